This design comes from an exercise in tuning for small area on the open sky130 flow, not from production work.
Where RTL was checked, it was by simulation tests only, not by an equivalence proof against the original.
The runs stand in the order in which they began. Some may have run side by side, so a run need not build on the results above it, and the first need not be the original design.
Some runs may be left out. An edit can pass the tests and still lose a function that they never use.
Only the layout flow was run in runs 2 to 4, 13 and 14; the RTL was not checked for function there.

<file path="flow/config.mk">
export PLATFORM = sky130hd
export DESIGN_NAME = dct2d_core
export DESIGN_NICKNAME = dct2d_core
export VERILOG_FILES = /design/flow/design.v
export SDC_FILE = /design/flow/constraint.sdc
export NUM_CORES = 4
export LEC_CHECK = 0
export CAP_MARGIN = 20
export CORE_MARGIN = 2
export CORE_UTILIZATION = 25
export GPL_ROUTABILITY_DRIVEN = 1
export PLACE_DENSITY = 0.35
export SLEW_MARGIN = 20
</file>
<file path="flow/run.sh">
#!/bin/bash
# synth_recipe.tcl (not shown) runs the flow's synth.tcl, then flattens the netlist and writes it again
# the make line also repeats each setting of config.mk as NAME=value (left out here)
make -C /OpenROAD-flow-scripts/flow DESIGN_CONFIG=/design/flow/config.mk WORK_HOME=/design/flow/orfs CLKGATE_MAP_FILE= SYNTH_SCRIPT=/design/flow/synth_recipe.tcl finish
</file>
<file path="flow/constraint.sdc">
create_clock -name core_clock -period 14.0 [get_ports {clk}]
set_input_delay 2.8000 -clock core_clock [delete_from_list [all_inputs] [get_ports {clk}]]
set_output_delay 2.8000 -clock core_clock [all_outputs]
set_load 0.01 [all_outputs]
</file>
<file path="flow/design.v">
module DCT_1D11to12(DCT_out, DCT_in);
    parameter BW = 11;
    output [12*8-1:0] DCT_out;
    input [8*BW-1:0] DCT_in;
    localparam signed c4 = 8'h2d;
    localparam signed c1 = 8'h3f; 
    localparam signed c2 = 8'h3f;  
    localparam signed c3 = 8'h35;
    localparam signed c5 = 8'h24;
    localparam signed c6 = 8'h18;
    localparam signed c7 = 8'hc;   
    wire signed [11-1:0] data_in [0:7];
    wire signed [13-1:0] even_p_07;
    wire signed [13-1:0] even_p_16;
    wire signed [13-1:0] even_p_25;
    wire signed [13-1:0] even_p_34;
    wire signed [13-1:0] even_m_07;
    wire signed [13-1:0] even_m_16;
    wire signed [13-1:0] even_m_25;
    wire signed [13-1:0] even_m_34;
    wire signed [BW+16-1:0] acc [0:7];
    wire signed [12-1:0] acc_rounded [0:7];
    wire signed [20-1:0] c4p07, c4p16, c4p25, c4p34;
    wire signed [16-1:0] c4p07_pre, c4p16_pre, c4p25_pre, c4p34_pre;
    wire signed [20-1:0] c2p07;
    wire signed [15-1:0] c6p16_pre, c6p25_pre;
    wire signed [17-1:0] c6p16, c6p25;
    wire signed [20-1:0] c2p34;
    wire signed [20-1:0] c1m07, c1m16, c1m25;
    wire signed[16-1:0] c3m07_101, c3m16_101, c3m34_101;
    wire signed[15-1:0] c3m07_11, c3m16_11, c3m34_11;
    wire signed[20-1:0] c3m07, c3m16, c3m34;
    wire signed [17-1:0] c5m07_pre, c5m25_pre, c5m34_pre;
    wire signed [18-1:0] c5m07, c5m25, c5m34;
    wire signed [15-1:0] c7m16_pre, c7m25_pre, c7m34_pre;
    wire signed [16-1:0] c7m16, c7m25, c7m34;    
    assign data_in[7] = DCT_in[BW*1-1:BW*0];
    assign data_in[6] = DCT_in[BW*2-1:BW*1];
    assign data_in[5] = DCT_in[BW*3-1:BW*2];
    assign data_in[4] = DCT_in[BW*4-1:BW*3];
    assign data_in[3] = DCT_in[BW*5-1:BW*4];
    assign data_in[2] = DCT_in[BW*6-1:BW*5];
    assign data_in[1] = DCT_in[BW*7-1:BW*6];
    assign data_in[0] = DCT_in[BW*8-1:BW*7]; 
    assign even_p_07 = $signed({data_in[0][10], data_in[0]}) + $signed({data_in[7][10], data_in[7]});
    assign even_p_16 = $signed({data_in[1][10], data_in[1]}) + $signed({data_in[6][10], data_in[6]});
    assign even_p_25 = $signed({data_in[2][10], data_in[2]}) + $signed({data_in[5][10], data_in[5]});
    assign even_p_34 = $signed({data_in[3][10], data_in[3]}) + $signed({data_in[4][10], data_in[4]});
    assign even_m_07 = $signed({data_in[0][10], data_in[0]}) - $signed({data_in[7][10], data_in[7]});
    assign even_m_16 = $signed({data_in[1][10], data_in[1]}) - $signed({data_in[6][10], data_in[6]});
    assign even_m_25 = $signed({data_in[2][10], data_in[2]}) - $signed({data_in[5][10], data_in[5]});
    assign even_m_34 = $signed({data_in[3][10], data_in[3]}) - $signed({data_in[4][10], data_in[4]});
    assign c4p07_pre = $signed(even_p_07[11:0]) + $signed({even_p_07[11:0], 2'b00});
    assign c4p16_pre = $signed(even_p_16[11:0]) + $signed({even_p_16[11:0], 2'b00});
    assign c4p25_pre = $signed(even_p_25[11:0]) + $signed({even_p_25[11:0], 2'b00});
    assign c4p34_pre = $signed(even_p_34[11:0]) + $signed({even_p_34[11:0], 2'b00});
    assign c4p07 = $signed(c4p07_pre[14:0]) + $signed({c4p07_pre[14:0], 3'd0});
    assign c4p16 = $signed(c4p16_pre[14:0]) + $signed({c4p16_pre[14:0], 3'd0});
    assign c4p25 = $signed(c4p25_pre[14:0]) + $signed({c4p25_pre[14:0], 3'd0});
    assign c4p34 = $signed(c4p34_pre[14:0]) + $signed({c4p34_pre[14:0], 3'd0});
    assign c2p07 = $signed({even_p_07[11:0], 6'd0}) - $signed(even_p_07[11:0]);
    assign c6p16_pre = $signed(even_p_16[11:0]) + $signed({even_p_16[11:0], 1'b0});
    assign c6p16 = {c6p16_pre[13:0], 3'd0};
    assign c6p25_pre = $signed(even_p_25[11:0]) + $signed({even_p_25[11:0], 1'b0});
    assign c6p25 = {c6p25_pre[13:0], 3'd0};
    assign c2p34 = $signed({even_p_34[11:0], 6'd0}) - $signed(even_p_34[11:0]);
    assign c1m07 = $signed({even_m_07[11:0], 6'd0}) - $signed(even_m_07[11:0]);
    assign c1m16 = $signed({even_m_16[11:0], 6'd0}) - $signed(even_m_16[11:0]);
    assign c1m25 = $signed({even_m_25[11:0], 6'd0}) - $signed(even_m_25[11:0]);
    assign c3m07_101 = $signed({even_m_07[11:0], 2'd0}) + $signed(even_m_07[11:0]);
    assign c3m07_11 = $signed({even_m_07[11:0], 1'b0}) + $signed(even_m_07[11:0]);
    assign c3m07 = $signed({c3m07_11[13:0], 4'd0}) + $signed(c3m07_101[14:0]);
    assign c3m16_101 = $signed({even_m_16[11:0], 2'd0}) + $signed(even_m_16[11:0]);
    assign c3m16_11 = $signed({even_m_16[11:0], 1'b0}) + $signed(even_m_16[11:0]);
    assign c3m16 = $signed({c3m16_11[13:0], 4'd0}) + $signed(c3m16_101[14:0]);
    assign c3m34_101 = $signed({even_m_34, 2'd0}) + $signed(even_m_34[11:0]);
    assign c3m34_11 = $signed({even_m_34, 1'b0}) + $signed(even_m_34[11:0]);
    assign c3m34 = $signed({c3m34_11[13:0], 4'd0}) + $signed(c3m34_101[14:0]);    
    assign c5m07_pre = $signed({even_m_07, 3'd0}) + $signed(even_m_07[11:0]);
    assign c5m07 = {c5m07_pre[15:0], 2'd0};
    assign c5m25_pre = $signed({even_m_25, 3'd0}) + $signed(even_m_25[11:0]);
    assign c5m25 = {c5m25_pre[15:0], 2'd0};
    assign c5m34_pre = $signed({even_m_34, 3'd0}) + $signed(even_m_34[11:0]);
    assign c5m34 = {c5m34_pre[15:0], 2'd0};        
    assign c7m16_pre = $signed({even_m_16[11:0], 1'b0}) + $signed(even_m_16[11:0]);
    assign c7m16 = {c7m16_pre[13:0], 2'd0};
    assign c7m25_pre = $signed({even_m_25[11:0], 1'b0}) + $signed(even_m_25[11:0]);
    assign c7m25 = {c7m25_pre[13:0], 2'd0};
    assign c7m34_pre = $signed({even_m_34[11:0], 1'b0}) + $signed(even_m_34[11:0]);
    assign c7m34 = {c7m34_pre[13:0], 2'd0};          
    assign acc[0] = c4p07 + c4p16 + c4p25 + c4p34;
    assign acc[2] = c2p07 + c6p16 - c6p25 - c2p34;
    assign acc[4] = c4p07 - c4p16 - c4p25 + c4p34;
    assign acc[1] = $signed(c1m07[18:0]) + $signed(c3m16[18:0]) + c5m25 + c7m34;
    assign acc[3] = $signed(c3m07[18:0]) - c7m16 - $signed(c1m25[18:0]) - c5m34;
    assign acc[5] = c5m07 - $signed(c1m16[18:0]) + c7m25 + $signed(c3m34[18:0]);
    assign acc_rounded[0] = acc[0] [9+12:9];  
    assign acc_rounded[2] = acc[2] [7+12:7];
    assign acc_rounded[4] = acc[4] [7+12:7];
    assign acc_rounded[1] = acc[1] [7+12:7];
    assign acc_rounded[3] = acc[3] [7+12:7];
    assign acc_rounded[5] = acc[5] [7+12:7];
    assign DCT_out = {acc_rounded[0], acc_rounded[1], acc_rounded[2], acc_rounded[3], acc_rounded[4], acc_rounded[5], 24'd0};    
endmodule
module DCT_1D_8to11(DCT_out, DCT_in);
    parameter BW = 11;
    output [8*BW-1:0] DCT_out;
    input [64-1:0] DCT_in;
    localparam signed c4 = 8'h2d;
    localparam signed c1 = 8'h3f;
    localparam signed c2 = 8'h3f;  
    localparam signed c3 = 8'h35;
    localparam signed c5 = 8'h24;
    localparam signed c6 = 8'h18;
    localparam signed c7 = 8'hc;    
    wire [8-1:0] data_in [0:7];
    wire signed [11-1:0] even_p_07;
    wire signed [11-1:0] even_p_16;
    wire signed [11-1:0] even_p_25;
    wire signed [11-1:0] even_p_34;
    wire signed [11-1:0] even_m_07;
    wire signed [11-1:0] even_m_16;
    wire signed [11-1:0] even_m_25;
    wire signed [11-1:0] even_m_34;
    wire signed [21-1:0] acc [0:7];
    wire signed [BW-1:0] acc_rounded [0:7];
    wire signed [18-1:0] c4p07, c4p16, c4p25, c4p34;
    wire signed [14-1:0] c4p07_pre, c4p16_pre, c4p25_pre, c4p34_pre;
    wire signed [18-1:0] c2p07;
    wire signed [13-1:0] c6p16_pre, c6p25_pre;
    wire signed [15-1:0] c6p16, c6p25;
    wire signed [18-1:0] c2p34;
    wire signed [18-1:0] c1m07, c1m16, c1m25;
    wire signed[14-1:0] c3m07_101, c3m16_101, c3m34_101;
    wire signed[13-1:0] c3m07_11, c3m16_11, c3m34_11;
    wire signed[18-1:0] c3m07, c3m16, c3m34;
    wire signed [15-1:0] c5m07_pre, c5m25_pre, c5m34_pre;
    wire signed [16-1:0] c5m07, c5m25, c5m34;
    wire signed [13-1:0] c7m16_pre, c7m25_pre, c7m34_pre;
    wire signed [14-1:0] c7m16, c7m25, c7m34;
    assign data_in[7] = DCT_in[7:0];
    assign data_in[6] = DCT_in[15:8];
    assign data_in[5] = DCT_in[23:16];
    assign data_in[4] = DCT_in[31:24];
    assign data_in[3] = DCT_in[39:32];
    assign data_in[2] = DCT_in[47:40];
    assign data_in[1] = DCT_in[55:48];
    assign data_in[0] = DCT_in[63:56];
    assign c4p07_pre = even_p_07[9:0] + {even_p_07[9:0], 2'b00};
    assign c4p07 = c4p07_pre[12:0] + {c4p07_pre[12:0], 3'd0};    
    assign c4p16_pre = even_p_16[9:0] + {even_p_16[9:0], 2'b00};
    assign c4p16 = c4p16_pre[12:0] + {c4p16_pre[12:0], 3'd0};
    assign c4p25_pre = even_p_25[9:0] + {even_p_25[9:0], 2'b00};
    assign c4p25 = c4p25_pre[12:0] + {c4p25_pre[12:0], 3'd0};
    assign c4p34_pre = even_p_34[9:0] + {even_p_34[9:0], 2'b00};
    assign c4p34 = c4p34_pre[12:0] + {c4p34_pre[12:0], 3'd0};
    assign c2p07 = {even_p_07[9:0], 6'd0} - even_p_07[9:0];
    assign c6p16_pre = even_p_16[9:0] + {even_p_16[9:0], 1'b0};
    assign c6p16 = {c6p16_pre[12:0], 3'd0};
    assign c6p25_pre = even_p_25[9:0] + {even_p_25[9:0], 1'b0};
    assign c6p25 = {c6p25_pre[12:0], 3'd0};
    assign c2p34 = {even_p_34[9:0], 6'd0} - even_p_34[9:0];
    assign c1m07 = $signed({even_m_07[9:0], 6'd0}) - $signed(even_m_07[9:0]);
    assign c1m16 = $signed({even_m_16[9:0], 6'd0}) - $signed(even_m_16[9:0]);
    assign c1m25 = $signed({even_m_25[9:0], 6'd0}) - $signed(even_m_25[9:0]);
    assign c3m07_101 = $signed({even_m_07[9:0], 2'd0}) + $signed(even_m_07[9:0]);
    assign c3m07_11 = $signed({even_m_07[9:0], 1'b0}) + $signed(even_m_07[9:0]);
    assign c3m07 = $signed({c3m07_11[11:0], 4'd0}) + $signed(c3m07_101[12:0]);
    assign c3m16_101 = $signed({even_m_16[9:0], 2'd0}) + $signed(even_m_16[9:0]);
    assign c3m16_11 = $signed({even_m_16[9:0], 1'b0}) + $signed(even_m_16[9:0]);
    assign c3m16 = $signed({c3m16_11[11:0], 4'd0}) + $signed(c3m16_101[12:0]);
    assign c3m34_101 = $signed({even_m_34, 2'd0}) + $signed(even_m_34[9:0]);
    assign c3m34_11 = $signed({even_m_34, 1'b0}) + $signed(even_m_34[9:0]);
    assign c3m34 = $signed({c3m34_11[11:0], 4'd0}) + $signed(c3m34_101[12:0]);    
    assign c5m07_pre = $signed({even_m_07, 3'd0}) + $signed(even_m_07[9:0]);
    assign c5m07 = {c5m07_pre[13:0], 2'd0};
    assign c5m25_pre = $signed({even_m_25, 3'd0}) + $signed(even_m_25[9:0]);
    assign c5m25 = {c5m25_pre[13:0], 2'd0};
    assign c5m34_pre = $signed({even_m_34, 3'd0}) + $signed(even_m_34[9:0]);
    assign c5m34 = {c5m34_pre[13:0], 2'd0};        
    assign c7m16_pre = $signed({even_m_16[9:0], 1'b0}) + $signed(even_m_16[9:0]);
    assign c7m16 = {c7m16_pre[11:0], 2'd0};
    assign c7m25_pre = $signed({even_m_25[9:0], 1'b0}) + $signed(even_m_25[9:0]);
    assign c7m25 = {c7m25_pre[11:0], 2'd0};
    assign c7m34_pre = $signed({even_m_34[9:0], 1'b0}) + $signed(even_m_34[9:0]);
    assign c7m34 = {c7m34_pre[11:0], 2'd0};           
    assign even_p_07 = {1'b0, data_in[0]} + {1'b0, data_in[7]};
    assign even_p_16 = {1'b0, data_in[1]} + {1'b0, data_in[6]};
    assign even_p_25 = {1'b0, data_in[2]} + {1'b0, data_in[5]};
    assign even_p_34 = {1'b0, data_in[3]} + {1'b0, data_in[4]};
    assign even_m_07 = {1'b0, data_in[0]} - {1'b0, data_in[7]};
    assign even_m_16 = {1'b0, data_in[1]} - {1'b0, data_in[6]};
    assign even_m_25 = {1'b0, data_in[2]} - {1'b0, data_in[5]};
    assign even_m_34 = {1'b0, data_in[3]} - {1'b0, data_in[4]};    
    assign acc[0] = c4p07[16:0] + c4p16[16:0] + c4p25[16:0] + c4p34[16:0];
    assign acc[2] = c2p07[16:0] + c6p16[14:0] - c6p25[14:0] - c2p34[16:0];
    assign acc[4] = c4p07[16:0] - c4p16[16:0] - c4p25[16:0] + c4p34[16:0];    
    assign acc[1] = $signed(c1m07[16:0]) + $signed(c3m16[16:0]) + c5m25 + c7m34;
    assign acc[3] = $signed(c3m07[16:0]) - c7m16 - $signed(c1m25[16:0]) - c5m34;
    assign acc[5] = c5m07 - $signed(c1m16[16:0]) + c7m25 + $signed(c3m34[16:0]);
    assign acc_rounded[0] = acc[0] [7+BW-1:7];
    assign acc_rounded[2] = acc[2] [5+BW-1:5];
    assign acc_rounded[4] = acc[4] [5+BW-1:5];
    assign acc_rounded[3] = acc[3] [5+BW-1:5];
    assign acc_rounded[5] = acc[5] [5+BW-1:5];
    assign acc_rounded[1] = acc[1][16] ? (acc[1][15] ? acc[1][5+BW-1:5] : 11'b100_0000_0000) : (acc[1][15] ? 11'b011_1111_1111 : acc[1] [5+BW-1:5]);
    assign DCT_out = {acc_rounded[0], acc_rounded[1], acc_rounded[2], acc_rounded[3], acc_rounded[4], acc_rounded[5], 22'd0};
endmodule
module TPmem_11b
#( parameter BW = 11 )
(  input [8*BW-1:0]  i_data,
   input 	   i_clk,
   input	   i_Reset,
   output reg [8*BW-1:0] o_data,
   output reg	   o_en
);
reg [4-1:0]  counter ;
reg [8*BW-1:0] array [6-1:0];   
reg [6*BW-1:0] array_6_;        
reg [6*BW-1:0] array_7_;
wire [8*BW-1:0] col [8-1:0];
wire [8*BW-1:0] row [8-1:0];
wire [3-1:0] index = counter[3-1:0] ;
reg [8*BW-1:0] w_data;
always@(posedge i_clk) begin
    if(~i_Reset) begin
    counter <= 4'b0;
    o_data <= {BW{8'b0}};
    o_en <= 1'b0; 
    end
    else    begin
	o_data <= w_data ;
	o_en <= 1'b1 ;
    counter <= counter + 4'b1;
    end
end
integer i;
always@(posedge i_clk) begin
    if(~i_Reset) begin
	array_7_ <= {66'd0};
	array_6_ <= {66'd0};
	array[5] <= {11{8'b0}};
	array[4] <= {11{8'b0}};
	array[3] <= {11{8'b0}};
	array[2] <= {11{8'b0}};
	array[1] <= {11{8'b0}};
	array[0] <= {11{8'b0}};
    end
    else    begin
        if(counter[3] == 0) begin
            case (index)
                3'd0: array[index] <= i_data ;
                3'd1: array[index] <= i_data ;
                3'd2: array[index] <= i_data ;
                3'd3: array[index] <= i_data ;
                3'd4: array[index] <= i_data ;
                3'd5: array[index] <= i_data ;
                3'd6: array_6_ <= i_data[88-1:22] ;
                3'd7: array_7_ <= i_data[88-1:22] ;
            endcase
        end
        else if (counter[3] == 1) begin
            for (i = 0; i < 6; i = i + 1) begin
                array[i][(8-index)*BW - 1 -: BW] <= i_data[(8 - i)*BW - 1 -: BW];
            end               
            case (index)
                3'd0: begin array_6_[(6-index)*BW -1 -: BW] <= i_data[2*BW-1:1*BW] ; 
                            array_7_[(6-index)*BW -1 -: BW] <= i_data[1*BW-1:0*BW] ;
                end
                3'd1: begin array_6_[(6-index)*BW -1 -: BW] <= i_data[2*BW-1:1*BW] ; 
                            array_7_[(6-index)*BW -1 -: BW] <= i_data[1*BW-1:0*BW] ;
                end
                3'd2: begin array_6_[(6-index)*BW -1 -: BW] <= i_data[2*BW-1:1*BW] ; 
                            array_7_[(6-index)*BW -1 -: BW] <= i_data[1*BW-1:0*BW] ;
                end
                3'd3: begin array_6_[(6-index)*BW -1 -: BW] <= i_data[2*BW-1:1*BW] ; 
                            array_7_[(6-index)*BW -1 -: BW] <= i_data[1*BW-1:0*BW] ;
                end
                3'd4: begin array_6_[(6-index)*BW -1 -: BW] <= i_data[2*BW-1:1*BW] ; 
                            array_7_[(6-index)*BW -1 -: BW] <= i_data[1*BW-1:0*BW] ;
                end
                3'd5: begin array_6_[(6-index)*BW -1 -: BW] <= i_data[2*BW-1:1*BW] ; 
                            array_7_[(6-index)*BW -1 -: BW] <= i_data[1*BW-1:0*BW] ;
                end
            endcase
            end
        end
    end
assign col[0] = {{array[0][8*BW-1:7*BW]},{array[1][8*BW-1:7*BW]},{array[2][8*BW-1:7*BW]},{array[3][8*BW-1:7*BW]},{array[4][8*BW-1:7*BW]},{array[5][8*BW-1:7*BW]},{array_6_[6*BW-1:5*BW]},{array_7_[6*BW-1:5*BW]}} ; 
assign col[1] = {{array[0][7*BW-1:6*BW]},{array[1][7*BW-1:6*BW]},{array[2][7*BW-1:6*BW]},{array[3][7*BW-1:6*BW]},{array[4][7*BW-1:6*BW]},{array[5][7*BW-1:6*BW]},{array_6_[5*BW-1:4*BW]},{array_7_[5*BW-1:4*BW]}} ; 
assign col[2] = {{array[0][6*BW-1:5*BW]},{array[1][6*BW-1:5*BW]},{array[2][6*BW-1:5*BW]},{array[3][6*BW-1:5*BW]},{array[4][6*BW-1:5*BW]},{array[5][6*BW-1:5*BW]},{array_6_[4*BW-1:3*BW]},{array_7_[4*BW-1:3*BW]}} ; 
assign col[3] = {{array[0][5*BW-1:4*BW]},{array[1][5*BW-1:4*BW]},{array[2][5*BW-1:4*BW]},{array[3][5*BW-1:4*BW]},{array[4][5*BW-1:4*BW]},{array[5][5*BW-1:4*BW]},{array_6_[3*BW-1:2*BW]},{array_7_[3*BW-1:2*BW]}} ; 
assign col[4] = {{array[0][4*BW-1:3*BW]},{array[1][4*BW-1:3*BW]},{array[2][4*BW-1:3*BW]},{array[3][4*BW-1:3*BW]},{array[4][4*BW-1:3*BW]},{array[5][4*BW-1:3*BW]},{array_6_[2*BW-1:1*BW]},{array_7_[2*BW-1:1*BW]}} ; 
assign col[5] = {{array[0][3*BW-1:2*BW]},{array[1][3*BW-1:2*BW]},{array[2][3*BW-1:2*BW]},{array[3][3*BW-1:2*BW]},{array[4][3*BW-1:2*BW]},{array[5][3*BW-1:2*BW]},{array_6_[1*BW-1:0*BW]},{array_7_[1*BW-1:0*BW]}} ; 
assign col[6] = {{array[0][2*BW-1:1*BW]},{array[1][2*BW-1:1*BW]},{array[2][2*BW-1:1*BW]},{array[3][2*BW-1:1*BW]},{array[4][2*BW-1:1*BW]},{array[5][2*BW-1:1*BW]}, 22'd0} ; 
assign col[7] = {{array[0][1*BW-1:0*BW]},{array[1][1*BW-1:0*BW]},{array[2][1*BW-1:0*BW]},{array[3][1*BW-1:0*BW]},{array[4][1*BW-1:0*BW]},{array[5][1*BW-1:0*BW]}, 22'd0} ; 
assign row[0] = array[0]; 
assign row[1] = array[1]; 
assign row[2] = array[2]; 
assign row[3] = array[3]; 
assign row[4] = array[4]; 
assign row[5] = array[5]; 
assign row[6] = {array_6_, 22'd0}; 
assign row[7] = {array_7_, 22'd0}; 
always@(*) begin
    if(counter[3]==1'b1) begin
    w_data = col[index] ;
    end
    else    begin
    w_data = row[index];
    end
end
endmodule
module TPmem_12b
#( parameter BW = 12 )
(  input [8*BW-1:0]  i_data,
   input 	   i_clk,
   input	   i_Reset,
   output reg [8*BW-1:0] o_data,
   output reg	   o_en
);
reg [4-1:0]  counter ;
reg [6*BW-1:0] array [6-1:0];
wire [8*BW-1:0] col [8-1:0];
wire [8*BW-1:0] row [8-1:0];
wire [3-1:0] index = counter[3-1:0] ;
reg [8*BW-1:0] w_data;
always@(posedge i_clk) begin
    if(~i_Reset) begin
    counter <= 4'b0;
    o_data <= {BW{8'b0}};
    o_en <= 1'b0; 
    end
    else    begin
	o_data <= w_data ;
	o_en <= 1'b1 ;
    counter <= counter + 4'b1;
    end
end
integer i;
always@(posedge i_clk) begin
    if(~i_Reset) begin
	array[5] <= {BW{6'b0}};
	array[4] <= {BW{6'b0}};
	array[3] <= {BW{6'b0}};
	array[2] <= {BW{6'b0}};
	array[1] <= {BW{6'b0}};
	array[0] <= {BW{6'b0}};
    end
    else    begin
        if(counter[3] == 0) begin
            array[index] <= i_data[8*BW-1:2*BW] ;
        end
        else if (counter[3] == 1) begin
            for (i = 0; i < 6; i = i + 1) begin
                array[i][(6-index)*BW - 1 -: BW] <= i_data[(8 - i)*BW - 1 -: BW];
            end             
        end
    end
end
assign col[0] = {{array[0][6*BW-1:5*BW]},{array[1][6*BW-1:5*BW]},{array[2][6*BW-1:5*BW]},{array[3][6*BW-1:5*BW]},{array[4][6*BW-1:5*BW]},{array[5][6*BW-1:5*BW]}, 24'd0} ; 
assign col[1] = {{array[0][5*BW-1:4*BW]},{array[1][5*BW-1:4*BW]},{array[2][5*BW-1:4*BW]},{array[3][5*BW-1:4*BW]},{array[4][5*BW-1:4*BW]},{array[5][5*BW-1:4*BW]}, 24'd0} ; 
assign col[2] = {{array[0][4*BW-1:3*BW]},{array[1][4*BW-1:3*BW]},{array[2][4*BW-1:3*BW]},{array[3][4*BW-1:3*BW]},{array[4][4*BW-1:3*BW]},{array[5][4*BW-1:3*BW]}, 24'd0} ; 
assign col[3] = {{array[0][3*BW-1:2*BW]},{array[1][3*BW-1:2*BW]},{array[2][3*BW-1:2*BW]},{array[3][3*BW-1:2*BW]},{array[4][3*BW-1:2*BW]},{array[5][3*BW-1:2*BW]}, 24'd0} ; 
assign col[4] = {{array[0][2*BW-1:1*BW]},{array[1][2*BW-1:1*BW]},{array[2][2*BW-1:1*BW]},{array[3][2*BW-1:1*BW]},{array[4][2*BW-1:1*BW]},{array[5][2*BW-1:1*BW]}, 24'd0} ; 
assign col[5] = {{array[0][1*BW-1:0*BW]},{array[1][1*BW-1:0*BW]},{array[2][1*BW-1:0*BW]},{array[3][1*BW-1:0*BW]},{array[4][1*BW-1:0*BW]},{array[5][1*BW-1:0*BW]}, 24'd0} ; 
assign col[6] = 96'd0; 
assign col[7] = 96'd0; 
assign row[0] = {array[0], 24'd0}; 
assign row[1] = {array[1], 24'd0}; 
assign row[2] = {array[2], 24'd0}; 
assign row[3] = {array[3], 24'd0}; 
assign row[4] = {array[4], 24'd0}; 
assign row[5] = {array[5], 24'd0}; 
assign row[6] = 96'd0;
assign row[7] = 96'd0;
always@(*) begin
    if(counter[3]==1'b1) begin
    w_data = col[index] ;
    end
    else    begin
    w_data = row[index];
    end
end
endmodule
module TPmem_new
#( parameter BW = 8 )
(  input [8*BW-1:0]  i_data,
   input 	   i_clk,
   input	   i_Reset,
   output reg [8*BW-1:0] o_data,
   output reg	   o_en
);
reg [4-1:0]  counter ;
reg [8*BW-1:0] array [8-1:0];
wire [8*BW-1:0] col [8-1:0];
wire [8*BW-1:0] row [8-1:0];
wire [3-1:0] index = counter[3-1:0] ;
reg [8*BW-1:0] w_data;
always@(posedge i_clk) begin
    if(~i_Reset) begin
    counter <= 4'b0;
    o_data <= {BW{8'b0}};
    o_en <= 1'b0; 
    end
    else    begin
	o_data <= w_data ;
	o_en <= 1'b1 ;
    counter <= counter + 4'b1;
    end
end
integer i;
always@(posedge i_clk) begin
    if(~i_Reset) begin
	array[7] <= {BW{8'b0}};
	array[6] <= {BW{8'b0}};
	array[5] <= {BW{8'b0}};
	array[4] <= {BW{8'b0}};
	array[3] <= {BW{8'b0}};
	array[2] <= {BW{8'b0}};
	array[1] <= {BW{8'b0}};
	array[0] <= {BW{8'b0}};
    end
    else    begin
        if(counter[3] == 0) begin
            array[index] <= i_data ;
        end
        else if (counter[3] == 1) begin
            for (i = 0; i < 8; i = i + 1) begin
                array[i][(8-index)*BW - 1 -: BW] <= i_data[(8 - i)*BW - 1 -: BW];
            end             
        end
    end
end
assign col[0] = {{array[0][8*BW-1:7*BW]},{array[1][8*BW-1:7*BW]},{array[2][8*BW-1:7*BW]},{array[3][8*BW-1:7*BW]},{array[4][8*BW-1:7*BW]},{array[5][8*BW-1:7*BW]},{array[6][8*BW-1:7*BW]},{array[7][8*BW-1:7*BW]}} ; 
assign col[1] = {{array[0][7*BW-1:6*BW]},{array[1][7*BW-1:6*BW]},{array[2][7*BW-1:6*BW]},{array[3][7*BW-1:6*BW]},{array[4][7*BW-1:6*BW]},{array[5][7*BW-1:6*BW]},{array[6][7*BW-1:6*BW]},{array[7][7*BW-1:6*BW]}} ; 
assign col[2] = {{array[0][6*BW-1:5*BW]},{array[1][6*BW-1:5*BW]},{array[2][6*BW-1:5*BW]},{array[3][6*BW-1:5*BW]},{array[4][6*BW-1:5*BW]},{array[5][6*BW-1:5*BW]},{array[6][6*BW-1:5*BW]},{array[7][6*BW-1:5*BW]}} ; 
assign col[3] = {{array[0][5*BW-1:4*BW]},{array[1][5*BW-1:4*BW]},{array[2][5*BW-1:4*BW]},{array[3][5*BW-1:4*BW]},{array[4][5*BW-1:4*BW]},{array[5][5*BW-1:4*BW]},{array[6][5*BW-1:4*BW]},{array[7][5*BW-1:4*BW]}} ; 
assign col[4] = {{array[0][4*BW-1:3*BW]},{array[1][4*BW-1:3*BW]},{array[2][4*BW-1:3*BW]},{array[3][4*BW-1:3*BW]},{array[4][4*BW-1:3*BW]},{array[5][4*BW-1:3*BW]},{array[6][4*BW-1:3*BW]},{array[7][4*BW-1:3*BW]}} ; 
assign col[5] = {{array[0][3*BW-1:2*BW]},{array[1][3*BW-1:2*BW]},{array[2][3*BW-1:2*BW]},{array[3][3*BW-1:2*BW]},{array[4][3*BW-1:2*BW]},{array[5][3*BW-1:2*BW]},{array[6][3*BW-1:2*BW]},{array[7][3*BW-1:2*BW]}} ; 
assign col[6] = {{array[0][2*BW-1:1*BW]},{array[1][2*BW-1:1*BW]},{array[2][2*BW-1:1*BW]},{array[3][2*BW-1:1*BW]},{array[4][2*BW-1:1*BW]},{array[5][2*BW-1:1*BW]},{array[6][2*BW-1:1*BW]},{array[7][2*BW-1:1*BW]}} ; 
assign col[7] = {{array[0][1*BW-1:0*BW]},{array[1][1*BW-1:0*BW]},{array[2][1*BW-1:0*BW]},{array[3][1*BW-1:0*BW]},{array[4][1*BW-1:0*BW]},{array[5][1*BW-1:0*BW]},{array[6][1*BW-1:0*BW]},{array[7][1*BW-1:0*BW]}} ; 
assign row[0] = array[0]; 
assign row[1] = array[1]; 
assign row[2] = array[2]; 
assign row[3] = array[3]; 
assign row[4] = array[4]; 
assign row[5] = array[5]; 
assign row[6] = array[6]; 
assign row[7] = array[7]; 
always@(*) begin
    if(counter[3]==1'b1) begin
    w_data = col[index] ;
    end
    else    begin
    w_data = row[index];
    end
end
endmodule
module dct2d_core(clk, reset, din, dout);
parameter BW = 11;
input clk, reset;
input  [64-1:0]   din;
output [12*8-1:0] dout;
wire [8*BW-1:0] i_data;
wire [8*BW-1:0] o_data;
wire [12*8-1:0] dct_2d_out;
reg [4-1:0] seq;
always @(posedge clk) begin
    if (!reset) begin
        seq <= 4'd0;
    end
    else if (seq != 4'd10) begin
        seq <= seq + 4'd1;
    end
end
DCT_1D_8to11 #(.BW(BW)) dct_in (i_data, din);
TPmem_11b #(.BW(11) ) tp_new0 (.i_data(i_data), .i_clk(clk), .i_Reset(reset & ~(seq == 4'd0)), .o_data(o_data), .o_en());
DCT_1D11to12 #(.BW(BW)) dct_out (dct_2d_out, o_data);
TPmem_12b #(.BW(12) ) tp_new1 (.i_data(dct_2d_out), .i_clk(clk), .i_Reset(reset & ~(seq == 4'd9)), .o_data(dout), .o_en());
endmodule
</file>
==> results of run 1 <==
-- metal layers --
layer | part of all wire, % | wire length, um
met3 | 9.7 | 79570
met1 | 39 | 320700
met5 | 0.044 | 361
met2 | 43 | 353900
met4 | 7.7 | 62850
-- metrics by stage --
stage	hold WS (ns)	instance area (um2)	utilization, %	cells
6_report	0.4843	134500	29.08	19803
5_1_grt	0.5143	134300	29.02	19704
4_1_cts	0.4835	134200	29.00	19692
3_5_place_dp	0.4748	128500	27.78	19378
3_3_place_gp	0.4637	128400	27.75	19375
2_1_floorplan	0.4417	116000	-	13251
-- worst max-delay path by stage --
stage | cells after the start | start | slack (ns) | end
floorplan | 36 | din[24] | 3.64 | tp_new0.array[0][46]
global placement | 27 | din[8] | 0.93 | tp_new0.array[2][82]
detailed placement | 31 | din[16] | 0.92 | tp_new0.array[1][28]
CTS | 31 | din[16] | 1.84 | tp_new0.array[1][28]
global route | 35 | din[9] | 1.23 | tp_new0.array[0][51]
finish | 31 | din[16] | 1.67 | tp_new0.array[1][28]
-- worst max-delay path: cells and delay by family --
| kind | cells | cell delay (ns) |
|---|---|---|
| compound gates | 14 | 4.43 |
| fa+ha+maj | 8 | 2.83 |
| buf+inv | 6 | 1.52 |
| simple gates | 2 | 1.04 |
| xor+xnor | 1 | 0.24 |
-- state kept, by name, indices dropped and copies added, names as in the netlist --
| register | count |
|---|---|
| seq | 4 |
| tp_new0.array | 528 |
| tp_new0.array_6_ | 66 |
| tp_new0.array_7_ | 66 |
| tp_new0.counter | 4 |
| tp_new0.o_data | 88 |
| tp_new1.array | 432 |
| tp_new1.counter | 4 |
| tp_new1.o_data | 72 |
-- cells in the mapped netlist (91+ instances only) --
master       n
edfxtp_1   828
buf_1      103
xnor2_1    423
nand3_1    241
o21bai_1   206
a221oi_1   248
inv_1     1329
o221ai_1   212
mux2i_1    118
nor2_1     976
mux2_2     201
a21oi_1    930
nand2_1   1564
o21ai_0    474
dfxtp_1    436
clkbuf_1   674
a222oi_1   120
a22oi_1    443
a21o_1     131
ha_1       815
xor2_1     171
nand4_1     91
fa_1       636
nor3_1     133
o22ai_1    469
-- cells by family after synthesis --
family	share of synthesized area (%)
muxes	3.166
and+or+nand+nor	12.40
buffers and inverters	7.074
adders and majority gates	19.83
xor gates and xnor gates	4.508
DFF	28.98
other	0.006479
AOI/OAI and AO/OA	24.04
-- layout make-up --
type	count	area (um2)	share of cell area, %
clock buffers	230	4806	3.573
inverters	1335	5012	3.726
clock inverters	84	808.3	0.6009
repair buffers	777	6292	4.678
multi-input cells	9834	75990	56.49
flip-flops and latches	1264	33610	24.99
well taps	6174	7725	5.743
diodes	105	262.8	0.1953
==> impl_metrics.tcl, run 1 <==
set metrics [dict create \
    gp_congestion 1.048 \
    min_to "tp_new1.o_data[85]" \
    final-max-slew-violation-count 0 \
    drt_iter0_drc 16471 \
    holdCritStartpoint "tp_new1.array[0][61]" \
    wl_um 817400 \
    r2r-start "tp_new0.o_data[34]" \
    whs_path_depth 2 \
    setup_viol 0 \
    mostFrequentLayoutCell "nand2_1" \
    grt_pass1_vias 114531 \
    numPortBuffers 137 \
    cp_max_fo 12 \
    cp.arrival_ns 12.94 \
    clock_latency_ns 0.99 \
    ys.warnings.count 5 \
    cts_resized 0 \
    layout.nets 14900 \
    setup_tns_ns 0 \
    critPathSlowestCell "o21ai_1" \
    hold_viol_final 0 \
    end_kind "flop" \
    n_fill_cell 49146 \
    hold_buffers 0 \
    grt_use_total_pct 33.65 \
    hold_class "flop to flop" \
    critPathMaxStageDelay_ns 0.74 \
    ys_ff_latch 1264 \
    ys_async_sr_fraction_pct 0 \
    die_width_um 684.9 \
    worst_pin_slew_ns 1.364 \
    io_pins 162 \
    hpwl_um 634900 \
    gr-total-overflow 0 \
    clk_path_buf_depth 4 \
    clock_sinks 1264 \
    routed-via-count 117948 \
    outcome "complete, no violations" \
    period_minus_slack_ns 12.33 \
    grt_pass1_wl_um 1073000 \
    grt_max_degree 119 \
    area_delta_synth_final_pct 16.05 \
    setup_ws_ns 1.673 \
    synth_top_area_share_pct 21.45 \
    min_period_over_period_pct 88.05 \
    met1_usage_pct 41.20 \
    start_util_pct 25.05 \
    slew_headroom_pct 8.995 \
    busiest_layer "met2" \
    fin_skew_ns 0.1178 \
    viasPerCell 5.956 \
    drc_errors 0 \
    r2r_end "tp_new1.array[3][43]" \
    rsz0062_at_grt "no" \
    die_y_um 684.9 \
    layout_common_cells "nand2_1 (1,559), inv_1 (1,327), nor2_1 (925), a21oi_1 (911), edfxtp_1 (828)" \
    worst_setup_path_start_kind "input pin" \
    tritoncts "done" \
    fmax_ghz 0.08112 \
    synth_area_leaders "edfxtp_1 (21%), fa_1 (11%), ha_1 (8.8%)" \
    htreeDepth 4 \
    yosysSeqAreaShare_pct 28.98 \
    core_area_mm2 0.4626 \
    wl_per_cell_um 41.28 \
    rr_worst_depth 33 \
    cts.clk_slew.worst_paths_ns 0.05 \
    yosysTopAreaCell "edfxtp_1" \
    dp_slack_ns 0.9161 \
    antenna_found_initial 114 \
    crit_type "input pin to flop" \
    drive_gt1_share_pct 10.97 \
    root_buffer "clkbuf_16" \
    numCtsBuffers 171 \
    syn-cell-area_mm2 0.1159 \
    postSynthCellCount 13227 \
    synth_cell_types 110 \
    cts_setup_buffers 0 \
    die-area_mm2 0.4691 \
    cp.required_ns 14.61 \
    syn_area_per_cell_um2 8.763 \
    cap_violations 0 \
    row_count 250 \
    ant_nets 0 \
    met3_usage_pct 9.661 \
    synth-edff-count 828 \
    grt_use_met2_pct 51.51 \
    rrSetupSlack_ns 3.34 \
    drt_first_pass_iters 9 \
    synth-main-ff-cell "edfxtp_1" \
]
Power of run 1 is not shown: default switching activity piles up to over one toggle a cycle in this logic, so the estimate is an artifact.
--- run 2: outline of the changes from run 1 ---
flow/design.v: 481 -> 2706 lines; modules unchanged: 0
  dct_row: new, 1129 lines, not shown
  dct_col: new, 1475 lines, shown in part
  dct_fa: new, 4 lines
  dct_ha: new, 4 lines
  xpose_in: new, 32 lines
  xpose_out: new, 34 lines
  dct2d_core: edited, 22 -> 28 lines
  removed: DCT_1D11to12, DCT_1D_8to11, TPmem_11b, TPmem_12b, TPmem_new
==> module dct_col as of run 2, first 46 of 1475 lines <==
module dct_col(input [87:0] din, output [70:0] dout);
    wire [10:0] x0 = din[87:77];
    wire [10:0] x1 = din[76:66];
    wire [10:0] x2 = din[65:55];
    wire [10:0] x3 = din[54:44];
    wire [10:0] x4 = din[43:33];
    wire [10:0] x5 = din[32:22];
    wire [10:0] x6 = din[21:11];
    wire [10:0] x7 = din[10:0];
    wire n1, n2;
    dct_ha hn1 (.a(x0[0]), .b(x7[0]), .s(n1), .co(n2));
    wire n3, n4;
    dct_fa fn3 (.a(x0[1]), .b(x7[1]), .c(n2), .s(n3), .co(n4));
    wire n5, n6;
    dct_fa fn5 (.a(x0[2]), .b(x7[2]), .c(n4), .s(n5), .co(n6));
    wire n7, n8;
    dct_fa fn7 (.a(x0[3]), .b(x7[3]), .c(n6), .s(n7), .co(n8));
    wire n9, n10;
    dct_fa fn9 (.a(x0[4]), .b(x7[4]), .c(n8), .s(n9), .co(n10));
    wire n11, n12;
    dct_fa fn11 (.a(x0[5]), .b(x7[5]), .c(n10), .s(n11), .co(n12));
    wire n13, n14;
    dct_fa fn13 (.a(x0[6]), .b(x7[6]), .c(n12), .s(n13), .co(n14));
    wire n15, n16;
    dct_fa fn15 (.a(x0[7]), .b(x7[7]), .c(n14), .s(n15), .co(n16));
    wire n17, n18;
    dct_fa fn17 (.a(x0[8]), .b(x7[8]), .c(n16), .s(n17), .co(n18));
    wire n19, n20;
    dct_fa fn19 (.a(x0[9]), .b(x7[9]), .c(n18), .s(n19), .co(n20));
    wire n21, n22;
    dct_fa fn21 (.a(x0[10]), .b(x7[10]), .c(~n20), .s(n21), .co(n22));
    wire n23, n24;
    wire n25 = x7[0] ^ x0[0];
    wire n26 = x7[0] | x0[0];
    wire n27, n28;
    dct_fa fn27 (.a(x0[1]), .b(~x7[1]), .c(x0[0]), .s(n27), .co(n28));
    wire n29 = n26 ^ n27;
    wire n30 = ~n26 & n27;
    wire n31, n32;
    dct_fa fn31 (.a(x0[2]), .b(~x7[2]), .c(n28), .s(n31), .co(n32));
    wire n33, n34;
    dct_ha hn33 (.a(n30), .b(n31), .s(n33), .co(n34));
    wire n35, n36;
    dct_fa fn35 (.a(x0[3]), .b(~x7[3]), .c(n32), .s(n35), .co(n36));
    wire n37, n38;
    dct_ha hn37 (.a(n34), .b(n35), .s(n37), .co(n38));
==> module dct_fa as of run 2 <==
module dct_fa(input a, input b, input c, output s, output co);
    assign s = a ^ b ^ c;
    assign co = (a & b) | (a & c) | (b & c);
endmodule
==> module dct_ha as of run 2 <==
module dct_ha(input a, input b, output s, output co);
    assign s = a ^ b;
    assign co = a & b;
endmodule
==> module xpose_in as of run 2 <==
module xpose_in(input clk, input [2:0] ph, input [64:0] rowc, output [87:0] colin);
    reg [8*10-1:0]  l0;
    reg [9*11-1:0]  l1;
    reg [10*11-1:0] l2;
    reg [11*11-1:0] l3;
    reg [12*11-1:0] l4;
    reg [13*11-1:0] l5;
    always @(posedge clk) begin
        l0 <= {l0[7*10-1:0],  rowc[64:55]};
        l1 <= {l1[8*11-1:0],  rowc[54:44]};
        l2 <= {l2[9*11-1:0],  rowc[43:33]};
        l3 <= {l3[10*11-1:0], rowc[32:22]};
        l4 <= {l4[11*11-1:0], rowc[21:11]};
        l5 <= {l5[12*11-1:0], rowc[10:0]};
    end
    wire s0 = (ph == 3'd5);
    wire s1 = (ph == 3'd6);
    wire s2 = (ph == 3'd7);
    wire s3 = (ph == 3'd0);
    wire s4 = (ph == 3'd1);
    wire s5 = (ph == 3'd2);
    genvar j;
    generate for (j = 0; j < 8; j = j + 1) begin : g_col
        assign colin[(8-j)*11-1 -: 11] =
              ({11{s0}} & {1'b0, l0[(7-j)*10 +: 10]})
            | ({11{s1}} & l1[(8-j)*11 +: 11])
            | ({11{s2}} & l2[(9-j)*11 +: 11])
            | ({11{s3}} & l3[(10-j)*11 +: 11])
            | ({11{s4}} & l4[(11-j)*11 +: 11])
            | ({11{s5}} & l5[(12-j)*11 +: 11]);
    end endgenerate
endmodule
==> module xpose_out as of run 2 <==
module xpose_out(input clk, input [2:0] ph, input valid, input [70:0] colc, output [95:0] dout);
    reg [6*11-1:0]  y0;
    reg [7*12-1:0]  y1;
    reg [8*12-1:0]  y2;
    reg [9*12-1:0]  y3;
    reg [10*12-1:0] y4;
    reg [11*12-1:0] y5;
    always @(posedge clk) begin
        y0 <= {y0[5*11-1:0],  colc[70:60]};
        y1 <= {y1[6*12-1:0],  colc[59:48]};
        y2 <= {y2[7*12-1:0],  colc[47:36]};
        y3 <= {y3[8*12-1:0],  colc[35:24]};
        y4 <= {y4[9*12-1:0],  colc[23:12]};
        y5 <= {y5[10*12-1:0], colc[11:0]};
    end
    wire o0 = valid & (ph == 3'd3);
    wire o1 = valid & (ph == 3'd4);
    wire o2 = valid & (ph == 3'd5);
    wire o3 = valid & (ph == 3'd6);
    wire o4 = valid & (ph == 3'd7);
    wire o5 = valid & (ph == 3'd0);
    genvar k;
    generate for (k = 0; k < 6; k = k + 1) begin : g_out
        wire [10:0] a0 = y0[(5-k)*11 +: 11];
        assign dout[(8-k)*12-1 -: 12] =
              ({12{o0}} & {a0[10], a0})
            | ({12{o1}} & y1[(6-k)*12 +: 12])
            | ({12{o2}} & y2[(7-k)*12 +: 12])
            | ({12{o3}} & y3[(8-k)*12 +: 12])
            | ({12{o4}} & y4[(9-k)*12 +: 12])
            | ({12{o5}} & y5[(10-k)*12 +: 12]);
    end endgenerate
    assign dout[23:0] = 24'd0;
endmodule
==> module dct2d_core as of run 2 <==
module dct2d_core(clk, reset, din, dout);
input clk, reset;
input  [64-1:0]   din;
output [12*8-1:0] dout;
reg [2:0] ph;
reg [1:0] blk;
always @(posedge clk) begin
    if (!reset) begin
        ph <= 3'd0;
        blk <= 2'd0;
    end else begin
        ph <= ph + 3'd1;
        if (ph == 3'd7 && blk != 2'd3) blk <= blk + 2'd1;
    end
end
wire valid = blk[1] & (blk[0] | (ph >= 3'd3));
reg [63:0] d1, d2, d3, d4;
always @(posedge clk) begin
    d1 <= din; d2 <= d1; d3 <= d2; d4 <= d3;
end
wire [64:0] rowc;
dct_row u_row (.din(d4), .dout(rowc));
wire [87:0] colin;
wire [70:0] colc;
xpose_in  u_xin  (.clk(clk), .ph(ph), .rowc(rowc), .colin(colin));
dct_col   u_col  (.din(colin), .dout(colc));
xpose_out u_xout (.clk(clk), .ph(ph), .valid(valid), .colc(colc), .dout(dout));
endmodule
--- a/flow/config.mk
+++ b/flow/config.mk
@@ -11,3 +11,4 @@
 export GPL_ROUTABILITY_DRIVEN = 1
 export PLACE_DENSITY = 0.35
 export SLEW_MARGIN = 20
+export SYNTH_HIERARCHICAL = 1
==> impl_metrics.tcl, run 2 <==
set metrics [dict create \
    cp.required_ns 14.67 \
    die-area_mm2 0.2596 \
    yosysTopAreaCell "dfxtp_1" \
    rsz0062_at_grt "no" \
    cts_setup_buffers 0 \
    cts.clk_slew.worst_paths_ns 0.06 \
    critPathMaxStageDelay_ns 0.65 \
    ys_ff_latch 1552 \
    drt_iter0_drc 1357 \
    layout.nets 5705 \
    start_util_pct 25.14 \
    grt_pass1_vias 36155 \
    critPathSlowestCell "dfxtp_4" \
    cp.arrival_ns 13.37 \
    postSynthCellCount 4297 \
    die_y_um 509.5 \
    ant_nets 0 \
    holdCritStartpoint "u_xout.y5[22]" \
    synth_common_cells "dfxtp_1 (1,552), fa_1 (996), inv_1 (383)" \
    syn-cell-area_mm2 0.06389 \
    period_minus_slack_ns 12.71 \
    viasPerCell 3.897 \
    synth_cell_types 55 \
    end_kind "flop" \
    numPortBuffers 137 \
    htreeDepth 4 \
    worst_pin_slew_ns 1.039 \
    drive_gt1_share_pct 9.706 \
    hpwl_um 136100 \
    wl_um 173500 \
    crit_family "adder cells" \
    path_buf_inv 5 \
    hold_viol_final 0 \
    drt_first_pass_iters 5 \
    synth-edff-count 0 \
    crit_start "ph[2]" \
    synth-main-ff-cell "dfxtp_1" \
    n_fill_cell 25561 \
    clock_latency_ns 0.85 \
    crit_type "flop to flop" \
    die_width_um 509.5 \
    final-max-slew-violation-count 0 \
    ys.warnings.count 9 \
    antenna_found_initial 3 \
    setup_viol 0 \
    clk_path_buf_depth 3 \
    setup_tns_ns 0 \
    ys_async_sr_fraction_pct 0 \
    root_buffer "clkbuf_16" \
    grt_max_degree 56 \
    drc_errors 0 \
    clock_sinks 1552 \
    wl_per_cell_um 21.82 \
    yosysSeqAreaShare_pct 48.63 \
    mostFrequentLayoutCell "dfxtp_1" \
    tritoncts "done" \
    cap_violations 0 \
    slew_headroom_pct 30.30 \
    r2r-start "ph[2]" \
    cts_resized 0 \
    gp_congestion 0.7834 \
    io_pins 162 \
    yosysMostFrequentCell "dfxtp_1" \
    fin_skew_ns 0.06151 \
    hold_buffers 0 \
    numCtsBuffers 165 \
    largest_reg_flops 143 \
    reg.largest.list "u_xin.l5 x143, u_xin.l4 x132, u_xout.y5 x132" \
    gr-total-overflow 0 \
    fmax_ghz 0.07871 \
    area_delta_synth_final_pct 16.15 \
    top_register "u_xin.l5" \
    row_count 185 \
    routed-via-count 30995 \
    core_area_mm2 0.2542 \
    outcome "complete, no violations" \
    grt_pass1_wl_um 253100 \
    synth_area_leaders "dfxtp_1 (49%), fa_1 (31%), ha_1 (3.7%)" \
    layout_common_cells "dfxtp_1 (1,549), fa_1 (996), inv_1 (383), ha_1 (188), clkbuf_16 (165)" \
    grt_use_total_pct 13.56 \
    worst_setup_path_start_kind "flop" \
    synth_top_area_share_pct 48.63 \
    min_period_over_period_pct 90.75 \
    syn_area_per_cell_um2 14.87 \
    cp_max_fo 28 \
    hold_class "flop to flop" \
    critPathMostFrequentCell "fa_1" \
]
==> run 2: changes by cell type after synthesis, moves of 411 or more <==
cell,delta
dfxtp_1,+1116
nor2_1,-974
inv_1,-946
edfxtp_1,-828
ha_1,-627
o21ai_0,-462
a21oi_1,-923
xnor2_1,-411
nand2_1,-1439
clkbuf_1,-640
o22ai_1,-469
==> run 2: path summary, 6_finish.rpt <==
check                  end  slack, ns  cells past startpoint
max          u_xout.y3[11]       1.29                     33
min          u_xout.y5[34]       0.29                      0
max reg2reg  u_xout.y3[11]       1.29                     33
min reg2reg  u_xout.y5[34]       0.29                      0
==> run 2: cell families after synthesis <==
logic type	count (synthesis)	share of synthesized area (%)
flip-flops	1552	48.63
adder cells (fa/ha/maj)	1194	35.05
buffers and inverters	624	4.771
AO/OA/AOI/OAI	371	4.459
multiplexers	267	4.420
AND/OR/NAND/NOR	255	2.133
XOR/XNOR	33	0.5307
other	1	0.005870
==> run 2: per-stage QoR <==
stage          hold WS (ns)  util [%]  cells  instance area [um2]  setup WS [ns]
2_1_floorplan        0.3096         -   4320                63970          2.015
3_3_place_gp         0.3099     26.96   7654                68530          1.295
3_5_place_dp         0.3121     26.97   7654                68540          1.211
4_1_cts              0.2807     29.19   7951                74200          1.176
5_1_grt              0.2943     29.20   7953                74200         0.7660
6_report             0.2916     29.20   7953                74200          1.295
==> run 2: cell type report <==
cell class              instances  area, um2  area share, %
diodes                          2      5.005       0.006745
clock buffers                 230       4603          6.203
clock inverters                67       1061          1.430
multi-input cells            2144      29880          40.27
inverters                     384       1441          1.942
flip-flops and latches       1552      31080          41.89
well taps                    3366       4212          5.676
repair buffers                208       1917          2.583
==> run 2: Yosys stat by module, one instance, submodules excluded <==
module	copies in the design	cells inside	flops+latches
dct_ha	135	1	0
xpose_in	1	1227	685
dct_fa	996	1	0
xpose_out	1	1069	606
dct_row	1	265	0
dct_col	1	329	0
dct2d_core	1	276	261
==> run 2: per-layer routing <==
metal / up-vias / track usage (%) / part of all wire (%)
met1: 16208 / 16.20 / 41
met4: 0 / 3.013 / 1.7
li1: 14127 / - / -
met3: 183 / 2.017 / 2.9
met2: 477 / 25.37 / 54
met5: - / 0 / 0
Power of run 2 is left out for the same reason.
--- run 3: outline of the changes from run 2 ---
flow/design.v: 2706 -> 2380 lines; modules unchanged: 2
  dct_row: edited, 1129 -> 990 lines, not shown
  dct_col: edited, 1475 -> 1288 lines, shown in part
  xpose_in: edited, 32 -> 32 lines
  xpose_out: edited, 34 -> 34 lines
  dct2d_core: edited, 28 -> 28 lines
==> module dct_col, changes in run 3, first 38 of 2484 lines <==
@@ -29,1447 +29,1260 @@
     dct_fa fn19 (.a(x0[9]), .b(x7[9]), .c(n18), .s(n19), .co(n20));
     wire n21, n22;
     dct_fa fn21 (.a(x0[10]), .b(x7[10]), .c(~n20), .s(n21), .co(n22));
-    wire n23, n24;
-    wire n25 = x7[0] ^ x0[0];
-    wire n26 = x7[0] | x0[0];
+    wire n23 = x0[0] | ~x7[0];
+    wire n24 = x0[0] ^ x7[0];
+    wire n25, n26;
+    dct_fa fn25 (.a(x0[1]), .b(~x7[1]), .c(n23), .s(n25), .co(n26));
     wire n27, n28;
-    dct_fa fn27 (.a(x0[1]), .b(~x7[1]), .c(x0[0]), .s(n27), .co(n28));
-    wire n29 = n26 ^ n27;
-    wire n30 = ~n26 & n27;
+    dct_fa fn27 (.a(x0[2]), .b(~x7[2]), .c(n26), .s(n27), .co(n28));
+    wire n29, n30;
+    dct_fa fn29 (.a(x0[3]), .b(~x7[3]), .c(n28), .s(n29), .co(n30));
     wire n31, n32;
-    dct_fa fn31 (.a(x0[2]), .b(~x7[2]), .c(n28), .s(n31), .co(n32));
+    dct_fa fn31 (.a(x0[4]), .b(~x7[4]), .c(n30), .s(n31), .co(n32));
     wire n33, n34;
-    dct_ha hn33 (.a(n30), .b(n31), .s(n33), .co(n34));
+    dct_fa fn33 (.a(x0[5]), .b(~x7[5]), .c(n32), .s(n33), .co(n34));
     wire n35, n36;
-    dct_fa fn35 (.a(x0[3]), .b(~x7[3]), .c(n32), .s(n35), .co(n36));
+    dct_fa fn35 (.a(x0[6]), .b(~x7[6]), .c(n34), .s(n35), .co(n36));
     wire n37, n38;
-    dct_ha hn37 (.a(n34), .b(n35), .s(n37), .co(n38));
+    dct_fa fn37 (.a(x0[7]), .b(~x7[7]), .c(n36), .s(n37), .co(n38));
     wire n39, n40;
-    dct_fa fn39 (.a(x0[4]), .b(~x7[4]), .c(n36), .s(n39), .co(n40));
+    dct_fa fn39 (.a(x0[8]), .b(~x7[8]), .c(n38), .s(n39), .co(n40));
     wire n41, n42;
-    dct_ha hn41 (.a(n38), .b(n39), .s(n41), .co(n42));
+    dct_fa fn41 (.a(x0[9]), .b(~x7[9]), .c(n40), .s(n41), .co(n42));
     wire n43, n44;
-    dct_fa fn43 (.a(x0[5]), .b(~x7[5]), .c(n40), .s(n43), .co(n44));
==> module xpose_in as of run 3 <==
module xpose_in(input clk, input [7:0] oh, input [64:0] rowc, output [87:0] colin);
    reg [8*10-1:0]  l0;
    reg [9*11-1:0]  l1;
    reg [10*11-1:0] l2;
    reg [11*11-1:0] l3;
    reg [12*11-1:0] l4;
    reg [13*11-1:0] l5;
    always @(posedge clk) begin
        l0 <= {l0[7*10-1:0],  rowc[64:55]};
        l1 <= {l1[8*11-1:0],  rowc[54:44]};
        l2 <= {l2[9*11-1:0],  rowc[43:33]};
        l3 <= {l3[10*11-1:0], rowc[32:22]};
        l4 <= {l4[11*11-1:0], rowc[21:11]};
        l5 <= {l5[12*11-1:0], rowc[10:0]};
    end
    wire s0 = oh[5];
    wire s1 = oh[6];
    wire s2 = oh[7];
    wire s3 = oh[0];
    wire s4 = oh[1];
    wire s5 = oh[2];
    genvar j;
    generate for (j = 0; j < 8; j = j + 1) begin : g_col
        assign colin[(8-j)*11-1 -: 11] =
              ({11{s0}} & {1'b0, l0[(7-j)*10 +: 10]})
            | ({11{s1}} & l1[(8-j)*11 +: 11])
            | ({11{s2}} & l2[(9-j)*11 +: 11])
            | ({11{s3}} & l3[(10-j)*11 +: 11])
            | ({11{s4}} & l4[(11-j)*11 +: 11])
            | ({11{s5}} & l5[(12-j)*11 +: 11]);
    end endgenerate
endmodule
==> module xpose_out as of run 3 <==
module xpose_out(input clk, input [7:0] oh, input valid, input [70:0] colc, output [95:0] dout);
    reg [6*11-1:0]  y0;
    reg [7*12-1:0]  y1;
    reg [8*12-1:0]  y2;
    reg [9*12-1:0]  y3;
    reg [10*12-1:0] y4;
    reg [11*12-1:0] y5;
    always @(posedge clk) begin
        y0 <= {y0[5*11-1:0],  colc[70:60]};
        y1 <= {y1[6*12-1:0],  colc[59:48]};
        y2 <= {y2[7*12-1:0],  colc[47:36]};
        y3 <= {y3[8*12-1:0],  colc[35:24]};
        y4 <= {y4[9*12-1:0],  colc[23:12]};
        y5 <= {y5[10*12-1:0], colc[11:0]};
    end
    wire o0 = valid & oh[3];
    wire o1 = valid & oh[4];
    wire o2 = valid & oh[5];
    wire o3 = valid & oh[6];
    wire o4 = valid & oh[7];
    wire o5 = valid & oh[0];
    genvar k;
    generate for (k = 0; k < 6; k = k + 1) begin : g_out
        wire [10:0] a0 = y0[(5-k)*11 +: 11];
        assign dout[(8-k)*12-1 -: 12] =
              ({12{o0}} & {a0[10], a0})
            | ({12{o1}} & y1[(6-k)*12 +: 12])
            | ({12{o2}} & y2[(7-k)*12 +: 12])
            | ({12{o3}} & y3[(8-k)*12 +: 12])
            | ({12{o4}} & y4[(9-k)*12 +: 12])
            | ({12{o5}} & y5[(10-k)*12 +: 12]);
    end endgenerate
    assign dout[23:0] = 24'd0;
endmodule
==> module dct2d_core as of run 3 <==
module dct2d_core(clk, reset, din, dout);
input clk, reset;
input  [64-1:0]   din;
output [12*8-1:0] dout;
reg [7:0] oh;
reg [1:0] blk;
always @(posedge clk) begin
    if (!reset) begin
        oh <= 8'd1;
        blk <= 2'd0;
    end else begin
        oh <= {oh[6:0], oh[7]};
        if (oh[7] && blk != 2'd3) blk <= blk + 2'd1;
    end
end
wire valid = blk[1] & (blk[0] | ~(oh[0] | oh[1] | oh[2]));
reg [63:0] d1, d2, d3, d4;
always @(posedge clk) begin
    d1 <= din; d2 <= d1; d3 <= d2; d4 <= d3;
end
wire [64:0] rowc;
dct_row u_row (.din(d4), .dout(rowc));
wire [87:0] colin;
wire [70:0] colc;
xpose_in  u_xin  (.clk(clk), .oh(oh), .rowc(rowc), .colin(colin));
dct_col   u_col  (.din(colin), .dout(colc));
xpose_out u_xout (.clk(clk), .oh(oh), .valid(valid), .colc(colc), .dout(dout));
endmodule
--- a/flow/config.mk
+++ b/flow/config.mk
@@ -7,8 +7,9 @@
 export LEC_CHECK = 0
 export CAP_MARGIN = 20
 export CORE_MARGIN = 2
-export CORE_UTILIZATION = 25
+export CORE_UTILIZATION = 50
+export CTS_BUF_LIST = sky130_fd_sc_hd__clkbuf_2
 export GPL_ROUTABILITY_DRIVEN = 1
-export PLACE_DENSITY = 0.35
+export PLACE_DENSITY = 0.6
 export SLEW_MARGIN = 20
 export SYNTH_HIERARCHICAL = 1
==> impl_metrics.tcl, run 3 <==
set metrics [dict create \
    core_area_mm2 0.1181 \
    yosysMostFrequentCell "dfxtp_1" \
    setup_tns_ns 0 \
    fmax_ghz 0.07329 \
    setup_viol 0 \
    syn-cell-area_mm2 0.05956 \
    period_minus_slack_ns 13.65 \
    final-max-slew-violation-count 0 \
    ys.warnings.count 9 \
    wl_per_cell_um 20.72 \
    mostFrequentLayoutCell "dfxtp_1" \
    fin_util_pct 55.52 \
    min_period_over_period_pct 97.46 \
    dp_slack_ns -0.2418 \
    drive_gt1_share_pct 16.65 \
    grt_max_degree 78 \
    worst_pin_slew_ns 1.062 \
    ys_async_sr_fraction_pct 0 \
    synth_common_cells "dfxtp_1 (1,557), fa_1 (994), a22oi_1 (433)" \
    drt_iter0_drc 1545 \
    ant_nets 0 \
    layout_common_cells "dfxtp_1 (1,549), fa_1 (979), clkbuf_2 (529), a22oi_1 (428), inv_1 (308)" \
    viasPerCell 4.927 \
    crit_type "flop to flop" \
    cts.clk_slew.worst_paths_ns 0.10 \
    io_pins 162 \
    clock_sinks 1557 \
    cp_max_fo 8 \
    die_width_um 349.1 \
    hold_viol_final 0 \
    hold_class "flop to flop" \
    fin_skew_ns 0.2268 \
    slew_headroom_pct 29.17 \
    syn_area_per_cell_um2 15.59 \
    clk_path_buf_depth 4 \
    n_fill_cell 9774 \
    drt_first_pass_iters 5 \
    yosysSeqAreaShare_pct 52.34 \
    cp.arrival_ns 15.09 \
    area_delta_synth_final_pct 10.07 \
    critPathMaxStageDelay_ns 0.53 \
    synth-edff-count 0 \
    grt_pass1_wl_um 195200 \
    hold_buffers 0 \
    holdWs_ns 0.2145 \
    drc_errors 0 \
    hpwl_um 95760 \
    die-area_mm2 0.1219 \
    reg.largest.list "u_xin.l5 x143, u_xin.l4 x132, u_xout.y5 x132" \
    numCtsBuffers 376 \
    top_register "u_xin.l5" \
    routed-via-count 29806 \
    gp_congestion 0.8663 \
    row_count 126 \
    wl_um 125300 \
    end_kind "flop" \
    cp.required_ns 15.45 \
    synth_top_area_share_pct 52.34 \
    critPathSlowestCell "fa_1" \
    regArea_mm2 0.03119 \
    setup_ws_ns 0.3549 \
    root_buffer "clkbuf_2" \
    outcome "complete, no violations" \
    multi_input_area_mm2 0.02572 \
    synth-main-ff-cell "dfxtp_1" \
    grt_pass1_vias 34197 \
    crit_family "adder cells" \
    synth_cell_types 35 \
    htreeDepth 5 \
    clock_latency_ns 1.65 \
    cap_violations 0 \
    die_y_um 349.1 \
    postSynthCellCount 3820 \
    numPortBuffers 137 \
    yosysTopAreaCell "dfxtp_1" \
    ys_ff_latch 1557 \
    tritoncts "done" \
    critPathMostFrequentCell "fa_1" \
    worst_setup_path_start_kind "flop" \
    antenna_found_initial 5 \
    start_util_pct 50.44 \
    grt_use_total_pct 21.59 \
    path_buf_inv 9 \
    layout.nets 5359 \
    largest_reg_flops 143 \
    gr-total-overflow 0 \
    synth_area_leaders "dfxtp_1 (52%), fa_1 (33%), a22oi_1 (5.5%)" \
]
-- run 3: cell types whose count changed after synthesis, sizes merged, moves of 38 or more --
cell    before  now
o211ai      51    0
mux2       121    0
or2         38    0
nand2      125   12
a221oi      42    0
inv        383  309
mux2i      146    1
o221ai      62    0
a22oi      145  464
ha         188   39
nand3        5   80
-- run 3: Yosys stat by module, one instance, submodules excluded, excerpt --
module,copies in the design,cell area [um2],cells
dct2d_core,1,5455,285
dct_col,1,1316,250
dct_fa,994,20.02,1
dct_ha,19,12.51,1
dct_row,1,1162,209
xpose_in,1,16650,1088
-- run 3: routing by layer --
layer  routed length, um  GRT usage, %  vias up
li1                    -             -    13460
met1               50500         25.67    15486
met2               65840         38.07      633
met3                4494         4.215      225
met4                4483         9.368        2
met5                  16             0        -
-- run 3: timing repair --
action                     in CTS  in global routing
setup endpoints to repair       1                  3
gates resized for setup        12                  9
setup buffers                  11                  1
pin swaps                       5                  7
-- run 3: final cells by class --
type	count	share of cell area, %
flip-flops and latches	1557	47.58
multi-input cells	1756	39.23
clock buffers	529	4.038
repair buffers	260	3.519
well taps	1536	2.932
inverters	309	1.769
clock inverters	93	0.8894
diodes	9	0.03435
-- run 3: path summary, 6_finish.rpt --
check / end / cells past startpoint / startpoint / slack, ns
min reg2reg: u_xout.y2[24] / 0 / u_xout.y2[12] / 0.21
min: u_xout.y2[24] / 0 / u_xout.y2[12] / 0.21
max: u_xout.y3[11] / 41 / oh[7] / 0.35
max reg2reg: u_xout.y3[11] / 41 / oh[7] / 0.35
-- run 3: metrics by stage --
step	cell area (um2)	std cells
final	65560	6049
after CTS	65500	6039
after global placement	62140	5406
after floorplan	59650	3843
after global routing	65560	6049
after detailed placement	62140	5406
-- run 3: cells by family (layout without fill, tap and decap cells) --
group | Yosys count | after routing | synth area share [%]
buffers and inverters | 530 | 1191 | 4.746
DFF | 1557 | 1557 | 52.34
AOI/OAI and AO/OA | 546 | 546 | 7.021
xor gates and xnor gates | 13 | 13 | 0.3151
adders and majority gates | 1043 | 1043 | 34.42
other | 1 | 33 | 0.006296
and+or+nand+nor | 129 | 129 | 1.141
muxes | 1 | 1 | 0.01681
Power of run 3 is left out for the same reason.
==> run 4: changes to the inputs <==
--- a/flow/config.mk
+++ b/flow/config.mk
@@ -7,9 +7,9 @@
 export LEC_CHECK = 0
 export CAP_MARGIN = 20
 export CORE_MARGIN = 2
-export CORE_UTILIZATION = 50
-export CTS_BUF_LIST = sky130_fd_sc_hd__clkbuf_2
+export CORE_UTILIZATION = 25
+export CTS_BUF_LIST = sky130_fd_sc_hd__clkbuf_4
 export GPL_ROUTABILITY_DRIVEN = 1
-export PLACE_DENSITY = 0.6
+export PLACE_DENSITY = 0.35
 export SLEW_MARGIN = 20
 export SYNTH_HIERARCHICAL = 1
==> impl_metrics.tcl, run 4 <==
set metrics [dict create \
    synth_area_leaders "dfxtp_1 (52%), fa_1 (33%), a22oi_1 (5.5%)" \
    r2r-start "oh[0]" \
    crit_type "flop to flop" \
    gr-total-overflow 0 \
    postSynthCellCount 3820 \
    synthSimpleGateAreaFrac_pct 1.141 \
    row_count 179 \
    antenna_found_initial 16 \
    core_area_mm2 0.2374 \
    end_kind "flop" \
    grt_max_degree 66 \
    min_period_over_period_pct 96.73 \
    die_width_um 492.1 \
    drt_iter0_drc 1187 \
    synth-compound-area-share_pct 7.021 \
    fin_util_pct 29.27 \
    drive_gt1_share_pct 18.71 \
    ys_async_sr_fraction_pct 0 \
    numCtsBuffers 413 \
    yosysSeqAreaShare_pct 52.34 \
    grt_use_total_pct 12.66 \
    cp.required_ns 15.14 \
    largest_reg_flops 143 \
    crit_end "u_xout.y5[11]" \
    htreeDepth 5 \
    fin_skew_ns 0.1333 \
    drc_errors 0 \
    worst_setup_path_start_kind "flop" \
    synth-edff-count 0 \
    synth-main-ff-cell "dfxtp_1" \
    crit_start "oh[0]" \
    synth_cell_types 35 \
    layout.nets 5413 \
    ant_nets 0 \
    critPathSlowestCell "fa_2" \
    r2r_end "u_xout.y5[11]" \
    setup_tns_ns 0 \
    root_buffer "clkbuf_4" \
    ys_ff_latch 1557 \
    synth_fa_ha_area_share_pct 34.42 \
    hpwl_um 113900 \
    start_util_pct 25.09 \
    critPathMaxStageDelay_ns 0.60 \
    die_y_um 492.1 \
    mostFrequentLayoutCell "dfxtp_1" \
    cp_max_fo 11 \
    yosys.area_share.xor_xnor_pct 0.3151 \
    worst_pin_slew_ns 1.003 \
    synth_top_family_by_area "adder cells" \
    cts.clk_slew.worst_paths_ns 0.07 \
    final-max-slew-violation-count 0 \
    io_pins 162 \
    ys.warnings.count 9 \
    synth_top_area_share_pct 52.34 \
    wl_per_cell_um 19.33 \
    gp_congestion 0.7615 \
    hold_class "flop to flop" \
    fmax_ghz 0.07385 \
    yosysTopAreaCell "dfxtp_1" \
    grt_pass1_vias 35045 \
    n_fill_cell 24215 \
    layout_common_cells "dfxtp_1 (1,549), fa_1 (972), clkbuf_4 (610), a22oi_1 (429), inv_1 (307)" \
    setup_viol 0 \
    hold_viol_final 0 \
    period_minus_slack_ns 13.54 \
    grt_pass1_wl_um 225800 \
    cp.arrival_ns 14.69 \
    clock_latency_ns 1.33 \
    yosysMostFrequentCell "dfxtp_1" \
    synthMuxAreaShare_pct 0.01681 \
    clk_path_buf_depth 4 \
    rsz0062_at_grt "no" \
    tritoncts "done" \
    critPathMostFrequentCell "fa_1" \
    syn_area_per_cell_um2 15.59 \
    syn-cell-area_mm2 0.05956 \
    outcome "complete, no violations" \
    dp_slack_ns -0.3212 \
    rrSetupSlack_ns 0.46 \
    synth_common_cells "dfxtp_1 (1,557), fa_1 (994), a22oi_1 (433)" \
    clock_sinks 1557 \
    cap_violations 0 \
    drt_first_pass_iters 5 \
    reg.largest.list "u_xin.l5 x143, u_xin.l4 x132, u_xout.y5 x132" \
    area_delta_synth_final_pct 16.67 \
    setup_ws_ns 0.4584 \
    rr_worst_depth 35 \
    wl_um 149700 \
    die-area_mm2 0.2422 \
    numPortBuffers 137 \
    viasPerCell 3.832 \
    routed-via-count 29669 \
    slew_headroom_pct 33.17 \
    top_register "u_xin.l5" \
]
==> run 4: cell count changes in the layout (fill, tap and decap cells not counted), sizes merged <==
cell / change
buf: +17
diode: +1
clkinv: -31
clkinvlp: +1
inv: -3
clkbuf: +81
bufinv: -4
==> run 4: cells by family (layout without fill, tap and decap cells) <==
| kind of cell | Yosys count | after routing |
|---|---|---|
| flops | 1557 | 1557 |
| compound gates | 546 | 546 |
| xor+xnor | 13 | 13 |
| other cells | 1 | 34 |
| simple gates | 129 | 129 |
| buf+inv | 530 | 1252 |
| mux | 1 | 1 |
| fa+ha+maj | 1043 | 1043 |
==> run 4: what timing repair did <==
action,CTS,global route
setup endpoints to repair,2,3
buffers inserted,8,1
pin swaps,7,13
gates resized for setup,15,21
hold buffers,0,0
==> run 4: through the flow <==
stage	std cells	hold slack, ns	instance area (um2)
floorplan	3843	0.3096	59650
global placement	7057	0.3099	64340
detailed placement	7057	0.3121	64340
CTS	7731	0.2421	69380
global route	7739	0.2558	69480
finish	7742	0.2471	69490
==> run 4: how the worst min path moves through the flow <==
stage	start	endpoint	cells after the start
after floorplan	d1[0]	d2[0]	0
after global placement	u_xout.y2[0]	u_xout.y2[12]	0
after detailed placement	d1[38]	d2[38]	0
after CTS	d3[57]	d4[57]	0
after global routing	u_xin.l2[14]	u_xin.l2[25]	0
final	d3[57]	d4[57]	0
==> run 4: layout make-up <==
| type | instances | area (um2) | share of cell area [%] |
|---|---|---|---|
| Multi-Input combinational cell | 1756 | 25760 | 37.07 |
| Sequential cell | 1557 | 31200 | 44.90 |
| Antenna cell | 10 | 25.02 | 0.03601 |
| Timing Repair Buffer | 277 | 2455 | 3.533 |
| Clock inverter | 56 | 346.6 | 0.4988 |
| Tap cell | 3167 | 3963 | 5.703 |
| Inverter | 309 | 1160 | 1.669 |
| Clock buffer | 610 | 4579 | 6.590 |
==> run 4: Yosys stat by module, one instance, submodules excluded <==
module | cell area, um2 | flops+latches | times used | cells inside
xpose_in | 16650 | 685 | 1 | 1088
xpose_out | 14830 | 606 | 1 | 975
dct2d_core | 5455 | 266 | 1 | 285
dct_col | 1316 | 0 | 1 | 250
dct_row | 1162 | 0 | 1 | 209
dct_fa | 20.02 | 0 | 994 | 1
dct_ha | 12.51 | 0 | 19 | 1
==> run 4: layer usage <==
layer | GRT usage (%) | share of wire (%) | routed length, um
met5 | 0 | 0.0087 | 13
met1 | 14.87 | 41 | 61770
met4 | 3.983 | 2.2 | 3221
met2 | 22.84 | 53 | 78750
met3 | 2.733 | 3.9 | 5905
==> run 4: worst max-delay path: cells and delay by family, from the launching register on <==
family	cells	cell delay (ns)
flops	1	0.41
compound gates	1	0.17
fa+ha+maj	27	11.62
simple gates	1	0.13
buf+inv	5	0.67
xor+xnor	1	0.40
Power of run 4 is left out for the same reason.
==> run 5: too many edits to list; what changed since run 4 <==
flow/design.v: 2380 -> 2380 lines; modules unchanged: 5
  dct_row: edited, 990 -> 990 lines, not shown
  dct_col: edited, 1288 -> 1288 lines, shown in part
==> module dct_col, changes in run 5, first 36 of 1203 lines <==
@@ -338,76 +338,76 @@
     wire n329, n330;
     dct_fa fn329 (.a(n227), .b(n229), .c(n233), .s(n329), .co(n330));
     wire n331, n332;
-    dct_fa fn331 (.a(n327), .b(n329), .c(n328), .s(n331), .co(n332));
+    dct_fa fn331 (.a(n327), .b(n328), .c(n329), .s(n331), .co(n332));
     wire n333, n334;
     dct_fa fn333 (.a(n225), .b(n229), .c(n231), .s(n333), .co(n334));
     wire n335, n336;
-    dct_fa fn335 (.a(n235), .b(n330), .c(n333), .s(n335), .co(n336));
-    wire n337 = n335 & n332;
+    dct_fa fn335 (.a(n333), .b(n235), .c(n330), .s(n335), .co(n336));
+    wire n337 = n332 & n335;
     wire n338, n339;
     dct_fa fn338 (.a(n227), .b(n231), .c(n233), .s(n338), .co(n339));
     wire n340, n341;
-    dct_fa fn340 (.a(n237), .b(n334), .c(n338), .s(n340), .co(n341));
+    dct_fa fn340 (.a(n334), .b(n338), .c(n237), .s(n340), .co(n341));
     wire n342, n343;
-    dct_fa fn342 (.a(n336), .b(n340), .c(n337), .s(n342), .co(n343));
+    dct_fa fn342 (.a(n336), .b(n337), .c(n340), .s(n342), .co(n343));
     wire n344, n345;
     dct_fa fn344 (.a(n229), .b(n233), .c(n235), .s(n344), .co(n345));
     wire n346, n347;
-    dct_fa fn346 (.a(n239), .b(n339), .c(n344), .s(n346), .co(n347));
+    dct_fa fn346 (.a(n339), .b(n344), .c(n239), .s(n346), .co(n347));
     wire n348, n349;
-    dct_fa fn348 (.a(n341), .b(n346), .c(n343), .s(n348), .co(n349));
+    dct_fa fn348 (.a(n341), .b(n343), .c(n346), .s(n348), .co(n349));
     wire n350, n351;
     dct_fa fn350 (.a(n231), .b(n235), .c(n237), .s(n350), .co(n351));
     wire n352, n353;
-    dct_fa fn352 (.a(n241), .b(n345), .c(n350), .s(n352), .co(n353));
+    dct_fa fn352 (.a(n345), .b(n350), .c(n241), .s(n352), .co(n353));
     wire n354, n355;
-    dct_fa fn354 (.a(n347), .b(n352), .c(n349), .s(n354), .co(n355));
--- a/flow/config.mk
+++ b/flow/config.mk
@@ -7,9 +7,11 @@
 export LEC_CHECK = 0
 export CAP_MARGIN = 20
 export CORE_MARGIN = 2
-export CORE_UTILIZATION = 25
-export CTS_BUF_LIST = sky130_fd_sc_hd__clkbuf_4
+export CORE_UTILIZATION = 50
+export CTS_BUF_LIST = sky130_fd_sc_hd__clkbuf_8
+export CTS_CLUSTER_DIAMETER = 80
+export CTS_CLUSTER_SIZE = 20
 export GPL_ROUTABILITY_DRIVEN = 1
-export PLACE_DENSITY = 0.35
+export PLACE_DENSITY = 0.6
 export SLEW_MARGIN = 20
 export SYNTH_HIERARCHICAL = 1
==> impl_metrics.tcl, run 5 <==
set metrics [dict create \
    wl_um 116700 \
    clock_sinks 1557 \
    ys.warnings.count 9 \
    min_period_over_period_pct 86.76 \
    row_count 126 \
    grt_pass1_wl_um 184100 \
    grt_use_total_pct 20.21 \
    drt_iter0_drc 1638 \
    cap_violations 0 \
    top_register "u_xin.l5" \
    core_area_mm2 0.1182 \
    grt_pass1_vias 31334 \
    wl_per_cell_um 21.35 \
    yosysSeqAreaShare_pct 52.24 \
    synth-edff-count 0 \
    outcome "complete, no violations" \
    die-area_mm2 0.1221 \
    cts.clk_slew.worst_paths_ns 0.11 \
    die_y_um 349.4 \
    area_delta_synth_final_pct 5.788 \
    critPathMaxStageDelay_ns 0.81 \
    crit_start "oh[6]" \
    hold_viol_final 0 \
    fin_util_pct 53.38 \
    grt_use_met2_pct 34.97 \
    antenna_found_initial 5 \
    clk_path_buf_depth 3 \
    cts_resized 0 \
    reg.largest.list "u_xin.l5 x143, u_xin.l4 x132, u_xout.y5 x132" \
    period_minus_slack_ns 12.15 \
    drt_first_pass_iters 5 \
    ys_async_sr_fraction_pct 0 \
    htreeDepth 3 \
    whs_path_depth 0 \
    routed-via-count 27509 \
    numCtsBuffers 91 \
    rsz0062_at_grt "no" \
    layout.nets 5001 \
    layout_common_cells "dfxtp_1 (1,549), fa_1 (994), a22oi_1 (433), inv_1 (332), clkdlybuf4s50_1 (137)" \
    viasPerCell 5.036 \
    crit_type "flop to flop" \
    ys_ff_latch 1557 \
    synth_cell_types 36 \
    syn_area_per_cell_um2 15.53 \
    root_buffer "clkbuf_8" \
    start_util_pct 50.46 \
    hpwl_um 90360 \
    fin_skew_ns 0.04870 \
    largest_reg_flops 143 \
    setup_viol 0 \
    hold_buffers 0 \
    worst_pin_slew_ns 1.036 \
    gr-total-overflow 0 \
    holdCritStartpoint "u_xin.l5[2]" \
    r2r-start "oh[6]" \
    tritoncts "done" \
    cp.arrival_ns 12.81 \
    io_pins 162 \
    slew_headroom_pct 30.73 \
    busiest_layer "met2" \
    clock_latency_ns 0.80 \
    postSynthCellCount 3842 \
    critPathSlowestCell "dfxtp_4" \
    yosysTopAreaCell "dfxtp_1" \
    rr_worst_depth 27 \
    synth_top_area_share_pct 52.24 \
    numPortBuffers 137 \
    cts_setup_buffers 0 \
    critPathMostFrequentCell "fa_1" \
    mostFrequentLayoutCell "dfxtp_1" \
    synth_common_cells "dfxtp_1 (1,557), fa_1 (994), a22oi_1 (433)" \
    drive_gt1_share_pct 4.869 \
    cp.required_ns 14.66 \
    setup_tns_ns 0 \
    ant_nets 0 \
    met3_usage_pct 2.748 \
    cp_max_fo 49 \
    synth-main-ff-cell "dfxtp_1" \
    grt_max_degree 76 \
    drc_errors 0 \
    yosysMostFrequentCell "dfxtp_1" \
    syn-cell-area_mm2 0.05966 \
    fmax_ghz 0.08233 \
    end_kind "flop" \
    hold_class "flop to flop" \
    die_width_um 349.4 \
    final-max-slew-violation-count 0 \
    synth_area_leaders "dfxtp_1 (52%), fa_1 (33%), a22oi_1 (5.4%)" \
    met1_usage_pct 26.50 \
    gp_congestion 0.8560 \
    worst_setup_path_start_kind "flop" \
]
==> run 5: cell families (layout without fill, tap and decap cells) <==
family          count (synthesis)  count (layout)  synth area share (%)
flops                        1557            1557                 52.24
fa+ha+maj                    1043            1043                 34.36
buf+inv                       552             610                 4.914
compound gates                546             546                 7.008
simple gates                  129             129                 1.139
xor+xnor                       13              13                0.3146
other cells                     1              28              0.006285
mux                             1               1               0.01678
==> run 5: worst paths after layout <==
path                            slack (ns)             to
worst max-delay path                  1.85  u_xout.y4[11]
worst min-delay path                  0.29   u_xin.l5[13]
worst max register to register        1.85  u_xout.y4[11]
worst min register to register        0.29   u_xin.l5[13]
==> run 5: layout make-up <==
type	count	area, um2
Inverter	325	1220
Tap cell	1536	1922
Multi-Input combinational cell	1756	25650
Antenna cell	4	10.01
Sequential cell	1557	31190
Clock buffer	94	1294
Clock inverter	20	201.4
Fill cell	9772	55120
Timing Repair Buffer	171	1627
==> run 5: layer usage <==
| metal | vias up | wire [um] |
|---|---|---|
| li1 | 12396 | - |
| met1 | 14501 | 49720 |
| met2 | 459 | 59440 |
| met3 | 153 | 3809 |
| met4 | 0 | 3687 |
| met5 | - | 0 |
==> run 5: modules after synthesis (local to each module, per instance) <==
module	cells	copies in the design	flops+latches
dct_ha	1	22	0
dct_row	217	1	0
dct_fa	1	994	0
dct_col	261	1	0
dct2d_core	285	1	266
xpose_in	1088	1	685
xpose_out	975	1	606
==> run 5: worst max-delay path, delay by kind of cell, from the launching register on <==
family,cells,cell delay (ns)
xor gates and xnor gates,1,0.41
buffers and inverters,2,0.63
and+or+nand+nor,1,0.20
AOI/OAI and AO/OA,1,0.17
DFF,1,0.81
adders and majority gates,22,9.73
==> run 5: per-stage QoR <==
stage	setup slack (ns)	hold slack, ns	area, um2	std cells
after global placement	1.904	0.3098	61610	5345
after global routing	1.284	0.2826	63110	5462
final	1.854	0.2936	63120	5463
after floorplan	2.930	0.3096	59750	3865
after detailed placement	1.780	0.3121	61610	5345
after CTS	1.741	0.2730	63110	5459
Power of run 5 is left out for the same reason.
==> run 6: changes to the inputs <==
--- a/flow/config.mk
+++ b/flow/config.mk
@@ -8,9 +8,9 @@
 export CAP_MARGIN = 20
 export CORE_MARGIN = 2
 export CORE_UTILIZATION = 50
-export CTS_BUF_LIST = sky130_fd_sc_hd__clkbuf_8
+export CTS_BUF_LIST = sky130_fd_sc_hd__clkbuf_16
 export CTS_CLUSTER_DIAMETER = 80
-export CTS_CLUSTER_SIZE = 20
+export CTS_CLUSTER_SIZE = 30
 export GPL_ROUTABILITY_DRIVEN = 1
 export PLACE_DENSITY = 0.6
 export SLEW_MARGIN = 20
==> impl_metrics.tcl, run 6 <==
set metrics [dict create \
    area_delta_synth_final_pct 6.713 \
    hold_buffers 0 \
    place_area_mm2 0.06161 \
    ys_async_sr_fraction_pct 0 \
    ant_nets 0 \
    antenna_found_initial 4 \
    core_area_mm2 0.1182 \
    ys.warnings.count 9 \
    clk_path_buf_depth 3 \
    cap_violations 0 \
    wl_per_cell_um 21.38 \
    final-max-slew-violation-count 0 \
    routed-via-count 27426 \
    yosysMostFrequentCell "dfxtp_1" \
    grt_use_total_pct 20.18 \
    yosysSeqAreaShare_pct 52.24 \
    hold_class "flop to flop" \
    hold_viol_final 0 \
    top_register "u_xin.l5" \
    whs_path_depth 0 \
    critPathMaxStageDelay_ns 0.82 \
    clock_sinks 1557 \
    cts.clk_slew.worst_paths_ns 0.11 \
    setup_tns_ns 0 \
    mostFrequentLayoutCell "dfxtp_1" \
    syn_area_per_cell_um2 15.53 \
    yosysTopAreaCell "dfxtp_1" \
    reg.largest.list "u_xin.l5 x143, u_xin.l4 x132, u_xout.y5 x132" \
    drt_iter0_drc 1626 \
    n_fill_cell 9709 \
    min_period_over_period_pct 86.43 \
    cp.required_ns 14.57 \
    syn-cell-area_mm2 0.05966 \
    drt_first_pass_iters 8 \
    fin_area_mm2 0.06367 \
    gr-total-overflow 0 \
    layout_common_cells "dfxtp_1 (1,549), fa_1 (994), a22oi_1 (433), inv_1 (327), clkdlybuf4s50_1 (137)" \
    synth-edff-count 0 \
    numPortBuffers 137 \
    largest_reg_flops 143 \
    layout.nets 4977 \
    synth_area_leaders "dfxtp_1 (52%), fa_1 (33%), a22oi_1 (5.4%)" \
    root_buffer "clkbuf_16" \
    cp_max_fo 49 \
    worst_setup_path_start_kind "flop" \
    setup_ws_ns 1.900 \
    multi_input_area_mm2 0.02565 \
    row_count 126 \
    critPathSlowestCell "dfxtp_4" \
    grt_pass1_wl_um 183700 \
    numCtsBuffers 67 \
    synth_common_cells "dfxtp_1 (1,557), fa_1 (994), a22oi_1 (433)" \
    critPathMostFrequentCell "fa_1" \
    crit_type "flop to flop" \
    synth_top_area_share_pct 52.24 \
    outcome "complete, no violations" \
    io_pins 162 \
    fin_skew_ns 0.04199 \
    antenna_cells 0 \
    period_minus_slack_ns 12.10 \
    grt_pass1_vias 31054 \
    fmax_ghz 0.08264 \
    rsz0062_at_grt "no" \
    htreeDepth 3 \
    worst_pin_slew_ns 1.038 \
    start_util_pct 50.46 \
    wl_um 116300 \
    drc_errors 0 \
    synth-main-ff-cell "dfxtp_1" \
    fin_util_pct 53.85 \
    die_width_um 349.4 \
    viasPerCell 5.043 \
    tritoncts "done" \
    end_kind "flop" \
    die_y_um 349.4 \
    grt_max_degree 76 \
    drive_gt1_share_pct 4.485 \
    hpwl_um 90360 \
    die-area_mm2 0.1221 \
    gp_congestion 0.8560 \
    postSynthCellCount 3842 \
    cts_resized 0 \
    rr_worst_depth 27 \
    cp.arrival_ns 12.67 \
    cts_setup_buffers 0 \
    ys_ff_latch 1557 \
    regArea_mm2 0.03119 \
    setup_viol 0 \
    synth_cell_types 36 \
    clock_latency_ns 0.68 \
    dp_slack_ns 1.780 \
    slew_headroom_pct 30.79 \
]
==> run 6: area by class of cell <==
type                       count  area share [%]
sequential                  1557           49.00
multi-input combinational   1756           40.28
tap                         1536           3.019
clock buffer                  70           2.751
timing repair buffer         171           2.555
inverter                     325           1.916
clock inverter                23          0.4795
==> run 6: layer usage <==
| layer | up-vias | share of wire, % | global-route usage, % |
|---|---|---|---|
| met5 | - | 0 | 0 |
| met3 | 127 | 2.8 | 2.323 |
| met1 | 14511 | 43 | 26.83 |
| met4 | 0 | 2.7 | 5.313 |
| met2 | 418 | 52 | 35.24 |
| li1 | 12370 | - | - |
==> run 6: path summary, 6_finish.rpt <==
| check | start | endpoint | slack, ns |
|---|---|---|---|
| worst min register to register | u_xout.y5[35] | u_xout.y5[47] | 0.31 |
| worst min-delay path | u_xout.y5[35] | u_xout.y5[47] | 0.31 |
| worst max-delay path | oh[6] | u_xout.y4[11] | 1.90 |
| worst max register to register | oh[6] | u_xout.y4[11] | 1.90 |
==> run 6: Yosys stat by module, one instance, submodules excluded <==
module / cells / copies in the design / flip-flops and latches / area (um2)
dct2d_core: 285 / 1 / 266 / 5455
dct_col: 261 / 1 / 0 / 1364
dct_fa: 1 / 994 / 0 / 20.02
dct_ha: 1 / 22 / 0 / 12.51
dct_row: 217 / 1 / 0 / 1182
xpose_in: 1088 / 1 / 685 / 16650
xpose_out: 975 / 1 / 606 / 14830
==> run 6: through the flow <==
step,hold slack (ns),cells
floorplan,0.3096,3865
global placement,0.3098,5345
detailed placement,0.3121,5345
CTS,0.3164,5438
global route,0.3229,5438
finish,0.3080,5438
==> run 6: critical path: cells and delay by family (launching register included) <==
| kind | cells | cell delay (ns) |
|---|---|---|
| XOR/XNOR | 1 | 0.40 |
| adder cells (fa/ha/maj) | 22 | 9.72 |
| AO/OA/AOI/OAI | 1 | 0.17 |
| buffers and inverters | 2 | 0.62 |
| AND/OR/NAND/NOR | 1 | 0.20 |
| flip-flops | 1 | 0.82 |
==> run 6: kinds of logic (layout without fill, tap and decap cells) <==
| family | Yosys count | after routing | synth area share [%] |
|---|---|---|---|
| compound gates | 546 | 546 | 7.008 |
| mux | 1 | 1 | 0.01678 |
| flops | 1557 | 1557 | 52.24 |
| simple gates | 129 | 129 | 1.139 |
| other cells | 1 | 24 | 0.006285 |
| xor+xnor | 13 | 13 | 0.3146 |
| buf+inv | 552 | 589 | 4.914 |
| fa+ha+maj | 1043 | 1043 | 34.36 |
Power of run 6 is left out for the same reason.
==> run 7: changes to the inputs <==
--- a/flow/config.mk
+++ b/flow/config.mk
@@ -8,9 +8,9 @@
 export CAP_MARGIN = 20
 export CORE_MARGIN = 2
 export CORE_UTILIZATION = 50
-export CTS_BUF_LIST = sky130_fd_sc_hd__clkbuf_16
-export CTS_CLUSTER_DIAMETER = 80
-export CTS_CLUSTER_SIZE = 30
+export CTS_BUF_LIST = sky130_fd_sc_hd__clkbuf_8
+export CTS_CLUSTER_DIAMETER = 60
+export CTS_CLUSTER_SIZE = 16
 export GPL_ROUTABILITY_DRIVEN = 1
 export PLACE_DENSITY = 0.6
 export SLEW_MARGIN = 20
==> impl_metrics.tcl, run 7 <==
set metrics [dict create \
    tritoncts "done" \
    synth_area_leaders "dfxtp_1 (52%), fa_1 (33%), a22oi_1 (5.4%)" \
    r2r_end "u_xout.y4[11]" \
    yosysTopAreaCell "dfxtp_1" \
    worst_pin_slew_ns 1.045 \
    worst_setup_path_start_kind "flop" \
    rsz0062_at_grt "no" \
    rr_worst_depth 27 \
    slew_headroom_pct 30.32 \
    grt_pass1_wl_um 184500 \
    mostFrequentLayoutCell "dfxtp_1" \
    gr-total-overflow 0 \
    die-area_mm2 0.1221 \
    cp_max_fo 49 \
    rrSetupSlack_ns 1.84 \
    fmax_ghz 0.08222 \
    numPortBuffers 137 \
    yosysMostFrequentCell "dfxtp_1" \
    postSynthCellCount 3842 \
    min_period_over_period_pct 86.88 \
    synth_cell_types 36 \
    yosysSeqAreaShare_pct 52.24 \
    syn-cell-area_mm2 0.05966 \
    grt_max_degree 76 \
    hold_buffers 0 \
    end_kind "flop" \
    numCtsBuffers 118 \
    antenna_found_initial 6 \
    gp_congestion 0.8560 \
    die_y_um 349.4 \
    htreeDepth 3 \
    grt_pass1_vias 31584 \
    cts_resized 0 \
    start_util_pct 50.46 \
    hold_viol_final 0 \
    r2r-start "oh[6]" \
    row_count 126 \
    drc_errors 0 \
    area_delta_synth_final_pct 6.608 \
    drive_gt1_share_pct 5.881 \
    reg.largest.list "u_xin.l5 x143, u_xin.l4 x132, u_xout.y5 x132" \
    final-max-slew-violation-count 0 \
    ant_nets 0 \
    clock_latency_ns 0.81 \
    synth_common_cells "dfxtp_1 (1,557), fa_1 (994), a22oi_1 (433)" \
    synth-main-ff-cell "dfxtp_1" \
    drt_first_pass_iters 5 \
    ys.warnings.count 9 \
    crit_end "u_xout.y4[11]" \
    period_minus_slack_ns 12.16 \
    cts_setup_buffers 0 \
    die_width_um 349.4 \
    synth-edff-count 0 \
    drt_iter0_drc 1522 \
    outcome "complete, no violations" \
    root_buffer "clkbuf_8" \
    setup_tns_ns 0 \
    io_pins 162 \
    ys_ff_latch 1557 \
    cp.required_ns 14.69 \
    cts.clk_slew.worst_paths_ns 0.09 \
    layout_common_cells "dfxtp_1 (1,549), fa_1 (994), a22oi_1 (433), inv_1 (329), clkdlybuf4s50_1 (137)" \
    ys_async_sr_fraction_pct 0 \
    hpwl_um 90360 \
    cp.arrival_ns 12.85 \
    top_register "u_xin.l5" \
    cap_violations 0 \
    setup_viol 0 \
    wl_um 116700 \
    grt_use_total_pct 20.24 \
    clk_path_buf_depth 3 \
    layout.nets 5028 \
    viasPerCell 5.045 \
    routed-via-count 27753 \
    syn_area_per_cell_um2 15.53 \
    wl_per_cell_um 21.21 \
    synth_top_area_share_pct 52.24 \
    crit_type "flop to flop" \
    clock_sinks 1557 \
    largest_reg_flops 143 \
    hold_class "flop to flop" \
    whs_path_depth 0 \
    core_area_mm2 0.1182 \
    crit_start "oh[6]" \
    fin_skew_ns 0.05931 \
]
[run 7: cell counts after synthesis]
No cell type changed its count.
[run 7: cell type report]
cell class / count / area (um2)
clock buffers: 120 / 1652
well taps: 1536 / 1922
diodes: 3 / 7.507
fillers: 9718 / 54630
repair buffers: 171 / 1627
clock inverters: 33 / 335.3
flip-flops and latches: 1557 / 31190
inverters: 325 / 1220
multi-input cells: 1756 / 25650
[run 7: logic make-up (layout without fill, tap and decap cells)]
kind of cell | after synthesis | after routing | share of synthesized area [%]
AOI/OAI and AO/OA | 546 | 546 | 7.008
xor gates and xnor gates | 13 | 13 | 0.3146
muxes | 1 | 1 | 0.01678
buffers and inverters | 552 | 649 | 4.914
and+or+nand+nor | 129 | 129 | 1.139
DFF | 1557 | 1557 | 52.24
other | 1 | 27 | 0.006285
adders and majority gates | 1043 | 1043 | 34.36
[run 7: worst min path at each step]
| stage | end | startpoint | slack, ns |
|---|---|---|---|
| detailed placement | d2[11] | d1[11] | 0.31 |
| floorplan | d2[0] | d1[0] | 0.31 |
| finish | u_xout.y5[36] | u_xout.y5[24] | 0.31 |
| CTS | u_xout.y3[97] | u_xout.y3[85] | 0.30 |
| global placement | d2[14] | d1[14] | 0.31 |
| global route | u_xout.y3[97] | u_xout.y3[85] | 0.31 |
[run 7: through the flow]
stage | util (%) | hold WS (ns) | instance area (um2) | cells | setup WS, ns
final | 53.79 | 0.3118 | 63610 | 5501 | 1.837
after global routing | 53.79 | 0.3082 | 63610 | 5501 | 1.305
after CTS | 53.79 | 0.2981 | 63600 | 5498 | 1.749
after detailed placement | 52.11 | 0.3121 | 61610 | 5345 | 1.780
after global placement | 52.11 | 0.3098 | 61610 | 5345 | 1.904
after floorplan | - | 0.3096 | 59750 | 3865 | 2.930
[run 7: per-layer routing]
metal / track usage, % / vias up / wire length [um]
li1: - / 12473 / -
met1: 26.41 / 14618 / 49570
met2: 35.24 / 514 / 59910
met3: 2.945 / 148 / 3991
met4: 5.797 / 0 / 3193
met5: 0 / - / 0
[run 7: modules after synthesis (local to each module, per instance), excerpt]
module      flip-flops and latches  cells inside  times used  area (um2)
dct_row                          0           217           1        1182
dct_ha                           0             1          22       12.51
dct2d_core                     266           285           1        5455
dct_col                          0           261           1        1364
dct_fa                           0             1         994       20.02
xpose_in                       685          1088           1       16650
[run 7: worst max-delay path, cell delays in order (launching register included)]
cell and delay [ns]:
dfxtp_4 0.80, buf_4 0.57, a22oi_1 0.17, nand3_1 0.20, ha_1 0.19, fa_1 0.49
fa_1 0.47, fa_1 0.56, inv_1 0.07, fa_1 0.41, fa_1 0.40, fa_1 0.39
fa_1 0.41, fa_1 0.68, fa_1 0.48, fa_1 0.40, fa_1 0.43, fa_1 0.43
fa_1 0.42, fa_1 0.42, fa_1 0.43, fa_1 0.41, fa_1 0.54, fa_1 0.47
fa_1 0.40, fa_1 0.39, fa_1 0.53, xor3_1 0.41
Power of run 7 is left out for the same reason.
==> run 8: changes to the inputs <==
==> flow/flow/run.sh (new file) <==
#!/bin/bash
set -euo pipefail
export BUFFER_PORTS_ARGS="-buffer_cell sky130_fd_sc_hd__buf_1"
bash standard.sh > standard_flow.log 2>&1
==> flow/standard.sh (new file) <==
#!/bin/bash
# synth_recipe.tcl (not shown) runs the flow's synth.tcl, then flattens the netlist and writes it again
# the make line also repeats each setting of config.mk as NAME=value (left out here)
make -C /OpenROAD-flow-scripts/flow DESIGN_CONFIG=/design/flow/config.mk WORK_HOME=/design/flow/orfs CLKGATE_MAP_FILE= SYNTH_SCRIPT=/design/flow/synth_recipe.tcl "${@:-finish}"
removed: flow/run.sh
==> impl_metrics.tcl, run 8 <==
set metrics [dict create \
    n_fill_cell 9932 \
    tritoncts "done" \
    hold_viol_final 0 \
    synth_cell_types 36 \
    drive_gt1_share_pct 5.692 \
    layout_common_cells "dfxtp_1 (1,549), fa_1 (994), a22oi_1 (433), inv_1 (328), buf_1 (137)" \
    cp_max_fo 58 \
    fin_skew_ns 0.08228 \
    period_minus_slack_ns 11.78 \
    crit_type "flop to flop" \
    core_area_mm2 0.1182 \
    mostFrequentLayoutCell "dfxtp_1" \
    wl_per_cell_um 20.92 \
    synth_top_family_by_area "adder cells" \
    cts_setup_buffers 0 \
    slew_headroom_pct 25.95 \
    htreeDepth 3 \
    ant_nets 0 \
    fmax_ghz 0.08488 \
    yosysMostFrequentCell "dfxtp_1" \
    dp_slack_ns 2.185 \
    synth-compound-area-share_pct 7.008 \
    cap_violations 0 \
    largest_reg_flops 143 \
    worst_setup_path_start_kind "flop" \
    rsz0062_at_grt "no" \
    synthSimpleGateAreaFrac_pct 1.139 \
    synth_fa_ha_area_share_pct 34.36 \
    ys_ff_latch 1557 \
    multi_input_area_mm2 0.02565 \
    numCtsBuffers 117 \
    die-area_mm2 0.1221 \
    cts_resized 0 \
    row_count 126 \
    io_pins 162 \
    cts.clk_slew.worst_paths_ns 0.10 \
    ys_async_sr_fraction_pct 0 \
    numPortBuffers 137 \
    syn-cell-area_mm2 0.05966 \
    start_util_pct 50.46 \
    routed-via-count 27771 \
    synth-main-ff-cell "dfxtp_1" \
    synth_top_area_share_pct 52.24 \
    setup_viol 0 \
    clock_latency_ns 0.83 \
    clock_sinks 1557 \
    critPathSlowestCell "dfxtp_4" \
    cp.arrival_ns 12.50 \
    antenna_found_initial 2 \
    critPathMaxStageDelay_ns 0.85 \
    yosysTopAreaCell "dfxtp_1" \
    synth_area_leaders "dfxtp_1 (52%), fa_1 (33%), a22oi_1 (5.4%)" \
    synthMuxAreaShare_pct 0.01678 \
    die_width_um 349.4 \
    setup_ws_ns 2.219 \
    setup_tns_ns 0 \
    postSynthCellCount 3842 \
    yosys.area_share.xor_xnor_pct 0.3146 \
    fin_util_pct 53.06 \
    final-max-slew-violation-count 0 \
    drt_iter0_drc 1670 \
    gr-total-overflow 0 \
    end_kind "flop" \
    drc_errors 0 \
    ys.warnings.count 9 \
    wl_um 114900 \
    reg.largest.list "u_xin.l5 x143, u_xin.l4 x132, u_xout.y5 x132" \
    min_period_over_period_pct 84.15 \
    clk_path_buf_depth 3 \
    critPathMostFrequentCell "fa_1" \
    die_y_um 349.4 \
    top_register "u_xin.l5" \
    gp_congestion 0.8402 \
    hold_class "flop to flop" \
    root_buffer "clkbuf_8" \
    synth-edff-count 0 \
    viasPerCell 5.057 \
    grt_max_degree 80 \
    grt_pass1_wl_um 181800 \
    hold_buffers 0 \
    synth_common_cells "dfxtp_1 (1,557), fa_1 (994), a22oi_1 (433)" \
    grt_pass1_vias 31677 \
    drt_first_pass_iters 6 \
    worst_pin_slew_ns 1.111 \
    hpwl_um 88880 \
    syn_area_per_cell_um2 15.53 \
    yosysSeqAreaShare_pct 52.24 \
    cp.required_ns 14.71 \
    outcome "complete, no violations" \
    layout.nets 5024 \
    area_delta_synth_final_pct 5.159 \
    regArea_mm2 0.03119 \
    grt_use_total_pct 19.80 \
]
-- run 8: area by class of cell --
class | instances | area share, %
clock buffers | 118 | 2.588
multi-input cells | 1756 | 40.88
diodes | 3 | 0.01197
well taps | 1536 | 3.063
inverters | 325 | 1.944
repair buffers | 168 | 1.191
flip-flops and latches | 1557 | 49.72
clock inverters | 29 | 0.6023
-- run 8: cells by family after synthesis --
logic type      count (synthesis)
buf+inv                       552
other cells                     1
compound gates                546
simple gates                  129
flops                        1557
mux                             1
xor+xnor                       13
fa+ha+maj                    1043
-- run 8: modules after synthesis (local to each module, per instance) --
| module | area, um2 | flip-flops and latches |
|---|---|---|
| dct_ha | 12.51 | 0 |
| dct_fa | 20.02 | 0 |
| xpose_out | 14830 | 606 |
| xpose_in | 16650 | 685 |
| dct2d_core | 5455 | 266 |
| dct_col | 1364 | 0 |
| dct_row | 1182 | 0 |
-- run 8: critical path: cells and delay by family (launching register included) --
kind	cells	cell delay (ns)
XOR/XNOR	1	0.41
AO/OA/AOI/OAI	1	0.21
AND/OR/NAND/NOR	1	0.27
adder cells (fa/ha/maj)	22	9.86
flip-flops	1	0.85
-- run 8: through the flow --
| step | hold slack [ns] | instance area, um2 | std cells |
|---|---|---|---|
| finish | 0.2926 | 62740 | 5492 |
| global route | 0.2831 | 62740 | 5490 |
| CTS | 0.2768 | 62730 | 5489 |
| detailed placement | 0.3121 | 60730 | 5342 |
| global placement | 0.3096 | 60730 | 5342 |
| floorplan | 0.3096 | 59750 | 3865 |
-- run 8: metal layers --
metal	track usage, %	vias to the layer above	share of wire [%]
li1	-	12457	-
met1	25.60	14649	43
met3	2.546	162	3.2
met4	6.061	0	3.3
met2	34.81	503	51
met5	0	-	0
-- run 8: path summary, 6_finish.rpt --
check / from / to / slack (ns) / cells after the start
hold reg to reg: u_xout.y2[24] / u_xout.y2[36] / 0.29 / 0
setup / recovery: oh[7] / u_xout.y4[11] / 2.22 / 25
hold / removal: u_xout.y2[24] / u_xout.y2[36] / 0.29 / 0
setup reg to reg: oh[7] / u_xout.y4[11] / 2.22 / 25
Power of run 8 is left out for the same reason.
==> run 9: changes to the inputs <==
--- a/flow/design.v
+++ b/flow/design.v
@@ -2305,15 +2305,20 @@
     wire s3 = oh[0];
     wire s4 = oh[1];
     wire s5 = oh[2];
-    genvar j;
+    genvar j, b;
     generate for (j = 0; j < 8; j = j + 1) begin : g_col
-        assign colin[(8-j)*11-1 -: 11] =
-              ({11{s0}} & {1'b0, l0[(7-j)*10 +: 10]})
-            | ({11{s1}} & l1[(8-j)*11 +: 11])
-            | ({11{s2}} & l2[(9-j)*11 +: 11])
-            | ({11{s3}} & l3[(10-j)*11 +: 11])
-            | ({11{s4}} & l4[(11-j)*11 +: 11])
-            | ({11{s5}} & l5[(12-j)*11 +: 11]);
+        wire [10:0] v0 = {1'b0, l0[(7-j)*10 +: 10]};
+        wire [10:0] v1 = l1[(8-j)*11 +: 11];
+        wire [10:0] v2 = l2[(9-j)*11 +: 11];
+        wire [10:0] v3 = l3[(10-j)*11 +: 11];
+        wire [10:0] v4 = l4[(11-j)*11 +: 11];
+        wire [10:0] v5 = l5[(12-j)*11 +: 11];
+        for (b = 0; b < 11; b = b + 1) begin : g_bit
+            wire na, nb;
+            dct_aoi222 ma (.a0(s0), .b0(v0[b]), .a1(s1), .b1(v1[b]), .a2(s2), .b2(v2[b]), .y(na));
+            dct_aoi222 mb (.a0(s3), .b0(v3[b]), .a1(s4), .b1(v4[b]), .a2(s5), .b2(v5[b]), .y(nb));
+            assign colin[(7-j)*11 + b] = ~(na & nb);
+        end
     end endgenerate
 endmodule
 module xpose_out(input clk, input [7:0] oh, input valid, input [70:0] colc, output [95:0] dout);
@@ -2337,19 +2342,27 @@
     wire o3 = valid & oh[6];
     wire o4 = valid & oh[7];
     wire o5 = valid & oh[0];
-    genvar k;
+    genvar k, b;
     generate for (k = 0; k < 6; k = k + 1) begin : g_out
         wire [10:0] a0 = y0[(5-k)*11 +: 11];
-        assign dout[(8-k)*12-1 -: 12] =
-              ({12{o0}} & {a0[10], a0})
-            | ({12{o1}} & y1[(6-k)*12 +: 12])
-            | ({12{o2}} & y2[(7-k)*12 +: 12])
-            | ({12{o3}} & y3[(8-k)*12 +: 12])
-            | ({12{o4}} & y4[(9-k)*12 +: 12])
-            | ({12{o5}} & y5[(10-k)*12 +: 12]);
+        wire [11:0] v0 = {a0[10], a0};
+        wire [11:0] v1 = y1[(6-k)*12 +: 12];
+        wire [11:0] v2 = y2[(7-k)*12 +: 12];
+        wire [11:0] v3 = y3[(8-k)*12 +: 12];
+        wire [11:0] v4 = y4[(9-k)*12 +: 12];
+        wire [11:0] v5 = y5[(10-k)*12 +: 12];
+        for (b = 0; b < 12; b = b + 1) begin : g_bit
+            wire na, nb;
+            dct_aoi222 ma (.a0(o0), .b0(v0[b]), .a1(o1), .b1(v1[b]), .a2(o2), .b2(v2[b]), .y(na));
+            dct_aoi222 mb (.a0(o3), .b0(v3[b]), .a1(o4), .b1(v4[b]), .a2(o5), .b2(v5[b]), .y(nb));
+            assign dout[(7-k)*12 + b] = ~(na & nb);
+        end
     end endgenerate
     assign dout[23:0] = 24'd0;
 endmodule
+module dct_aoi222(input a0, input b0, input a1, input b1, input a2, input b2, output y);
+    assign y = ~((a0 & b0) | (a1 & b1) | (a2 & b2));
+endmodule
 module dct2d_core(clk, reset, din, dout);
 input clk, reset;
 input  [64-1:0]   din;
==> impl_metrics.tcl, run 9 <==
set metrics [dict create \
    outcome "complete, no violations" \
    worst_setup_path_start_kind "flop" \
    yosysSeqAreaShare_pct 53.70 \
    grt_pass1_vias 30375 \
    postSynthCellCount 3582 \
    syn-cell-area_mm2 0.05805 \
    hold_viol_final 0 \
    gr-total-overflow 0 \
    viasPerCell 5.079 \
    holdWs_ns 0.2896 \
    place_area_mm2 0.05987 \
    cp_max_fo 91 \
    synth_cell_types 29 \
    hpwl_um 84540 \
    drive_gt1_share_pct 4.967 \
    wl_um 109500 \
    gp_congestion 0.8628 \
    core_area_mm2 0.1157 \
    largest_reg_flops 143 \
    mostFrequentLayoutCell "dfxtp_1" \
    synthMuxAreaShare_pct 0.01724 \
    dr_wl_met3_um 5392 \
    synth_common_cells "dfxtp_1 (1,557), fa_1 (994), inv_1 (324)" \
    reg.largest.list "u_xin.l5 x143, u_xin.l4 x132, u_xout.y5 x132" \
    die_width_um 344.7 \
    synth-edff-count 0 \
    htreeDepth 3 \
    grt_use_total_pct 19.33 \
    ys.warnings.count 9 \
    wl_per_cell_um 20.55 \
    cap_violations 0 \
    die-area_mm2 0.1188 \
    clock_sinks 1557 \
    min_period_over_period_pct 85.82 \
    final-max-slew-violation-count 0 \
    synth_area_leaders "dfxtp_1 (54%), fa_1 (34%), a222oi_1 (5.5%)" \
    drt_first_pass_iters 7 \
    clk_path_buf_depth 3 \
    numPortBuffers 137 \
    synth-compound-area-share_pct 5.539 \
    cp.arrival_ns 12.69 \
    cts.clk_slew.worst_paths_ns 0.10 \
    hold_class "flop to flop" \
    ant_nets 0 \
    tritoncts "done" \
    io_pins 162 \
    fin_skew_ns 0.07029 \
    fmax_ghz 0.08323 \
    synth_top_area_share_pct 53.70 \
    setup_tns_ns 0 \
    antenna_found_initial 14 \
    synth-main-ff-cell "dfxtp_1" \
    routed-via-count 27073 \
    wl_met2_um 55910 \
    drc_errors 0 \
    layout.nets 4873 \
    slew_headroom_pct 24.14 \
    hold_buffers 0 \
    yosys.area_share.xor_xnor_pct 0.3233 \
    grt_max_degree 92 \
    fin_area_mm2 0.06206 \
    start_util_pct 50.16 \
    numCtsBuffers 118 \
    syn_area_per_cell_um2 16.21 \
    die_y_um 344.7 \
    ys_async_sr_fraction_pct 0 \
    yosysMostFrequentCell "dfxtp_1" \
    synthSimpleGateAreaFrac_pct 1.528 \
    synth_top_family_by_area "adder cells" \
    drt_iter0_drc 2669 \
    synth_fa_ha_area_share_pct 35.31 \
    rsz0062_at_grt "no" \
    worst_pin_slew_ns 1.138 \
    cts_setup_buffers 0 \
    row_count 125 \
    clock_latency_ns 0.83 \
    top_layer "met5" \
    layout_common_cells "dfxtp_1 (1,551), fa_1 (994), inv_1 (327), a222oi_1 (320), nand2_1 (164)" \
    crit_type "flop to flop" \
    period_minus_slack_ns 12.02 \
    ys_ff_latch 1557 \
    yosysTopAreaCell "dfxtp_1" \
    wl_met1_um 45190 \
    area_delta_synth_final_pct 6.910 \
    grt_pass1_wl_um 172300 \
    end_kind "flop" \
    setup_viol 0 \
    cts_resized 0 \
    top_register "u_xin.l5" \
    cp.required_ns 14.67 \
    n_fill_cell 9580 \
    root_buffer "clkbuf_8" \
]
run 9: changes by cell type after synthesis, sizes merged, moves of 6 or more:
cell | previous run | this run
a22oi | 464 | 0
a222oi | 8 | 320
nand2 | 12 | 164
buf | 220 | 113
nand3 | 80 | 0
a31oi | 72 | 0
clkbuf | 7 | 0
and2 | 14 | 20
run 9: area by class of cell:
class                   count  area (um2)  area share, %
flip-flops and latches   1557       31190          50.26
multi-input cells        1618       24930          40.18
well taps                1524        1907          3.073
clock buffers             121        1665          2.683
inverters                 324        1216          1.960
repair buffers            155       729.5          1.175
clock inverters            30       414.1         0.6673
diodes                      1       2.502       0.004032
run 9: per-module statistics from Yosys, one instance, submodules excluded:
module	copies in the design	area [um2]
dct2d_core	1	5455
dct_aoi222	320	10.01
dct_col	1	1364
dct_fa	994	20.02
dct_ha	22	12.51
dct_row	1	1182
xpose_in	1	14050
xpose_out	1	12620
run 9: cells by family after synthesis:
kind of cell	count (synthesis)
compound gates	322
xor+xnor	13
fa+ha+maj	1043
buf+inv	437
flops	1557
mux	1
other cells	2
simple gates	207
run 9: worst max-delay path, stage by stage (launching register included):
cell	delay [ns]
dfxtp_4	1.02
a222oi_1	0.30
nand2_1	0.19
ha_1	0.18
fa_1	0.48
fa_1	0.47
fa_1	0.40
fa_1	0.39
fa_1	0.40
fa_1	0.55
inv_1	0.07
fa_1	0.42
fa_1	0.71
fa_1	0.50
fa_1	0.40
fa_1	0.44
fa_1	0.44
fa_1	0.45
fa_1	0.45
fa_1	0.44
fa_1	0.42
fa_1	0.53
fa_1	0.45
fa_1	0.39
fa_1	0.40
fa_1	0.53
xor3_1	0.42
run 9: metrics by stage:
| stage | setup WS [ns] | util (%) | instances |
|---|---|---|---|
| after detailed placement | 1.901 | 51.73 | 5174 |
| after global placement | 2.087 | 51.73 | 5174 |
| after floorplan | 1.801 | - | 3612 |
| final | 1.985 | 53.62 | 5330 |
| after CTS | 1.850 | 53.53 | 5325 |
| after global routing | 1.471 | 53.62 | 5330 |
run 9: layer usage:
metal,up-vias,track usage (%)
li1,12086,-
met1,14173,24.94
met2,650,33.65
met3,156,3.221
met4,8,5.682
met5,-,0
run 9: worst paths after layout:
kind                   endpoint  cells past startpoint  slack, ns           from
setup / recovery  u_xout.y4[11]                     26       1.98          oh[0]
hold reg to reg   u_xout.y2[22]                      0       0.29  u_xout.y2[10]
setup reg to reg  u_xout.y4[11]                     26       1.98          oh[0]
hold / removal    u_xout.y2[22]                      0       0.29  u_xout.y2[10]
Power of run 9 is left out for the same reason.
==> run 10: changes to the inputs <==
--- a/flow/config.mk
+++ b/flow/config.mk
@@ -8,9 +8,9 @@
 export CAP_MARGIN = 20
 export CORE_MARGIN = 2
 export CORE_UTILIZATION = 50
-export CTS_BUF_LIST = sky130_fd_sc_hd__clkbuf_8
-export CTS_CLUSTER_DIAMETER = 60
-export CTS_CLUSTER_SIZE = 16
+export CTS_BUF_LIST = sky130_fd_sc_hd__clkbuf_4 sky130_fd_sc_hd__clkbuf_8
+export CTS_CLUSTER_DIAMETER = 50
+export CTS_CLUSTER_SIZE = 14
 export GPL_ROUTABILITY_DRIVEN = 1
 export PLACE_DENSITY = 0.6
 export SLEW_MARGIN = 20
==> impl_metrics.tcl, run 10 <==
set metrics [dict create \
    yosysSeqAreaShare_pct 53.70 \
    period_minus_slack_ns 11.98 \
    r2r_end "u_xout.y4[11]" \
    min_to "u_xout.y2[22]" \
    drt_first_pass_iters 8 \
    ys.warnings.count 9 \
    setup_viol 0 \
    drt_iter0_drc 2672 \
    viasPerCell 5.061 \
    htreeDepth 4 \
    ys_async_sr_fraction_pct 0 \
    gp_congestion 0.8628 \
    top_layer "met5" \
    syn-cell-area_mm2 0.05805 \
    gr-total-overflow 0 \
    ant_nets 0 \
    outcome "complete, no violations" \
    reg.largest.list "u_xin.l5 x143, u_xin.l4 x132, u_xout.y5 x132" \
    synth-main-ff-cell "dfxtp_1" \
    fmax_ghz 0.08346 \
    yosys.area_share.xor_xnor_pct 0.3233 \
    antenna_found_initial 9 \
    final-max-slew-violation-count 0 \
    holdCritStartpoint "u_xout.y2[10]" \
    yosysTopAreaCell "dfxtp_1" \
    root_buffer "clkbuf_8" \
    rrSetupSlack_ns 2.02 \
    synth_fa_ha_area_share_pct 35.31 \
    crit_type "flop to flop" \
    worst_setup_path_start_kind "flop" \
    largest_reg_flops 143 \
    cp.arrival_ns 12.68 \
    cts_setup_buffers 0 \
    row_count 125 \
    clock_sinks 1557 \
    numCtsBuffers 142 \
    synthMuxAreaShare_pct 0.01724 \
    wl_met1_um 46010 \
    routed-via-count 27191 \
    die-area_mm2 0.1188 \
    hold_buffers 0 \
    grt_pass1_wl_um 174000 \
    rr_worst_depth 26 \
    synthSimpleGateAreaFrac_pct 1.528 \
    tritoncts "done" \
    synth_top_area_share_pct 53.70 \
    synth_cell_types 29 \
    grt_pass1_vias 30711 \
    layout.nets 4897 \
    wl_per_cell_um 20.47 \
    hold_class "flop to flop" \
    rsz0062_at_grt "no" \
    layout_common_cells "dfxtp_1 (1,551), fa_1 (994), inv_1 (324), a222oi_1 (320), nand2_1 (164)" \
    hpwl_um 84540 \
    synth_top_family_by_area "adder cells" \
    cap_violations 0 \
    ys_ff_latch 1557 \
    synth_area_leaders "dfxtp_1 (54%), fa_1 (34%), a222oi_1 (5.5%)" \
    synth_common_cells "dfxtp_1 (1,557), fa_1 (994), inv_1 (324)" \
    synth-edff-count 0 \
    fin_skew_ns 0.05461 \
    setup_tns_ns 0 \
    whs_path_depth 0 \
    cp_max_fo 58 \
    die_y_um 344.7 \
    cp.required_ns 14.70 \
    top_register "u_xin.l5" \
    area_delta_synth_final_pct 7.792 \
    cts.clk_slew.worst_paths_ns 0.09 \
    postSynthCellCount 3582 \
    hold_viol_final 0 \
    numPortBuffers 137 \
    grt_max_degree 92 \
    fin_cells 5373 \
    yosysMostFrequentCell "dfxtp_1" \
    drive_gt1_share_pct 6.083 \
    n_fill_cell 9530 \
    core_area_mm2 0.1157 \
    io_pins 162 \
    grt_use_total_pct 19.53 \
    dr_wl_met3_um 4512 \
    synth-compound-area-share_pct 5.539 \
    cts_resized 0 \
    die_width_um 344.7 \
    crit_start "oh[7]" \
    clk_path_buf_depth 3 \
    place_inst 5174 \
    clock_latency_ns 0.84 \
    mostFrequentLayoutCell "dfxtp_1" \
    wl_met2_um 57110 \
    r2r-start "oh[7]" \
    drc_errors 0 \
    end_kind "flop" \
    worst_pin_slew_ns 1.137 \
    start_util_pct 50.16 \
    wl_um 110000 \
    syn_area_per_cell_um2 16.21 \
    slew_headroom_pct 24.20 \
    min_period_over_period_pct 85.59 \
]
run 10: worst max-delay path by stage:
stage / cells after the start / slack, ns / endpoint
2_1_floorplan: 27 / 1.80 / u_xout.y4[11]
3_3_place_gp: 26 / 2.09 / u_xout.y4[11]
3_5_place_dp: 26 / 1.90 / u_xout.y4[11]
4_1_cts: 26 / 1.93 / u_xout.y4[11]
5_1_grt: 26 / 1.56 / u_xout.y4[11]
6_report: 26 / 2.02 / u_xout.y4[11]
run 10: stage by stage:
stage / setup slack, ns / hold slack [ns] / cell area [um2] / util (%)
2_1_floorplan: 1.801 / 0.3096 / 58160 / -
3_3_place_gp: 2.087 / 0.3096 / 59870 / 51.73
3_5_place_dp: 1.901 / 0.3121 / 59870 / 51.73
4_1_cts: 1.929 / 0.2926 / 62460 / 53.97
5_1_grt: 1.558 / 0.2905 / 62570 / 54.06
6_report: 2.018 / 0.2910 / 62570 / 54.06
run 10: modules after synthesis, one instance, submodules excluded:
module,copies in the design,cell area (um2),cells,flip-flops and latches
xpose_in,1,14050,774,685
xpose_out,1,12620,709,606
dct2d_core,1,5455,285,266
dct_col,1,1364,261,0
dct_row,1,1182,217,0
dct_fa,994,20.02,1,0
dct_ha,22,12.51,1,0
dct_aoi222,320,10.01,1,0
run 10: logic make-up after synthesis:
kind of cell,after synthesis
flip-flops,1557
adder cells (fa/ha/maj),1043
buffers and inverters,437
AO/OA/AOI/OAI,322
AND/OR/NAND/NOR,207
XOR/XNOR,13
other,2
multiplexers,1
run 10: area by class of cell:
type / instances / area [um2] / share of cell area [%]
Inverter: 324 / 1216 / 1.944
Timing Repair Buffer: 155 / 729.5 / 1.166
Tap cell: 1524 / 1907 / 3.047
Clock buffer: 158 / 2131 / 3.405
Clock inverter: 35 / 457.9 / 0.7319
Sequential cell: 1557 / 31190 / 49.85
Multi-Input combinational cell: 1618 / 24930 / 39.85
Antenna cell: 2 / 5.005 / 0.007998
run 10: critical path: stages, from the launching register on:
cell	delay, ns
dfxtp_4	0.65
buf_4	0.63
a222oi_1	0.19
nand2_1	0.18
fa_1	0.51
fa_1	0.47
fa_1	0.40
fa_1	0.39
fa_1	0.40
fa_1	0.55
inv_1	0.07
fa_1	0.42
fa_1	0.71
fa_1	0.50
fa_1	0.40
fa_1	0.44
fa_1	0.44
fa_1	0.45
fa_1	0.45
fa_1	0.43
fa_1	0.42
fa_1	0.53
fa_1	0.45
fa_1	0.39
fa_1	0.40
fa_1	0.54
xor3_1	0.42
run 10: routing by layer:
| layer | track usage (%) | vias up |
|---|---|---|
| met5 | 0 | - |
| met3 | 3.161 | 139 |
| li1 | - | 12170 |
| met1 | 25.07 | 14261 |
| met2 | 34.39 | 619 |
| met4 | 5.321 | 2 |
Power of run 10 is left out for the same reason.
==> run 11: changes to the inputs <==
--- a/flow/config.mk
+++ b/flow/config.mk
@@ -8,9 +8,9 @@
 export CAP_MARGIN = 20
 export CORE_MARGIN = 2
 export CORE_UTILIZATION = 50
-export CTS_BUF_LIST = sky130_fd_sc_hd__clkbuf_4 sky130_fd_sc_hd__clkbuf_8
-export CTS_CLUSTER_DIAMETER = 50
-export CTS_CLUSTER_SIZE = 14
+export CTS_BUF_LIST = sky130_fd_sc_hd__clkbuf_4
+export CTS_CLUSTER_DIAMETER = 40
+export CTS_CLUSTER_SIZE = 10
 export GPL_ROUTABILITY_DRIVEN = 1
 export PLACE_DENSITY = 0.6
 export SLEW_MARGIN = 20
==> impl_metrics.tcl, run 11 <==
set metrics [dict create \
    outcome "complete, no violations" \
    r2r_end "u_xout.y4[11]" \
    fmax_ghz 0.08361 \
    largest_reg_flops 143 \
    setup_ws_ns 2.040 \
    synth_area_leaders "dfxtp_1 (54%), fa_1 (34%), a222oi_1 (5.5%)" \
    synth_cell_types 29 \
    area_delta_synth_final_pct 6.807 \
    die_width_um 344.7 \
    tritoncts "done" \
    cts.clk_slew.worst_paths_ns 0.10 \
    synth_top_family_by_area "adder cells" \
    cp.required_ns 15.01 \
    hold_class "flop to flop" \
    hold_viol_final 0 \
    synth_common_cells "dfxtp_1 (1,557), fa_1 (994), inv_1 (324)" \
    r2r-start "oh[0]" \
    postSynthCellCount 3582 \
    io_pins 162 \
    slew_headroom_pct 24.05 \
    ys_ff_latch 1557 \
    top_register "u_xin.l5" \
    drc_errors 0 \
    drt_first_pass_iters 10 \
    yosysMostFrequentCell "dfxtp_1" \
    synth-main-ff-cell "dfxtp_1" \
    die_y_um 344.7 \
    cp.arrival_ns 12.97 \
    start_util_pct 50.16 \
    dp_slack_ns 1.901 \
    cp_max_fo 91 \
    yosysSeqAreaShare_pct 53.70 \
    cap_violations 0 \
    grt_max_degree 92 \
    final-max-slew-violation-count 0 \
    setup_viol 0 \
    crit_start "oh[0]" \
    synth-edff-count 0 \
    synthSimpleGateAreaFrac_pct 1.528 \
    period_minus_slack_ns 11.96 \
    synth_fa_ha_area_share_pct 35.31 \
    wl_per_cell_um 20.31 \
    layout.nets 4946 \
    row_count 125 \
    die-area_mm2 0.1188 \
    cts_setup_buffers 0 \
    synth_top_area_share_pct 53.70 \
    cts_resized 0 \
    antenna_found_initial 10 \
    drt_iter0_drc 2713 \
    crit_type "flop to flop" \
    fin_skew_ns 0.08302 \
    crit_end "u_xout.y4[11]" \
    numCtsBuffers 191 \
    whs_path_depth 0 \
    layout_common_cells "dfxtp_1 (1,551), fa_1 (994), inv_1 (324), a222oi_1 (320), clkbuf_4 (201)" \
    core_area_mm2 0.1157 \
    synth-compound-area-share_pct 5.539 \
    n_fill_cell 9634 \
    ant_nets 0 \
    gp_congestion 0.8628 \
    routed-via-count 27554 \
    worst_setup_path_start_kind "flop" \
    drive_gt1_share_pct 7.256 \
    root_buffer "clkbuf_4" \
    rsz0062_at_grt "no" \
    wl_um 110200 \
    viasPerCell 5.076 \
    synthMuxAreaShare_pct 0.01724 \
    multi_input_area_mm2 0.02493 \
    grt_pass1_vias 31030 \
    gr-total-overflow 0 \
    mostFrequentLayoutCell "dfxtp_1" \
    syn_area_per_cell_um2 16.21 \
    hold_buffers 0 \
    end_kind "flop" \
    clock_sinks 1557 \
    grt_use_total_pct 19.59 \
    yosysTopAreaCell "dfxtp_1" \
    worst_pin_slew_ns 1.139 \
    yosys.area_share.xor_xnor_pct 0.3233 \
    ys.warnings.count 9 \
    clk_path_buf_depth 3 \
    numPortBuffers 137 \
    clock_latency_ns 1.11 \
    reg.largest.list "u_xin.l5 x143, u_xin.l4 x132, u_xout.y5 x132" \
    htreeDepth 4 \
    fin_util_pct 53.57 \
    rrSetupSlack_ns 2.04 \
    regArea_mm2 0.03119 \
    setup_tns_ns 0 \
    hpwl_um 84540 \
    syn-cell-area_mm2 0.05805 \
    ys_async_sr_fraction_pct 0 \
    grt_pass1_wl_um 174700 \
    rr_worst_depth 26 \
    min_period_over_period_pct 85.43 \
]
## run 11: cell counts after synthesis
Identical to the previous run, type by type.
## run 11: cell type report
type                       instances  area share, %
antenna                            4        0.01614
clock buffer                     201          2.434
clock inverter                    45         0.8113
inverter                         324          1.962
multi-input combinational       1618          40.22
sequential                      1557          50.31
tap                             1524          3.075
timing repair buffer             155          1.177
## run 11: worst min path at each step
stage,startpoint,to,slack (ns)
CTS,u_xout.y3[35],u_xout.y3[47],0.29
global placement,u_xout.y2[1],u_xout.y2[13],0.31
floorplan,d1[0],d2[0],0.31
global route,u_xout.y3[35],u_xout.y3[47],0.28
finish,u_xout.y3[35],u_xout.y3[47],0.30
detailed placement,d1[20],d2[20],0.31
## run 11: logic make-up after synthesis
group,count (synthesis)
flops,1557
fa+ha+maj,1043
buf+inv,437
compound gates,322
simple gates,207
xor+xnor,13
other cells,2
mux,1
## run 11: routing by layer
| metal | vias to the layer above | share of wire, % | global-route usage [%] | routed length (um) |
|---|---|---|---|---|
| met5 | - | 0.016 | 0 | 18 |
| met4 | 4 | 2.0 | 5.763 | 2207 |
| met3 | 138 | 4.5 | 3.298 | 4943 |
| met2 | 668 | 52 | 34.43 | 57440 |
| met1 | 14393 | 41 | 24.96 | 45610 |
| li1 | 12351 | - | - | - |
## run 11: modules after synthesis, one instance, submodules excluded
module | area [um2] | cells | flip-flops and latches
dct_ha | 12.51 | 1 | 0
dct2d_core | 5455 | 285 | 266
dct_aoi222 | 10.01 | 1 | 0
xpose_out | 12620 | 709 | 606
dct_col | 1364 | 261 | 0
dct_fa | 20.02 | 1 | 0
dct_row | 1182 | 217 | 0
xpose_in | 14050 | 774 | 685
## run 11: stage by stage
step                      hold slack (ns)  area, um2  cells
after floorplan                    0.3096      58160   3612
after global placement             0.3096      59870   5174
after detailed placement           0.3121      59870   5174
after CTS                          0.2866      61880   5420
after global routing               0.2788      62000   5427
final                              0.2967      62000   5428
## run 11: worst max-delay path, cell delays in order, from the launching register on
cell	delay, ns
dfxtp_4	1.02
a222oi_1	0.30
nand2_1	0.19
ha_1	0.18
fa_1	0.49
fa_1	0.48
fa_1	0.40
fa_1	0.39
fa_1	0.40
fa_1	0.55
inv_1	0.07
fa_1	0.42
fa_1	0.71
fa_1	0.50
fa_1	0.40
fa_1	0.44
fa_1	0.44
fa_1	0.45
fa_1	0.45
fa_1	0.44
fa_1	0.42
fa_1	0.53
fa_1	0.45
fa_1	0.39
fa_1	0.40
fa_1	0.53
xor3_1	0.43
Power of run 11 is left out for the same reason.
## Run 12: large edit since run 11, in outline
flow/design.v: 2393 -> 2265 lines; modules unchanged: 5
  dct_row: edited, 990 -> 940 lines, not shown
  dct_col: edited, 1288 -> 1206 lines, shown in part
  xpose_in: edited, 37 -> 41 lines
==> module dct_col, changes in run 12, first 38 of 1620 lines <==
@@ -331,958 +331,876 @@
     dct_fa fn321 (.a(~n65), .b(n109), .c(n320), .s(n321), .co(n322));
     wire n323, n324;
     dct_fa fn323 (.a(~n66), .b(n110), .c(n322), .s(n323), .co(n324));
-    wire n325 = n225 & n229;
-    wire n326, n327;
-    dct_fa fn326 (.a(n225), .b(n227), .c(n231), .s(n326), .co(n327));
-    wire n328 = n325 & n326;
+    wire n325, n326;
+    dct_ha hn325 (.a(n225), .b(n231), .s(n325), .co(n326));
+    wire n327, n328;
+    dct_fa fn327 (.a(n227), .b(n233), .c(n326), .s(n327), .co(n328));
     wire n329, n330;
-    dct_fa fn329 (.a(n227), .b(n229), .c(n233), .s(n329), .co(n330));
+    dct_fa fn329 (.a(n229), .b(n235), .c(n328), .s(n329), .co(n330));
     wire n331, n332;
-    dct_fa fn331 (.a(n327), .b(n328), .c(n329), .s(n331), .co(n332));
+    dct_fa fn331 (.a(n231), .b(n237), .c(n330), .s(n331), .co(n332));
     wire n333, n334;
-    dct_fa fn333 (.a(n225), .b(n229), .c(n231), .s(n333), .co(n334));
+    dct_fa fn333 (.a(n233), .b(n239), .c(n332), .s(n333), .co(n334));
     wire n335, n336;
-    dct_fa fn335 (.a(n333), .b(n235), .c(n330), .s(n335), .co(n336));
-    wire n337 = n332 & n335;
-    wire n338, n339;
-    dct_fa fn338 (.a(n227), .b(n231), .c(n233), .s(n338), .co(n339));
-    wire n340, n341;
-    dct_fa fn340 (.a(n334), .b(n338), .c(n237), .s(n340), .co(n341));
-    wire n342, n343;
-    dct_fa fn342 (.a(n336), .b(n337), .c(n340), .s(n342), .co(n343));
-    wire n344, n345;
-    dct_fa fn344 (.a(n229), .b(n233), .c(n235), .s(n344), .co(n345));
-    wire n346, n347;
-    dct_fa fn346 (.a(n339), .b(n344), .c(n239), .s(n346), .co(n347));
-    wire n348, n349;
-    dct_fa fn348 (.a(n341), .b(n343), .c(n346), .s(n348), .co(n349));
-    wire n350, n351;
-    dct_fa fn350 (.a(n231), .b(n235), .c(n237), .s(n350), .co(n351));
==> module xpose_in, changes in run 12 <==
@@ -27,11 +27,15 @@
         wire [10:0] v3 = l3[(10-j)*11 +: 11];
         wire [10:0] v4 = l4[(11-j)*11 +: 11];
         wire [10:0] v5 = l5[(12-j)*11 +: 11];
-        for (b = 0; b < 11; b = b + 1) begin : g_bit
+        for (b = 0; b < 10; b = b + 1) begin : g_bit
             wire na, nb;
             dct_aoi222 ma (.a0(s0), .b0(v0[b]), .a1(s1), .b1(v1[b]), .a2(s2), .b2(v2[b]), .y(na));
             dct_aoi222 mb (.a0(s3), .b0(v3[b]), .a1(s4), .b1(v4[b]), .a2(s5), .b2(v5[b]), .y(nb));
             assign colin[(7-j)*11 + b] = ~(na & nb);
         end
+        wire ta, tb;
+        dct_aoi222 ta_m (.a0(s1), .b0(v1[10]), .a1(s2), .b1(v2[10]), .a2(s3), .b2(v3[10]), .y(ta));
+        assign tb = ~((s4 & v4[10]) | (s5 & v5[10]));
+        assign colin[(7-j)*11 + 10] = ~(ta & tb);
     end endgenerate
 endmodule
==> impl_metrics.tcl, run 12 <==
set metrics [dict create \
    cts_setup_buffers 0 \
    clk_path_buf_depth 3 \
    ant_nets 0 \
    numCtsBuffers 185 \
    n_fill_cell 9365 \
    synth-main-ff-cell "dfxtp_1" \
    grt_pass1_vias 30555 \
    drt_first_pass_iters 9 \
    rrSetupSlack_ns 1.93 \
    synth_top_area_share_pct 55.00 \
    ys_async_sr_fraction_pct 0 \
    cts.clk_slew.worst_paths_ns 0.10 \
    top_register "u_xin.l5" \
    area_delta_synth_final_pct 6.273 \
    die_y_um 340.7 \
    tritoncts "done" \
    syn-cell-area_mm2 0.05667 \
    wl_per_cell_um 20.39 \
    min_period_over_period_pct 86.19 \
    grt_use_total_pct 19.66 \
    io_pins 162 \
    yosysSeqAreaShare_pct 55.00 \
    synth-edff-count 0 \
    clock_latency_ns 1.13 \
    htreeDepth 4 \
    critPathMaxStageDelay_ns 0.67 \
    gr-total-overflow 0 \
    grt_max_degree 74 \
    gp_congestion 0.8711 \
    crit_type "flop to flop" \
    cp.required_ns 15.01 \
    place_area_mm2 0.05839 \
    antenna_found_initial 5 \
    synth_common_cells "dfxtp_1 (1,557), fa_1 (914), inv_1 (345)" \
    row_count 123 \
    hold_viol_final 0 \
    wl_um 109100 \
    place_inst 5104 \
    routed-via-count 27056 \
    ys_ff_latch 1557 \
    fin_skew_ns 0.1059 \
    viasPerCell 5.057 \
    rsz0062_at_grt "no" \
    reg.largest.list "u_xin.l5 x143, u_xin.l4 x132, u_xout.y5 x132" \
    postSynthCellCount 3547 \
    fmax_ghz 0.08287 \
    ys.warnings.count 9 \
    cp_max_fo 66 \
    yosysMostFrequentCell "dfxtp_1" \
    largest_reg_flops 143 \
    start_util_pct 50.37 \
    final-max-slew-violation-count 0 \
    synth_area_leaders "dfxtp_1 (55%), fa_1 (32%), a222oi_1 (5.5%)" \
    setup_viol 0 \
    die_width_um 340.7 \
    period_minus_slack_ns 12.07 \
    dp_slack_ns 1.936 \
    fin_area_mm2 0.06022 \
    cap_violations 0 \
    synth_cell_types 29 \
    cp.arrival_ns 13.08 \
    clock_sinks 1557 \
    drc_errors 0 \
    grt_pass1_wl_um 171700 \
    syn_area_per_cell_um2 15.98 \
    numPortBuffers 137 \
    cts_resized 0 \
    fin_cells 5350 \
    critPathMostFrequentCell "fa_1" \
    layout_common_cells "dfxtp_1 (1,551), fa_1 (914), inv_1 (345), a222oi_1 (312), clkbuf_4 (198)" \
    core_area_mm2 0.1125 \
    root_buffer "clkbuf_4" \
    drive_gt1_share_pct 6.972 \
    slew_headroom_pct 30.77 \
    worst_pin_slew_ns 1.038 \
    die-area_mm2 0.1160 \
    critPathSlowestCell "buf_4" \
    end_kind "flop" \
    hpwl_um 84040 \
    layout.nets 4821 \
    worst_setup_path_start_kind "flop" \
    setup_tns_ns 0 \
    drt_iter0_drc 2650 \
    setup_ws_ns 1.933 \
    mostFrequentLayoutCell "dfxtp_1" \
    hold_buffers 0 \
    outcome "complete, no violations" \
    hold_class "flop to flop" \
    yosysTopAreaCell "dfxtp_1" \
]
==> run 12: cell count changes after synthesis, sizes merged, moves of 3 or more <==
cell | previous run | this run
a222oi | 320 | 312
a22oi | 0 | 8
and3 | 3 | 0
fa | 994 | 914
ha | 39 | 50
inv | 324 | 345
nand2 | 164 | 167
nor2 | 4 | 7
xnor2 | 7 | 20
xor3 | 4 | 0
==> run 12: path summary, 6_finish.rpt <==
path | start | end | cells past startpoint
setup / recovery | oh[5] | u_xout.y0[10] | 30
hold / removal | u_xin.l1[4] | u_xin.l1[15] | 0
setup reg to reg | oh[5] | u_xout.y0[10] | 30
hold reg to reg | u_xin.l1[4] | u_xin.l1[15] | 0
==> run 12: per-module statistics from Yosys, one instance, submodules excluded <==
module | area [um2] | cells | copies in the design
dct_aoi222 | 10.01 | 1 | 312
dct_col | 1384 | 278 | 1
xpose_in | 14130 | 783 | 1
dct_row | 1257 | 234 | 1
dct_ha | 12.51 | 1 | 32
dct2d_core | 5455 | 285 | 1
dct_fa | 20.02 | 1 | 914
xpose_out | 12620 | 709 | 1
==> run 12: kinds of logic after synthesis <==
group / share of synthesized area, %
AOI/OAI and AO/OA: 5.683
xor gates and xnor gates: 0.3246
adders and majority gates: 33.59
buffers and inverters: 3.829
DFF: 55.00
muxes: 0.01766
other: 0.006617
and+or+nand+nor: 1.543
==> run 12: final cells by class <==
type | instances | area, um2 | share of cell area (%)
diodes | 6 | 15.01 | 0.02493
flip-flops and latches | 1557 | 31190 | 51.79
inverters | 345 | 1295 | 2.150
repair buffers | 149 | 604.3 | 1.003
clock buffers | 198 | 1486 | 2.468
well taps | 1500 | 1877 | 3.116
multi-input cells | 1553 | 23430 | 38.90
clock inverters | 42 | 330.3 | 0.5485
==> run 12: metal layers <==
metal  track usage (%)  vias to the layer above  part of all wire [%]  routed length, um
met3             3.693                      177                   4.6               4994
met1             24.91                    14002                    42              45860
met2             34.12                      693                    51              55470
li1                  -                    12182                     -                  -
met4             6.342                        2                   2.5               2737
met5                 0                        -                 0.012                 13
==> run 12: metrics by stage <==
stage / hold slack, ns / util (%)
final: 0.3039 / 53.53
after global routing: 0.2742 / 53.53
after CTS: 0.2872 / 53.52
after detailed placement: 0.3121 / 51.90
after global placement: 0.3098 / 51.90
after floorplan: 0.3096 / -
==> run 12: worst max-delay path: cells and delay by family, from the launching register on <==
family | cells | cell delay (ns)
fa+ha+maj | 21 | 9.53
buf+inv | 5 | 0.97
flops | 1 | 0.56
xor+xnor | 2 | 0.35
compound gates | 1 | 0.30
simple gates | 1 | 0.21
Power of run 12 is left out for the same reason.
--- run 13: outline of the changes from run 12 ---
flow/design.v: 2265 -> 2226 lines; modules unchanged: 6
  dct_row: edited, 940 -> 925 lines, not shown
  dct_col: edited, 1206 -> 1182 lines, shown in part
==> module dct_col, changes in run 13, first 35 of 1093 lines <==
@@ -569,638 +569,614 @@
     assign s2[17] = ~n521;
     assign s2[18] = n523;
     wire n524, n525;
-    dct_ha hn524 (.a(n24), .b(n29), .s(n524), .co(n525));
+    dct_ha hn524 (.a(n68), .b(n69), .s(n524), .co(n525));
     wire n526, n527;
-    dct_fa fn526 (.a(n25), .b(n31), .c(n525), .s(n526), .co(n527));
+    dct_fa fn526 (.a(n69), .b(n71), .c(n525), .s(n526), .co(n527));
     wire n528, n529;
-    dct_fa fn528 (.a(n27), .b(n33), .c(n527), .s(n528), .co(n529));
+    dct_fa fn528 (.a(n71), .b(n73), .c(n527), .s(n528), .co(n529));
     wire n530, n531;
-    dct_fa fn530 (.a(n29), .b(n35), .c(n529), .s(n530), .co(n531));
+    dct_fa fn530 (.a(n73), .b(n75), .c(n529), .s(n530), .co(n531));
     wire n532, n533;
-    dct_fa fn532 (.a(n31), .b(n37), .c(n531), .s(n532), .co(n533));
+    dct_fa fn532 (.a(n75), .b(n77), .c(n531), .s(n532), .co(n533));
     wire n534, n535;
-    dct_fa fn534 (.a(n33), .b(n39), .c(n533), .s(n534), .co(n535));
+    dct_fa fn534 (.a(n77), .b(n79), .c(n533), .s(n534), .co(n535));
     wire n536, n537;
-    dct_fa fn536 (.a(n35), .b(n41), .c(n535), .s(n536), .co(n537));
+    dct_fa fn536 (.a(n79), .b(n81), .c(n535), .s(n536), .co(n537));
     wire n538, n539;
-    dct_fa fn538 (.a(n37), .b(n43), .c(n537), .s(n538), .co(n539));
+    dct_fa fn538 (.a(n81), .b(n83), .c(n537), .s(n538), .co(n539));
     wire n540, n541;
-    dct_fa fn540 (.a(n39), .b(n44), .c(n539), .s(n540), .co(n541));
+    dct_fa fn540 (.a(n83), .b(n85), .c(n539), .s(n540), .co(n541));
     wire n542, n543;
-    dct_fa fn542 (.a(n41), .b(n541), .c(n540), .s(n542), .co(n543));
+    dct_fa fn542 (.a(n85), .b(n87), .c(n541), .s(n542), .co(n543));
     wire n544, n545;
-    dct_fa fn544 (.a(n43), .b(n543), .c(n542), .s(n544), .co(n545));
==> impl_metrics.tcl, run 13 <==
set metrics [dict create \
    outcome "complete, no violations" \
    drc_errors 0 \
    grt_max_degree 74 \
    layout_common_cells "dfxtp_1 (1,551), fa_1 (894), inv_1 (385), a222oi_1 (312), clkbuf_4 (210)" \
    gr-total-overflow 0 \
    clock_latency_ns 1.13 \
    htreeDepth 4 \
    n_fill_cell 9406 \
    wl_met1_um 44700 \
    clock_sinks 1557 \
    yosysTopAreaCell "dfxtp_1" \
    worst_pin_slew_ns 0.9920 \
    grt_pass1_vias 30458 \
    synth_cell_types 30 \
    multi_input_area_mm2 0.02305 \
    setup_viol 0 \
    viasPerCell 5.016 \
    antenna_found_initial 9 \
    wl_um 108500 \
    fin_skew_ns 0.1045 \
    synth_area_leaders "dfxtp_1 (55%), fa_1 (32%), a222oi_1 (5.5%)" \
    die_width_um 340.0 \
    hold_class "flop to flop" \
    setup_ws_ns 1.654 \
    syn_area_per_cell_um2 15.81 \
    grt_use_total_pct 19.62 \
    cts_setup_buffers 0 \
    critPathSlowestCell "buf_4" \
    cp_max_fo 63 \
    rsz0062_at_grt "no" \
    cap_violations 0 \
    tritoncts "done" \
    die-area_mm2 0.1156 \
    ys_ff_latch 1557 \
    setup_tns_ns 0 \
    top_register "u_xin.l5" \
    die_y_um 340.0 \
    drt_iter0_drc 2232 \
    hold_viol_final 0 \
    yosysSeqAreaShare_pct 55.23 \
    slew_headroom_pct 33.87 \
    clk_path_buf_depth 3 \
    layout.nets 4830 \
    syn-cell-area_mm2 0.05644 \
    min_period_over_period_pct 88.19 \
    io_pins 162 \
    crit_type "flop to flop" \
    critPathMostFrequentCell "fa_1" \
    ant_nets 0 \
    routed-via-count 27039 \
    wl_met2_um 55180 \
    cp.required_ns 15.01 \
    postSynthCellCount 3569 \
    area_delta_synth_final_pct 6.950 \
    reg.largest.list "u_xin.l5 x143, u_xin.l4 x132, u_xout.y5 x132" \
    cts.clk_slew.worst_paths_ns 0.11 \
    synth-edff-count 0 \
    fin_cells 5391 \
    cts_resized 0 \
    final-max-slew-violation-count 0 \
    end_kind "flop" \
    fin_util_pct 53.80 \
    row_count 123 \
    numPortBuffers 137 \
    gp_congestion 0.8922 \
    worst_setup_path_start_kind "flop" \
    drt_first_pass_iters 6 \
    synth-main-ff-cell "dfxtp_1" \
    drive_gt1_share_pct 7.419 \
    synth_top_area_share_pct 55.23 \
    critPathMaxStageDelay_ns 0.66 \
    start_util_pct 50.31 \
    regArea_mm2 0.03119 \
    synth_common_cells "dfxtp_1 (1,557), fa_1 (894), inv_1 (385)" \
    cp.arrival_ns 13.36 \
    period_minus_slack_ns 12.35 \
    dr_wl_met3_um 5467 \
    numCtsBuffers 191 \
    ys.warnings.count 9 \
    root_buffer "clkbuf_4" \
    largest_reg_flops 143 \
    yosysMostFrequentCell "dfxtp_1" \
    top_layer "met5" \
    fmax_ghz 0.08100 \
    place_inst 5127 \
    hold_buffers 0 \
    dp_slack_ns 1.551 \
    hpwl_um 84140 \
    grt_pass1_wl_um 170600 \
    wl_per_cell_um 20.12 \
    mostFrequentLayoutCell "dfxtp_1" \
    ys_async_sr_fraction_pct 0 \
    core_area_mm2 0.1122 \
]
==> run 13: worst max-delay path, delay by kind of cell (launching register included) <==
kind	cells	cell delay, ns
AOI/OAI and AO/OA	1	0.24
DFF	1	0.61
and+or+nand+nor	1	0.19
adders and majority gates	22	9.93
buffers and inverters	5	0.97
xor gates and xnor gates	2	0.34
==> run 13: per-module statistics from Yosys (local to each module, per instance) <==
module / flops+latches / cells
dct2d_core: 266 / 285
dct_col: 0 / 301
dct_ha: 0 / 1
dct_row: 0 / 254
xpose_out: 606 / 709
dct_fa: 0 / 1
dct_aoi222: 0 / 1
xpose_in: 685 / 783
==> run 13: layout make-up <==
| type | instances | area share [%] |
|---|---|---|
| sequential | 1557 | 51.67 |
| multi-input combinational | 1536 | 38.19 |
| tap | 1500 | 3.109 |
| clock buffer | 210 | 2.612 |
| inverter | 385 | 2.394 |
| timing repair buffer | 149 | 1.001 |
| clock inverter | 45 | 0.9867 |
| antenna | 9 | 0.03731 |
==> run 13: logic make-up (layout without fill, tap and decap cells) <==
| family | after synthesis | in the layout | share of synthesized area [%] |
|---|---|---|---|
| adders and majority gates | 954 | 954 | 33.02 |
| other | 1 | 33 | 0.006644 |
| DFF | 1557 | 1557 | 55.23 |
| AOI/OAI and AO/OA | 324 | 324 | 5.697 |
| xor gates and xnor gates | 24 | 24 | 0.3724 |
| and+or+nand+nor | 209 | 209 | 1.563 |
| muxes | 1 | 1 | 0.01774 |
| buffers and inverters | 499 | 789 | 4.097 |
==> run 13: worst paths after layout <==
| path | startpoint | to | slack, ns | cells past startpoint |
|---|---|---|---|---|
| min | u_xout.y3[2] | u_xout.y3[14] | 0.29 | 0 |
| min reg2reg | u_xout.y3[2] | u_xout.y3[14] | 0.29 | 0 |
| max | oh[5] | u_xout.y0[10] | 1.65 | 31 |
| max reg2reg | oh[5] | u_xout.y0[10] | 1.65 | 31 |
==> run 13: stage by stage <==
| step | area, um2 | hold WS (ns) |
|---|---|---|
| 6_report | 60360 | 0.2944 |
| 5_1_grt | 60350 | 0.2745 |
| 4_1_cts | 60340 | 0.2661 |
| 3_5_place_dp | 58170 | 0.3121 |
| 3_3_place_gp | 58170 | 0.3096 |
| 2_1_floorplan | 56530 | 0.3096 |
==> run 13: per-layer routing <==
metal | vias up | track usage, %
met1 | 13927 | 24.31
met4 | 4 | 7.255
met5 | - | 0
met3 | 190 | 4.083
li1 | 12233 | -
met2 | 685 | 33.93
Power of run 13 is left out for the same reason.
==> run 14: changes to the inputs <==
--- a/flow/design.v
+++ b/flow/design.v
@@ -2114,60 +2114,393 @@
     assign co = a & b;
 endmodule
 module xpose_in(input clk, input [7:0] oh, input [64:0] rowc, output [87:0] colin);
-    reg [8*10-1:0]  l0;
-    reg [9*11-1:0]  l1;
-    reg [10*11-1:0] l2;
-    reg [11*11-1:0] l3;
-    reg [12*11-1:0] l4;
-    reg [13*11-1:0] l5;
+    reg [129:0] l0;
+    reg [87:0] l1;
+    reg [98:0] l2;
+    reg [109:0] l3;
+    reg [120:0] l4;
+    reg [131:0] l5;
     always @(posedge clk) begin
-        l0 <= {l0[7*10-1:0],  rowc[64:55]};
-        l1 <= {l1[8*11-1:0],  rowc[54:44]};
-        l2 <= {l2[9*11-1:0],  rowc[43:33]};
-        l3 <= {l3[10*11-1:0], rowc[32:22]};
-        l4 <= {l4[11*11-1:0], rowc[21:11]};
-        l5 <= {l5[12*11-1:0], rowc[10:0]};
+        l0 <= {l0[119:0], rowc[64:55]};
+        l1 <= {l1[76:0], rowc[54:44]};
+        l2 <= {l2[87:0], rowc[43:33]};
+        l3 <= {l3[98:0], rowc[32:22]};
+        l4 <= {l4[109:0], rowc[21:11]};
+        l5 <= {l5[120:0], rowc[10:0]};
     end
-    wire s0 = oh[5];
-    wire s1 = oh[6];
-    wire s2 = oh[7];
-    wire s3 = oh[0];
-    wire s4 = oh[1];
-    wire s5 = oh[2];
-    genvar j, b;
-    generate for (j = 0; j < 8; j = j + 1) begin : g_col
-        wire [10:0] v0 = {1'b0, l0[(7-j)*10 +: 10]};
-        wire [10:0] v1 = l1[(8-j)*11 +: 11];
-        wire [10:0] v2 = l2[(9-j)*11 +: 11];
-        wire [10:0] v3 = l3[(10-j)*11 +: 11];
-        wire [10:0] v4 = l4[(11-j)*11 +: 11];
-        wire [10:0] v5 = l5[(12-j)*11 +: 11];
-        for (b = 0; b < 10; b = b + 1) begin : g_bit
-            wire na, nb;
-            dct_aoi222 ma (.a0(s0), .b0(v0[b]), .a1(s1), .b1(v1[b]), .a2(s2), .b2(v2[b]), .y(na));
-            dct_aoi222 mb (.a0(s3), .b0(v3[b]), .a1(s4), .b1(v4[b]), .a2(s5), .b2(v5[b]), .y(nb));
-            assign colin[(7-j)*11 + b] = ~(na & nb);
-        end
-        wire ta, tb;
-        dct_aoi222 ta_m (.a0(s1), .b0(v1[10]), .a1(s2), .b1(v2[10]), .a2(s3), .b2(v3[10]), .y(ta));
-        assign tb = ~((s4 & v4[10]) | (s5 & v5[10]));
-        assign colin[(7-j)*11 + 10] = ~(ta & tb);
-    end endgenerate
+    wire s0 = oh[5];    
+    wire s1 = oh[6];    
+    wire s2 = oh[7];    
+    wire s3 = oh[0];    
+    wire s4 = oh[1];    
+    wire s5 = oh[2];    
+    wire c0_0a, c0_0b;
+    dct_aoi222 c0_0ma (.a0(s5), .b0(l0[120]), .a1(s0), .b1(l1[77]), .a2(s1), .b2(l2[88]), .y(c0_0a));
+    dct_aoi222 c0_0mb (.a0(s2), .b0(l3[99]), .a1(s3), .b1(l4[110]), .a2(s4), .b2(l5[121]), .y(c0_0b));
+    assign colin[77] = ~(c0_0a & c0_0b);
+    wire c0_1a, c0_1b;
+    dct_aoi222 c0_1ma (.a0(s5), .b0(l0[121]), .a1(s0), .b1(l1[78]), .a2(s1), .b2(l2[89]), .y(c0_1a));
+    dct_aoi222 c0_1mb (.a0(s2), .b0(l3[100]), .a1(s3), .b1(l4[111]), .a2(s4), .b2(l5[122]), .y(c0_1b));
+    assign colin[78] = ~(c0_1a & c0_1b);
+    wire c0_2a, c0_2b;
+    dct_aoi222 c0_2ma (.a0(s5), .b0(l0[122]), .a1(s0), .b1(l1[79]), .a2(s1), .b2(l2[90]), .y(c0_2a));
+    dct_aoi222 c0_2mb (.a0(s2), .b0(l3[101]), .a1(s3), .b1(l4[112]), .a2(s4), .b2(l5[123]), .y(c0_2b));
+    assign colin[79] = ~(c0_2a & c0_2b);
+    wire c0_3a, c0_3b;
+    dct_aoi222 c0_3ma (.a0(s5), .b0(l0[123]), .a1(s0), .b1(l1[80]), .a2(s1), .b2(l2[91]), .y(c0_3a));
+    dct_aoi222 c0_3mb (.a0(s2), .b0(l3[102]), .a1(s3), .b1(l4[113]), .a2(s4), .b2(l5[124]), .y(c0_3b));
+    assign colin[80] = ~(c0_3a & c0_3b);
+    wire c0_4a, c0_4b;
+    dct_aoi222 c0_4ma (.a0(s5), .b0(l0[124]), .a1(s0), .b1(l1[81]), .a2(s1), .b2(l2[92]), .y(c0_4a));
+    dct_aoi222 c0_4mb (.a0(s2), .b0(l3[103]), .a1(s3), .b1(l4[114]), .a2(s4), .b2(l5[125]), .y(c0_4b));
+    assign colin[81] = ~(c0_4a & c0_4b);
+    wire c0_5a, c0_5b;
+    dct_aoi222 c0_5ma (.a0(s5), .b0(l0[125]), .a1(s0), .b1(l1[82]), .a2(s1), .b2(l2[93]), .y(c0_5a));
+    dct_aoi222 c0_5mb (.a0(s2), .b0(l3[104]), .a1(s3), .b1(l4[115]), .a2(s4), .b2(l5[126]), .y(c0_5b));
+    assign colin[82] = ~(c0_5a & c0_5b);
+    wire c0_6a, c0_6b;
+    dct_aoi222 c0_6ma (.a0(s5), .b0(l0[126]), .a1(s0), .b1(l1[83]), .a2(s1), .b2(l2[94]), .y(c0_6a));
+    dct_aoi222 c0_6mb (.a0(s2), .b0(l3[105]), .a1(s3), .b1(l4[116]), .a2(s4), .b2(l5[127]), .y(c0_6b));
+    assign colin[83] = ~(c0_6a & c0_6b);
+    wire c0_7a, c0_7b;
+    dct_aoi222 c0_7ma (.a0(s5), .b0(l0[127]), .a1(s0), .b1(l1[84]), .a2(s1), .b2(l2[95]), .y(c0_7a));
+    dct_aoi222 c0_7mb (.a0(s2), .b0(l3[106]), .a1(s3), .b1(l4[117]), .a2(s4), .b2(l5[128]), .y(c0_7b));
+    assign colin[84] = ~(c0_7a & c0_7b);
+    wire c0_8a, c0_8b;
+    dct_aoi222 c0_8ma (.a0(s5), .b0(l0[128]), .a1(s0), .b1(l1[85]), .a2(s1), .b2(l2[96]), .y(c0_8a));
+    dct_aoi222 c0_8mb (.a0(s2), .b0(l3[107]), .a1(s3), .b1(l4[118]), .a2(s4), .b2(l5[129]), .y(c0_8b));
+    assign colin[85] = ~(c0_8a & c0_8b);
+    wire c0_9a, c0_9b;
+    dct_aoi222 c0_9ma (.a0(s5), .b0(l0[129]), .a1(s0), .b1(l1[86]), .a2(s1), .b2(l2[97]), .y(c0_9a));
+    dct_aoi222 c0_9mb (.a0(s2), .b0(l3[108]), .a1(s3), .b1(l4[119]), .a2(s4), .b2(l5[130]), .y(c0_9b));
+    assign colin[86] = ~(c0_9a & c0_9b);
+    wire c0_10a, c0_10b;
+    dct_aoi222 c0_10ma (.a0(s0), .b0(l1[87]), .a1(s1), .b1(l2[98]), .a2(s2), .b2(l3[109]), .y(c0_10a));
+    assign c0_10b = ~((s3 & l4[120]) | (s4 & l5[131]));
+    assign colin[87] = ~(c0_10a & c0_10b);
+    wire c1_0a, c1_0b;
+    dct_aoi222 c1_0ma (.a0(s5), .b0(l0[110]), .a1(s0), .b1(l1[66]), .a2(s1), .b2(l2[77]), .y(c1_0a));
+    dct_aoi222 c1_0mb (.a0(s2), .b0(l3[88]), .a1(s3), .b1(l4[99]), .a2(s4), .b2(l5[110]), .y(c1_0b));
+    assign colin[66] = ~(c1_0a & c1_0b);
+    wire c1_1a, c1_1b;
+    dct_aoi222 c1_1ma (.a0(s5), .b0(l0[111]), .a1(s0), .b1(l1[67]), .a2(s1), .b2(l2[78]), .y(c1_1a));
+    dct_aoi222 c1_1mb (.a0(s2), .b0(l3[89]), .a1(s3), .b1(l4[100]), .a2(s4), .b2(l5[111]), .y(c1_1b));
+    assign colin[67] = ~(c1_1a & c1_1b);
+    wire c1_2a, c1_2b;
+    dct_aoi222 c1_2ma (.a0(s5), .b0(l0[112]), .a1(s0), .b1(l1[68]), .a2(s1), .b2(l2[79]), .y(c1_2a));
+    dct_aoi222 c1_2mb (.a0(s2), .b0(l3[90]), .a1(s3), .b1(l4[101]), .a2(s4), .b2(l5[112]), .y(c1_2b));
+    assign colin[68] = ~(c1_2a & c1_2b);
+    wire c1_3a, c1_3b;
+    dct_aoi222 c1_3ma (.a0(s5), .b0(l0[113]), .a1(s0), .b1(l1[69]), .a2(s1), .b2(l2[80]), .y(c1_3a));
+    dct_aoi222 c1_3mb (.a0(s2), .b0(l3[91]), .a1(s3), .b1(l4[102]), .a2(s4), .b2(l5[113]), .y(c1_3b));
+    assign colin[69] = ~(c1_3a & c1_3b);
+    wire c1_4a, c1_4b;
+    dct_aoi222 c1_4ma (.a0(s5), .b0(l0[114]), .a1(s0), .b1(l1[70]), .a2(s1), .b2(l2[81]), .y(c1_4a));
+    dct_aoi222 c1_4mb (.a0(s2), .b0(l3[92]), .a1(s3), .b1(l4[103]), .a2(s4), .b2(l5[114]), .y(c1_4b));
+    assign colin[70] = ~(c1_4a & c1_4b);
+    wire c1_5a, c1_5b;
+    dct_aoi222 c1_5ma (.a0(s5), .b0(l0[115]), .a1(s0), .b1(l1[71]), .a2(s1), .b2(l2[82]), .y(c1_5a));
+    dct_aoi222 c1_5mb (.a0(s2), .b0(l3[93]), .a1(s3), .b1(l4[104]), .a2(s4), .b2(l5[115]), .y(c1_5b));
+    assign colin[71] = ~(c1_5a & c1_5b);
+    wire c1_6a, c1_6b;
+    dct_aoi222 c1_6ma (.a0(s5), .b0(l0[116]), .a1(s0), .b1(l1[72]), .a2(s1), .b2(l2[83]), .y(c1_6a));
+    dct_aoi222 c1_6mb (.a0(s2), .b0(l3[94]), .a1(s3), .b1(l4[105]), .a2(s4), .b2(l5[116]), .y(c1_6b));
+    assign colin[72] = ~(c1_6a & c1_6b);
+    wire c1_7a, c1_7b;
+    dct_aoi222 c1_7ma (.a0(s5), .b0(l0[117]), .a1(s0), .b1(l1[73]), .a2(s1), .b2(l2[84]), .y(c1_7a));
+    dct_aoi222 c1_7mb (.a0(s2), .b0(l3[95]), .a1(s3), .b1(l4[106]), .a2(s4), .b2(l5[117]), .y(c1_7b));
+    assign colin[73] = ~(c1_7a & c1_7b);
+    wire c1_8a, c1_8b;
+    dct_aoi222 c1_8ma (.a0(s5), .b0(l0[118]), .a1(s0), .b1(l1[74]), .a2(s1), .b2(l2[85]), .y(c1_8a));
+    dct_aoi222 c1_8mb (.a0(s2), .b0(l3[96]), .a1(s3), .b1(l4[107]), .a2(s4), .b2(l5[118]), .y(c1_8b));
+    assign colin[74] = ~(c1_8a & c1_8b);
+    wire c1_9a, c1_9b;
+    dct_aoi222 c1_9ma (.a0(s5), .b0(l0[119]), .a1(s0), .b1(l1[75]), .a2(s1), .b2(l2[86]), .y(c1_9a));
+    dct_aoi222 c1_9mb (.a0(s2), .b0(l3[97]), .a1(s3), .b1(l4[108]), .a2(s4), .b2(l5[119]), .y(c1_9b));
+    assign colin[75] = ~(c1_9a & c1_9b);
+    wire c1_10a, c1_10b;
+    dct_aoi222 c1_10ma (.a0(s0), .b0(l1[76]), .a1(s1), .b1(l2[87]), .a2(s2), .b2(l3[98]), .y(c1_10a));
+    assign c1_10b = ~((s3 & l4[109]) | (s4 & l5[120]));
+    assign colin[76] = ~(c1_10a & c1_10b);
+    wire c2_0a, c2_0b;
+    dct_aoi222 c2_0ma (.a0(s5), .b0(l0[100]), .a1(s0), .b1(l1[55]), .a2(s1), .b2(l2[66]), .y(c2_0a));
+    dct_aoi222 c2_0mb (.a0(s2), .b0(l3[77]), .a1(s3), .b1(l4[88]), .a2(s4), .b2(l5[99]), .y(c2_0b));
+    assign colin[55] = ~(c2_0a & c2_0b);
+    wire c2_1a, c2_1b;
+    dct_aoi222 c2_1ma (.a0(s5), .b0(l0[101]), .a1(s0), .b1(l1[56]), .a2(s1), .b2(l2[67]), .y(c2_1a));
+    dct_aoi222 c2_1mb (.a0(s2), .b0(l3[78]), .a1(s3), .b1(l4[89]), .a2(s4), .b2(l5[100]), .y(c2_1b));
+    assign colin[56] = ~(c2_1a & c2_1b);
+    wire c2_2a, c2_2b;
+    dct_aoi222 c2_2ma (.a0(s5), .b0(l0[102]), .a1(s0), .b1(l1[57]), .a2(s1), .b2(l2[68]), .y(c2_2a));
+    dct_aoi222 c2_2mb (.a0(s2), .b0(l3[79]), .a1(s3), .b1(l4[90]), .a2(s4), .b2(l5[101]), .y(c2_2b));
+    assign colin[57] = ~(c2_2a & c2_2b);
+    wire c2_3a, c2_3b;
+    dct_aoi222 c2_3ma (.a0(s5), .b0(l0[103]), .a1(s0), .b1(l1[58]), .a2(s1), .b2(l2[69]), .y(c2_3a));
+    dct_aoi222 c2_3mb (.a0(s2), .b0(l3[80]), .a1(s3), .b1(l4[91]), .a2(s4), .b2(l5[102]), .y(c2_3b));
+    assign colin[58] = ~(c2_3a & c2_3b);
+    wire c2_4a, c2_4b;
+    dct_aoi222 c2_4ma (.a0(s5), .b0(l0[104]), .a1(s0), .b1(l1[59]), .a2(s1), .b2(l2[70]), .y(c2_4a));
+    dct_aoi222 c2_4mb (.a0(s2), .b0(l3[81]), .a1(s3), .b1(l4[92]), .a2(s4), .b2(l5[103]), .y(c2_4b));
+    assign colin[59] = ~(c2_4a & c2_4b);
+    wire c2_5a, c2_5b;
+    dct_aoi222 c2_5ma (.a0(s5), .b0(l0[105]), .a1(s0), .b1(l1[60]), .a2(s1), .b2(l2[71]), .y(c2_5a));
+    dct_aoi222 c2_5mb (.a0(s2), .b0(l3[82]), .a1(s3), .b1(l4[93]), .a2(s4), .b2(l5[104]), .y(c2_5b));
+    assign colin[60] = ~(c2_5a & c2_5b);
+    wire c2_6a, c2_6b;
+    dct_aoi222 c2_6ma (.a0(s5), .b0(l0[106]), .a1(s0), .b1(l1[61]), .a2(s1), .b2(l2[72]), .y(c2_6a));
+    dct_aoi222 c2_6mb (.a0(s2), .b0(l3[83]), .a1(s3), .b1(l4[94]), .a2(s4), .b2(l5[105]), .y(c2_6b));
+    assign colin[61] = ~(c2_6a & c2_6b);
+    wire c2_7a, c2_7b;
+    dct_aoi222 c2_7ma (.a0(s5), .b0(l0[107]), .a1(s0), .b1(l1[62]), .a2(s1), .b2(l2[73]), .y(c2_7a));
+    dct_aoi222 c2_7mb (.a0(s2), .b0(l3[84]), .a1(s3), .b1(l4[95]), .a2(s4), .b2(l5[106]), .y(c2_7b));
+    assign colin[62] = ~(c2_7a & c2_7b);
+    wire c2_8a, c2_8b;
+    dct_aoi222 c2_8ma (.a0(s5), .b0(l0[108]), .a1(s0), .b1(l1[63]), .a2(s1), .b2(l2[74]), .y(c2_8a));
+    dct_aoi222 c2_8mb (.a0(s2), .b0(l3[85]), .a1(s3), .b1(l4[96]), .a2(s4), .b2(l5[107]), .y(c2_8b));
+    assign colin[63] = ~(c2_8a & c2_8b);
+    wire c2_9a, c2_9b;
+    dct_aoi222 c2_9ma (.a0(s5), .b0(l0[109]), .a1(s0), .b1(l1[64]), .a2(s1), .b2(l2[75]), .y(c2_9a));
+    dct_aoi222 c2_9mb (.a0(s2), .b0(l3[86]), .a1(s3), .b1(l4[97]), .a2(s4), .b2(l5[108]), .y(c2_9b));
+    assign colin[64] = ~(c2_9a & c2_9b);
+    wire c2_10a, c2_10b;
+    dct_aoi222 c2_10ma (.a0(s0), .b0(l1[65]), .a1(s1), .b1(l2[76]), .a2(s2), .b2(l3[87]), .y(c2_10a));
+    assign c2_10b = ~((s3 & l4[98]) | (s4 & l5[109]));
+    assign colin[65] = ~(c2_10a & c2_10b);
+    wire c3_0a, c3_0b;
+    dct_aoi222 c3_0ma (.a0(s5), .b0(l0[90]), .a1(s0), .b1(l1[44]), .a2(s1), .b2(l2[55]), .y(c3_0a));
+    dct_aoi222 c3_0mb (.a0(s2), .b0(l3[66]), .a1(s3), .b1(l4[77]), .a2(s4), .b2(l5[88]), .y(c3_0b));
+    assign colin[44] = ~(c3_0a & c3_0b);
+    wire c3_1a, c3_1b;
+    dct_aoi222 c3_1ma (.a0(s5), .b0(l0[91]), .a1(s0), .b1(l1[45]), .a2(s1), .b2(l2[56]), .y(c3_1a));
+    dct_aoi222 c3_1mb (.a0(s2), .b0(l3[67]), .a1(s3), .b1(l4[78]), .a2(s4), .b2(l5[89]), .y(c3_1b));
+    assign colin[45] = ~(c3_1a & c3_1b);
+    wire c3_2a, c3_2b;
+    dct_aoi222 c3_2ma (.a0(s5), .b0(l0[92]), .a1(s0), .b1(l1[46]), .a2(s1), .b2(l2[57]), .y(c3_2a));
+    dct_aoi222 c3_2mb (.a0(s2), .b0(l3[68]), .a1(s3), .b1(l4[79]), .a2(s4), .b2(l5[90]), .y(c3_2b));
+    assign colin[46] = ~(c3_2a & c3_2b);
+    wire c3_3a, c3_3b;
+    dct_aoi222 c3_3ma (.a0(s5), .b0(l0[93]), .a1(s0), .b1(l1[47]), .a2(s1), .b2(l2[58]), .y(c3_3a));
+    dct_aoi222 c3_3mb (.a0(s2), .b0(l3[69]), .a1(s3), .b1(l4[80]), .a2(s4), .b2(l5[91]), .y(c3_3b));
+    assign colin[47] = ~(c3_3a & c3_3b);
+    wire c3_4a, c3_4b;
+    dct_aoi222 c3_4ma (.a0(s5), .b0(l0[94]), .a1(s0), .b1(l1[48]), .a2(s1), .b2(l2[59]), .y(c3_4a));
+    dct_aoi222 c3_4mb (.a0(s2), .b0(l3[70]), .a1(s3), .b1(l4[81]), .a2(s4), .b2(l5[92]), .y(c3_4b));
+    assign colin[48] = ~(c3_4a & c3_4b);
+    wire c3_5a, c3_5b;
+    dct_aoi222 c3_5ma (.a0(s5), .b0(l0[95]), .a1(s0), .b1(l1[49]), .a2(s1), .b2(l2[60]), .y(c3_5a));
+    dct_aoi222 c3_5mb (.a0(s2), .b0(l3[71]), .a1(s3), .b1(l4[82]), .a2(s4), .b2(l5[93]), .y(c3_5b));
+    assign colin[49] = ~(c3_5a & c3_5b);
+    wire c3_6a, c3_6b;
+    dct_aoi222 c3_6ma (.a0(s5), .b0(l0[96]), .a1(s0), .b1(l1[50]), .a2(s1), .b2(l2[61]), .y(c3_6a));
+    dct_aoi222 c3_6mb (.a0(s2), .b0(l3[72]), .a1(s3), .b1(l4[83]), .a2(s4), .b2(l5[94]), .y(c3_6b));
+    assign colin[50] = ~(c3_6a & c3_6b);
+    wire c3_7a, c3_7b;
+    dct_aoi222 c3_7ma (.a0(s5), .b0(l0[97]), .a1(s0), .b1(l1[51]), .a2(s1), .b2(l2[62]), .y(c3_7a));
+    dct_aoi222 c3_7mb (.a0(s2), .b0(l3[73]), .a1(s3), .b1(l4[84]), .a2(s4), .b2(l5[95]), .y(c3_7b));
+    assign colin[51] = ~(c3_7a & c3_7b);
+    wire c3_8a, c3_8b;
+    dct_aoi222 c3_8ma (.a0(s5), .b0(l0[98]), .a1(s0), .b1(l1[52]), .a2(s1), .b2(l2[63]), .y(c3_8a));
+    dct_aoi222 c3_8mb (.a0(s2), .b0(l3[74]), .a1(s3), .b1(l4[85]), .a2(s4), .b2(l5[96]), .y(c3_8b));
+    assign colin[52] = ~(c3_8a & c3_8b);
+    wire c3_9a, c3_9b;
+    dct_aoi222 c3_9ma (.a0(s5), .b0(l0[99]), .a1(s0), .b1(l1[53]), .a2(s1), .b2(l2[64]), .y(c3_9a));
+    dct_aoi222 c3_9mb (.a0(s2), .b0(l3[75]), .a1(s3), .b1(l4[86]), .a2(s4), .b2(l5[97]), .y(c3_9b));
+    assign colin[53] = ~(c3_9a & c3_9b);
+    wire c3_10a, c3_10b;
+    dct_aoi222 c3_10ma (.a0(s0), .b0(l1[54]), .a1(s1), .b1(l2[65]), .a2(s2), .b2(l3[76]), .y(c3_10a));
+    assign c3_10b = ~((s3 & l4[87]) | (s4 & l5[98]));
+    assign colin[54] = ~(c3_10a & c3_10b);
+    wire c4_0a, c4_0b;
+    dct_aoi222 c4_0ma (.a0(s5), .b0(l0[80]), .a1(s0), .b1(l1[33]), .a2(s1), .b2(l2[44]), .y(c4_0a));
+    dct_aoi222 c4_0mb (.a0(s2), .b0(l3[55]), .a1(s3), .b1(l4[66]), .a2(s4), .b2(l5[77]), .y(c4_0b));
+    assign colin[33] = ~(c4_0a & c4_0b);
+    wire c4_1a, c4_1b;
+    dct_aoi222 c4_1ma (.a0(s5), .b0(l0[81]), .a1(s0), .b1(l1[34]), .a2(s1), .b2(l2[45]), .y(c4_1a));
+    dct_aoi222 c4_1mb (.a0(s2), .b0(l3[56]), .a1(s3), .b1(l4[67]), .a2(s4), .b2(l5[78]), .y(c4_1b));
+    assign colin[34] = ~(c4_1a & c4_1b);
+    wire c4_2a, c4_2b;
+    dct_aoi222 c4_2ma (.a0(s5), .b0(l0[82]), .a1(s0), .b1(l1[35]), .a2(s1), .b2(l2[46]), .y(c4_2a));
+    dct_aoi222 c4_2mb (.a0(s2), .b0(l3[57]), .a1(s3), .b1(l4[68]), .a2(s4), .b2(l5[79]), .y(c4_2b));
+    assign colin[35] = ~(c4_2a & c4_2b);
+    wire c4_3a, c4_3b;
+    dct_aoi222 c4_3ma (.a0(s5), .b0(l0[83]), .a1(s0), .b1(l1[36]), .a2(s1), .b2(l2[47]), .y(c4_3a));
+    dct_aoi222 c4_3mb (.a0(s2), .b0(l3[58]), .a1(s3), .b1(l4[69]), .a2(s4), .b2(l5[80]), .y(c4_3b));
+    assign colin[36] = ~(c4_3a & c4_3b);
+    wire c4_4a, c4_4b;
+    dct_aoi222 c4_4ma (.a0(s5), .b0(l0[84]), .a1(s0), .b1(l1[37]), .a2(s1), .b2(l2[48]), .y(c4_4a));
+    dct_aoi222 c4_4mb (.a0(s2), .b0(l3[59]), .a1(s3), .b1(l4[70]), .a2(s4), .b2(l5[81]), .y(c4_4b));
+    assign colin[37] = ~(c4_4a & c4_4b);
+    wire c4_5a, c4_5b;
+    dct_aoi222 c4_5ma (.a0(s5), .b0(l0[85]), .a1(s0), .b1(l1[38]), .a2(s1), .b2(l2[49]), .y(c4_5a));
+    dct_aoi222 c4_5mb (.a0(s2), .b0(l3[60]), .a1(s3), .b1(l4[71]), .a2(s4), .b2(l5[82]), .y(c4_5b));
+    assign colin[38] = ~(c4_5a & c4_5b);
+    wire c4_6a, c4_6b;
+    dct_aoi222 c4_6ma (.a0(s5), .b0(l0[86]), .a1(s0), .b1(l1[39]), .a2(s1), .b2(l2[50]), .y(c4_6a));
+    dct_aoi222 c4_6mb (.a0(s2), .b0(l3[61]), .a1(s3), .b1(l4[72]), .a2(s4), .b2(l5[83]), .y(c4_6b));
+    assign colin[39] = ~(c4_6a & c4_6b);
+    wire c4_7a, c4_7b;
+    dct_aoi222 c4_7ma (.a0(s5), .b0(l0[87]), .a1(s0), .b1(l1[40]), .a2(s1), .b2(l2[51]), .y(c4_7a));
+    dct_aoi222 c4_7mb (.a0(s2), .b0(l3[62]), .a1(s3), .b1(l4[73]), .a2(s4), .b2(l5[84]), .y(c4_7b));
+    assign colin[40] = ~(c4_7a & c4_7b);
+    wire c4_8a, c4_8b;
+    dct_aoi222 c4_8ma (.a0(s5), .b0(l0[88]), .a1(s0), .b1(l1[41]), .a2(s1), .b2(l2[52]), .y(c4_8a));
+    dct_aoi222 c4_8mb (.a0(s2), .b0(l3[63]), .a1(s3), .b1(l4[74]), .a2(s4), .b2(l5[85]), .y(c4_8b));
+    assign colin[41] = ~(c4_8a & c4_8b);
+    wire c4_9a, c4_9b;
+    dct_aoi222 c4_9ma (.a0(s5), .b0(l0[89]), .a1(s0), .b1(l1[42]), .a2(s1), .b2(l2[53]), .y(c4_9a));
+    dct_aoi222 c4_9mb (.a0(s2), .b0(l3[64]), .a1(s3), .b1(l4[75]), .a2(s4), .b2(l5[86]), .y(c4_9b));
+    assign colin[42] = ~(c4_9a & c4_9b);
+    wire c4_10a, c4_10b;
+    dct_aoi222 c4_10ma (.a0(s0), .b0(l1[43]), .a1(s1), .b1(l2[54]), .a2(s2), .b2(l3[65]), .y(c4_10a));
+    assign c4_10b = ~((s3 & l4[76]) | (s4 & l5[87]));
+    assign colin[43] = ~(c4_10a & c4_10b);
+    wire c5_0a, c5_0b;
+    dct_aoi222 c5_0ma (.a0(s5), .b0(l0[70]), .a1(s0), .b1(l1[22]), .a2(s1), .b2(l2[33]), .y(c5_0a));
+    dct_aoi222 c5_0mb (.a0(s2), .b0(l3[44]), .a1(s3), .b1(l4[55]), .a2(s4), .b2(l5[66]), .y(c5_0b));
+    assign colin[22] = ~(c5_0a & c5_0b);
+    wire c5_1a, c5_1b;
+    dct_aoi222 c5_1ma (.a0(s5), .b0(l0[71]), .a1(s0), .b1(l1[23]), .a2(s1), .b2(l2[34]), .y(c5_1a));
+    dct_aoi222 c5_1mb (.a0(s2), .b0(l3[45]), .a1(s3), .b1(l4[56]), .a2(s4), .b2(l5[67]), .y(c5_1b));
+    assign colin[23] = ~(c5_1a & c5_1b);
+    wire c5_2a, c5_2b;
+    dct_aoi222 c5_2ma (.a0(s5), .b0(l0[72]), .a1(s0), .b1(l1[24]), .a2(s1), .b2(l2[35]), .y(c5_2a));
+    dct_aoi222 c5_2mb (.a0(s2), .b0(l3[46]), .a1(s3), .b1(l4[57]), .a2(s4), .b2(l5[68]), .y(c5_2b));
+    assign colin[24] = ~(c5_2a & c5_2b);
+    wire c5_3a, c5_3b;
+    dct_aoi222 c5_3ma (.a0(s5), .b0(l0[73]), .a1(s0), .b1(l1[25]), .a2(s1), .b2(l2[36]), .y(c5_3a));
+    dct_aoi222 c5_3mb (.a0(s2), .b0(l3[47]), .a1(s3), .b1(l4[58]), .a2(s4), .b2(l5[69]), .y(c5_3b));
+    assign colin[25] = ~(c5_3a & c5_3b);
+    wire c5_4a, c5_4b;
+    dct_aoi222 c5_4ma (.a0(s5), .b0(l0[74]), .a1(s0), .b1(l1[26]), .a2(s1), .b2(l2[37]), .y(c5_4a));
+    dct_aoi222 c5_4mb (.a0(s2), .b0(l3[48]), .a1(s3), .b1(l4[59]), .a2(s4), .b2(l5[70]), .y(c5_4b));
+    assign colin[26] = ~(c5_4a & c5_4b);
+    wire c5_5a, c5_5b;
+    dct_aoi222 c5_5ma (.a0(s5), .b0(l0[75]), .a1(s0), .b1(l1[27]), .a2(s1), .b2(l2[38]), .y(c5_5a));
+    dct_aoi222 c5_5mb (.a0(s2), .b0(l3[49]), .a1(s3), .b1(l4[60]), .a2(s4), .b2(l5[71]), .y(c5_5b));
+    assign colin[27] = ~(c5_5a & c5_5b);
+    wire c5_6a, c5_6b;
+    dct_aoi222 c5_6ma (.a0(s5), .b0(l0[76]), .a1(s0), .b1(l1[28]), .a2(s1), .b2(l2[39]), .y(c5_6a));
+    dct_aoi222 c5_6mb (.a0(s2), .b0(l3[50]), .a1(s3), .b1(l4[61]), .a2(s4), .b2(l5[72]), .y(c5_6b));
+    assign colin[28] = ~(c5_6a & c5_6b);
+    wire c5_7a, c5_7b;
+    dct_aoi222 c5_7ma (.a0(s5), .b0(l0[77]), .a1(s0), .b1(l1[29]), .a2(s1), .b2(l2[40]), .y(c5_7a));
+    dct_aoi222 c5_7mb (.a0(s2), .b0(l3[51]), .a1(s3), .b1(l4[62]), .a2(s4), .b2(l5[73]), .y(c5_7b));
+    assign colin[29] = ~(c5_7a & c5_7b);
+    wire c5_8a, c5_8b;
+    dct_aoi222 c5_8ma (.a0(s5), .b0(l0[78]), .a1(s0), .b1(l1[30]), .a2(s1), .b2(l2[41]), .y(c5_8a));
+    dct_aoi222 c5_8mb (.a0(s2), .b0(l3[52]), .a1(s3), .b1(l4[63]), .a2(s4), .b2(l5[74]), .y(c5_8b));
+    assign colin[30] = ~(c5_8a & c5_8b);
+    wire c5_9a, c5_9b;
+    dct_aoi222 c5_9ma (.a0(s5), .b0(l0[79]), .a1(s0), .b1(l1[31]), .a2(s1), .b2(l2[42]), .y(c5_9a));
+    dct_aoi222 c5_9mb (.a0(s2), .b0(l3[53]), .a1(s3), .b1(l4[64]), .a2(s4), .b2(l5[75]), .y(c5_9b));
+    assign colin[31] = ~(c5_9a & c5_9b);
+    wire c5_10a, c5_10b;
+    dct_aoi222 c5_10ma (.a0(s0), .b0(l1[32]), .a1(s1), .b1(l2[43]), .a2(s2), .b2(l3[54]), .y(c5_10a));
+    assign c5_10b = ~((s3 & l4[65]) | (s4 & l5[76]));
+    assign colin[32] = ~(c5_10a & c5_10b);
+    wire c6_0a, c6_0b;
+    dct_aoi222 c6_0ma (.a0(s5), .b0(l0[60]), .a1(s0), .b1(l1[11]), .a2(s1), .b2(l2[22]), .y(c6_0a));
+    dct_aoi222 c6_0mb (.a0(s2), .b0(l3[33]), .a1(s3), .b1(l4[44]), .a2(s4), .b2(l5[55]), .y(c6_0b));
+    assign colin[11] = ~(c6_0a & c6_0b);
+    wire c6_1a, c6_1b;
+    dct_aoi222 c6_1ma (.a0(s5), .b0(l0[61]), .a1(s0), .b1(l1[12]), .a2(s1), .b2(l2[23]), .y(c6_1a));
+    dct_aoi222 c6_1mb (.a0(s2), .b0(l3[34]), .a1(s3), .b1(l4[45]), .a2(s4), .b2(l5[56]), .y(c6_1b));
+    assign colin[12] = ~(c6_1a & c6_1b);
+    wire c6_2a, c6_2b;
+    dct_aoi222 c6_2ma (.a0(s5), .b0(l0[62]), .a1(s0), .b1(l1[13]), .a2(s1), .b2(l2[24]), .y(c6_2a));
+    dct_aoi222 c6_2mb (.a0(s2), .b0(l3[35]), .a1(s3), .b1(l4[46]), .a2(s4), .b2(l5[57]), .y(c6_2b));
+    assign colin[13] = ~(c6_2a & c6_2b);
+    wire c6_3a, c6_3b;
+    dct_aoi222 c6_3ma (.a0(s5), .b0(l0[63]), .a1(s0), .b1(l1[14]), .a2(s1), .b2(l2[25]), .y(c6_3a));
+    dct_aoi222 c6_3mb (.a0(s2), .b0(l3[36]), .a1(s3), .b1(l4[47]), .a2(s4), .b2(l5[58]), .y(c6_3b));
+    assign colin[14] = ~(c6_3a & c6_3b);
+    wire c6_4a, c6_4b;
+    dct_aoi222 c6_4ma (.a0(s5), .b0(l0[64]), .a1(s0), .b1(l1[15]), .a2(s1), .b2(l2[26]), .y(c6_4a));
+    dct_aoi222 c6_4mb (.a0(s2), .b0(l3[37]), .a1(s3), .b1(l4[48]), .a2(s4), .b2(l5[59]), .y(c6_4b));
+    assign colin[15] = ~(c6_4a & c6_4b);
+    wire c6_5a, c6_5b;
+    dct_aoi222 c6_5ma (.a0(s5), .b0(l0[65]), .a1(s0), .b1(l1[16]), .a2(s1), .b2(l2[27]), .y(c6_5a));
+    dct_aoi222 c6_5mb (.a0(s2), .b0(l3[38]), .a1(s3), .b1(l4[49]), .a2(s4), .b2(l5[60]), .y(c6_5b));
+    assign colin[16] = ~(c6_5a & c6_5b);
+    wire c6_6a, c6_6b;
+    dct_aoi222 c6_6ma (.a0(s5), .b0(l0[66]), .a1(s0), .b1(l1[17]), .a2(s1), .b2(l2[28]), .y(c6_6a));
+    dct_aoi222 c6_6mb (.a0(s2), .b0(l3[39]), .a1(s3), .b1(l4[50]), .a2(s4), .b2(l5[61]), .y(c6_6b));
+    assign colin[17] = ~(c6_6a & c6_6b);
+    wire c6_7a, c6_7b;
+    dct_aoi222 c6_7ma (.a0(s5), .b0(l0[67]), .a1(s0), .b1(l1[18]), .a2(s1), .b2(l2[29]), .y(c6_7a));
+    dct_aoi222 c6_7mb (.a0(s2), .b0(l3[40]), .a1(s3), .b1(l4[51]), .a2(s4), .b2(l5[62]), .y(c6_7b));
+    assign colin[18] = ~(c6_7a & c6_7b);
+    wire c6_8a, c6_8b;
+    dct_aoi222 c6_8ma (.a0(s5), .b0(l0[68]), .a1(s0), .b1(l1[19]), .a2(s1), .b2(l2[30]), .y(c6_8a));
+    dct_aoi222 c6_8mb (.a0(s2), .b0(l3[41]), .a1(s3), .b1(l4[52]), .a2(s4), .b2(l5[63]), .y(c6_8b));
+    assign colin[19] = ~(c6_8a & c6_8b);
+    wire c6_9a, c6_9b;
+    dct_aoi222 c6_9ma (.a0(s5), .b0(l0[69]), .a1(s0), .b1(l1[20]), .a2(s1), .b2(l2[31]), .y(c6_9a));
+    dct_aoi222 c6_9mb (.a0(s2), .b0(l3[42]), .a1(s3), .b1(l4[53]), .a2(s4), .b2(l5[64]), .y(c6_9b));
+    assign colin[20] = ~(c6_9a & c6_9b);
+    wire c6_10a, c6_10b;
+    dct_aoi222 c6_10ma (.a0(s0), .b0(l1[21]), .a1(s1), .b1(l2[32]), .a2(s2), .b2(l3[43]), .y(c6_10a));
+    assign c6_10b = ~((s3 & l4[54]) | (s4 & l5[65]));
+    assign colin[21] = ~(c6_10a & c6_10b);
+    wire c7_0a, c7_0b;
+    dct_aoi222 c7_0ma (.a0(s5), .b0(l0[50]), .a1(s0), .b1(l1[0]), .a2(s1), .b2(l2[11]), .y(c7_0a));
+    dct_aoi222 c7_0mb (.a0(s2), .b0(l3[22]), .a1(s3), .b1(l4[33]), .a2(s4), .b2(l5[44]), .y(c7_0b));
+    assign colin[0] = ~(c7_0a & c7_0b);
+    wire c7_1a, c7_1b;
+    dct_aoi222 c7_1ma (.a0(s5), .b0(l0[51]), .a1(s0), .b1(l1[1]), .a2(s1), .b2(l2[12]), .y(c7_1a));
+    dct_aoi222 c7_1mb (.a0(s2), .b0(l3[23]), .a1(s3), .b1(l4[34]), .a2(s4), .b2(l5[45]), .y(c7_1b));
+    assign colin[1] = ~(c7_1a & c7_1b);
+    wire c7_2a, c7_2b;
+    dct_aoi222 c7_2ma (.a0(s5), .b0(l0[52]), .a1(s0), .b1(l1[2]), .a2(s1), .b2(l2[13]), .y(c7_2a));
+    dct_aoi222 c7_2mb (.a0(s2), .b0(l3[24]), .a1(s3), .b1(l4[35]), .a2(s4), .b2(l5[46]), .y(c7_2b));
+    assign colin[2] = ~(c7_2a & c7_2b);
+    wire c7_3a, c7_3b;
+    dct_aoi222 c7_3ma (.a0(s5), .b0(l0[53]), .a1(s0), .b1(l1[3]), .a2(s1), .b2(l2[14]), .y(c7_3a));
+    dct_aoi222 c7_3mb (.a0(s2), .b0(l3[25]), .a1(s3), .b1(l4[36]), .a2(s4), .b2(l5[47]), .y(c7_3b));
+    assign colin[3] = ~(c7_3a & c7_3b);
+    wire c7_4a, c7_4b;
+    dct_aoi222 c7_4ma (.a0(s5), .b0(l0[54]), .a1(s0), .b1(l1[4]), .a2(s1), .b2(l2[15]), .y(c7_4a));
+    dct_aoi222 c7_4mb (.a0(s2), .b0(l3[26]), .a1(s3), .b1(l4[37]), .a2(s4), .b2(l5[48]), .y(c7_4b));
+    assign colin[4] = ~(c7_4a & c7_4b);
+    wire c7_5a, c7_5b;
+    dct_aoi222 c7_5ma (.a0(s5), .b0(l0[55]), .a1(s0), .b1(l1[5]), .a2(s1), .b2(l2[16]), .y(c7_5a));
+    dct_aoi222 c7_5mb (.a0(s2), .b0(l3[27]), .a1(s3), .b1(l4[38]), .a2(s4), .b2(l5[49]), .y(c7_5b));
+    assign colin[5] = ~(c7_5a & c7_5b);
+    wire c7_6a, c7_6b;
+    dct_aoi222 c7_6ma (.a0(s5), .b0(l0[56]), .a1(s0), .b1(l1[6]), .a2(s1), .b2(l2[17]), .y(c7_6a));
+    dct_aoi222 c7_6mb (.a0(s2), .b0(l3[28]), .a1(s3), .b1(l4[39]), .a2(s4), .b2(l5[50]), .y(c7_6b));
+    assign colin[6] = ~(c7_6a & c7_6b);
+    wire c7_7a, c7_7b;
+    dct_aoi222 c7_7ma (.a0(s5), .b0(l0[57]), .a1(s0), .b1(l1[7]), .a2(s1), .b2(l2[18]), .y(c7_7a));
+    dct_aoi222 c7_7mb (.a0(s2), .b0(l3[29]), .a1(s3), .b1(l4[40]), .a2(s4), .b2(l5[51]), .y(c7_7b));
+    assign colin[7] = ~(c7_7a & c7_7b);
+    wire c7_8a, c7_8b;
+    dct_aoi222 c7_8ma (.a0(s5), .b0(l0[58]), .a1(s0), .b1(l1[8]), .a2(s1), .b2(l2[19]), .y(c7_8a));
+    dct_aoi222 c7_8mb (.a0(s2), .b0(l3[30]), .a1(s3), .b1(l4[41]), .a2(s4), .b2(l5[52]), .y(c7_8b));
+    assign colin[8] = ~(c7_8a & c7_8b);
+    wire c7_9a, c7_9b;
+    dct_aoi222 c7_9ma (.a0(s5), .b0(l0[59]), .a1(s0), .b1(l1[9]), .a2(s1), .b2(l2[20]), .y(c7_9a));
+    dct_aoi222 c7_9mb (.a0(s2), .b0(l3[31]), .a1(s3), .b1(l4[42]), .a2(s4), .b2(l5[53]), .y(c7_9b));
+    assign colin[9] = ~(c7_9a & c7_9b);
+    wire c7_10a, c7_10b;
+    dct_aoi222 c7_10ma (.a0(s0), .b0(l1[10]), .a1(s1), .b1(l2[21]), .a2(s2), .b2(l3[32]), .y(c7_10a));
+    assign c7_10b = ~((s3 & l4[43]) | (s4 & l5[54]));
+    assign colin[10] = ~(c7_10a & c7_10b);
 endmodule
 module xpose_out(input clk, input [7:0] oh, input valid, input [70:0] colc, output [95:0] dout);
-    reg [6*11-1:0]  y0;
-    reg [7*12-1:0]  y1;
-    reg [8*12-1:0]  y2;
-    reg [9*12-1:0]  y3;
-    reg [10*12-1:0] y4;
-    reg [11*12-1:0] y5;
+    reg [65:0] y0;
+    reg [83:0] y1;
+    reg [95:0] y2;
+    reg [107:0] y3;
+    reg [119:0] y4;
+    reg [131:0] y5;
     always @(posedge clk) begin
-        y0 <= {y0[5*11-1:0],  colc[70:60]};
-        y1 <= {y1[6*12-1:0],  colc[59:48]};
-        y2 <= {y2[7*12-1:0],  colc[47:36]};
-        y3 <= {y3[8*12-1:0],  colc[35:24]};
-        y4 <= {y4[9*12-1:0],  colc[23:12]};
-        y5 <= {y5[10*12-1:0], colc[11:0]};
+        y0 <= {y0[54:0], colc[70:60]};
+        y1 <= {y1[71:0], colc[59:48]};
+        y2 <= {y2[83:0], colc[47:36]};
+        y3 <= {y3[95:0], colc[35:24]};
+        y4 <= {y4[107:0], colc[23:12]};
+        y5 <= {y5[119:0], colc[11:0]};
     end
     wire o0 = valid & oh[3];
     wire o1 = valid & oh[4];
@@ -2175,22 +2508,294 @@
     wire o3 = valid & oh[6];
     wire o4 = valid & oh[7];
     wire o5 = valid & oh[0];
-    genvar k, b;
-    generate for (k = 0; k < 6; k = k + 1) begin : g_out
-        wire [10:0] a0 = y0[(5-k)*11 +: 11];
-        wire [11:0] v0 = {a0[10], a0};
-        wire [11:0] v1 = y1[(6-k)*12 +: 12];
-        wire [11:0] v2 = y2[(7-k)*12 +: 12];
-        wire [11:0] v3 = y3[(8-k)*12 +: 12];
-        wire [11:0] v4 = y4[(9-k)*12 +: 12];
-        wire [11:0] v5 = y5[(10-k)*12 +: 12];
-        for (b = 0; b < 12; b = b + 1) begin : g_bit
-            wire na, nb;
-            dct_aoi222 ma (.a0(o0), .b0(v0[b]), .a1(o1), .b1(v1[b]), .a2(o2), .b2(v2[b]), .y(na));
-            dct_aoi222 mb (.a0(o3), .b0(v3[b]), .a1(o4), .b1(v4[b]), .a2(o5), .b2(v5[b]), .y(nb));
-            assign dout[(7-k)*12 + b] = ~(na & nb);
-        end
-    end endgenerate
+    wire d0_0a, d0_0b;
+    dct_aoi222 d0_0ma (.a0(o0), .b0(y0[0]), .a1(o1), .b1(y1[12]), .a2(o2), .b2(y2[24]), .y(d0_0a));
+    dct_aoi222 d0_0mb (.a0(o3), .b0(y3[36]), .a1(o4), .b1(y4[48]), .a2(o5), .b2(y5[60]), .y(d0_0b));
+    assign dout[84] = ~(d0_0a & d0_0b);
+    wire d0_1a, d0_1b;
+    dct_aoi222 d0_1ma (.a0(o0), .b0(y0[1]), .a1(o1), .b1(y1[13]), .a2(o2), .b2(y2[25]), .y(d0_1a));
+    dct_aoi222 d0_1mb (.a0(o3), .b0(y3[37]), .a1(o4), .b1(y4[49]), .a2(o5), .b2(y5[61]), .y(d0_1b));
+    assign dout[85] = ~(d0_1a & d0_1b);
+    wire d0_2a, d0_2b;
+    dct_aoi222 d0_2ma (.a0(o0), .b0(y0[2]), .a1(o1), .b1(y1[14]), .a2(o2), .b2(y2[26]), .y(d0_2a));
+    dct_aoi222 d0_2mb (.a0(o3), .b0(y3[38]), .a1(o4), .b1(y4[50]), .a2(o5), .b2(y5[62]), .y(d0_2b));
+    assign dout[86] = ~(d0_2a & d0_2b);
+    wire d0_3a, d0_3b;
+    dct_aoi222 d0_3ma (.a0(o0), .b0(y0[3]), .a1(o1), .b1(y1[15]), .a2(o2), .b2(y2[27]), .y(d0_3a));
+    dct_aoi222 d0_3mb (.a0(o3), .b0(y3[39]), .a1(o4), .b1(y4[51]), .a2(o5), .b2(y5[63]), .y(d0_3b));
+    assign dout[87] = ~(d0_3a & d0_3b);
+    wire d0_4a, d0_4b;
+    dct_aoi222 d0_4ma (.a0(o0), .b0(y0[4]), .a1(o1), .b1(y1[16]), .a2(o2), .b2(y2[28]), .y(d0_4a));
+    dct_aoi222 d0_4mb (.a0(o3), .b0(y3[40]), .a1(o4), .b1(y4[52]), .a2(o5), .b2(y5[64]), .y(d0_4b));
+    assign dout[88] = ~(d0_4a & d0_4b);
+    wire d0_5a, d0_5b;
+    dct_aoi222 d0_5ma (.a0(o0), .b0(y0[5]), .a1(o1), .b1(y1[17]), .a2(o2), .b2(y2[29]), .y(d0_5a));
+    dct_aoi222 d0_5mb (.a0(o3), .b0(y3[41]), .a1(o4), .b1(y4[53]), .a2(o5), .b2(y5[65]), .y(d0_5b));
+    assign dout[89] = ~(d0_5a & d0_5b);
+    wire d0_6a, d0_6b;
+    dct_aoi222 d0_6ma (.a0(o0), .b0(y0[6]), .a1(o1), .b1(y1[18]), .a2(o2), .b2(y2[30]), .y(d0_6a));
+    dct_aoi222 d0_6mb (.a0(o3), .b0(y3[42]), .a1(o4), .b1(y4[54]), .a2(o5), .b2(y5[66]), .y(d0_6b));
+    assign dout[90] = ~(d0_6a & d0_6b);
+    wire d0_7a, d0_7b;
+    dct_aoi222 d0_7ma (.a0(o0), .b0(y0[7]), .a1(o1), .b1(y1[19]), .a2(o2), .b2(y2[31]), .y(d0_7a));
+    dct_aoi222 d0_7mb (.a0(o3), .b0(y3[43]), .a1(o4), .b1(y4[55]), .a2(o5), .b2(y5[67]), .y(d0_7b));
+    assign dout[91] = ~(d0_7a & d0_7b);
+    wire d0_8a, d0_8b;
+    dct_aoi222 d0_8ma (.a0(o0), .b0(y0[8]), .a1(o1), .b1(y1[20]), .a2(o2), .b2(y2[32]), .y(d0_8a));
+    dct_aoi222 d0_8mb (.a0(o3), .b0(y3[44]), .a1(o4), .b1(y4[56]), .a2(o5), .b2(y5[68]), .y(d0_8b));
+    assign dout[92] = ~(d0_8a & d0_8b);
+    wire d0_9a, d0_9b;
+    dct_aoi222 d0_9ma (.a0(o0), .b0(y0[9]), .a1(o1), .b1(y1[21]), .a2(o2), .b2(y2[33]), .y(d0_9a));
+    dct_aoi222 d0_9mb (.a0(o3), .b0(y3[45]), .a1(o4), .b1(y4[57]), .a2(o5), .b2(y5[69]), .y(d0_9b));
+    assign dout[93] = ~(d0_9a & d0_9b);
+    wire d0_10a, d0_10b;
+    dct_aoi222 d0_10ma (.a0(o0), .b0(y0[10]), .a1(o1), .b1(y1[22]), .a2(o2), .b2(y2[34]), .y(d0_10a));
+    dct_aoi222 d0_10mb (.a0(o3), .b0(y3[46]), .a1(o4), .b1(y4[58]), .a2(o5), .b2(y5[70]), .y(d0_10b));
+    assign dout[94] = ~(d0_10a & d0_10b);
+    wire d0_11a, d0_11b;
+    dct_aoi222 d0_11ma (.a0(o0), .b0(y0[10]), .a1(o1), .b1(y1[23]), .a2(o2), .b2(y2[35]), .y(d0_11a));
+    dct_aoi222 d0_11mb (.a0(o3), .b0(y3[47]), .a1(o4), .b1(y4[59]), .a2(o5), .b2(y5[71]), .y(d0_11b));
+    assign dout[95] = ~(d0_11a & d0_11b);
+    wire d1_0a, d1_0b;
+    dct_aoi222 d1_0ma (.a0(o0), .b0(y0[55]), .a1(o1), .b1(y1[72]), .a2(o2), .b2(y2[84]), .y(d1_0a));
+    dct_aoi222 d1_0mb (.a0(o3), .b0(y3[96]), .a1(o4), .b1(y4[108]), .a2(o5), .b2(y5[120]), .y(d1_0b));
+    assign dout[72] = ~(d1_0a & d1_0b);
+    wire d1_1a, d1_1b;
+    dct_aoi222 d1_1ma (.a0(o0), .b0(y0[56]), .a1(o1), .b1(y1[73]), .a2(o2), .b2(y2[85]), .y(d1_1a));
+    dct_aoi222 d1_1mb (.a0(o3), .b0(y3[97]), .a1(o4), .b1(y4[109]), .a2(o5), .b2(y5[121]), .y(d1_1b));
+    assign dout[73] = ~(d1_1a & d1_1b);
+    wire d1_2a, d1_2b;
+    dct_aoi222 d1_2ma (.a0(o0), .b0(y0[57]), .a1(o1), .b1(y1[74]), .a2(o2), .b2(y2[86]), .y(d1_2a));
+    dct_aoi222 d1_2mb (.a0(o3), .b0(y3[98]), .a1(o4), .b1(y4[110]), .a2(o5), .b2(y5[122]), .y(d1_2b));
+    assign dout[74] = ~(d1_2a & d1_2b);
+    wire d1_3a, d1_3b;
+    dct_aoi222 d1_3ma (.a0(o0), .b0(y0[58]), .a1(o1), .b1(y1[75]), .a2(o2), .b2(y2[87]), .y(d1_3a));
+    dct_aoi222 d1_3mb (.a0(o3), .b0(y3[99]), .a1(o4), .b1(y4[111]), .a2(o5), .b2(y5[123]), .y(d1_3b));
+    assign dout[75] = ~(d1_3a & d1_3b);
+    wire d1_4a, d1_4b;
+    dct_aoi222 d1_4ma (.a0(o0), .b0(y0[59]), .a1(o1), .b1(y1[76]), .a2(o2), .b2(y2[88]), .y(d1_4a));
+    dct_aoi222 d1_4mb (.a0(o3), .b0(y3[100]), .a1(o4), .b1(y4[112]), .a2(o5), .b2(y5[124]), .y(d1_4b));
+    assign dout[76] = ~(d1_4a & d1_4b);
+    wire d1_5a, d1_5b;
+    dct_aoi222 d1_5ma (.a0(o0), .b0(y0[60]), .a1(o1), .b1(y1[77]), .a2(o2), .b2(y2[89]), .y(d1_5a));
+    dct_aoi222 d1_5mb (.a0(o3), .b0(y3[101]), .a1(o4), .b1(y4[113]), .a2(o5), .b2(y5[125]), .y(d1_5b));
+    assign dout[77] = ~(d1_5a & d1_5b);
+    wire d1_6a, d1_6b;
+    dct_aoi222 d1_6ma (.a0(o0), .b0(y0[61]), .a1(o1), .b1(y1[78]), .a2(o2), .b2(y2[90]), .y(d1_6a));
+    dct_aoi222 d1_6mb (.a0(o3), .b0(y3[102]), .a1(o4), .b1(y4[114]), .a2(o5), .b2(y5[126]), .y(d1_6b));
+    assign dout[78] = ~(d1_6a & d1_6b);
+    wire d1_7a, d1_7b;
+    dct_aoi222 d1_7ma (.a0(o0), .b0(y0[62]), .a1(o1), .b1(y1[79]), .a2(o2), .b2(y2[91]), .y(d1_7a));
+    dct_aoi222 d1_7mb (.a0(o3), .b0(y3[103]), .a1(o4), .b1(y4[115]), .a2(o5), .b2(y5[127]), .y(d1_7b));
+    assign dout[79] = ~(d1_7a & d1_7b);
+    wire d1_8a, d1_8b;
+    dct_aoi222 d1_8ma (.a0(o0), .b0(y0[63]), .a1(o1), .b1(y1[80]), .a2(o2), .b2(y2[92]), .y(d1_8a));
+    dct_aoi222 d1_8mb (.a0(o3), .b0(y3[104]), .a1(o4), .b1(y4[116]), .a2(o5), .b2(y5[128]), .y(d1_8b));
+    assign dout[80] = ~(d1_8a & d1_8b);
+    wire d1_9a, d1_9b;
+    dct_aoi222 d1_9ma (.a0(o0), .b0(y0[64]), .a1(o1), .b1(y1[81]), .a2(o2), .b2(y2[93]), .y(d1_9a));
+    dct_aoi222 d1_9mb (.a0(o3), .b0(y3[105]), .a1(o4), .b1(y4[117]), .a2(o5), .b2(y5[129]), .y(d1_9b));
+    assign dout[81] = ~(d1_9a & d1_9b);
+    wire d1_10a, d1_10b;
+    dct_aoi222 d1_10ma (.a0(o0), .b0(y0[65]), .a1(o1), .b1(y1[82]), .a2(o2), .b2(y2[94]), .y(d1_10a));
+    dct_aoi222 d1_10mb (.a0(o3), .b0(y3[106]), .a1(o4), .b1(y4[118]), .a2(o5), .b2(y5[130]), .y(d1_10b));
+    assign dout[82] = ~(d1_10a & d1_10b);
+    wire d1_11a, d1_11b;
+    dct_aoi222 d1_11ma (.a0(o0), .b0(y0[65]), .a1(o1), .b1(y1[83]), .a2(o2), .b2(y2[95]), .y(d1_11a));
+    dct_aoi222 d1_11mb (.a0(o3), .b0(y3[107]), .a1(o4), .b1(y4[119]), .a2(o5), .b2(y5[131]), .y(d1_11b));
+    assign dout[83] = ~(d1_11a & d1_11b);
+    wire d2_0a, d2_0b;
+    dct_aoi222 d2_0ma (.a0(o0), .b0(y0[44]), .a1(o1), .b1(y1[60]), .a2(o2), .b2(y2[72]), .y(d2_0a));
+    dct_aoi222 d2_0mb (.a0(o3), .b0(y3[84]), .a1(o4), .b1(y4[96]), .a2(o5), .b2(y5[108]), .y(d2_0b));
+    assign dout[60] = ~(d2_0a & d2_0b);
+    wire d2_1a, d2_1b;
+    dct_aoi222 d2_1ma (.a0(o0), .b0(y0[45]), .a1(o1), .b1(y1[61]), .a2(o2), .b2(y2[73]), .y(d2_1a));
+    dct_aoi222 d2_1mb (.a0(o3), .b0(y3[85]), .a1(o4), .b1(y4[97]), .a2(o5), .b2(y5[109]), .y(d2_1b));
+    assign dout[61] = ~(d2_1a & d2_1b);
+    wire d2_2a, d2_2b;
+    dct_aoi222 d2_2ma (.a0(o0), .b0(y0[46]), .a1(o1), .b1(y1[62]), .a2(o2), .b2(y2[74]), .y(d2_2a));
+    dct_aoi222 d2_2mb (.a0(o3), .b0(y3[86]), .a1(o4), .b1(y4[98]), .a2(o5), .b2(y5[110]), .y(d2_2b));
+    assign dout[62] = ~(d2_2a & d2_2b);
+    wire d2_3a, d2_3b;
+    dct_aoi222 d2_3ma (.a0(o0), .b0(y0[47]), .a1(o1), .b1(y1[63]), .a2(o2), .b2(y2[75]), .y(d2_3a));
+    dct_aoi222 d2_3mb (.a0(o3), .b0(y3[87]), .a1(o4), .b1(y4[99]), .a2(o5), .b2(y5[111]), .y(d2_3b));
+    assign dout[63] = ~(d2_3a & d2_3b);
+    wire d2_4a, d2_4b;
+    dct_aoi222 d2_4ma (.a0(o0), .b0(y0[48]), .a1(o1), .b1(y1[64]), .a2(o2), .b2(y2[76]), .y(d2_4a));
+    dct_aoi222 d2_4mb (.a0(o3), .b0(y3[88]), .a1(o4), .b1(y4[100]), .a2(o5), .b2(y5[112]), .y(d2_4b));
+    assign dout[64] = ~(d2_4a & d2_4b);
+    wire d2_5a, d2_5b;
+    dct_aoi222 d2_5ma (.a0(o0), .b0(y0[49]), .a1(o1), .b1(y1[65]), .a2(o2), .b2(y2[77]), .y(d2_5a));
+    dct_aoi222 d2_5mb (.a0(o3), .b0(y3[89]), .a1(o4), .b1(y4[101]), .a2(o5), .b2(y5[113]), .y(d2_5b));
+    assign dout[65] = ~(d2_5a & d2_5b);
+    wire d2_6a, d2_6b;
+    dct_aoi222 d2_6ma (.a0(o0), .b0(y0[50]), .a1(o1), .b1(y1[66]), .a2(o2), .b2(y2[78]), .y(d2_6a));
+    dct_aoi222 d2_6mb (.a0(o3), .b0(y3[90]), .a1(o4), .b1(y4[102]), .a2(o5), .b2(y5[114]), .y(d2_6b));
+    assign dout[66] = ~(d2_6a & d2_6b);
+    wire d2_7a, d2_7b;
+    dct_aoi222 d2_7ma (.a0(o0), .b0(y0[51]), .a1(o1), .b1(y1[67]), .a2(o2), .b2(y2[79]), .y(d2_7a));
+    dct_aoi222 d2_7mb (.a0(o3), .b0(y3[91]), .a1(o4), .b1(y4[103]), .a2(o5), .b2(y5[115]), .y(d2_7b));
+    assign dout[67] = ~(d2_7a & d2_7b);
+    wire d2_8a, d2_8b;
+    dct_aoi222 d2_8ma (.a0(o0), .b0(y0[52]), .a1(o1), .b1(y1[68]), .a2(o2), .b2(y2[80]), .y(d2_8a));
+    dct_aoi222 d2_8mb (.a0(o3), .b0(y3[92]), .a1(o4), .b1(y4[104]), .a2(o5), .b2(y5[116]), .y(d2_8b));
+    assign dout[68] = ~(d2_8a & d2_8b);
+    wire d2_9a, d2_9b;
+    dct_aoi222 d2_9ma (.a0(o0), .b0(y0[53]), .a1(o1), .b1(y1[69]), .a2(o2), .b2(y2[81]), .y(d2_9a));
+    dct_aoi222 d2_9mb (.a0(o3), .b0(y3[93]), .a1(o4), .b1(y4[105]), .a2(o5), .b2(y5[117]), .y(d2_9b));
+    assign dout[69] = ~(d2_9a & d2_9b);
+    wire d2_10a, d2_10b;
+    dct_aoi222 d2_10ma (.a0(o0), .b0(y0[54]), .a1(o1), .b1(y1[70]), .a2(o2), .b2(y2[82]), .y(d2_10a));
+    dct_aoi222 d2_10mb (.a0(o3), .b0(y3[94]), .a1(o4), .b1(y4[106]), .a2(o5), .b2(y5[118]), .y(d2_10b));
+    assign dout[70] = ~(d2_10a & d2_10b);
+    wire d2_11a, d2_11b;
+    dct_aoi222 d2_11ma (.a0(o0), .b0(y0[54]), .a1(o1), .b1(y1[71]), .a2(o2), .b2(y2[83]), .y(d2_11a));
+    dct_aoi222 d2_11mb (.a0(o3), .b0(y3[95]), .a1(o4), .b1(y4[107]), .a2(o5), .b2(y5[119]), .y(d2_11b));
+    assign dout[71] = ~(d2_11a & d2_11b);
+    wire d3_0a, d3_0b;
+    dct_aoi222 d3_0ma (.a0(o0), .b0(y0[33]), .a1(o1), .b1(y1[48]), .a2(o2), .b2(y2[60]), .y(d3_0a));
+    dct_aoi222 d3_0mb (.a0(o3), .b0(y3[72]), .a1(o4), .b1(y4[84]), .a2(o5), .b2(y5[96]), .y(d3_0b));
+    assign dout[48] = ~(d3_0a & d3_0b);
+    wire d3_1a, d3_1b;
+    dct_aoi222 d3_1ma (.a0(o0), .b0(y0[34]), .a1(o1), .b1(y1[49]), .a2(o2), .b2(y2[61]), .y(d3_1a));
+    dct_aoi222 d3_1mb (.a0(o3), .b0(y3[73]), .a1(o4), .b1(y4[85]), .a2(o5), .b2(y5[97]), .y(d3_1b));
+    assign dout[49] = ~(d3_1a & d3_1b);
+    wire d3_2a, d3_2b;
+    dct_aoi222 d3_2ma (.a0(o0), .b0(y0[35]), .a1(o1), .b1(y1[50]), .a2(o2), .b2(y2[62]), .y(d3_2a));
+    dct_aoi222 d3_2mb (.a0(o3), .b0(y3[74]), .a1(o4), .b1(y4[86]), .a2(o5), .b2(y5[98]), .y(d3_2b));
+    assign dout[50] = ~(d3_2a & d3_2b);
+    wire d3_3a, d3_3b;
+    dct_aoi222 d3_3ma (.a0(o0), .b0(y0[36]), .a1(o1), .b1(y1[51]), .a2(o2), .b2(y2[63]), .y(d3_3a));
+    dct_aoi222 d3_3mb (.a0(o3), .b0(y3[75]), .a1(o4), .b1(y4[87]), .a2(o5), .b2(y5[99]), .y(d3_3b));
+    assign dout[51] = ~(d3_3a & d3_3b);
+    wire d3_4a, d3_4b;
+    dct_aoi222 d3_4ma (.a0(o0), .b0(y0[37]), .a1(o1), .b1(y1[52]), .a2(o2), .b2(y2[64]), .y(d3_4a));
+    dct_aoi222 d3_4mb (.a0(o3), .b0(y3[76]), .a1(o4), .b1(y4[88]), .a2(o5), .b2(y5[100]), .y(d3_4b));
+    assign dout[52] = ~(d3_4a & d3_4b);
+    wire d3_5a, d3_5b;
+    dct_aoi222 d3_5ma (.a0(o0), .b0(y0[38]), .a1(o1), .b1(y1[53]), .a2(o2), .b2(y2[65]), .y(d3_5a));
+    dct_aoi222 d3_5mb (.a0(o3), .b0(y3[77]), .a1(o4), .b1(y4[89]), .a2(o5), .b2(y5[101]), .y(d3_5b));
+    assign dout[53] = ~(d3_5a & d3_5b);
+    wire d3_6a, d3_6b;
+    dct_aoi222 d3_6ma (.a0(o0), .b0(y0[39]), .a1(o1), .b1(y1[54]), .a2(o2), .b2(y2[66]), .y(d3_6a));
+    dct_aoi222 d3_6mb (.a0(o3), .b0(y3[78]), .a1(o4), .b1(y4[90]), .a2(o5), .b2(y5[102]), .y(d3_6b));
+    assign dout[54] = ~(d3_6a & d3_6b);
+    wire d3_7a, d3_7b;
+    dct_aoi222 d3_7ma (.a0(o0), .b0(y0[40]), .a1(o1), .b1(y1[55]), .a2(o2), .b2(y2[67]), .y(d3_7a));
+    dct_aoi222 d3_7mb (.a0(o3), .b0(y3[79]), .a1(o4), .b1(y4[91]), .a2(o5), .b2(y5[103]), .y(d3_7b));
+    assign dout[55] = ~(d3_7a & d3_7b);
+    wire d3_8a, d3_8b;
+    dct_aoi222 d3_8ma (.a0(o0), .b0(y0[41]), .a1(o1), .b1(y1[56]), .a2(o2), .b2(y2[68]), .y(d3_8a));
+    dct_aoi222 d3_8mb (.a0(o3), .b0(y3[80]), .a1(o4), .b1(y4[92]), .a2(o5), .b2(y5[104]), .y(d3_8b));
+    assign dout[56] = ~(d3_8a & d3_8b);
+    wire d3_9a, d3_9b;
+    dct_aoi222 d3_9ma (.a0(o0), .b0(y0[42]), .a1(o1), .b1(y1[57]), .a2(o2), .b2(y2[69]), .y(d3_9a));
+    dct_aoi222 d3_9mb (.a0(o3), .b0(y3[81]), .a1(o4), .b1(y4[93]), .a2(o5), .b2(y5[105]), .y(d3_9b));
+    assign dout[57] = ~(d3_9a & d3_9b);
+    wire d3_10a, d3_10b;
+    dct_aoi222 d3_10ma (.a0(o0), .b0(y0[43]), .a1(o1), .b1(y1[58]), .a2(o2), .b2(y2[70]), .y(d3_10a));
+    dct_aoi222 d3_10mb (.a0(o3), .b0(y3[82]), .a1(o4), .b1(y4[94]), .a2(o5), .b2(y5[106]), .y(d3_10b));
+    assign dout[58] = ~(d3_10a & d3_10b);
+    wire d3_11a, d3_11b;
+    dct_aoi222 d3_11ma (.a0(o0), .b0(y0[43]), .a1(o1), .b1(y1[59]), .a2(o2), .b2(y2[71]), .y(d3_11a));
+    dct_aoi222 d3_11mb (.a0(o3), .b0(y3[83]), .a1(o4), .b1(y4[95]), .a2(o5), .b2(y5[107]), .y(d3_11b));
+    assign dout[59] = ~(d3_11a & d3_11b);
+    wire d4_0a, d4_0b;
+    dct_aoi222 d4_0ma (.a0(o0), .b0(y0[22]), .a1(o1), .b1(y1[36]), .a2(o2), .b2(y2[48]), .y(d4_0a));
+    dct_aoi222 d4_0mb (.a0(o3), .b0(y3[60]), .a1(o4), .b1(y4[72]), .a2(o5), .b2(y5[84]), .y(d4_0b));
+    assign dout[36] = ~(d4_0a & d4_0b);
+    wire d4_1a, d4_1b;
+    dct_aoi222 d4_1ma (.a0(o0), .b0(y0[23]), .a1(o1), .b1(y1[37]), .a2(o2), .b2(y2[49]), .y(d4_1a));
+    dct_aoi222 d4_1mb (.a0(o3), .b0(y3[61]), .a1(o4), .b1(y4[73]), .a2(o5), .b2(y5[85]), .y(d4_1b));
+    assign dout[37] = ~(d4_1a & d4_1b);
+    wire d4_2a, d4_2b;
+    dct_aoi222 d4_2ma (.a0(o0), .b0(y0[24]), .a1(o1), .b1(y1[38]), .a2(o2), .b2(y2[50]), .y(d4_2a));
+    dct_aoi222 d4_2mb (.a0(o3), .b0(y3[62]), .a1(o4), .b1(y4[74]), .a2(o5), .b2(y5[86]), .y(d4_2b));
+    assign dout[38] = ~(d4_2a & d4_2b);
+    wire d4_3a, d4_3b;
+    dct_aoi222 d4_3ma (.a0(o0), .b0(y0[25]), .a1(o1), .b1(y1[39]), .a2(o2), .b2(y2[51]), .y(d4_3a));
+    dct_aoi222 d4_3mb (.a0(o3), .b0(y3[63]), .a1(o4), .b1(y4[75]), .a2(o5), .b2(y5[87]), .y(d4_3b));
+    assign dout[39] = ~(d4_3a & d4_3b);
+    wire d4_4a, d4_4b;
+    dct_aoi222 d4_4ma (.a0(o0), .b0(y0[26]), .a1(o1), .b1(y1[40]), .a2(o2), .b2(y2[52]), .y(d4_4a));
+    dct_aoi222 d4_4mb (.a0(o3), .b0(y3[64]), .a1(o4), .b1(y4[76]), .a2(o5), .b2(y5[88]), .y(d4_4b));
+    assign dout[40] = ~(d4_4a & d4_4b);
+    wire d4_5a, d4_5b;
+    dct_aoi222 d4_5ma (.a0(o0), .b0(y0[27]), .a1(o1), .b1(y1[41]), .a2(o2), .b2(y2[53]), .y(d4_5a));
+    dct_aoi222 d4_5mb (.a0(o3), .b0(y3[65]), .a1(o4), .b1(y4[77]), .a2(o5), .b2(y5[89]), .y(d4_5b));
+    assign dout[41] = ~(d4_5a & d4_5b);
+    wire d4_6a, d4_6b;
+    dct_aoi222 d4_6ma (.a0(o0), .b0(y0[28]), .a1(o1), .b1(y1[42]), .a2(o2), .b2(y2[54]), .y(d4_6a));
+    dct_aoi222 d4_6mb (.a0(o3), .b0(y3[66]), .a1(o4), .b1(y4[78]), .a2(o5), .b2(y5[90]), .y(d4_6b));
+    assign dout[42] = ~(d4_6a & d4_6b);
+    wire d4_7a, d4_7b;
+    dct_aoi222 d4_7ma (.a0(o0), .b0(y0[29]), .a1(o1), .b1(y1[43]), .a2(o2), .b2(y2[55]), .y(d4_7a));
+    dct_aoi222 d4_7mb (.a0(o3), .b0(y3[67]), .a1(o4), .b1(y4[79]), .a2(o5), .b2(y5[91]), .y(d4_7b));
+    assign dout[43] = ~(d4_7a & d4_7b);
+    wire d4_8a, d4_8b;
+    dct_aoi222 d4_8ma (.a0(o0), .b0(y0[30]), .a1(o1), .b1(y1[44]), .a2(o2), .b2(y2[56]), .y(d4_8a));
+    dct_aoi222 d4_8mb (.a0(o3), .b0(y3[68]), .a1(o4), .b1(y4[80]), .a2(o5), .b2(y5[92]), .y(d4_8b));
+    assign dout[44] = ~(d4_8a & d4_8b);
+    wire d4_9a, d4_9b;
+    dct_aoi222 d4_9ma (.a0(o0), .b0(y0[31]), .a1(o1), .b1(y1[45]), .a2(o2), .b2(y2[57]), .y(d4_9a));
+    dct_aoi222 d4_9mb (.a0(o3), .b0(y3[69]), .a1(o4), .b1(y4[81]), .a2(o5), .b2(y5[93]), .y(d4_9b));
+    assign dout[45] = ~(d4_9a & d4_9b);
+    wire d4_10a, d4_10b;
+    dct_aoi222 d4_10ma (.a0(o0), .b0(y0[32]), .a1(o1), .b1(y1[46]), .a2(o2), .b2(y2[58]), .y(d4_10a));
+    dct_aoi222 d4_10mb (.a0(o3), .b0(y3[70]), .a1(o4), .b1(y4[82]), .a2(o5), .b2(y5[94]), .y(d4_10b));
+    assign dout[46] = ~(d4_10a & d4_10b);
+    wire d4_11a, d4_11b;
+    dct_aoi222 d4_11ma (.a0(o0), .b0(y0[32]), .a1(o1), .b1(y1[47]), .a2(o2), .b2(y2[59]), .y(d4_11a));
+    dct_aoi222 d4_11mb (.a0(o3), .b0(y3[71]), .a1(o4), .b1(y4[83]), .a2(o5), .b2(y5[95]), .y(d4_11b));
+    assign dout[47] = ~(d4_11a & d4_11b);
+    wire d5_0a, d5_0b;
+    dct_aoi222 d5_0ma (.a0(o0), .b0(y0[11]), .a1(o1), .b1(y1[24]), .a2(o2), .b2(y2[36]), .y(d5_0a));
+    dct_aoi222 d5_0mb (.a0(o3), .b0(y3[48]), .a1(o4), .b1(y4[60]), .a2(o5), .b2(y5[72]), .y(d5_0b));
+    assign dout[24] = ~(d5_0a & d5_0b);
+    wire d5_1a, d5_1b;
+    dct_aoi222 d5_1ma (.a0(o0), .b0(y0[12]), .a1(o1), .b1(y1[25]), .a2(o2), .b2(y2[37]), .y(d5_1a));
+    dct_aoi222 d5_1mb (.a0(o3), .b0(y3[49]), .a1(o4), .b1(y4[61]), .a2(o5), .b2(y5[73]), .y(d5_1b));
+    assign dout[25] = ~(d5_1a & d5_1b);
+    wire d5_2a, d5_2b;
+    dct_aoi222 d5_2ma (.a0(o0), .b0(y0[13]), .a1(o1), .b1(y1[26]), .a2(o2), .b2(y2[38]), .y(d5_2a));
+    dct_aoi222 d5_2mb (.a0(o3), .b0(y3[50]), .a1(o4), .b1(y4[62]), .a2(o5), .b2(y5[74]), .y(d5_2b));
+    assign dout[26] = ~(d5_2a & d5_2b);
+    wire d5_3a, d5_3b;
+    dct_aoi222 d5_3ma (.a0(o0), .b0(y0[14]), .a1(o1), .b1(y1[27]), .a2(o2), .b2(y2[39]), .y(d5_3a));
+    dct_aoi222 d5_3mb (.a0(o3), .b0(y3[51]), .a1(o4), .b1(y4[63]), .a2(o5), .b2(y5[75]), .y(d5_3b));
+    assign dout[27] = ~(d5_3a & d5_3b);
+    wire d5_4a, d5_4b;
+    dct_aoi222 d5_4ma (.a0(o0), .b0(y0[15]), .a1(o1), .b1(y1[28]), .a2(o2), .b2(y2[40]), .y(d5_4a));
+    dct_aoi222 d5_4mb (.a0(o3), .b0(y3[52]), .a1(o4), .b1(y4[64]), .a2(o5), .b2(y5[76]), .y(d5_4b));
+    assign dout[28] = ~(d5_4a & d5_4b);
+    wire d5_5a, d5_5b;
+    dct_aoi222 d5_5ma (.a0(o0), .b0(y0[16]), .a1(o1), .b1(y1[29]), .a2(o2), .b2(y2[41]), .y(d5_5a));
+    dct_aoi222 d5_5mb (.a0(o3), .b0(y3[53]), .a1(o4), .b1(y4[65]), .a2(o5), .b2(y5[77]), .y(d5_5b));
+    assign dout[29] = ~(d5_5a & d5_5b);
+    wire d5_6a, d5_6b;
+    dct_aoi222 d5_6ma (.a0(o0), .b0(y0[17]), .a1(o1), .b1(y1[30]), .a2(o2), .b2(y2[42]), .y(d5_6a));
+    dct_aoi222 d5_6mb (.a0(o3), .b0(y3[54]), .a1(o4), .b1(y4[66]), .a2(o5), .b2(y5[78]), .y(d5_6b));
+    assign dout[30] = ~(d5_6a & d5_6b);
+    wire d5_7a, d5_7b;
+    dct_aoi222 d5_7ma (.a0(o0), .b0(y0[18]), .a1(o1), .b1(y1[31]), .a2(o2), .b2(y2[43]), .y(d5_7a));
+    dct_aoi222 d5_7mb (.a0(o3), .b0(y3[55]), .a1(o4), .b1(y4[67]), .a2(o5), .b2(y5[79]), .y(d5_7b));
+    assign dout[31] = ~(d5_7a & d5_7b);
+    wire d5_8a, d5_8b;
+    dct_aoi222 d5_8ma (.a0(o0), .b0(y0[19]), .a1(o1), .b1(y1[32]), .a2(o2), .b2(y2[44]), .y(d5_8a));
+    dct_aoi222 d5_8mb (.a0(o3), .b0(y3[56]), .a1(o4), .b1(y4[68]), .a2(o5), .b2(y5[80]), .y(d5_8b));
+    assign dout[32] = ~(d5_8a & d5_8b);
+    wire d5_9a, d5_9b;
+    dct_aoi222 d5_9ma (.a0(o0), .b0(y0[20]), .a1(o1), .b1(y1[33]), .a2(o2), .b2(y2[45]), .y(d5_9a));
+    dct_aoi222 d5_9mb (.a0(o3), .b0(y3[57]), .a1(o4), .b1(y4[69]), .a2(o5), .b2(y5[81]), .y(d5_9b));
+    assign dout[33] = ~(d5_9a & d5_9b);
+    wire d5_10a, d5_10b;
+    dct_aoi222 d5_10ma (.a0(o0), .b0(y0[21]), .a1(o1), .b1(y1[34]), .a2(o2), .b2(y2[46]), .y(d5_10a));
+    dct_aoi222 d5_10mb (.a0(o3), .b0(y3[58]), .a1(o4), .b1(y4[70]), .a2(o5), .b2(y5[82]), .y(d5_10b));
+    assign dout[34] = ~(d5_10a & d5_10b);
+    wire d5_11a, d5_11b;
+    dct_aoi222 d5_11ma (.a0(o0), .b0(y0[21]), .a1(o1), .b1(y1[35]), .a2(o2), .b2(y2[47]), .y(d5_11a));
+    dct_aoi222 d5_11mb (.a0(o3), .b0(y3[59]), .a1(o4), .b1(y4[71]), .a2(o5), .b2(y5[83]), .y(d5_11b));
+    assign dout[35] = ~(d5_11a & d5_11b);
     assign dout[23:0] = 24'd0;
 endmodule
 module dct_aoi222(input a0, input b0, input a1, input b1, input a2, input b2, output y);
==> impl_metrics.tcl, run 14 <==
set metrics [dict create \
    multi_input_area_mm2 0.02305 \
    synthSimpleGateAreaFrac_pct 1.566 \
    viasPerCell 5.036 \
    layout_common_cells "dfxtp_1 (1,546), fa_1 (894), inv_1 (385), a222oi_1 (312), clkbuf_4 (201)" \
    drc_errors 0 \
    wl_um 109800 \
    synth_common_cells "dfxtp_1 (1,552), fa_1 (894), inv_1 (385)" \
    holdWs_ns 0.2721 \
    yosysMostFrequentCell "dfxtp_1" \
    period_minus_slack_ns 12.33 \
    syn-cell-area_mm2 0.05634 \
    die_y_um 339.7 \
    synth-compound-area-share_pct 5.708 \
    rrSetupSlack_ns 1.67 \
    synth-main-ff-cell "dfxtp_1" \
    gp_congestion 0.8694 \
    die_width_um 339.7 \
    mostFrequentLayoutCell "dfxtp_1" \
    worst_pin_slew_ns 0.9875 \
    drive_gt1_share_pct 7.141 \
    ys_async_sr_fraction_pct 0 \
    fin_skew_ns 0.09346 \
    wl_per_cell_um 20.43 \
    hpwl_um 85030 \
    grt_max_degree 74 \
    worst_setup_path_start_kind "flop" \
    htreeDepth 4 \
    critPathMostFrequentCell "fa_1" \
    area_delta_synth_final_pct 6.529 \
    ys_ff_latch 1552 \
    met1_usage_pct 25.02 \
    r2r_end "u_xout.y0[10]" \
    yosysSeqAreaShare_pct 55.15 \
    hold_viol_final 0 \
    start_util_pct 50.22 \
    tritoncts "done" \
    grt_use_total_pct 19.80 \
    n_fill_cell 9409 \
    gr-total-overflow 0 \
    outcome "complete, no violations" \
    synth_top_area_share_pct 55.15 \
    cp.required_ns 15.01 \
    drt_iter0_drc 2429 \
    postSynthCellCount 3564 \
    row_count 123 \
    crit_end "u_xout.y0[10]" \
    cp_max_fo 63 \
    routed-via-count 27058 \
    final-max-slew-violation-count 0 \
    numPortBuffers 137 \
    grt_use_met2_pct 34.49 \
    grt_pass1_wl_um 172500 \
    synth_cell_types 30 \
    syn_area_per_cell_um2 15.81 \
    root_buffer "clkbuf_4" \
    synth_top_family_by_area "adder cells" \
    clk_path_buf_depth 3 \
    hold_class "flop to flop" \
    hold_buffers 0 \
    synth_area_leaders "dfxtp_1 (55%), fa_1 (32%), a222oi_1 (5.5%)" \
    cts.clk_slew.worst_paths_ns 0.10 \
    fin_util_pct 53.50 \
    synthMuxAreaShare_pct 0.01777 \
    critPathMaxStageDelay_ns 0.66 \
    end_kind "flop" \
    io_pins 162 \
    regArea_mm2 0.03109 \
    drt_first_pass_iters 7 \
    setup_tns_ns 0 \
    clock_sinks 1552 \
    min_period_over_period_pct 88.06 \
    ant_nets 0 \
    antenna_found_initial 5 \
    r2r-start "oh[2]" \
    clock_latency_ns 1.11 \
    die-area_mm2 0.1154 \
    reg.largest.list "u_xin.l5 x132, u_xout.y5 x132, u_xin.l0 x130" \
    rsz0062_at_grt "no" \
    crit_type "flop to flop" \
    rr_worst_depth 31 \
    busiest_layer "met2" \
    fmax_ghz 0.08111 \
    critPathSlowestCell "buf_4" \
    yosys.area_share.xor_xnor_pct 0.3731 \
    crit_start "oh[2]" \
    core_area_mm2 0.1122 \
    numCtsBuffers 187 \
    grt_pass1_vias 30409 \
    yosysTopAreaCell "dfxtp_1" \
    cts_resized 0 \
    met3_usage_pct 3.590 \
    cts_setup_buffers 0 \
    synth-edff-count 0 \
    setup_viol 0 \
    slew_headroom_pct 34.17 \
    synth_fa_ha_area_share_pct 33.08 \
    ys.warnings.count 9 \
    layout.nets 4822 \
    cp.arrival_ns 13.34 \
    cap_violations 0 \
]
[run 14: cells by family after synthesis]
kind of cell / count (synthesis)
AO/OA/AOI/OAI: 324
XOR/XNOR: 24
adder cells (fa/ha/maj): 954
buffers and inverters: 499
flip-flops: 1552
multiplexers: 1
other: 1
AND/OR/NAND/NOR: 209
[run 14: how the worst min path moves through the flow]
stage / cells after the start / start / slack, ns / endpoint
finish: 0 / u_xin.l4[19] / 0.27 / u_xin.l4[30]
global route: 0 / u_xin.l0[9] / 0.28 / u_xin.l0[19]
CTS: 0 / u_xin.l4[19] / 0.26 / u_xin.l4[30]
detailed placement: 0 / d1[17] / 0.31 / d2[17]
global placement: 0 / u_xout.y5[17] / 0.31 / u_xout.y5[29]
floorplan: 0 / d1[0] / 0.31 / d2[0]
[run 14: Yosys stat by module (local to each module, per instance)]
module | area [um2] | cells | copies in the design | flops+latches
dct_aoi222 | 10.01 | 1 | 312 | 0
dct_col | 1476 | 301 | 1 | 0
xpose_out | 12620 | 709 | 1 | 606
dct_fa | 20.02 | 1 | 894 | 0
dct_row | 1349 | 254 | 1 | 0
dct_ha | 12.51 | 1 | 31 | 0
dct2d_core | 5455 | 285 | 1 | 266
xpose_in | 14030 | 778 | 1 | 680
[run 14: metal layers]
| metal | wire [um] | share of wire [%] | up-vias |
|---|---|---|---|
| li1 | - | - | 12210 |
| met1 | 46140 | 42 | 14004 |
| met2 | 55900 | 51 | 672 |
| met3 | 4866 | 4.4 | 172 |
| met4 | 2840 | 2.6 | 0 |
| met5 | 0 | 0 | - |
[run 14: cell type report]
| class | count | share of cell area, % |
|---|---|---|
| repair buffers | 150 | 1.019 |
| diodes | 8 | 0.03336 |
| clock buffers | 201 | 2.514 |
| inverters | 385 | 2.408 |
| clock inverters | 41 | 0.6900 |
| flip-flops and latches | 1552 | 51.80 |
| multi-input cells | 1536 | 38.41 |
| well taps | 1500 | 3.127 |
[run 14: through the flow]
| stage | std cells | worst slack (ns) | area, um2 |
|---|---|---|---|
| after floorplan | 3587 | 1.428 | 56430 |
| after global placement | 5123 | 1.700 | 58070 |
| final | 5373 | 1.671 | 60020 |
| after global routing | 5372 | 1.053 | 60020 |
| after detailed placement | 5123 | 1.618 | 58070 |
| after CTS | 5365 | 1.603 | 60000 |
[run 14: critical path: cells and delay by family, from the launching register on]
| family | cells | cell delay [ns] |
|---|---|---|
| AOI/OAI and AO/OA | 1 | 0.24 |
| xor gates and xnor gates | 2 | 0.35 |
| adders and majority gates | 22 | 9.87 |
| buffers and inverters | 5 | 0.98 |
| DFF | 1 | 0.62 |
| and+or+nand+nor | 1 | 0.19 |
Power of run 14 is left out for the same reason.
--- run 15: outline of the changes from run 14 ---
flow/design.v: 2831 -> 2801 lines; modules unchanged: 6
  dct_row: edited, 925 -> 914 lines, not shown
  dct_col: edited, 1182 -> 1163 lines, shown in part
==> module dct_col, changes in run 15, first 34 of 1458 lines <==
@@ -360,823 +360,804 @@
     wire n351, n352;
     dct_fa fn351 (.a(n250), .b(n350), .c(n349), .s(n351), .co(n352));
     wire n353 = n225 & n229;
-    wire n354, n355;
-    dct_fa fn354 (.a(n227), .b(n353), .c(n325), .s(n354), .co(n355));
-    wire n356, n357;
-    dct_fa fn356 (.a(n229), .b(n327), .c(n355), .s(n356), .co(n357));
-    wire n358, n359;
-    dct_fa fn358 (.a(n325), .b(n329), .c(n357), .s(n358), .co(n359));
+    wire n354 = (n227 & n353) | (n227 & n325) | (n353 & n325);
+    wire n355 = (n229 & n327) | (n229 & n354) | (n327 & n354);
+    wire n356 = (n325 & n329) | (n325 & n355) | (n329 & n355);
+    wire n357 = (n327 & n331) | (n327 & n356) | (n331 & n356);
+    wire n358 = (n329 & n333) | (n329 & n357) | (n333 & n357);
+    wire n359 = (n331 & n335) | (n331 & n358) | (n335 & n358);
     wire n360, n361;
-    dct_fa fn360 (.a(n327), .b(n331), .c(n359), .s(n360), .co(n361));
+    dct_fa fn360 (.a(n333), .b(n337), .c(n359), .s(n360), .co(n361));
     wire n362, n363;
-    dct_fa fn362 (.a(n329), .b(n333), .c(n361), .s(n362), .co(n363));
+    dct_fa fn362 (.a(n335), .b(n339), .c(n361), .s(n362), .co(n363));
     wire n364, n365;
-    dct_fa fn364 (.a(n331), .b(n335), .c(n363), .s(n364), .co(n365));
+    dct_fa fn364 (.a(n337), .b(n341), .c(n363), .s(n364), .co(n365));
     wire n366, n367;
-    dct_fa fn366 (.a(n333), .b(n337), .c(n365), .s(n366), .co(n367));
+    dct_fa fn366 (.a(n339), .b(n343), .c(n365), .s(n366), .co(n367));
     wire n368, n369;
-    dct_fa fn368 (.a(n335), .b(n339), .c(n367), .s(n368), .co(n369));
+    dct_fa fn368 (.a(n341), .b(n345), .c(n367), .s(n368), .co(n369));
     wire n370, n371;
-    dct_fa fn370 (.a(n337), .b(n341), .c(n369), .s(n370), .co(n371));
+    dct_fa fn370 (.a(n343), .b(n347), .c(n369), .s(n370), .co(n371));
==> impl_metrics.tcl, run 15 <==
set metrics [dict create \
    hold_viol_final 0 \
    cp.arrival_ns 13.42 \
    syn_area_per_cell_um2 15.65 \
    critPathMostFrequentCell "fa_1" \
    synth_area_leaders "dfxtp_1 (55%), fa_1 (31%), a222oi_1 (5.6%)" \
    busiest_layer "met2" \
    io_pins 162 \
    layout_common_cells "dfxtp_1 (1,546), fa_1 (864), inv_1 (392), a222oi_1 (312), clkbuf_4 (193)" \
    worst_pin_slew_ns 0.9735 \
    syn-cell-area_mm2 0.05605 \
    synth-compound-area-share_pct 6.173 \
    hpwl_um 86310 \
    synth_top_family_by_area "adder cells" \
    start_util_pct 50.51 \
    grt_max_degree 91 \
    yosys.area_share.xor_xnor_pct 0.3282 \
    area_delta_synth_final_pct 6.608 \
    hold_buffers 0 \
    clk_path_buf_depth 3 \
    grt_use_total_pct 20.14 \
    numCtsBuffers 186 \
    ys_ff_latch 1552 \
    slew_headroom_pct 35.10 \
    routed-via-count 27452 \
    clock_latency_ns 1.08 \
    ys_async_sr_fraction_pct 0 \
    drt_iter0_drc 2719 \
    fin_skew_ns 0.09779 \
    postSynthCellCount 3582 \
    met3_usage_pct 4.262 \
    synth-edff-count 0 \
    cp_max_fo 65 \
    setup_viol 0 \
    row_count 122 \
    cts_setup_buffers 0 \
    place_area_mm2 0.05778 \
    met1_usage_pct 24.99 \
    synth_common_cells "dfxtp_1 (1,552), fa_1 (864), inv_1 (392)" \
    period_minus_slack_ns 12.46 \
    end_kind "flop" \
    synth_cell_types 48 \
    wl_per_cell_um 20.67 \
    hold_class "flop to flop" \
    drt_first_pass_iters 7 \
    cap_violations 0 \
    gr-total-overflow 0 \
    core_area_mm2 0.1110 \
    reg.largest.list "u_xin.l5 x132, u_xout.y5 x132, u_xin.l0 x130" \
    critPathMaxStageDelay_ns 0.66 \
    synth_fa_ha_area_share_pct 32.35 \
    crit_type "flop to flop" \
    antenna_found_initial 10 \
    layout.nets 4810 \
    outcome "complete, no violations" \
    clock_sinks 1552 \
    synth_top_area_share_pct 55.43 \
    numPortBuffers 137 \
    gp_congestion 0.8809 \
    cts.clk_slew.worst_paths_ns 0.10 \
    yosysSeqAreaShare_pct 55.43 \
    die_y_um 338.8 \
    die-area_mm2 0.1148 \
    grt_pass1_vias 30842 \
    synthSimpleGateAreaFrac_pct 1.547 \
    tritoncts "done" \
    rsz0062_at_grt "no" \
    fin_area_mm2 0.05975 \
    fmax_ghz 0.08023 \
    cts_resized 0 \
    min_period_over_period_pct 89.03 \
    ys.warnings.count 9 \
    drive_gt1_share_pct 6.735 \
    setup_tns_ns 0 \
    yosysMostFrequentCell "dfxtp_1" \
    worst_setup_path_start_kind "flop" \
    critPathSlowestCell "buf_4" \
    ant_nets 0 \
    mostFrequentLayoutCell "dfxtp_1" \
    grt_pass1_wl_um 174300 \
    drc_errors 0 \
    cp.required_ns 14.96 \
    synth-main-ff-cell "dfxtp_1" \
    htreeDepth 4 \
    wl_um 111000 \
    die_width_um 338.8 \
    final-max-slew-violation-count 0 \
    synthMuxAreaShare_pct 0.01786 \
    grt_use_met2_pct 34.55 \
    yosysTopAreaCell "dfxtp_1" \
    root_buffer "clkbuf_4" \
    viasPerCell 5.112 \
]
==> run 15: area by class of cell <==
| cell class | count | area, um2 |
|---|---|---|
| Fill cell | 9219 | 51220 |
| Tap cell | 1488 | 1862 |
| Antenna cell | 7 | 17.52 |
| Timing Repair Buffer | 150 | 631.9 |
| Clock inverter | 41 | 481.7 |
| Inverter | 392 | 1471 |
| Clock buffer | 193 | 1449 |
| Sequential cell | 1552 | 31090 |
| Multi-Input combinational cell | 1547 | 22750 |
==> run 15: Yosys stat by module (local to each module, per instance), a selection <==
module / flops+latches / times used
dct2d_core: 266 / 1
dct_fa: 0 / 864
dct_ha: 0 / 31
dct_row: 0 / 1
xpose_in: 680 / 1
xpose_out: 606 / 1
==> run 15: worst max-delay path, delay by kind of cell (launching register included) <==
kind	cells	cell delay, ns
adders and majority gates	22	10.05
DFF	1	0.56
AOI/OAI and AO/OA	1	0.26
xor gates and xnor gates	2	0.35
buffers and inverters	5	0.96
and+or+nand+nor	1	0.20
==> run 15: worst paths after layout <==
path                     start             to  slack [ns]  cells past startpoint
setup / recovery         oh[2]  u_xout.y0[10]        1.54                     31
hold / removal    u_xin.l0[13]   u_xin.l0[23]        0.26                      0
setup reg to reg         oh[2]  u_xout.y0[10]        1.54                     31
hold reg to reg   u_xin.l0[13]   u_xin.l0[23]        0.26                      0
==> run 15: stage by stage <==
step	utilization [%]	worst slack, ns	cells	hold WS, ns
2_1_floorplan	-	1.428	3605	0.3096
3_3_place_gp	52.06	1.640	5128	0.3098
3_5_place_dp	52.06	1.524	5128	0.3121
4_1_cts	53.80	1.453	5362	0.2317
5_1_grt	53.84	0.9727	5368	0.2633
6_report	53.84	1.536	5370	0.2633
==> run 15: cells by family (layout without fill, tap and decap cells) <==
family	count (synthesis)	in the layout
compound gates	359	359
xor+xnor	21	21
mux	1	1
flops	1552	1552
buf+inv	506	776
fa+ha+maj	934	934
simple gates	208	208
other cells	1	31
==> run 15: per-layer routing <==
layer | vias to the layer above | share of wire, %
met4 | 6 | 2.9
met5 | - | 0.037
li1 | 12362 | -
met1 | 14072 | 41
met2 | 803 | 51
met3 | 209 | 5.4
Power of run 15 is left out for the same reason.
==> run 16: changes to the inputs <==
--- a/flow/design.v
+++ b/flow/design.v
@@ -375,9 +375,9 @@
     wire n343, n344;
     dct_fa fn343 (.a(n206), .b(n227), .c(n229), .s(n343), .co(n344));
     wire n345, n346;
-    dct_fa fn345 (.a(n343), .b(~n217), .c(n340), .s(n345), .co(n346));
-    wire n347, n348;
-    dct_ha hn347 (.a(n342), .b(n345), .s(n347), .co(n348));
+    dct_fa fn345 (.a(n343), .b(n340), .c(n342), .s(n345), .co(n346));
+    wire n347 = n217 ^ n345;
+    wire n348 = ~n217 & n345;
     wire n349, n350;
     dct_fa fn349 (.a(n207), .b(n229), .c(n231), .s(n349), .co(n350));
     wire n351, n352;
@@ -393,27 +393,27 @@
     wire n361, n362;
     dct_fa fn361 (.a(n211), .b(n233), .c(n235), .s(n361), .co(n362));
     wire n363, n364;
-    dct_fa fn363 (.a(n356), .b(n361), .c(~n222), .s(n363), .co(n364));
+    dct_fa fn363 (.a(n356), .b(n361), .c(n358), .s(n363), .co(n364));
     wire n365, n366;
-    dct_fa fn365 (.a(n358), .b(n363), .c(n360), .s(n365), .co(n366));
+    dct_fa fn365 (.a(~n222), .b(n360), .c(n363), .s(n365), .co(n366));
     wire n367, n368;
     dct_fa fn367 (.a(n213), .b(n235), .c(n237), .s(n367), .co(n368));
     wire n369, n370;
     dct_fa fn369 (.a(n362), .b(n367), .c(n364), .s(n369), .co(n370));
     wire n371, n372;
-    dct_fa fn371 (.a(n369), .b(n366), .c(n365), .s(n371), .co(n372));
+    dct_fa fn371 (.a(n366), .b(n365), .c(n369), .s(n371), .co(n372));
     wire n373, n374;
     dct_fa fn373 (.a(n215), .b(n237), .c(n239), .s(n373), .co(n374));
     wire n375, n376;
     dct_fa fn375 (.a(n368), .b(n373), .c(n370), .s(n375), .co(n376));
     wire n377, n378;
-    dct_fa fn377 (.a(n375), .b(n372), .c(n371), .s(n377), .co(n378));
+    dct_fa fn377 (.a(n372), .b(n371), .c(n375), .s(n377), .co(n378));
     wire n379, n380;
     dct_fa fn379 (.a(n217), .b(n239), .c(n240), .s(n379), .co(n380));
     wire n381, n382;
     dct_fa fn381 (.a(n374), .b(n379), .c(n376), .s(n381), .co(n382));
     wire n383, n384;
-    dct_fa fn383 (.a(n381), .b(n378), .c(n377), .s(n383), .co(n384));
+    dct_fa fn383 (.a(n378), .b(n377), .c(n381), .s(n383), .co(n384));
     wire n385, n386;
     dct_fa fn385 (.a(n219), .b(n240), .c(n380), .s(n385), .co(n386));
     wire n387, n388;
@@ -423,7 +423,7 @@
     wire n391 = n222 ^ n390 ^ n389;
     wire [15:0] s2;
     assign s2[5] = n341;
-    assign s2[6] = n347;
+    assign s2[6] = ~n347;
     assign s2[7] = n353;
     assign s2[8] = n359;
     assign s2[9] = ~n365;
@@ -538,14 +538,14 @@
     wire n494, n495;
     dct_fa fn494 (.a(n57), .b(n488), .c(n492), .s(n494), .co(n495));
     wire n496, n497;
-    dct_fa fn496 (.a(~n450), .b(n490), .c(n494), .s(n496), .co(n497));
-    wire n498 = n491 & n496;
+    dct_fa fn496 (.a(n490), .b(n494), .c(n491), .s(n496), .co(n497));
+    wire n498 = ~n450 & n496;
     wire n499, n500;
     dct_fa fn499 (.a(n392), .b(n464), .c(n414), .s(n499), .co(n500));
     wire n501, n502;
     dct_fa fn501 (.a(n493), .b(n59), .c(n495), .s(n501), .co(n502));
     wire n503, n504;
-    dct_fa fn503 (.a(n499), .b(n497), .c(n501), .s(n503), .co(n504));
+    dct_fa fn503 (.a(n499), .b(n501), .c(n497), .s(n503), .co(n504));
     wire n505, n506;
     dct_fa fn505 (.a(~n452), .b(n498), .c(n503), .s(n505), .co(n506));
     wire n507, n508;
@@ -553,9 +553,9 @@
     wire n509, n510;
     dct_fa fn509 (.a(n416), .b(n500), .c(n61), .s(n509), .co(n510));
     wire n511, n512;
-    dct_fa fn511 (.a(n502), .b(n507), .c(n504), .s(n511), .co(n512));
+    dct_fa fn511 (.a(n502), .b(n507), .c(n509), .s(n511), .co(n512));
     wire n513, n514;
-    dct_fa fn513 (.a(n509), .b(n506), .c(n511), .s(n513), .co(n514));
+    dct_fa fn513 (.a(n504), .b(n511), .c(n506), .s(n513), .co(n514));
     wire n515 = n454 ^ n513;
     wire n516 = ~n454 & n513;
     wire n517, n518;
@@ -565,7 +565,7 @@
     wire n521, n522;
     dct_fa fn521 (.a(n510), .b(n517), .c(n512), .s(n521), .co(n522));
     wire n523, n524;
-    dct_fa fn523 (.a(n519), .b(n514), .c(n521), .s(n523), .co(n524));
+    dct_fa fn523 (.a(n519), .b(n521), .c(n514), .s(n523), .co(n524));
     wire n525, n526;
     dct_fa fn525 (.a(~n456), .b(n516), .c(n523), .s(n525), .co(n526));
     wire n527, n528;
@@ -577,7 +577,7 @@
     wire n533, n534;
     dct_fa fn533 (.a(n458), .b(n522), .c(n531), .s(n533), .co(n534));
     wire n535, n536;
-    dct_fa fn535 (.a(n524), .b(n533), .c(n526), .s(n535), .co(n536));
+    dct_fa fn535 (.a(n533), .b(n524), .c(n526), .s(n535), .co(n536));
     wire n537, n538;
     dct_fa fn537 (.a(n23), .b(n400), .c(n472), .s(n537), .co(n538));
     wire n539, n540;
@@ -591,41 +591,41 @@
     wire n547, n548;
     dct_fa fn547 (.a(n25), .b(n402), .c(n538), .s(n547), .co(n548));
     wire n549, n550;
-    dct_fa fn549 (.a(n474), .b(n424), .c(~n540), .s(n549), .co(n550));
+    dct_fa fn549 (.a(n540), .b(n542), .c(n547), .s(n549), .co(n550));
     wire n551, n552;
-    dct_fa fn551 (.a(n542), .b(n547), .c(~n549), .s(n551), .co(n552));
+    dct_fa fn551 (.a(n474), .b(n424), .c(n462), .s(n551), .co(n552));
     wire n553, n554;
-    dct_fa fn553 (.a(~n462), .b(n544), .c(n551), .s(n553), .co(n554));
+    dct_fa fn553 (.a(n544), .b(n549), .c(n546), .s(n553), .co(n554));
     wire n555, n556;
-    dct_fa fn555 (.a(n553), .b(n546), .c(n545), .s(n555), .co(n556));
+    dct_fa fn555 (.a(~n551), .b(n545), .c(n553), .s(n555), .co(n556));
     wire n557, n558;
     dct_fa fn557 (.a(n27), .b(n404), .c(n426), .s(n557), .co(n558));
     wire n559, n560;
-    dct_fa fn559 (.a(n476), .b(~n548), .c(n550), .s(n559), .co(n560));
+    dct_fa fn559 (.a(n548), .b(n550), .c(n557), .s(n559), .co(n560));
     wire n561, n562;
-    dct_fa fn561 (.a(~n463), .b(n552), .c(n557), .s(n561), .co(n562));
+    dct_fa fn561 (.a(n476), .b(n463), .c(n552), .s(n561), .co(n562));
     wire n563, n564;
-    dct_fa fn563 (.a(~n559), .b(n554), .c(n561), .s(n563), .co(n564));
+    dct_fa fn563 (.a(n559), .b(n554), .c(n556), .s(n563), .co(n564));
     wire n565, n566;
-    dct_fa fn565 (.a(n563), .b(n556), .c(n555), .s(n565), .co(n566));
+    dct_fa fn565 (.a(~n561), .b(n555), .c(n563), .s(n565), .co(n566));
     wire n567, n568;
-    dct_fa fn567 (.a(n29), .b(~n406), .c(n427), .s(n567), .co(n568));
+    dct_fa fn567 (.a(n29), .b(n427), .c(n558), .s(n567), .co(n568));
     wire n569, n570;
-    dct_fa fn569 (.a(n478), .b(~n558), .c(n560), .s(n569), .co(n570));
+    dct_fa fn569 (.a(n406), .b(n478), .c(n562), .s(n569), .co(n570));
     wire n571, n572;
-    dct_fa fn571 (.a(n567), .b(n562), .c(~n569), .s(n571), .co(n572));
+    dct_fa fn571 (.a(n560), .b(n567), .c(~n569), .s(n571), .co(n572));
     wire n573, n574;
-    dct_fa fn573 (.a(n564), .b(n571), .c(n566), .s(n573), .co(n574));
+    dct_fa fn573 (.a(n571), .b(n564), .c(n566), .s(n573), .co(n574));
     wire n575, n576;
-    dct_fa fn575 (.a(n31), .b(n408), .c(n568), .s(n575), .co(n576));
+    dct_fa fn575 (.a(n31), .b(n408), .c(n480), .s(n575), .co(n576));
     wire n577, n578;
-    dct_fa fn577 (.a(n480), .b(~n570), .c(n575), .s(n577), .co(n578));
+    dct_fa fn577 (.a(n568), .b(n575), .c(n572), .s(n577), .co(n578));
     wire n579, n580;
-    dct_fa fn579 (.a(n572), .b(n577), .c(n574), .s(n579), .co(n580));
+    dct_fa fn579 (.a(~n570), .b(n577), .c(n574), .s(n579), .co(n580));
     wire n581, n582;
     dct_fa fn581 (.a(n32), .b(n409), .c(n481), .s(n581), .co(n582));
     wire n583, n584;
-    dct_fa fn583 (.a(n576), .b(n578), .c(n581), .s(n583), .co(n584));
+    dct_fa fn583 (.a(n576), .b(n581), .c(n578), .s(n583), .co(n584));
     wire n585, n586;
     dct_fa fn585 (.a(n583), .b(n580), .c(n579), .s(n585), .co(n586));
     wire n587, n588;
@@ -646,133 +646,133 @@
     wire n589 = n18 & n82;
     wire n590 = (n19 & n83) | (n19 & n589) | (n83 & n589);
     wire n591, n592;
-    dct_fa fn591 (.a(~n18), .b(n50), .c(n114), .s(n591), .co(n592));
+    dct_fa fn591 (.a(n18), .b(n21), .c(n85), .s(n591), .co(n592));
     wire n593, n594;
-    dct_fa fn593 (.a(n21), .b(n85), .c(n590), .s(n593), .co(n594));
-    wire n595 = ~n591 & n593;
+    dct_fa fn593 (.a(n50), .b(n114), .c(~n590), .s(n593), .co(n594));
+    wire n595 = n591 & ~n593;
     wire n596, n597;
-    dct_fa fn596 (.a(~n19), .b(n115), .c(n592), .s(n596), .co(n597));
+    dct_fa fn596 (.a(n19), .b(n23), .c(n87), .s(n596), .co(n597));
     wire n598, n599;
-    dct_fa fn598 (.a(n23), .b(n87), .c(n594), .s(n598), .co(n599));
+    dct_fa fn598 (.a(n115), .b(n392), .c(n594), .s(n598), .co(n599));
     wire n600, n601;
-    dct_fa fn600 (.a(n392), .b(n596), .c(~n595), .s(n600), .co(n601));
-    wire n602 = n598 | ~n600;
+    dct_fa fn600 (.a(n592), .b(n595), .c(n596), .s(n600), .co(n601));
+    wire n602 = ~n598 | n600;
     wire n603, n604;
-    dct_fa fn603 (.a(n18), .b(n21), .c(~n117), .s(n603), .co(n604));
+    dct_fa fn603 (.a(n18), .b(n21), .c(n25), .s(n603), .co(n604));
     wire n605, n606;
-    dct_fa fn605 (.a(n597), .b(n394), .c(~n603), .s(n605), .co(n606));
+    dct_fa fn605 (.a(n117), .b(n394), .c(n599), .s(n605), .co(n606));
     wire n607, n608;
-    dct_fa fn607 (.a(n25), .b(n89), .c(n599), .s(n607), .co(n608));
+    dct_fa fn607 (.a(n89), .b(n597), .c(n601), .s(n607), .co(n608));
     wire n609, n610;
-    dct_fa fn609 (.a(n605), .b(n601), .c(~n607), .s(n609), .co(n610));
-    wire n611 = n602 & ~n609;
+    dct_fa fn609 (.a(n603), .b(n602), .c(n607), .s(n609), .co(n610));
+    wire n611 = ~n605 & n609;
     wire n612, n613;
-    dct_fa fn612 (.a(n114), .b(~n19), .c(n119), .s(n612), .co(n613));
+    dct_fa fn612 (.a(n114), .b(n119), .c(n396), .s(n612), .co(n613));
     wire n614, n615;
-    dct_fa fn614 (.a(n396), .b(n606), .c(n612), .s(n614), .co(n615));
+    dct_fa fn614 (.a(n19), .b(n428), .c(n27), .s(n614), .co(n615));
     wire n616, n617;
-    dct_fa fn616 (.a(n604), .b(n428), .c(n27), .s(n616), .co(n617));
+    dct_fa fn616 (.a(n91), .b(n604), .c(n608), .s(n616), .co(n617));
     wire n618, n619;
-    dct_fa fn618 (.a(n91), .b(n608), .c(~n614), .s(n618), .co(n619));
+    dct_fa fn618 (.a(n614), .b(n610), .c(n616), .s(n618), .co(n619));
     wire n620, n621;
-    dct_fa fn620 (.a(~n610), .b(n616), .c(n618), .s(n620), .co(n621));
-    wire n622 = n611 | n620;
-    wire n623 = n611 ^ n620;
+    dct_fa fn620 (.a(n606), .b(n612), .c(~n611), .s(n620), .co(n621));
+    wire n622 = n618 | ~n620;
+    wire n623 = n618 ^ n620;
     wire n624, n625;
-    dct_fa fn624 (.a(n115), .b(n121), .c(n613), .s(n624), .co(n625));
+    dct_fa fn624 (.a(n115), .b(n121), .c(n398), .s(n624), .co(n625));
     wire n626, n627;
-    dct_fa fn626 (.a(n398), .b(n615), .c(n624), .s(n626), .co(n627));
+    dct_fa fn626 (.a(n447), .b(n430), .c(n29), .s(n626), .co(n627));
     wire n628, n629;
-    dct_fa fn628 (.a(n447), .b(n430), .c(n29), .s(n628), .co(n629));
+    dct_fa fn628 (.a(n93), .b(n615), .c(n617), .s(n628), .co(n629));
     wire n630, n631;
-    dct_fa fn630 (.a(n93), .b(n617), .c(n619), .s(n630), .co(n631));
+    dct_fa fn630 (.a(n626), .b(n619), .c(n628), .s(n630), .co(n631));
     wire n632, n633;
-    dct_fa fn632 (.a(n621), .b(n628), .c(n630), .s(n632), .co(n633));
+    dct_fa fn632 (.a(n613), .b(n624), .c(n621), .s(n632), .co(n633));
     wire n634, n635;
-    dct_fa fn634 (.a(~n626), .b(n622), .c(n632), .s(n634), .co(n635));
+    dct_fa fn634 (.a(n630), .b(n622), .c(~n632), .s(n634), .co(n635));
     wire n636, n637;
-    dct_fa fn636 (.a(n117), .b(n123), .c(n625), .s(n636), .co(n637));
+    dct_fa fn636 (.a(n117), .b(n123), .c(n400), .s(n636), .co(n637));
     wire n638, n639;
-    dct_fa fn638 (.a(n400), .b(n627), .c(n636), .s(n638), .co(n639));
+    dct_fa fn638 (.a(n448), .b(n432), .c(n31), .s(n638), .co(n639));
     wire n640, n641;
-    dct_fa fn640 (.a(n448), .b(n432), .c(n31), .s(n640), .co(n641));
+    dct_fa fn640 (.a(n95), .b(n627), .c(n629), .s(n640), .co(n641));
     wire n642, n643;
-    dct_fa fn642 (.a(n95), .b(n629), .c(n631), .s(n642), .co(n643));
+    dct_fa fn642 (.a(n638), .b(n631), .c(n640), .s(n642), .co(n643));
     wire n644, n645;
-    dct_fa fn644 (.a(n633), .b(n640), .c(n642), .s(n644), .co(n645));
+    dct_fa fn644 (.a(n625), .b(n636), .c(n633), .s(n644), .co(n645));
     wire n646, n647;
-    dct_fa fn646 (.a(~n638), .b(n635), .c(n644), .s(n646), .co(n647));
+    dct_fa fn646 (.a(n642), .b(n635), .c(~n644), .s(n646), .co(n647));
     wire n648, n649;
-    dct_fa fn648 (.a(n119), .b(n125), .c(n637), .s(n648), .co(n649));
+    dct_fa fn648 (.a(n119), .b(n125), .c(n402), .s(n648), .co(n649));
     wire n650, n651;
     dct_fa fn650 (.a(n450), .b(n434), .c(n32), .s(n650), .co(n651));
     wire n652, n653;
-    dct_fa fn652 (.a(n402), .b(n639), .c(n648), .s(n652), .co(n653));
+    dct_fa fn652 (.a(n96), .b(n639), .c(n650), .s(n652), .co(n653));
     wire n654, n655;
-    dct_fa fn654 (.a(n96), .b(n641), .c(n643), .s(n654), .co(n655));
+    dct_fa fn654 (.a(n641), .b(n652), .c(n643), .s(n654), .co(n655));
     wire n656, n657;
-    dct_fa fn656 (.a(n650), .b(n645), .c(n654), .s(n656), .co(n657));
+    dct_fa fn656 (.a(n637), .b(n648), .c(n645), .s(n656), .co(n657));
     wire n658, n659;
-    dct_fa fn658 (.a(~n652), .b(n647), .c(n656), .s(n658), .co(n659));
+    dct_fa fn658 (.a(n654), .b(n647), .c(~n656), .s(n658), .co(n659));
     wire n660, n661;
-    dct_fa fn660 (.a(n121), .b(n127), .c(n649), .s(n660), .co(n661));
+    dct_fa fn660 (.a(n121), .b(n127), .c(n404), .s(n660), .co(n661));
     wire n662, n663;
     dct_fa fn662 (.a(n452), .b(n436), .c(n651), .s(n662), .co(n663));
     wire n664, n665;
-    dct_fa fn664 (.a(n404), .b(n653), .c(n660), .s(n664), .co(n665));
+    dct_fa fn664 (.a(n653), .b(n662), .c(n655), .s(n664), .co(n665));
     wire n666, n667;
-    dct_fa fn666 (.a(n655), .b(n662), .c(~n664), .s(n666), .co(n667));
+    dct_fa fn666 (.a(n649), .b(n660), .c(n657), .s(n666), .co(n667));
     wire n668, n669;
-    dct_fa fn668 (.a(n657), .b(n666), .c(n659), .s(n668), .co(n669));
+    dct_fa fn668 (.a(n664), .b(n659), .c(~n666), .s(n668), .co(n669));
     wire n670, n671;
-    dct_fa fn670 (.a(n123), .b(~n454), .c(n128), .s(n670), .co(n671));
+    dct_fa fn670 (.a(n123), .b(n128), .c(n438), .s(n670), .co(n671));
     wire n672, n673;
-    dct_fa fn672 (.a(n661), .b(n670), .c(n438), .s(n672), .co(n673));
+    dct_fa fn672 (.a(n454), .b(n406), .c(n663), .s(n672), .co(n673));
     wire n674, n675;
-    dct_fa fn674 (.a(n406), .b(n663), .c(~n665), .s(n674), .co(n675));
+    dct_fa fn674 (.a(n661), .b(n670), .c(~n672), .s(n674), .co(n675));
     wire n676, n677;
-    dct_fa fn676 (.a(n667), .b(~n672), .c(n674), .s(n676), .co(n677));
+    dct_fa fn676 (.a(n665), .b(n669), .c(n668), .s(n676), .co(n677));
     wire n678, n679;
-    dct_fa fn678 (.a(n676), .b(n669), .c(n668), .s(n678), .co(n679));
+    dct_fa fn678 (.a(n674), .b(n667), .c(~n676), .s(n678), .co(n679));
     wire n680, n681;
-    dct_fa fn680 (.a(n125), .b(~n456), .c(n671), .s(n680), .co(n681));
+    dct_fa fn680 (.a(n125), .b(n440), .c(n408), .s(n680), .co(n681));
     wire n682, n683;
-    dct_fa fn682 (.a(n680), .b(n440), .c(n408), .s(n682), .co(n683));
+    dct_fa fn682 (.a(n671), .b(n675), .c(n680), .s(n682), .co(n683));
     wire n684, n685;
-    dct_fa fn684 (.a(~n673), .b(n675), .c(n677), .s(n684), .co(n685));
+    dct_fa fn684 (.a(n456), .b(n673), .c(~n682), .s(n684), .co(n685));
     wire n686, n687;
-    dct_fa fn686 (.a(~n682), .b(n684), .c(n679), .s(n686), .co(n687));
+    dct_fa fn686 (.a(n684), .b(n677), .c(~n679), .s(n686), .co(n687));
     wire n688, n689;
-    dct_fa fn688 (.a(n127), .b(n458), .c(n681), .s(n688), .co(n689));
+    dct_fa fn688 (.a(n127), .b(n458), .c(n409), .s(n688), .co(n689));
     wire n690, n691;
-    dct_fa fn690 (.a(n409), .b(n688), .c(n442), .s(n690), .co(n691));
+    dct_fa fn690 (.a(n442), .b(n681), .c(n688), .s(n690), .co(n691));
     wire n692, n693;
-    dct_fa fn692 (.a(n683), .b(~n685), .c(n690), .s(n692), .co(n693));
+    dct_fa fn692 (.a(n683), .b(n690), .c(~n685), .s(n692), .co(n693));
     wire n694, n695;
     dct_fa fn694 (.a(~n692), .b(n687), .c(n686), .s(n694), .co(n695));
     wire n696, n697;
     dct_fa fn696 (.a(n128), .b(n460), .c(n689), .s(n696), .co(n697));
     wire n698, n699;
-    dct_fa fn698 (.a(n696), .b(~n444), .c(n691), .s(n698), .co(n699));
+    dct_fa fn698 (.a(n691), .b(n696), .c(n693), .s(n698), .co(n699));
     wire n700, n701;
-    dct_fa fn700 (.a(n693), .b(n698), .c(~n695), .s(n700), .co(n701));
+    dct_fa fn700 (.a(n444), .b(~n698), .c(n695), .s(n700), .co(n701));
     wire n702, n703;
-    dct_fa fn702 (.a(n462), .b(~n697), .c(n445), .s(n702), .co(n703));
+    dct_fa fn702 (.a(n462), .b(n445), .c(~n697), .s(n702), .co(n703));
     wire n704, n705;
-    dct_fa fn704 (.a(n699), .b(~n702), .c(n701), .s(n704), .co(n705));
+    dct_fa fn704 (.a(n702), .b(~n699), .c(n701), .s(n704), .co(n705));
     wire n706 = n463 ^ n703 ^ n705;
     wire [15:0] s3;
-    assign s3[5] = ~n623;
+    assign s3[5] = n623;
     assign s3[6] = n634;
     assign s3[7] = n646;
     assign s3[8] = n658;
     assign s3[9] = ~n668;
-    assign s3[10] = n678;
+    assign s3[10] = ~n678;
     assign s3[11] = ~n686;
     assign s3[12] = n694;
-    assign s3[13] = ~n700;
-    assign s3[14] = ~n704;
-    assign s3[15] = ~n706;
+    assign s3[13] = n700;
+    assign s3[14] = n704;
+    assign s3[15] = n706;
     wire n707 = n50 & n114;
     wire n708 = (n51 & n115) | (n51 & n707) | (n115 & n707);
     wire n709, n710;
@@ -835,79 +835,79 @@
     wire n766, n767;
     dct_fa fn766 (.a(n753), .b(n434), .c(n128), .s(n766), .co(n767));
     wire n768, n769;
-    dct_fa fn768 (.a(~n53), .b(n755), .c(n764), .s(n768), .co(n769));
+    dct_fa fn768 (.a(n755), .b(n764), .c(n757), .s(n768), .co(n769));
     wire n770, n771;
-    dct_fa fn770 (.a(n757), .b(n766), .c(n768), .s(n770), .co(n771));
+    dct_fa fn770 (.a(n766), .b(n759), .c(n768), .s(n770), .co(n771));
     wire n772, n773;
-    dct_fa fn772 (.a(~n474), .b(n759), .c(n770), .s(n772), .co(n773));
+    dct_fa fn772 (.a(n761), .b(n770), .c(n763), .s(n772), .co(n773));
     wire n774, n775;
-    dct_fa fn774 (.a(n761), .b(n772), .c(n763), .s(n774), .co(n775));
+    dct_fa fn774 (.a(n53), .b(n474), .c(~n772), .s(n774), .co(n775));
     wire n776, n777;
     dct_fa fn776 (.a(n418), .b(n95), .c(n127), .s(n776), .co(n777));
     wire n778, n779;
     dct_fa fn778 (.a(n765), .b(n436), .c(n767), .s(n778), .co(n779));
     wire n780, n781;
-    dct_fa fn780 (.a(~n55), .b(n769), .c(n776), .s(n780), .co(n781));
+    dct_fa fn780 (.a(n776), .b(n769), .c(n778), .s(n780), .co(n781));
     wire n782, n783;
-    dct_fa fn782 (.a(n771), .b(n778), .c(n780), .s(n782), .co(n783));
+    dct_fa fn782 (.a(n771), .b(n780), .c(n773), .s(n782), .co(n783));
     wire n784, n785;
-    dct_fa fn784 (.a(~n476), .b(n773), .c(n782), .s(n784), .co(n785));
+    dct_fa fn784 (.a(n55), .b(n476), .c(n775), .s(n784), .co(n785));
     wire n786, n787;
-    dct_fa fn786 (.a(n784), .b(n775), .c(n774), .s(n786), .co(n787));
+    dct_fa fn786 (.a(n774), .b(~n782), .c(n784), .s(n786), .co(n787));
     wire n788, n789;
     dct_fa fn788 (.a(n96), .b(n420), .c(n128), .s(n788), .co(n789));
     wire n790, n791;
-    dct_fa fn790 (.a(~n57), .b(n777), .c(n788), .s(n790), .co(n791));
+    dct_fa fn790 (.a(n777), .b(n788), .c(n779), .s(n790), .co(n791));
     wire n792, n793;
-    dct_fa fn792 (.a(n779), .b(n781), .c(n790), .s(n792), .co(n793));
+    dct_fa fn792 (.a(n57), .b(n438), .c(n478), .s(n792), .co(n793));
     wire n794, n795;
-    dct_fa fn794 (.a(~n438), .b(n783), .c(n792), .s(n794), .co(n795));
+    dct_fa fn794 (.a(n781), .b(n790), .c(n783), .s(n794), .co(n795));
     wire n796, n797;
-    dct_fa fn796 (.a(~n478), .b(n785), .c(n794), .s(n796), .co(n797));
+    dct_fa fn796 (.a(n792), .b(n785), .c(n787), .s(n796), .co(n797));
     wire n798, n799;
-    dct_fa fn798 (.a(n796), .b(n787), .c(n786), .s(n798), .co(n799));
+    dct_fa fn798 (.a(~n794), .b(n786), .c(n796), .s(n798), .co(n799));
     wire n800, n801;
-    dct_fa fn800 (.a(~n59), .b(n422), .c(n789), .s(n800), .co(n801));
+    dct_fa fn800 (.a(n422), .b(n789), .c(n791), .s(n800), .co(n801));
     wire n802, n803;
-    dct_fa fn802 (.a(n791), .b(n800), .c(n793), .s(n802), .co(n803));
+    dct_fa fn802 (.a(n59), .b(n440), .c(n793), .s(n802), .co(n803));
     wire n804, n805;
-    dct_fa fn804 (.a(~n440), .b(n795), .c(n802), .s(n804), .co(n805));
+    dct_fa fn804 (.a(n800), .b(n480), .c(n795), .s(n804), .co(n805));
     wire n806, n807;
-    dct_fa fn806 (.a(n480), .b(n797), .c(n804), .s(n806), .co(n807));
+    dct_fa fn806 (.a(n802), .b(n797), .c(n799), .s(n806), .co(n807));
     wire n808, n809;
-    dct_fa fn808 (.a(n806), .b(n799), .c(n798), .s(n808), .co(n809));
+    dct_fa fn808 (.a(~n804), .b(n798), .c(n806), .s(n808), .co(n809));
     wire n810, n811;
-    dct_fa fn810 (.a(n61), .b(n424), .c(~n801), .s(n810), .co(n811));
+    dct_fa fn810 (.a(n61), .b(n424), .c(n442), .s(n810), .co(n811));
     wire n812, n813;
-    dct_fa fn812 (.a(n810), .b(n442), .c(~n803), .s(n812), .co(n813));
+    dct_fa fn812 (.a(n801), .b(n481), .c(~n810), .s(n812), .co(n813));
     wire n814, n815;
-    dct_fa fn814 (.a(n481), .b(n805), .c(~n812), .s(n814), .co(n815));
+    dct_fa fn814 (.a(~n803), .b(n812), .c(n805), .s(n814), .co(n815));
     wire n816, n817;
-    dct_fa fn816 (.a(n807), .b(n814), .c(n809), .s(n816), .co(n817));
+    dct_fa fn816 (.a(~n814), .b(n807), .c(n809), .s(n816), .co(n817));
     wire n818, n819;
-    dct_fa fn818 (.a(n63), .b(~n426), .c(n811), .s(n818), .co(n819));
+    dct_fa fn818 (.a(n426), .b(n444), .c(n813), .s(n818), .co(n819));
     wire n820, n821;
-    dct_fa fn820 (.a(n818), .b(~n444), .c(n813), .s(n820), .co(n821));
+    dct_fa fn820 (.a(n63), .b(n811), .c(~n818), .s(n820), .co(n821));
     wire n822, n823;
-    dct_fa fn822 (.a(n815), .b(~n820), .c(n817), .s(n822), .co(n823));
+    dct_fa fn822 (.a(n820), .b(~n815), .c(n817), .s(n822), .co(n823));
     wire n824, n825;
-    dct_fa fn824 (.a(n64), .b(~n427), .c(n819), .s(n824), .co(n825));
+    dct_fa fn824 (.a(n427), .b(n445), .c(n819), .s(n824), .co(n825));
     wire n826, n827;
-    dct_fa fn826 (.a(~n445), .b(n824), .c(n821), .s(n826), .co(n827));
+    dct_fa fn826 (.a(n64), .b(n821), .c(~n824), .s(n826), .co(n827));
     wire n828, n829;
-    dct_fa fn828 (.a(~n826), .b(n823), .c(n822), .s(n828), .co(n829));
+    dct_fa fn828 (.a(n826), .b(n823), .c(n822), .s(n828), .co(n829));
     wire n830 = n825 ^ n827 ^ n829;
     wire [15:0] s5;
     assign s5[5] = n738;
     assign s5[6] = n751;
     assign s5[7] = n762;
-    assign s5[8] = ~n774;
-    assign s5[9] = ~n786;
-    assign s5[10] = ~n798;
-    assign s5[11] = n808;
-    assign s5[12] = n816;
-    assign s5[13] = ~n822;
-    assign s5[14] = n828;
+    assign s5[8] = n774;
+    assign s5[9] = n786;
+    assign s5[10] = n798;
+    assign s5[11] = ~n808;
+    assign s5[12] = ~n816;
+    assign s5[13] = n822;
+    assign s5[14] = ~n828;
     assign s5[15] = n830;
     wire [10:0] r1 = s1[16] ? (s1[15] ? s1[15:5] : 11'h400) : (s1[15] ? 11'h3ff : s1[15:5]);
     assign dout = {s0[16:7], r1, s2[15:5], s3[15:5], s4[15:5], s5[15:5]};
@@ -1394,8 +1394,8 @@
     wire n446, n447;
     dct_fa fn446 (.a(n278), .b(n305), .c(n307), .s(n446), .co(n447));
     wire n448, n449;
-    dct_fa fn448 (.a(n446), .b(~n289), .c(n444), .s(n448), .co(n449));
-    wire n450 = n445 & n448;
+    dct_fa fn448 (.a(n446), .b(n444), .c(n445), .s(n448), .co(n449));
+    wire n450 = ~n289 & n448;
     wire n451, n452;
     dct_fa fn451 (.a(n279), .b(n307), .c(n309), .s(n451), .co(n452));
     wire n453, n454;
@@ -1429,27 +1429,27 @@
     wire n481, n482;
     dct_fa fn481 (.a(n289), .b(n317), .c(n319), .s(n481), .co(n482));
     wire n483, n484;
-    dct_fa fn483 (.a(n476), .b(n481), .c(~n300), .s(n483), .co(n484));
+    dct_fa fn483 (.a(n476), .b(n481), .c(n478), .s(n483), .co(n484));
     wire n485, n486;
-    dct_fa fn485 (.a(n478), .b(n483), .c(n480), .s(n485), .co(n486));
+    dct_fa fn485 (.a(~n300), .b(n480), .c(n483), .s(n485), .co(n486));
     wire n487, n488;
     dct_fa fn487 (.a(n291), .b(n319), .c(n321), .s(n487), .co(n488));
     wire n489, n490;
     dct_fa fn489 (.a(n482), .b(n487), .c(n484), .s(n489), .co(n490));
     wire n491, n492;
-    dct_fa fn491 (.a(n489), .b(n486), .c(n485), .s(n491), .co(n492));
+    dct_fa fn491 (.a(n486), .b(n485), .c(n489), .s(n491), .co(n492));
     wire n493, n494;
     dct_fa fn493 (.a(n293), .b(n321), .c(n323), .s(n493), .co(n494));
     wire n495, n496;
     dct_fa fn495 (.a(n488), .b(n493), .c(n490), .s(n495), .co(n496));
     wire n497, n498;
-    dct_fa fn497 (.a(n495), .b(n492), .c(n491), .s(n497), .co(n498));
+    dct_fa fn497 (.a(n492), .b(n491), .c(n495), .s(n497), .co(n498));
     wire n499, n500;
     dct_fa fn499 (.a(n295), .b(n323), .c(n324), .s(n499), .co(n500));
     wire n501, n502;
     dct_fa fn501 (.a(n494), .b(n499), .c(n496), .s(n501), .co(n502));
     wire n503, n504;
-    dct_fa fn503 (.a(n501), .b(n498), .c(n497), .s(n503), .co(n504));
+    dct_fa fn503 (.a(n498), .b(n497), .c(n501), .s(n503), .co(n504));
     wire n505, n506;
     dct_fa fn505 (.a(n297), .b(n324), .c(n500), .s(n505), .co(n506));
     wire n507, n508;
@@ -1605,23 +1605,23 @@
     wire n644, n645;
     dct_fa fn644 (.a(n75), .b(n638), .c(n642), .s(n644), .co(n645));
     wire n646, n647;
-    dct_fa fn646 (.a(~n588), .b(n640), .c(n644), .s(n646), .co(n647));
-    wire n648 = n641 & n646;
+    dct_fa fn646 (.a(n640), .b(n644), .c(n641), .s(n646), .co(n647));
+    wire n648 = ~n588 & n646;
     wire n649, n650;
     dct_fa fn649 (.a(n512), .b(n608), .c(n540), .s(n649), .co(n650));
     wire n651, n652;
     dct_fa fn651 (.a(n643), .b(n77), .c(n645), .s(n651), .co(n652));
     wire n653, n654;
-    dct_fa fn653 (.a(n649), .b(n647), .c(n651), .s(n653), .co(n654));
+    dct_fa fn653 (.a(n649), .b(n651), .c(n647), .s(n653), .co(n654));
     wire n655 = (~n590 & n648) | (~n590 & n653) | (n648 & n653);
     wire n656, n657;
     dct_fa fn656 (.a(n24), .b(n514), .c(n610), .s(n656), .co(n657));
     wire n658, n659;
     dct_fa fn658 (.a(n542), .b(n650), .c(n79), .s(n658), .co(n659));
     wire n660, n661;
-    dct_fa fn660 (.a(n652), .b(n656), .c(n654), .s(n660), .co(n661));
+    dct_fa fn660 (.a(n652), .b(n656), .c(n658), .s(n660), .co(n661));
     wire n662, n663;
-    dct_fa fn662 (.a(n658), .b(n655), .c(n660), .s(n662), .co(n663));
+    dct_fa fn662 (.a(n654), .b(n660), .c(n655), .s(n662), .co(n663));
     wire n664 = ~n592 & n662;
     wire n665, n666;
     dct_fa fn665 (.a(n25), .b(n516), .c(n612), .s(n665), .co(n666));
@@ -1630,7 +1630,7 @@
     wire n669, n670;
     dct_fa fn669 (.a(n659), .b(n665), .c(n661), .s(n669), .co(n670));
     wire n671, n672;
-    dct_fa fn671 (.a(n667), .b(n663), .c(n669), .s(n671), .co(n672));
+    dct_fa fn671 (.a(n667), .b(n669), .c(n663), .s(n671), .co(n672));
     wire n673, n674;
     dct_fa fn673 (.a(~n594), .b(n664), .c(n671), .s(n673), .co(n674));
     wire n675, n676;
@@ -1640,7 +1640,7 @@
     wire n679, n680;
     dct_fa fn679 (.a(n668), .b(n675), .c(n670), .s(n679), .co(n680));
     wire n681, n682;
-    dct_fa fn681 (.a(n677), .b(n672), .c(n679), .s(n681), .co(n682));
+    dct_fa fn681 (.a(n677), .b(n679), .c(n672), .s(n681), .co(n682));
     wire n683, n684;
     dct_fa fn683 (.a(~n596), .b(n674), .c(n681), .s(n683), .co(n684));
     wire n685, n686;
@@ -1650,7 +1650,7 @@
     wire n689, n690;
     dct_fa fn689 (.a(n678), .b(n685), .c(n680), .s(n689), .co(n690));
     wire n691, n692;
-    dct_fa fn691 (.a(n687), .b(n682), .c(n689), .s(n691), .co(n692));
+    dct_fa fn691 (.a(n687), .b(n689), .c(n682), .s(n691), .co(n692));
     wire n693, n694;
     dct_fa fn693 (.a(~n598), .b(n684), .c(n691), .s(n693), .co(n694));
     wire n695, n696;
@@ -1660,7 +1660,7 @@
     wire n699, n700;
     dct_fa fn699 (.a(n688), .b(n695), .c(n690), .s(n699), .co(n700));
     wire n701, n702;
-    dct_fa fn701 (.a(n697), .b(n692), .c(n699), .s(n701), .co(n702));
+    dct_fa fn701 (.a(n697), .b(n699), .c(n692), .s(n701), .co(n702));
     wire n703, n704;
     dct_fa fn703 (.a(~n600), .b(n694), .c(n701), .s(n703), .co(n704));
     wire n705, n706;
@@ -1672,7 +1672,7 @@
     wire n711, n712;
     dct_fa fn711 (.a(n602), .b(n700), .c(n709), .s(n711), .co(n712));
     wire n713, n714;
-    dct_fa fn713 (.a(n702), .b(n711), .c(n704), .s(n713), .co(n714));
+    dct_fa fn713 (.a(n711), .b(n702), .c(n704), .s(n713), .co(n714));
     wire n715, n716;
     dct_fa fn715 (.a(n35), .b(n526), .c(n622), .s(n715), .co(n716));
     wire n717, n718;
@@ -1686,41 +1686,41 @@
     wire n725, n726;
     dct_fa fn725 (.a(n37), .b(n528), .c(n716), .s(n725), .co(n726));
     wire n727, n728;
-    dct_fa fn727 (.a(n624), .b(n556), .c(~n718), .s(n727), .co(n728));
+    dct_fa fn727 (.a(n718), .b(n720), .c(n725), .s(n727), .co(n728));
     wire n729, n730;
-    dct_fa fn729 (.a(n720), .b(n725), .c(~n727), .s(n729), .co(n730));
+    dct_fa fn729 (.a(n624), .b(n556), .c(n606), .s(n729), .co(n730));
     wire n731, n732;
-    dct_fa fn731 (.a(~n606), .b(n722), .c(n729), .s(n731), .co(n732));
+    dct_fa fn731 (.a(n722), .b(n727), .c(n724), .s(n731), .co(n732));
     wire n733, n734;
-    dct_fa fn733 (.a(n731), .b(n724), .c(n723), .s(n733), .co(n734));
+    dct_fa fn733 (.a(~n729), .b(n723), .c(n731), .s(n733), .co(n734));
     wire n735, n736;
     dct_fa fn735 (.a(n39), .b(n530), .c(n558), .s(n735), .co(n736));
     wire n737, n738;
-    dct_fa fn737 (.a(n626), .b(~n726), .c(n728), .s(n737), .co(n738));
+    dct_fa fn737 (.a(n726), .b(n728), .c(n735), .s(n737), .co(n738));
     wire n739, n740;
-    dct_fa fn739 (.a(~n607), .b(n730), .c(n735), .s(n739), .co(n740));
+    dct_fa fn739 (.a(n626), .b(n607), .c(n730), .s(n739), .co(n740));
     wire n741, n742;
-    dct_fa fn741 (.a(~n737), .b(n732), .c(n739), .s(n741), .co(n742));
+    dct_fa fn741 (.a(n737), .b(n732), .c(n734), .s(n741), .co(n742));
     wire n743, n744;
-    dct_fa fn743 (.a(n741), .b(n734), .c(n733), .s(n743), .co(n744));
+    dct_fa fn743 (.a(~n739), .b(n733), .c(n741), .s(n743), .co(n744));
     wire n745, n746;
-    dct_fa fn745 (.a(n41), .b(~n532), .c(n559), .s(n745), .co(n746));
+    dct_fa fn745 (.a(n41), .b(n559), .c(n736), .s(n745), .co(n746));
     wire n747, n748;
-    dct_fa fn747 (.a(n628), .b(~n736), .c(n738), .s(n747), .co(n748));
+    dct_fa fn747 (.a(n532), .b(n628), .c(n740), .s(n747), .co(n748));
     wire n749, n750;
-    dct_fa fn749 (.a(n745), .b(n740), .c(~n747), .s(n749), .co(n750));
+    dct_fa fn749 (.a(n738), .b(n745), .c(~n747), .s(n749), .co(n750));
     wire n751, n752;
-    dct_fa fn751 (.a(n742), .b(n749), .c(n744), .s(n751), .co(n752));
+    dct_fa fn751 (.a(n749), .b(n742), .c(n744), .s(n751), .co(n752));
     wire n753, n754;
-    dct_fa fn753 (.a(n43), .b(n534), .c(n746), .s(n753), .co(n754));
+    dct_fa fn753 (.a(n43), .b(n534), .c(n630), .s(n753), .co(n754));
     wire n755, n756;
-    dct_fa fn755 (.a(n630), .b(~n748), .c(n753), .s(n755), .co(n756));
+    dct_fa fn755 (.a(n746), .b(n753), .c(n750), .s(n755), .co(n756));
     wire n757, n758;
-    dct_fa fn757 (.a(n750), .b(n755), .c(n752), .s(n757), .co(n758));
+    dct_fa fn757 (.a(~n748), .b(n755), .c(n752), .s(n757), .co(n758));
     wire n759, n760;
     dct_fa fn759 (.a(n44), .b(n535), .c(n631), .s(n759), .co(n760));
     wire n761, n762;
-    dct_fa fn761 (.a(n754), .b(n756), .c(n759), .s(n761), .co(n762));
+    dct_fa fn761 (.a(n754), .b(n759), .c(n756), .s(n761), .co(n762));
     wire n763, n764;
     dct_fa fn763 (.a(n761), .b(n758), .c(n757), .s(n763), .co(n764));
     wire n765 = n760 ^ n762 ^ n764;
@@ -1740,154 +1740,154 @@
     wire n766 = n24 & n112;
     wire n767 = (n25 & n113) | (n25 & n766) | (n113 & n766);
     wire n768, n769;
-    dct_fa fn768 (.a(~n24), .b(n68), .c(n156), .s(n768), .co(n769));
+    dct_fa fn768 (.a(n24), .b(n27), .c(n115), .s(n768), .co(n769));
     wire n770, n771;
-    dct_fa fn770 (.a(n27), .b(n115), .c(n767), .s(n770), .co(n771));
-    wire n772 = ~n768 & n770;
+    dct_fa fn770 (.a(n68), .b(n156), .c(~n767), .s(n770), .co(n771));
+    wire n772 = n768 & ~n770;
     wire n773, n774;
-    dct_fa fn773 (.a(~n25), .b(n157), .c(n769), .s(n773), .co(n774));
+    dct_fa fn773 (.a(n25), .b(n29), .c(n117), .s(n773), .co(n774));
     wire n775, n776;
-    dct_fa fn775 (.a(n29), .b(n117), .c(n771), .s(n775), .co(n776));
+    dct_fa fn775 (.a(n157), .b(n512), .c(n771), .s(n775), .co(n776));
     wire n777, n778;
-    dct_fa fn777 (.a(n512), .b(n773), .c(~n772), .s(n777), .co(n778));
-    wire n779 = n775 | ~n777;
+    dct_fa fn777 (.a(n769), .b(n772), .c(n773), .s(n777), .co(n778));
+    wire n779 = ~n775 | n777;
     wire n780, n781;
-    dct_fa fn780 (.a(n24), .b(n27), .c(~n159), .s(n780), .co(n781));
+    dct_fa fn780 (.a(n24), .b(n27), .c(n31), .s(n780), .co(n781));
     wire n782, n783;
-    dct_fa fn782 (.a(n774), .b(n514), .c(~n780), .s(n782), .co(n783));
+    dct_fa fn782 (.a(n159), .b(n514), .c(n776), .s(n782), .co(n783));
     wire n784, n785;
-    dct_fa fn784 (.a(n31), .b(n119), .c(n776), .s(n784), .co(n785));
+    dct_fa fn784 (.a(n119), .b(n774), .c(n778), .s(n784), .co(n785));
     wire n786, n787;
-    dct_fa fn786 (.a(n782), .b(n778), .c(~n784), .s(n786), .co(n787));
-    wire n788 = n779 & ~n786;
+    dct_fa fn786 (.a(n780), .b(n779), .c(n784), .s(n786), .co(n787));
+    wire n788 = ~n782 & n786;
     wire n789, n790;
-    dct_fa fn789 (.a(n156), .b(~n25), .c(n161), .s(n789), .co(n790));
+    dct_fa fn789 (.a(n156), .b(n161), .c(n516), .s(n789), .co(n790));
     wire n791, n792;
-    dct_fa fn791 (.a(n516), .b(n783), .c(n789), .s(n791), .co(n792));
+    dct_fa fn791 (.a(n25), .b(n560), .c(n33), .s(n791), .co(n792));
     wire n793, n794;
-    dct_fa fn793 (.a(n781), .b(n560), .c(n33), .s(n793), .co(n794));
+    dct_fa fn793 (.a(n121), .b(n781), .c(n785), .s(n793), .co(n794));
     wire n795, n796;
-    dct_fa fn795 (.a(n121), .b(n785), .c(~n791), .s(n795), .co(n796));
+    dct_fa fn795 (.a(n791), .b(n787), .c(n793), .s(n795), .co(n796));
     wire n797, n798;
-    dct_fa fn797 (.a(~n787), .b(n793), .c(n795), .s(n797), .co(n798));
-    wire n799 = n788 | n797;
+    dct_fa fn797 (.a(n783), .b(n789), .c(~n788), .s(n797), .co(n798));
+    wire n799 = n795 | ~n797;
     wire n800, n801;
-    dct_fa fn800 (.a(n157), .b(n163), .c(n790), .s(n800), .co(n801));
+    dct_fa fn800 (.a(n157), .b(n163), .c(n518), .s(n800), .co(n801));
     wire n802, n803;
-    dct_fa fn802 (.a(n518), .b(n792), .c(n800), .s(n802), .co(n803));
+    dct_fa fn802 (.a(n585), .b(n562), .c(n35), .s(n802), .co(n803));
     wire n804, n805;
-    dct_fa fn804 (.a(n585), .b(n562), .c(n35), .s(n804), .co(n805));
+    dct_fa fn804 (.a(n123), .b(n792), .c(n794), .s(n804), .co(n805));
     wire n806, n807;
-    dct_fa fn806 (.a(n123), .b(n794), .c(n796), .s(n806), .co(n807));
+    dct_fa fn806 (.a(n802), .b(n796), .c(n804), .s(n806), .co(n807));
     wire n808, n809;
-    dct_fa fn808 (.a(n798), .b(n804), .c(n806), .s(n808), .co(n809));
-    wire n810 = (~n802 & n799) | (~n802 & n808) | (n799 & n808);
+    dct_fa fn808 (.a(n790), .b(n800), .c(n798), .s(n808), .co(n809));
+    wire n810 = (n806 & n799) | (n806 & ~n808) | (n799 & ~n808);
     wire n811, n812;
-    dct_fa fn811 (.a(n159), .b(n165), .c(n801), .s(n811), .co(n812));
+    dct_fa fn811 (.a(n159), .b(n165), .c(n520), .s(n811), .co(n812));
     wire n813, n814;
-    dct_fa fn813 (.a(n520), .b(n803), .c(n811), .s(n813), .co(n814));
+    dct_fa fn813 (.a(n586), .b(n564), .c(n37), .s(n813), .co(n814));
     wire n815, n816;
-    dct_fa fn815 (.a(n586), .b(n564), .c(n37), .s(n815), .co(n816));
+    dct_fa fn815 (.a(n125), .b(n803), .c(n805), .s(n815), .co(n816));
     wire n817, n818;
-    dct_fa fn817 (.a(n125), .b(n805), .c(n807), .s(n817), .co(n818));
+    dct_fa fn817 (.a(n813), .b(n807), .c(n815), .s(n817), .co(n818));
     wire n819, n820;
-    dct_fa fn819 (.a(n809), .b(n815), .c(n817), .s(n819), .co(n820));
+    dct_fa fn819 (.a(n801), .b(n811), .c(n809), .s(n819), .co(n820));
     wire n821, n822;
-    dct_fa fn821 (.a(~n813), .b(n810), .c(n819), .s(n821), .co(n822));
+    dct_fa fn821 (.a(n817), .b(n810), .c(~n819), .s(n821), .co(n822));
     wire n823, n824;
-    dct_fa fn823 (.a(n161), .b(n167), .c(n812), .s(n823), .co(n824));
+    dct_fa fn823 (.a(n161), .b(n167), .c(n522), .s(n823), .co(n824));
     wire n825, n826;
-    dct_fa fn825 (.a(n522), .b(n814), .c(n823), .s(n825), .co(n826));
+    dct_fa fn825 (.a(n588), .b(n566), .c(n39), .s(n825), .co(n826));
     wire n827, n828;
-    dct_fa fn827 (.a(n588), .b(n566), .c(n39), .s(n827), .co(n828));
+    dct_fa fn827 (.a(n127), .b(n814), .c(n816), .s(n827), .co(n828));
     wire n829, n830;
-    dct_fa fn829 (.a(n127), .b(n816), .c(n818), .s(n829), .co(n830));
+    dct_fa fn829 (.a(n825), .b(n818), .c(n827), .s(n829), .co(n830));
     wire n831, n832;
-    dct_fa fn831 (.a(n820), .b(n827), .c(n829), .s(n831), .co(n832));
+    dct_fa fn831 (.a(n812), .b(n823), .c(n820), .s(n831), .co(n832));
     wire n833, n834;
-    dct_fa fn833 (.a(~n825), .b(n822), .c(n831), .s(n833), .co(n834));
+    dct_fa fn833 (.a(n829), .b(n822), .c(~n831), .s(n833), .co(n834));
     wire n835, n836;
-    dct_fa fn835 (.a(n163), .b(n169), .c(n824), .s(n835), .co(n836));
+    dct_fa fn835 (.a(n163), .b(n169), .c(n524), .s(n835), .co(n836));
     wire n837, n838;
-    dct_fa fn837 (.a(n524), .b(n826), .c(n835), .s(n837), .co(n838));
+    dct_fa fn837 (.a(n590), .b(n568), .c(n41), .s(n837), .co(n838));
     wire n839, n840;
-    dct_fa fn839 (.a(n590), .b(n568), .c(n41), .s(n839), .co(n840));
+    dct_fa fn839 (.a(n129), .b(n826), .c(n828), .s(n839), .co(n840));
     wire n841, n842;
-    dct_fa fn841 (.a(n129), .b(n828), .c(n830), .s(n841), .co(n842));
+    dct_fa fn841 (.a(n837), .b(n830), .c(n839), .s(n841), .co(n842));
     wire n843, n844;
-    dct_fa fn843 (.a(n832), .b(n839), .c(n841), .s(n843), .co(n844));
+    dct_fa fn843 (.a(n824), .b(n835), .c(n832), .s(n843), .co(n844));
     wire n845, n846;
-    dct_fa fn845 (.a(~n837), .b(n834), .c(n843), .s(n845), .co(n846));
+    dct_fa fn845 (.a(n841), .b(n834), .c(~n843), .s(n845), .co(n846));
     wire n847, n848;
-    dct_fa fn847 (.a(n165), .b(n171), .c(n836), .s(n847), .co(n848));
+    dct_fa fn847 (.a(n165), .b(n171), .c(n526), .s(n847), .co(n848));
     wire n849, n850;
-    dct_fa fn849 (.a(n526), .b(n838), .c(n847), .s(n849), .co(n850));
+    dct_fa fn849 (.a(n592), .b(n570), .c(n43), .s(n849), .co(n850));
     wire n851, n852;
-    dct_fa fn851 (.a(n592), .b(n570), .c(n43), .s(n851), .co(n852));
+    dct_fa fn851 (.a(n131), .b(n838), .c(n840), .s(n851), .co(n852));
     wire n853, n854;
-    dct_fa fn853 (.a(n131), .b(n840), .c(n842), .s(n853), .co(n854));
+    dct_fa fn853 (.a(n849), .b(n842), .c(n851), .s(n853), .co(n854));
     wire n855, n856;
-    dct_fa fn855 (.a(n844), .b(n851), .c(n853), .s(n855), .co(n856));
+    dct_fa fn855 (.a(n836), .b(n847), .c(n844), .s(n855), .co(n856));
     wire n857, n858;
-    dct_fa fn857 (.a(~n849), .b(n846), .c(n855), .s(n857), .co(n858));
+    dct_fa fn857 (.a(n853), .b(n846), .c(~n855), .s(n857), .co(n858));
     wire n859, n860;
-    dct_fa fn859 (.a(n167), .b(n173), .c(n848), .s(n859), .co(n860));
+    dct_fa fn859 (.a(n167), .b(n173), .c(n528), .s(n859), .co(n860));
     wire n861, n862;
     dct_fa fn861 (.a(n594), .b(n572), .c(n44), .s(n861), .co(n862));
     wire n863, n864;
-    dct_fa fn863 (.a(n528), .b(n850), .c(n859), .s(n863), .co(n864));
+    dct_fa fn863 (.a(n132), .b(n850), .c(n861), .s(n863), .co(n864));
     wire n865, n866;
-    dct_fa fn865 (.a(n132), .b(n852), .c(n854), .s(n865), .co(n866));
+    dct_fa fn865 (.a(n852), .b(n863), .c(n854), .s(n865), .co(n866));
     wire n867, n868;
-    dct_fa fn867 (.a(n861), .b(n856), .c(n865), .s(n867), .co(n868));
+    dct_fa fn867 (.a(n848), .b(n859), .c(n856), .s(n867), .co(n868));
     wire n869, n870;
-    dct_fa fn869 (.a(~n863), .b(n858), .c(n867), .s(n869), .co(n870));
+    dct_fa fn869 (.a(n865), .b(n858), .c(~n867), .s(n869), .co(n870));
     wire n871, n872;
-    dct_fa fn871 (.a(n169), .b(n175), .c(n860), .s(n871), .co(n872));
+    dct_fa fn871 (.a(n169), .b(n175), .c(n530), .s(n871), .co(n872));
     wire n873, n874;
     dct_fa fn873 (.a(n596), .b(n574), .c(n862), .s(n873), .co(n874));
     wire n875, n876;
-    dct_fa fn875 (.a(n530), .b(n864), .c(n871), .s(n875), .co(n876));
+    dct_fa fn875 (.a(n864), .b(n873), .c(n866), .s(n875), .co(n876));
     wire n877, n878;
-    dct_fa fn877 (.a(n866), .b(n873), .c(~n875), .s(n877), .co(n878));
+    dct_fa fn877 (.a(n860), .b(n871), .c(n868), .s(n877), .co(n878));
     wire n879, n880;
-    dct_fa fn879 (.a(n868), .b(n877), .c(n870), .s(n879), .co(n880));
+    dct_fa fn879 (.a(n875), .b(n870), .c(~n877), .s(n879), .co(n880));
     wire n881, n882;
-    dct_fa fn881 (.a(n171), .b(~n598), .c(n176), .s(n881), .co(n882));
+    dct_fa fn881 (.a(n171), .b(n176), .c(n576), .s(n881), .co(n882));
     wire n883, n884;
-    dct_fa fn883 (.a(n872), .b(n881), .c(n576), .s(n883), .co(n884));
+    dct_fa fn883 (.a(n598), .b(n532), .c(n874), .s(n883), .co(n884));
     wire n885, n886;
-    dct_fa fn885 (.a(n532), .b(n874), .c(~n876), .s(n885), .co(n886));
+    dct_fa fn885 (.a(n872), .b(n881), .c(~n883), .s(n885), .co(n886));
     wire n887, n888;
-    dct_fa fn887 (.a(n878), .b(~n883), .c(n885), .s(n887), .co(n888));
+    dct_fa fn887 (.a(n876), .b(n880), .c(n879), .s(n887), .co(n888));
     wire n889, n890;
-    dct_fa fn889 (.a(n887), .b(n880), .c(n879), .s(n889), .co(n890));
+    dct_fa fn889 (.a(n885), .b(n878), .c(~n887), .s(n889), .co(n890));
     wire n891, n892;
-    dct_fa fn891 (.a(n173), .b(~n600), .c(n882), .s(n891), .co(n892));
+    dct_fa fn891 (.a(n173), .b(n578), .c(n534), .s(n891), .co(n892));
     wire n893, n894;
-    dct_fa fn893 (.a(n891), .b(n578), .c(n534), .s(n893), .co(n894));
+    dct_fa fn893 (.a(n882), .b(n886), .c(n891), .s(n893), .co(n894));
     wire n895, n896;
-    dct_fa fn895 (.a(~n884), .b(n886), .c(n888), .s(n895), .co(n896));
+    dct_fa fn895 (.a(n600), .b(n884), .c(~n893), .s(n895), .co(n896));
     wire n897, n898;
-    dct_fa fn897 (.a(~n893), .b(n895), .c(n890), .s(n897), .co(n898));
+    dct_fa fn897 (.a(n895), .b(n888), .c(~n890), .s(n897), .co(n898));
     wire n899, n900;
-    dct_fa fn899 (.a(n175), .b(n602), .c(n892), .s(n899), .co(n900));
+    dct_fa fn899 (.a(n175), .b(n602), .c(n535), .s(n899), .co(n900));
     wire n901, n902;
-    dct_fa fn901 (.a(n535), .b(n899), .c(n580), .s(n901), .co(n902));
+    dct_fa fn901 (.a(n580), .b(n892), .c(n899), .s(n901), .co(n902));
     wire n903, n904;
-    dct_fa fn903 (.a(n894), .b(~n896), .c(n901), .s(n903), .co(n904));
+    dct_fa fn903 (.a(n894), .b(n901), .c(~n896), .s(n903), .co(n904));
     wire n905, n906;
     dct_fa fn905 (.a(~n903), .b(n898), .c(n897), .s(n905), .co(n906));
     wire n907, n908;
     dct_fa fn907 (.a(n176), .b(n604), .c(n900), .s(n907), .co(n908));
     wire n909, n910;
-    dct_fa fn909 (.a(n907), .b(~n582), .c(n902), .s(n909), .co(n910));
+    dct_fa fn909 (.a(n902), .b(n907), .c(n904), .s(n909), .co(n910));
     wire n911, n912;
-    dct_fa fn911 (.a(n904), .b(n909), .c(~n906), .s(n911), .co(n912));
+    dct_fa fn911 (.a(n582), .b(~n909), .c(n906), .s(n911), .co(n912));
     wire n913, n914;
-    dct_fa fn913 (.a(n606), .b(~n908), .c(n583), .s(n913), .co(n914));
+    dct_fa fn913 (.a(n606), .b(n583), .c(~n908), .s(n913), .co(n914));
     wire n915, n916;
-    dct_fa fn915 (.a(n910), .b(~n913), .c(n912), .s(n915), .co(n916));
+    dct_fa fn915 (.a(n913), .b(~n910), .c(n912), .s(n915), .co(n916));
     wire n917 = n607 ^ n914 ^ n916;
     wire [18:0] s3;
     assign s3[7] = n821;
@@ -1896,12 +1896,12 @@
     assign s3[10] = n857;
     assign s3[11] = n869;
     assign s3[12] = ~n879;
-    assign s3[13] = n889;
+    assign s3[13] = ~n889;
     assign s3[14] = ~n897;
     assign s3[15] = n905;
-    assign s3[16] = ~n911;
-    assign s3[17] = ~n915;
-    assign s3[18] = ~n917;
+    assign s3[16] = n911;
+    assign s3[17] = n915;
+    assign s3[18] = n917;
     wire n918 = n68 & n156;
     wire n919 = (n69 & n157) | (n69 & n918) | (n157 & n918);
     wire n920, n921;
@@ -1998,80 +1998,80 @@
     wire n1011, n1012;
     dct_fa fn1011 (.a(n998), .b(n572), .c(n176), .s(n1011), .co(n1012));
     wire n1013, n1014;
-    dct_fa fn1013 (.a(~n77), .b(n1000), .c(n1009), .s(n1013), .co(n1014));
+    dct_fa fn1013 (.a(n1000), .b(n1009), .c(n1002), .s(n1013), .co(n1014));
     wire n1015, n1016;
-    dct_fa fn1015 (.a(n1002), .b(n1011), .c(n1013), .s(n1015), .co(n1016));
+    dct_fa fn1015 (.a(n1011), .b(n1004), .c(n1013), .s(n1015), .co(n1016));
     wire n1017, n1018;
-    dct_fa fn1017 (.a(~n624), .b(n1004), .c(n1015), .s(n1017), .co(n1018));
+    dct_fa fn1017 (.a(n1006), .b(n1015), .c(n1008), .s(n1017), .co(n1018));
     wire n1019, n1020;
-    dct_fa fn1019 (.a(n1006), .b(n1017), .c(n1008), .s(n1019), .co(n1020));
+    dct_fa fn1019 (.a(n77), .b(n624), .c(~n1017), .s(n1019), .co(n1020));
     wire n1021, n1022;
     dct_fa fn1021 (.a(n550), .b(n131), .c(n175), .s(n1021), .co(n1022));
     wire n1023, n1024;
     dct_fa fn1023 (.a(n1010), .b(n574), .c(n1012), .s(n1023), .co(n1024));
     wire n1025, n1026;
-    dct_fa fn1025 (.a(~n79), .b(n1014), .c(n1021), .s(n1025), .co(n1026));
+    dct_fa fn1025 (.a(n1021), .b(n1014), .c(n1023), .s(n1025), .co(n1026));
     wire n1027, n1028;
-    dct_fa fn1027 (.a(n1016), .b(n1023), .c(n1025), .s(n1027), .co(n1028));
+    dct_fa fn1027 (.a(n1016), .b(n1025), .c(n1018), .s(n1027), .co(n1028));
     wire n1029, n1030;
-    dct_fa fn1029 (.a(~n626), .b(n1018), .c(n1027), .s(n1029), .co(n1030));
+    dct_fa fn1029 (.a(n79), .b(n626), .c(n1020), .s(n1029), .co(n1030));
     wire n1031, n1032;
-    dct_fa fn1031 (.a(n1029), .b(n1020), .c(n1019), .s(n1031), .co(n1032));
+    dct_fa fn1031 (.a(n1019), .b(~n1027), .c(n1029), .s(n1031), .co(n1032));
     wire n1033, n1034;
     dct_fa fn1033 (.a(n132), .b(n552), .c(n176), .s(n1033), .co(n1034));
     wire n1035, n1036;
-    dct_fa fn1035 (.a(~n81), .b(n1022), .c(n1033), .s(n1035), .co(n1036));
+    dct_fa fn1035 (.a(n1022), .b(n1033), .c(n1024), .s(n1035), .co(n1036));
     wire n1037, n1038;
-    dct_fa fn1037 (.a(n1024), .b(n1026), .c(n1035), .s(n1037), .co(n1038));
+    dct_fa fn1037 (.a(n81), .b(n576), .c(n628), .s(n1037), .co(n1038));
     wire n1039, n1040;
-    dct_fa fn1039 (.a(~n576), .b(n1028), .c(n1037), .s(n1039), .co(n1040));
+    dct_fa fn1039 (.a(n1026), .b(n1035), .c(n1028), .s(n1039), .co(n1040));
     wire n1041, n1042;
-    dct_fa fn1041 (.a(~n628), .b(n1030), .c(n1039), .s(n1041), .co(n1042));
+    dct_fa fn1041 (.a(n1037), .b(n1030), .c(n1032), .s(n1041), .co(n1042));
     wire n1043, n1044;
-    dct_fa fn1043 (.a(n1041), .b(n1032), .c(n1031), .s(n1043), .co(n1044));
+    dct_fa fn1043 (.a(~n1039), .b(n1031), .c(n1041), .s(n1043), .co(n1044));
     wire n1045, n1046;
-    dct_fa fn1045 (.a(~n83), .b(n554), .c(n1034), .s(n1045), .co(n1046));
+    dct_fa fn1045 (.a(n554), .b(n1034), .c(n1036), .s(n1045), .co(n1046));
     wire n1047, n1048;
-    dct_fa fn1047 (.a(n1036), .b(n1045), .c(n1038), .s(n1047), .co(n1048));
+    dct_fa fn1047 (.a(n83), .b(n578), .c(n1038), .s(n1047), .co(n1048));
     wire n1049, n1050;
-    dct_fa fn1049 (.a(~n578), .b(n1040), .c(n1047), .s(n1049), .co(n1050));
+    dct_fa fn1049 (.a(n1045), .b(n630), .c(n1040), .s(n1049), .co(n1050));
     wire n1051, n1052;
-    dct_fa fn1051 (.a(n630), .b(n1042), .c(n1049), .s(n1051), .co(n1052));
+    dct_fa fn1051 (.a(n1047), .b(n1042), .c(n1044), .s(n1051), .co(n1052));
     wire n1053, n1054;
-    dct_fa fn1053 (.a(n1051), .b(n1044), .c(n1043), .s(n1053), .co(n1054));
+    dct_fa fn1053 (.a(~n1049), .b(n1043), .c(n1051), .s(n1053), .co(n1054));
     wire n1055, n1056;
-    dct_fa fn1055 (.a(n85), .b(n556), .c(~n1046), .s(n1055), .co(n1056));
+    dct_fa fn1055 (.a(n85), .b(n556), .c(n580), .s(n1055), .co(n1056));
     wire n1057, n1058;
-    dct_fa fn1057 (.a(n1055), .b(n580), .c(~n1048), .s(n1057), .co(n1058));
+    dct_fa fn1057 (.a(n1046), .b(n631), .c(~n1055), .s(n1057), .co(n1058));
     wire n1059, n1060;
-    dct_fa fn1059 (.a(n631), .b(n1050), .c(~n1057), .s(n1059), .co(n1060));
+    dct_fa fn1059 (.a(~n1048), .b(n1057), .c(n1050), .s(n1059), .co(n1060));
     wire n1061, n1062;
-    dct_fa fn1061 (.a(n1052), .b(n1059), .c(n1054), .s(n1061), .co(n1062));
+    dct_fa fn1061 (.a(~n1059), .b(n1052), .c(n1054), .s(n1061), .co(n1062));
     wire n1063, n1064;
-    dct_fa fn1063 (.a(n87), .b(~n558), .c(n1056), .s(n1063), .co(n1064));
+    dct_fa fn1063 (.a(n558), .b(n582), .c(n1058), .s(n1063), .co(n1064));
     wire n1065, n1066;
-    dct_fa fn1065 (.a(n1063), .b(~n582), .c(n1058), .s(n1065), .co(n1066));
+    dct_fa fn1065 (.a(n87), .b(n1056), .c(~n1063), .s(n1065), .co(n1066));
     wire n1067, n1068;
-    dct_fa fn1067 (.a(n1060), .b(~n1065), .c(n1062), .s(n1067), .co(n1068));
+    dct_fa fn1067 (.a(n1065), .b(~n1060), .c(n1062), .s(n1067), .co(n1068));
     wire n1069, n1070;
-    dct_fa fn1069 (.a(n88), .b(~n559), .c(n1064), .s(n1069), .co(n1070));
+    dct_fa fn1069 (.a(n559), .b(n583), .c(n1064), .s(n1069), .co(n1070));
     wire n1071, n1072;
-    dct_fa fn1071 (.a(~n583), .b(n1069), .c(n1066), .s(n1071), .co(n1072));
+    dct_fa fn1071 (.a(n88), .b(n1066), .c(~n1069), .s(n1071), .co(n1072));
     wire n1073, n1074;
-    dct_fa fn1073 (.a(~n1071), .b(n1068), .c(n1067), .s(n1073), .co(n1074));
+    dct_fa fn1073 (.a(n1071), .b(n1068), .c(n1067), .s(n1073), .co(n1074));
     wire n1075 = n1070 ^ n1072 ^ n1074;
     wire [18:0] s5;
     assign s5[7] = n971;
     assign s5[8] = n983;
     assign s5[9] = n995;
     assign s5[10] = n1007;
-    assign s5[11] = ~n1019;
-    assign s5[12] = ~n1031;
-    assign s5[13] = ~n1043;
-    assign s5[14] = n1053;
-    assign s5[15] = n1061;
-    assign s5[16] = ~n1067;
-    assign s5[17] = n1073;
+    assign s5[11] = n1019;
+    assign s5[12] = n1031;
+    assign s5[13] = n1043;
+    assign s5[14] = ~n1053;
+    assign s5[15] = ~n1061;
+    assign s5[16] = n1067;
+    assign s5[17] = ~n1073;
     assign s5[18] = n1075;
     assign dout = {s0[19:9], s1[18:7], s2[18:7], s3[18:7], s4[18:7], s5[18:7]};
 endmodule
==> impl_metrics.tcl, run 16 <==
set metrics [dict create \
    outcome "complete, no violations" \
    htreeDepth 4 \
    rsz0062_at_grt "no" \
    fin_skew_ns 0.07946 \
    crit_type "flop to flop" \
    core_area_mm2 0.1108 \
    worst_pin_slew_ns 0.9521 \
    layout_common_cells "dfxtp_1 (1,546), fa_1 (864), inv_1 (343), a222oi_1 (312), clkbuf_4 (193)" \
    clock_sinks 1552 \
    wl_um 109800 \
    routed-via-count 27107 \
    gp_congestion 0.9001 \
    critPathMaxStageDelay_ns 0.83 \
    area_delta_synth_final_pct 6.431 \
    cp.arrival_ns 14.08 \
    synth-edff-count 0 \
    ys_async_sr_fraction_pct 0 \
    clk_path_buf_depth 3 \
    numPortBuffers 137 \
    io_pins 162 \
    drt_first_pass_iters 9 \
    end_kind "flop" \
    critPathSlowestCell "fa_1" \
    yosysMostFrequentCell "dfxtp_1" \
    hold_class "flop to flop" \
    cts_resized 0 \
    cp.required_ns 15.04 \
    syn-cell-area_mm2 0.05593 \
    worst_setup_path_start_kind "flop" \
    critPathMostFrequentCell "fa_1" \
    syn_area_per_cell_um2 15.78 \
    clock_latency_ns 1.12 \
    gr-total-overflow 0 \
    root_buffer "clkbuf_4" \
    drc_errors 0 \
    tritoncts "done" \
    antenna_found_initial 3 \
    cts_setup_buffers 0 \
    cap_violations 0 \
    mostFrequentLayoutCell "dfxtp_1" \
    ant_nets 0 \
    drt_iter0_drc 2605 \
    n_fill_cell 9269 \
    synth_area_leaders "dfxtp_1 (56%), fa_1 (31%), a222oi_1 (5.6%)" \
    die_y_um 338.5 \
    hold_buffers 0 \
    die_width_um 338.5 \
    postSynthCellCount 3545 \
    ys_ff_latch 1552 \
    synth-main-ff-cell "dfxtp_1" \
    reg.largest.list "u_xin.l5 x132, u_xout.y5 x132, u_xin.l0 x130" \
    final-max-slew-violation-count 0 \
    cp_max_fo 34 \
    viasPerCell 5.082 \
    grt_pass1_vias 30065 \
    synth_common_cells "dfxtp_1 (1,552), fa_1 (864), inv_1 (343)" \
    start_util_pct 50.47 \
    setup_viol 0 \
    fmax_ghz 0.07668 \
    grt_use_total_pct 20.06 \
    row_count 122 \
    grt_max_degree 73 \
    layout.nets 4774 \
    min_period_over_period_pct 93.15 \
    drive_gt1_share_pct 7.033 \
    ys.warnings.count 9 \
    setup_tns_ns 0 \
    die-area_mm2 0.1146 \
    hold_viol_final 0 \
    yosysSeqAreaShare_pct 55.55 \
    numCtsBuffers 184 \
    synth_top_area_share_pct 55.55 \
    yosysTopAreaCell "dfxtp_1" \
    cts.clk_slew.worst_paths_ns 0.11 \
    wl_per_cell_um 20.58 \
    hpwl_um 86550 \
    period_minus_slack_ns 13.04 \
    synth_cell_types 45 \
    slew_headroom_pct 36.53 \
    grt_pass1_wl_um 173900 \
]
run 16: cell families after synthesis:
logic type,synth area share [%]
mux,0.01790
fa+ha+maj,32.34
flops,55.55
simple gates,1.606
compound gates,6.245
xor+xnor,0.3288
buf+inv,3.910
other cells,0.006704
run 16: critical path, delay by kind of cell, from the launching register on:
kind / cells / cell delay, ns
AO/OA/AOI/OAI: 1 / 0.23
AND/OR/NAND/NOR: 1 / 0.16
adder cells (fa/ha/maj): 26 / 11.40
flip-flops: 1 / 0.80
buffers and inverters: 2 / 0.10
XOR/XNOR: 2 / 0.31
run 16: cell type report:
class / instances / area (um2) / area share (%)
flip-flops and latches: 1552 / 31090 / 52.22
multi-input cells: 1553 / 22770 / 38.26
well taps: 1488 / 1862 / 3.127
clock buffers: 193 / 1449 / 2.434
inverters: 343 / 1287 / 2.163
repair buffers: 159 / 679.4 / 1.141
clock inverters: 39 / 372.9 / 0.6263
diodes: 7 / 17.52 / 0.02942
run 16: worst paths after layout:
| path | endpoint | slack (ns) | start | depth (start not counted) |
|---|---|---|---|---|
| max | u_xout.y5[11] | 0.96 | oh[2] | 32 |
| min | u_xin.l4[35] | 0.30 | u_xin.l4[24] | 0 |
| max reg2reg | u_xout.y5[11] | 0.96 | oh[2] | 32 |
| min reg2reg | u_xin.l4[35] | 0.30 | u_xin.l4[24] | 0 |
run 16: Yosys stat by module (local to each module, per instance):
module / flops+latches / area, um2 / cells inside / times used
dct_fa: 0 / 20.02 / 1 / 864
dct_ha: 0 / 12.51 / 1 / 30
dct_row: 0 / 1413 / 257 / 1
xpose_in: 680 / 14030 / 778 / 1
dct2d_core: 266 / 5455 / 285 / 1
xpose_out: 606 / 12620 / 709 / 1
dct_col: 0 / 1622 / 310 / 1
dct_aoi222: 0 / 10.01 / 1 / 312
run 16: routing by layer:
layer	routed length [um]	GRT usage, %	up-vias
met1	47530	26.33	14026
met3	4666	3.426	128
met2	55550	34.49	673
met5	0	0	-
li1	-	-	12280
met4	2035	5.426	0
run 16: metrics by stage:
step | std cells | utilization, % | cell area [um2] | hold WS (ns) | worst slack, ns
3_5_place_dp | 5095 | 52.06 | 57690 | 0.3121 | 0.8504
3_3_place_gp | 5095 | 52.06 | 57690 | 0.3098 | 0.9326
5_1_grt | 5332 | 53.71 | 59530 | 0.2964 | 0.4149
4_1_cts | 5327 | 53.70 | 59510 | 0.2851 | 0.8565
2_1_floorplan | 3568 | - | 56020 | 0.3096 | 0.3484
6_report | 5334 | 53.72 | 59530 | 0.2960 | 0.9596
Power of run 16 is left out for the same reason.
==> run 17: changes to the inputs <==
--- a/flow/config.mk
+++ b/flow/config.mk
@@ -9,8 +9,8 @@
 export CORE_MARGIN = 2
 export CORE_UTILIZATION = 50
 export CTS_BUF_LIST = sky130_fd_sc_hd__clkbuf_4
-export CTS_CLUSTER_DIAMETER = 40
-export CTS_CLUSTER_SIZE = 10
+export CTS_CLUSTER_DIAMETER = 30
+export CTS_CLUSTER_SIZE = 12
 export GPL_ROUTABILITY_DRIVEN = 1
 export PLACE_DENSITY = 0.6
 export SLEW_MARGIN = 20
==> impl_metrics.tcl, run 17 <==
set metrics [dict create \
    synth_area_leaders "dfxtp_1 (56%), fa_1 (31%), a222oi_1 (5.6%)" \
    rsz0062_at_grt "no" \
    synth_top_area_share_pct 55.55 \
    root_buffer "clkbuf_4" \
    hold_viol_final 0 \
    yosysMostFrequentCell "dfxtp_1" \
    ys_async_sr_fraction_pct 0 \
    path_buf_inv 2 \
    synth_cell_types 45 \
    core_area_mm2 0.1108 \
    cp.required_ns 15.07 \
    outcome "complete, no violations" \
    die-area_mm2 0.1146 \
    syn_area_per_cell_um2 15.78 \
    wl_per_cell_um 20.06 \
    antenna_found_initial 8 \
    tritoncts "done" \
    worst_pin_slew_ns 0.9613 \
    yosysTopAreaCell "dfxtp_1" \
    clk_path_buf_depth 3 \
    fmax_ghz 0.07661 \
    yosysSeqAreaShare_pct 55.55 \
    layout_common_cells "dfxtp_1 (1,546), fa_1 (864), inv_1 (343), a222oi_1 (312), clkbuf_4 (238)" \
    die_y_um 338.5 \
    slew_headroom_pct 35.91 \
    worst_setup_path_start_kind "flop" \
    grt_pass1_vias 30345 \
    cp_max_fo 34 \
    hold_class "flop to flop" \
    critPathSlowestCell "dfxtp_2" \
    hpwl_um 86550 \
    ys.warnings.count 9 \
    viasPerCell 5.000 \
    drt_first_pass_iters 6 \
    htreeDepth 4 \
    ys_ff_latch 1552 \
    drc_errors 0 \
    min_period_over_period_pct 93.23 \
    critPathMaxStageDelay_ns 0.81 \
    ant_nets 0 \
    mostFrequentLayoutCell "dfxtp_1" \
    area_delta_synth_final_pct 9.950 \
    drive_gt1_share_pct 10.92 \
    synth_common_cells "dfxtp_1 (1,552), fa_1 (864), inv_1 (343)" \
    crit_type "flop to flop" \
    n_fill_cell 9112 \
    drt_iter0_drc 2722 \
    final-max-slew-violation-count 0 \
    fin_skew_ns 0.1126 \
    row_count 122 \
    routed-via-count 27609 \
    end_kind "flop" \
    io_pins 162 \
    clock_latency_ns 1.18 \
    cts.clk_slew.worst_paths_ns 0.11 \
    hold_buffers 0 \
    numPortBuffers 137 \
    gr-total-overflow 0 \
    cts_setup_buffers 0 \
    postSynthCellCount 3545 \
    reg.largest.list "u_xin.l5 x132, u_xout.y5 x132, u_xin.l0 x130" \
    syn-cell-area_mm2 0.05593 \
    layout.nets 4814 \
    die_width_um 338.5 \
    wl_um 110800 \
    setup_tns_ns 0 \
    cts_resized 0 \
    grt_use_total_pct 20.19 \
    critPathMostFrequentCell "fa_1" \
    cp.arrival_ns 14.12 \
    grt_pass1_wl_um 174300 \
    clock_sinks 1552 \
    period_minus_slack_ns 13.05 \
    gp_congestion 0.9001 \
    crit_family "adder cells" \
    numCtsBuffers 224 \
    start_util_pct 50.47 \
    grt_max_degree 73 \
    cap_violations 0 \
    synth-edff-count 0 \
    synth-main-ff-cell "dfxtp_1" \
    setup_viol 0 \
]
run 17: path summary, 6_finish.rpt:
path	from	to	slack (ns)	depth (start not counted)
max	oh[2]	u_xout.y5[11]	0.95	32
min	u_xout.y1[53]	u_xout.y1[65]	0.27	0
max reg2reg	oh[2]	u_xout.y5[11]	0.95	32
min reg2reg	u_xout.y1[53]	u_xout.y1[65]	0.27	0
run 17: through the flow:
| step | area [um2] | setup WS [ns] | instances | hold WS (ns) | util, % |
|---|---|---|---|---|---|
| after global placement | 57690 | 0.9326 | 5095 | 0.3098 | 52.06 |
| after detailed placement | 57690 | 0.8504 | 5095 | 0.3121 | 52.06 |
| after global routing | 61500 | 0.4428 | 5521 | 0.2515 | 55.49 |
| final | 61500 | 0.9477 | 5522 | 0.2730 | 55.50 |
| after floorplan | 56020 | 0.3484 | 3568 | 0.3096 | - |
| after CTS | 61490 | 0.8779 | 5517 | 0.2587 | 55.48 |
run 17: cell type report:
type	count	area (um2)	area share, %
flip-flops and latches	1552	31090	50.55
multi-input cells	1553	22770	37.03
clock inverters	184	2008	3.265
well taps	1488	1862	3.027
clock buffers	238	1787	2.905
inverters	343	1287	2.093
repair buffers	159	679.4	1.105
diodes	5	12.51	0.02034
run 17: routing by layer:
layer	vias up	track usage (%)	share of wire, %
li1	12562	-	-
met1	14155	25.63	42
met2	727	34.17	50
met3	157	4.464	5.1
met4	8	7.130	2.7
met5	-	0	0.048
run 17: cell families (layout without fill, tap and decap cells):
group | Yosys count | in the layout | synth area share, %
compound gates | 363 | 363 | 6.245
xor+xnor | 21 | 21 | 0.3288
fa+ha+maj | 930 | 930 | 32.34
buf+inv | 463 | 924 | 3.910
flops | 1552 | 1552 | 55.55
mux | 1 | 1 | 0.01790
other cells | 1 | 29 | 0.006704
simple gates | 214 | 214 | 1.606
run 17: modules after synthesis (local to each module, per instance):
module      cell area, um2  flip-flops and latches  cells  times used
xpose_in             14030                     680    778           1
dct_fa               20.02                       0      1         864
dct_aoi222           10.01                       0      1         312
dct2d_core            5455                     266    285           1
dct_row               1413                       0    257           1
dct_col               1622                       0    310           1
dct_ha               12.51                       0      1          30
xpose_out            12620                     606    709           1
Power of run 17 is left out for the same reason.
==> run 18: changes to the inputs <==
--- a/flow/config.mk
+++ b/flow/config.mk
@@ -8,9 +8,9 @@
 export CAP_MARGIN = 20
 export CORE_MARGIN = 2
 export CORE_UTILIZATION = 50
-export CTS_BUF_LIST = sky130_fd_sc_hd__clkbuf_4
-export CTS_CLUSTER_DIAMETER = 30
-export CTS_CLUSTER_SIZE = 12
+export CTS_BUF_LIST = sky130_fd_sc_hd__clkbuf_16
+export CTS_CLUSTER_DIAMETER = 60
+export CTS_CLUSTER_SIZE = 28
 export GPL_ROUTABILITY_DRIVEN = 1
 export PLACE_DENSITY = 0.6
 export SLEW_MARGIN = 20
==> impl_metrics.tcl, run 18 <==
set metrics [dict create \
    fin_cells 5239 \
    drive_gt1_share_pct 4.880 \
    fmax_ghz 0.07644 \
    clk_path_buf_depth 3 \
    mostFrequentLayoutCell "dfxtp_1" \
    hold_viol_final 0 \
    fin_skew_ns 0.03449 \
    start_util_pct 50.47 \
    layout_common_cells "dfxtp_1 (1,546), fa_1 (864), inv_1 (345), a222oi_1 (312), nand2_1 (171)" \
    synth_top_area_share_pct 55.55 \
    die_width_um 338.5 \
    ys_ff_latch 1552 \
    synthSimpleGateAreaFrac_pct 1.606 \
    critPathMaxStageDelay_ns 0.82 \
    reg.largest.list "u_xin.l5 x132, u_xout.y5 x132, u_xin.l0 x130" \
    hold_class "flop to flop" \
    synth-compound-area-share_pct 6.245 \
    layout.nets 4673 \
    hold_buffers 0 \
    cp.arrival_ns 13.70 \
    outcome "complete, no violations" \
    die-area_mm2 0.1146 \
    cap_violations 0 \
    place_area_mm2 0.05769 \
    drc_errors 0 \
    die_y_um 338.5 \
    place_inst 5095 \
    clock_sinks 1552 \
    dp_slack_ns 0.8504 \
    setup_tns_ns 0 \
    end_kind "flop" \
    ys.warnings.count 9 \
    routed-via-count 26544 \
    numPortBuffers 137 \
    synth_common_cells "dfxtp_1 (1,552), fa_1 (864), inv_1 (343)" \
    wl_per_cell_um 20.89 \
    yosysSeqAreaShare_pct 55.55 \
    hpwl_um 86550 \
    wl_um 109500 \
    rrSetupSlack_ns 0.92 \
    htreeDepth 3 \
    gp_congestion 0.9001 \
    drt_first_pass_iters 7 \
    critPathSlowestCell "fa_1" \
    critPathMostFrequentCell "fa_1" \
    cts_resized 0 \
    cp.required_ns 14.62 \
    synth_area_leaders "dfxtp_1 (56%), fa_1 (31%), a222oi_1 (5.6%)" \
    tritoncts "done" \
    worst_setup_path_start_kind "flop" \
    clock_latency_ns 0.69 \
    cts.clk_slew.worst_paths_ns 0.09 \
    ant_nets 0 \
    postSynthCellCount 3545 \
    setup_ws_ns 0.9185 \
    worst_pin_slew_ns 0.9386 \
    min_period_over_period_pct 93.44 \
    final-max-slew-violation-count 0 \
    numCtsBuffers 83 \
    drt_iter0_drc 2778 \
    synthMuxAreaShare_pct 0.01790 \
    grt_pass1_wl_um 171400 \
    ys_async_sr_fraction_pct 0 \
    synth-edff-count 0 \
    synth-main-ff-cell "dfxtp_1" \
    synth_cell_types 45 \
    fin_area_mm2 0.06065 \
    antenna_found_initial 6 \
    yosysTopAreaCell "dfxtp_1" \
    rsz0062_at_grt "no" \
    n_fill_cell 9079 \
    syn_area_per_cell_um2 15.78 \
    syn-cell-area_mm2 0.05593 \
    cts_setup_buffers 0 \
    synth_fa_ha_area_share_pct 32.34 \
    cp_max_fo 34 \
    slew_headroom_pct 37.43 \
    synth_top_family_by_area "adder cells" \
    yosysMostFrequentCell "dfxtp_1" \
    viasPerCell 5.067 \
    area_delta_synth_final_pct 8.431 \
    crit_type "flop to flop" \
    period_minus_slack_ns 13.08 \
    grt_pass1_vias 29045 \
    grt_max_degree 73 \
    row_count 122 \
    root_buffer "clkbuf_16" \
    yosys.area_share.xor_xnor_pct 0.3288 \
    setup_viol 0 \
    gr-total-overflow 0 \
    grt_use_total_pct 19.79 \
    core_area_mm2 0.1108 \
    io_pins 162 \
]
## run 18: Yosys stat by module, one instance, submodules excluded
module      area, um2  times used  cells
dct_col          1622           1    310
dct_aoi222      10.01         312      1
dct2d_core       5455           1    285
xpose_in        14030           1    778
dct_row          1413           1    257
dct_fa          20.02         864      1
xpose_out       12620           1    709
dct_ha          12.51          30      1
## run 18: final cells by class
cell class	instances	area, um2	share of cell area (%)
Clock buffer	84	2102	3.466
Inverter	343	1287	2.123
Clock inverter	59	853.3	1.407
Timing Repair Buffer	159	679.4	1.120
Tap cell	1488	1862	3.070
Sequential cell	1552	31090	51.26
Antenna cell	1	2.502	0.004126
Multi-Input combinational cell	1553	22770	37.55
## run 18: logic make-up after synthesis
group	Yosys count
AOI/OAI and AO/OA	363
muxes	1
adders and majority gates	930
and+or+nand+nor	214
buffers and inverters	463
other	1
xor gates and xnor gates	21
DFF	1552
## run 18: critical path: cells and delay by family, from the launching register on
kind | cells | cell delay [ns]
xor gates and xnor gates | 2 | 0.31
adders and majority gates | 26 | 11.41
buffers and inverters | 2 | 0.10
AOI/OAI and AO/OA | 1 | 0.23
and+or+nand+nor | 1 | 0.16
DFF | 1 | 0.81
## run 18: routing by layer
layer | wire (um) | global-route usage (%) | vias to the layer above
met5 | 54 | 0 | -
met4 | 3102 | 5.852 | 8
met3 | 5014 | 3.011 | 150
met2 | 54340 | 33.98 | 618
met1 | 46960 | 26.07 | 13726
li1 | - | - | 12042
## run 18: path summary, 6_finish.rpt
check                start            end  cells past startpoint
min reg2reg  u_xout.y3[22]  u_xout.y3[34]                      0
min          u_xout.y3[22]  u_xout.y3[34]                      0
max                  oh[2]  u_xout.y5[11]                     32
max reg2reg          oh[2]  u_xout.y5[11]                     32
## run 18: per-stage QoR
step	util, %	hold WS [ns]
3_3_place_gp	52.06	0.3098
6_report	54.73	0.3063
4_1_cts	54.73	0.3106
3_5_place_dp	52.06	0.3121
2_1_floorplan	-	0.3096
5_1_grt	54.73	0.3093
Power of run 18 is left out for the same reason.
==> run 19: changes to the inputs <==
--- a/flow/config.mk
+++ b/flow/config.mk
@@ -9,8 +9,8 @@
 export CORE_MARGIN = 2
 export CORE_UTILIZATION = 50
 export CTS_BUF_LIST = sky130_fd_sc_hd__clkbuf_16
-export CTS_CLUSTER_DIAMETER = 60
-export CTS_CLUSTER_SIZE = 28
+export CTS_CLUSTER_DIAMETER = 70
+export CTS_CLUSTER_SIZE = 35
 export GPL_ROUTABILITY_DRIVEN = 1
 export PLACE_DENSITY = 0.6
 export SLEW_MARGIN = 20
==> impl_metrics.tcl, run 19 <==
set metrics [dict create \
    critPathMaxStageDelay_ns 0.82 \
    layout_common_cells "dfxtp_1 (1,546), fa_1 (864), inv_1 (345), a222oi_1 (312), nand2_1 (171)" \
    synth_common_cells "dfxtp_1 (1,552), fa_1 (864), inv_1 (343)" \
    area_delta_synth_final_pct 7.438 \
    clk_path_buf_depth 3 \
    viasPerCell 5.070 \
    synth-edff-count 0 \
    setup_viol 0 \
    ys.warnings.count 9 \
    cp.required_ns 14.63 \
    wl_per_cell_um 20.94 \
    synth-main-ff-cell "dfxtp_1" \
    syn_area_per_cell_um2 15.78 \
    drt_iter0_drc 2728 \
    holdWs_ns 0.2898 \
    io_pins 162 \
    reg.largest.list "u_xin.l5 x132, u_xout.y5 x132, u_xin.l0 x130" \
    cp_max_fo 34 \
    htreeDepth 3 \
    tritoncts "done" \
    hold_class "flop to flop" \
    postSynthCellCount 3545 \
    synth_cell_types 45 \
    n_fill_cell 9141 \
    cp.arrival_ns 13.70 \
    synth_top_area_share_pct 55.55 \
    crit_type "flop to flop" \
    ys_ff_latch 1552 \
    r2r_end "u_xout.y5[11]" \
    critPathMostFrequentCell "fa_1" \
    wl_um 109100 \
    layout.nets 4657 \
    grt_max_degree 73 \
    clock_latency_ns 0.69 \
    cap_violations 0 \
    min_to "u_xin.l3[18]" \
    critPathSlowestCell "dfxtp_2" \
    ant_nets 0 \
    clock_sinks 1552 \
    drive_gt1_share_pct 4.088 \
    yosysSeqAreaShare_pct 55.55 \
    regArea_mm2 0.03109 \
    numCtsBuffers 67 \
    setup_tns_ns 0 \
    rr_worst_depth 32 \
    cts.clk_slew.worst_paths_ns 0.12 \
    die_y_um 338.5 \
    outcome "complete, no violations" \
    period_minus_slack_ns 13.07 \
    worst_pin_slew_ns 0.9525 \
    fin_skew_ns 0.04741 \
    gp_congestion 0.9001 \
    grt_pass1_vias 28806 \
    hold_viol_final 0 \
    yosysMostFrequentCell "dfxtp_1" \
    numPortBuffers 137 \
    cts_setup_buffers 0 \
    syn-cell-area_mm2 0.05593 \
    final-max-slew-violation-count 0 \
    routed-via-count 26405 \
    r2r-start "oh[2]" \
    mostFrequentLayoutCell "dfxtp_1" \
    fin_util_pct 54.23 \
    synth_area_leaders "dfxtp_1 (56%), fa_1 (31%), a222oi_1 (5.6%)" \
    start_util_pct 50.47 \
    die_width_um 338.5 \
    whs_path_depth 0 \
    core_area_mm2 0.1108 \
    rsz0062_at_grt "no" \
    root_buffer "clkbuf_16" \
    rrSetupSlack_ns 0.93 \
    cts_resized 0 \
    antenna_found_initial 6 \
    drt_first_pass_iters 8 \
    end_kind "flop" \
    row_count 122 \
    slew_headroom_pct 36.50 \
    grt_pass1_wl_um 170100 \
    hold_buffers 0 \
    die-area_mm2 0.1146 \
    ys_async_sr_fraction_pct 0 \
    gr-total-overflow 0 \
    worst_setup_path_start_kind "flop" \
    min_period_over_period_pct 93.37 \
    grt_use_total_pct 19.68 \
    fmax_ghz 0.07650 \
    holdCritStartpoint "u_xin.l3[7]" \
    yosysTopAreaCell "dfxtp_1" \
    drc_errors 0 \
    hpwl_um 86550 \
    multi_input_area_mm2 0.02277 \
]
-- run 19: changes by cell type in the layout (fill, tap and decap cells not counted), sizes merged --
cell,before,now
clkinvlp,2,1
bufinv,3,1
inv,370,368
diode,1,2
clkbuf,84,68
clkinv,27,16
-- run 19: kinds of logic after synthesis --
logic type	Yosys count	share of synthesized area, %
simple gates	214	1.606
flops	1552	55.55
fa+ha+maj	930	32.34
other cells	1	0.006704
mux	1	0.01790
xor+xnor	21	0.3288
buf+inv	463	3.910
compound gates	363	6.245
-- run 19: worst max path at each step --
stage / start / end / slack, ns / cells past startpoint
2_1_floorplan: oh[7] / u_xout.y5[11] / 0.35 / 33
3_3_place_gp: oh[2] / u_xout.y5[11] / 0.93 / 32
3_5_place_dp: oh[2] / u_xout.y5[11] / 0.85 / 32
4_1_cts: oh[2] / u_xout.y5[11] / 0.85 / 32
5_1_grt: oh[2] / u_xout.y5[11] / 0.42 / 32
6_report: oh[2] / u_xout.y5[11] / 0.93 / 32
-- run 19: stage by stage --
step / std cells / area [um2] / setup slack [ns]
detailed placement: 5095 / 57690 / 0.8504
CTS: 5206 / 60090 / 0.8510
global route: 5206 / 60090 / 0.4183
floorplan: 3568 / 56020 / 0.3484
finish: 5208 / 60100 / 0.9279
global placement: 5095 / 57690 / 0.9326
-- run 19: per-module statistics from Yosys (local to each module, per instance) --
module / cells / area (um2)
xpose_out: 709 / 12620
dct_ha: 1 / 12.51
dct_col: 310 / 1622
dct_row: 257 / 1413
xpose_in: 778 / 14030
dct_aoi222: 1 / 10.01
dct_fa: 1 / 20.02
dct2d_core: 285 / 5455
-- run 19: cell type report --
cell class | count | share of cell area, %
antenna | 2 | 0.008328
clock buffer | 68 | 2.832
clock inverter | 43 | 1.158
inverter | 343 | 2.142
multi-input combinational | 1553 | 37.90
sequential | 1552 | 51.73
tap | 1488 | 3.098
timing repair buffer | 159 | 1.131
-- run 19: worst max-delay path, delay by kind of cell (launching register included) --
kind                       cells  cell delay (ns)
xor gates and xnor gates       2             0.31
DFF                            1             0.82
and+or+nand+nor                1             0.16
AOI/OAI and AO/OA              1             0.23
adders and majority gates     26            11.38
buffers and inverters          2             0.10
-- run 19: metal layers --
metal  wire, um  global-route usage, %
met1      46610                  25.83
met2      54070                  33.50
met3       5067                  3.460
met4       3251                  5.935
met5         55                      0
Power of run 19 is left out for the same reason.
==> run 20: changes to the inputs <==
==> flow/flow/run.sh (replaced) <==
#!/bin/bash
set -euo pipefail
export BUFFER_PORTS_ARGS="-buffer_cell sky130_fd_sc_hd__buf_1"
export CTS_ARGS="-sink_clustering_enable -repair_clock_nets -dont_use_dummy_load -buf_list sky130_fd_sc_hd__clkbuf_4 -sink_clustering_size 10 -sink_clustering_max_diameter 40"
bash standard.sh > standard_flow.log 2>&1
--- a/flow/config.mk
+++ b/flow/config.mk
@@ -8,9 +8,9 @@
 export CAP_MARGIN = 20
 export CORE_MARGIN = 2
 export CORE_UTILIZATION = 50
-export CTS_BUF_LIST = sky130_fd_sc_hd__clkbuf_16
-export CTS_CLUSTER_DIAMETER = 70
-export CTS_CLUSTER_SIZE = 35
+export CTS_BUF_LIST = sky130_fd_sc_hd__clkbuf_4
+export CTS_CLUSTER_DIAMETER = 40
+export CTS_CLUSTER_SIZE = 10
 export GPL_ROUTABILITY_DRIVEN = 1
 export PLACE_DENSITY = 0.6
 export SLEW_MARGIN = 20
==> impl_metrics.tcl, run 20 <==
set metrics [dict create \
    outcome "complete, no violations" \
    synth-main-ff-cell "dfxtp_1" \
    cts_setup_buffers 0 \
    numCtsBuffers 184 \
    synth_top_area_share_pct 55.55 \
    critPathMostFrequentCell "fa_1" \
    postSynthCellCount 3545 \
    hold_class "flop to flop" \
    ant_nets 0 \
    syn_area_per_cell_um2 15.78 \
    viasPerCell 5.105 \
    clock_sinks 1552 \
    end_kind "flop" \
    row_count 122 \
    routed-via-count 26979 \
    fin_skew_ns 0.1709 \
    critPathMaxStageDelay_ns 0.82 \
    syn-cell-area_mm2 0.05593 \
    drive_gt1_share_pct 6.014 \
    htreeDepth 4 \
    wl_per_cell_um 20.82 \
    period_minus_slack_ns 13.06 \
    min_period_over_period_pct 93.27 \
    clk_path_buf_depth 3 \
    ys_async_sr_fraction_pct 0 \
    ys_ff_latch 1552 \
    grt_max_degree 73 \
    cts_resized 0 \
    antenna_found_initial 8 \
    drt_iter0_drc 2547 \
    cts.clk_slew.worst_paths_ns 0.10 \
    synth_cell_types 45 \
    area_delta_synth_final_pct 5.639 \
    worst_setup_path_start_kind "flop" \
    hold_viol_final 0 \
    drc_errors 0 \
    slew_headroom_pct 35.38 \
    die_width_um 338.5 \
    critPathSlowestCell "fa_1" \
    fmax_ghz 0.07658 \
    cp.required_ns 14.98 \
    synth-edff-count 0 \
    gr-total-overflow 0 \
    synth_area_leaders "dfxtp_1 (56%), fa_1 (31%), a222oi_1 (5.6%)" \
    yosysMostFrequentCell "dfxtp_1" \
    tritoncts "done" \
    die_y_um 338.5 \
    layout.nets 4774 \
    synth_common_cells "dfxtp_1 (1,552), fa_1 (864), inv_1 (343)" \
    hpwl_um 86550 \
    worst_pin_slew_ns 0.9693 \
    reg.largest.list "u_xin.l5 x132, u_xout.y5 x132, u_xin.l0 x130" \
    grt_pass1_vias 29849 \
    n_fill_cell 9300 \
    hold_buffers 0 \
    crit_type "flop to flop" \
    yosysSeqAreaShare_pct 55.55 \
    yosysTopAreaCell "dfxtp_1" \
    die-area_mm2 0.1146 \
    ys.warnings.count 9 \
    grt_pass1_wl_um 172600 \
    gp_congestion 0.9001 \
    mostFrequentLayoutCell "dfxtp_1" \
    numPortBuffers 137 \
    start_util_pct 50.47 \
    wl_um 110000 \
    clock_latency_ns 1.11 \
    rsz0062_at_grt "no" \
    layout_common_cells "dfxtp_1 (1,546), fa_1 (864), inv_1 (343), a222oi_1 (312), clkbuf_4 (184)" \
    drt_first_pass_iters 8 \
    core_area_mm2 0.1108 \
    cap_violations 0 \
    final-max-slew-violation-count 0 \
    io_pins 162 \
    cp_max_fo 34 \
    setup_viol 0 \
    setup_tns_ns 0 \
    cp.arrival_ns 14.04 \
    grt_use_total_pct 20.01 \
    root_buffer "clkbuf_4" \
]
run 20: cell count changes in the layout (fill, tap and decap cells not counted), moves of 2 or more:
cell,delta
clkbuf_4,+184
clkbuf_16,-68
clkinv_16,-7
clkinv_8,-7
inv_12,-7
inv_6,-6
inv_8,-6
diode_2,+4
inv_16,-4
inv_1,-2
run 20: cell families (layout without fill, tap and decap cells):
kind of cell             count (synthesis)  after routing  synth area share (%)
flip-flops                            1552           1552                 55.55
adder cells (fa/ha/maj)                930            930                 32.34
buffers and inverters                  463            686                 3.910
AO/OA/AOI/OAI                          363            363                 6.245
AND/OR/NAND/NOR                        214            214                 1.606
XOR/XNOR                                21             21                0.3288
other                                    1             30              0.006704
multiplexers                             1              1               0.01790
run 20: path summary, 6_finish.rpt:
path / slack (ns) / endpoint / depth (start not counted) / start
min: 0.25 / u_xout.y2[30] / 0 / u_xout.y2[18]
min reg2reg: 0.25 / u_xout.y2[30] / 0 / u_xout.y2[18]
max: 0.94 / u_xout.y5[11] / 32 / oh[2]
max reg2reg: 0.94 / u_xout.y5[11] / 32 / oh[2]
run 20: final cells by class:
type / instances / area, um2 / area share (%)
clock buffer: 184 / 1381 / 2.338
timing repair buffer: 159 / 679.4 / 1.150
tap: 1488 / 1862 / 3.151
inverter: 343 / 1287 / 2.179
antenna: 6 / 15.01 / 0.02541
sequential: 1552 / 31090 / 52.62
multi-input combinational: 1553 / 22770 / 38.54
run 20: through the flow:
| step | worst slack, ns | utilization [%] | instances | hold WS, ns | cell area (um2) |
|---|---|---|---|---|---|
| 2_1_floorplan | 0.3484 | - | 3568 | 0.3096 | 56020 |
| 3_3_place_gp | 0.9326 | 52.06 | 5095 | 0.3098 | 57690 |
| 3_5_place_dp | 0.8504 | 52.06 | 5095 | 0.3121 | 57690 |
| 4_1_cts | 0.8585 | 53.31 | 5279 | 0.2373 | 59070 |
| 5_1_grt | 0.4180 | 53.32 | 5284 | 0.2536 | 59090 |
| 6_report | 0.9415 | 53.32 | 5285 | 0.2514 | 59090 |
run 20: critical path, delay by kind of cell (launching register included):
kind | cells | cell delay [ns]
adders and majority gates | 26 | 11.39
DFF | 1 | 0.81
xor gates and xnor gates | 2 | 0.31
AOI/OAI and AO/OA | 1 | 0.24
and+or+nand+nor | 1 | 0.16
buffers and inverters | 2 | 0.10
run 20: modules after synthesis, one instance, submodules excluded:
module,flops+latches,cell area (um2),times used
dct_aoi222,0,10.01,312
xpose_out,606,12620,1
dct_ha,0,12.51,30
dct_row,0,1413,1
dct_fa,0,20.02,864
dct2d_core,266,5455,1
dct_col,0,1622,1
xpose_in,680,14030,1
run 20: per-layer routing:
layer	wire, um	up-vias	global-route usage (%)
met5	53	-	0
met4	3302	8	6.750
met3	5889	178	4.413
li1	-	12226	-
met2	54280	704	33.75
met1	46510	13863	25.65
Power of run 20 is left out for the same reason.
==> run 21: changes to the inputs <==
==> flow/flow/run.sh (replaced) <==
#!/bin/bash
set -euo pipefail
export BUFFER_PORTS_ARGS="-buffer_cell sky130_fd_sc_hd__buf_1"
export CTS_ARGS="-sink_clustering_enable -repair_clock_nets -dont_use_dummy_load -buf_list sky130_fd_sc_hd__clkbuf_4 -sink_clustering_size 12 -sink_clustering_max_diameter 40"
bash standard.sh > standard_flow.log 2>&1
==> impl_metrics.tcl, run 21 <==
set metrics [dict create \
    numPortBuffers 137 \
    clk_path_buf_depth 3 \
    drt_first_pass_iters 8 \
    grt_use_total_pct 19.97 \
    hpwl_um 86550 \
    ys.warnings.count 9 \
    io_pins 162 \
    dp_slack_ns 0.8504 \
    crit_type "flop to flop" \
    cts.clk_slew.worst_paths_ns 0.11 \
    core_area_mm2 0.1108 \
    critPathSlowestCell "fa_1" \
    htreeDepth 4 \
    rsz0062_at_grt "no" \
    wl_um 109900 \
    critPathMaxStageDelay_ns 0.82 \
    wl_per_cell_um 20.87 \
    ys_ff_latch 1552 \
    layout_common_cells "dfxtp_1 (1,546), fa_1 (864), inv_1 (343), a222oi_1 (312), nand2_1 (171)" \
    syn_area_per_cell_um2 15.78 \
    hold_class "flop to flop" \
    holdCritStartpoint "u_xout.y0[6]" \
    synth_cell_types 45 \
    fin_skew_ns 0.1840 \
    layout.nets 4751 \
    grt_pass1_vias 29649 \
    drive_gt1_share_pct 5.441 \
    r2r_end "u_xout.y5[11]" \
    critPathMostFrequentCell "fa_1" \
    crit_start "oh[2]" \
    mostFrequentLayoutCell "dfxtp_1" \
    outcome "complete, no violations" \
    worst_setup_path_start_kind "flop" \
    drc_errors 0 \
    met3_usage_pct 4.346 \
    path_buf_inv 2 \
    grt_pass1_wl_um 172000 \
    cts_resized 0 \
    die-area_mm2 0.1146 \
    min_to "u_xout.y0[17]" \
    end_kind "flop" \
    met1_usage_pct 25.67 \
    cp.arrival_ns 14.01 \
    synth_common_cells "dfxtp_1 (1,552), fa_1 (864), inv_1 (343)" \
    cp.required_ns 15.00 \
    synth_top_area_share_pct 55.55 \
    synth-edff-count 0 \
    rr_worst_depth 32 \
    cap_violations 0 \
    tritoncts "done" \
    routed-via-count 26838 \
    grt_max_degree 73 \
    gr-total-overflow 0 \
    fmax_ghz 0.07689 \
    gp_congestion 0.9001 \
    numCtsBuffers 161 \
    synth-main-ff-cell "dfxtp_1" \
    root_buffer "clkbuf_4" \
    period_minus_slack_ns 13.01 \
    crit_family "adder cells" \
    busiest_layer "met2" \
    min_period_over_period_pct 92.90 \
    start_util_pct 50.47 \
    whs_path_depth 0 \
    r2r-start "oh[2]" \
    cts_setup_buffers 0 \
    clock_latency_ns 1.10 \
    slew_headroom_pct 37.14 \
    die_y_um 338.5 \
    hold_viol_final 0 \
    drt_iter0_drc 2526 \
    antenna_found_initial 9 \
    clock_sinks 1552 \
    worst_pin_slew_ns 0.9429 \
    die_width_um 338.5 \
    yosysSeqAreaShare_pct 55.55 \
    viasPerCell 5.098 \
    hold_buffers 0 \
    cp_max_fo 34 \
    ys_async_sr_fraction_pct 0 \
    area_delta_synth_final_pct 5.339 \
    yosysTopAreaCell "dfxtp_1" \
    grt_use_met2_pct 33.62 \
    yosysMostFrequentCell "dfxtp_1" \
    synth_area_leaders "dfxtp_1 (56%), fa_1 (31%), a222oi_1 (5.6%)" \
    setup_viol 0 \
    syn-cell-area_mm2 0.05593 \
    rrSetupSlack_ns 0.99 \
    setup_tns_ns 0 \
    final-max-slew-violation-count 0 \
    reg.largest.list "u_xin.l5 x132, u_xout.y5 x132, u_xin.l0 x130" \
    ant_nets 0 \
    setup_ws_ns 0.9946 \
    postSynthCellCount 3545 \
    row_count 122 \
]
==> run 21: area by class of cell <==
class / count / area, um2
flip-flops and latches: 1552 / 31090
inverters: 343 / 1287
well taps: 1488 / 1862
diodes: 8 / 20.02
multi-input cells: 1553 / 22770
fillers: 9328 / 51900
clock buffers: 161 / 1209
repair buffers: 159 / 679.4
==> run 21: worst max-delay path by stage <==
stage | to | slack [ns] | depth (start not counted)
5_1_grt | u_xout.y5[11] | 0.50 | 32
3_5_place_dp | u_xout.y5[11] | 0.85 | 32
4_1_cts | u_xout.y5[11] | 0.90 | 32
3_3_place_gp | u_xout.y5[11] | 0.93 | 32
6_report | u_xout.y5[11] | 0.99 | 32
2_1_floorplan | u_xout.y5[11] | 0.35 | 33
==> run 21: logic make-up after synthesis <==
logic type	share of synthesized area, %
compound gates	6.245
xor+xnor	0.3288
fa+ha+maj	32.34
buf+inv	3.910
flops	55.55
mux	0.01790
other cells	0.006704
simple gates	1.606
==> run 21: modules after synthesis, one instance, submodules excluded <==
| module | flip-flops and latches | cells inside | area (um2) | times used |
|---|---|---|---|---|
| xpose_out | 606 | 709 | 12620 | 1 |
| dct_ha | 0 | 1 | 12.51 | 30 |
| dct_col | 0 | 310 | 1622 | 1 |
| dct_row | 0 | 257 | 1413 | 1 |
| xpose_in | 680 | 778 | 14030 | 1 |
| dct_aoi222 | 0 | 1 | 10.01 | 312 |
| dct2d_core | 266 | 285 | 5455 | 1 |
| dct_fa | 0 | 1 | 20.02 | 864 |
==> run 21: through the flow <==
step,instances,utilization (%),area (um2),hold slack [ns]
6_report,5264,53.17,58920,0.2365
3_3_place_gp,5095,52.06,57690,0.3098
3_5_place_dp,5095,52.06,57690,0.3121
4_1_cts,5256,53.15,58900,0.2200
2_1_floorplan,3568,-,56020,0.3096
5_1_grt,5263,53.17,58920,0.2247
==> run 21: worst register-to-register path, delay by kind of cell, from the launching register on <==
kind	cells	cell delay (ns)
AO/OA/AOI/OAI	1	0.24
XOR/XNOR	2	0.31
adder cells (fa/ha/maj)	26	11.41
flip-flops	1	0.81
AND/OR/NAND/NOR	1	0.16
buffers and inverters	2	0.10
==> run 21: per-layer routing <==
metal | share of wire, % | vias up | wire length [um]
met5 | 0.048 | - | 53
met4 | 3.2 | 8 | 3469
met3 | 5.3 | 189 | 5811
met2 | 49 | 712 | 53970
met1 | 42 | 13766 | 46580
li1 | - | 12163 | -
Power of run 21 is left out for the same reason.
==> run 22: changes to the inputs <==
--- a/flow/config.mk
+++ b/flow/config.mk
@@ -7,11 +7,11 @@
 export LEC_CHECK = 0
 export CAP_MARGIN = 20
 export CORE_MARGIN = 2
-export CORE_UTILIZATION = 50
+export CORE_UTILIZATION = 44
 export CTS_BUF_LIST = sky130_fd_sc_hd__clkbuf_4
 export CTS_CLUSTER_DIAMETER = 40
 export CTS_CLUSTER_SIZE = 10
 export GPL_ROUTABILITY_DRIVEN = 1
-export PLACE_DENSITY = 0.6
+export PLACE_DENSITY = 0.55
 export SLEW_MARGIN = 20
 export SYNTH_HIERARCHICAL = 1
==> impl_metrics.tcl, run 22 <==
set metrics [dict create \
    ys_async_sr_fraction_pct 0 \
    grt_pass1_vias 30036 \
    fin_skew_ns 0.1478 \
    end_kind "flop" \
    viasPerCell 4.964 \
    syn_area_per_cell_um2 15.78 \
    cap_violations 0 \
    top_layer "met5" \
    clock_latency_ns 1.13 \
    wl_met1_um 46110 \
    syn-cell-area_mm2 0.05593 \
    grt_use_total_pct 17.88 \
    numCtsBuffers 166 \
    critPathMaxStageDelay_ns 0.81 \
    io_pins 162 \
    root_buffer "clkbuf_4" \
    place_area_mm2 0.05786 \
    drt_first_pass_iters 7 \
    gp_congestion 0.9145 \
    wl_um 112100 \
    numPortBuffers 137 \
    min_period_over_period_pct 92.90 \
    ys_ff_latch 1552 \
    reg.largest.list "u_xin.l5 x132, u_xout.y5 x132, u_xin.l0 x130" \
    cts.clk_slew.worst_paths_ns 0.11 \
    layout_common_cells "dfxtp_1 (1,546), fa_1 (864), inv_1 (343), a222oi_1 (312), nand2_1 (171)" \
    antenna_found_initial 10 \
    core_area_mm2 0.1259 \
    hold_viol_final 0 \
    critPathMostFrequentCell "fa_1" \
    slew_headroom_pct 28.89 \
    synth_cell_types 45 \
    wl_met2_um 56320 \
    regArea_mm2 0.03109 \
    yosysTopAreaCell "dfxtp_1" \
    cp.arrival_ns 14.03 \
    layout.nets 4751 \
    drt_iter0_drc 2603 \
    grt_pass1_wl_um 174700 \
    gr-total-overflow 0 \
    start_util_pct 44.43 \
    worst_setup_path_start_kind "flop" \
    n_fill_cell 11205 \
    die-area_mm2 0.1300 \
    hpwl_um 87150 \
    outcome "complete, no violations" \
    crit_type "flop to flop" \
    die_y_um 360.5 \
    clk_path_buf_depth 3 \
    multi_input_area_mm2 0.02278 \
    cp_max_fo 33 \
    period_minus_slack_ns 13.01 \
    hold_buffers 0 \
    mostFrequentLayoutCell "dfxtp_1" \
    drive_gt1_share_pct 5.441 \
    setup_tns_ns 0 \
    final-max-slew-violation-count 0 \
    die_width_um 360.5 \
    synth_area_leaders "dfxtp_1 (56%), fa_1 (31%), a222oi_1 (5.6%)" \
    htreeDepth 4 \
    dr_wl_met3_um 6537 \
    area_delta_synth_final_pct 5.722 \
    synth-main-ff-cell "dfxtp_1" \
    yosysSeqAreaShare_pct 55.55 \
    fmax_ghz 0.07689 \
    clock_sinks 1552 \
    critPathSlowestCell "dfxtp_2" \
    ys.warnings.count 9 \
    yosysMostFrequentCell "dfxtp_1" \
    routed-via-count 26951 \
    rsz0062_at_grt "no" \
    synth-edff-count 0 \
    hold_class "flop to flop" \
    cts_setup_buffers 0 \
    cts_resized 0 \
    setup_viol 0 \
    ant_nets 0 \
    drc_errors 0 \
    cp.required_ns 15.03 \
    worst_pin_slew_ns 1.067 \
    synth_common_cells "dfxtp_1 (1,552), fa_1 (864), inv_1 (343)" \
    grt_max_degree 73 \
    fin_area_mm2 0.05914 \
    tritoncts "done" \
    synth_top_area_share_pct 55.55 \
    wl_per_cell_um 20.65 \
    postSynthCellCount 3545 \
    row_count 130 \
]
## run 22: cell counts after synthesis
No cell type changed its count.
## run 22: area by class of cell
type	count	area share, %
antenna	11	0.04655
clock buffer	166	2.107
inverter	343	2.177
multi-input combinational	1553	38.52
sequential	1552	52.57
tap	1650	3.491
timing repair buffer	154	1.085
## run 22: metrics by stage
| stage | hold WS [ns] | utilization (%) | setup slack, ns | std cells |
|---|---|---|---|---|
| after floorplan | 0.3096 | - | 0.3484 | 3568 |
| after global placement | 0.3097 | 45.96 | 0.8992 | 5252 |
| after detailed placement | 0.3121 | 45.96 | 0.8493 | 5252 |
| after CTS | 0.2229 | 46.95 | 0.9227 | 5418 |
| after global routing | 0.2290 | 46.96 | 0.4666 | 5425 |
| final | 0.2461 | 46.97 | 0.9942 | 5429 |
## run 22: worst paths after layout
| path | start | end | slack (ns) | cells after the start |
|---|---|---|---|---|
| worst max-delay path | oh[2] | u_xout.y5[11] | 0.99 | 32 |
| worst min-delay path | u_xin.l1[70] | u_xin.l1[81] | 0.25 | 0 |
| worst max register to register | oh[2] | u_xout.y5[11] | 0.99 | 32 |
| worst min register to register | u_xin.l1[70] | u_xin.l1[81] | 0.25 | 0 |
## run 22: Yosys stat by module (local to each module, per instance)
module	flip-flops and latches	copies in the design	cell area [um2]	cells inside
xpose_in	680	1	14030	778
xpose_out	606	1	12620	709
dct_row	0	1	1413	257
dct_fa	0	864	20.02	1
dct2d_core	266	1	5455	285
dct_col	0	1	1622	310
dct_aoi222	0	312	10.01	1
dct_ha	0	30	12.51	1
## run 22: cells by family after synthesis
| logic type | count (synthesis) | synth area share, % |
|---|---|---|
| flops | 1552 | 55.55 |
| buf+inv | 463 | 3.910 |
| fa+ha+maj | 930 | 32.34 |
| other cells | 1 | 0.006704 |
| xor+xnor | 21 | 0.3288 |
| compound gates | 363 | 6.245 |
| simple gates | 214 | 1.606 |
| mux | 1 | 0.01790 |
## run 22: metal layers
| layer | GRT usage [%] | up-vias |
|---|---|---|
| met2 | 30.78 | 774 |
| met4 | 6.014 | 6 |
| met5 | 0 | - |
| li1 | - | 12184 |
| met3 | 4.457 | 179 |
| met1 | 21.93 | 13808 |
## run 22: worst max-delay path: cells and delay by family (launching register included)
family | cells | cell delay [ns]
and+or+nand+nor | 1 | 0.16
DFF | 1 | 0.81
buffers and inverters | 2 | 0.10
AOI/OAI and AO/OA | 1 | 0.24
xor gates and xnor gates | 2 | 0.32
adders and majority gates | 26 | 11.40
Power of run 22 is left out for the same reason.
==> run 23: changes to the inputs <==
--- a/flow/config.mk
+++ b/flow/config.mk
@@ -7,11 +7,11 @@
 export LEC_CHECK = 0
 export CAP_MARGIN = 20
 export CORE_MARGIN = 2
-export CORE_UTILIZATION = 44
+export CORE_UTILIZATION = 56
 export CTS_BUF_LIST = sky130_fd_sc_hd__clkbuf_4
 export CTS_CLUSTER_DIAMETER = 40
 export CTS_CLUSTER_SIZE = 10
 export GPL_ROUTABILITY_DRIVEN = 1
-export PLACE_DENSITY = 0.55
+export PLACE_DENSITY = 0.66
 export SLEW_MARGIN = 20
 export SYNTH_HIERARCHICAL = 1
==> impl_metrics.tcl, run 23 <==
set metrics [dict create \
    ys_ff_latch 1552 \
    cts_setup_buffers 0 \
    cts.clk_slew.worst_paths_ns 0.11 \
    slew_headroom_pct 38.75 \
    r2r-start "oh[2]" \
    place_inst 4890 \
    numCtsBuffers 163 \
    synth-main-ff-cell "dfxtp_1" \
    synth_area_leaders "dfxtp_1 (56%), fa_1 (31%), a222oi_1 (5.6%)" \
    area_delta_synth_final_pct 4.841 \
    regArea_mm2 0.03109 \
    wl_um 108500 \
    reg.largest.list "u_xin.l5 x132, u_xout.y5 x132, u_xin.l0 x130" \
    final-max-slew-violation-count 0 \
    met1_usage_pct 28.17 \
    gp_congestion 0.9231 \
    clock_sinks 1552 \
    drc_errors 0 \
    synth-edff-count 0 \
    holdCritStartpoint "u_xout.y5[15]" \
    grt_use_met2_pct 36.75 \
    worst_pin_slew_ns 0.9188 \
    critPathMaxStageDelay_ns 0.84 \
    tritoncts "done" \
    hold_class "flop to flop" \
    synth_common_cells "dfxtp_1 (1,552), fa_1 (864), inv_1 (343)" \
    synth_top_area_share_pct 55.55 \
    busiest_layer "met2" \
    met3_usage_pct 5.230 \
    gr-total-overflow 0 \
    start_util_pct 56.67 \
    routed-via-count 26968 \
    mostFrequentLayoutCell "dfxtp_1" \
    io_pins 162 \
    yosysMostFrequentCell "dfxtp_1" \
    rr_worst_depth 32 \
    drt_iter0_drc 3078 \
    clock_latency_ns 1.08 \
    ant_nets 0 \
    yosysSeqAreaShare_pct 55.55 \
    holdWs_ns 0.2567 \
    yosysTopAreaCell "dfxtp_1" \
    antenna_found_initial 8 \
    synth_cell_types 45 \
    critPathMostFrequentCell "fa_1" \
    grt_pass1_vias 29354 \
    syn-cell-area_mm2 0.05593 \
    cp_max_fo 35 \
    whs_path_depth 0 \
    n_fill_cell 7666 \
    setup_tns_ns 0 \
    outcome "complete, no violations" \
    wl_per_cell_um 21.45 \
    ys_async_sr_fraction_pct 0 \
    min_period_over_period_pct 93.38 \
    postSynthCellCount 3545 \
    root_buffer "clkbuf_4" \
    min_to "u_xout.y5[27]" \
    grt_max_degree 73 \
    crit_type "flop to flop" \
    layout.nets 4749 \
    critPathSlowestCell "fa_1" \
    numPortBuffers 137 \
    rrSetupSlack_ns 0.93 \
    htreeDepth 4 \
    end_kind "flop" \
    hold_viol_final 0 \
    period_minus_slack_ns 13.07 \
    syn_area_per_cell_um2 15.78 \
    drt_first_pass_iters 8 \
    grt_pass1_wl_um 167900 \
    cap_violations 0 \
    fin_cells 5057 \
    die-area_mm2 0.1024 \
    fin_skew_ns 0.1119 \
    rsz0062_at_grt "no" \
    core_area_mm2 0.09871 \
    viasPerCell 5.333 \
    grt_use_total_pct 22.09 \
    cp.arrival_ns 14.06 \
    row_count 115 \
    multi_input_area_mm2 0.02277 \
    die_width_um 320.0 \
    die_y_um 320.0 \
    cts_resized 0 \
    hpwl_um 85820 \
    r2r_end "u_xout.y5[11]" \
    worst_setup_path_start_kind "flop" \
    setup_viol 0 \
    clk_path_buf_depth 3 \
    drive_gt1_share_pct 5.390 \
    cp.required_ns 14.98 \
    layout_common_cells "dfxtp_1 (1,546), fa_1 (864), inv_1 (343), a222oi_1 (312), nand2_1 (171)" \
    fmax_ghz 0.07649 \
    ys.warnings.count 9 \
    hold_buffers 0 \
]
## run 23: modules after synthesis (local to each module, per instance)
module      flops+latches  cells  cell area [um2]
xpose_in              680    778            14030
xpose_out             606    709            12620
dct2d_core            266    285             5455
dct_col                 0    310             1622
dct_row                 0    257             1413
dct_fa                  0      1            20.02
dct_ha                  0      1            12.51
dct_aoi222              0      1            10.01
## run 23: cell families (layout without fill, tap and decap cells)
family,after synthesis,count (layout),share of synthesized area [%]
and+or+nand+nor,214,214,1.606
AOI/OAI and AO/OA,363,363,6.245
other,1,28,0.006704
DFF,1552,1552,55.55
buffers and inverters,463,661,3.910
adders and majority gates,930,930,32.34
xor gates and xnor gates,21,21,0.3288
muxes,1,1,0.01790
## run 23: metal layers
metal  up-vias  wire length, um
met4         8             3492
met5         -               60
met1     13784            44800
met2       790            53520
li1      12194                -
met3       192             6577
## run 23: final cells by class
| type | count | area share (%) |
|---|---|---|
| Multi-Input combinational cell | 1553 | 38.83 |
| Tap cell | 1287 | 2.746 |
| Sequential cell | 1552 | 53.02 |
| Antenna cell | 4 | 0.01707 |
| Clock buffer | 163 | 2.087 |
| Timing Repair Buffer | 155 | 1.107 |
| Inverter | 343 | 2.195 |
## run 23: worst max-delay path by stage
stage | startpoint | endpoint | cells past startpoint
after floorplan | oh[7] | u_xout.y5[11] | 33
after global placement | oh[2] | u_xout.y5[11] | 33
after detailed placement | oh[2] | u_xout.y5[11] | 33
after CTS | oh[2] | u_xout.y5[11] | 33
after global routing | oh[2] | u_xout.y5[11] | 32
final | oh[2] | u_xout.y5[11] | 32
## run 23: stage by stage
stage          setup WS [ns]  util (%)  instance area, um2
6_report              0.9264     59.41               58640
3_3_place_gp          0.9690     58.16               57410
4_1_cts               0.8895     59.40               58630
3_5_place_dp          0.8375     58.16               57410
2_1_floorplan         0.3484         -               56020
5_1_grt               0.4996     59.40               58640
## run 23: worst max-delay path, delay by kind of cell (launching register included)
kind | cells | cell delay [ns]
simple gates | 1 | 0.15
flops | 1 | 0.81
fa+ha+maj | 26 | 11.46
buf+inv | 2 | 0.10
xor+xnor | 2 | 0.30
compound gates | 1 | 0.23
Power of run 23 is left out for the same reason.
==> run 24: changes to the inputs <==
==> flow/run.sh (new file) <==
#!/bin/bash
# synth_recipe.tcl (not shown) runs the flow's synth.tcl, then flattens the netlist and writes it again
# the make line also repeats each setting of config.mk as NAME=value (left out here)
make -C /OpenROAD-flow-scripts/flow DESIGN_CONFIG=/design/flow/config.mk WORK_HOME=/design/flow/orfs CLKGATE_MAP_FILE= SYNTH_SCRIPT=/design/flow/synth_recipe.tcl finish
--- a/flow/config.mk
+++ b/flow/config.mk
@@ -7,11 +7,11 @@
 export LEC_CHECK = 0
 export CAP_MARGIN = 20
 export CORE_MARGIN = 2
-export CORE_UTILIZATION = 56
+export CORE_UTILIZATION = 50
 export CTS_BUF_LIST = sky130_fd_sc_hd__clkbuf_4
 export CTS_CLUSTER_DIAMETER = 40
 export CTS_CLUSTER_SIZE = 10
 export GPL_ROUTABILITY_DRIVEN = 1
-export PLACE_DENSITY = 0.66
+export PLACE_DENSITY = 0.6
 export SLEW_MARGIN = 20
 export SYNTH_HIERARCHICAL = 1
removed: flow/flow/run.sh
removed: flow/standard.sh
==> impl_metrics.tcl, run 24 <==
set metrics [dict create \
    core_area_mm2 0.1108 \
    die_y_um 338.5 \
    ys_async_sr_fraction_pct 0 \
    start_util_pct 50.47 \
    synth-edff-count 0 \
    cap_violations 0 \
    critPathMostFrequentCell "fa_1" \
    rr_worst_depth 33 \
    viasPerCell 5.085 \
    synth_common_cells "dfxtp_1 (1,552), fa_1 (864), inv_1 (343)" \
    period_minus_slack_ns 13.08 \
    cts_resized 0 \
    routed-via-count 27130 \
    drt_first_pass_iters 9 \
    cp.required_ns 14.99 \
    gp_congestion 0.9082 \
    grt_max_degree 73 \
    hpwl_um 88470 \
    fin_skew_ns 0.08668 \
    tritoncts "done" \
    reg.largest.list "u_xin.l5 x132, u_xout.y5 x132, u_xin.l0 x130" \
    crit_type "flop to flop" \
    cts_setup_buffers 0 \
    critPathSlowestCell "fa_1" \
    fin_area_mm2 0.06046 \
    hold_class "flop to flop" \
    dp_slack_ns 0.8868 \
    row_count 122 \
    die-area_mm2 0.1146 \
    outcome "complete, no violations" \
    syn-cell-area_mm2 0.05593 \
    die_width_um 338.5 \
    cp_max_fo 27 \
    clk_path_buf_depth 3 \
    whs_path_depth 0 \
    worst_pin_slew_ns 0.9994 \
    holdWs_ns 0.2776 \
    io_pins 162 \
    setup_viol 0 \
    ant_nets 0 \
    hold_viol_final 0 \
    n_fill_cell 9320 \
    yosysMostFrequentCell "dfxtp_1" \
    min_period_over_period_pct 93.43 \
    final-max-slew-violation-count 0 \
    worst_setup_path_start_kind "flop" \
    wl_um 112200 \
    fmax_ghz 0.07645 \
    synth_cell_types 45 \
    synth_area_leaders "dfxtp_1 (56%), fa_1 (31%), a222oi_1 (5.6%)" \
    numCtsBuffers 184 \
    drt_iter0_drc 2548 \
    hold_buffers 0 \
    cts.clk_slew.worst_paths_ns 0.10 \
    mostFrequentLayoutCell "dfxtp_1" \
    setup_tns_ns 0 \
    yosysTopAreaCell "dfxtp_1" \
    drive_gt1_share_pct 7.135 \
    critPathMaxStageDelay_ns 0.83 \
    wl_per_cell_um 21.03 \
    grt_use_total_pct 20.33 \
    end_kind "flop" \
    synth-main-ff-cell "dfxtp_1" \
    rsz0062_at_grt "no" \
    clock_latency_ns 1.10 \
    area_delta_synth_final_pct 8.093 \
    slew_headroom_pct 33.38 \
    ys_ff_latch 1552 \
    grt_pass1_vias 30258 \
    ys.warnings.count 9 \
    drc_errors 0 \
    postSynthCellCount 3545 \
    gr-total-overflow 0 \
    grt_pass1_wl_um 175600 \
    cp.arrival_ns 14.07 \
    setup_ws_ns 0.9201 \
    place_area_mm2 0.05855 \
    layout.nets 4774 \
    root_buffer "clkbuf_4" \
    numPortBuffers 137 \
    htreeDepth 4 \
    layout_common_cells "dfxtp_1 (1,546), fa_1 (864), inv_1 (343), a222oi_1 (312), clkbuf_4 (198)" \
    syn_area_per_cell_um2 15.78 \
    clock_sinks 1552 \
    antenna_found_initial 4 \
    yosysSeqAreaShare_pct 55.55 \
    synth_top_area_share_pct 55.55 \
]
## run 24: changes by cell type in the layout (fill, tap and decap cells not counted), sizes merged, moves of 3 or more
cell           delta
diode             +3
buf             -133
clkbuf           +35
clkinv           +14
clkdlybuf4s50   +137
inv              +13
bufinv            +7
## run 24: cell type report
type,count,area [um2],share of cell area (%)
inverter,343,1287,2.129
clock inverter,35,407.9,0.6746
timing repair buffer,159,1536,2.541
sequential,1552,31090,51.42
antenna,7,17.52,0.02897
clock buffer,198,1486,2.458
multi-input combinational,1553,22770,37.67
tap,1488,1862,3.079
## run 24: cells by family after synthesis
| family | Yosys count | synth area share [%] |
|---|---|---|
| mux | 1 | 0.01790 |
| fa+ha+maj | 930 | 32.34 |
| buf+inv | 463 | 3.910 |
| compound gates | 363 | 6.245 |
| xor+xnor | 21 | 0.3288 |
| other cells | 1 | 0.006704 |
| simple gates | 214 | 1.606 |
| flops | 1552 | 55.55 |
## run 24: critical path, delay by kind of cell (launching register included)
family	cells	cell delay, ns
adders and majority gates	26	11.42
DFF	1	0.52
AOI/OAI and AO/OA	1	0.41
xor gates and xnor gates	2	0.32
buffers and inverters	3	0.18
and+or+nand+nor	1	0.15
## run 24: path summary, 6_finish.rpt
| kind | startpoint | to | slack, ns |
|---|---|---|---|
| setup / recovery | oh[2] | u_xout.y5[11] | 0.92 |
| hold / removal | u_xout.y2[7] | u_xout.y2[19] | 0.28 |
| setup reg to reg | oh[2] | u_xout.y5[11] | 0.92 |
| hold reg to reg | u_xout.y2[7] | u_xout.y2[19] | 0.28 |
## run 24: modules after synthesis (local to each module, per instance)
module / times used / flops+latches / area, um2
xpose_in: 1 / 680 / 14030
dct_fa: 864 / 0 / 20.02
xpose_out: 1 / 606 / 12620
dct_ha: 30 / 0 / 12.51
dct_row: 1 / 0 / 1413
dct_aoi222: 312 / 0 / 10.01
dct2d_core: 1 / 266 / 5455
dct_col: 1 / 0 / 1622
## run 24: routing by layer
layer	vias up	track usage (%)	part of all wire [%]
li1	12276	-	-
met1	14026	25.92	42
met2	698	35.72	52
met3	130	3.841	4.9
met4	0	5.111	1.7
met5	-	0	0
## run 24: per-stage QoR
step / std cells / utilization, %
floorplan: 3568 / -
global placement: 5095 / 52.83
detailed placement: 5095 / 52.83
CTS: 5328 / 54.54
global route: 5334 / 54.56
finish: 5335 / 54.56
Power of run 24 is left out for the same reason.
==> run 25: changes to the inputs <==
==> flow/flow/run.sh (new file) <==
#!/bin/bash
set -euo pipefail
export BUFFER_PORTS_ARGS="-buffer_cell sky130_fd_sc_hd__buf_1"
export CTS_ARGS="-sink_clustering_enable -repair_clock_nets -dont_use_dummy_load -buf_list sky130_fd_sc_hd__clkbuf_4 -sink_clustering_size 12 -sink_clustering_max_diameter 40"
bash standard.sh > standard_flow.log 2>&1
==> flow/standard.sh (new file) <==
#!/bin/bash
# synth_recipe.tcl (not shown) runs the flow's synth.tcl, then flattens the netlist and writes it again
# the make line also repeats each setting of config.mk as NAME=value (left out here)
make -C /OpenROAD-flow-scripts/flow DESIGN_CONFIG=/design/flow/config.mk WORK_HOME=/design/flow/orfs CLKGATE_MAP_FILE= SYNTH_SCRIPT=/design/flow/synth_recipe.tcl "${@:-finish}"
==> flow/config.mk (replaced) <==
export PLATFORM = sky130hd
export DESIGN_NAME = dct2d_core
export DESIGN_NICKNAME = dct2d_core
export VERILOG_FILES = /design/flow/design.v
export SDC_FILE = /design/flow/constraint.sdc
export NUM_CORES = 4
export LEC_CHECK = 0
export CAP_MARGIN = 0
export CORE_MARGIN = 2
export CORE_UTILIZATION = 50
export GPL_ROUTABILITY_DRIVEN = 1
export PLACE_DENSITY = 0.6
export SLEW_MARGIN = 0
export SYNTH_HIERARCHICAL = 1
removed: flow/run.sh
==> impl_metrics.tcl, run 25 <==
set metrics [dict create \
    grt_max_degree 73 \
    die_width_um 338.5 \
    synth-edff-count 0 \
    mostFrequentLayoutCell "dfxtp_1" \
    worst_pin_slew_ns 0.9429 \
    fmax_ghz 0.07689 \
    drive_gt1_share_pct 5.441 \
    grt_use_total_pct 19.97 \
    ys_async_sr_fraction_pct 0 \
    synth_area_leaders "dfxtp_1 (56%), fa_1 (31%), a222oi_1 (5.6%)" \
    hold_class "flop to flop" \
    ys_ff_latch 1552 \
    hpwl_um 86550 \
    drt_first_pass_iters 8 \
    clock_latency_ns 1.10 \
    io_pins 162 \
    wl_um 109900 \
    row_count 122 \
    grt_pass1_vias 29649 \
    grt_pass1_wl_um 172000 \
    clk_path_buf_depth 3 \
    cp.arrival_ns 14.01 \
    routed-via-count 26838 \
    htreeDepth 4 \
    end_kind "flop" \
    layout_common_cells "dfxtp_1 (1,546), fa_1 (864), inv_1 (343), a222oi_1 (312), nand2_1 (171)" \
    hold_viol_final 0 \
    setup_viol 0 \
    period_minus_slack_ns 13.01 \
    gr-total-overflow 0 \
    reg.largest.list "u_xin.l5 x132, u_xout.y5 x132, u_xin.l0 x130" \
    start_util_pct 50.47 \
    crit_type "flop to flop" \
    ys.warnings.count 9 \
    critPathSlowestCell "fa_1" \
    synth_common_cells "dfxtp_1 (1,552), fa_1 (864), inv_1 (343)" \
    die-area_mm2 0.1146 \
    critPathMostFrequentCell "fa_1" \
    rsz0062_at_grt "no" \
    area_delta_synth_final_pct 5.339 \
    hold_buffers 0 \
    gp_congestion 0.9001 \
    die_y_um 338.5 \
    holdWs_ns 0.2365 \
    outcome "complete, no violations" \
    final-max-slew-violation-count 0 \
    cap_violations 0 \
    cts.clk_slew.worst_paths_ns 0.11 \
    core_area_mm2 0.1108 \
    syn_area_per_cell_um2 15.78 \
    setup_ws_ns 0.9946 \
    drt_iter0_drc 2526 \
    yosysMostFrequentCell "dfxtp_1" \
    clock_sinks 1552 \
    antenna_found_initial 9 \
    min_period_over_period_pct 92.90 \
    tritoncts "done" \
    slew_headroom_pct 37.14 \
    cts_setup_buffers 0 \
    wl_per_cell_um 20.87 \
    synth_cell_types 45 \
    cp.required_ns 15.00 \
    dp_slack_ns 0.8504 \
    viasPerCell 5.098 \
    setup_tns_ns 0 \
    syn-cell-area_mm2 0.05593 \
    drc_errors 0 \
    yosysSeqAreaShare_pct 55.55 \
    worst_setup_path_start_kind "flop" \
    numCtsBuffers 161 \
    root_buffer "clkbuf_4" \
    critPathMaxStageDelay_ns 0.82 \
    yosysTopAreaCell "dfxtp_1" \
    numPortBuffers 137 \
    cts_resized 0 \
    ant_nets 0 \
    postSynthCellCount 3545 \
    synth-main-ff-cell "dfxtp_1" \
    synth_top_area_share_pct 55.55 \
    layout.nets 4751 \
    cp_max_fo 34 \
    fin_skew_ns 0.1840 \
]
run 25: cell counts after synthesis:
No cell type changed its count.
run 25: path summary, 6_finish.rpt:
kind | slack (ns) | endpoint | from | cells after the start
worst min register to register | 0.24 | u_xout.y0[17] | u_xout.y0[6] | 0
worst max-delay path | 0.99 | u_xout.y5[11] | oh[2] | 32
worst max register to register | 0.99 | u_xout.y5[11] | oh[2] | 32
worst min-delay path | 0.24 | u_xout.y0[17] | u_xout.y0[6] | 0
run 25: layer usage:
metal / routed length [um] / vias up / global-route usage (%)
li1: - / 12163 / -
met1: 46580 / 13766 / 25.67
met2: 53970 / 712 / 33.62
met3: 5811 / 189 / 4.346
met4: 3469 / 8 / 6.815
met5: 53 / - / 0
run 25: critical path: cells and delay by family (launching register included):
family	cells	cell delay [ns]
xor+xnor	2	0.31
buf+inv	2	0.10
flops	1	0.81
fa+ha+maj	26	11.41
compound gates	1	0.23
simple gates	1	0.16
run 25: kinds of logic (layout without fill, tap and decap cells):
group                    count (synthesis)  after routing  share of synthesized area [%]
buffers and inverters                  463            663                          3.910
flip-flops                            1552           1552                          55.55
adder cells (fa/ha/maj)                930            930                          32.34
other                                    1             32                       0.006704
AND/OR/NAND/NOR                        214            214                          1.606
XOR/XNOR                                21             21                         0.3288
AO/OA/AOI/OAI                          363            363                          6.245
multiplexers                             1              1                        0.01790
run 25: per-stage QoR:
step | cells | utilization [%] | cell area [um2]
after global placement | 5095 | 52.06 | 57690
after floorplan | 3568 | - | 56020
after detailed placement | 5095 | 52.06 | 57690
final | 5264 | 53.17 | 58920
after global routing | 5263 | 53.17 | 58920
after CTS | 5256 | 53.15 | 58900
run 25: cell type report:
cell class / instances / area, um2
well taps: 1488 / 1862
diodes: 8 / 20.02
multi-input cells: 1553 / 22770
inverters: 343 / 1287
clock buffers: 161 / 1209
flip-flops and latches: 1552 / 31090
fillers: 9328 / 51900
repair buffers: 159 / 679.4
run 25: per-module statistics from Yosys, one instance, submodules excluded, excerpt:
module / area (um2) / cells
xpose_in: 14030 / 778
dct_row: 1413 / 257
dct_ha: 12.51 / 1
dct_aoi222: 10.01 / 1
dct_fa: 20.02 / 1
dct_col: 1622 / 310
xpose_out: 12620 / 709
Power of run 25 is left out for the same reason.

## afterwards: timing with drivers on the ports
How much do the figures lean on ideal ports? The routed layouts below were timed once more, with nothing changed but the port constraints. Step 1 (the two cells are an assumption about what drives the block):
set clk [get_ports {clk}]
set_driving_cell -lib_cell sky130_fd_sc_hd__clkbuf_16 $clk
set_driving_cell -lib_cell sky130_fd_sc_hd__buf_2 [delete_from_list [all_inputs] $clk]
Step 2 moves the port delays by t, midway between the first and last clock arrival at a register: inputs arrive t later, outputs are due t later. That takes back most of the time a late clock gives input paths. a / b / c = ideal / step 1 / step 2; a / b = the first two.
| run | t (ns) | slack for setup (ns) | hold slack, ns | latest minus earliest clock arrival (ns) | pins driven straight from the clock port |
|---|---|---|---|---|---|
| run 1 | 1.051 | 1.673 / 1.775 / 0.723 | 0.484 / 0.484 / 0.484 | 0.119 / 0.119 | 1 |
| run 2 | 0.910 | 1.295 / 1.295 / 1.295 | 0.292 / 0.292 / 0.292 | 0.066 / 0.067 | 1 |
| run 3 | 1.602 | 0.355 / 0.355 / 0.355 | 0.214 / 0.214 / 0.214 | 0.227 / 0.226 | 1 |
| run 4 | 1.349 | 0.458 / 0.458 / 0.458 | 0.247 / 0.247 / 0.247 | 0.152 / 0.151 | 1 |
| run 5 | 0.845 | 1.854 / 1.854 / 1.854 | 0.294 / 0.294 / 0.294 | 0.051 / 0.051 | 1 |
| run 6 | 0.728 | 1.900 / 1.900 / 1.900 | 0.308 / 0.308 / 0.308 | 0.046 / 0.047 | 1 |
| run 7 | 0.851 | 1.837 / 1.837 / 1.837 | 0.312 / 0.312 / 0.312 | 0.065 / 0.065 | 1 |
| run 8 | 0.858 | 2.219 / 2.219 / 2.219 | 0.293 / 0.293 / 0.293 | 0.088 / 0.088 | 1 |
| run 9 | 0.857 | 1.985 / 1.985 / 1.985 | 0.290 / 0.290 / 0.290 | 0.078 / 0.078 | 1 |
| run 10 | 0.875 | 2.018 / 2.018 / 2.018 | 0.291 / 0.291 / 0.291 | 0.054 / 0.054 | 1 |
| run 11 | 1.141 | 2.040 / 2.040 / 2.040 | 0.297 / 0.297 / 0.297 | 0.089 / 0.089 | 1 |
| run 12 | 1.148 | 1.933 / 1.933 / 1.933 | 0.304 / 0.304 / 0.304 | 0.106 / 0.106 | 1 |
| run 13 | 1.145 | 1.654 / 1.654 / 1.654 | 0.294 / 0.294 / 0.294 | 0.105 / 0.105 | 1 |
| run 14 | 1.130 | 1.671 / 1.671 / 1.671 | 0.272 / 0.272 / 0.272 | 0.104 / 0.104 | 1 |
| run 15 | 1.094 | 1.536 / 1.536 / 1.536 | 0.263 / 0.263 / 0.263 | 0.098 / 0.098 | 1 |
| run 16 | 1.147 | 0.960 / 0.960 / 0.960 | 0.296 / 0.296 / 0.296 | 0.088 / 0.087 | 1 |
| run 17 | 1.196 | 0.948 / 0.948 / 0.948 | 0.273 / 0.273 / 0.273 | 0.123 / 0.123 | 1 |
| run 18 | 0.744 | 0.919 / 0.919 / 0.919 | 0.306 / 0.306 / 0.306 | 0.040 / 0.041 | 1 |
| run 19 | 0.740 | 0.928 / 0.928 / 0.928 | 0.290 / 0.290 / 0.290 | 0.050 / 0.050 | 1 |
| run 20 | 1.087 | 0.942 / 0.942 / 0.942 | 0.251 / 0.251 / 0.251 | 0.173 / 0.173 | 1 |
| run 21 | 1.080 | 0.995 / 0.995 / 0.995 | 0.237 / 0.237 / 0.237 | 0.188 / 0.188 | 1 |
| run 22 | 1.125 | 0.994 / 0.994 / 0.994 | 0.246 / 0.246 / 0.246 | 0.148 / 0.148 | 1 |
| run 23 | 1.086 | 0.926 / 0.926 / 0.926 | 0.257 / 0.257 / 0.257 | 0.112 / 0.112 | 1 |
| run 24 | 1.122 | 0.920 / 0.920 / 0.920 | 0.278 / 0.278 / 0.278 | 0.089 / 0.088 | 1 |
| run 25 | 1.080 | 0.995 / 0.995 / 0.995 | 0.237 / 0.237 / 0.237 | 0.188 / 0.188 | 1 |
After both steps every run listed still meets setup and hold. For run 1, which loses most, drivers alone change the setup slack by +0.102 ns; drivers and shift together by -0.950 ns.
